This design comes from an exercise in tuning for small area on the open sky130 flow, not from production work. At most, simulation tests tie the RTL to the original design; equivalence was not proved. The runs stand in the order in which they began. Some may have run side by side, so a run need not build on the results above it, and the first need not be the original design. Some runs may be left out. An edit can pass the tests and still lose a function that they never use. The RTL of runs 5 and 14 was laid out without a check of its function.

`design/flow/design.v`:
```
module project(
		CLOCK_50,						 
      KEY,
      SW,
		plot,
		x,
		y,
		colour,
		HEX0,
		HEX1,
		HEX2
	   );
	input			CLOCK_50;				 
	input   [9:0]   SW;
	input   [3:0]   KEY;
	output			plot;
	output	[7:0]	x;
	output	[6:0]	y;
	output	[2:0]	colour;
	output [6:0]HEX0, HEX1, HEX2;
	wire resetn;
	assign resetn = KEY[0];
	reg [2:0] colour;
	reg [7:0] x;
	reg [6:0] y;
	reg writeEn;
	assign plot = writeEn;
    wire [2:0] colourBg, colour1, colour2, colour3, colour4,colour5,colour6,colour7,colour8,colour9,colour10,colour11,colour12, colourp, coloure,colourm, colourClear,colourentrance,colourcrush;
	 wire [7:0]x0, x1,x2, x3, x4,x5,x6,x7,x8,x9,x10,x11,x12, xp, xm, xc,xe,xentrance,xcrush;
	 wire [6:0]y0, y1,y2, y3, y4,y5,y6,y7,y8,y9,y10,y11,y12, yp, ym, yc,ye,yentrance,ycrush;
	 wire finish_F0, finish_F1, finish_F2, finish_F3, finish_F4,finish_F5,finish_F6,finish_F7,finish_F8,finish_F9,finish_F10,finish_F11,finish_F12, finish_p, finish_e,finish_m, finish_c,finish_entrance,finish_crush;
	 wire writeEnBc, writeEn1, writeEn2, writeEn3, writeEn4,writeEn5,writeEn6,writeEn7,writeEn8,writeEn9,writeEn10,writeEn11,writeEn12, writeEnp, writeEnm, writeEnc,writeEne,writeEnentrance,writeEncrush;
	 wire ENbc, EN1,EN2, EN3, EN4,EN5,EN6,EN7,EN8,EN9,EN10,EN11,EN12, ENp, ENm, ENc,ENe,ENentrance,ENcrush;
	 wire resetCar;
	 wire [4:0] mux;
	 reg ENcount;
	 counter count0(
	 .CLOCK_50(CLOCK_50), 
	 .resetn(resetCar), 
	 .HEX0(HEX0), 
	 .HEX1(HEX1), 
	 .HEX2(HEX2),
	 .EN(ENcount));
	 always@(posedge CLOCK_50)
	 begin
		if(~resetCar)ENcount <= 0;
		else if(x_ori_h == 8'd26 && y_ori_h == 8'd21) ENcount <= 1;
		else if((endgame)||(crushed))ENcount <= 0;
	 end
	entrance entrance0(
		.resetn(resetCar),.clock(CLOCK_50), .EN(ENentrance),
		.plot(writeEnentrance),.finish(finish_entrance),
		.x(xentrance),
		.y(yentrance),
		.colour_out(colourentrance));
	 background b0(
		.resetn(resetCar),
		.clock(CLOCK_50),
		.EN(ENbc),
		.plot(writeEnBc),
		.finish(finish_F0),
		.x(x0),
		.y(y0),
		.colour_out(colourBg));
	menu m0(
	.resetn(resetCar), 
	.clock(CLOCK_50), 
	.EN(ENm),
	.plot(writeEnm), 
	.finish(finish_m), 
	.x(xm),
	.y(ym),
	.colour_out(colourm));
	crush crush0(
	.resetn(resetCar), 
	.clock(CLOCK_50), 
	.EN(ENcrush),
	.plot(writeEncrush), 
	.finish(finish_crush), 
	.x(xcrush),
	.y(ycrush),
	.colour_out(colourcrush));
	endgame e0(
	.resetn(resetCar), 
	.clock(CLOCK_50), 
	.EN(ENe),
	.plot(writeEne), 
	.finish(finish_e), 
	.x(xe),
	.y(ye),
	.colour_out(coloure));
	clearAll clear0 (
	.resetn(resetCar), 
	.clock(CLOCK_50), 
	.enable(ENc), 
	.finish_draw(finish_c), 
	.plot(writeEnc), 
	.output_x(xc), 
	.output_y(yc), 
	.colour_out(colourClear));
	 wire [7:0]x_ori_c1,x_ori_c2,x_ori_c3,x_ori_c4,x_ori_c5,x_ori_c6,x_ori_c7,x_ori_c8,x_ori_c9, x_ori_c10,x_ori_c11,x_ori_c12;
	 wire [6:0]y_ori_c9, y_ori_c10;
	 wire right, down,right1,down1;
      	car1 c1(
			.colour(3'b001),
			.resetn(resetCar),
			.clk(CLOCK_50),
			.EN(EN1),
			.plot(writeEn1),
			.finish_F1(finish_F1),
			.x(x1),
			.y(y1),
		   .colour_out(colour1),
			.x_ori(x_ori_c1));
	   	car2 c2(
			.colour(3'b010),
			.resetn(resetCar),
			.clk(CLOCK_50),
			.EN(EN2),
			.plot(writeEn2),
			.finish_F2(finish_F2),
			.x(x2),
			.y(y2),
		   .colour_out(colour2),
			.x_ori(x_ori_c2));
	   	car3 c3(
			.colour(3'b011),
			.resetn(resetCar),
			.clk(CLOCK_50),
			.EN(EN3),
			.plot(writeEn3),
			.finish_F3(finish_F3),
			.x(x3),
			.y(y3),
		   .colour_out(colour3),
			.x_ori(x_ori_c3));
			car4 c4(
			.colour(3'b100),
			.resetn(resetCar),
			.clk(CLOCK_50),
			.EN(EN4),
			.plot(writeEn4),
			.finish_F4(finish_F4),
			.x(x4),
			.y(y4),
		   .colour_out(colour4),
			.x_ori(x_ori_c4));
      	car5 c5(
			.colour(3'b101),
			.resetn(resetCar),
			.clk(CLOCK_50),
			.EN(EN5),
			.plot(writeEn5),
			.finish_F1(finish_F5),
			.x(x5),
			.y(y5),
		   .colour_out(colour5),
			.x_ori(x_ori_c5));
	   	car6 c6(
			.colour(3'b110),
			.resetn(resetCar),
			.clk(CLOCK_50),
			.EN(EN6),
			.plot(writeEn6),
			.finish_F2(finish_F6),
			.x(x6),
			.y(y6),
		   .colour_out(colour6),
			.x_ori(x_ori_c6));
	   	car7 c7(
			.colour(3'b111),
			.resetn(resetCar),
			.clk(CLOCK_50),
			.EN(EN7),
			.plot(writeEn7),
			.finish_F3(finish_F7),
			.x(x7),
			.y(y7),
		   .colour_out(colour7),
			.x_ori(x_ori_c7));
	   	car8 c8(
			.colour(3'b001),
			.resetn(resetCar),
			.clk(CLOCK_50),
			.EN(EN8),
			.plot(writeEn8),
			.finish_F3(finish_F8),
			.x(x8),
			.y(y8),
		   .colour_out(colour8),
			.x_ori(x_ori_c8));
		motocar9 c9(
		.colour(3'b110),
		.resetn(resetCar),
		.clk(CLOCK_50),
		.EN(EN9),
		.right(right), 
		.down(down),
		.plot(writeEn9),
		.finish_F1(finish_F9),
		.x(x9),
		.y(y9),
		.colour_out(colour9),
		.x_ori(x_ori_c9),
		.y_ori(y_ori_c9)
		);
		motocar10 c10(
		.colour(3'b110),
		.resetn(resetCar),
		.clk(CLOCK_50),
		.EN(EN10),
		.right(right1), 
		.down(down1),
		.plot(writeEn10),
		.finish_F1(finish_F10),
		.x(x10),
		.y(y10),
		.colour_out(colour10),
		.x_ori(x_ori_c10),
		.y_ori(y_ori_c10)
		);
      	car11 c11(
			.colour(3'b001),
			.resetn(resetCar),
			.clk(CLOCK_50),
			.EN(EN11),
			.plot(writeEn11),
			.finish_F1(finish_F11),
			.x(x11),
			.y(y11),
		   .colour_out(colour11),
			.x_ori(x_ori_c11));
	   	car12 c12(
			.colour(3'b011),
			.resetn(resetCar),
			.clk(CLOCK_50),
			.EN(EN12),
			.plot(writeEn12),
			.finish_F3(finish_F12),
			.x(x12),
			.y(y12),
		   .colour_out(colour12),
			.x_ori(x_ori_c12));
		wire [7:0] x_ori_h;
		wire [6:0] y_ori_h;
		human h1(
		.colour(SW[6:4]),
		.resetn(resetCar),
		.clk(CLOCK_50),
		.EN(ENp), 
		.left(SW[3]), 
		.right(SW[2]), 
		.up(SW[1]), 
		.down(SW[0]),
		.plot(writeEnp),
		.finish_P(finish_p),
		.x(xp),
		.y(yp),
		.x_ori(x_ori_h),
		.y_ori(y_ori_h),
		.colour_out(colourp));
		wire crushed, enCompare,level_up,endgame;
		comparator cmp0(
		.resetn(resetCar), 
		.clock(CLOCK_50), 
		.human_x(x_ori_h), 
		.car1_x(x_ori_c1),
		.car2_x(x_ori_c2),
		.car3_x(x_ori_c3),
		.car4_x(x_ori_c4),
		.car5_x(x_ori_c5),
		.car6_x(x_ori_c6),
		.car7_x(x_ori_c7),
		.car8_x(x_ori_c8),
		.car9_x(x_ori_c9),
		.car9_y(y_ori_c9),
		.right(right),
		.down(down),
		.car10_x(x_ori_c10),
		.car10_y(y_ori_c10),
		.car11_x(x_ori_c11),
		.car12_x(x_ori_c12),
		.right1(right1),
		.down1(down1),
		.human_y(y_ori_h), 
		.crushed(crushed),
		.enable(enCompare),
		.level_up(level_up),
		.endgame(endgame));
		BIGFSM F1(
		.finish_bc(finish_F0),
		.finish_F1(finish_F1), 
		.finish_F2(finish_F2),
		.finish_F3(finish_F3),
		.finish_F4(finish_F4),
		.finish_F5(finish_F5),
		.finish_F6(finish_F6),
		.finish_F7(finish_F7),
		.finish_F8(finish_F8),
		.finish_F9(finish_F9),
		.finish_F10(finish_F10),
		.finish_F11(finish_F11),
		.finish_F12(finish_F12),
		.finish_p(finish_p),
		.finish_m(finish_m),
		.finish_c(finish_c),
		.finish_e(finish_e),
		.finish_entrance(finish_entrance),
		.finish_crush(finish_crush),
		.clk(CLOCK_50),
		.resetn(resetn),
		.start(KEY[1]),
		.crushed(crushed),
		.level_up(level_up),
		.ENbc(ENbc),
		.EN1(EN1), 
		.EN2(EN2),
		.EN3(EN3),
		.EN4(EN4),
		.EN5(EN5),
		.EN6(EN6),
		.EN7(EN7),
		.EN8(EN8),
		.EN9(EN9),
		.EN10(EN10),
		.EN11(EN11),
		.EN12(EN12),
		.ENp(ENp),
		.ENm(ENm),
		.ENc(ENc),
		.ENe(ENe),
		.ENentrance(ENentrance),
		.ENcrush(ENcrush),
		.ENcompare(enCompare),
		.resetCar(resetCar),
		.mux(mux),
		.endgame(endgame));
			always @(*)
			begin
			   if (mux == 5'b00000)begin
					writeEn <= writeEnBc;
					x <= x0;
					y <= y0;
					colour <= colourBg;
					end
				else if (mux == 5'b00010)begin
					writeEn <= writeEn2;
					x <= x2;
					y <= y2;
					colour <= colour2;
					end
				else if (mux == 5'b00001)begin
					writeEn <= writeEn1;
					x <= x1;
					y <= y1;
					colour <= colour1;
					end
				else if (mux == 5'b00011)begin
					writeEn <= writeEn3;
					x <= x3;
					y <= y3;
					colour <= colour3;
					end
				else if (mux == 5'b00100)begin
					writeEn <= writeEn4;
					x <= x4;
					y <= y4;
					colour <= colour4;
					end
				else if (mux == 5'b00101)begin
					writeEn <= writeEnp;
					x <= xp;
					y <= yp;
					colour <= colourp;
					end
				else if (mux == 5'b00110)begin
					writeEn <= writeEnm;
					x <= xm;
					y <= ym;
					colour <= colourm;
					end
				else if (mux == 5'b00111)begin
					writeEn <= writeEnc;
					x <= xc;
					y <= yc;
					colour <= colourClear;
					end
				else if (mux == 5'b01000)begin
					writeEn <= writeEn5;
					x <= x5;
					y <= y5;
					colour <= colour5;
					end
				else if (mux == 5'b01001)begin
					writeEn <= writeEn6;
					x <= x6;
					y <= y6;
					colour <= colour6;
					end
				else if (mux == 5'b01010)begin
					writeEn <= writeEn7;
					x <= x7;
					y <= y7;
					colour <= colour7;
					end
				else if (mux == 5'b01011)begin
					writeEn <= writeEn8;
					x <= x8;
					y <= y8;
					colour <= colour8;
					end
				else if (mux == 5'b01100)begin
					writeEn <= writeEn9;
					x <= x9;
					y <= y9;
					colour <= colour9;
					end
				else if (mux == 5'b01101)begin
					writeEn <= writeEn10;
					x <= x10;
					y <= y10;
					colour <= colour10;
					end
				else if (mux == 5'b01110)begin
					writeEn <= writeEne;
					x <= xe;
					y <= ye;
					colour <= coloure;
					end
				else if (mux == 5'b01111)begin
					writeEn <= writeEnentrance;
					x <= xentrance;
					y <= yentrance;
					colour <= colourentrance;
					end
				else if (mux == 5'b10000)begin
					writeEn <= writeEn11;
					x <= x11;
					y <= y11;
					colour <= colour11;
					end
				else if (mux == 5'b10001)begin
					writeEn <= writeEn12;
					x <= x12;
					y <= y12;
					colour <= colour12;
					end
				else if (mux == 5'b10010)begin
					writeEn <= writeEncrush;
					x <= xcrush;
					y <= ycrush;
					colour <= colourcrush;
					end
				else begin
				   writeEn <= 0;
					x <= 0;
					y <= 0;
					colour <= 3'b000;
					end
			end
endmodule
module BIGFSM (
		input finish_bc, finish_F1, finish_F2, finish_F3, finish_F4,finish_F5,finish_F6,finish_F7,finish_F8,finish_F9,finish_F10,finish_F11,finish_F12, finish_p, finish_m,finish_c,finish_e,finish_entrance, finish_crush, 
		clk,resetn, start,crushed,level_up,endgame,
		output reg ENbc, EN1, EN2, EN3, EN4,EN5,EN6,EN7,EN8,EN9,EN10,EN11,EN12, ENp,ENm, ENc,ENe,ENentrance,ENcrush,ENcompare, resetCar,	
		output reg [4:0] mux);
		reg [4:0]current_state,next_state;
	localparam  Initiate   = 32'd0,
					Menu       = 32'd1,
					BackGround = 32'd2,
	            CAR1       = 32'd3,
			      CAR2       = 32'd4,
					CAR21       = 32'd19,
					CAR3       = 32'd5,
					CAR4       = 32'd6,
					CAR5       = 32'd10,
					CAR6       = 32'd11,
					CAR61       = 32'd20,
					CAR7       = 32'd12,
					CAR8       = 32'd13,
					CAR9       = 32'd14,
					CAR91       = 32'd15,
					CAR10       = 32'd16,
					CAR11       = 32'd21,
					CAR12       = 32'd22,
					END        = 32'd17,
					Human1     = 32'd7,
					Clear      = 32'd8,
					Crushed    = 32'd9,
					ENTRANCE   = 32'd18,
					Crush    = 32'd23;
	always @(*)
	begin: state_table
		case (current_state)
		   Initiate:       next_state = Menu;
			Menu:     		next_state = finish_m&~start ?  Clear : Menu;
			Clear:     		next_state = finish_c ?  ENTRANCE : Clear;
			ENTRANCE:      next_state = finish_entrance? BackGround : ENTRANCE;
			BackGround:     next_state = finish_bc ?  CAR1 : BackGround;
			CAR1:           next_state = finish_F1 ?  CAR2 : CAR1;
			CAR2:           next_state = finish_F2 ?  CAR21 : CAR2;
			CAR21:           next_state = finish_F2 ?  CAR3 : CAR21;
			CAR3:           next_state = finish_F3 ?  CAR4 : CAR3;
			CAR4:           next_state = finish_F4 ?  CAR5 : CAR4;
			CAR5:           next_state = finish_F5 ?  CAR6 : CAR5;
			CAR6:           next_state = finish_F6 ?  CAR61 : CAR6;
			CAR61:           next_state = finish_F6 ?  CAR7 : CAR61;
			CAR7:           next_state = finish_F7 ?  CAR8 : CAR7;
			CAR8:           next_state = finish_F8 ? CAR9 : CAR8;
			CAR9:          begin
								if (level_up)
									next_state = finish_F9 ? CAR91 : CAR9;
								else
									next_state = CAR91;
								end
			CAR91:         begin
								if (level_up)
									next_state = finish_F9 ? CAR10 : CAR91;
								else
									next_state = CAR10;
								end
			CAR10:         begin
								if (level_up)
									next_state = finish_F10 ? CAR11 : CAR10;
								else
									next_state = CAR11;
								end
			CAR11:          begin
								if (level_up)
									next_state = finish_F11 ? CAR12 : CAR11;
								else
									next_state = CAR12;
								end
			CAR12:          begin
								if (level_up)
									next_state = finish_F12 ? Human1 : CAR12;
								else
									next_state = Human1;
								end
			Human1:         next_state = finish_p?   Crush : Human1;
			Crush:            begin
									if (crushed)
										next_state = Crush;
									else
										next_state = END;
								end
			END:            begin
									if (endgame)
										next_state = END;
									else
										next_state = BackGround;
								end
			default: next_state = BackGround;
		endcase
	end
	always @(*)
	begin: signals
	  ENbc = 1'b0;
		EN1 = 1'b0;
		EN2 = 1'b0;
		EN3 = 1'b0;
		EN4 = 1'b0;
		EN5 = 1'b0;
		EN6 = 1'b0;
		EN7 = 1'b0;
		EN8 = 1'b0;
		EN9 = 1'b0;
		EN10 = 1'b0;
		EN11 = 1'b0;
		EN12 = 1'b0;
		ENp = 1'b0;
		ENm = 1'b0;
		ENc = 1'b0;
		ENe = 1'b0;
		ENentrance = 1'b0;
		mux = 5'b00000;
		ENcompare = 1'b0;
		ENcrush = 1'b0;
		resetCar = resetn;
		case (current_state)
		Initiate: begin
			resetCar = 1'b0;
			end
		ENTRANCE: begin
			ENentrance = 1'b1;
			mux = 5'b01111;
			end
		BackGround: begin
			ENbc = 1'b1;
			mux = 5'b00000;
			end
		CAR1: begin
			EN1 = 1'b1;
			mux = 5'b00001;
			end
		CAR2: begin
			EN2 = 1'b1;
			mux = 5'b00010;
			end
		CAR21: begin
			EN2 = 1'b1;
			mux = 5'b00010;
			end
		CAR3: begin
			EN3 = 1'b1;
			mux = 5'b00011;
			end
		CAR4: begin
			EN4 = 1'b1;
			mux = 5'b00100;
			end
		CAR5: begin
			EN5 = 1'b1;
			mux = 5'b01000;
			end
		CAR6: begin
			EN6 = 1'b1;
			mux = 5'b01001;
			end
		CAR61: begin
			EN6 = 1'b1;
			mux = 5'b01001;
			end
		CAR7: begin
			EN7 = 1'b1;
			mux = 5'b01010;
			end
		CAR8: begin
			EN8 = 1'b1;
			mux = 5'b01011;
			end
		CAR9:
		begin
		if(level_up)
			begin
			EN9 = 1'b1;
			mux = 5'b01100;
			end
		end
		CAR91: 
		begin
		if(level_up)
			begin
			EN9 = 1'b1;
			mux = 5'b01100;
			end
		end
		CAR10: 
		begin
		if(level_up)
			begin
			EN10 = 1'b1;
			mux = 5'b01101;
			end
		end
		CAR11: 
		begin
		if(level_up)
			begin
			EN11 = 1'b1;
			mux = 5'b10000;
			end
		end
		CAR12: 
		begin
		if(level_up)
			begin
			EN12 = 1'b1;
			mux = 5'b10001;
			end
		end
		Human1: 
		begin
			ENp = 1'b1;
			mux = 5'b00101;
		end
		Menu: begin
			ENm = 1'b1;
			mux = 5'b00110;
			end
		Clear: begin
			ENc = 1'b1;
			mux = 5'b00111;
			end
		END: begin
			if(endgame)begin
				ENe = 1'b1;
				mux = 5'b01110;
				end
			end
		Crush: begin
			if(crushed)begin
				ENcrush = 1'b1;
				mux = 5'b10010;
				end
			end
		endcase
	end
always@(posedge clk)
    begin: state_FFs
        if(!resetn)
            current_state <= Clear;
        else
            current_state <= next_state;
    end  
endmodule
module clearAll(resetn, clock, enable, finish_draw, plot, output_x, output_y, colour_out);
	input resetn, clock, enable; 
	output reg finish_draw, plot;
	output reg [7:0] output_x;
	output reg [6:0] output_y;
	output reg [2:0] colour_out;
	reg [7:0] input_x;
	reg [6:0] input_y; 
	always @(posedge clock)
	begin: load_register
		if (!resetn) begin
			colour_out <= 3'b000;
			input_x <= 0;
			input_y <= 0;
			end
		else 
			begin
			colour_out <= 3'b000;
			end
	end
	reg [7:0] q; 
	reg [6:0] p; 
	always @(posedge clock)
	begin: counter_draw
		if (!resetn) begin
			finish_draw <= 1'b0;
			q <= 0;
			p <= 0;
			plot <= 1'b0;
			end
		else if (enable)
			begin
				if(p == 120 && q == 160)begin
					finish_draw <= 1'b1;
					q <= 0;
					p <= 0;
				end
				else if (q == 160) begin
					q <= 0;
					p <= p + 1'b1;
					plot <= 1'b1;
					end
				else begin
					finish_draw <= 1'b0;
					q <= q + 1'b1;
					plot <= 1'b1;
					end
			end
	end
	always @(*)
	begin
		output_x = 0;   
		output_y = 0;
		if (!resetn) begin
			output_x = input_x;
			output_y = input_y;
		end
		else if(enable)
			begin
				output_x = input_x + q;
				output_y = input_y + p;
			end
	end
endmodule
module counter(CLOCK_50, resetn, HEX0, HEX1, HEX2, EN);
input CLOCK_50;
input resetn, EN;
output [6:0]HEX0, HEX1, HEX2;
wire [11:0]toHex;
theCounter t0 (.clock(CLOCK_50), .out(toHex), .resetn(resetn), .EN(EN));
seven_seg_decoder s0(.LED(HEX0[6:0]), .c(toHex[3:0]));
seven_seg_decoder s1(.LED(HEX1[6:0]), .c(toHex[7:4]));
seven_seg_decoder s2(.LED(HEX2[6:0]), .c(toHex[11:8]));
endmodule
module seven_seg_decoder (LED, c);
	input [3:0] c;
	output [6:0] LED;
	assign LED[0] = ~c[3] & ~c[2] & ~c[1] & c[0] | ~c[3] & c[2] & ~c[1] & ~c[0] | c[3] & ~c[2] & c[1] & c[0] | c[3] & c[2] & ~c[1] & c[0];
	assign LED[1] = ~c[3] & c[2] & ~c[1] & c[0] | c[3] & c[2] & ~c[0] | c[3] & c[1] & c[0] | c[2] & c[1] & ~c[0];
	assign LED[2] = c[3] & c[2] & ~c[0] | c[3] & c[2] & c[1] | ~c[3] & ~c[2] & c[1] & ~c[0];
	assign LED[3] = ~c[3] & c[2] & ~c[1] & ~c[0] | ~c[3] & ~c[2] & ~c[1] & c[0] | c[2] & c[1] & c[0] | c[3] & ~c[2] & c[1] & ~c[0];
	assign LED[4] = ~c[3] & c[2] & ~c[1] | ~c[3] & c[0] | ~c[2] & ~c[1] & c[0];
	assign LED[5] = ~c[3] & ~c[2] & c[0] | ~c[3] & c[1] & c[0] | ~c[3] & ~c[2] & c[1] | c[3] & c[2] & ~c[1] & c[0];
	assign LED[6] = ~c[3] & ~c[2] & ~c[1] | c[3] & c[2] & ~c[1] & ~c[0] | ~c[3] & c[2] & c[1] & c[0];
endmodule
module theCounter(clock, out, resetn, EN);
input clock, resetn, EN;
output [11:0]out;
wire [27:0]rateDriveOut;
wire enable;
RateDivider r0(.d(5*10**4-1), .clock(clock),.resetn(resetn),.enable(EN),.q(rateDriveOut), .parload(~enable));
assign enable = (rateDriveOut == 0) ? 1 : 0;
DisplayCounter d0(.clock(clock),.resetn(resetn), .enable(enable), .q(out[3:0]), .q2(out[7:4]), .q3(out[11:8]));
endmodule
module RateDivider(d,clock,resetn,enable, q, parload);
input clock, parload;
input resetn;
input enable;
input [27:0]d;
output reg [27:0]q;
	always @(posedge clock)  
	begin
		if (resetn == 1'b0 )  
			q <= d;  
		else if (parload == 1'b0)  
			q <= d;  
		else if ( enable == 1'b1 )  
			q <= q - 1'b1;  
	end
endmodule
module DisplayCounter(clock,resetn, enable, q, q2, q3);
input clock;
input resetn;
input enable;
output reg [3:0]q, q2, q3;
	always @(posedge clock)  
	begin
		if (resetn == 1'b0 )  
		begin
			q <= 0;  
			q2<= 0;
			q3 <= 0;
		end
		else if ( q == 4'b1010 )
		begin
			q <= 4'b0;  
			q2 <= q2 + 1'b1;  
		end
		else if ( q2 == 4'b1010 )
		begin
			q2 <= 4'b0;  
			q3 <= q3 + 1'b1;  
		end
		else if ( enable == 1'b1 )  
			q <= q + 1'b1;  
	end
endmodule
module car1(
		input [2:0] colour,
		input resetn,
		input clk,
		input EN,
		output plot,
		output finish_F1,
		output [7:0]x,
		output [6:0]y,
		output [2:0]colour_out,
		output [7:0]x_ori
		);
	wire draw;
	wire en_xy, en_delay, erase_colour, finish_draw, finish_erase, right;
	datapath1 D1(
			.colour(colour),
			.clk(clk),
			.resetn(resetn),
			.en_xy(en_xy), 
			.en_delay(en_delay),
			.erase_colour(erase_colour), 
			.draw(draw), 
			.right(right),
			.finish_draw(finish_draw),
			.finish_erase(finish_erase),
			.x(x),
			.y(y),
			.colour_out(colour_out),
			.x_ori(x_ori));
	FSM1 F1(
			.clk(clk), 
			.resetn(resetn),
			.finish_draw(finish_draw),
			.finish_erase(finish_erase),
			.EN(EN),
			.en_xy(en_xy), 
			.en_delay(en_delay), 
			.erase_colour(erase_colour), 
			.draw(draw), 
			.right(right),
			.finish_F1(finish_F1),
			.plot(plot),
			.x(x),
			.y(y));
endmodule
module datapath1(
			input [2:0]colour,
			input clk,
			input resetn,
			input en_xy, en_delay,erase_colour, draw, right,
			output finish_draw,
			output reg finish_erase,
			output reg [7:0]x,
			output reg [6:0]y,
			output reg [2:0]colour_out,
			output [7:0]x_ori);
			always @(*)
			begin
				if (resetn == 1'b0)
					colour_out <= 3'b000;
				else
				begin
					if (erase_colour == 1'b1)
						colour_out <= 3'b000;
					else
						colour_out <= colour;
				end
			end
			reg [19:0]q;
			always @(posedge clk)
			begin
				if (resetn == 1'b0)
					q <= 20'd0;
				else if (q == 20'd83)
					q <= 20'd0;
				else 
				begin
					if (en_delay == 1'b1)
						q <= q + 1'b1;
				end
			end
			wire en_frame;
			assign en_frame = (q == 20'd83)? 1:0;
			reg [3:0]frame;
			always @(posedge clk)
			begin
				if (resetn == 1'b0)
					frame <= 4'b0000;
				else if (frame == 4'd2)
					frame <= 4'b0000;
				else
				begin
					if (en_frame == 1'b1)
						frame <= frame + 1'b1;
				end
			end
			assign finish_draw = (frame == 4'd2)? 1:0;
			reg [7:0]x_original;
			reg [6:0]y_original;
			assign x_ori = x_original;
			always @(posedge clk)
			begin
				if (resetn == 1'b0)begin
					x_original <= 8'd27;
					y_original <= 7'd27;
					end
				else if (en_xy == 1'b1)
				begin
					if (x_original == 8'd127)
						x_original <= 8'd26;
					else
						x_original <= x_original + 1'b1;
				end
			end
			reg [4:0]q2;
			always @(posedge clk)
			begin
				if (resetn == 1'b0)begin
					q2 <= 5'b00000;
					finish_erase <= 1'b0;
					end
				else if (finish_draw)
					q2 <= 5'b00000;
				else if (draw)
				begin
					if (q2 == 5'b11111)begin
						q2 <= 5'b00000;
						finish_erase <= 1'b1;
						end
					else begin
						q2 <= q2 + 1'b1;
						finish_erase <= 1'b0;
						end
				end
			end
			always @(*)
			begin
				x = 0;   
				y = 0;
				if (!resetn) begin
					x = x_original;
					y = y_original;
				end
				else if(draw)
				begin
					x = x_original + q2[2:0];
					y = y_original + q2[4:3];
				end
			end
endmodule
module FSM1(
			input clk, resetn,finish_draw,finish_erase,EN,
			output reg en_xy, en_delay, erase_colour, draw, right,finish_F1,plot,
			input [7:0]x,
			input [6:0]y);
			reg [2:0] current_state, next_state;
			localparam  ERASE= 3'd0,
							NEW_XY = 3'd1,
							DRAW = 3'd2,
							WAIT = 3'd3;
			always @(*)
			begin: state_table
				case (current_state)
					WAIT: next_state = EN ? ERASE : WAIT;
					ERASE: next_state = finish_erase ? NEW_XY : ERASE;
					NEW_XY: next_state = DRAW;
					DRAW: next_state = finish_draw ?  WAIT: DRAW;
					default: next_state = WAIT;
				endcase
			end
			always @(*)
			begin: signals
				en_xy = 1'b0; 
				en_delay = 1'b0;
				erase_colour = 1'b0;
				draw = 1'b0;
				plot = 1'b0;
				finish_F1 = finish_draw;
				case (current_state)
					DRAW: begin
					en_delay = 1'b1;
					erase_colour = 1'b0;
					draw = 1'b1;
					plot = 1'b1;
						end
					ERASE: begin
					erase_colour = 1'b1;
					draw = 1'b1;
					plot = 1'b1;
					end
					NEW_XY :
					begin
					en_xy = 1'b1;
					end
					WAIT :
					begin
					end
				endcase
			end
			always@(posedge clk)
			begin: state_FFs
				if(!resetn)
					current_state <= WAIT;
				else
					current_state <= next_state;
			end  
endmodule
module car2(
		input [2:0] colour,
		input resetn,
		input clk,
		input EN,
		output plot,
		output finish_F2,
		output [7:0]x,
		output [6:0]y,
		output [2:0]colour_out,
		output [7:0]x_ori);
	wire draw;
	wire en_xy, en_delay, erase_colour, finish_draw, finish_erase, right;
	datapath D1(
			.colour(colour),
			.clk(clk),
			.resetn(resetn),
			.en_xy(en_xy), 
			.en_delay(en_delay),
			.erase_colour(erase_colour), 
			.draw(draw), 
			.right(right),
			.finish_draw(finish_draw),
			.finish_erase(finish_erase),
			.x(x),
			.y(y),
			.colour_out(colour_out),
			.x_ori(x_ori));
	FSM F1(
			.clk(clk), 
			.resetn(resetn),
			.finish_draw(finish_draw),
			.finish_erase(finish_erase),
			.EN(EN),
			.en_xy(en_xy), 
			.en_delay(en_delay), 
			.erase_colour(erase_colour), 
			.draw(draw), 
			.right(right),
			.finish_F1(finish_F2),
			.plot(plot),
			.x(x),
			.y(y));
endmodule
module datapath(
			input [2:0]colour,
			input clk,
			input resetn,
			input en_xy, en_delay,erase_colour, draw, right,
			output finish_draw,
			output reg finish_erase,
			output reg [7:0]x,
			output reg [6:0]y,
			output reg [2:0]colour_out,
			output [7:0]x_ori);
			always @(*)
			begin
				if (resetn == 1'b0)
					colour_out <= 3'b000;
				else
				begin
					if (erase_colour == 1'b1)
						colour_out <= 3'b000;
					else
						colour_out <= colour;
				end
			end
			reg [19:0]q;
			always @(posedge clk)
			begin
				if (resetn == 1'b0)
					q <= 20'd0;
				else if (q == 20'd83)
					q <= 20'd0;
				else 
				begin
					if (en_delay == 1'b1)
						q <= q + 1'b1;
				end
			end
			wire en_frame;
			assign en_frame = (q == 20'd83)? 1:0;
			reg [3:0]frame;
			always @(posedge clk)
			begin
				if (resetn == 1'b0)
					frame <= 4'b0000;
				else if (frame == 4'd5)
					frame <= 4'b0000;
				else
				begin
					if (en_frame == 1'b1)
						frame <= frame + 1'b1;
				end
			end
			assign finish_draw = (frame == 4'd5)? 1:0;
			reg [7:0]x_original;
			reg [6:0]y_original;
			assign x_ori = x_original;
			always @(posedge clk)
			begin
				if (resetn == 1'b0)begin
					x_original <= 8'd27;
					y_original <= 7'd60;
					end
				else if (en_xy == 1'b1)
				begin
					if (right == 1'b1)
						x_original <= x_original + 1'b1;
					else
						x_original <= x_original - 1'b1;
				end
			end
			reg [5:0]q2;
			always @(posedge clk)
			begin
				if (resetn == 1'b0)begin
					q2 <= 6'b000000;
					finish_erase <= 1'b0;
					end
				else if (finish_draw)
					q2 <= 6'b000000;
				else if (draw)
				begin
					if (q2 == 6'b111111)begin
						q2 <= 6'b000000;
						finish_erase <= 1'b1;
						end
					else begin
						q2 <= q2 + 1'b1;
						finish_erase <= 1'b0;
						end
				end
			end
			always @(*)
			begin
				x = 0;   
				y = 0;
				if (!resetn) begin
					x = x_original;
					y = y_original;
				end
				else if(draw)
				begin
					x = x_original + q2[3:0];
					y = y_original + q2[5:4];
				end
			end
endmodule
module FSM(
			input clk, resetn,finish_draw,finish_erase,EN,
			output reg en_xy, en_delay, erase_colour, draw, right,finish_F1,plot,
			input [7:0]x,
			input [6:0]y);
			reg [2:0] current_state, next_state;
			localparam  ERASE= 3'd0,
							NEW_XY = 3'd1,
							DRAW = 3'd2,
							WAIT = 3'd3;
			always @(*)
			begin: state_table
				case (current_state)
					WAIT: next_state = EN? ERASE: WAIT;
					ERASE: next_state = finish_erase ? NEW_XY : ERASE;
					NEW_XY: next_state = DRAW;
					DRAW: next_state = finish_draw ?  WAIT: DRAW;
					default: next_state = WAIT;
				endcase
			end
			always @(*)
			begin: signals
				en_xy = 1'b0; 
				en_delay = 1'b0;
				erase_colour = 1'b0;
				draw = 1'b0;
				plot = 1'b0;
				finish_F1 = finish_draw;
				case (current_state)
					DRAW: begin
					en_delay = 1'b1;
					erase_colour = 1'b0;
					draw = 1'b1;
					plot = 1'b1;
						end
					ERASE: begin
					erase_colour = 1'b1;
					draw = 1'b1;
					plot = 1'b1;
					end
					NEW_XY :
					begin
					en_xy = 1'b1;
					end
					WAIT :
					begin
					end
				endcase
			end
			always @(posedge clk)
			begin
				if(!resetn)
					right <= 1'b1;
				else
				begin
					if (x == 8'd26)
						right <= 1'b1;
					if (x == 8'd80)
						right <= 1'b0;
				end	
			end
			always@(posedge clk)
			begin: state_FFs
				if(!resetn)
					current_state <= ERASE;
				else
					current_state <= next_state;
			end  
endmodule
module car3(
		input [2:0] colour,
		input resetn,
		input clk,
		input EN,
		output plot,
		output finish_F3,
		output [7:0]x,
		output [6:0]y,
		output [2:0]colour_out,
		output [7:0]x_ori);
	wire draw;
	wire en_xy, en_delay, erase_colour, finish_draw, finish_erase, right;
	datapath2 D1(
			.colour(colour),
			.clk(clk),
			.resetn(resetn),
			.en_xy(en_xy), 
			.en_delay(en_delay),
			.erase_colour(erase_colour), 
			.draw(draw), 
			.right(right),
			.finish_draw(finish_draw),
			.finish_erase(finish_erase),
			.x(x),
			.y(y),
			.colour_out(colour_out),
			.x_ori(x_ori));
	FSM2 F1(
			.clk(clk), 
			.resetn(resetn),
			.finish_draw(finish_draw),
			.finish_erase(finish_erase),
			.EN(EN),
			.en_xy(en_xy), 
			.en_delay(en_delay), 
			.erase_colour(erase_colour), 
			.draw(draw), 
			.right(right),
			.finish_F1(finish_F3),
			.plot(plot),
			.x(x),
			.y(y));
endmodule
module datapath2(
			input [2:0]colour,
			input clk,
			input resetn,
			input en_xy, en_delay,erase_colour, draw, right,
			output finish_draw,
			output reg finish_erase,
			output reg [7:0]x,
			output reg [6:0]y,
			output reg [2:0]colour_out,
			output [7:0]x_ori);
			always @(*)
			begin
				if (resetn == 1'b0)
					colour_out <= 3'b000;
				else
				begin
					if (erase_colour == 1'b1)
						colour_out <= 3'b000;
					else
						colour_out <= colour;
				end
			end
			reg [19:0]q;
			always @(posedge clk)
			begin
				if (resetn == 1'b0)
					q <= 20'd0;
				else if (q == 20'd83)
					q <= 20'd0;
				else 
				begin
					if (en_delay == 1'b1)
						q <= q + 1'b1;
				end
			end
			wire en_frame;
			assign en_frame = (q == 20'd83)? 1:0;
			reg [3:0]frame;
			always @(posedge clk)
			begin
				if (resetn == 1'b0)
					frame <= 4'b0000;
				else if (frame == 4'd5)
					frame <= 4'b0000;
				else
				begin
					if (en_frame == 1'b1)
						frame <= frame + 1'b1;
				end
			end
			assign finish_draw = (frame == 4'd5)? 1:0;
			reg [7:0]x_original;
			reg [6:0]y_original;
			assign x_ori = x_original;
			always @(posedge clk)
			begin
				if (resetn == 1'b0)begin
					x_original <= 8'd47;
					y_original <= 7'd90;
					end
				else if (en_xy == 1'b1)
				begin
					if (x_original == 8'd127)
						x_original <= 8'd26;
					else
						x_original <= x_original + 1'b1;
				end
			end
			reg [4:0]q2;
			always @(posedge clk)
			begin
				if (resetn == 1'b0)begin
					q2 <= 5'b00000;
					finish_erase <= 1'b0;
					end
				else if (finish_draw)
					q2 <= 5'b00000;
				else if (draw)
				begin
					if (q2 == 5'b11111)begin
						q2 <= 5'b00000;
						finish_erase <= 1'b1;
						end
					else begin
						q2 <= q2 + 1'b1;
						finish_erase <= 1'b0;
						end
				end
			end
			always @(*)
			begin
				x = 0;   
				y = 0;
				if (!resetn) begin
					x = x_original;
					y = y_original;
				end
				else if(draw)
				begin
					x = x_original + q2[2:0];
					y = y_original + q2[4:3];
				end
			end
endmodule
module FSM2(
			input clk, resetn,finish_draw,finish_erase,EN,
			output reg en_xy, en_delay, erase_colour, draw, right,finish_F1,plot,
			input [7:0]x,
			input [6:0]y);
			reg [2:0] current_state, next_state;
			localparam  ERASE= 3'd0,
							NEW_XY = 3'd1,
							DRAW = 3'd2,
							WAIT = 3'd3;
			always @(*)
			begin: state_table
				case (current_state)
					WAIT: next_state = EN? ERASE: WAIT;
					ERASE: next_state = finish_erase ? NEW_XY : ERASE;
					NEW_XY: next_state = DRAW;
					DRAW: next_state = finish_draw ?  WAIT: DRAW;
					default: next_state = WAIT;
				endcase
			end
			always @(*)
			begin: signals
				en_xy = 1'b0; 
				en_delay = 1'b0;
				erase_colour = 1'b0;
				draw = 1'b0;
				plot = 1'b0;
				finish_F1 = finish_draw;
				case (current_state)
					DRAW: begin
					en_delay = 1'b1;
					erase_colour = 1'b0;
					draw = 1'b1;
					plot = 1'b1;
						end
					ERASE: begin
					erase_colour = 1'b1;
					draw = 1'b1;
					plot = 1'b1;
					end
					NEW_XY :
					begin
					en_xy = 1'b1;
					end
					WAIT :
					begin
					end
				endcase
			end
			always@(posedge clk)
			begin: state_FFs
				if(!resetn)
					current_state <= WAIT;
				else
					current_state <= next_state;
			end  
endmodule
module car4(
		input [2:0] colour,
		input resetn,
		input clk,
		input EN,
		output plot,
		output finish_F4,
		output [7:0]x,
		output [6:0]y,
		output [2:0]colour_out,
		output [7:0]x_ori);
	wire draw;
	wire en_xy, en_delay, erase_colour, finish_draw, finish_erase, right;
	datapath4 D1(
			.colour(colour),
			.clk(clk),
			.resetn(resetn),
			.en_xy(en_xy), 
			.en_delay(en_delay),
			.erase_colour(erase_colour), 
			.draw(draw), 
			.right(right),
			.finish_draw(finish_draw),
			.finish_erase(finish_erase),
			.x(x),
			.y(y),
			.colour_out(colour_out),
			.x_ori(x_ori));
	FSM4 F1(
			.clk(clk), 
			.resetn(resetn),
			.finish_draw(finish_draw),
			.finish_erase(finish_erase),
			.EN(EN),
			.en_xy(en_xy), 
			.en_delay(en_delay), 
			.erase_colour(erase_colour), 
			.draw(draw), 
			.right(right),
			.finish_F1(finish_F4),
			.plot(plot),
			.x(x),
			.y(y));
endmodule
module datapath4(
			input [2:0]colour,
			input clk,
			input resetn,
			input en_xy, en_delay,erase_colour, draw, right,
			output finish_draw,
			output reg finish_erase,
			output reg [7:0]x,
			output reg [6:0]y,
			output reg [2:0]colour_out,
			output [7:0]x_ori);
			always @(*)
			begin
				if (resetn == 1'b0)
					colour_out <= 3'b000;
				else
				begin
					if (erase_colour == 1'b1)
						colour_out <= 3'b000;
					else
						colour_out <= colour;
				end
			end
			reg [19:0]q;
			always @(posedge clk)
			begin
				if (resetn == 1'b0)
					q <= 20'd0;
				else if (q == 20'd83)
					q <= 20'd0;
				else 
				begin
					if (en_delay == 1'b1)
						q <= q + 1'b1;
				end
			end
			wire en_frame;
			assign en_frame = (q == 20'd83)? 1:0;
			reg [3:0]frame;
			always @(posedge clk)
			begin
				if (resetn == 1'b0)
					frame <= 4'b0000;
				else if (frame == 4'd1)
					frame <= 4'b0000;
				else
				begin
					if (en_frame == 1'b1)
						frame <= frame + 1'b1;
				end
			end
			assign finish_draw = (frame == 4'd1)? 1:0;
			reg [7:0]x_original;
			reg [6:0]y_original;
			assign x_ori = x_original;
			always @(posedge clk)
			begin
				if (resetn == 1'b0)begin
					x_original <= 8'd64;
					y_original <= 7'd27;
					end
				else if (en_xy == 1'b1)
				begin
					if (x_original == 8'd127)
						x_original <= 8'd26;
					else
						x_original <= x_original + 1'b1;
				end
			end
			reg [4:0]q2;
			always @(posedge clk)
			begin
				if (resetn == 1'b0)begin
					q2 <= 5'd0;
					finish_erase <= 1'b0;
					end
				else if (finish_draw)
					q2 <= 5'd0;
				else if (draw)
				begin
					if (q2 == 5'b11111)begin
						q2 <= 6'd0;
						finish_erase <= 1'b1;
						end
					else begin
						q2 <= q2 + 1'b1;
						finish_erase <= 1'b0;
						end
				end
			end
			always @(*)
			begin
				x = 0;   
				y = 0;
				if (!resetn) begin
					x = x_original;
					y = y_original;
				end
				else if(draw)
				begin
					x = x_original + q2[2:0];
					y = y_original + q2[4:3];
				end
			end
endmodule
module FSM4(
			input clk, resetn,finish_draw,finish_erase,EN,
			output reg en_xy, en_delay, erase_colour, draw, right,finish_F1,plot,
			input [7:0]x,
			input [6:0]y);
			reg [2:0] current_state, next_state;
			localparam  ERASE= 3'd0,
							NEW_XY = 3'd1,
							DRAW = 3'd2,
							WAIT = 3'd3;
			always @(*)
			begin: state_table
				case (current_state)
					WAIT: next_state = EN ? ERASE : WAIT;
					ERASE: next_state = finish_erase ? NEW_XY : ERASE;
					NEW_XY: next_state = DRAW;
					DRAW: next_state = finish_draw ?  WAIT: DRAW;
					default: next_state = WAIT;
				endcase
			end
			always @(*)
			begin: signals
				en_xy = 1'b0; 
				en_delay = 1'b0;
				erase_colour = 1'b0;
				draw = 1'b0;
				plot = 1'b0;
				finish_F1 = finish_draw;
				case (current_state)
					DRAW: begin
					en_delay = 1'b1;
					erase_colour = 1'b0;
					draw = 1'b1;
					plot = 1'b1;
						end
					ERASE: begin
					erase_colour = 1'b1;
					draw = 1'b1;
					plot = 1'b1;
					end
					NEW_XY :
					begin
					en_xy = 1'b1;
					end
					WAIT :
					begin
					end
				endcase
			end
			always@(posedge clk)
			begin: state_FFs
				if(!resetn)
					current_state <= WAIT;
				else
					current_state <= next_state;
			end  
endmodule
module car5(
		input [2:0] colour,
		input resetn,
		input clk,
		input EN,
		output plot,
		output finish_F1,
		output [7:0]x,
		output [6:0]y,
		output [2:0]colour_out,
		output [7:0]x_ori
		);
	wire draw;
	wire en_xy, en_delay, erase_colour, finish_draw, finish_erase, right;
	datapathcar5 D1(
			.colour(colour),
			.clk(clk),
			.resetn(resetn),
			.en_xy(en_xy), 
			.en_delay(en_delay),
			.erase_colour(erase_colour), 
			.draw(draw), 
			.right(right),
			.finish_draw(finish_draw),
			.finish_erase(finish_erase),
			.x(x),
			.y(y),
			.colour_out(colour_out),
			.x_ori(x_ori));
	FSMcar5 F1(
			.clk(clk), 
			.resetn(resetn),
			.finish_draw(finish_draw),
			.finish_erase(finish_erase),
			.EN(EN),
			.en_xy(en_xy), 
			.en_delay(en_delay), 
			.erase_colour(erase_colour), 
			.draw(draw), 
			.right(right),
			.finish_F1(finish_F1),
			.plot(plot),
			.x(x),
			.y(y));
endmodule
module datapathcar5(
			input [2:0]colour,
			input clk,
			input resetn,
			input en_xy, en_delay,erase_colour, draw, right,
			output finish_draw,
			output reg finish_erase,
			output reg [7:0]x,
			output reg [6:0]y,
			output reg [2:0]colour_out,
			output [7:0]x_ori);
			always @(*)
			begin
				if (resetn == 1'b0)
					colour_out <= 3'b000;
				else
				begin
					if (erase_colour == 1'b1)
						colour_out <= 3'b000;
					else
						colour_out <= colour;
				end
			end
			reg [19:0]q;
			always @(posedge clk)
			begin
				if (resetn == 1'b0)
					q <= 20'd0;
				else if (q == 20'd83)
					q <= 20'd0;
				else 
				begin
					if (en_delay == 1'b1)
						q <= q + 1'b1;
				end
			end
			wire en_frame;
			assign en_frame = (q == 20'd83)? 1:0;
			reg [3:0]frame;
			always @(posedge clk)
			begin
				if (resetn == 1'b0)
					frame <= 4'b0000;
				else if (frame == 4'd2)
					frame <= 4'b0000;
				else
				begin
					if (en_frame == 1'b1)
						frame <= frame + 1'b1;
				end
			end
			assign finish_draw = (frame == 4'd2)? 1:0;
			reg [7:0]x_original;
			reg [6:0]y_original;
			assign x_ori = x_original;
			always @(posedge clk)
			begin
				if (resetn == 1'b0)begin
					x_original <= 8'd102;
					y_original <= 7'd27;
					end
				else if (en_xy == 1'b1)
				begin
					if (x_original == 8'd127)
						x_original <= 8'd26;
					else
						x_original <= x_original + 1'b1;
				end
			end
			reg [4:0]q2;
			always @(posedge clk)
			begin
				if (resetn == 1'b0)begin
					q2 <= 5'b00000;
					finish_erase <= 1'b0;
					end
				else if (finish_draw)
					q2 <= 5'b00000;
				else if (draw)
				begin
					if (q2 == 5'b11111)begin
						q2 <= 5'b00000;
						finish_erase <= 1'b1;
						end
					else begin
						q2 <= q2 + 1'b1;
						finish_erase <= 1'b0;
						end
				end
			end
			always @(*)
			begin
				x = 0;   
				y = 0;
				if (!resetn) begin
					x = x_original;
					y = y_original;
				end
				else if(draw)
				begin
					x = x_original + q2[2:0];
					y = y_original + q2[4:3];
				end
			end
endmodule
module FSMcar5(
			input clk, resetn,finish_draw,finish_erase,EN,
			output reg en_xy, en_delay, erase_colour, draw, right,finish_F1,plot,
			input [7:0]x,
			input [6:0]y);
			reg [2:0] current_state, next_state;
			localparam  ERASE= 3'd0,
							NEW_XY = 3'd1,
							DRAW = 3'd2,
							WAIT = 3'd3;
			always @(*)
			begin: state_table
				case (current_state)
					WAIT: next_state = EN ? ERASE : WAIT;
					ERASE: next_state = finish_erase ? NEW_XY : ERASE;
					NEW_XY: next_state = DRAW;
					DRAW: next_state = finish_draw ?  WAIT: DRAW;
					default: next_state = WAIT;
				endcase
			end
			always @(*)
			begin: signals
				en_xy = 1'b0; 
				en_delay = 1'b0;
				erase_colour = 1'b0;
				draw = 1'b0;
				plot = 1'b0;
				finish_F1 = finish_draw;
				case (current_state)
					DRAW: begin
					en_delay = 1'b1;
					erase_colour = 1'b0;
					draw = 1'b1;
					plot = 1'b1;
						end
					ERASE: begin
					erase_colour = 1'b1;
					draw = 1'b1;
					plot = 1'b1;
					end
					NEW_XY :
					begin
					en_xy = 1'b1;
					end
					WAIT :
					begin
					end
				endcase
			end
			always@(posedge clk)
			begin: state_FFs
				if(!resetn)
					current_state <= WAIT;
				else
					current_state <= next_state;
			end  
endmodule
module car6(
		input [2:0] colour,
		input resetn,
		input clk,
		input EN,
		output plot,
		output finish_F2,
		output [7:0]x,
		output [6:0]y,
		output [2:0]colour_out,
		output [7:0]x_ori);
	wire draw;
	wire en_xy, en_delay, erase_colour, finish_draw, finish_erase, right;
	datapathcar6 D1(
			.colour(colour),
			.clk(clk),
			.resetn(resetn),
			.en_xy(en_xy), 
			.en_delay(en_delay),
			.erase_colour(erase_colour), 
			.draw(draw), 
			.right(right),
			.finish_draw(finish_draw),
			.finish_erase(finish_erase),
			.x(x),
			.y(y),
			.colour_out(colour_out),
			.x_ori(x_ori));
	FSMcar6 F1(
			.clk(clk), 
			.resetn(resetn),
			.finish_draw(finish_draw),
			.finish_erase(finish_erase),
			.EN(EN),
			.en_xy(en_xy), 
			.en_delay(en_delay), 
			.erase_colour(erase_colour), 
			.draw(draw), 
			.right(right),
			.finish_F1(finish_F2),
			.plot(plot),
			.x(x),
			.y(y));
endmodule
module datapathcar6(
			input [2:0]colour,
			input clk,
			input resetn,
			input en_xy, en_delay,erase_colour, draw, right,
			output finish_draw,
			output reg finish_erase,
			output reg [7:0]x,
			output reg [6:0]y,
			output reg [2:0]colour_out,
			output [7:0]x_ori);
			always @(*)
			begin
				if (resetn == 1'b0)
					colour_out <= 3'b000;
				else
				begin
					if (erase_colour == 1'b1)
						colour_out <= 3'b000;
					else
						colour_out <= colour;
				end
			end
			reg [19:0]q;
			always @(posedge clk)
			begin
				if (resetn == 1'b0)
					q <= 20'd0;
				else if (q == 20'd83)
					q <= 20'd0;
				else 
				begin
					if (en_delay == 1'b1)
						q <= q + 1'b1;
				end
			end
			wire en_frame;
			assign en_frame = (q == 20'd83)? 1:0;
			reg [3:0]frame;
			always @(posedge clk)
			begin
				if (resetn == 1'b0)
					frame <= 4'b0000;
				else if (frame == 4'd5)
					frame <= 4'b0000;
				else
				begin
					if (en_frame == 1'b1)
						frame <= frame + 1'b1;
				end
			end
			assign finish_draw = (frame == 4'd5)? 1:0;
			reg [7:0]x_original;
			reg [6:0]y_original;
			assign x_ori = x_original;
			always @(posedge clk)
			begin
				if (resetn == 1'b0)begin
					x_original <= 8'd105;
					y_original <= 7'd60;
					end
				else if (en_xy == 1'b1)
				begin
					if (right == 1'b1)
						x_original <= x_original + 1'b1;
					else
						x_original <= x_original - 1'b1;
				end
			end
			reg [5:0]q2;
			always @(posedge clk)
			begin
				if (resetn == 1'b0)begin
					q2 <= 6'b000000;
					finish_erase <= 1'b0;
					end
				else if (finish_draw)
					q2 <= 6'b000000;
				else if (draw)
				begin
					if (q2 == 6'b111111)begin
						q2 <= 6'b000000;
						finish_erase <= 1'b1;
						end
					else begin
						q2 <= q2 + 1'b1;
						finish_erase <= 1'b0;
						end
				end
			end
			always @(*)
			begin
				x = 0;   
				y = 0;
				if (!resetn) begin
					x = x_original;
					y = y_original;
				end
				else if(draw)
				begin
					x = x_original + q2[3:0];
					y = y_original + q2[5:4];
				end
			end
endmodule
module FSMcar6(
			input clk, resetn,finish_draw,finish_erase,EN,
			output reg en_xy, en_delay, erase_colour, draw, right,finish_F1,plot,
			input [7:0]x,
			input [6:0]y);
			reg [2:0] current_state, next_state;
			localparam  ERASE= 3'd0,
							NEW_XY = 3'd1,
							DRAW = 3'd2,
							WAIT = 3'd3;
			always @(*)
			begin: state_table
				case (current_state)
					WAIT: next_state = EN? ERASE: WAIT;
					ERASE: next_state = finish_erase ? NEW_XY : ERASE;
					NEW_XY: next_state = DRAW;
					DRAW: next_state = finish_draw ?  WAIT: DRAW;
					default: next_state = WAIT;
				endcase
			end
			always @(*)
			begin: signals
				en_xy = 1'b0; 
				en_delay = 1'b0;
				erase_colour = 1'b0;
				draw = 1'b0;
				plot = 1'b0;
				finish_F1 = finish_draw;
				case (current_state)
					DRAW: begin
					en_delay = 1'b1;
					erase_colour = 1'b0;
					draw = 1'b1;
					plot = 1'b1;
						end
					ERASE: begin
					erase_colour = 1'b1;
					draw = 1'b1;
					plot = 1'b1;
					end
					NEW_XY :
					begin
					en_xy = 1'b1;
					end
					WAIT :
					begin
					end
				endcase
			end
			always @(posedge clk)
			begin
				if(!resetn)
					right <= 1'b1;
				else
				begin
					if (x == 8'd80)
						right <= 1'b1;
					if (x == 8'd134)
						right <= 1'b0;
				end	
			end
			always@(posedge clk)
			begin: state_FFs
				if(!resetn)
					current_state <= ERASE;
				else
					current_state <= next_state;
			end  
endmodule
module car7(
		input [2:0] colour,
		input resetn,
		input clk,
		input EN,
		output plot,
		output finish_F3,
		output [7:0]x,
		output [6:0]y,
		output [2:0]colour_out,
		output [7:0]x_ori);
	wire draw;
	wire en_xy, en_delay, erase_colour, finish_draw, finish_erase, right;
	datapathcar7 D1(
			.colour(colour),
			.clk(clk),
			.resetn(resetn),
			.en_xy(en_xy), 
			.en_delay(en_delay),
			.erase_colour(erase_colour), 
			.draw(draw), 
			.right(right),
			.finish_draw(finish_draw),
			.finish_erase(finish_erase),
			.x(x),
			.y(y),
			.colour_out(colour_out),
			.x_ori(x_ori));
	FSMcar7 F1(
			.clk(clk), 
			.resetn(resetn),
			.finish_draw(finish_draw),
			.finish_erase(finish_erase),
			.EN(EN),
			.en_xy(en_xy), 
			.en_delay(en_delay), 
			.erase_colour(erase_colour), 
			.draw(draw), 
			.right(right),
			.finish_F1(finish_F3),
			.plot(plot),
			.x(x),
			.y(y));
endmodule
module datapathcar7(
			input [2:0]colour,
			input clk,
			input resetn,
			input en_xy, en_delay,erase_colour, draw, right,
			output finish_draw,
			output reg finish_erase,
			output reg [7:0]x,
			output reg [6:0]y,
			output reg [2:0]colour_out,
			output [7:0]x_ori);
			always @(*)
			begin
				if (resetn == 1'b0)
					colour_out <= 3'b000;
				else
				begin
					if (erase_colour == 1'b1)
						colour_out <= 3'b000;
					else
						colour_out <= colour;
				end
			end
			reg [19:0]q;
			always @(posedge clk)
			begin
				if (resetn == 1'b0)
					q <= 20'd0;
				else if (q == 20'd83)
					q <= 20'd0;
				else 
				begin
					if (en_delay == 1'b1)
						q <= q + 1'b1;
				end
			end
			wire en_frame;
			assign en_frame = (q == 20'd83)? 1:0;
			reg [3:0]frame;
			always @(posedge clk)
			begin
				if (resetn == 1'b0)
					frame <= 4'b0000;
				else if (frame == 4'd5)
					frame <= 4'b0000;
				else
				begin
					if (en_frame == 1'b1)
						frame <= frame + 1'b1;
				end
			end
			assign finish_draw = (frame == 4'd5)? 1:0;
			reg [7:0]x_original;
			reg [6:0]y_original;
			assign x_ori = x_original;
			always @(posedge clk)
			begin
				if (resetn == 1'b0)begin
					x_original <= 8'd87;
					y_original <= 7'd90;
					end
				else if (en_xy == 1'b1)
				begin
					if (x_original == 8'd127)
						x_original <= 8'd26;
					else
						x_original <= x_original + 1'b1;
				end
			end
			reg [4:0]q2;
			always @(posedge clk)
			begin
				if (resetn == 1'b0)begin
					q2 <= 5'b00000;
					finish_erase <= 1'b0;
					end
				else if (finish_draw)
					q2 <= 5'b00000;
				else if (draw)
				begin
					if (q2 == 5'b11111)begin
						q2 <= 5'b00000;
						finish_erase <= 1'b1;
						end
					else begin
						q2 <= q2 + 1'b1;
						finish_erase <= 1'b0;
						end
				end
			end
			always @(*)
			begin
				x = 0;   
				y = 0;
				if (!resetn) begin
					x = x_original;
					y = y_original;
				end
				else if(draw)
				begin
					x = x_original + q2[2:0];
					y = y_original + q2[4:3];
				end
			end
endmodule
module FSMcar7(
			input clk, resetn,finish_draw,finish_erase,EN,
			output reg en_xy, en_delay, erase_colour, draw, right,finish_F1,plot,
			input [7:0]x,
			input [6:0]y);
			reg [2:0] current_state, next_state;
			localparam  ERASE= 3'd0,
							NEW_XY = 3'd1,
							DRAW = 3'd2,
							WAIT = 3'd3;
			always @(*)
			begin: state_table
				case (current_state)
					WAIT: next_state = EN? ERASE: WAIT;
					ERASE: next_state = finish_erase ? NEW_XY : ERASE;
					NEW_XY: next_state = DRAW;
					DRAW: next_state = finish_draw ?  WAIT: DRAW;
					default: next_state = WAIT;
				endcase
			end
			always @(*)
			begin: signals
				en_xy = 1'b0; 
				en_delay = 1'b0;
				erase_colour = 1'b0;
				draw = 1'b0;
				plot = 1'b0;
				finish_F1 = finish_draw;
				case (current_state)
					DRAW: begin
					en_delay = 1'b1;
					erase_colour = 1'b0;
					draw = 1'b1;
					plot = 1'b1;
						end
					ERASE: begin
					erase_colour = 1'b1;
					draw = 1'b1;
					plot = 1'b1;
					end
					NEW_XY :
					begin
					en_xy = 1'b1;
					end
					WAIT :
					begin
					end
				endcase
			end
			always@(posedge clk)
			begin: state_FFs
				if(!resetn)
					current_state <= WAIT;
				else
					current_state <= next_state;
			end  
endmodule
module car8(
		input [2:0] colour,
		input resetn,
		input clk,
		input EN,
		output plot,
		output finish_F3,
		output [7:0]x,
		output [6:0]y,
		output [2:0]colour_out,
		output [7:0]x_ori);
	wire draw;
	wire en_xy, en_delay, erase_colour, finish_draw, finish_erase, right;
	datapathcar8 D1(
			.colour(colour),
			.clk(clk),
			.resetn(resetn),
			.en_xy(en_xy), 
			.en_delay(en_delay),
			.erase_colour(erase_colour), 
			.draw(draw), 
			.right(right),
			.finish_draw(finish_draw),
			.finish_erase(finish_erase),
			.x(x),
			.y(y),
			.colour_out(colour_out),
			.x_ori(x_ori));
	FSMcar8 F1(
			.clk(clk), 
			.resetn(resetn),
			.finish_draw(finish_draw),
			.finish_erase(finish_erase),
			.EN(EN),
			.en_xy(en_xy), 
			.en_delay(en_delay), 
			.erase_colour(erase_colour), 
			.draw(draw), 
			.right(right),
			.finish_F1(finish_F3),
			.plot(plot),
			.x(x),
			.y(y));
endmodule
module datapathcar8(
			input [2:0]colour,
			input clk,
			input resetn,
			input en_xy, en_delay,erase_colour, draw, right,
			output finish_draw,
			output reg finish_erase,
			output reg [7:0]x,
			output reg [6:0]y,
			output reg [2:0]colour_out,
			output [7:0]x_ori);
			always @(*)
			begin
				if (resetn == 1'b0)
					colour_out <= 3'b000;
				else
				begin
					if (erase_colour == 1'b1)
						colour_out <= 3'b000;
					else
						colour_out <= colour;
				end
			end
			reg [19:0]q;
			always @(posedge clk)
			begin
				if (resetn == 1'b0)
					q <= 20'd0;
				else if (q == 20'd833)
					q <= 20'd0;
				else 
				begin
					if (en_delay == 1'b1)
						q <= q + 1'b1;
				end
			end
			wire en_frame;
			assign en_frame = (q == 20'd833)? 1:0;
			reg [3:0]frame;
			always @(posedge clk)
			begin
				if (resetn == 1'b0)
					frame <= 4'b0000;
				else if (frame == 4'd5)
					frame <= 4'b0000;
				else
				begin
					if (en_frame == 1'b1)
						frame <= frame + 1'b1;
				end
			end
			assign finish_draw = (frame == 4'd5)? 1:0;
			reg [7:0]x_original;
			reg [6:0]y_original;
			assign x_ori = x_original;
			always @(posedge clk)
			begin
				if (resetn == 1'b0)begin
					x_original <= 8'd107;
					y_original <= 7'd90;
					end
				else if (en_xy == 1'b1)
				begin
					if (x_original == 8'd127)
						x_original <= 8'd26;
					else
						x_original <= x_original + 1'b1;
				end
			end
			reg [4:0]q2;
			always @(posedge clk)
			begin
				if (resetn == 1'b0)begin
					q2 <= 5'd0;
					finish_erase <= 1'b0;
					end
				else if (finish_draw)
					q2 <= 5'd0;
				else if (draw)
				begin
					if (q2 == 5'b11111)begin
						q2 <= 5'd0;
						finish_erase <= 1'b1;
						end
					else begin
						q2 <= q2 + 1'b1;
						finish_erase <= 1'b0;
						end
				end
			end
			always @(*)
			begin
				x = 0;   
				y = 0;
				if (!resetn) begin
					x = x_original;
					y = y_original;
				end
				else if(draw)
				begin
					x = x_original + q2[2:0];
					y = y_original + q2[4:3];
				end
			end
endmodule
module FSMcar8(
			input clk, resetn,finish_draw,finish_erase,EN,
			output reg en_xy, en_delay, erase_colour, draw, right,finish_F1,plot,
			input [7:0]x,
			input [6:0]y);
			reg [2:0] current_state, next_state;
			localparam  ERASE= 3'd0,
							NEW_XY = 3'd1,
							DRAW = 3'd2,
							WAIT = 3'd3;
			always @(*)
			begin: state_table
				case (current_state)
					WAIT: next_state = EN? ERASE: WAIT;
					ERASE: next_state = finish_erase ? NEW_XY : ERASE;
					NEW_XY: next_state = DRAW;
					DRAW: next_state = finish_draw ?  WAIT: DRAW;
					default: next_state = WAIT;
				endcase
			end
			always @(*)
			begin: signals
				en_xy = 1'b0; 
				en_delay = 1'b0;
				erase_colour = 1'b0;
				draw = 1'b0;
				plot = 1'b0;
				finish_F1 = finish_draw;
				case (current_state)
					DRAW: begin
					en_delay = 1'b1;
					erase_colour = 1'b0;
					draw = 1'b1;
					plot = 1'b1;
						end
					ERASE: begin
					erase_colour = 1'b1;
					draw = 1'b1;
					plot = 1'b1;
					end
					NEW_XY :
					begin
					en_xy = 1'b1;
					end
					WAIT :
					begin
					end
				endcase
			end
			always@(posedge clk)
			begin: state_FFs
				if(!resetn)
					current_state <= WAIT;
				else
					current_state <= next_state;
			end  
endmodule
module car11(
		input [2:0] colour,
		input resetn,
		input clk,
		input EN,
		output plot,
		output finish_F1,
		output [7:0]x,
		output [6:0]y,
		output [2:0]colour_out,
		output [7:0]x_ori
		);
	wire draw;
	wire en_xy, en_delay, erase_colour, finish_draw, finish_erase, right;
	datapath11 D1(
			.colour(colour),
			.clk(clk),
			.resetn(resetn),
			.en_xy(en_xy), 
			.en_delay(en_delay),
			.erase_colour(erase_colour), 
			.draw(draw), 
			.right(right),
			.finish_draw(finish_draw),
			.finish_erase(finish_erase),
			.x(x),
			.y(y),
			.colour_out(colour_out),
			.x_ori(x_ori));
	FSM11 F1(
			.clk(clk), 
			.resetn(resetn),
			.finish_draw(finish_draw),
			.finish_erase(finish_erase),
			.EN(EN),
			.en_xy(en_xy), 
			.en_delay(en_delay), 
			.erase_colour(erase_colour), 
			.draw(draw), 
			.right(right),
			.finish_F1(finish_F1),
			.plot(plot),
			.x(x),
			.y(y));
endmodule
module datapath11(
			input [2:0]colour,
			input clk,
			input resetn,
			input en_xy, en_delay,erase_colour, draw, right,
			output finish_draw,
			output reg finish_erase,
			output reg [7:0]x,
			output reg [6:0]y,
			output reg [2:0]colour_out,
			output [7:0]x_ori);
			always @(*)
			begin
				if (resetn == 1'b0)
					colour_out <= 3'b000;
				else
				begin
					if (erase_colour == 1'b1)
						colour_out <= 3'b000;
					else
						colour_out <= colour;
				end
			end
			reg [19:0]q;
			always @(posedge clk)
			begin
				if (resetn == 1'b0)
					q <= 20'd0;
				else if (q == 20'd8)
					q <= 20'd0;
				else 
				begin
					if (en_delay == 1'b1)
						q <= q + 1'b1;
				end
			end
			wire en_frame;
			assign en_frame = (q == 20'd8)? 1:0;
			reg [3:0]frame;
			always @(posedge clk)
			begin
				if (resetn == 1'b0)
					frame <= 4'b0000;
				else if (frame == 4'd2)
					frame <= 4'b0000;
				else
				begin
					if (en_frame == 1'b1)
						frame <= frame + 1'b1;
				end
			end
			assign finish_draw = (frame == 4'd2)? 1:0;
			reg [7:0]x_original;
			reg [6:0]y_original;
			assign x_ori = x_original;
			always @(posedge clk)
			begin
				if (resetn == 1'b0)begin
					x_original <= 8'd45;
					y_original <= 7'd45;
					end
				else if (en_xy == 1'b1)
				begin
					if (x_original == 8'd127)
						x_original <= 8'd26;
					else
						x_original <= x_original + 1'b1;
				end
			end
			reg [4:0]q2;
			always @(posedge clk)
			begin
				if (resetn == 1'b0)begin
					q2 <= 5'b00000;
					finish_erase <= 1'b0;
					end
				else if (finish_draw)
					q2 <= 5'b00000;
				else if (draw)
				begin
					if (q2 == 5'b11111)begin
						q2 <= 5'b00000;
						finish_erase <= 1'b1;
						end
					else begin
						q2 <= q2 + 1'b1;
						finish_erase <= 1'b0;
						end
				end
			end
			always @(*)
			begin
				x = 0;   
				y = 0;
				if (!resetn) begin
					x = x_original;
					y = y_original;
				end
				else if(draw)
				begin
					x = x_original + q2[2:0];
					y = y_original + q2[4:3];
				end
			end
endmodule
module FSM11(
			input clk, resetn,finish_draw,finish_erase,EN,
			output reg en_xy, en_delay, erase_colour, draw, right,finish_F1,plot,
			input [7:0]x,
			input [6:0]y);
			reg [2:0] current_state, next_state;
			localparam  ERASE= 3'd0,
							NEW_XY = 3'd1,
							DRAW = 3'd2,
							WAIT = 3'd3;
			always @(*)
			begin: state_table
				case (current_state)
					WAIT: next_state = EN ? ERASE : WAIT;
					ERASE: next_state = finish_erase ? NEW_XY : ERASE;
					NEW_XY: next_state = DRAW;
					DRAW: next_state = finish_draw ?  WAIT: DRAW;
					default: next_state = WAIT;
				endcase
			end
			always @(*)
			begin: signals
				en_xy = 1'b0; 
				en_delay = 1'b0;
				erase_colour = 1'b0;
				draw = 1'b0;
				plot = 1'b0;
				finish_F1 = finish_draw;
				case (current_state)
					DRAW: begin
					en_delay = 1'b1;
					erase_colour = 1'b0;
					draw = 1'b1;
					plot = 1'b1;
						end
					ERASE: begin
					erase_colour = 1'b1;
					draw = 1'b1;
					plot = 1'b1;
					end
					NEW_XY :
					begin
					en_xy = 1'b1;
					end
					WAIT :
					begin
					end
				endcase
			end
			always@(posedge clk)
			begin: state_FFs
				if(!resetn)
					current_state <= WAIT;
				else
					current_state <= next_state;
			end  
endmodule
module car12(
		input [2:0] colour,
		input resetn,
		input clk,
		input EN,
		output plot,
		output finish_F3,
		output [7:0]x,
		output [6:0]y,
		output [2:0]colour_out,
		output [7:0]x_ori);
	wire draw;
	wire en_xy, en_delay, erase_colour, finish_draw, finish_erase, right;
	datapath12 D1(
			.colour(colour),
			.clk(clk),
			.resetn(resetn),
			.en_xy(en_xy), 
			.en_delay(en_delay),
			.erase_colour(erase_colour), 
			.draw(draw), 
			.right(right),
			.finish_draw(finish_draw),
			.finish_erase(finish_erase),
			.x(x),
			.y(y),
			.colour_out(colour_out),
			.x_ori(x_ori));
	FSM12 F1(
			.clk(clk), 
			.resetn(resetn),
			.finish_draw(finish_draw),
			.finish_erase(finish_erase),
			.EN(EN),
			.en_xy(en_xy), 
			.en_delay(en_delay), 
			.erase_colour(erase_colour), 
			.draw(draw), 
			.right(right),
			.finish_F1(finish_F3),
			.plot(plot),
			.x(x),
			.y(y));
endmodule
module datapath12(
			input [2:0]colour,
			input clk,
			input resetn,
			input en_xy, en_delay,erase_colour, draw, right,
			output finish_draw,
			output reg finish_erase,
			output reg [7:0]x,
			output reg [6:0]y,
			output reg [2:0]colour_out,
			output [7:0]x_ori);
			always @(*)
			begin
				if (resetn == 1'b0)
					colour_out <= 3'b000;
				else
				begin
					if (erase_colour == 1'b1)
						colour_out <= 3'b000;
					else
						colour_out <= colour;
				end
			end
			reg [19:0]q;
			always @(posedge clk)
			begin
				if (resetn == 1'b0)
					q <= 20'd0;
				else if (q == 20'd8)
					q <= 20'd0;
				else 
				begin
					if (en_delay == 1'b1)
						q <= q + 1'b1;
				end
			end
			wire en_frame;
			assign en_frame = (q == 20'd8)? 1:0;
			reg [3:0]frame;
			always @(posedge clk)
			begin
				if (resetn == 1'b0)
					frame <= 4'b0000;
				else if (frame == 4'd5)
					frame <= 4'b0000;
				else
				begin
					if (en_frame == 1'b1)
						frame <= frame + 1'b1;
				end
			end
			assign finish_draw = (frame == 4'd5)? 1:0;
			reg [7:0]x_original;
			reg [6:0]y_original;
			assign x_ori = x_original;
			always @(posedge clk)
			begin
				if (resetn == 1'b0)begin
					x_original <= 8'd62;
					y_original <= 7'd75;
					end
				else if (en_xy == 1'b1)
				begin
					if (x_original == 8'd127)
						x_original <= 8'd26;
					else
						x_original <= x_original + 1'b1;
				end
			end
			reg [4:0]q2;
			always @(posedge clk)
			begin
				if (resetn == 1'b0)begin
					q2 <= 5'b00000;
					finish_erase <= 1'b0;
					end
				else if (finish_draw)
					q2 <= 5'b00000;
				else if (draw)
				begin
					if (q2 == 5'b11111)begin
						q2 <= 5'b00000;
						finish_erase <= 1'b1;
						end
					else begin
						q2 <= q2 + 1'b1;
						finish_erase <= 1'b0;
						end
				end
			end
			always @(*)
			begin
				x = 0;   
				y = 0;
				if (!resetn) begin
					x = x_original;
					y = y_original;
				end
				else if(draw)
				begin
					x = x_original + q2[2:0];
					y = y_original + q2[4:3];
				end
			end
endmodule
module FSM12(
			input clk, resetn,finish_draw,finish_erase,EN,
			output reg en_xy, en_delay, erase_colour, draw, right,finish_F1,plot,
			input [7:0]x,
			input [6:0]y);
			reg [2:0] current_state, next_state;
			localparam  ERASE= 3'd0,
							NEW_XY = 3'd1,
							DRAW = 3'd2,
							WAIT = 3'd3;
			always @(*)
			begin: state_table
				case (current_state)
					WAIT: next_state = EN? ERASE: WAIT;
					ERASE: next_state = finish_erase ? NEW_XY : ERASE;
					NEW_XY: next_state = DRAW;
					DRAW: next_state = finish_draw ?  WAIT: DRAW;
					default: next_state = WAIT;
				endcase
			end
			always @(*)
			begin: signals
				en_xy = 1'b0; 
				en_delay = 1'b0;
				erase_colour = 1'b0;
				draw = 1'b0;
				plot = 1'b0;
				finish_F1 = finish_draw;
				case (current_state)
					DRAW: begin
					en_delay = 1'b1;
					erase_colour = 1'b0;
					draw = 1'b1;
					plot = 1'b1;
						end
					ERASE: begin
					erase_colour = 1'b1;
					draw = 1'b1;
					plot = 1'b1;
					end
					NEW_XY :
					begin
					en_xy = 1'b1;
					end
					WAIT :
					begin
					end
				endcase
			end
			always@(posedge clk)
			begin: state_FFs
				if(!resetn)
					current_state <= WAIT;
				else
					current_state <= next_state;
			end  
endmodule
module motocar9(
		input [2:0] colour,
		input resetn,
		input clk,
		input EN,
		input right, down,
		output plot,
		output finish_F1,
		output [7:0]x,
		output [6:0]y,
		output [2:0]colour_out,
		output [7:0]x_ori,
		output [6:0]y_ori
		);
	wire draw;
	wire en_xy, en_delay, erase_colour, finish_draw, finish_erase;
	datapathcar9 D1(
			.colour(colour),
			.clk(clk),
			.resetn(resetn),
			.en_xy(en_xy), 
			.en_delay(en_delay),
			.erase_colour(erase_colour), 
			.draw(draw), 
			.right(right),
			.down(down),
			.finish_draw(finish_draw),
			.finish_erase(finish_erase),
			.x(x),
			.y(y),
			.colour_out(colour_out),
			.x_ori(x_ori),
			.y_ori(y_ori));
	FSMcar9 F1(
			.clk(clk), 
			.resetn(resetn),
			.finish_draw(finish_draw),
			.finish_erase(finish_erase),
			.EN(EN),
			.en_xy(en_xy), 
			.en_delay(en_delay), 
			.erase_colour(erase_colour), 
			.draw(draw),
			.finish_F1(finish_F1),
			.plot(plot),
			.x(x),
			.y(y));
endmodule
module datapathcar9(
			input [2:0]colour,
			input clk,
			input resetn,
			input en_xy, en_delay,erase_colour, draw, right,down,
			output finish_draw,
			output reg finish_erase,
			output reg [7:0]x,
			output reg [6:0]y,
			output reg [2:0]colour_out,
			output [7:0]x_ori,
			output [6:0]y_ori);
			always @(*)
			begin
				if (resetn == 1'b0)
					colour_out <= 3'b000;
				else
				begin
					if (erase_colour == 1'b1)
						colour_out <= 3'b000;
					else
						colour_out <= colour;
				end
			end
			reg [19:0]q;
			always @(posedge clk)
			begin
				if (resetn == 1'b0)
					q <= 20'd0;
				else if (q == 20'd83)
					q <= 20'd0;
				else 
				begin
					if (en_delay == 1'b1)
						q <= q + 1'b1;
				end
			end
			wire en_frame;
			assign en_frame = (q == 20'd83)? 1:0;
			reg [3:0]frame;
			always @(posedge clk)
			begin
				if (resetn == 1'b0)
					frame <= 4'b0000;
				else if (frame == 4'd2)
					frame <= 4'b0000;
				else
				begin
					if (en_frame == 1'b1)
						frame <= frame + 1'b1;
				end
			end
			assign finish_draw = (frame == 4'd2)? 1:0;
			reg [7:0]x_original;
			reg [6:0]y_original;
			assign x_ori = x_original;
			assign y_ori = y_original;
			always @(posedge clk)
			begin
				if (resetn == 1'b0)begin
					x_original <= 8'd30;
					y_original <= 7'd28;
					end
				else if (en_xy == 1'b1)
				begin
					if (right && down)begin
						x_original <= x_original + 1'b1;
						y_original <= y_original + 1'b1;
						end
					else if (!right && down)begin
						x_original <= x_original - 1'b1;
						y_original <= y_original + 1'b1;
						end
					else if (right && !down)begin
						x_original <= x_original + 1'b1;
						y_original <= y_original - 1'b1;
						end
					else begin
						x_original <= x_original - 1'b1;
						y_original <= y_original - 1'b1;
						end
				end
			end
			reg [1:0]q2;
			always @(posedge clk)
			begin
				if (resetn == 1'b0)begin
					q2 <= 2'd0;
					finish_erase <= 1'b0;
					end
				else if (finish_draw)
					q2 <= 2'd0;
				else if (draw)
				begin
					if (q2 == 2'b11)begin
						q2 <= 2'd0;
						finish_erase <= 1'b1;
						end
					else begin
						q2 <= q2 + 1'b1;
						finish_erase <= 1'b0;
						end
				end
				else
					q2 <= 2'd0;
			end
			always @(*)
			begin
				x = 0;   
				y = 0;
				if (!resetn) begin
					x = x_original;
					y = y_original;
				end
				else if(draw)
				begin
					x = x_original + q2[1:0];
					y = y_original;
				end
			end
endmodule
module FSMcar9(
			input clk, resetn,finish_draw,finish_erase,EN,
			output reg en_xy, en_delay, erase_colour, draw,finish_F1,plot,
			input [7:0]x,
			input [6:0]y);
			reg [2:0] current_state, next_state;
			localparam  ERASE= 3'd0,
							NEW_XY = 3'd1,
							DRAW = 3'd2,
							WAIT = 3'd3;
			always @(*)
			begin: state_table
				case (current_state)
					WAIT: next_state = EN ? ERASE : WAIT;
					ERASE: next_state = finish_erase ? NEW_XY : ERASE;
					NEW_XY: next_state = DRAW;
					DRAW: next_state = finish_draw ?  WAIT: DRAW;
					default: next_state = WAIT;
				endcase
			end
			always @(*)
			begin: signals
				en_xy = 1'b0; 
				en_delay = 1'b0;
				erase_colour = 1'b0;
				draw = 1'b0;
				plot = 1'b0;
				finish_F1 = finish_draw;
				case (current_state)
					DRAW: begin
					en_delay = 1'b1;
					erase_colour = 1'b0;
					draw = 1'b1;
					plot = 1'b1;
						end
					ERASE: begin
					erase_colour = 1'b1;
					draw = 1'b1;
					plot = 1'b1;
					end
					NEW_XY :
					begin
					en_xy = 1'b1;
					end
					WAIT :
					begin
					end
				endcase
			end
			always@(posedge clk)
			begin: state_FFs
				if(!resetn)
					current_state <= WAIT;
				else
					current_state <= next_state;
			end  
endmodule
module motocar10(
		input [2:0] colour,
		input resetn,
		input clk,
		input EN,
		input right, down,
		output plot,
		output finish_F1,
		output [7:0]x,
		output [6:0]y,
		output [2:0]colour_out,
		output [7:0]x_ori,
		output [6:0]y_ori
		);
	wire draw;
	wire en_xy, en_delay, erase_colour, finish_draw, finish_erase;
	datapathcar10 D1(
			.colour(colour),
			.clk(clk),
			.resetn(resetn),
			.en_xy(en_xy), 
			.en_delay(en_delay),
			.erase_colour(erase_colour), 
			.draw(draw), 
			.right(right),
			.down(down),
			.finish_draw(finish_draw),
			.finish_erase(finish_erase),
			.x(x),
			.y(y),
			.colour_out(colour_out),
			.x_ori(x_ori),
			.y_ori(y_ori));
	FSMcar10 F1(
			.clk(clk), 
			.resetn(resetn),
			.finish_draw(finish_draw),
			.finish_erase(finish_erase),
			.EN(EN),
			.en_xy(en_xy), 
			.en_delay(en_delay), 
			.erase_colour(erase_colour), 
			.draw(draw),
			.finish_F1(finish_F1),
			.plot(plot),
			.x(x),
			.y(y));
endmodule
module datapathcar10(
			input [2:0]colour,
			input clk,
			input resetn,
			input en_xy, en_delay,erase_colour, draw, right,down,
			output finish_draw,
			output reg finish_erase,
			output reg [7:0]x,
			output reg [6:0]y,
			output reg [2:0]colour_out,
			output [7:0]x_ori,
			output [6:0]y_ori);
			always @(*)
			begin
				if (resetn == 1'b0)
					colour_out <= 3'b000;
				else
				begin
					if (erase_colour == 1'b1)
						colour_out <= 3'b000;
					else
						colour_out <= colour;
				end
			end
			reg [19:0]q;
			always @(posedge clk)
			begin
				if (resetn == 1'b0)
					q <= 20'd0;
				else if (q == 20'd83)
					q <= 20'd0;
				else 
				begin
					if (en_delay == 1'b1)
						q <= q + 1'b1;
				end
			end
			wire en_frame;
			assign en_frame = (q == 20'd83)? 1:0;
			reg [3:0]frame;
			always @(posedge clk)
			begin
				if (resetn == 1'b0)
					frame <= 4'b0000;
				else if (frame == 4'd2)
					frame <= 4'b0000;
				else
				begin
					if (en_frame == 1'b1)
						frame <= frame + 1'b1;
				end
			end
			assign finish_draw = (frame == 4'd2)? 1:0;
			reg [7:0]x_original;
			reg [6:0]y_original;
			assign x_ori = x_original;
			assign y_ori = y_original;
			always @(posedge clk)
			begin
				if (resetn == 1'b0)begin
					x_original <= 8'd60;
					y_original <= 7'd91;
					end
				else if (en_xy == 1'b1)
				begin
					if (right && down)begin
						x_original <= x_original + 1'b1;
						y_original <= y_original + 1'b1;
						end
					else if (!right && down)begin
						x_original <= x_original - 1'b1;
						y_original <= y_original + 1'b1;
						end
					else if (right && !down)begin
						x_original <= x_original + 1'b1;
						y_original <= y_original - 1'b1;
						end
					else begin
						x_original <= x_original - 1'b1;
						y_original <= y_original - 1'b1;
						end
				end
			end
			reg [1:0]q2;
			always @(posedge clk)
			begin
				if (resetn == 1'b0)begin
					q2 <= 2'd0;
					finish_erase <= 1'b0;
					end
				else if (finish_draw)
					q2 <= 2'd0;
				else if (draw)
				begin
					if (q2 == 2'b11)begin
						q2 <= 2'd0;
						finish_erase <= 1'b1;
						end
					else begin
						q2 <= q2 + 1'b1;
						finish_erase <= 1'b0;
						end
				end
				else
					q2 <= 2'd0;
			end
			always @(*)
			begin
				x = 0;   
				y = 0;
				if (!resetn) begin
					x = x_original;
					y = y_original;
				end
				else if(draw)
				begin
					x = x_original + q2[1:0];
					y = y_original;
				end
			end
endmodule
module FSMcar10(
			input clk, resetn,finish_draw,finish_erase,EN,
			output reg en_xy, en_delay, erase_colour, draw,finish_F1,plot,
			input [7:0]x,
			input [6:0]y);
			reg [2:0] current_state, next_state;
			localparam  ERASE= 3'd0,
							NEW_XY = 3'd1,
							DRAW = 3'd2,
							WAIT = 3'd3;
			always @(*)
			begin: state_table
				case (current_state)
					WAIT: next_state = EN ? ERASE : WAIT;
					ERASE: next_state = finish_erase ? NEW_XY : ERASE;
					NEW_XY: next_state = DRAW;
					DRAW: next_state = finish_draw ?  WAIT: DRAW;
					default: next_state = WAIT;
				endcase
			end
			always @(*)
			begin: signals
				en_xy = 1'b0; 
				en_delay = 1'b0;
				erase_colour = 1'b0;
				draw = 1'b0;
				plot = 1'b0;
				finish_F1 = finish_draw;
				case (current_state)
					DRAW: begin
					en_delay = 1'b1;
					erase_colour = 1'b0;
					draw = 1'b1;
					plot = 1'b1;
						end
					ERASE: begin
					erase_colour = 1'b1;
					draw = 1'b1;
					plot = 1'b1;
					end
					NEW_XY :
					begin
					en_xy = 1'b1;
					end
					WAIT :
					begin
					end
				endcase
			end
			always@(posedge clk)
			begin: state_FFs
				if(!resetn)
					current_state <= WAIT;
				else
					current_state <= next_state;
			end  
endmodule
module human(
		input [2:0] colour,
		input resetn,
		input clk,
		input EN, left, right, up, down,
		output plot,
		output finish_P,
		output [7:0] x,
		output [6:0] y,
		output [7:0] x_ori,
		output [6:0] y_ori,
		output [2:0] colour_out);
	wire draw;
	wire en_xy, erase_colour, finish_draw, finish_erase;
	locationCounter l1(.resetn(resetn), 
						.clock(clk), 
						.en_move(en_xy), 
						.left(left), 
						.right(right), 
						.up(up), 
						.down(down), 
						.x_out(x_ori), 
						.y_out(y_ori));
	drawPeople d1(.clock(clk), 
					.resetn(resetn), 
					.enable(draw), 
					.erase(erase_colour), 
					.input_x(x_ori), 
					.input_y(y_ori), 
					.colour(colour),  
					.output_x(x), 
					.output_y(y), 
					.colour_out(colour_out), 
					.finish_draw(finish_draw),
					.finish_erase(finish_erase),
					.plot(plot));
	FSMPeople f1(.clk(clk), 
				.resetn(resetn),
				.finish_draw(finish_draw), 
				.finish_erase(finish_erase),
				.EN(EN), 
				.en_xy(en_xy), 
				.erase_colour(erase_colour), 
				.en_draw(draw), 
				.finish_Fp(finish_P));
endmodule
module locationCounter(resetn, clock, en_move, left, right, up, down, x_out, y_out);
	input resetn, clock, en_move, left, right, up, down;
	output reg [7:0] x_out;
	output reg [6:0] y_out;
	always@(posedge clock)
	begin 
		if(!resetn)
			x_out <= 8'd5;
		else if(en_move)
		begin
			if(x_out == 8'd133) 
			begin
				if(left)
					x_out <= x_out - 1'b1;
				else
					x_out <= x_out;
			end
			else if(x_out == 8'd26) 
			begin
				if(right)
					x_out <= x_out + 1'b1;
				else
					x_out <= x_out;
			end
			else
			begin
				if(left)
					x_out <= x_out - 1'b1;
				else if(right)
					x_out <= x_out + 1'b1;
				else
					x_out <= x_out;
			end
		end
		if(!resetn)
			y_out <= 7'd7;
		else if(en_move)
		begin
			if(y_out == 8'd9 || y_out == 8'd5 || x_out == 8'd9 || x_out == 8'd4) 
				begin
					x_out <= 8'd26;
					y_out <= 8'd21;
				end
			else if(y_out == 8'd102) 
			begin
				if(up)
					y_out <= y_out - 1'b1;
				else
					y_out <= y_out;
			end
			else if(y_out == 8'd21) 
			begin
				if(down)
					y_out <= y_out + 1'b1;
				else
					y_out <= y_out;
			end
			else
			begin
				if(up)
					y_out <= y_out - 1'b1;
				else if(down)
					y_out <= y_out + 1'b1;
				else
					y_out <= y_out;
			end
		end
	end
endmodule
module drawPeople(clock, resetn, enable, erase, input_x, input_y, colour,  output_x, output_y, colour_out, finish_draw, finish_erase, plot);
	input resetn, clock, enable, erase;
	input [7:0] input_x;
	input [6:0] input_y;
	input [2:0] colour;
	output reg finish_draw, finish_erase, plot;
	output reg [7:0] output_x;
	output reg [6:0] output_y;
	output reg [2:0] colour_out;
	always @(posedge clock)
	begin: load_register
		if (!resetn) begin
			colour_out <= 3'b000;
			end
		else 
			begin
				if (erase)
					colour_out <= 3'b000;
				else
					colour_out <= colour;
			end
	end
	reg [2:0] q2;
	always @(posedge clock)
	begin: counter
		if (!resetn) begin
			q2 <= 3'b000;
			finish_draw <= 1'b0;
			finish_erase <= 1'b0;
			plot <= 1'b0;
			end
		else if (enable)
			begin
				if (q2 == 3'b111) begin
					q2 <= 3'b000;
					finish_draw <= 1'b1;
					finish_erase <= 1'b1 & erase;
					plot <= 1'b0;
					end
				else begin
					q2<= q2 + 1'b1;
					finish_draw <= 1'b0;
					finish_erase <= 1'b0;
					plot <= 1'b1;
					end
			end
	end
	reg [1:0] q;
	always @(posedge clock)
	begin: counter_draw
		if (!resetn) begin
			q <= 2'b00;
			end
		else if (enable)
			begin
				if (q == 2'b11) begin
					q <= 2'b00;
					end
				else begin
					q <= q + 1'b1;
					end
			end
	end
	reg [7:0] hold_x;
	reg [6:0] hold_y;
	always @(posedge clock)
	begin: hold_register
		if (!resetn || enable) begin
			hold_x <= output_x;
			hold_y <= output_y;
		end
	end
	always @(*)
	begin
		output_x = hold_x;
		output_y = hold_y;
		if (!resetn) begin
			output_x = input_x;
			output_y = input_y;
		end
		else if(enable)
			begin
				output_x = input_x + q[0];
				output_y = input_y + q[1];
			end
	end
endmodule
module FSMPeople(
			input clk, resetn,finish_draw, finish_erase, EN,
			output reg en_xy, erase_colour, en_draw, finish_Fp);
			reg [2:0] current_state, next_state;
			localparam  ERASE= 3'd0,
							NEW_XY = 3'd1,
							DRAW = 3'd2,
							WAIT = 3'd3;
			always @(*)
			begin: state_table
				case (current_state)
					WAIT: next_state = EN ? ERASE : WAIT;
					ERASE: next_state = finish_erase ? NEW_XY : ERASE;
					NEW_XY: next_state = DRAW;
					DRAW: next_state = finish_draw ?  WAIT: DRAW;
					default: next_state = WAIT;
				endcase
			end
			always @(*)
			begin: signals
				en_xy = 1'b0;
				erase_colour = 1'b0;
				en_draw = 1'b0;
				finish_Fp = finish_draw & ~finish_erase;
				case (current_state)
					DRAW: begin
					en_draw = 1'b1;
						end
					ERASE: begin
					erase_colour = 1'b1;
					en_draw = 1'b1;
					end
					NEW_XY :
					begin
					en_xy = 1'b1;
					end
					WAIT :
					begin
					end
				endcase
			end
			always@(posedge clk)
			begin: state_FFs
				if(!resetn)
					current_state <= ERASE;
				else
					current_state <= next_state;
			end  
endmodule
module comparator(resetn, clock, 
						human_x, car1_x,car2_x,car3_x, car4_x, car5_x,car6_x,car7_x,car8_x,car9_x,car9_y,car10_x,car10_y,car11_x,car12_x,
						right,down,right1,down1,
						human_y, crushed, enable,level_up,endgame);
	input resetn, clock, enable;
	input [7:0]human_x, car1_x,car2_x,car3_x,car4_x,car5_x,car6_x,car7_x,car8_x,car9_x,car10_x,car11_x,car12_x;
	input [6:0]car9_y,car10_y;
	input [6:0]human_y;
	output reg crushed, endgame;
	output reg level_up;
	output reg right, down,right1,down1;
	always@(posedge clock)
	begin
		if (!resetn) begin
			right <= 1'b1;
			down <= 1'b1;
		end
		else begin
		if (car9_x <= 8'd26)
			right <= 1'b1;
		if (car9_x >= 8'd130)
			right <= 1'b0;
		if ((car9_y >= 7'd27)&& (car9_y <= 7'd31))begin	 
			if (car9_x == car1_x + 7'd8)begin
				right <= 1'b1;
				end
			if (car9_x + 2'd3 == car1_x)begin
				right <= 1'b0;
				end
			if (car9_x == car4_x + 7'd8)begin
				right <= 1'b1;
				end
			if (car9_x + 2'd3 == car4_x)begin
				right <= 1'b0;
				end
			if (car9_x == car5_x + 7'd8)begin
				right <= 1'b1;
				end
			if (car9_x + 2'd3 == car5_x)begin
				right <= 1'b0;
				end
		end
		if ((car9_y >= 7'd45)&&(car9_y <= 7'd49))begin
			if ((car9_x == car11_x + 7'd8))begin
				right <= 1'b1;
				end
			if (car9_x + 2'd3 == car11_x)begin
				right <= 1'b0;
				end
		end
		if((car9_y >= 7'd60) && (car9_y <= 7'd64))begin 
			if (car9_x == car2_x + 7'd16)begin
				right <= 1'b1;
				end
			if (car9_x + 2'd3 == car2_x)begin
				right <= 1'b0;
				end
			if (car9_x == car6_x + 7'd16)begin
				right <= 1'b1;
				end
			if (car9_x + 2'd3 == car6_x)begin
				right <= 1'b0;
				end
		end
		if ((car9_y >= 7'd75)&&(car9_y <= 7'd79))begin
			if ((car9_x == car12_x + 7'd8))begin
				right <= 1'b1;
				end
			if (car9_x + 2'd3 == car12_x)begin
				right <= 1'b0;
				end
			end
		if((car9_y >= 7'd90) && (car9_y <= 7'd94))begin 
			if (car9_x == car3_x + 7'd8)begin
				right <= 1'b1;
				end
			if (car9_x + 2'd3 == car3_x)begin
				right <= 1'b0;
				end
			if (car9_x == car7_x + 7'd8)begin
				right <= 1'b1;
				end
			if (car9_x + 2'd3 == car7_x)begin
				right <= 1'b0;
				end
			if (car9_x == car8_x + 7'd8)begin
				right <= 1'b1;
				end
			if (car9_x +2'd3 == car8_x)begin
				right <= 1'b0;
				end
		end
		if (car9_y == 7'd24)
			down <= 1'b1;
		if (car9_y == 7'd26)begin
			if (((car9_x >= car1_x) && (car9_x <= car1_x + 8))||((car9_x >= car4_x)&&(car9_x <= car4_x+8))||((car9_x >= car5_x)&&(car9_x <= car5_x+8)))
				down <= 1'b0;
		end
		if (car9_y == 7'd32)begin
			if (((car9_x >= car1_x) && (car9_x <= car1_x + 8))||((car9_x >= car4_x)&&(car9_x <= car4_x+8))||((car9_x >= car5_x)&&(car9_x <= car5_x+8)))
				down <= 1'b1;
		end
		if (car9_y == 7'd45)begin
			if ((car9_x >= car11_x)&&(car9_x <= car11_x + 8))
				down <= 1'b0;
		end
		if (car9_y == 7'd49)begin
			if ((car9_x >= car11_x)&&(car9_x <= car11_x + 8))
				down <= 1'b1;
		end
		if (car9_y == 7'd59)begin
			if (((car9_x >= car2_x)&&(car9_x <= car2_x+16))||((car9_x >= car6_x)&&(car9_x <= car6_x + 16)))
				down <= 1'b0;
		end
		if (car9_y == 7'd65)begin
			if (((car9_x >= car2_x)&&(car9_x <= car2_x+16))||((car9_x >= car6_x)&&(car9_x <= car6_x + 16)))
				down <= 1'b1;
		end
		if (car9_y == 7'd75)begin
			if ((car9_x >= car12_x)&&(car9_x <= car12_x + 8))
				down <= 1'b0;
		end
		if (car9_y == 7'd79)begin
			if ((car9_x >= car12_x)&&(car9_x <= car12_x + 8))
				down <= 1'b1;
		end
		if (car9_y == 7'd89)begin
			if (((car9_x >= car3_x) && (car9_x <= car3_x + 8))||((car9_x >= car7_x)&&(car9_x <= car7_x+8))||((car9_x >= car8_x)&&(car9_x <= car8_x+8)))
				down <= 1'b0;
		end
		if (car9_y == 7'd95)begin
			if (((car9_x >= car3_x) && (car9_x <= car3_x + 8))||((car9_x >= car7_x)&&(car9_x <= car7_x+8))||((car9_x >= car8_x)&&(car9_x <= car8_x+8)))
				down <= 1'b1;
		end
		if (car9_y == 7'd103)begin
			down <= 1'b0;
		end
		end
	end
	always@(posedge clock)
	begin
		if (!resetn) begin
			right1 <= 1'b1;
			down1 <= 1'b1;
		end
		else begin
		if (car10_x <= 8'd26)
			right1 <= 1'b1;
		if (car10_x >= 8'd130)
			right1 <= 1'b0;
		if ((car10_y >= 7'd27)&& (car10_y <= 7'd31))begin	 
			if (car10_x == car1_x + 7'd8)begin
				right1 <= 1'b1;
				end
			if (car10_x + 2'd3 == car1_x)begin
				right1 <= 1'b0;
				end
			if (car10_x == car4_x + 7'd8)begin
				right1 <= 1'b1;
				end
			if (car10_x + 2'd3 == car4_x)begin
				right1 <= 1'b0;
				end
			if (car10_x == car5_x + 7'd8)begin
				right1 <= 1'b1;
				end
			if (car10_x + 2'd3 == car5_x)begin
				right1 <= 1'b0;
				end
		end
		if ((car10_y >= 7'd45)&&(car10_y <= 7'd49))begin
			if ((car10_x == car11_x + 7'd8))begin
				right1 <= 1'b1;
				end
			if (car10_x + 2'd3 == car11_x)begin
				right1 <= 1'b0;
				end
		end
		if((car10_y >= 7'd60) && (car10_y <= 7'd64))begin 
			if (car10_x == car2_x + 7'd16)begin
				right1 <= 1'b1;
				end
			if (car10_x + 2'd3 == car2_x)begin
				right1 <= 1'b0;
				end
			if (car10_x == car6_x + 7'd16)begin
				right1 <= 1'b1;
				end
			if (car10_x + 2'd3 == car6_x)begin
				right1 <= 1'b0;
				end
		end
		if ((car10_y >= 7'd75)&&(car10_y <= 7'd79))begin
			if ((car10_x == car12_x + 7'd8))begin
				right1 <= 1'b1;
				end
			if (car10_x + 2'd3 == car12_x)begin
				right1 <= 1'b0;
				end
		end
		if((car10_y >= 7'd90) && (car10_y <= 7'd94))begin 
			if (car10_x == car3_x + 7'd8)begin
				right1 <= 1'b1;
				end
			if (car10_x + 2'd3 == car3_x)begin
				right1 <= 1'b0;
				end
			if (car10_x == car7_x + 7'd8)begin
				right1 <= 1'b1;
				end
			if (car10_x + 2'd3 == car7_x)begin
				right1 <= 1'b0;
				end
			if (car10_x == car8_x + 7'd8)begin
				right1 <= 1'b1;
				end
			if (car10_x +2'd3 == car8_x)begin
				right1 <= 1'b0;
				end
		end
		if (car10_y == 7'd24)
			down1 <= 1'b1;
		if (car10_y == 7'd26)begin
			if (((car10_x >= car1_x) && (car10_x <= car1_x + 8))||((car10_x >= car4_x)&&(car10_x <= car4_x+8))||((car10_x >= car5_x)&&(car10_x <= car5_x+8)))
				down1 <= 1'b0;
		end
		if (car10_y == 7'd32)begin
			if (((car10_x >= car1_x) && (car10_x <= car1_x + 8))||((car10_x >= car4_x)&&(car10_x <= car4_x+8))||((car10_x >= car5_x)&&(car10_x <= car5_x+8)))
				down1 <= 1'b1;
		end
		if (car10_y == 7'd45)begin
			if ((car10_x >= car11_x)&&(car10_x <= car11_x + 8))
				down1 <= 1'b0;
		end
		if (car10_y == 7'd49)begin
			if ((car10_x >= car11_x)&&(car10_x <= car11_x + 8))
				down1 <= 1'b1;
		end
		if (car10_y == 7'd59)begin
			if (((car10_x >= car2_x)&&(car10_x <= car2_x+16))||((car10_x >= car6_x)&&(car10_x <= car6_x + 16)))
				down1 <= 1'b0;
		end
		if (car10_y == 7'd65)begin
			if (((car10_x >= car2_x)&&(car10_x <= car2_x+16))||((car10_x >= car6_x)&&(car10_x <= car6_x + 16)))
				down1 <= 1'b1;
		end
		if (car10_y == 7'd75)begin
			if ((car10_x >= car12_x)&&(car10_x <= car12_x + 8))
				down1 <= 1'b0;
		end
		if (car10_y == 7'd79)begin
			if ((car10_x >= car12_x)&&(car10_x <= car12_x + 8))
				down1 <= 1'b1;
		end
		if (car10_y == 7'd89)begin
			if (((car10_x >= car3_x) && (car10_x <= car3_x + 8))||((car10_x >= car7_x)&&(car10_x <= car7_x+8))||((car10_x >= car8_x)&&(car10_x <= car8_x+8)))
				down1 <= 1'b0;
		end
		if (car10_y == 7'd95)begin
			if (((car10_x >= car3_x) && (car10_x <= car3_x + 8))||((car10_x >= car7_x)&&(car10_x <= car7_x+8))||((car10_x >= car8_x)&&(car10_x <= car8_x+8)))
				down1 <= 1'b1;
		end
		if (car10_y == 7'd103)begin
			down1 <= 1'b0;
		end
		end
	end
	always@(posedge clock)
	begin
		if(!resetn)
			level_up<= 1'b0;
		else if((human_x == 8'd133) && (human_y == 7'd102))
			level_up <= 1'b1;
	end
	always@(posedge clock)
	begin
	if(!resetn)begin 
		crushed <= 1'b0;
		endgame <= 1'b0;
		end
	else 
		begin
		if((human_y >= 7'd27) && (human_y <= 7'd31)) 
			begin
			if((human_x <= car1_x + 7'd8) && (human_x >= car1_x))
				crushed <= 1'b1;
			else if ((human_x <= car5_x + 7'd8) && (human_x >= car5_x))
				crushed <= 1'b1;
			else if ((human_x <= car4_x + 7'd8) && (human_x >= car4_x))
				crushed <= 1'b1;
			end
		if (level_up)begin
			if ((human_y >= 7'd45)&&(human_y <= 7'd49))begin
				if ((human_x <= car11_x + 7'd8)&&(human_x >= car11_x))
					crushed <= 1'b1;
			end
			else if ((human_y >= 7'd75)&&(human_y <= 7'd79))begin
				if ((human_x >= car12_x)&&(human_x <= car12_x + 8'd8))
					crushed <= 1'b1;
			end
			else if ((human_y == car9_y)||(human_y + 1'b1 == car9_y))
			begin
				if  ((human_x >= car9_x) && (human_x <= car9_x + 1'd4))
					crushed <= 1'b1;
				if ((human_x + 1'b1 >= car9_x) && (human_x + 1'b1 <= car9_x + 1'd4))
					crushed <= 1'b1;
			end
			else if ((human_y == car10_y)||(human_y + 1'b1 == car10_y))
			begin
				if  ((human_x >= car10_x) && (human_x <= car10_x + 1'd4))
					crushed <= 1'b1;
				if ((human_x + 1'b1 >= car10_x) && (human_x + 1'b1 <= car10_x + 1'd4))
					crushed <= 1'b1;
			end
			else if ((human_x == 8'd133)&&(human_y == 7'd21))
				endgame <= 1'b1;
		end
		if((human_y >= 7'd60) && (human_y <= 7'd64)) 
			begin
			if((human_x <= car2_x + 7'd16) && (human_x >= car2_x))
				crushed <= 1'b1;
			else if((human_x <= car6_x + 7'd16) && (human_x >= car6_x))
				crushed <= 1'b1;
			end
		if((human_y >= 7'd90) && (human_y <= 7'd94)) 
			begin
			if((human_x <= car3_x + 7'd8) && (human_x >= car3_x))
				crushed <= 1'b1;
			else if((human_x <= car7_x + 7'd8) && (human_x >= car7_x))
				crushed <= 1'b1;
			else if((human_x <= car8_x + 7'd8) && (human_x >= car8_x))
				crushed <= 1'b1;
			end
		end
	end
endmodule
module background(
		input resetn,clock, EN,
		output plot,finish,
		output reg [7:0]x,
		output reg [6:0]y,
		output [2:0]colour_out);
	wire h1,h2,v1,v2,b1;
	wire [7:0]x_h1, x_h2, x_v1, x_v2,x1;
	wire [6:0]y_h1, y_h2, y_v1, y_v2,y1;
	wire finish_draw_h1, finish_draw_h2, finish_draw_v1,finish_draw_v2,finish_draw1;
	datapath3 d0(
	.resetn(resetn), 
	.clock(clock),
	.h1(h1),.h2(h2),.v1(v1),.v2(v2),.b1(b1),
	.x_h1(x_h1),.x_h2(x_h2),.x_v1(x_v1),.x_v2(x_v2),.x1(x1),
	.y_h1(y_h1), .y_h2(y_h2), .y_v1(y_v1),.y_v2(y_v2),.y1(y1),
	.colour_out(colour_out),.finish_draw_h1(finish_draw_h1), .finish_draw_h2(finish_draw_h2), 
	.finish_draw_v1(finish_draw_v1),.finish_draw_v2(finish_draw_v2),.finish_draw1(finish_draw1));
	wire enh1,enh2,env1,env2,enb1;
	FSM3 f0(
	.clock(clock), .resetn(resetn), .EN(EN),
	.enh1(enh1), .enh2(enh2),.env1(env1),.env2(env2),.enb1(enb1),.h1(h1),.h2(h2),
	.v1(v1),.v2(v2),.b1(b1), .plot(plot), .finish(finish),
	.finish_draw_h1(finish_draw_h1),.finish_draw_h2(finish_draw_h2),
	.finish_draw_v1(finish_draw_v1),.finish_draw_v2(finish_draw_v2),.finish_draw1(finish_draw1));
	always @(*)
	begin
		x = 0;   
		y = 0;
		if (enh1 == 1'b1)begin
			x = x_h1;
			y = y_h1;
			end
		else if (enh2 == 1'b1)begin
			x = x_h2;
			y = y_h2;
			end
		else if (env1 == 1'b1)begin
			x = x_v1;
			y = y_v1;
				end
		else if (env2 == 1'b1)begin
			x = x_v2;
			y = y_v2;
			end
		else if (b1)begin
			x = x1;
			y = y1;
			end
	end
endmodule
module datapath3(
	input resetn, clock,
	input  h1,h2,v1,v2,b1,
	output reg [7:0]x_h1,x_h2,x_v1,x_v2,
	output reg [6:0]y_h1, y_h2, y_v1,y_v2,
	output [7:0]x1,
	output [6:0]y1,
	output reg [2:0] colour_out,
	output finish_draw_h1, finish_draw_h2, finish_draw_v1,finish_draw_v2,finish_draw1);
	always @(posedge clock)
	begin
		if (resetn == 1'b0)
			colour_out <= 3'b000;
		else if (b1)
			colour_out <= 3'b100;
		else
			colour_out <= 3'b100;
	end
	always @(posedge clock)
	begin
		if (!resetn)begin
			x_h1 <= 8'd25;
			y_h1 <= 7'd20;
			end
		else if (x_h1 == 8'd135)
			x_h1 <= 8'd25;
		else 
		begin
			if (h1 == 1'b1)
				x_h1 <= x_h1 + 1'b1;
		end
	end
	assign finish_draw_h1 = (x_h1 == 8'd135)? 1 : 0;
	always @(posedge clock)
	begin
		if (!resetn)begin
			x_h2 <= 8'd25;
			y_h2 <= 7'd104;
			end
		else if (x_h2 == 8'd135)
			x_h2 <= 8'd25;
		else 
		begin
			if (h2 == 1'b1)
				x_h2 <= x_h2 + 1'b1;
		end
	end
	assign finish_draw_h2 = (x_h2 == 8'd135)? 1 : 0;
	always @(posedge clock)
	begin
		if (!resetn)begin
			x_v1 <= 8'd25;
			y_v1 <= 7'd20;
			end
		else if (y_v1 == 7'd104)
			y_v1 <= 8'd20;
		else 
		begin
			if (v1 == 1'b1)
				y_v1 <= y_v1 + 1'b1;
		end
	end
	assign finish_draw_v1 = (y_v1 == 7'd104)? 1:0;
	always @(posedge clock)
	begin
		if (!resetn)begin
			x_v2 <= 8'd135;
			y_v2 <= 7'd20;
			end
		else if (y_v2 == 7'd104)
			y_v2 <= 7'd20;
		else 
		begin
			if (v2 == 1'b1)
				y_v2 <= y_v2 + 1'b1;
		end
	end
	assign finish_draw_v2 = (y_v2 == 7'd104)? 1:0;
	reg [1:0]q1;
	always@(posedge clock)
	begin
		if (!resetn)begin
			q1 <= 2'd0;
			end
		else if (q1 == 2'b11)
			q1 <= 2'd0;
		else if (b1)
			q1 <= q1 + 1'b1;
		else
			q1 <= 2'd0;
	end
	assign x1 = 8'd133 + q1[0];
	assign y1 = 7'd21 + q1[1];
	assign finish_draw1 = (q1 == 2'b11)? 1:0;
endmodule
module FSM3 (
	input clock, resetn,finish_draw_h1,finish_draw_h2,finish_draw_v1,finish_draw_v2,finish_draw1, EN,
	output reg enh1, enh2,env1,env2,enb1, h1,h2,v1,v2,b1, plot, finish);
reg [3:0] current_state, next_state;
	localparam 
				Begin   = 4'd0,
				DRAW_h1 = 4'd1,
				DRAW_h2 = 4'd2,
				DRAW_v1 = 4'd3,
				DRAW_v2 = 4'd4,
				DRAW_b1 = 4'd6,
				WAIT    = 4'd5;
	always @(*)
	begin: state_table
		case (current_state)
			Begin: next_state = EN? DRAW_h1 : Begin;
			DRAW_h1: next_state = finish_draw_h1? DRAW_h2 : DRAW_h1;
			DRAW_h2: next_state = finish_draw_h2? DRAW_v1 : DRAW_h2;
			DRAW_v1: next_state = finish_draw_v1? DRAW_v2 : DRAW_v1;
			DRAW_v2: next_state = finish_draw_v2? DRAW_b1 : DRAW_v2;
			DRAW_b1: next_state = finish_draw1? WAIT : DRAW_b1;
			WAIT: next_state = Begin;
			default: next_state = Begin;
		endcase
	end
	always @(*)
	begin: signals
		plot = 1'b0;
		enh1 = 1'b0;
		enh2 = 1'b0;
		env1 = 1'b0;
		env2 = 1'b0;
		enb1 = 1'b0;
		h1 = 1'b0;
		h2 = 1'b0;
		v1 = 1'b0;
		v2 = 1'b0;
		b1 = 1'b0;
		finish = 1'b0;
		case (current_state)
		Begin:begin
		end
		DRAW_h1:begin
			h1 = 1'b1;
			enh1 = 1'b1;
			plot = 1'b1;
		end
		DRAW_h2:begin
			h2 = 1'b1;
			enh2 = 1'b1;
			plot = 1'b1;
		end
		DRAW_v1:begin
			v1 = 1'b1;
			env1 = 1'b1;
			plot = 1'b1;
		end
		DRAW_v2:begin
			v2 = 1'b1;
			env2 = 1'b1;
			plot = 1'b1;
		end
		DRAW_b1:begin
			b1 = 1'b1;
			enb1 = 1'b1;
			plot = 1'b1;
		end
		WAIT:begin
			finish = 1'b1;
		end
		endcase
	end
always@(posedge clock)
    begin: state_FFs
        if(!resetn)
            current_state <= Begin;
        else
            current_state <= next_state;
    end  
endmodule
module menu(
	input resetn, clock, EN,
	output plot, finish, 
	output [7:0]x,
	output [6:0]y,
	output [2:0]colour_out);
	wire b1,b2,b3,b4,b5,b6,b7;
	wire reset_data;
	wire finish_draw_b1,finish_draw_b2,finish_draw_b3,finish_draw_b4,finish_draw_b5,finish_draw_b6,finish_draw_b7;
	datapathm dm(
		.b1(b1),.b2(b2),.b3(b3),.b4(b4),.b5(b5),.b6(b6),.b7(b7),
		.clock(clock), .reset_data(reset_data),
		.x(x),
		.y(y),
		.colour_out(colour_out),
		.finish_draw_b1(finish_draw_b1),.finish_draw_b2(finish_draw_b2),.finish_draw_b3(finish_draw_b3),
		.finish_draw_b4(finish_draw_b4),.finish_draw_b5(finish_draw_b5),.finish_draw_b6(finish_draw_b6),
		.finish_draw_b7(finish_draw_b7));
	FSMm Fm(
		.clock(clock), .resetn(resetn),.EN(EN),
		.finish_draw_b1(finish_draw_b1),.finish_draw_b2(finish_draw_b2),
		.finish_draw_b3(finish_draw_b3),.finish_draw_b4(finish_draw_b4),
		.finish_draw_b5(finish_draw_b5),
		.finish_draw_b6(finish_draw_b6),.finish_draw_b7(finish_draw_b7),
		.b1(b1),.b2(b2),.b3(b3),.b4(b4),.b5(b5),.b6(b6),.b7(b7), 
		.plot(plot),.finish_draw(finish),.reset_data(reset_data));
endmodule
module datapathm(
		input b1,b2,b3,b4,b5,b6,b7,
		input clock, reset_data,
		output reg [7:0]x,
		output reg [6:0]y,
		output reg [2:0] colour_out,
		output finish_draw_b1,finish_draw_b2,finish_draw_b3,finish_draw_b4,finish_draw_b5,finish_draw_b6,finish_draw_b7);
	always @(posedge clock)
	begin
		if (!reset_data)
			colour_out <= 3'b000;
		else
			colour_out <= 3'b011;
	end
	reg [7:0]x1,x2,x3,x4,x5,x6,x7;
	reg [6:0]y1,y2,y3,y4,y5,y6,y7;
	always @(posedge clock)
	begin
		if (!reset_data)begin
			x1 <= 8'd0;
			end
		else if (x1 == 8'd10)
			x1 <= 8'd0;
		else if (b1 == 1'b1)begin
			x1 <= x1 + 1'b1;
			end
		else
			x1 <= 8'd0;
	end
	wire eny1;
	assign eny1 = (x1 == 10)? 1:0;
	always @(posedge clock)
	begin
		if (!reset_data)begin
			y1 <= 7'd0;
			end
		else if (y1 == 7'd20)
			y1 <= 7'd0;
		else if (eny1 == 1'b1)begin
			y1 <= y1 + 1'b1;
			end
		else if (eny1 == 1'b0)begin 
			y1 <= y1;
			end
		else
			y1 <= 7'd0;	
	end
	assign finish_draw_b1 = (y1 == 7'd20)? 1:0;
	always @(posedge clock)
	begin
		if (!reset_data)begin
			x2 <= 8'd0;
			end
		else if (x2 == 8'd20)
			x2 <= 8'd0;
		else if (b2 == 1'b1)begin
			x2 <= x2 + 1'b1;
			end
		else
			x2 <= 8'd0;
	end
	wire eny2;
	assign eny2 = (x2 == 20)? 1:0;
	always @(posedge clock)
	begin
		if (!reset_data)begin
			y2 <= 7'd0;
			end
		else if (y2 == 7'd30)
			y2 <= 7'd0;
		else if (eny2 == 1'b1)begin
			y2 <= y2 + 1'b1;
			end
		else if (eny2 == 1'b0)begin 
			y2 <= y2;
			end
		else
			y2 <= 7'd0;	
	end
	assign finish_draw_b2 = (y2 == 7'd30)? 1:0;
	always @(posedge clock)
	begin
		if (!reset_data)begin
			x3 <= 8'd0;
			end
		else if (x3 == 8'd3)
			x3 <= 8'd0;
		else if (b3 == 1'b1)begin
			x3 <= x3 + 1'b1;
			end
		else
			x3 <= 8'd0;
	end
	wire eny3;
	assign eny3 = (x3 == 3)? 1:0;
	always @(posedge clock)
	begin
		if (!reset_data)begin
			y3 <= 7'd0;
			end
		else if (y3 == 7'd10)
			y3 <= 7'd0;
		else if (eny3 == 1'b1)begin
			y3 <= y3 + 1'b1;
			end
		else if (eny3 == 1'b0)begin 
			y3 <= y3;
			end
		else
			y3 <= 7'd0;	
	end
	assign finish_draw_b3 = (y3 == 7'd10)? 1:0;
	always @(posedge clock)
	begin
		if (!reset_data)begin
			x5 <= 8'd0;
			end
		else if (x5 == 8'd60)
			x5 <= 8'd0;
		else if (b5 == 1'b1)begin
			x5 <= x5 + 1'b1;
			end
		else
			x5 <= 8'd0;
	end
	wire eny5;
	assign eny5 = (x5 == 8'd60)? 1:0;
	always @(posedge clock)
	begin
		if (!reset_data)begin
			y5 <= 7'd0;
			end
		else if (y5 == 7'd35)
			y5 <= 7'd0;
		else if (eny5 == 1'b1)begin
			y5 <= y5 + 1'b1;
			end
		else if (eny5 == 1'b0)begin 
			y5 <= y5;
			end
		else
			y5 <= 7'd0;	
	end
	assign finish_draw_b5 = (y5 == 7'd35)? 1:0;
	always @(posedge clock)
	begin
		if (!reset_data)begin
			x7 <= 8'd0;
			end
		else if (x7 == 8'd7)
			x7 <= 8'd0;
		else if (b7 == 1'b1)begin
			x7 <= x7 + 1'b1;
			end
		else
			x7 <= 8'd0;
	end
	wire eny7;
	assign eny7 = (x7 == 7)? 1:0;
	always @(posedge clock)
	begin
		if (!reset_data)begin
			y7 <= 7'd0;
			end
		else if (y7 == 7'd3)
			y7 <= 7'd0;
		else if (eny7 == 1'b1)begin
			y7 <= y7 + 1'b1;
			end
		else if (eny7 == 1'b0)begin 
			y7 <= y7;
			end
		else
			y7 <= 7'd0;	
	end
	assign finish_draw_b7 = (y7 == 7'd3)? 1:0;
	reg [5:0]q;
	reg [5:0]q1;
	always @(posedge clock)
	begin
		if (!reset_data)
			q <= 6'b0000000;
		else if (q == 6'b100111)
			q <= 6'b000000;
		else if (b4 == 1'b1)
			q <= q + 1;
	end
	always @(posedge clock)
	begin
		if (!reset_data)
			q1 <= 6'b0000000;
		else if (q == 6'b100111)
			q1 <= 6'b000000;
		else if (b6 == 1'b1)
			q1 <= q1 + 1;
	end
	assign finish_draw_b4 = (q == 6'b100111)? 1:0;
	assign finish_draw_b6 = (q1 == 6'b100111)? 1:0;
	always @(*)
	begin
		x = 0;   
		y = 0;
		if (b1)begin
			x = 8'd80 + x1;
			y = 7'd50 + y1;
			end
		else if (b2)begin
			x = 8'd90 + x2;
			y = 7'd40 + y2;
			end
		else if (b3)begin
			x = 8'd110 + x3;
			y = 7'd55 + y3;
			end
		else if (b4)begin
			x = 8'd87 + q[2:0];
			y = 7'd70 + q[5:3];
			end
		else if (b5)begin
			x = 8'd113 + x5;
			y = 7'd35 + y5;
			end
		else if (b6)begin
			x = 8'd120 + q1[2:0];
			y = 7'd70 + q1[5:3];
			end
		else if (b7)begin
			x = 8'd83 + x7;
			y = 7'd47 + y7;
			end
	end
endmodule
module FSMm (
	input clock, resetn,EN,finish_draw_b1,finish_draw_b2,finish_draw_b3,finish_draw_b4,finish_draw_b5,finish_draw_b6,finish_draw_b7,
	output reg enb1, enb2,enb3,enb4,enb5,enb6, enb7, b1,b2,b3,b4,b5,b6,b7, plot, finish_draw,reset_data);
	reg [4:0] current_state, next_state;
	localparam DRAW_b1 = 5'd0,
				DRAW_b2 = 5'd1,
				DRAW_b3 = 5'd2,
				DRAW_b4 = 5'd3,
				DRAW_b5 = 5'd4,
				DRAW_b6 = 5'd5,
				DRAW_b7 = 5'd6,
				WAIT = 5'd7,
				RESET = 5'd8;
	always @(*)
	begin: state_table
		case (current_state)
			RESET: next_state = EN? DRAW_b1: RESET;
			DRAW_b1: next_state = finish_draw_b1? DRAW_b2 : DRAW_b1;
			DRAW_b2: next_state = finish_draw_b2? DRAW_b3 : DRAW_b2;
			DRAW_b3: next_state = finish_draw_b3? DRAW_b4 : DRAW_b3;
			DRAW_b4: next_state = finish_draw_b4? DRAW_b5 : DRAW_b4;
			DRAW_b5: next_state = finish_draw_b5? DRAW_b6 : DRAW_b5;
			DRAW_b6: next_state = finish_draw_b6? DRAW_b7 : DRAW_b6;
			DRAW_b7: next_state = finish_draw_b7? WAIT : DRAW_b7;
			WAIT: next_state = WAIT;
			default: next_state = RESET;
		endcase
	end
	always @(*)
	begin: signals
		plot = 1'b0;
		enb1 = 1'b0;
		enb2 = 1'b0;
		enb3 = 1'b0;
		enb4 = 1'b0;
		enb5 = 1'b0;
		enb6 = 1'b0;
		enb7 = 1'b0;
		b1 = 1'b0;
		b2 = 1'b0;
		b3 = 1'b0;
		b4 = 1'b0;
		b5 = 1'b0;
		b6 = 1'b0;
		b7 = 1'b0;
		reset_data = resetn;
		finish_draw = 1'b0;
		case (current_state)
		RESET:begin
			reset_data = 1'b0;
			end
		DRAW_b1:begin
			b1 = 1'b1;
			enb1 = 1'b1;
			plot = 1'b1;
		end
		DRAW_b2:begin
			b2 = 1'b1;
			enb2 = 1'b1;
			plot = 1'b1;
		end
		DRAW_b3:begin
			b3 = 1'b1;
			enb3 = 1'b1;
			plot = 1'b1;
		end
		DRAW_b4:begin
			b4 = 1'b1;
			enb4 = 1'b1;
			plot = 1'b1;
		end
		DRAW_b5:begin
			b5 = 1'b1;
			enb5 = 1'b1;
			plot = 1'b1;
		end
		DRAW_b6:begin
			b6 = 1'b1;
			enb6 = 1'b1;
			plot = 1'b1;
		end
		DRAW_b7:begin
			b7 = 1'b1;
			enb7 = 1'b1;
			plot = 1'b1;
		end
		WAIT:begin
			finish_draw = 1'b1;
		end
		endcase
	end
	always@(posedge clock)
    begin: state_FFs
        if(!resetn)
            current_state <= RESET;
        else
            current_state <= next_state;
    end  
endmodule
module crush(
	input resetn, clock, EN,
	output plot, finish, 
	output [7:0]x,
	output [6:0]y,
	output [2:0]colour_out);
	wire b1,b2,b3,b4,b5,b6,b7;
	wire reset_data;
	wire finish_draw_b1,finish_draw_b2,finish_draw_b3,finish_draw_b4,finish_draw_b5,finish_draw_b6,finish_draw_b7;
	datapathcrush dm(
		.b1(b1),.b2(b2),.b3(b3),.b4(b4),.b5(b5),.b6(b6),.b7(b7),
		.clock(clock), .reset_data(reset_data),
		.x(x),
		.y(y),
		.colour_out(colour_out),
		.finish_draw_b1(finish_draw_b1),.finish_draw_b2(finish_draw_b2),.finish_draw_b3(finish_draw_b3),
		.finish_draw_b4(finish_draw_b4),.finish_draw_b5(finish_draw_b5),.finish_draw_b6(finish_draw_b6),
		.finish_draw_b7(finish_draw_b7));
	FSMcrush Fm(
		.clock(clock), .resetn(resetn),.EN(EN),
		.finish_draw_b1(finish_draw_b1),.finish_draw_b2(finish_draw_b2),
		.finish_draw_b3(finish_draw_b3),.finish_draw_b4(finish_draw_b4),
		.finish_draw_b5(finish_draw_b5),
		.finish_draw_b6(finish_draw_b6),.finish_draw_b7(finish_draw_b7),
		.b1(b1),.b2(b2),.b3(b3),.b4(b4),.b5(b5),.b6(b6),.b7(b7), 
		.plot(plot),.finish_draw(finish),.reset_data(reset_data));
endmodule
module datapathcrush(
		input b1,b2,b3,b4,b5,b6,b7,
		input clock, reset_data,
		output reg [7:0]x,
		output reg [6:0]y,
		output reg [2:0] colour_out,
		output finish_draw_b1,finish_draw_b2,finish_draw_b3,finish_draw_b4,finish_draw_b5,finish_draw_b6,finish_draw_b7);
	always @(posedge clock)
	begin
		if (!reset_data)
			colour_out <= 3'b000;
		else
			colour_out <= 3'b011;
	end
	reg [7:0]x1,x2,x3,x4,x5,x6,x7;
	reg [6:0]y1,y2,y3,y4,y5,y6,y7;
	always @(posedge clock)
	begin
		if (!reset_data)begin
			x1 <= 8'd0;
			end
		else if (x1 == 8'd10)
			x1 <= 8'd0;
		else if (b1 == 1'b1)begin
			x1 <= x1 + 1'b1;
			end
		else
			x1 <= 8'd0;
	end
	wire eny1;
	assign eny1 = (x1 == 10)? 1:0;
	always @(posedge clock)
	begin
		if (!reset_data)begin
			y1 <= 7'd0;
			end
		else if (y1 == 7'd20)
			y1 <= 7'd0;
		else if (eny1 == 1'b1)begin
			y1 <= y1 + 1'b1;
			end
		else if (eny1 == 1'b0)begin 
			y1 <= y1;
			end
		else
			y1 <= 7'd0;	
	end
	assign finish_draw_b1 = (y1 == 7'd20)? 1:0;
	always @(posedge clock)
	begin
		if (!reset_data)begin
			x2 <= 8'd0;
			end
		else if (x2 == 8'd20)
			x2 <= 8'd0;
		else if (b2 == 1'b1)begin
			x2 <= x2 + 1'b1;
			end
		else
			x2 <= 8'd0;
	end
	wire eny2;
	assign eny2 = (x2 == 20)? 1:0;
	always @(posedge clock)
	begin
		if (!reset_data)begin
			y2 <= 7'd0;
			end
		else if (y2 == 7'd30)
			y2 <= 7'd0;
		else if (eny2 == 1'b1)begin
			y2 <= y2 + 1'b1;
			end
		else if (eny2 == 1'b0)begin 
			y2 <= y2;
			end
		else
			y2 <= 7'd0;	
	end
	assign finish_draw_b2 = (y2 == 7'd30)? 1:0;
	always @(posedge clock)
	begin
		if (!reset_data)begin
			x3 <= 8'd0;
			end
		else if (x3 == 8'd3)
			x3 <= 8'd0;
		else if (b3 == 1'b1)begin
			x3 <= x3 + 1'b1;
			end
		else
			x3 <= 8'd0;
	end
	wire eny3;
	assign eny3 = (x3 == 3)? 1:0;
	always @(posedge clock)
	begin
		if (!reset_data)begin
			y3 <= 7'd0;
			end
		else if (y3 == 7'd10)
			y3 <= 7'd0;
		else if (eny3 == 1'b1)begin
			y3 <= y3 + 1'b1;
			end
		else if (eny3 == 1'b0)begin 
			y3 <= y3;
			end
		else
			y3 <= 7'd0;	
	end
	assign finish_draw_b3 = (y3 == 7'd10)? 1:0;
	always @(posedge clock)
	begin
		if (!reset_data)begin
			x5 <= 8'd0;
			end
		else if (x5 == 8'd60)
			x5 <= 8'd0;
		else if (b5 == 1'b1)begin
			x5 <= x5 + 1'b1;
			end
		else
			x5 <= 8'd0;
	end
	wire eny5;
	assign eny5 = (x5 == 8'd60)? 1:0;
	always @(posedge clock)
	begin
		if (!reset_data)begin
			y5 <= 7'd0;
			end
		else if (y5 == 7'd35)
			y5 <= 7'd0;
		else if (eny5 == 1'b1)begin
			y5 <= y5 + 1'b1;
			end
		else if (eny5 == 1'b0)begin 
			y5 <= y5;
			end
		else
			y5 <= 7'd0;	
	end
	assign finish_draw_b5 = (y5 == 7'd35)? 1:0;
	always @(posedge clock)
	begin
		if (!reset_data)begin
			x7 <= 8'd0;
			end
		else if (x7 == 8'd7)
			x7 <= 8'd0;
		else if (b7 == 1'b1)begin
			x7 <= x7 + 1'b1;
			end
		else
			x7 <= 8'd0;
	end
	wire eny7;
	assign eny7 = (x7 == 7)? 1:0;
	always @(posedge clock)
	begin
		if (!reset_data)begin
			y7 <= 7'd0;
			end
		else if (y7 == 7'd3)
			y7 <= 7'd0;
		else if (eny7 == 1'b1)begin
			y7 <= y7 + 1'b1;
			end
		else if (eny7 == 1'b0)begin 
			y7 <= y7;
			end
		else
			y7 <= 7'd0;	
	end
	assign finish_draw_b7 = (y7 == 7'd3)? 1:0;
	reg [5:0]q;
	reg [5:0]q1;
	always @(posedge clock)
	begin
		if (!reset_data)
			q <= 6'b0000000;
		else if (q == 6'b100111)
			q <= 6'b000000;
		else if (b4 == 1'b1)
			q <= q + 1;
	end
	always @(posedge clock)
	begin
		if (!reset_data)
			q1 <= 6'b0000000;
		else if (q == 6'b100111)
			q1 <= 6'b000000;
		else if (b6 == 1'b1)
			q1 <= q1 + 1;
	end
	assign finish_draw_b4 = (q == 6'b100111)? 1:0;
	assign finish_draw_b6 = (q1 == 6'b100111)? 1:0;
	always @(*)
	begin
		x = 0;   
		y = 0;
		if (b1)begin
			x = 8'd80 + x1;
			y = 7'd50 + y1;
			end
		else if (b2)begin
			x = 8'd90 + x2;
			y = 7'd40 + y2;
			end
		else if (b3)begin
			x = 8'd110 + x3;
			y = 7'd55 + y3;
			end
		else if (b4)begin
			x = 8'd87 + q[2:0];
			y = 7'd70 + q[5:3];
			end
		else if (b5)begin
			x = 8'd113 + x5;
			y = 7'd35 + y5;
			end
		else if (b6)begin
			x = 8'd120 + q1[2:0];
			y = 7'd70 + q1[5:3];
			end
		else if (b7)begin
			x = 8'd83 + x7;
			y = 7'd47 + y7;
			end
	end
endmodule
module FSMcrush (
	input clock, resetn,EN,finish_draw_b1,finish_draw_b2,finish_draw_b3,finish_draw_b4,finish_draw_b5,finish_draw_b6,finish_draw_b7,
	output reg enb1, enb2,enb3,enb4,enb5,enb6, enb7, b1,b2,b3,b4,b5,b6,b7, plot, finish_draw,reset_data);
	reg [4:0] current_state, next_state;
	localparam DRAW_b1 = 5'd0,
				DRAW_b2 = 5'd1,
				DRAW_b3 = 5'd2,
				DRAW_b4 = 5'd3,
				DRAW_b5 = 5'd4,
				DRAW_b6 = 5'd5,
				DRAW_b7 = 5'd6,
				WAIT = 5'd7,
				RESET = 5'd8;
	always @(*)
	begin: state_table
		case (current_state)
			RESET: next_state = EN? DRAW_b1: RESET;
			DRAW_b1: next_state = finish_draw_b1? DRAW_b2 : DRAW_b1;
			DRAW_b2: next_state = finish_draw_b2? DRAW_b3 : DRAW_b2;
			DRAW_b3: next_state = finish_draw_b3? DRAW_b4 : DRAW_b3;
			DRAW_b4: next_state = finish_draw_b4? DRAW_b5 : DRAW_b4;
			DRAW_b5: next_state = finish_draw_b5? DRAW_b6 : DRAW_b5;
			DRAW_b6: next_state = finish_draw_b6? DRAW_b7 : DRAW_b6;
			DRAW_b7: next_state = finish_draw_b7? WAIT : DRAW_b7;
			WAIT: next_state = WAIT;
			default: next_state = RESET;
		endcase
	end
	always @(*)
	begin: signals
		plot = 1'b0;
		enb1 = 1'b0;
		enb2 = 1'b0;
		enb3 = 1'b0;
		enb4 = 1'b0;
		enb5 = 1'b0;
		enb6 = 1'b0;
		enb7 = 1'b0;
		b1 = 1'b0;
		b2 = 1'b0;
		b3 = 1'b0;
		b4 = 1'b0;
		b5 = 1'b0;
		b6 = 1'b0;
		b7 = 1'b0;
		reset_data = resetn;
		finish_draw = 1'b0;
		case (current_state)
		RESET:begin
			reset_data = 1'b0;
			end
		DRAW_b1:begin
			b1 = 1'b1;
			enb1 = 1'b1;
			plot = 1'b1;
		end
		DRAW_b2:begin
			b2 = 1'b1;
			enb2 = 1'b1;
			plot = 1'b1;
		end
		DRAW_b3:begin
			b3 = 1'b1;
			enb3 = 1'b1;
			plot = 1'b1;
		end
		DRAW_b4:begin
			b4 = 1'b1;
			enb4 = 1'b1;
			plot = 1'b1;
		end
		DRAW_b5:begin
			b5 = 1'b1;
			enb5 = 1'b1;
			plot = 1'b1;
		end
		DRAW_b6:begin
			b6 = 1'b1;
			enb6 = 1'b1;
			plot = 1'b1;
		end
		DRAW_b7:begin
			b7 = 1'b1;
			enb7 = 1'b1;
			plot = 1'b1;
		end
		WAIT:begin
			finish_draw = 1'b1;
		end
		endcase
	end
	always@(posedge clock)
    begin: state_FFs
        if(!resetn)
            current_state <= RESET;
        else
            current_state <= next_state;
    end  
endmodule
module endgame(
	input resetn, clock, EN,
	output plot, finish, 
	output [7:0]x,
	output [6:0]y,
	output [2:0]colour_out);
	wire b1,b2,b3,b4,b5,b6,b7,b8,b9,b10,b11;
	wire reset_data;
	wire finish_draw_b1,finish_draw_b2,finish_draw_b3,finish_draw_b4,finish_draw_b5,finish_draw_b6,finish_draw_b7,finish_draw_b8,finish_draw_b9,finish_draw_b10,finish_draw_b11;
	datapathe de(
		.b1(b1),.b2(b2),.b3(b3),.b4(b4),.b5(b5),.b6(b6),.b7(b7),.b8(b8),.b9(b9),.b10(b10),.b11(b11),
		.clock(clock), .reset_data(reset_data),
		.x(x),
		.y(y),
		.colour_out(colour_out),
		.finish_draw_b1(finish_draw_b1),.finish_draw_b2(finish_draw_b2),.finish_draw_b3(finish_draw_b3),
		.finish_draw_b4(finish_draw_b4),.finish_draw_b5(finish_draw_b5),.finish_draw_b6(finish_draw_b6),
		.finish_draw_b7(finish_draw_b7),.finish_draw_b8(finish_draw_b8),.finish_draw_b9(finish_draw_b9),
		.finish_draw_b10(finish_draw_b10),.finish_draw_b11(finish_draw_b11));
	FSMe Fe(
		.clock(clock), .resetn(resetn),.EN(EN),
		.finish_draw_b1(finish_draw_b1),.finish_draw_b2(finish_draw_b2),
		.finish_draw_b3(finish_draw_b3),.finish_draw_b4(finish_draw_b4),
		.finish_draw_b5(finish_draw_b5),
		.finish_draw_b6(finish_draw_b6),.finish_draw_b7(finish_draw_b7),
		.finish_draw_b8(finish_draw_b8),.finish_draw_b9(finish_draw_b9),
		.finish_draw_b10(finish_draw_b10),.finish_draw_b11(finish_draw_b11),
		.b1(b1),.b2(b2),.b3(b3),.b4(b4),.b5(b5),.b6(b6),.b7(b7),.b8(b8),.b9(b9),.b10(b10),.b11(b11), 
		.plot(plot),.finish_draw(finish),.reset_data(reset_data));
endmodule
module datapathe(
		input b1,b2,b3,b4,b5,b6,b7,b8,b9,b10,b11,
		input clock, reset_data,
		output reg [7:0]x,
		output reg [6:0]y,
		output reg [2:0] colour_out,
		output finish_draw_b1,finish_draw_b2,finish_draw_b3,finish_draw_b4,finish_draw_b5,finish_draw_b6,finish_draw_b7,finish_draw_b8,finish_draw_b9,finish_draw_b10,finish_draw_b11);
	always @(posedge clock)
	begin
		if (!reset_data)
			colour_out <= 3'b000;
		else
			colour_out <= 3'b011;
	end
	reg [7:0]x1,x2,x3,x4,x5,x6,x7,x8,x9,x10,x11;
	reg [6:0]y1,y2,y3,y4,y5,y6,y7,y8,y9,y10,y11;
	reg [7:0]q1,q2,q3,q4,q5,q7,q8,q9,q10,q11;
	reg [8:0]q6;
	always @(posedge clock)
	begin
		if (!reset_data)
			q1 <= 8'd0;
		else if (q1 == 8'b01100111)
			q1 <= 8'd0;
		else if (b1 == 1'b1)
			q1 <= q1 + 1;
	end
	assign finish_draw_b1 = (q1 == 8'b01100111)? 1:0;
	always @(posedge clock)
	begin
		if (!reset_data)
			q2 <= 8'd0;
		else if (q2 == 8'b01010011)
			q2 <= 8'd0;
		else if (b2 == 1'b1)
			q2 <= q2 + 1;
	end
	assign finish_draw_b2 = (q2 == 8'b01010011)? 1:0;
	always @(posedge clock)
	begin
		if (!reset_data)
			q3 <= 8'd0;
		else if (q3 == 8'b00111111)
			q3<= 8'd0;
		else if (b3 == 1'b1)
			q3 <= q3 + 1;
	end
	assign finish_draw_b3 = (q3 == 8'b00111111)? 1:0;
	always @(posedge clock)
	begin
		if (!reset_data)
			q4 <= 8'd0;
		else if (q4 == 8'd01010011)
			q4 <= 8'd0;
		else if (b4 == 1'b1)
			q4 <= q4 + 1;
	end
	assign finish_draw_b4 = (q4 == 8'd01010011)? 1:0;
	always @(posedge clock)
	begin
		if (!reset_data)
			q5 <= 8'd0;
		else if (q5 == 8'b01100111)
			q5 <= 8'd0;
		else if (b5 == 1'b1)
			q5 <= q5 + 1;
	end
	assign finish_draw_b5 = (q5 == 8'b01100111)? 1:0;
	always @(posedge clock)
	begin
		if (!reset_data)
			q6 <= 9'd0;
		else if (q6 == 9'b101000111)
			q6 <= 9'd0;
		else if (b6 == 1'b1)
			q6 <= q6 + 1;
	end
	assign finish_draw_b6 = (q6 == 9'b101000111)? 1:0;
	always @(posedge clock)
	begin
		if (!reset_data)
			q7 <= 8'd0;
		else if (q7 == 8'b10100011)
			q7 <= 8'd0;
		else if (b7 == 1'b1)
			q7 <= q7 + 1;
	end
	assign finish_draw_b7 = (q7 == 8'b10100011)? 1:0;
	always @(posedge clock)
	begin
		if (!reset_data)
			q8 <= 8'd0;
		else if (q8 == 8'b01010011)
			q8 <= 8'd0;
		else if (b8 == 1'b1)
			q8 <= q8 + 1;
	end
	assign finish_draw_b8 = (q8 == 8'b01010011)? 1:0;
	always @(posedge clock)
	begin
		if (!reset_data)
			q9 <= 8'd0;
		else if (q9 == 8'b01010011)
			q9 <= 8'd0;
		else if (b9 == 1'b1)
			q9 <= q9 + 1;
	end
	assign finish_draw_b9 = (q9 == 8'b01010011)? 1:0;
	always @(posedge clock)
	begin
		if (!reset_data)
			q10 <= 8'd0;
		else if (q10 == 8'b01010011)
			q10 <= 8'd0;
		else if (b10 == 1'b1)
			q10 <= q10 + 1;
	end
	assign finish_draw_b10 = (q10 == 8'b01010011)? 1:0;
	always @(posedge clock)
	begin
		if (!reset_data)
			q11 <= 8'd0;
		else if (q7 == 8'b10100011)
			q11 <= 8'd0;
		else if (b11 == 1'b1)
			q11 <= q11 + 1;
	end
	assign finish_draw_b11 = (q11 == 8'b10100011)? 1:0;
	always @(*)
	begin
		x = 0;   
		y = 0;
		if (b1)begin
			x = 8'd40 + q1[1:0];
			y = 7'd40 + q1[7:2];
			end
		else if (b2)begin
			x = 8'd44 + q2[1:0];
			y = 7'd60 + q2[7:2];
			end
		else if (b3)begin
			x = 8'd48 + q3[1:0];
			y = 7'd50 + q3[7:2];
			end
		else if (b4)begin
			x = 8'd52 + q4[1:0];
			y = 7'd60 + q4[7:2];
			end
		else if (b5)begin
			x = 8'd56 + q5[1:0];
			y = 7'd40 + q5[7:2];
			end
		else if (b6)begin
			x = 8'd70 + q6[2:0];
			y = 7'd40 + q6[8:3];
			end
		else if (b7)begin
			x = 8'd88 + q7[1:0];
			y = 7'd40 + q7[7:2];
			end
		else if (b8)begin
			x = 8'd92 + q8[1:0];
			y = 7'd40 + q8[7:2];
			end
		else if (b9)begin
			x = 8'd96 + q9[1:0];
			y = 7'd50 + q9[7:2];
			end
		else if (b10)begin
			x = 8'd100 + q10[1:0];
			y = 7'd60 + q10[7:2];
			end
		else if (b11)begin
			x = 8'd104 + q11[1:0];
			y = 7'd40 + q11[7:2];
			end
	end
endmodule
module FSMe (
	input clock, resetn,EN,finish_draw_b1,finish_draw_b2,finish_draw_b3,finish_draw_b4,finish_draw_b5,finish_draw_b6,finish_draw_b7,finish_draw_b8,finish_draw_b9,finish_draw_b10,finish_draw_b11,
	output reg enb1, enb2,enb3,enb4,enb5,enb6, enb7,enb8,enb9,enb10,enb11, b1,b2,b3,b4,b5,b6,b7,b8,b9,b10,b11, plot, finish_draw,reset_data);
	reg [4:0] current_state, next_state;
	localparam DRAW_b1 = 5'd0,
				DRAW_b2 = 5'd1,
				DRAW_b3 = 5'd2,
				DRAW_b4 = 5'd3,
				DRAW_b5 = 5'd4,
				DRAW_b6 = 5'd5,
				DRAW_b7 = 5'd6,
				DRAW_b8 = 5'd7,
				DRAW_b9 = 5'd8,
				DRAW_b10 = 5'd9,
				DRAW_b11 = 5'd10,
				WAIT = 5'd11,
				Begin = 5'd12;
	always @(*)
	begin: state_table
		case (current_state)
			Begin: next_state = EN? DRAW_b1 : Begin;
			DRAW_b1: next_state = finish_draw_b1? DRAW_b2 : DRAW_b1;
			DRAW_b2: next_state = finish_draw_b2? DRAW_b3 : DRAW_b2;
			DRAW_b3: next_state = finish_draw_b3? DRAW_b4 : DRAW_b3;
			DRAW_b4: next_state = finish_draw_b4? DRAW_b5 : DRAW_b4;
			DRAW_b5: next_state = finish_draw_b5? DRAW_b6 : DRAW_b5;
			DRAW_b6: next_state = finish_draw_b6? DRAW_b7 : DRAW_b6;
			DRAW_b7: next_state = finish_draw_b7? DRAW_b8 : DRAW_b7;
			DRAW_b8: next_state = finish_draw_b8? DRAW_b9 : DRAW_b8;
			DRAW_b9: next_state = finish_draw_b9? DRAW_b10 : DRAW_b9;
			DRAW_b10: next_state = finish_draw_b10? DRAW_b11 : DRAW_b10;
			DRAW_b11: next_state = finish_draw_b11? WAIT : DRAW_b11;
			WAIT: next_state = WAIT;
			default: next_state = Begin;
		endcase
	end
	always @(*)
	begin: signals
		plot = 1'b0;
		enb1 = 1'b0;
		enb2 = 1'b0;
		enb3 = 1'b0;
		enb4 = 1'b0;
		enb5 = 1'b0;
		enb6 = 1'b0;
		enb7 = 1'b0;
		enb8 = 1'b0;
		enb9 = 1'b0;
		enb10 = 1'b0;
		enb11 = 1'b0;
		b1 = 1'b0;
		b2 = 1'b0;
		b3 = 1'b0;
		b4 = 1'b0;
		b5 = 1'b0;
		b6 = 1'b0;
		b7 = 1'b0;
		b8 = 1'b0;
		b9 = 1'b0;
		b10 = 1'b0;
		b11 = 1'b0;
		reset_data = resetn;
		finish_draw = 1'b0;
		case (current_state)
		Begin:begin
			end
		DRAW_b1:begin
			b1 = 1'b1;
			enb1 = 1'b1;
			plot = 1'b1;
		end
		DRAW_b2:begin
			b2 = 1'b1;
			enb2 = 1'b1;
			plot = 1'b1;
		end
		DRAW_b3:begin
			b3 = 1'b1;
			enb3 = 1'b1;
			plot = 1'b1;
		end
		DRAW_b4:begin
			b4 = 1'b1;
			enb4 = 1'b1;
			plot = 1'b1;
		end
		DRAW_b5:begin
			b5 = 1'b1;
			enb5 = 1'b1;
			plot = 1'b1;
		end
		DRAW_b6:begin
			b6 = 1'b1;
			enb6 = 1'b1;
			plot = 1'b1;
		end
		DRAW_b7:begin
			b7 = 1'b1;
			enb7 = 1'b1;
			plot = 1'b1;
		end
		DRAW_b8:begin
			b8 = 1'b1;
			enb8 = 1'b1;
			plot = 1'b1;
		end
		DRAW_b9:begin
			b9 = 1'b1;
			enb9 = 1'b1;
			plot = 1'b1;
		end
		DRAW_b10:begin
			b10 = 1'b1;
			enb10 = 1'b1;
			plot = 1'b1;
		end
		DRAW_b11:begin
			b11 = 1'b1;
			enb11 = 1'b1;
			plot = 1'b1;
		end
		WAIT:begin
			finish_draw = 1'b1;
		end
		endcase
	end
	always@(posedge clock)
    begin: state_FFs
        if(!resetn)
            current_state <= Begin;
        else
            current_state <= next_state;
    end  
endmodule
module entrance(
		input resetn,clock, EN,
		output plot,finish,
		output reg [7:0]x,
		output reg [6:0]y,
		output [2:0]colour_out);
	wire b1,b2,b3,b4;
	wire [7:0]x1,x2,x3,x4;
	wire [6:0]y1,y2,y3,y4;
	wire finish_draw_b1,finish_draw_b2, finish_draw_b3,finish_draw_b4;
	datapathentrance d0(
	.resetn(resetn), 
	.clock(clock),
	.b1(b1),.b2(b2),.b3(b3),.b4(b4),
	.x1(x1),.x2(x2),.x3(x3),.x4(x4),
	.y1(y1),.y2(y2),.y3(y3),.y4(y4),
	.colour_out(colour_out),
	.finish_draw_b1(finish_draw_b1),.finish_draw_b2(finish_draw_b2),
	.finish_draw_b3(finish_draw_b3),.finish_draw_b4(finish_draw_b4));
	wire enb1,enb2, enb3,enb4;
	FSMentrance f0(
	.clock(clock), .resetn(resetn), .EN(EN),
	.enb1(enb1),.enb2(enb2),.enb3(enb3),.enb4(enb4),
	.b1(b1),.b2(b2),.b3(b3),.b4(b4), .plot(plot), .finish(finish),
	.finish_draw_b1(finish_draw_b1),.finish_draw_b2(finish_draw_b2),
	.finish_draw_b3(finish_draw_b3),.finish_draw_b4(finish_draw_b4));
	always @(*)
	begin
		x = 0;   
		y = 0;
		if (enb1 == 1'b1)begin
			x = x1;
			y = y1;
			end
		else if (enb2 == 1'b1)begin
			x = x2;
			y = y2;
			end
		else if (enb3 == 1'b1)begin
			x = x3;
			y = y3;
			end
		else if (enb4 == 1'b1)begin
			x = x4;
			y = y4;
			end
	end
endmodule
module datapathentrance(
	input resetn, clock,
	input  b1,b2,b3,b4,
	output [7:0]x1,x2,x3,x4,
	output [6:0]y1,y2,y3,y4,
	output reg [2:0] colour_out,
	output finish_draw_b1,finish_draw_b2,finish_draw_b3,finish_draw_b4);
	always @(posedge clock)
	begin
		if (resetn == 1'b0)
			colour_out <= 3'b000;
		else if (b1)
			colour_out <= 3'b100;
		else if (b2)begin
			if (q1 <= 6'b000110)
				colour_out <= 3'b100;
			else
				colour_out <= 3'b000;
		end
		else if (b3)begin
			if (q3 == 2'b11)
				colour_out <= 3'b010;
			else
				colour_out <= 3'b110;
			end
		else if (b4)
			colour_out <= 3'b010;
		else
			colour_out <= 3'b100;
	end
	reg [7:0]q;
	reg [5:0]q1;
	always @(posedge clock)
	begin
		if (!resetn)
			q <= 8'd0;
		else if (q == 8'b11111111)
			q <= 8'd0;
		else if (b1 == 1'b1)
			q <= q + 1;
		else
			q <= 6'd0;
	end
	always @(posedge clock)
	begin
		if (!resetn)
			q1 <= 6'd0;
		else if (q1 == 6'b111111)
			q1 <= 6'd0;
		else if (b2 == 1'b1)
			q1 <= q1 + 1;
		else
			q1 <= 6'd0;
	end
	assign x1 = q[3:0];
	assign y1 = q[7:4];
	assign x2 = 4 + q1[2:0];
	assign y2 = 4 + q1[5:3];
	assign finish_draw_b1 = (q == 8'b11111111)? 1:0;
	assign finish_draw_b2 = (q1 == 6'b111111)? 1:0;
	reg [1:0]q3,q4;
	always @(posedge clock)
	begin
		if (!resetn)
			q3 <= 2'd0;
		else if (q1 == 2'b11)
			q3 <= 2'd0;
		else if (b3 == 1'b1)
			q3 <= q3 + 1;
		else
			q3 <= 2'd0;
	end
	always @(posedge clock)
	begin
		if (!resetn)
			q4 <= 2'd0;
		else if (q4 == 2'b11)
			q4 <= 2'd0;
		else if (b4 == 1'b1)
			q4 <= q4 + 1;
		else
			q4 <= 2'd0;
	end
	assign x3 = 8'd133 + q3[0];
	assign y3 = 8'd102 + q3[1];
	assign x4 = 8'd133 + q4[0];
	assign y4 = 8'd21 + q4[1];
	assign finish_draw_b3 = (q3 == 2'b11)? 1:0;
	assign finish_draw_b4 = (q4 == 2'b11)? 1:0;
endmodule
module FSMentrance (
	input clock, resetn,finish_draw_b1,finish_draw_b2,finish_draw_b3,finish_draw_b4, EN,
	output reg enb1, enb2,enb3, enb4, b1, b2,b3, b4, plot, finish);
reg [3:0] current_state, next_state;
	localparam 
				Begin   = 4'd0,
				WAIT    = 4'd1,
				DRAW_B1 = 4'd2,
				DRAW_B2 = 4'd3,
				DRAW_B3 = 4'd4,
				DRAW_B4 = 4'd5;
	always @(*)
	begin: state_table
		case (current_state)
			Begin: next_state = EN? DRAW_B1 : Begin;
			DRAW_B1: next_state = finish_draw_b1? DRAW_B2 : DRAW_B1;
			DRAW_B2: next_state = finish_draw_b2? DRAW_B3 : DRAW_B2;
			DRAW_B3: next_state = finish_draw_b3? DRAW_B4 : DRAW_B3;
			DRAW_B4: next_state = finish_draw_b4? WAIT : DRAW_B4;
			WAIT: next_state = Begin;
			default: next_state = Begin;
		endcase
	end
	always @(*)
	begin: signals
		plot = 1'b0;
		enb1 = 1'b0;
		enb2 = 1'b0;
		enb3 = 1'b0;
		enb4 = 1'b0;
		b1 = 1'b0;
		b2 = 1'b0;
		b3 = 1'b0;
		b4 = 1'b0;
		finish = 1'b0;
		case (current_state)
		Begin:begin
		end
		DRAW_B1:begin
			b1 = 1'b1;
			enb1 = 1'b1;
			plot = 1'b1;
		end
		DRAW_B2:begin
			b2 = 1'b1;
			enb2 = 1'b1;
			plot = 1'b1;
		end
		DRAW_B3:begin
			b3 = 1'b1;
			enb3 = 1'b1;
			plot = 1'b1;
		end
		DRAW_B4:begin
			b4 = 1'b1;
			enb4 = 1'b1;
			plot = 1'b1;
		end
		WAIT:begin
			finish = 1'b1;
		end
		endcase
	end
always@(posedge clock)
    begin: state_FFs
        if(!resetn)
            current_state <= Begin;
        else
            current_state <= next_state;
    end  
endmodule
```
`design/flow/run.sh`:
```
#!/bin/bash
# synth_recipe.tcl (not shown) runs the flow's synth.tcl, then flattens the netlist and writes it again
# the make line also repeats each setting of config.mk as NAME=value (left out here)
make -C /OpenROAD-flow-scripts/flow DESIGN_CONFIG=/design/flow/config.mk WORK_HOME=/design/flow/orfs CLKGATE_MAP_FILE= SYNTH_SCRIPT=/design/flow/synth_recipe.tcl finish
```
`design/flow/config.mk`:
```
export PLATFORM = sky130hd
export DESIGN_NAME = project
export DESIGN_NICKNAME = project
export VERILOG_FILES = /design/flow/design.v
export SDC_FILE = /design/flow/constraint.sdc
export NUM_CORES = 4
export LEC_CHECK = 0
export CAP_MARGIN = 20
export CORE_MARGIN = 2
export CORE_UTILIZATION = 40
export SLEW_MARGIN = 20
```
`design/flow/constraint.sdc`:
```
create_clock -name core_clock -period 10.0 [get_ports {CLOCK_50}]
set_input_delay 2.0000 -clock core_clock [delete_from_list [all_inputs] [get_ports {CLOCK_50}]]
set_output_delay 2.0000 -clock core_clock [all_outputs]
set_load 0.01 [all_outputs]
```
==> results.sh, run 1 <==
export IMPL_synth_most_common_cell="nor2_1"
export IMPL_status="no timing/DRC/antenna violations"
export IMPL_routedWlPerCell_um=21.5
export IMPL_max_freq_mhz=115
export IMPL_syn_area_um2=68500
export IMPL_yosysSeqAreaShare_pct=28.1
export IMPL_cts_inserted_buffers=109
export IMPL_cts_root_buf="clkbuf_16"
export IMPL_grt_usage_pct=26.1
export IMPL_drt_iter0_drc=6033
export IMPL_antenna_found_initial=8
export IMPL_hold_viol_final=0
export IMPL_worst_path_max_fanout=88
export IMPL_clkLatencyLatePin_ns=0.77
export IMPL_yosys_area_share_adder_pct=13.5
export IMPL_grt_pass1_vias=59600
export IMPL_setup_viol=0
export IMPL_synth_nets=9451
export IMPL_place_congestion=1.03
export IMPL_gr_total_overflow=0
export IMPL_ant_nets=0
export IMPL_start_util_pct=40.4
export IMPL_cts_num_sinks=953
export IMPL_pin_count=55
export IMPL_finalCriticalPeriod_ns=8.66
export IMPL_dpl_cell_count=10700
export IMPL_syn2layout_area_growth_pct=9.31
export IMPL_vias=63500
export IMPL_synth_compound_area_share_pct=16.1
export IMPL_synth_flop_cell="dfxtp_1"
export IMPL_design_area_um2=74900
export IMPL_slew_headroom_pct=15.0
export IMPL_fin_nets=9317
export IMPL_yosysTopAreaCellShare_pct=27.4
export IMPL_rows=151
export IMPL_critPathLaunchType="primary input"
export IMPL_ys_seq_elements=953
export IMPL_cts_tree="done"
export IMPL_routed_via_density=5.84
export IMPL_dpl_cell_area_um2=71100
export IMPL_fp_dieArea_um2=175000
export IMPL_die_height_um=418
export IMPL_yosysWarnings=52
export IMPL_drcViolationCount=0
export IMPL_period_share_pct=86.6
export IMPL_die_w_um=418
export IMPL_postCtsHoldBufs=0
export IMPL_yosysTopAreaCell="dfxtp_1"
export IMPL_synth_edff_count=15
export IMPL_avgSynthCellArea_um2=7.87
export IMPL_io_buffers=49
export IMPL_async_flop_share_pct=0
export IMPL_required_ns=8.00
export IMPL_rsz0062_at_grt="no"
export IMPL_finalSetupTns_ns=0
export IMPL_ctsResizeCount=0
export IMPL_hp_class="flop to flop"
export IMPL_cts_max_path_buffers=3
export IMPL_clkTransAtPathRegs_ns=0.06
export IMPL_fin_cells=10900
export IMPL_cp_data_arrival_time_ns=6.66
export IMPL_synthXorXnorAreaFrac_pct=12.8
export IMPL_synth_top_family_by_area="simple AND/OR/NAND/NOR gates"
export IMPL_ys_types=95
export IMPL_synthTopCellsByArea="dfxtp_1 27%, ha_1 13%, xnor2_1 7.1%"
export IMPL_syn_inst=8704
export IMPL_layout_drive_gt1_share_pct=4.55
export IMPL_fin_skew_ns=0.0384
export IMPL_synth_mux_area_share_pct=1.23
export IMPL_critPathKind="primary input to output pin"
export IMPL_slew_violations=0
export IMPL_ctsHtreeMaxLevel=3
export IMPL_hpwl_um=175000
export IMPL_grt_pass1_wl_um=358000
export IMPL_grt_max_degree=136
export IMPL_cts_setup_buffers=0
export IMPL_endpoint_kind="output pin"
export IMPL_finalWirelength_um=234000
export IMPL_synth_simple_area_share_pct=23.8
export IMPL_max_cap_viol_count=0
export IMPL_tightestPinTransition_ns=1.27
export IMPL_synth_commonest_cells="1169 x nor2_1, 938 x dfxtp_1, 725 x nand2_1, 718 x ha_1, 554 x xnor2_1"
export IMPL_core_um2=170000
export IMPL_first_pass_iters=9
flip-flops by register name (all words and copies together) (netlist names), 20 cells and up:
signal / flops
c1.D1.q: 20
c10.D1.q: 20
c11.D1.q: 20
c12.D1.q: 20
c2.D1.q: 20
c3.D1.q: 20
c4.D1.q: 20
c5.D1.q: 20
c6.D1.q: 20
c7.D1.q: 20
c8.D1.q: 20
c9.D1.q: 20
count0.t0.r0.q: 28
layout by cell type (no fill, tap or decap), types with 52 or more instances in the layout:
master     Yosys  routed
a211oi_1      89      89
a21o_1        84      84
a21oi_1      553     553
a31oi_1       60      60
and3_1       137     137
buf_4          0     119
clkbuf_16      0     109
dfxtp_1      938     930
ha_1         718     717
inv_1        369     369
mux2i_1       73      73
nand2_1      725     725
nand2b_1     104     104
nand3_1      260     260
nand4_1      233     233
nor2_1      1169    1167
nor2b_1      104     104
nor3_1       196     196
nor4_1       107     106
o21ai_0      484     476
o22ai_1       52      52
or3_1         81      81
xnor2_1      554     553
xor2_1       426     426
cell type report:
type	instances	area [um^2]
multi-input cells	6955	46200
repair buffers	171	1430
flip-flops and latches	953	19200
fillers	16800	94800
clock buffers	151	3090
well taps	2218	2780
inverters	380	1430
diodes	2	5.00
clock inverters	52	696
critical path: stages:
cell and delay [ns]:
clkdlybuf4s50_1 0.74, o21ai_4 0.24, inv_8 0.57, buf_4 0.44, o211ai_1 0.16, o211ai_1 0.12
a21oi_1 0.12, a311oi_1 0.88, o21ai_0 0.42, a221o_1 0.47, clkdlybuf4s50_1 0.50
path summary, 6_finish.rpt:
kind / from / endpoint / slack (ns) / depth (start not counted)
worst max-delay path: KEY[0] / y[0] / 1.34 / 11
worst min-delay path: entrance0.d0.q3[0]$_SDFF_PP0_ / entrance0.d0.q3[0]$_SDFF_PP0_ / 0.45 / 1
worst max register to register: c5.D1.x_original[3]$_SDFFE_PN0N_ / cmp0.right$_SDFF_PN1_ / 5.18 / 14
worst min register to register: entrance0.d0.q3[0]$_SDFF_PP0_ / entrance0.d0.q3[0]$_SDFF_PP0_ / 0.45 / 1
layer usage:
layer,share of wire [%],global-route usage (%),up-vias
met5,0.029,0,-
met3,7.9,4.20,583
met1,43,34.7,30200
met4,5.8,13.3,10
li1,-,-,30400
met2,43,40.6,2308
kinds of logic (layout without fill, tap and decap cells):
logic type | after synthesis | count (layout)
flops | 953 | 953
compound gates | 1773 | 1773
other cells | 0 | 2
xor+xnor | 989 | 989
simple gates | 3378 | 3378
buf+inv | 796 | 754
fa+ha+maj | 732 | 732
mux | 83 | 83
metrics by stage:
step	setup slack [ns]	hold slack (ns)	util, %
2_1_floorplan	4.33	0.415	-
3_3_place_gp	1.46	0.432	41.9
3_5_place_dp	1.48	0.437	41.9
4_1_cts	1.44	0.450	44.1
5_1_grt	1.34	0.477	44.1
6_report	1.34	0.450	44.1
Power of run 1 is not shown: the default activity estimate is doubtful for this run.
==> inputs of run 2 (changes only) <==
==> design/flow/design.v (replaced) <==
module project(
	CLOCK_50,
	KEY,
	SW,
	plot,
	x,
	y,
	colour,
	HEX0,
	HEX1,
	HEX2
	);
	input          CLOCK_50;
	input  [9:0]   SW;
	input  [3:0]   KEY;
	output reg     plot;
	output [7:0]   x;
	output [6:0]   y;
	output reg [2:0] colour;
	output [6:0]   HEX0, HEX1, HEX2;
	wire clk = CLOCK_50;
	wire rn  = KEY[0];
	localparam S_CLR = 5'd0,  S_ENT = 5'd1,  S_BG  = 5'd2,
	           S_C1  = 5'd3,  S_C2  = 5'd4,  S_C21 = 5'd5,  S_C3  = 5'd6,
	           S_C4  = 5'd7,  S_C5  = 5'd8,  S_C6  = 5'd9,  S_C61 = 5'd10,
	           S_C7  = 5'd11, S_C8  = 5'd12, S_C9  = 5'd13, S_C91 = 5'd14,
	           S_C10 = 5'd15, S_C11 = 5'd16, S_C12 = 5'd17, S_HUM = 5'd18,
	           S_CRU = 5'd19, S_END = 5'd20;
	reg [4:0] st;
	reg [3:0] ph;
	reg [7:0] u;
	reg [6:0] v;
	reg [6:0] x1, x2, x3, x4, x5, x6, x7, x8, x11, x12;
	reg r2, r6;                   
	reg [7:0] x9, x10;            
	reg [6:0] y9, y10;
	reg [7:0] hx;                 
	reg [6:0] hy;
	reg [1:0] hq;                 
	reg [2:0] hcol;               
	reg fr1, frL, fe10;           
	reg level_up, crushed, endgame;
	reg right, down, right1, down1;
	wire iscar = (st >= S_C1) && (st <= S_C12);
	wire ismoto = (st == S_C9) || (st == S_C91) || (st == S_C10);
	wire iswide = (st == S_C2) || (st == S_C21) || (st == S_C6) || (st == S_C61);
	wire active = iscar && ((st < S_C9) || level_up);
	reg [7:0] cx;
	reg [6:0] cy;
	reg [2:0] ccol;
	reg [12:0] lterm;
	reg first;
	always @(*) begin
		cx = 8'd0; cy = 7'd0; ccol = 3'd0; lterm = 13'd0;
		first = 1'b0;
		case (st)
		S_C1:  begin cx = {1'b0,x1};  cy = 7'd27; ccol = 3'b001; lterm = 13'd168;  first = fr1; end
		S_C2,
		S_C21: begin cx = {1'b0,x2};  cy = 7'd60; ccol = 3'b010; lterm = 13'd420; end
		S_C3:  begin cx = {1'b0,x3};  cy = 7'd90; ccol = 3'b011; lterm = 13'd420;  first = fr1; end
		S_C4:  begin cx = {1'b0,x4};  cy = 7'd27; ccol = 3'b100; lterm = 13'd84;   first = fr1; end
		S_C5:  begin cx = {1'b0,x5};  cy = 7'd27; ccol = 3'b101; lterm = 13'd168;  first = fr1; end
		S_C6,
		S_C61: begin cx = {1'b0,x6};  cy = 7'd60; ccol = 3'b110; lterm = 13'd420; end
		S_C7:  begin cx = {1'b0,x7};  cy = 7'd90; ccol = 3'b111; lterm = 13'd420;  first = fr1; end
		S_C8:  begin cx = {1'b0,x8};  cy = 7'd90; ccol = 3'b001; lterm = 13'd4170; first = fr1; end
		S_C9:  begin cx = x9;  cy = y9;  ccol = 3'b110; lterm = 13'd167; first = frL; end
		S_C91: begin cx = x9;  cy = y9;  ccol = 3'b110; lterm = 13'd167; end
		S_C10: begin cx = x10; cy = y10; ccol = 3'b110; lterm = 13'd167; first = frL; end
		S_C11: begin cx = {1'b0,x11}; cy = 7'd45; ccol = 3'b001; lterm = 13'd18;  first = frL; end
		S_C12: begin cx = {1'b0,x12}; cy = 7'd75; ccol = 3'b011; lterm = 13'd45;  first = frL; end
		default: ;
		endcase
	end
	wire [12:0] R = {v[4:0], u};
	wire [12:0] lend = lterm + first;
	wire mfe = ((st == S_C91) && frL) || ((st == S_C10) && fe10);
	wire erase_done = ismoto ? (mfe ? (R == 13'd0) : (R == 13'd4)) :
	                  iswide ? (R == 13'd64) : (R == 13'd32);
	wire draw_done = (R == lend);
	reg [7:0] nhx;
	reg [6:0] nhy;
	always @(*) begin
		nhx = hx; nhy = hy;
		if (hx == 8'd133) begin
			if (SW[3]) nhx = hx - 1'b1;
		end else if (hx == 8'd26) begin
			if (SW[2]) nhx = hx + 1'b1;
		end else begin
			if (SW[3]) nhx = hx - 1'b1;
			else if (SW[2]) nhx = hx + 1'b1;
		end
		if (hy == 7'd9 || hy == 7'd5 || hx == 8'd9 || hx == 8'd4) begin
			nhx = 8'd26; nhy = 7'd21;
		end else if (hy == 7'd102) begin
			if (SW[1]) nhy = hy - 1'b1;
		end else if (hy == 7'd21) begin
			if (SW[0]) nhy = hy + 1'b1;
		end else begin
			if (SW[1]) nhy = hy - 1'b1;
			else if (SW[0]) nhy = hy + 1'b1;
		end
	end
	wire hmove = ((st == S_HUM) && (u == 8'd9)) ||
	             ((st == S_CLR) && (ph == 4'd1) && (v == 7'd0) && (u == 8'd9));
	wire newxy = active && (ph == 4'd2);
	always @(posedge clk) begin
		if (!rn) begin
			st <= S_CLR; ph <= 4'd0; u <= 8'd0; v <= 7'd0;
			fr1 <= 1'b1; frL <= 1'b1; fe10 <= 1'b0;
		end else begin
			case (st)
			S_CLR: begin
				if (ph == 4'd0) begin
					ph <= 4'd1; u <= u + 1'b1;
				end else if (ph == 4'd1) begin
					if (u == 8'd160) begin
						u <= 8'd0;
						if (v == 7'd120) begin v <= 7'd0; ph <= 4'd2; end
						else v <= v + 1'b1;
					end else u <= u + 1'b1;
				end else begin
					st <= S_ENT; ph <= 4'd0; u <= 8'd0; v <= 7'd0;
				end
			end
			S_ENT: begin
				if (ph == 4'd0) ph <= 4'd1;
				else if (ph == 4'd5) begin st <= S_BG; ph <= 4'd0; end
				else begin
					if ((ph == 4'd1 && u == 8'd15 && v == 7'd15) ||
					    (ph == 4'd2 && u == 8'd7 && v == 7'd7) ||
					    (ph >= 4'd3 && u == 8'd1 && v == 7'd1)) begin
						ph <= ph + 1'b1; u <= 8'd0; v <= 7'd0;
					end else if ((ph == 4'd1 && u == 8'd15) ||
					             (ph == 4'd2 && u == 8'd7) ||
					             (ph >= 4'd3 && u == 8'd1)) begin
						u <= 8'd0; v <= v + 1'b1;
					end else u <= u + 1'b1;
				end
			end
			S_BG: begin
				if (ph == 4'd0) ph <= 4'd1;
				else if (ph == 4'd6) begin st <= S_C1; ph <= 4'd0; end
				else if (ph == 4'd5) begin
					if (u == 8'd1 && v == 7'd1) begin ph <= 4'd6; u <= 8'd0; v <= 7'd0; end
					else if (u == 8'd1) begin u <= 8'd0; v <= v + 1'b1; end
					else u <= u + 1'b1;
				end else begin
					if (((ph == 4'd1 || ph == 4'd2) && u == 8'd110) ||
					    ((ph == 4'd3 || ph == 4'd4) && u == 8'd84)) begin
						ph <= ph + 1'b1; u <= 8'd0;
					end else u <= u + 1'b1;
				end
			end
			S_HUM: begin
				if (u == 8'd17) begin st <= S_CRU; u <= 8'd0; end
				else u <= u + 1'b1;
			end
			S_CRU: begin
				if (!crushed && ph == 4'd0) st <= S_END;
				else if (ph == 4'd0) ph <= 4'd1;
				else if (ph != 4'd8) begin
					if ((ph == 4'd1 && v == 7'd20) ||
					    (ph == 4'd2 && v == 7'd30) ||
					    (ph == 4'd3 && v == 7'd10) ||
					    (ph == 4'd4 && v == 7'd4 && u == 8'd7) ||
					    (ph == 4'd5 && v == 7'd35) ||
					    (ph == 4'd6 && v == 7'd4 && u == 8'd7) ||
					    (ph == 4'd7 && v == 7'd3)) begin
						ph <= ph + 1'b1; u <= 8'd0; v <= 7'd0;
					end else if ((ph == 4'd1 && u == 8'd10) ||
					             (ph == 4'd2 && u == 8'd20) ||
					             (ph == 4'd3 && u == 8'd3) ||
					             (ph == 4'd4 && u == 8'd7) ||
					             (ph == 4'd5 && u == 8'd60) ||
					             (ph == 4'd6 && u == 8'd7) ||
					             (ph == 4'd7 && u == 8'd7)) begin
						u <= 8'd0; v <= v + 1'b1;
					end else u <= u + 1'b1;
				end
			end
			S_END: begin
				if (!endgame && ph == 4'd0) st <= S_BG;
				else if (ph == 4'd0) ph <= 4'd1;
				else if (ph != 4'd12) begin
					if ((ph == 4'd1 && v == 7'd25 && u == 8'd3) ||
					    (ph == 4'd2 && v == 7'd20 && u == 8'd3) ||
					    (ph == 4'd3 && v == 7'd15 && u == 8'd3) ||
					    (ph == 4'd4 && v == 7'd22 && u == 8'd3) ||
					    (ph == 4'd5 && v == 7'd25 && u == 8'd3) ||
					    (ph == 4'd6 && v == 7'd40 && u == 8'd7) ||
					    (ph == 4'd7 && v == 7'd40 && u == 8'd3) ||
					    (ph == 4'd8 && v == 7'd20 && u == 8'd3) ||
					    (ph == 4'd9 && v == 7'd20 && u == 8'd3) ||
					    (ph == 4'd10 && v == 7'd20 && u == 8'd3) ||
					    (ph == 4'd11 && v == 7'd40 && u == 8'd3)) begin
						ph <= ph + 1'b1; u <= 8'd0; v <= 7'd0;
					end else if ((ph == 4'd6 && u == 8'd7) || (ph != 4'd6 && u == 8'd3)) begin
						u <= 8'd0; v <= v + 1'b1;
					end else u <= u + 1'b1;
				end
			end
			default: begin  
				if (!active) st <= st + 1'b1;
				else case (ph)
				4'd0: ph <= 4'd1;
				4'd1: begin
					if (erase_done) ph <= 4'd2;
					{v[4:0], u} <= R + 1'b1;
				end
				4'd2: begin
					ph <= 4'd3;
					u <= ismoto ? 8'd0 : 8'd1; v <= 7'd0;
				end
				default: begin
					if (draw_done) begin
						st <= st + 1'b1; ph <= 4'd0; u <= 8'd0; v <= 7'd0;
						if (st == S_C8) fr1 <= 1'b0;
						if (st == S_C12) frL <= 1'b0;
						if (st == S_C10) fe10 <= frL;
					end else {v[4:0], u} <= R + 1'b1;
				end
				endcase
			end
			endcase
		end
	end
	always @(posedge clk) begin
		if (!rn) begin
			x1 <= 7'd27; x2 <= 7'd28; x3 <= 7'd47; x4 <= 7'd64; x5 <= 7'd102;
			x6 <= 7'd106; x7 <= 7'd87; x8 <= 7'd107; x11 <= 7'd45; x12 <= 7'd62;
			r2 <= 1'b1; r6 <= 1'b1;
			x9 <= 8'd30; y9 <= 7'd28; x10 <= 8'd60; y10 <= 7'd91;
			hx <= 8'd5; hy <= 7'd7;
			hq <= 2'd1;
		end else begin
			if (newxy) begin
				case (st)
				S_C1:  x1 <= (x1 == 7'd127) ? 7'd26 : x1 + 1'b1;
				S_C3:  x3 <= (x3 == 7'd127) ? 7'd26 : x3 + 1'b1;
				S_C4:  x4 <= (x4 == 7'd127) ? 7'd26 : x4 + 1'b1;
				S_C5:  x5 <= (x5 == 7'd127) ? 7'd26 : x5 + 1'b1;
				S_C7:  x7 <= (x7 == 7'd127) ? 7'd26 : x7 + 1'b1;
				S_C8:  x8 <= (x8 == 7'd127) ? 7'd26 : x8 + 1'b1;
				S_C11: x11 <= (x11 == 7'd127) ? 7'd26 : x11 + 1'b1;
				S_C12: x12 <= (x12 == 7'd127) ? 7'd26 : x12 + 1'b1;
				S_C2, S_C21: begin
					x2 <= r2 ? x2 + 1'b1 : x2 - 1'b1;
					if (r2 && x2 == 7'd64) r2 <= 1'b0;
					else if (!r2 && x2 == 7'd27) r2 <= 1'b1;
				end
				S_C6, S_C61: begin
					x6 <= r6 ? x6 + 1'b1 : x6 - 1'b1;
					if (r6 && x6 == 7'd118) r6 <= 1'b0;
					else if (!r6 && x6 == 7'd81) r6 <= 1'b1;
				end
				S_C9, S_C91: begin
					x9 <= right ? x9 + 1'b1 : x9 - 1'b1;
					y9 <= down ? y9 + 1'b1 : y9 - 1'b1;
				end
				S_C10: begin
					x10 <= right1 ? x10 + 1'b1 : x10 - 1'b1;
					y10 <= down1 ? y10 + 1'b1 : y10 - 1'b1;
				end
				default: ;
				endcase
			end
			if (hmove) begin hx <= nhx; hy <= nhy; end
			if (st == S_HUM && u != 8'd0 && u != 8'd9) hq <= hq + 1'b1;
		end
	end
	always @(posedge clk) begin
		if (!rn) hcol <= 3'b000;
		else if (st == S_HUM && u >= 8'd1 && u <= 8'd8) hcol <= 3'b000;
		else hcol <= SW[6:4];
	end
	wire [7:0] human_x = hx;
	wire [6:0] human_y = hy;
	wire [7:0] car1_x = {1'b0,x1}, car2_x = {1'b0,x2}, car3_x = {1'b0,x3}, car4_x = {1'b0,x4};
	wire [7:0] car5_x = {1'b0,x5}, car6_x = {1'b0,x6}, car7_x = {1'b0,x7}, car8_x = {1'b0,x8};
	wire [7:0] car11_x = {1'b0,x11}, car12_x = {1'b0,x12};
	wire [7:0] car9_x = x9, car10_x = x10;
	wire [6:0] car9_y = y9, car10_y = y10;
	always@(posedge clk)
	begin
		if (!rn) begin
			right <= 1'b1;
			down <= 1'b1;
		end
		else begin
		if (car9_x <= 8'd26)
			right <= 1'b1;
		if (car9_x >= 8'd130)
			right <= 1'b0;
		if ((car9_y >= 7'd27)&& (car9_y <= 7'd31))begin
			if (car9_x == car1_x + 7'd8) right <= 1'b1;
			if (car9_x + 2'd3 == car1_x) right <= 1'b0;
			if (car9_x == car4_x + 7'd8) right <= 1'b1;
			if (car9_x + 2'd3 == car4_x) right <= 1'b0;
			if (car9_x == car5_x + 7'd8) right <= 1'b1;
			if (car9_x + 2'd3 == car5_x) right <= 1'b0;
		end
		if ((car9_y >= 7'd45)&&(car9_y <= 7'd49))begin
			if ((car9_x == car11_x + 7'd8)) right <= 1'b1;
			if (car9_x + 2'd3 == car11_x) right <= 1'b0;
		end
		if((car9_y >= 7'd60) && (car9_y <= 7'd64))begin
			if (car9_x == car2_x + 7'd16) right <= 1'b1;
			if (car9_x + 2'd3 == car2_x) right <= 1'b0;
			if (car9_x == car6_x + 7'd16) right <= 1'b1;
			if (car9_x + 2'd3 == car6_x) right <= 1'b0;
		end
		if ((car9_y >= 7'd75)&&(car9_y <= 7'd79))begin
			if ((car9_x == car12_x + 7'd8)) right <= 1'b1;
			if (car9_x + 2'd3 == car12_x) right <= 1'b0;
		end
		if((car9_y >= 7'd90) && (car9_y <= 7'd94))begin
			if (car9_x == car3_x + 7'd8) right <= 1'b1;
			if (car9_x + 2'd3 == car3_x) right <= 1'b0;
			if (car9_x == car7_x + 7'd8) right <= 1'b1;
			if (car9_x + 2'd3 == car7_x) right <= 1'b0;
			if (car9_x == car8_x + 7'd8) right <= 1'b1;
			if (car9_x +2'd3 == car8_x) right <= 1'b0;
		end
		if (car9_y == 7'd24)
			down <= 1'b1;
		if (car9_y == 7'd26)begin
			if (((car9_x >= car1_x) && (car9_x <= car1_x + 8))||((car9_x >= car4_x)&&(car9_x <= car4_x+8))||((car9_x >= car5_x)&&(car9_x <= car5_x+8)))
				down <= 1'b0;
		end
		if (car9_y == 7'd32)begin
			if (((car9_x >= car1_x) && (car9_x <= car1_x + 8))||((car9_x >= car4_x)&&(car9_x <= car4_x+8))||((car9_x >= car5_x)&&(car9_x <= car5_x+8)))
				down <= 1'b1;
		end
		if (car9_y == 7'd45)begin
			if ((car9_x >= car11_x)&&(car9_x <= car11_x + 8))
				down <= 1'b0;
		end
		if (car9_y == 7'd49)begin
			if ((car9_x >= car11_x)&&(car9_x <= car11_x + 8))
				down <= 1'b1;
		end
		if (car9_y == 7'd59)begin
			if (((car9_x >= car2_x)&&(car9_x <= car2_x+16))||((car9_x >= car6_x)&&(car9_x <= car6_x + 16)))
				down <= 1'b0;
		end
		if (car9_y == 7'd65)begin
			if (((car9_x >= car2_x)&&(car9_x <= car2_x+16))||((car9_x >= car6_x)&&(car9_x <= car6_x + 16)))
				down <= 1'b1;
		end
		if (car9_y == 7'd75)begin
			if ((car9_x >= car12_x)&&(car9_x <= car12_x + 8))
				down <= 1'b0;
		end
		if (car9_y == 7'd79)begin
			if ((car9_x >= car12_x)&&(car9_x <= car12_x + 8))
				down <= 1'b1;
		end
		if (car9_y == 7'd89)begin
			if (((car9_x >= car3_x) && (car9_x <= car3_x + 8))||((car9_x >= car7_x)&&(car9_x <= car7_x+8))||((car9_x >= car8_x)&&(car9_x <= car8_x+8)))
				down <= 1'b0;
		end
		if (car9_y == 7'd95)begin
			if (((car9_x >= car3_x) && (car9_x <= car3_x + 8))||((car9_x >= car7_x)&&(car9_x <= car7_x+8))||((car9_x >= car8_x)&&(car9_x <= car8_x+8)))
				down <= 1'b1;
		end
		if (car9_y == 7'd103)begin
			down <= 1'b0;
		end
		end
	end
	always@(posedge clk)
	begin
		if (!rn) begin
			right1 <= 1'b1;
			down1 <= 1'b1;
		end
		else begin
		if (car10_x <= 8'd26)
			right1 <= 1'b1;
		if (car10_x >= 8'd130)
			right1 <= 1'b0;
		if ((car10_y >= 7'd27)&& (car10_y <= 7'd31))begin
			if (car10_x == car1_x + 7'd8) right1 <= 1'b1;
			if (car10_x + 2'd3 == car1_x) right1 <= 1'b0;
			if (car10_x == car4_x + 7'd8) right1 <= 1'b1;
			if (car10_x + 2'd3 == car4_x) right1 <= 1'b0;
			if (car10_x == car5_x + 7'd8) right1 <= 1'b1;
			if (car10_x + 2'd3 == car5_x) right1 <= 1'b0;
		end
		if ((car10_y >= 7'd45)&&(car10_y <= 7'd49))begin
			if ((car10_x == car11_x + 7'd8)) right1 <= 1'b1;
			if (car10_x + 2'd3 == car11_x) right1 <= 1'b0;
		end
		if((car10_y >= 7'd60) && (car10_y <= 7'd64))begin
			if (car10_x == car2_x + 7'd16) right1 <= 1'b1;
			if (car10_x + 2'd3 == car2_x) right1 <= 1'b0;
			if (car10_x == car6_x + 7'd16) right1 <= 1'b1;
			if (car10_x + 2'd3 == car6_x) right1 <= 1'b0;
		end
		if ((car10_y >= 7'd75)&&(car10_y <= 7'd79))begin
			if ((car10_x == car12_x + 7'd8)) right1 <= 1'b1;
			if (car10_x + 2'd3 == car12_x) right1 <= 1'b0;
		end
		if((car10_y >= 7'd90) && (car10_y <= 7'd94))begin
			if (car10_x == car3_x + 7'd8) right1 <= 1'b1;
			if (car10_x + 2'd3 == car3_x) right1 <= 1'b0;
			if (car10_x == car7_x + 7'd8) right1 <= 1'b1;
			if (car10_x + 2'd3 == car7_x) right1 <= 1'b0;
			if (car10_x == car8_x + 7'd8) right1 <= 1'b1;
			if (car10_x +2'd3 == car8_x) right1 <= 1'b0;
		end
		if (car10_y == 7'd24)
			down1 <= 1'b1;
		if (car10_y == 7'd26)begin
			if (((car10_x >= car1_x) && (car10_x <= car1_x + 8))||((car10_x >= car4_x)&&(car10_x <= car4_x+8))||((car10_x >= car5_x)&&(car10_x <= car5_x+8)))
				down1 <= 1'b0;
		end
		if (car10_y == 7'd32)begin
			if (((car10_x >= car1_x) && (car10_x <= car1_x + 8))||((car10_x >= car4_x)&&(car10_x <= car4_x+8))||((car10_x >= car5_x)&&(car10_x <= car5_x+8)))
				down1 <= 1'b1;
		end
		if (car10_y == 7'd45)begin
			if ((car10_x >= car11_x)&&(car10_x <= car11_x + 8))
				down1 <= 1'b0;
		end
		if (car10_y == 7'd49)begin
			if ((car10_x >= car11_x)&&(car10_x <= car11_x + 8))
				down1 <= 1'b1;
		end
		if (car10_y == 7'd59)begin
			if (((car10_x >= car2_x)&&(car10_x <= car2_x+16))||((car10_x >= car6_x)&&(car10_x <= car6_x + 16)))
				down1 <= 1'b0;
		end
		if (car10_y == 7'd65)begin
			if (((car10_x >= car2_x)&&(car10_x <= car2_x+16))||((car10_x >= car6_x)&&(car10_x <= car6_x + 16)))
				down1 <= 1'b1;
		end
		if (car10_y == 7'd75)begin
			if ((car10_x >= car12_x)&&(car10_x <= car12_x + 8))
				down1 <= 1'b0;
		end
		if (car10_y == 7'd79)begin
			if ((car10_x >= car12_x)&&(car10_x <= car12_x + 8))
				down1 <= 1'b1;
		end
		if (car10_y == 7'd89)begin
			if (((car10_x >= car3_x) && (car10_x <= car3_x + 8))||((car10_x >= car7_x)&&(car10_x <= car7_x+8))||((car10_x >= car8_x)&&(car10_x <= car8_x+8)))
				down1 <= 1'b0;
		end
		if (car10_y == 7'd95)begin
			if (((car10_x >= car3_x) && (car10_x <= car3_x + 8))||((car10_x >= car7_x)&&(car10_x <= car7_x+8))||((car10_x >= car8_x)&&(car10_x <= car8_x+8)))
				down1 <= 1'b1;
		end
		if (car10_y == 7'd103)begin
			down1 <= 1'b0;
		end
		end
	end
	always@(posedge clk)
	begin
		if(!rn)
			level_up<= 1'b0;
		else if((human_x == 8'd133) && (human_y == 7'd102))
			level_up <= 1'b1;
	end
	always@(posedge clk)
	begin
	if(!rn)begin
		crushed <= 1'b0;
		endgame <= 1'b0;
		end
	else
		begin
		if((human_y >= 7'd27) && (human_y <= 7'd31))
			begin
			if((human_x <= car1_x + 7'd8) && (human_x >= car1_x))
				crushed <= 1'b1;
			else if ((human_x <= car5_x + 7'd8) && (human_x >= car5_x))
				crushed <= 1'b1;
			else if ((human_x <= car4_x + 7'd8) && (human_x >= car4_x))
				crushed <= 1'b1;
			end
		if (level_up)begin
			if ((human_y >= 7'd45)&&(human_y <= 7'd49))begin
				if ((human_x <= car11_x + 7'd8)&&(human_x >= car11_x))
					crushed <= 1'b1;
			end
			else if ((human_y >= 7'd75)&&(human_y <= 7'd79))begin
				if ((human_x >= car12_x)&&(human_x <= car12_x + 8'd8))
					crushed <= 1'b1;
			end
			else if ((human_y == car9_y)||(human_y + 1'b1 == car9_y))
			begin
				if  ((human_x >= car9_x) && (human_x <= car9_x + 1'd4))
					crushed <= 1'b1;
				if ((human_x + 1'b1 >= car9_x) && (human_x + 1'b1 <= car9_x + 1'd4))
					crushed <= 1'b1;
			end
			else if ((human_y == car10_y)||(human_y + 1'b1 == car10_y))
			begin
				if  ((human_x >= car10_x) && (human_x <= car10_x + 1'd4))
					crushed <= 1'b1;
				if ((human_x + 1'b1 >= car10_x) && (human_x + 1'b1 <= car10_x + 1'd4))
					crushed <= 1'b1;
			end
			else if ((human_x == 8'd133)&&(human_y == 7'd21))
				endgame <= 1'b1;
		end
		if((human_y >= 7'd60) && (human_y <= 7'd64))
			begin
			if((human_x <= car2_x + 7'd16) && (human_x >= car2_x))
				crushed <= 1'b1;
			else if((human_x <= car6_x + 7'd16) && (human_x >= car6_x))
				crushed <= 1'b1;
			end
		if((human_y >= 7'd90) && (human_y <= 7'd94))
			begin
			if((human_x <= car3_x + 7'd8) && (human_x >= car3_x))
				crushed <= 1'b1;
			else if((human_x <= car7_x + 7'd8) && (human_x >= car7_x))
				crushed <= 1'b1;
			else if((human_x <= car8_x + 7'd8) && (human_x >= car8_x))
				crushed <= 1'b1;
			end
		end
	end
	reg ENcount;
	always @(posedge clk) begin
		if (!rn) ENcount <= 1'b0;
		else if (hx == 8'd26 && hy == 7'd21) ENcount <= 1'b1;
		else if (endgame || crushed) ENcount <= 1'b0;
	end
	reg [15:0] rdiv;
	reg [3:0] d0, d1, d2;
	wire tick = (rdiv == 16'd0);
	always @(posedge clk) begin
		if (!rn) rdiv <= 16'd49999;
		else if (tick) rdiv <= 16'd49999;
		else if (ENcount) rdiv <= rdiv - 1'b1;
	end
	always @(posedge clk) begin
		if (!rn) begin d0 <= 4'd0; d1 <= 4'd0; d2 <= 4'd0; end
		else if (d0 == 4'd10) begin d0 <= 4'd0; d1 <= d1 + 1'b1; end
		else if (d1 == 4'd10) begin d1 <= 4'd0; d2 <= d2 + 1'b1; end
		else if (tick) d0 <= d0 + 1'b1;
	end
	seg7 s0(.c(d0), .LED(HEX0));
	seg7 s1(.c(d1), .LED(HEX1));
	seg7 s2(.c(d2), .LED(HEX2));
	reg [7:0] bx, ox;
	reg [6:0] by, oy;
	reg offen;
	wire [1:0] hqm = hq - 1'b1;
	always @(*) begin
		plot = 1'b0; bx = 8'd0; by = 7'd0; ox = 8'd0; oy = 7'd0; colour = 3'b000;
		offen = 1'b1;
		case (st)
		S_CLR: begin
			plot = (ph != 4'd0); ox = u; oy = v; offen = rn;
		end
		S_ENT: begin
			case (ph)
			4'd1: begin plot = 1'b1; ox = u; oy = v; colour = 3'b100; end
			4'd2: begin plot = 1'b1; bx = 8'd4; by = 7'd4; ox = u; oy = v;
			            colour = (v == 7'd0) ? 3'b100 : 3'b000; end
			4'd3: begin plot = 1'b1; bx = 8'd133; by = 7'd102; ox = u; oy = v;
			            colour = (u == 8'd0 && v == 7'd0) ? 3'b000 : 3'b110; end
			4'd4: begin plot = 1'b1; bx = 8'd133; by = 7'd21; ox = u; oy = v; colour = 3'b010; end
			default: ;
			endcase
		end
		S_BG: begin
			colour = 3'b100;
			case (ph)
			4'd1: begin plot = 1'b1; bx = 8'd25; by = 7'd20; ox = u; end
			4'd2: begin plot = 1'b1; bx = 8'd25; by = 7'd104; ox = u; end
			4'd3: begin plot = 1'b1; bx = 8'd25; by = 7'd20; oy = u[6:0]; end
			4'd4: begin plot = 1'b1; bx = 8'd135; by = 7'd20; oy = u[6:0]; end
			4'd5: begin plot = 1'b1; bx = 8'd133; by = 7'd21; ox = u; oy = v; end
			default: ;
			endcase
		end
		S_HUM: begin
			plot = (u != 8'd8) && (u != 8'd17);
			bx = hx; by = hy; colour = hcol; offen = rn;
			if (u == 8'd0 || u == 8'd9) begin ox = {7'd0, hqm[0]}; oy = {6'd0, hqm[1]}; end
			else begin ox = {7'd0, hq[0]}; oy = {6'd0, hq[1]}; end
		end
		S_CRU: begin
			colour = (ph == 4'd1 && u == 8'd0 && v == 7'd0) ? 3'b000 : 3'b011;
			ox = u; oy = v;
			plot = (ph != 4'd0) && (ph != 4'd8);
			case (ph)
			4'd1: begin bx = 8'd80;  by = 7'd50; end
			4'd2: begin bx = 8'd90;  by = 7'd40; end
			4'd3: begin bx = 8'd110; by = 7'd55; end
			4'd4: begin bx = 8'd87;  by = 7'd70; end
			4'd5: begin bx = 8'd113; by = 7'd35; end
			4'd6: begin bx = 8'd120; by = 7'd70; end
			4'd7: begin bx = 8'd83;  by = 7'd47; end
			default: ;
			endcase
		end
		S_END: begin
			colour = 3'b011;
			ox = u; oy = v;
			plot = (ph != 4'd0) && (ph != 4'd12);
			case (ph)
			4'd1:  begin bx = 8'd40;  by = 7'd40; end
			4'd2:  begin bx = 8'd44;  by = 7'd60; end
			4'd3:  begin bx = 8'd48;  by = 7'd50; end
			4'd4:  begin bx = 8'd52;  by = 7'd60; end
			4'd5:  begin bx = 8'd56;  by = 7'd40; end
			4'd6:  begin bx = 8'd70;  by = 7'd40; end
			4'd7:  begin bx = 8'd88;  by = 7'd40; end
			4'd8:  begin bx = 8'd92;  by = 7'd40; end
			4'd9:  begin bx = 8'd96;  by = 7'd50; end
			4'd10: begin bx = 8'd100; by = 7'd60; end
			4'd11: begin bx = 8'd104; by = 7'd40; end
			default: ;
			endcase
		end
		default: begin  
			if (active) begin
				plot = (ph == 4'd1) || (ph == 4'd3);
				bx = cx; by = cy; offen = rn;
				colour = (ph == 4'd3 && rn) ? ccol : 3'b000;
				if (ismoto) ox = {6'd0, u[1:0]};
				else if (iswide) begin ox = {4'd0, u[3:0]}; oy = {5'd0, u[5:4]}; end
				else begin ox = {5'd0, u[2:0]}; oy = {5'd0, u[4:3]}; end
			end
		end
		endcase
	end
	assign x = bx + (offen ? ox : 8'd0);
	assign y = by + (offen ? oy : 7'd0);
endmodule
module seg7 (LED, c);
	input [3:0] c;
	output [6:0] LED;
	assign LED[0] = ~c[3] & ~c[2] & ~c[1] & c[0] | ~c[3] & c[2] & ~c[1] & ~c[0] | c[3] & ~c[2] & c[1] & c[0] | c[3] & c[2] & ~c[1] & c[0];
	assign LED[1] = ~c[3] & c[2] & ~c[1] & c[0] | c[3] & c[2] & ~c[0] | c[3] & c[1] & c[0] | c[2] & c[1] & ~c[0];
	assign LED[2] = c[3] & c[2] & ~c[0] | c[3] & c[2] & c[1] | ~c[3] & ~c[2] & c[1] & ~c[0];
	assign LED[3] = ~c[3] & c[2] & ~c[1] & ~c[0] | ~c[3] & ~c[2] & ~c[1] & c[0] | c[2] & c[1] & c[0] | c[3] & ~c[2] & c[1] & ~c[0];
	assign LED[4] = ~c[3] & c[2] & ~c[1] | ~c[3] & c[0] | ~c[2] & ~c[1] & c[0];
	assign LED[5] = ~c[3] & ~c[2] & c[0] | ~c[3] & c[1] & c[0] | ~c[3] & ~c[2] & c[1] | c[3] & c[2] & ~c[1] & c[0];
	assign LED[6] = ~c[3] & ~c[2] & ~c[1] | c[3] & c[2] & ~c[1] & ~c[0] | ~c[3] & c[2] & c[1] & c[0];
endmodule
==> results.sh, run 2 <==
export IMPL_slew_violations=0
export IMPL_ctsResizeCount=0
export IMPL_critPathKind="flop to output pin"
export IMPL_layout_common_cells="485 x ha_1, 288 x a21oi_1, 286 x nor2_1"
export IMPL_syn_inst=3643
export IMPL_cp_data_arrival_time_ns=6.08
export IMPL_grt_pass1_vias=25300
export IMPL_multi_input_area_um2=22000
export IMPL_diodes=0
export IMPL_antenna_found_initial=3
export IMPL_start_util_pct=40.5
export IMPL_final_common_cell="ha_1"
export IMPL_max_cap_viol_count=0
export IMPL_regMostFlops="rdiv"
export IMPL_required_ns=8.00
export IMPL_yosysWarnings=5
export IMPL_endpoint_kind="output pin"
export IMPL_slew_headroom_pct=23.9
export IMPL_fp_dieArea_um2=70400
export IMPL_clkTransAtPathRegs_ns=0.09
export IMPL_cts_num_sinks=196
export IMPL_core_um2=67400
export IMPL_yosysTopAreaCell="ha_1"
export IMPL_cts_root_buf="clkbuf_16"
export IMPL_seqCellArea_um2=3940
export IMPL_clkLatencyLatePin_ns=0.51
export IMPL_status="no timing/DRC/antenna violations"
export IMPL_yosysTopAreaCellShare_pct=22.2
export IMPL_layout_drive_gt1_share_pct=4.17
export IMPL_yosysSeqAreaShare_pct=14.4
export IMPL_die_height_um=265
export IMPL_critPathLaunchType="flop"
export IMPL_path_cells="nand3b_1 > nor3_1 > a221oi_1 > nand2_1 > nand2_1 > nand2_1 > nand2_1 > o22ai_1 > ha_1 > fa_1 > a21oi_1 > nor2_1 > nor2_1 > o21bai_1 > a21oi_1 > xor2_1 > xnor2_1 > clkdlybuf4s50_1"
export IMPL_postCtsHoldBufs=0
export IMPL_ys_seq_elements=196
export IMPL_synth_most_common_cell="ha_1"
export IMPL_n_fill_cell=6877
export IMPL_rsz0062_at_grt="no"
export IMPL_setup_viol=0
export IMPL_hp_class="flop to flop"
export IMPL_slowest_stage="dfxtp_1"
export IMPL_period_share_pct=80.8
export IMPL_largest_reg_flops=16
export IMPL_async_flop_share_pct=0
export IMPL_gr_total_overflow=0
export IMPL_syn_area_um2=27300
export IMPL_cts_setup_buffers=0
export IMPL_finalCriticalPeriod_ns=8.08
export IMPL_synth_flop_cell="dfxtp_1"
export IMPL_first_pass_iters=6
export IMPL_hold_viol_final=0
export IMPL_cpPeakStageDelay_ns=1.05
export IMPL_rows=95
export IMPL_routed_via_density=6.24
export IMPL_synth_nets=4151
export IMPL_ctsHtreeMaxLevel=4
export IMPL_finalSetupTns_ns=0
export IMPL_grt_usage_pct=29.0
export IMPL_finalWirelength_um=104000
export IMPL_drt_iter0_drc=3326
export IMPL_tightestPinTransition_ns=1.14
export IMPL_drcViolationCount=0
export IMPL_io_buffers=48
export IMPL_routedWlPerCell_um=23.2
export IMPL_cp_common_cell="nand2_1"
export IMPL_cts_inserted_buffers=17
export IMPL_place_congestion=0.998
export IMPL_fin_nets=4094
export IMPL_hpwl_um=74800
export IMPL_cts_tree="done"
export IMPL_syn2layout_area_growth_pct=7.22
export IMPL_grt_pass1_wl_um=157000
export IMPL_max_freq_mhz=124
export IMPL_die_w_um=265
export IMPL_worst_path_max_fanout=36
export IMPL_synthTopCellsByArea="ha_1 22%, dfxtp_1 14%, xnor2_1 8.0%"
export IMPL_fin_skew_ns=0.0136
export IMPL_cts_max_path_buffers=2
export IMPL_pin_count=55
export IMPL_grt_max_degree=52
export IMPL_vias=27900
export IMPL_ant_nets=0
export IMPL_synth_commonest_cells="485 x ha_1, 288 x a21oi_1, 287 x nor2_1, 279 x nand2_1, 248 x xnor2_1"
export IMPL_ys_types=99
export IMPL_avgSynthCellArea_um2=7.50
export IMPL_synth_edff_count=0
run 2: cell count changes after synthesis, sizes merged, moves of 181 or more:
cell	delta
o21ai	-263
ha	-233
inv	-187
xor2	-359
nand4	-181
dfxtp	-742
nor2	-879
xnor2	-310
a21oi	-266
nand2	-443
run 2: worst paths after layout:
| path | startpoint | endpoint | slack (ns) | cells after the start |
|---|---|---|---|---|
| worst min register to register | fe10$_SDFFE_PN0P_ | fe10$_SDFFE_PN0P_ | 0.49 | 2 |
| worst max register to register | st[4]$_SDFFE_PN0P_ | flop | 3.57 | 19 |
| worst min-delay path | fe10$_SDFFE_PN0P_ | fe10$_SDFFE_PN0P_ | 0.49 | 2 |
| worst max-delay path | st[4]$_SDFFE_PN0P_ | y[6] | 1.92 | 18 |
run 2: cells by family (layout without fill, tap and decap cells):
| logic type | after synthesis | count (layout) | share of synthesized area (%) |
|---|---|---|---|
| buffers and inverters | 379 | 335 | 5.30 |
| XOR/XNOR | 320 | 320 | 10.3 |
| AO/OA/AOI/OAI | 989 | 989 | 23.2 |
| AND/OR/NAND/NOR | 1240 | 1240 | 23.1 |
| adder cells (fa/ha/maj) | 496 | 496 | 22.9 |
| flip-flops | 196 | 196 | 14.4 |
| multiplexers | 23 | 23 | 0.843 |
run 2: layout make-up:
cell class / instances / share of cell area [%]
timing repair buffer: 115 / 3.35
multi-input combinational: 3068 / 75.0
inverter: 188 / 2.42
tap: 873 / 3.73
clock buffer: 17 / 1.45
clock inverter: 15 / 0.649
sequential: 196 / 13.4
run 2: routing by layer:
metal	GRT usage [%]	vias up	wire length, um
met3	5.03	253	9850
met1	41.1	13100	46600
li1	-	13100	-
met5	0	-	39
met4	13.0	6	4590
met2	42.8	1367	42800
run 2: stage by stage:
| step | hold slack (ns) | setup slack [ns] | util, % | instance area (um^2) | std cells |
|---|---|---|---|---|---|
| after floorplan | 0.440 | 3.96 | - | 27300 | 3643 |
| after global placement | 0.460 | 2.67 | 42.5 | 28700 | 4439 |
| after detailed placement | 0.464 | 2.65 | 42.5 | 28700 | 4440 |
| after CTS | 0.484 | 2.06 | 43.5 | 29300 | 4472 |
| after global routing | 0.503 | 1.56 | 43.5 | 29300 | 4472 |
| final | 0.488 | 1.92 | 43.5 | 29300 | 4472 |
run 2: worst max-delay path: cells and delay by family, from the launching register on:
family	cells	cell delay, ns
simple gates	8	1.62
compound gates	5	1.40
flops	1	1.05
fa+ha+maj	2	0.62
buf+inv	1	0.55
xor+xnor	2	0.31
Power of run 2 is not shown: the default activity estimate is doubtful for this run.
==> inputs of run 3 (changes only) <==
==> design/flow/design.v (replaced) <==
module project(
	CLOCK_50,
	KEY,
	SW,
	plot,
	x,
	y,
	colour,
	HEX0,
	HEX1,
	HEX2
	);
	input          CLOCK_50;
	input  [9:0]   SW;
	input  [3:0]   KEY;
	output reg     plot;
	output [7:0]   x;
	output [6:0]   y;
	output reg [2:0] colour;
	output [6:0]   HEX0, HEX1, HEX2;
	wire clk = CLOCK_50;
	wire rn  = KEY[0];
	localparam S_CLR = 5'd0,  S_ENT = 5'd1,  S_BG  = 5'd2,
	           S_C1  = 5'd3,  S_C2  = 5'd4,  S_C21 = 5'd5,  S_C3  = 5'd6,
	           S_C4  = 5'd7,  S_C5  = 5'd8,  S_C6  = 5'd9,  S_C61 = 5'd10,
	           S_C7  = 5'd11, S_C8  = 5'd12, S_C9  = 5'd13, S_C91 = 5'd14,
	           S_C10 = 5'd15, S_C11 = 5'd16, S_C12 = 5'd17, S_HUM = 5'd18,
	           S_CRU = 5'd19, S_END = 5'd20;
	reg [4:0] st;
	reg [3:0] ph;
	reg [7:0] u;
	reg [6:0] v;
	reg [6:0] x1, x2, x3, x4, x5, x6, x7, x8, x11, x12;
	reg r2, r6;                   
	reg [7:0] x9, x10;            
	reg [6:0] y9, y10;
	reg [7:0] hx;                 
	reg [6:0] hy;
	reg [1:0] hq;                 
	reg [2:0] hcol;               
	reg fr1, frL, fe10;           
	reg level_up, crushed, endgame;
	reg right, down, right1, down1;
	reg [7:0] cxr;                
	wire iscar = (st >= S_C1) && (st <= S_C12);
	wire ismoto = (st == S_C9) || (st == S_C91) || (st == S_C10);
	wire iswide = (st == S_C2) || (st == S_C21) || (st == S_C6) || (st == S_C61);
	wire active = iscar && ((st < S_C9) || level_up);
	reg [6:0] cy;
	reg [2:0] ccol;
	reg [12:0] lterm;
	reg first;
	always @(*) begin
		cy = 7'd0; ccol = 3'd0; lterm = 13'd0;
		first = 1'b0;
		case (st)
		S_C1:  begin cy = 7'd27; ccol = 3'b001; lterm = 13'd168;  first = fr1; end
		S_C2,
		S_C21: begin cy = 7'd60; ccol = 3'b010; lterm = 13'd420; end
		S_C3:  begin cy = 7'd90; ccol = 3'b011; lterm = 13'd420;  first = fr1; end
		S_C4:  begin cy = 7'd27; ccol = 3'b100; lterm = 13'd84;   first = fr1; end
		S_C5:  begin cy = 7'd27; ccol = 3'b101; lterm = 13'd168;  first = fr1; end
		S_C6,
		S_C61: begin cy = 7'd60; ccol = 3'b110; lterm = 13'd420; end
		S_C7:  begin cy = 7'd90; ccol = 3'b111; lterm = 13'd420;  first = fr1; end
		S_C8:  begin cy = 7'd90; ccol = 3'b001; lterm = 13'd4170; first = fr1; end
		S_C9:  begin cy = y9;  ccol = 3'b110; lterm = 13'd167; first = frL; end
		S_C91: begin cy = y9;  ccol = 3'b110; lterm = 13'd167; end
		S_C10: begin cy = y10; ccol = 3'b110; lterm = 13'd167; first = frL; end
		S_C11: begin cy = 7'd45; ccol = 3'b001; lterm = 13'd18;  first = frL; end
		S_C12: begin cy = 7'd75; ccol = 3'b011; lterm = 13'd45;  first = frL; end
		default: ;
		endcase
	end
	reg cdir, cdy;
	always @(*) begin
		cdir = 1'b1; cdy = 1'b1;
		case (st)
		S_C2, S_C21: cdir = r2;
		S_C6, S_C61: cdir = r6;
		S_C9, S_C91: begin cdir = right; cdy = down; end
		S_C10: begin cdir = right1; cdy = down1; end
		default: ;
		endcase
	end
	wire wrapcar = !ismoto && !iswide;
	wire [7:0] nx = (wrapcar && cx == 8'd127) ? 8'd26 : (cdir ? cx + 1'b1 : cx - 1'b1);
	wire [6:0] ny = cdy ? cy + 1'b1 : cy - 1'b1;
	wire [7:0] cx = cxr;
	wire [12:0] R = {v[4:0], u};
	wire [12:0] lend = lterm + first;
	wire mfe = ((st == S_C91) && frL) || ((st == S_C10) && fe10);
	wire erase_done = ismoto ? (mfe ? (R == 13'd0) : (R == 13'd4)) :
	                  iswide ? (R == 13'd64) : (R == 13'd32);
	wire draw_done = (R == lend);
	wire mvl = SW[3] && (hx != 8'd26);
	wire mvr = SW[2] && (hx != 8'd133) && ((hx == 8'd26) || !SW[3]);
	wire mvu = SW[1] && (hy != 7'd21);
	wire mvd = SW[0] && (hy != 7'd102) && ((hy == 7'd21) || !SW[1]);
	wire jump = (hy == 7'd9) || (hy == 7'd5) || (hx == 8'd9) || (hx == 8'd4);
	wire [7:0] nhx = jump ? 8'd26 : hx + {{7{mvl}}, mvl | mvr};
	wire [6:0] nhy = jump ? 7'd21 : hy + {{6{mvu}}, mvu | mvd};
	wire hmove = ((st == S_HUM) && (u == 8'd9)) ||
	             ((st == S_CLR) && (ph == 4'd1) && (v == 7'd0) && (u == 8'd9));
	wire newxy = active && (ph == 4'd2);
	always @(posedge clk) begin
		if (!rn) begin
			st <= S_CLR; ph <= 4'd0; u <= 8'd0; v <= 7'd0;
			fr1 <= 1'b1; frL <= 1'b1; fe10 <= 1'b0;
		end else begin
			case (st)
			S_CLR: begin
				if (ph == 4'd0) begin
					ph <= 4'd1; u <= u + 1'b1;
				end else if (ph == 4'd1) begin
					if (u == 8'd160) begin
						u <= 8'd0;
						if (v == 7'd120) begin v <= 7'd0; ph <= 4'd2; end
						else v <= v + 1'b1;
					end else u <= u + 1'b1;
				end else begin
					st <= S_ENT; ph <= 4'd0; u <= 8'd0; v <= 7'd0;
				end
			end
			S_ENT: begin
				if (ph == 4'd0) ph <= 4'd1;
				else if (ph == 4'd5) begin st <= S_BG; ph <= 4'd0; end
				else begin
					if ((ph == 4'd1 && u == 8'd15 && v == 7'd15) ||
					    (ph == 4'd2 && u == 8'd7 && v == 7'd7) ||
					    (ph >= 4'd3 && u == 8'd1 && v == 7'd1)) begin
						ph <= ph + 1'b1; u <= 8'd0; v <= 7'd0;
					end else if ((ph == 4'd1 && u == 8'd15) ||
					             (ph == 4'd2 && u == 8'd7) ||
					             (ph >= 4'd3 && u == 8'd1)) begin
						u <= 8'd0; v <= v + 1'b1;
					end else u <= u + 1'b1;
				end
			end
			S_BG: begin
				if (ph == 4'd0) ph <= 4'd1;
				else if (ph == 4'd6) begin st <= S_C1; ph <= 4'd0; end
				else if (ph == 4'd5) begin
					if (u == 8'd1 && v == 7'd1) begin ph <= 4'd6; u <= 8'd0; v <= 7'd0; end
					else if (u == 8'd1) begin u <= 8'd0; v <= v + 1'b1; end
					else u <= u + 1'b1;
				end else begin
					if (((ph == 4'd1 || ph == 4'd2) && u == 8'd110) ||
					    ((ph == 4'd3 || ph == 4'd4) && u == 8'd84)) begin
						ph <= ph + 1'b1; u <= 8'd0;
					end else u <= u + 1'b1;
				end
			end
			S_HUM: begin
				if (u == 8'd17) begin st <= S_CRU; u <= 8'd0; end
				else u <= u + 1'b1;
			end
			S_CRU: begin
				if (!crushed && ph == 4'd0) st <= S_END;
				else if (ph == 4'd0) ph <= 4'd1;
				else if (ph != 4'd8) begin
					if ((ph == 4'd1 && v == 7'd20) ||
					    (ph == 4'd2 && v == 7'd30) ||
					    (ph == 4'd3 && v == 7'd10) ||
					    (ph == 4'd4 && v == 7'd4 && u == 8'd7) ||
					    (ph == 4'd5 && v == 7'd35) ||
					    (ph == 4'd6 && v == 7'd4 && u == 8'd7) ||
					    (ph == 4'd7 && v == 7'd3)) begin
						ph <= ph + 1'b1; u <= 8'd0; v <= 7'd0;
					end else if ((ph == 4'd1 && u == 8'd10) ||
					             (ph == 4'd2 && u == 8'd20) ||
					             (ph == 4'd3 && u == 8'd3) ||
					             (ph == 4'd4 && u == 8'd7) ||
					             (ph == 4'd5 && u == 8'd60) ||
					             (ph == 4'd6 && u == 8'd7) ||
					             (ph == 4'd7 && u == 8'd7)) begin
						u <= 8'd0; v <= v + 1'b1;
					end else u <= u + 1'b1;
				end
			end
			S_END: begin
				if (!endgame && ph == 4'd0) st <= S_BG;
				else if (ph == 4'd0) ph <= 4'd1;
				else if (ph != 4'd12) begin
					if ((ph == 4'd1 && v == 7'd25 && u == 8'd3) ||
					    (ph == 4'd2 && v == 7'd20 && u == 8'd3) ||
					    (ph == 4'd3 && v == 7'd15 && u == 8'd3) ||
					    (ph == 4'd4 && v == 7'd22 && u == 8'd3) ||
					    (ph == 4'd5 && v == 7'd25 && u == 8'd3) ||
					    (ph == 4'd6 && v == 7'd40 && u == 8'd7) ||
					    (ph == 4'd7 && v == 7'd40 && u == 8'd3) ||
					    (ph == 4'd8 && v == 7'd20 && u == 8'd3) ||
					    (ph == 4'd9 && v == 7'd20 && u == 8'd3) ||
					    (ph == 4'd10 && v == 7'd20 && u == 8'd3) ||
					    (ph == 4'd11 && v == 7'd40 && u == 8'd3)) begin
						ph <= ph + 1'b1; u <= 8'd0; v <= 7'd0;
					end else if ((ph == 4'd6 && u == 8'd7) || (ph != 4'd6 && u == 8'd3)) begin
						u <= 8'd0; v <= v + 1'b1;
					end else u <= u + 1'b1;
				end
			end
			default: begin  
				if (!active) st <= st + 1'b1;
				else case (ph)
				4'd0: ph <= 4'd1;
				4'd1: begin
					if (erase_done) ph <= 4'd2;
					{v[4:0], u} <= R + 1'b1;
				end
				4'd2: begin
					ph <= 4'd3;
					u <= ismoto ? 8'd0 : 8'd1; v <= 7'd0;
				end
				default: begin
					if (draw_done) begin
						st <= st + 1'b1; ph <= 4'd0; u <= 8'd0; v <= 7'd0;
						if (st == S_C8) fr1 <= 1'b0;
						if (st == S_C12) frL <= 1'b0;
						if (st == S_C10) fe10 <= frL;
					end else {v[4:0], u} <= R + 1'b1;
				end
				endcase
			end
			endcase
		end
	end
	always @(posedge clk) begin
		if (!rn) begin
			x1 <= 7'd27; x2 <= 7'd28; x3 <= 7'd47; x4 <= 7'd64; x5 <= 7'd102;
			x6 <= 7'd106; x7 <= 7'd87; x8 <= 7'd107; x11 <= 7'd45; x12 <= 7'd62;
			r2 <= 1'b1; r6 <= 1'b1;
			x9 <= 8'd30; y9 <= 7'd28; x10 <= 8'd60; y10 <= 7'd91;
			hx <= 8'd5; hy <= 7'd7;
			hq <= 2'd1;
		end else begin
			if (newxy) begin
				case (st)
				S_C1:  x1 <= nx[6:0];
				S_C2, S_C21: begin
					x2 <= nx[6:0];
					if (nx[6:0] == 7'd65) r2 <= 1'b0;
					else if (nx[6:0] == 7'd26) r2 <= 1'b1;
				end
				S_C3:  x3 <= nx[6:0];
				S_C4:  x4 <= nx[6:0];
				S_C5:  x5 <= nx[6:0];
				S_C6, S_C61: begin
					x6 <= nx[6:0];
					if (nx[6:0] == 7'd119) r6 <= 1'b0;
					else if (nx[6:0] == 7'd80) r6 <= 1'b1;
				end
				S_C7:  x7 <= nx[6:0];
				S_C8:  x8 <= nx[6:0];
				S_C9, S_C91: begin x9 <= nx; y9 <= ny; end
				S_C10: begin x10 <= nx; y10 <= ny; end
				S_C11: x11 <= nx[6:0];
				S_C12: x12 <= nx[6:0];
				default: ;
				endcase
			end
			if (hmove) begin hx <= nhx; hy <= nhy; end
			if (st == S_HUM && u != 8'd0 && u != 8'd9) hq <= hq + 1'b1;
		end
	end
	always @(posedge clk) begin
		if (iscar && ph == 4'd0) cxr <= pmux;
		else if (newxy) cxr <= nx;
	end
	always @(posedge clk) begin
		if (!rn) hcol <= 3'b000;
		else if (st == S_HUM && u >= 8'd1 && u <= 8'd8) hcol <= 3'b000;
		else hcol <= SW[6:4];
	end
	reg [4:0] sc;           
	reg pv, pr, pdv, pd;    
	reg [2:0] hf;           
	reg phit;
	reg [3:0] cidx;
	always @(*) begin
		case (st)
		S_C1: cidx = 4'd0;
		S_C4: cidx = 4'd1;
		S_C5: cidx = 4'd2;
		S_C11: cidx = 4'd3;
		S_C2, S_C21: cidx = 4'd4;
		S_C6, S_C61: cidx = 4'd5;
		S_C12: cidx = 4'd6;
		S_C3: cidx = 4'd7;
		S_C7: cidx = 4'd8;
		S_C8: cidx = 4'd9;
		S_C9, S_C91: cidx = 4'd10;
		default: cidx = 4'd11;
		endcase
	end
	wire crstep = (sc == 5'd10);
	wire hstep = (st == S_HUM) && (u <= 8'd9);
	wire hsub = crstep || hstep;
	wire sm = sc[4];
	wire [3:0] sk = sc[3:0];
	wire [3:0] msel = (iscar && (ph == 4'd0 || crstep)) ? cidx : hstep ? u[3:0] : sk;
	reg [7:0] pmux;
	always @(*) begin
		case (msel)
		4'd0: pmux = {1'b0, x1};
		4'd1: pmux = {1'b0, x4};
		4'd2: pmux = {1'b0, x5};
		4'd3: pmux = {1'b0, x11};
		4'd4: pmux = {1'b0, x2};
		4'd5: pmux = {1'b0, x6};
		4'd6: pmux = {1'b0, x12};
		4'd7: pmux = {1'b0, x3};
		4'd8: pmux = {1'b0, x7};
		4'd9: pmux = {1'b0, x8};
		4'd10: pmux = x9;
		default: pmux = x10;
		endcase
	end
	wire [7:0] sx = hsub ? hx : (sm ? x10 : x9);
	wire [6:0] sy = hsub ? hy : (sm ? y10 : y9);
	wire g1  = (msel <= 4'd2);
	wire g11 = (msel == 4'd3);
	wire g2  = (msel == 4'd4) || (msel == 4'd5);
	wire g12 = (msel == 4'd6);
	wire g3  = (msel >= 4'd7) && (msel <= 4'd9);
	wire srl = g1  ? (sy >= 7'd27 && sy <= 7'd31) :
	           g11 ? (sy >= 7'd45 && sy <= 7'd49) :
	           g2  ? (sy >= 7'd60 && sy <= 7'd64) :
	           g12 ? (sy >= 7'd75 && sy <= 7'd79) :
	           g3  ? (sy >= 7'd90 && sy <= 7'd94) : 1'b0;
	wire slw = g1  ? (sy >= 7'd26 && sy <= 7'd32) :
	           g11 ? (sy >= 7'd44 && sy <= 7'd50) :
	           g2  ? (sy >= 7'd59 && sy <= 7'd65) :
	           g12 ? (sy >= 7'd74 && sy <= 7'd80) :
	           g3  ? (sy >= 7'd89 && sy <= 7'd95) : 1'b0;
	wire sdtop = g1 ? (sy == 7'd26) : g11 ? (sy == 7'd45) : g2 ? (sy == 7'd59) :
	             g12 ? (sy == 7'd75) : g3 ? (sy == 7'd89) : 1'b0;
	wire sdbot = g1 ? (sy == 7'd32) : g11 ? (sy == 7'd49) : g2 ? (sy == 7'd65) :
	             g12 ? (sy == 7'd79) : g3 ? (sy == 7'd95) : 1'b0;
	wire gok = !(g11 || g12) || level_up;
	wire [8:0] sd = {1'b0, sx} - {1'b0, pmux};
	wire sneg = sd[8];
	wire [7:0] sdl = sd[7:0];
	wire in0 = !sneg && (g2 ? (sdl <= 8'd16) : (sdl <= 8'd8));
	wire inm = !sneg && (sdl != 8'd0) && (g2 ? (sdl <= 8'd17) : (sdl <= 8'd9));
	wire inp = (sd == 9'h1FF) || (!sneg && (g2 ? (sdl <= 8'd15) : (sdl <= 8'd7)));
	wire eqw = !sneg && (g2 ? (sdl == 8'd16) : (sdl == 8'd8));
	wire eqm3 = (sd == 9'h1FD);
	wire sf1 = srl && eqw;
	wire sf0 = srl && eqm3;
	wire sdt = sdtop && in0;
	wire sdb = sdbot && in0;
	wire first_step = (sk == 4'd0);
	wire pv0  = first_step ? ((sx <= 8'd26) || (sx >= 8'd130)) : pv;
	wire pr0  = first_step ? (sx <= 8'd26) : pr;
	wire pdv0 = first_step ? ((sy == 7'd24) || (sy == 7'd103)) : pdv;
	wire pd0  = first_step ? (sy == 7'd24) : pd;
	wire pv1  = pv0 || sf1 || sf0;
	wire pr1  = sf1 ? 1'b1 : sf0 ? 1'b0 : pr0;
	wire pdv1 = pdv0 || sdt || sdb;
	wire pd1  = sdt ? 1'b0 : sdb ? 1'b1 : pd0;
	wire scan_on = (sc != 5'd31) && !crstep;
	always @(posedge clk) begin
		if (!rn) begin
			sc <= 5'd31;
			right <= 1'b1; down <= 1'b1; right1 <= 1'b1; down1 <= 1'b1;
		end else if (newxy) begin
			sc <= 5'd10;
		end else if (crstep) begin
			sc <= 5'd0;
		end else if (scan_on) begin
			pv <= pv1; pr <= pr1; pdv <= pdv1; pd <= pd1;
			if (sk == 4'd9) begin
				sc <= sm ? 5'd31 : 5'd16;
				if (sm) begin
					if (pv1) right1 <= pr1;
					if (pdv1) down1 <= pd1;
				end else begin
					if (pv1) right <= pr1;
					if (pdv1) down <= pd1;
				end
			end else sc <= sc + 1'b1;
		end
	end
	wire hvalid = slw && gok;
	wire [2:0] hf1 = (u == 8'd0 ? 3'b000 : hf) | {3{hvalid}} & {inp, in0, inm};
	wire nlane = (nhy >= 7'd27 && nhy <= 7'd31) || (nhy >= 7'd45 && nhy <= 7'd49) ||
	             (nhy >= 7'd60 && nhy <= 7'd64) || (nhy >= 7'd75 && nhy <= 7'd79) ||
	             (nhy >= 7'd90 && nhy <= 7'd94);
	always @(posedge clk) begin
		if (hstep) hf <= hf1;
		if (hstep && u == 8'd9)
			phit <= !jump && nlane && (mvl ? hf1[0] : mvr ? hf1[2] : hf1[1]);
		else
			phit <= 1'b0;
	end
	wire crhit = crstep && iscar && srl && in0 && gok;
	wire L11 = (hy >= 7'd45) && (hy <= 7'd49);
	wire L12 = (hy >= 7'd75) && (hy <= 7'd79);
	wire [6:0] hy1 = hy + 1'b1;
	wire [7:0] hx1 = hx + 1'b1;
	wire m9y  = (hy == y9)  || (hy1 == y9);
	wire m10y = (hy == y10) || (hy1 == y10);
	wire hit9  = (hx == x9)  || (hx1 == x9);
	wire hit10 = (hx == x10) || (hx1 == x10);
	wire mhit = level_up && !L11 && !L12 && (m9y ? hit9 : (m10y && hit10));
	wire egame = level_up && !L11 && !L12 && !m9y && !m10y && (hx == 8'd133) && (hy == 7'd21);
	always@(posedge clk)
	begin
		if(!rn)
			level_up<= 1'b0;
		else if((hx == 8'd133) && (hy == 7'd102))
			level_up <= 1'b1;
	end
	always @(posedge clk) begin
		if (!rn) begin
			crushed <= 1'b0;
			endgame <= 1'b0;
		end else begin
			if (mhit || crhit || phit) crushed <= 1'b1;
			if (egame) endgame <= 1'b1;
		end
	end
	reg ENcount;
	always @(posedge clk) begin
		if (!rn) ENcount <= 1'b0;
		else if (hx == 8'd26 && hy == 7'd21) ENcount <= 1'b1;
		else if (endgame || crushed) ENcount <= 1'b0;
	end
	reg [15:0] rdiv;
	reg [3:0] d0, d1, d2;
	wire tick = (rdiv == 16'hd887);
	always @(posedge clk) begin
		if (!rn) rdiv <= 16'd1;
		else if (tick) rdiv <= 16'd1;
		else if (ENcount) rdiv <= {rdiv[14:0], rdiv[15] ^ rdiv[13] ^ rdiv[12] ^ rdiv[10]};
	end
	always @(posedge clk) begin
		if (!rn) begin d0 <= 4'd0; d1 <= 4'd0; d2 <= 4'd0; end
		else if (d0 == 4'd10) begin d0 <= 4'd0; d1 <= d1 + 1'b1; end
		else if (d1 == 4'd10) begin d1 <= 4'd0; d2 <= d2 + 1'b1; end
		else if (tick) d0 <= d0 + 1'b1;
	end
	seg7 s0(.c(d0), .LED(HEX0));
	seg7 s1(.c(d1), .LED(HEX1));
	seg7 s2(.c(d2), .LED(HEX2));
	reg [7:0] bx, ox;
	reg [6:0] by, oy;
	reg offen;
	wire [1:0] hqm = hq - 1'b1;
	always @(*) begin
		plot = 1'b0; bx = 8'd0; by = 7'd0; ox = 8'd0; oy = 7'd0; colour = 3'b000;
		offen = 1'b1;
		case (st)
		S_CLR: begin
			plot = (ph != 4'd0); ox = u; oy = v; offen = rn;
		end
		S_ENT: begin
			case (ph)
			4'd1: begin plot = 1'b1; ox = u; oy = v; colour = 3'b100; end
			4'd2: begin plot = 1'b1; bx = 8'd4; by = 7'd4; ox = u; oy = v;
			            colour = (v == 7'd0) ? 3'b100 : 3'b000; end
			4'd3: begin plot = 1'b1; bx = 8'd133; by = 7'd102; ox = u; oy = v;
			            colour = (u == 8'd0 && v == 7'd0) ? 3'b000 : 3'b110; end
			4'd4: begin plot = 1'b1; bx = 8'd133; by = 7'd21; ox = u; oy = v; colour = 3'b010; end
			default: ;
			endcase
		end
		S_BG: begin
			colour = 3'b100;
			case (ph)
			4'd1: begin plot = 1'b1; bx = 8'd25; by = 7'd20; ox = u; end
			4'd2: begin plot = 1'b1; bx = 8'd25; by = 7'd104; ox = u; end
			4'd3: begin plot = 1'b1; bx = 8'd25; by = 7'd20; oy = u[6:0]; end
			4'd4: begin plot = 1'b1; bx = 8'd135; by = 7'd20; oy = u[6:0]; end
			4'd5: begin plot = 1'b1; bx = 8'd133; by = 7'd21; ox = u; oy = v; end
			default: ;
			endcase
		end
		S_HUM: begin
			plot = (u != 8'd8) && (u != 8'd17);
			bx = hx; by = hy; colour = hcol; offen = rn;
			if (u == 8'd0 || u == 8'd9) begin ox = {7'd0, hqm[0]}; oy = {6'd0, hqm[1]}; end
			else begin ox = {7'd0, hq[0]}; oy = {6'd0, hq[1]}; end
		end
		S_CRU: begin
			colour = (ph == 4'd1 && u == 8'd0 && v == 7'd0) ? 3'b000 : 3'b011;
			ox = u; oy = v;
			plot = (ph != 4'd0) && (ph != 4'd8);
			case (ph)
			4'd1: begin bx = 8'd80;  by = 7'd50; end
			4'd2: begin bx = 8'd90;  by = 7'd40; end
			4'd3: begin bx = 8'd110; by = 7'd55; end
			4'd4: begin bx = 8'd87;  by = 7'd70; end
			4'd5: begin bx = 8'd113; by = 7'd35; end
			4'd6: begin bx = 8'd120; by = 7'd70; end
			4'd7: begin bx = 8'd83;  by = 7'd47; end
			default: ;
			endcase
		end
		S_END: begin
			colour = 3'b011;
			ox = u; oy = v;
			plot = (ph != 4'd0) && (ph != 4'd12);
			case (ph)
			4'd1:  begin bx = 8'd40;  by = 7'd40; end
			4'd2:  begin bx = 8'd44;  by = 7'd60; end
			4'd3:  begin bx = 8'd48;  by = 7'd50; end
			4'd4:  begin bx = 8'd52;  by = 7'd60; end
			4'd5:  begin bx = 8'd56;  by = 7'd40; end
			4'd6:  begin bx = 8'd70;  by = 7'd40; end
			4'd7:  begin bx = 8'd88;  by = 7'd40; end
			4'd8:  begin bx = 8'd92;  by = 7'd40; end
			4'd9:  begin bx = 8'd96;  by = 7'd50; end
			4'd10: begin bx = 8'd100; by = 7'd60; end
			4'd11: begin bx = 8'd104; by = 7'd40; end
			default: ;
			endcase
		end
		default: begin  
			if (active) begin
				plot = (ph == 4'd1) || (ph == 4'd3);
				bx = cx; by = cy; offen = rn;
				colour = (ph == 4'd3 && rn) ? ccol : 3'b000;
				if (ismoto) ox = {6'd0, u[1:0]};
				else if (iswide) begin ox = {4'd0, u[3:0]}; oy = {5'd0, u[5:4]}; end
				else begin ox = {5'd0, u[2:0]}; oy = {5'd0, u[4:3]}; end
			end
		end
		endcase
	end
	assign x = bx + (offen ? ox : 8'd0);
	assign y = by + (offen ? oy : 7'd0);
endmodule
module seg7 (LED, c);
	input [3:0] c;
	output [6:0] LED;
	assign LED[0] = ~c[3] & ~c[2] & ~c[1] & c[0] | ~c[3] & c[2] & ~c[1] & ~c[0] | c[3] & ~c[2] & c[1] & c[0] | c[3] & c[2] & ~c[1] & c[0];
	assign LED[1] = ~c[3] & c[2] & ~c[1] & c[0] | c[3] & c[2] & ~c[0] | c[3] & c[1] & c[0] | c[2] & c[1] & ~c[0];
	assign LED[2] = c[3] & c[2] & ~c[0] | c[3] & c[2] & c[1] | ~c[3] & ~c[2] & c[1] & ~c[0];
	assign LED[3] = ~c[3] & c[2] & ~c[1] & ~c[0] | ~c[3] & ~c[2] & ~c[1] & c[0] | c[2] & c[1] & c[0] | c[3] & ~c[2] & c[1] & ~c[0];
	assign LED[4] = ~c[3] & c[2] & ~c[1] | ~c[3] & c[0] | ~c[2] & ~c[1] & c[0];
	assign LED[5] = ~c[3] & ~c[2] & c[0] | ~c[3] & c[1] & c[0] | ~c[3] & ~c[2] & c[1] | c[3] & c[2] & ~c[1] & c[0];
	assign LED[6] = ~c[3] & ~c[2] & ~c[1] | c[3] & c[2] & ~c[1] & ~c[0] | ~c[3] & c[2] & c[1] & c[0];
endmodule
--- a/design/flow/config.mk
+++ b/design/flow/config.mk
@@ -7,2 +7,3 @@
 export LEC_CHECK = 0
+export ABC_AREA = 1
 export CAP_MARGIN = 20
==> results.sh, run 3 <==
export IMPL_status="no timing/DRC/antenna violations"
export IMPL_rsz0062_at_grt="no"
export IMPL_fin_skew_ns=0.0178
export IMPL_critPathLaunch="st[0]$_SDFFE_PN0N_"
export IMPL_clkLatencyLatePin_ns=0.57
export IMPL_finalWirelength_um=63100
export IMPL_hp_class="flop to flop"
export IMPL_highest_layer="met4"
export IMPL_cts_setup_buffers=0
export IMPL_grt_pass1_vias=17800
export IMPL_r2r_cells=30
export IMPL_largest_reg_flops=16
export IMPL_synth_commonest_cells="507 x nand2_1, 358 x inv_1, 234 x nor2_1, 220 x a21oi_1"
export IMPL_ys_types=72
export IMPL_postCtsHoldBufs=0
export IMPL_fin_nets=2819
export IMPL_finalSetupTns_ns=0
export IMPL_max_freq_mhz=114
export IMPL_routed_wl_met2_um=28000
export IMPL_drt_iter0_drc=1839
export IMPL_syn_area_um2=17700
export IMPL_synth_most_common_cell="nand2_1"
export IMPL_setup_viol=0
export IMPL_slew_violations=0
export IMPL_yosysWarnings=1
export IMPL_first_pass_iters=6
export IMPL_wl_met1_um=28600
export IMPL_ys_seq_elements=221
export IMPL_period_share_pct=88.1
export IMPL_ff2ff_setup_slack_ns=3.40
export IMPL_routedWlPerCell_um=19.0
export IMPL_grt_pass1_wl_um=99300
export IMPL_diodes=0
export IMPL_pin_count=55
export IMPL_timing_rr_start="sc[4]$_SDFFE_PN1P_"
export IMPL_async_flop_share_pct=0
export IMPL_ctsResizeCount=0
export IMPL_layout_common_cells="507 x nand2_1, 358 x inv_1, 234 x nor2_1"
export IMPL_io_buffers=48
export IMPL_place_congestion=0.986
export IMPL_die_w_um=215
export IMPL_synthTopCellsByArea="dfxtp_1 23%, nand2_1 11%, inv_1 7.6%"
export IMPL_tightestPinTransition_ns=1.03
export IMPL_grt_max_degree=62
export IMPL_endpoint_kind="output pin"
export IMPL_critPathKind="flop to output pin"
export IMPL_start_util_pct=40.4
export IMPL_cts_tree="done"
export IMPL_final_common_cell="nand2_1"
export IMPL_cts_root_buf="clkbuf_16"
export IMPL_avgSynthCellArea_um2=6.55
export IMPL_yosysTopAreaCellShare_pct=23.3
export IMPL_ctsHtreeMaxLevel=1
export IMPL_layout_drive_gt1_share_pct=7.26
export IMPL_max_cap_viol_count=0
export IMPL_rows=77
export IMPL_routed_via_density=5.67
export IMPL_crit_path_end="y[6]"
export IMPL_syn_inst=2706
export IMPL_hold_viol_final=0
export IMPL_cp_data_arrival_time_ns=6.81
export IMPL_critPathLaunchType="flop"
export IMPL_yosysTopAreaCell="dfxtp_1"
export IMPL_fp_dieArea_um2=46000
export IMPL_synth_flop_cell="dfxtp_1"
export IMPL_grt_usage_pct=26.7
export IMPL_cts_num_sinks=221
export IMPL_antenna_found_initial=0
export IMPL_finalCriticalPeriod_ns=8.81
export IMPL_worst_path_max_fanout=15
export IMPL_required_ns=8.00
export IMPL_vias=18800
export IMPL_yosysSeqAreaShare_pct=25.8
export IMPL_r2r_end="down1$_SDFFE_PN1P_"
export IMPL_gr_total_overflow=0
export IMPL_syn2layout_area_growth_pct=10.2
export IMPL_hpwl_um=47700
export IMPL_regMostFlops="rdiv"
export IMPL_slew_headroom_pct=31.0
export IMPL_clkTransAtPathRegs_ns=0.06
export IMPL_core_um2=43900
export IMPL_cts_inserted_buffers=28
export IMPL_wl_met3_um=4260
export IMPL_synth_nets=2820
export IMPL_die_height_um=215
export IMPL_cts_max_path_buffers=3
export IMPL_synth_edff_count=15
export IMPL_ant_nets=0
export IMPL_drcViolationCount=0
==> run 3: worst max-delay path: stages, from the launching register on <==
cell             delay [ns]
dfxtp_1                0.46
inv_1                  0.13
ha_1                   0.27
nand2_1                0.09
inv_1                  0.05
nand2_1                0.28
inv_1                  0.33
nor2_2                 0.28
nand2_2                0.15
nor2_4                 0.29
inv_2                  0.17
nor2_2                 0.59
inv_1                  0.45
a21oi_2                0.50
a221oi_1               0.21
ha_1                   0.28
fa_1                   0.41
a21oi_1                0.14
o21bai_1               0.10
nand2_1                0.07
nand2_1                0.05
a21oi_1                0.14
xnor2_1                0.15
xnor2_1                0.13
inv_1                  0.05
clkdlybuf4s50_1        0.47
==> run 3: cell type report <==
type	instances	area (um^2)
Sequential cell	221	4570
Clock inverter	9	103
Fill cell	4710	24400
Clock buffer	42	826
Multi-Input combinational cell	1990	11200
Tap cell	592	741
Timing Repair Buffer	59	561
Inverter	405	1520
==> run 3: kinds of logic (layout without fill, tap and decap cells) <==
kind of cell               Yosys count  count (layout)  share of synthesized area, %
AOI/OAI and AO/OA                  651             651                          21.7
xor gates and xnor gates            91              91                          4.50
adders and majority gates           99              99                          7.28
buffers and inverters              495             515                          10.9
DFF                                221             221                          25.8
muxes                                1               1                        0.0565
and+or+nand+nor                   1148            1148                          29.7
==> run 3: through the flow <==
step	setup WS (ns)	std cells	utilization (%)	hold slack, ns	cell area (um^2)
global route	0.878	3318	44.5	0.481	19500
CTS	1.43	3318	44.5	0.459	19500
global placement	2.10	3267	42.4	0.446	18600
detailed placement	2.03	3267	42.4	0.451	18600
floorplan	3.79	2706	-	0.430	17700
finish	1.19	3318	44.5	0.459	19500
==> run 3: per-layer routing <==
layer	global-route usage (%)	vias up
met3	3.16	128
met2	42.8	724
met1	37.1	8876
met4	9.54	0
met5	0	-
li1	-	9094
==> run 3: worst min-delay path by stage <==
stage | startpoint | end | slack [ns] | cells after the start
floorplan | x2[1]$_SDFFE_PN0P_ | x2[1]$_SDFFE_PN0P_ | 0.43 | 2
global placement | frL$_SDFFE_PN1P_ | frL$_SDFFE_PN1P_ | 0.45 | 2
detailed placement | fr1$_SDFFE_PN1P_ | fr1$_SDFFE_PN1P_ | 0.45 | 2
CTS | fr1$_SDFFE_PN1P_ | fr1$_SDFFE_PN1P_ | 0.46 | 2
global route | x2[1]$_SDFFE_PN0P_ | x2[1]$_SDFFE_PN0P_ | 0.48 | 2
finish | fr1$_SDFFE_PN1P_ | fr1$_SDFFE_PN1P_ | 0.46 | 2
Power of run 3 is not shown: the default activity estimate is doubtful for this run.
==> inputs of run 4 (changes only) <==
--- a/design/flow/design.v
+++ b/design/flow/design.v
@@ -32,3 +32,3 @@
 	reg [6:0] v;
-	reg [6:0] x1, x2, x3, x4, x5, x6, x7, x8, x11, x12;
+	reg [6:0] x1, x2, x6, x11;
 	reg r2, r6;                   
@@ -228,4 +228,3 @@
 		if (!rn) begin
-			x1 <= 7'd27; x2 <= 7'd28; x3 <= 7'd47; x4 <= 7'd64; x5 <= 7'd102;
-			x6 <= 7'd106; x7 <= 7'd87; x8 <= 7'd107; x11 <= 7'd45; x12 <= 7'd62;
+			x1 <= 7'd27; x2 <= 7'd28; x6 <= 7'd106; x11 <= 7'd45;
 			r2 <= 1'b1; r6 <= 1'b1;
@@ -243,5 +242,2 @@
 				end
-				S_C3:  x3 <= nx[6:0];
-				S_C4:  x4 <= nx[6:0];
-				S_C5:  x5 <= nx[6:0];
 				S_C6, S_C61: begin
@@ -251,4 +247,2 @@
 				end
-				S_C7:  x7 <= nx[6:0];
-				S_C8:  x8 <= nx[6:0];
 				S_C9, S_C91: begin x9 <= nx; y9 <= ny; end
@@ -256,3 +250,2 @@
 				S_C11: x11 <= nx[6:0];
-				S_C12: x12 <= nx[6:0];
 				default: ;
@@ -300,2 +293,27 @@
 	wire [3:0] msel = (iscar && (ph == 4'd0 || crstep)) ? cidx : hstep ? u[3:0] : sk;
+	wire c1m = (st > S_C1) || (st == S_C1 && ph == 4'd3);
+	wire ny3 = (st < S_C3) || (st == S_C3 && ph != 4'd3);
+	wire ny4 = (st < S_C4) || (st == S_C4 && ph != 4'd3);
+	wire ny5 = (st < S_C5) || (st == S_C5 && ph != 4'd3);
+	wire ny7 = (st < S_C7) || (st == S_C7 && ph != 4'd3);
+	wire ny8 = (st < S_C8) || (st == S_C8 && ph != 4'd3);
+	wire lag12 = level_up && ((st == S_C11 && ph == 4'd3) || (st == S_C12 && ph != 4'd3));
+	reg [7:0] koff;
+	reg rgb;
+	always @(*) begin
+		koff = 8'd0; rgb = 1'b0;
+		case (msel)
+		4'd1: koff = 8'd37 - (c1m && ny4);
+		4'd2: koff = 8'd75 - (c1m && ny5);
+		4'd3: rgb = 1'b1;
+		4'd6: begin rgb = 1'b1;
+		      koff = 8'd17 - lag12; end
+		4'd7: koff = 8'd20 - (c1m && ny3);
+		4'd8: koff = 8'd60 - (c1m && ny7);
+		4'd9: koff = 8'd80 - (c1m && ny8);
+		default: ;
+		endcase
+	end
+	wire [7:0] rp = {1'b0, rgb ? x11 : x1} + koff;
+	wire [7:0] rpos = rp[7] ? rp - 8'd102 : rp;
 	reg [7:0] pmux;
@@ -303,14 +321,7 @@
 		case (msel)
-		4'd0: pmux = {1'b0, x1};
-		4'd1: pmux = {1'b0, x4};
-		4'd2: pmux = {1'b0, x5};
-		4'd3: pmux = {1'b0, x11};
 		4'd4: pmux = {1'b0, x2};
 		4'd5: pmux = {1'b0, x6};
-		4'd6: pmux = {1'b0, x12};
-		4'd7: pmux = {1'b0, x3};
-		4'd8: pmux = {1'b0, x7};
-		4'd9: pmux = {1'b0, x8};
 		4'd10: pmux = x9;
-		default: pmux = x10;
+		4'd11: pmux = x10;
+		default: pmux = rpos;
 		endcase
@@ -324,16 +335,10 @@
 	wire g3  = (msel >= 4'd7) && (msel <= 4'd9);
-	wire srl = g1  ? (sy >= 7'd27 && sy <= 7'd31) :
-	           g11 ? (sy >= 7'd45 && sy <= 7'd49) :
-	           g2  ? (sy >= 7'd60 && sy <= 7'd64) :
-	           g12 ? (sy >= 7'd75 && sy <= 7'd79) :
-	           g3  ? (sy >= 7'd90 && sy <= 7'd94) : 1'b0;
-	wire slw = g1  ? (sy >= 7'd26 && sy <= 7'd32) :
-	           g11 ? (sy >= 7'd44 && sy <= 7'd50) :
-	           g2  ? (sy >= 7'd59 && sy <= 7'd65) :
-	           g12 ? (sy >= 7'd74 && sy <= 7'd80) :
-	           g3  ? (sy >= 7'd89 && sy <= 7'd95) : 1'b0;
-	wire sdtop = g1 ? (sy == 7'd26) : g11 ? (sy == 7'd45) : g2 ? (sy == 7'd59) :
-	             g12 ? (sy == 7'd75) : g3 ? (sy == 7'd89) : 1'b0;
-	wire sdbot = g1 ? (sy == 7'd32) : g11 ? (sy == 7'd49) : g2 ? (sy == 7'd65) :
-	             g12 ? (sy == 7'd79) : g3 ? (sy == 7'd95) : 1'b0;
+	wire gany = g1 || g11 || g2 || g12 || g3;
+	wire gsq = g11 || g12;      
+	wire [6:0] ybase = g1 ? 7'd27 : g11 ? 7'd45 : g2 ? 7'd60 : g12 ? 7'd75 : 7'd90;
+	wire [7:0] ydf = {1'b0, sy} - {1'b0, ybase};
+	wire srl = gany && !ydf[7] && (ydf[6:0] <= 7'd4);
+	wire slw = gany && ((ydf == 8'hFF) || (!ydf[7] && (ydf[6:0] <= 7'd5)));
+	wire sdtop = gany && (gsq ? (ydf == 8'd0) : (ydf == 8'hFF));
+	wire sdbot = gany && (gsq ? (ydf == 8'd4) : (ydf == 8'd5));
 	wire gok = !(g11 || g12) || level_up;
==> results.sh, run 4 <==
export IMPL_status="no timing/DRC/antenna violations"
export IMPL_synth_compound_area_share_pct=19.8
export IMPL_synth_top_family_by_area="simple AND/OR/NAND/NOR gates"
export IMPL_synth_flop_cell="dfxtp_1"
export IMPL_cts_root_buf="clkbuf_16"
export IMPL_setup_viol=0
export IMPL_max_cap_viol_count=0
export IMPL_core_um2=40600
export IMPL_layout_common_cells="537 x nand2_1, 330 x inv_1, 234 x nor2_1"
export IMPL_rsz0062_at_grt="no"
export IMPL_tightestPinTransition_ns=1.10
export IMPL_cp_data_arrival_time_ns=8.59
export IMPL_synthXorXnorAreaFrac_pct=5.56
export IMPL_drcViolationCount=0
export IMPL_synth_most_common_cell="nand2_1"
export IMPL_yosysTopAreaCell="dfxtp_1"
export IMPL_syn2layout_area_growth_pct=8.96
export IMPL_largest_reg_flops=16
export IMPL_final_common_cell="nand2_1"
export IMPL_synth_mux_area_share_pct=0.122
export IMPL_cts_inserted_buffers=17
export IMPL_gr_total_overflow=0
export IMPL_yosysTopAreaCellShare_pct=20.0
export IMPL_slew_violations=0
export IMPL_antenna_found_initial=0
export IMPL_cp_common_cell="nand2_1"
export IMPL_slew_headroom_pct=26.1
export IMPL_async_flop_share_pct=0
export IMPL_diodes=0
export IMPL_layout_drive_gt1_share_pct=5.96
export IMPL_fp_dieArea_um2=42600
export IMPL_grt_pass1_wl_um=90800
export IMPL_n_fill_cell=4300
export IMPL_grt_max_degree=74
export IMPL_yosys_area_share_adder_pct=9.19
export IMPL_drt_iter0_drc=1813
export IMPL_routedWlPerCell_um=18.8
export IMPL_grt_pass1_vias=16500
export IMPL_die_w_um=206
export IMPL_hold_viol_final=0
export IMPL_pin_count=55
export IMPL_grt_usage_pct=27.3
export IMPL_slowest_stage="nand3_1"
export IMPL_postCtsHoldBufs=0
export IMPL_ctsHtreeMaxLevel=4
export IMPL_place_congestion=0.999
export IMPL_cts_setup_buffers=0
export IMPL_cts_max_path_buffers=2
export IMPL_io_buffers=48
export IMPL_finalWirelength_um=58100
export IMPL_die_height_um=206
export IMPL_rows=74
export IMPL_fin_skew_ns=0.0155
export IMPL_critPathLaunchType="flop"
export IMPL_synth_simple_area_share_pct=32.3
export IMPL_syn_area_um2=16400
export IMPL_required_ns=10.32
export IMPL_fin_nets=2684
export IMPL_ant_nets=0
export IMPL_ys_types=71
export IMPL_hp_class="flop to flop"
export IMPL_max_freq_mhz=121
export IMPL_clkLatencyLatePin_ns=0.47
export IMPL_first_pass_iters=6
export IMPL_start_util_pct=40.3
export IMPL_synth_commonest_cells="537 x nand2_1, 331 x inv_1, 234 x nor2_1, 187 x a21oi_1, 182 x nand3_1"
export IMPL_period_share_pct=82.7
export IMPL_finalCriticalPeriod_ns=8.27
export IMPL_regMostFlops="rdiv"
export IMPL_ys_seq_elements=179
export IMPL_avgSynthCellArea_um2=6.43
export IMPL_clkTransAtPathRegs_ns=0.08
export IMPL_synth_edff_count=15
export IMPL_routed_via_density=5.70
export IMPL_hpwl_um=45300
export IMPL_vias=17700
export IMPL_endpoint_kind="flop"
export IMPL_worst_path_max_fanout=16
export IMPL_cts_tree="done"
export IMPL_yosysSeqAreaShare_pct=22.8
export IMPL_cts_num_sinks=179
export IMPL_finalSetupTns_ns=0
export IMPL_yosysWarnings=1
export IMPL_synth_nets=2680
export IMPL_ctsResizeCount=0
export IMPL_syn_inst=2550
export IMPL_synthTopCellsByArea="dfxtp_1 20%, nand2_1 12%, ha_1 8.1%"
export IMPL_critPathKind="flop to flop"
export IMPL_cpPeakStageDelay_ns=0.54
-- run 4: cells by family (layout without fill, tap and decap cells) --
group                      Yosys count  count (layout)
AOI/OAI and AO/OA                  548             548
buffers and inverters              437             454
DFF                                179             179
xor gates and xnor gates           104             104
muxes                                2               2
and+or+nand+nor                   1165            1165
adders and majority gates          115             115
-- run 4: area by class of cell --
cell class	instances	area, um^2	share of cell area, %
Multi-Input combinational cell	1934	11000	61.5
Sequential cell	179	3730	20.9
Inverter	363	1370	7.65
Tap cell	532	666	3.73
Timing Repair Buffer	59	561	3.14
Clock buffer	19	454	2.54
Clock inverter	13	97.6	0.547
-- run 4: metal layers --
layer,routed length (um),share of wire [%],GRT usage (%)
met1,25900,44,35.9
met2,26800,46,45.4
met3,3510,6.0,3.64
met4,2020,3.5,10.2
met5,0,0,0
-- run 4: path summary, 6_finish.rpt --
path | endpoint | slack, ns | cells past startpoint | startpoint
setup reg to reg | down$_SDFFE_PN1P_ | 1.73 | 46 | st[0]$_SDFFE_PN0P_
setup / recovery | down$_SDFFE_PN1P_ | 1.73 | 46 | st[0]$_SDFFE_PN0P_
hold reg to reg | right1$_SDFFE_PN1P_ | 0.47 | 2 | right1$_SDFFE_PN1P_
hold / removal | right1$_SDFFE_PN1P_ | 0.47 | 2 | right1$_SDFFE_PN1P_
-- run 4: critical path: cells and delay by family, from the launching register on --
| family | cells | cell delay, ns |
|---|---|---|
| DFF | 1 | 0.37 |
| AOI/OAI and AO/OA | 9 | 1.88 |
| buffers and inverters | 7 | 0.71 |
| adders and majority gates | 3 | 0.96 |
| and+or+nand+nor | 27 | 4.19 |
-- run 4: per-stage QoR --
step | cell area (um^2) | hold slack (ns) | util (%) | setup WS [ns] | cells
2_1_floorplan | 16400 | 0.429 | - | 3.64 | 2550
3_3_place_gp | 17300 | 0.443 | 42.6 | 2.05 | 3067
3_5_place_dp | 17300 | 0.447 | 42.6 | 1.91 | 3067
4_1_cts | 17900 | 0.467 | 43.9 | 1.85 | 3099
5_1_grt | 17900 | 0.494 | 43.9 | 0.910 | 3099
6_report | 17900 | 0.473 | 43.9 | 1.73 | 3099
Power of run 4 is not shown: the default activity estimate is doubtful for this run.
==> inputs of run 5 (changes only) <==
--- a/design/flow/design.v
+++ b/design/flow/design.v
@@ -104,2 +104,46 @@
 	             ((st == S_CLR) && (ph == 4'd1) && (v == 7'd0) && (u == 8'd9));
+	reg [7:0] pbx, pul, pud;
+	reg [6:0] pby, pvd;
+	reg [2:0] pcol;
+	reg pwait;
+	always @(*) begin
+		pbx = 8'd0; pby = 7'd0; pul = 8'd0; pud = 8'd0; pvd = 7'd0; pcol = 3'b000; pwait = 1'b0;
+		case ({st, ph})
+		{S_ENT, 4'd1}:  begin pul = 8'd15; pud = 8'd15; pvd = 7'd15; pcol = 3'b100; end
+		{S_ENT, 4'd2}:  begin pbx = 8'd4; pby = 7'd4; pul = 8'd7; pud = 8'd7; pvd = 7'd7;
+		                      pcol = (v == 7'd0) ? 3'b100 : 3'b000; end
+		{S_ENT, 4'd3}:  begin pbx = 8'd133; pby = 7'd102; pul = 8'd1; pud = 8'd1; pvd = 7'd1;
+		                      pcol = (u == 8'd0 && v == 7'd0) ? 3'b000 : 3'b110; end
+		{S_ENT, 4'd4}:  begin pbx = 8'd133; pby = 7'd21; pul = 8'd1; pud = 8'd1; pvd = 7'd1; pcol = 3'b010; end
+		{S_ENT, 4'd5}:  pwait = 1'b1;
+		{S_BG, 4'd1}:   begin pbx = 8'd25; pby = 7'd20; pul = 8'd110; pud = 8'd110; pvd = 7'd0; pcol = 3'b100; end
+		{S_BG, 4'd2}:   begin pbx = 8'd25; pby = 7'd104; pul = 8'd110; pud = 8'd110; pvd = 7'd0; pcol = 3'b100; end
+		{S_BG, 4'd3}:   begin pbx = 8'd25; pby = 7'd20; pul = 8'd0; pud = 8'd0; pvd = 7'd84; pcol = 3'b100; end
+		{S_BG, 4'd4}:   begin pbx = 8'd135; pby = 7'd20; pul = 8'd0; pud = 8'd0; pvd = 7'd84; pcol = 3'b100; end
+		{S_BG, 4'd5}:   begin pbx = 8'd133; pby = 7'd21; pul = 8'd1; pud = 8'd1; pvd = 7'd1; pcol = 3'b100; end
+		{S_BG, 4'd6}:   pwait = 1'b1;
+		{S_CRU, 4'd1}:  begin pbx = 8'd80;  pby = 7'd50; pul = 8'd10; pud = 8'd0; pvd = 7'd20;
+		                      pcol = (u == 8'd0 && v == 7'd0) ? 3'b000 : 3'b011; end
+		{S_CRU, 4'd2}:  begin pbx = 8'd90;  pby = 7'd40; pul = 8'd20; pud = 8'd0; pvd = 7'd30; pcol = 3'b011; end
+		{S_CRU, 4'd3}:  begin pbx = 8'd110; pby = 7'd55; pul = 8'd3;  pud = 8'd0; pvd = 7'd10; pcol = 3'b011; end
+		{S_CRU, 4'd4}:  begin pbx = 8'd87;  pby = 7'd70; pul = 8'd7;  pud = 8'd7; pvd = 7'd4;  pcol = 3'b011; end
+		{S_CRU, 4'd5}:  begin pbx = 8'd113; pby = 7'd35; pul = 8'd60; pud = 8'd0; pvd = 7'd35; pcol = 3'b011; end
+		{S_CRU, 4'd6}:  begin pbx = 8'd120; pby = 7'd70; pul = 8'd7;  pud = 8'd7; pvd = 7'd4;  pcol = 3'b011; end
+		{S_CRU, 4'd7}:  begin pbx = 8'd83;  pby = 7'd47; pul = 8'd7;  pud = 8'd0; pvd = 7'd3;  pcol = 3'b011; end
+		{S_CRU, 4'd8}:  pwait = 1'b1;
+		{S_END, 4'd1}:  begin pbx = 8'd40;  pby = 7'd40; pul = 8'd3; pud = 8'd3; pvd = 7'd25; pcol = 3'b011; end
+		{S_END, 4'd2}:  begin pbx = 8'd44;  pby = 7'd60; pul = 8'd3; pud = 8'd3; pvd = 7'd20; pcol = 3'b011; end
+		{S_END, 4'd3}:  begin pbx = 8'd48;  pby = 7'd50; pul = 8'd3; pud = 8'd3; pvd = 7'd15; pcol = 3'b011; end
+		{S_END, 4'd4}:  begin pbx = 8'd52;  pby = 7'd60; pul = 8'd3; pud = 8'd3; pvd = 7'd22; pcol = 3'b011; end
+		{S_END, 4'd5}:  begin pbx = 8'd56;  pby = 7'd40; pul = 8'd3; pud = 8'd3; pvd = 7'd25; pcol = 3'b011; end
+		{S_END, 4'd6}:  begin pbx = 8'd70;  pby = 7'd40; pul = 8'd7; pud = 8'd7; pvd = 7'd40; pcol = 3'b011; end
+		{S_END, 4'd7}:  begin pbx = 8'd88;  pby = 7'd40; pul = 8'd3; pud = 8'd3; pvd = 7'd40; pcol = 3'b011; end
+		{S_END, 4'd8}:  begin pbx = 8'd92;  pby = 7'd40; pul = 8'd3; pud = 8'd3; pvd = 7'd20; pcol = 3'b011; end
+		{S_END, 4'd9}:  begin pbx = 8'd96;  pby = 7'd50; pul = 8'd3; pud = 8'd3; pvd = 7'd20; pcol = 3'b011; end
+		{S_END, 4'd10}: begin pbx = 8'd100; pby = 7'd60; pul = 8'd3; pud = 8'd3; pvd = 7'd20; pcol = 3'b011; end
+		{S_END, 4'd11}: begin pbx = 8'd104; pby = 7'd40; pul = 8'd3; pud = 8'd3; pvd = 7'd40; pcol = 3'b011; end
+		{S_END, 4'd12}: pwait = 1'b1;
+		default: ;
+		endcase
+	end
 	wire newxy = active && (ph == 4'd2);
@@ -124,30 +168,15 @@
 			end
-			S_ENT: begin
-				if (ph == 4'd0) ph <= 4'd1;
-				else if (ph == 4'd5) begin st <= S_BG; ph <= 4'd0; end
-				else begin
-					if ((ph == 4'd1 && u == 8'd15 && v == 7'd15) ||
-					    (ph == 4'd2 && u == 8'd7 && v == 7'd7) ||
-					    (ph >= 4'd3 && u == 8'd1 && v == 7'd1)) begin
-						ph <= ph + 1'b1; u <= 8'd0; v <= 7'd0;
-					end else if ((ph == 4'd1 && u == 8'd15) ||
-					             (ph == 4'd2 && u == 8'd7) ||
-					             (ph >= 4'd3 && u == 8'd1)) begin
-						u <= 8'd0; v <= v + 1'b1;
-					end else u <= u + 1'b1;
-				end
-			end
-			S_BG: begin
-				if (ph == 4'd0) ph <= 4'd1;
-				else if (ph == 4'd6) begin st <= S_C1; ph <= 4'd0; end
-				else if (ph == 4'd5) begin
-					if (u == 8'd1 && v == 7'd1) begin ph <= 4'd6; u <= 8'd0; v <= 7'd0; end
-					else if (u == 8'd1) begin u <= 8'd0; v <= v + 1'b1; end
-					else u <= u + 1'b1;
-				end else begin
-					if (((ph == 4'd1 || ph == 4'd2) && u == 8'd110) ||
-					    ((ph == 4'd3 || ph == 4'd4) && u == 8'd84)) begin
-						ph <= ph + 1'b1; u <= 8'd0;
-					end else u <= u + 1'b1;
-				end
+			S_ENT, S_BG, S_CRU, S_END: begin
+				if (ph == 4'd0) begin
+					if (st == S_CRU && !crushed) st <= S_END;
+					else if (st == S_END && !endgame) st <= S_BG;
+					else ph <= 4'd1;
+				end else if (pwait) begin
+					if (st == S_ENT) begin st <= S_BG; ph <= 4'd0; end
+					else if (st == S_BG) begin st <= S_C1; ph <= 4'd0; end
+				end else if (u == pud && v == pvd) begin
+					ph <= ph + 1'b1; u <= 8'd0; v <= 7'd0;
+				end else if (u == pul) begin
+					u <= 8'd0; v <= v + 1'b1;
+				end else u <= u + 1'b1;
 			end
@@ -157,46 +186,2 @@
 			end
-			S_CRU: begin
-				if (!crushed && ph == 4'd0) st <= S_END;
-				else if (ph == 4'd0) ph <= 4'd1;
-				else if (ph != 4'd8) begin
-					if ((ph == 4'd1 && v == 7'd20) ||
-					    (ph == 4'd2 && v == 7'd30) ||
-					    (ph == 4'd3 && v == 7'd10) ||
-					    (ph == 4'd4 && v == 7'd4 && u == 8'd7) ||
-					    (ph == 4'd5 && v == 7'd35) ||
-					    (ph == 4'd6 && v == 7'd4 && u == 8'd7) ||
-					    (ph == 4'd7 && v == 7'd3)) begin
-						ph <= ph + 1'b1; u <= 8'd0; v <= 7'd0;
-					end else if ((ph == 4'd1 && u == 8'd10) ||
-					             (ph == 4'd2 && u == 8'd20) ||
-					             (ph == 4'd3 && u == 8'd3) ||
-					             (ph == 4'd4 && u == 8'd7) ||
-					             (ph == 4'd5 && u == 8'd60) ||
-					             (ph == 4'd6 && u == 8'd7) ||
-					             (ph == 4'd7 && u == 8'd7)) begin
-						u <= 8'd0; v <= v + 1'b1;
-					end else u <= u + 1'b1;
-				end
-			end
-			S_END: begin
-				if (!endgame && ph == 4'd0) st <= S_BG;
-				else if (ph == 4'd0) ph <= 4'd1;
-				else if (ph != 4'd12) begin
-					if ((ph == 4'd1 && v == 7'd25 && u == 8'd3) ||
-					    (ph == 4'd2 && v == 7'd20 && u == 8'd3) ||
-					    (ph == 4'd3 && v == 7'd15 && u == 8'd3) ||
-					    (ph == 4'd4 && v == 7'd22 && u == 8'd3) ||
-					    (ph == 4'd5 && v == 7'd25 && u == 8'd3) ||
-					    (ph == 4'd6 && v == 7'd40 && u == 8'd7) ||
-					    (ph == 4'd7 && v == 7'd40 && u == 8'd3) ||
-					    (ph == 4'd8 && v == 7'd20 && u == 8'd3) ||
-					    (ph == 4'd9 && v == 7'd20 && u == 8'd3) ||
-					    (ph == 4'd10 && v == 7'd20 && u == 8'd3) ||
-					    (ph == 4'd11 && v == 7'd40 && u == 8'd3)) begin
-						ph <= ph + 1'b1; u <= 8'd0; v <= 7'd0;
-					end else if ((ph == 4'd6 && u == 8'd7) || (ph != 4'd6 && u == 8'd3)) begin
-						u <= 8'd0; v <= v + 1'b1;
-					end else u <= u + 1'b1;
-				end
-			end
 			default: begin  
@@ -461,23 +446,5 @@
 		end
-		S_ENT: begin
-			case (ph)
-			4'd1: begin plot = 1'b1; ox = u; oy = v; colour = 3'b100; end
-			4'd2: begin plot = 1'b1; bx = 8'd4; by = 7'd4; ox = u; oy = v;
-			            colour = (v == 7'd0) ? 3'b100 : 3'b000; end
-			4'd3: begin plot = 1'b1; bx = 8'd133; by = 7'd102; ox = u; oy = v;
-			            colour = (u == 8'd0 && v == 7'd0) ? 3'b000 : 3'b110; end
-			4'd4: begin plot = 1'b1; bx = 8'd133; by = 7'd21; ox = u; oy = v; colour = 3'b010; end
-			default: ;
-			endcase
-		end
-		S_BG: begin
-			colour = 3'b100;
-			case (ph)
-			4'd1: begin plot = 1'b1; bx = 8'd25; by = 7'd20; ox = u; end
-			4'd2: begin plot = 1'b1; bx = 8'd25; by = 7'd104; ox = u; end
-			4'd3: begin plot = 1'b1; bx = 8'd25; by = 7'd20; oy = u[6:0]; end
-			4'd4: begin plot = 1'b1; bx = 8'd135; by = 7'd20; oy = u[6:0]; end
-			4'd5: begin plot = 1'b1; bx = 8'd133; by = 7'd21; ox = u; oy = v; end
-			default: ;
-			endcase
+		S_ENT, S_BG, S_CRU, S_END: begin
+			plot = (ph != 4'd0) && !pwait;
+			bx = pbx; by = pby; ox = u; oy = v; colour = pcol;
 		end
@@ -489,36 +456,2 @@
 		end
-		S_CRU: begin
-			colour = (ph == 4'd1 && u == 8'd0 && v == 7'd0) ? 3'b000 : 3'b011;
-			ox = u; oy = v;
-			plot = (ph != 4'd0) && (ph != 4'd8);
-			case (ph)
-			4'd1: begin bx = 8'd80;  by = 7'd50; end
-			4'd2: begin bx = 8'd90;  by = 7'd40; end
-			4'd3: begin bx = 8'd110; by = 7'd55; end
-			4'd4: begin bx = 8'd87;  by = 7'd70; end
-			4'd5: begin bx = 8'd113; by = 7'd35; end
-			4'd6: begin bx = 8'd120; by = 7'd70; end
-			4'd7: begin bx = 8'd83;  by = 7'd47; end
-			default: ;
-			endcase
-		end
-		S_END: begin
-			colour = 3'b011;
-			ox = u; oy = v;
-			plot = (ph != 4'd0) && (ph != 4'd12);
-			case (ph)
-			4'd1:  begin bx = 8'd40;  by = 7'd40; end
-			4'd2:  begin bx = 8'd44;  by = 7'd60; end
-			4'd3:  begin bx = 8'd48;  by = 7'd50; end
-			4'd4:  begin bx = 8'd52;  by = 7'd60; end
-			4'd5:  begin bx = 8'd56;  by = 7'd40; end
-			4'd6:  begin bx = 8'd70;  by = 7'd40; end
-			4'd7:  begin bx = 8'd88;  by = 7'd40; end
-			4'd8:  begin bx = 8'd92;  by = 7'd40; end
-			4'd9:  begin bx = 8'd96;  by = 7'd50; end
-			4'd10: begin bx = 8'd100; by = 7'd60; end
-			4'd11: begin bx = 8'd104; by = 7'd40; end
-			default: ;
-			endcase
-		end
 		default: begin  
--- a/design/flow/config.mk
+++ b/design/flow/config.mk
@@ -11,2 +11,5 @@
 export CORE_UTILIZATION = 40
+export CTS_BUF_LIST = sky130_fd_sc_hd__clkbuf_8
+export CTS_CLUSTER_DIAMETER = 150
+export CTS_CLUSTER_SIZE = 50
 export SLEW_MARGIN = 20
==> results.sh, run 5 <==
export IMPL_setup_viol=0
export IMPL_vias=17000
export IMPL_fin_ws_ns=1.37
export IMPL_yosysTopAreaCellShare_pct=19.5
export IMPL_final_common_cell="nand2_1"
export IMPL_cts_max_path_buffers=2
export IMPL_max_freq_mhz=116
export IMPL_fin_nets=2593
export IMPL_rows=72
export IMPL_ys_types=69
export IMPL_synth_most_common_cell="nand2_1"
export IMPL_max_cap_viol_count=0
export IMPL_diodes=0
export IMPL_synth_commonest_cells="548 x nand2_1, 322 x inv_1, 226 x nor2_1, 184 x a21oi_1, 154 x o21ai_0"
export IMPL_cts_num_sinks=168
export IMPL_hold_viol_final=0
export IMPL_grt_usage_pct=26.8
export IMPL_synth_edff_count=15
export IMPL_synthTopCellsByArea="dfxtp_1 20%, nand2_1 13%, ha_1 7.7%"
export IMPL_routedWlPerCell_um=18.4
export IMPL_yosysTopAreaCell="dfxtp_1"
export IMPL_start_util_pct=40.6
export IMPL_async_flop_share_pct=0
export IMPL_cp_data_arrival_time_ns=6.63
export IMPL_syn_inst=2462
export IMPL_finalSetupTns_ns=0
export IMPL_drcViolationCount=0
export IMPL_synth_flop_cell="dfxtp_1"
export IMPL_layout_common_cells="548 x nand2_1, 322 x inv_1, 226 x nor2_1"
export IMPL_ctsResizeCount=0
export IMPL_place_congestion=0.996
export IMPL_syn2layout_area_growth_pct=8.55
export IMPL_cts_inserted_buffers=17
export IMPL_critPathKind="flop to output pin"
export IMPL_yosysSeqAreaShare_pct=22.4
export IMPL_grt_max_degree=71
export IMPL_grt_pass1_wl_um=86100
export IMPL_layout_drive_gt1_share_pct=5.71
export IMPL_period_share_pct=86.3
export IMPL_slew_headroom_pct=35.2
export IMPL_cts_setup_buffers=0
export IMPL_pin_count=55
export IMPL_critPathLaunchType="flop"
export IMPL_core_um2=38600
export IMPL_clkTransAtPathRegs_ns=0.10
export IMPL_tightestPinTransition_ns=0.960
export IMPL_timing_hold_ws_ns=0.465
export IMPL_hp_class="flop to flop"
export IMPL_worst_path_max_fanout=17
export IMPL_endpoint_kind="output pin"
export IMPL_required_ns=8.00
export IMPL_routed_via_density=5.66
export IMPL_yosysWarnings=1
export IMPL_gr_total_overflow=0
export IMPL_hpwl_um=43200
export IMPL_first_pass_iters=8
export IMPL_rsz0062_at_grt="no"
export IMPL_cts_tree="done"
export IMPL_clkLatencyLatePin_ns=0.52
export IMPL_fin_skew_ns=0.0223
export IMPL_syn_area_um2=15700
export IMPL_cts_root_buf="clkbuf_8"
export IMPL_synth_nets=2583
export IMPL_status="no timing/DRC/antenna violations"
export IMPL_grt_pass1_vias=15700
export IMPL_antenna_found_initial=0
export IMPL_drt_iter0_drc=1503
export IMPL_ys_seq_elements=168
export IMPL_io_buffers=48
export IMPL_ctsHtreeMaxLevel=4
export IMPL_finalCriticalPeriod_ns=8.63
export IMPL_dp_slack_ns=1.69
export IMPL_die_height_um=202
export IMPL_slew_violations=0
export IMPL_die_w_um=202
export IMPL_ant_nets=0
export IMPL_postCtsHoldBufs=0
export IMPL_largest_reg_flops=16
export IMPL_avgSynthCellArea_um2=6.37
export IMPL_regMostFlops="rdiv"
export IMPL_fp_dieArea_um2=40800
export IMPL_finalWirelength_um=55300
export IMPL_n_fill_cell=4109
run 5: worst paths after layout:
kind	depth (start not counted)	startpoint	slack (ns)	end
max	21	st[0]$_SDFFE_PN0P_	1.37	x[7]
min	2	rdiv[7]$_SDFFE_PP0P_	0.47	rdiv[8]$_SDFFE_PP0P_
max reg2reg	46	st[4]$_SDFFE_PN0P_	1.59	down$_SDFFE_PN1P_
min reg2reg	2	rdiv[7]$_SDFFE_PP0P_	0.47	rdiv[8]$_SDFFE_PP0P_
run 5: cell families (layout without fill, tap and decap cells):
kind of cell / after synthesis / after routing / share of synthesized area, %
and+or+nand+nor: 1134 / 1134 / 32.1
AOI/OAI and AO/OA: 509 / 509 / 19.2
buffers and inverters: 419 / 442 / 10.3
DFF: 168 / 168 / 22.4
xor gates and xnor gates: 121 / 121 / 6.80
adders and majority gates: 106 / 106 / 8.89
muxes: 5 / 5 / 0.319
run 5: metal layers:
layer | wire, um | track usage [%] | up-vias
met4 | 1700 | 10.0 | 0
met3 | 4100 | 4.53 | 105
li1 | - | - | 8240
met5 | 0 | 0 | -
met1 | 24300 | 35.4 | 7985
met2 | 25100 | 43.6 | 655
run 5: layout make-up:
type	instances	area, um^2	share of cell area [%]
Tap cell	518	648	3.81
Clock buffer	18	248	1.46
Sequential cell	168	3510	20.6
Inverter	354	1330	7.80
Clock inverter	14	194	1.14
Multi-Input combinational cell	1875	10600	62.0
Timing Repair Buffer	56	536	3.15
run 5: worst max-delay path: stages, from the launching register on:
cell,delay (ns)
dfxtp_1,0.48
ha_1,0.37
nand2_1,0.12
nor2_1,0.65
nor2_1,0.13
nand2_2,0.26
nor2_4,0.15
inv_1,0.41
o21ai_1,0.20
nor2_2,0.54
inv_1,0.41
o221ai_1,0.57
ha_1,0.34
nand3_1,0.08
nand2_1,0.08
a21oi_1,0.14
o21bai_1,0.10
nand2_1,0.07
nand2_1,0.05
a21oi_1,0.15
xor2_1,0.21
clkdlybuf4s50_1,0.56
run 5: stage by stage:
stage | area (um^2) | instances | utilization, %
global placement | 16600 | 2971 | 42.9
CTS | 17000 | 3003 | 44.1
finish | 17000 | 3003 | 44.1
floorplan | 15700 | 2462 | -
global route | 17000 | 3003 | 44.1
detailed placement | 16600 | 2971 | 42.9
Power of run 5 is not shown: the default activity estimate is doubtful for this run.
==> inputs of run 6 (changes only) <==
--- a/design/flow/design.v
+++ b/design/flow/design.v
@@ -380,3 +380,5 @@
 		if (hstep) hf <= hf1;
-		if (hstep && u == 8'd9)
+		if (!rn)
+			phit <= 1'b0;
+		else if (hstep && u == 8'd9)
 			phit <= !jump && nlane && (mvl ? hf1[0] : mvr ? hf1[2] : hf1[1]);
--- a/design/flow/config.mk
+++ b/design/flow/config.mk
@@ -12,4 +12,4 @@
 export CTS_BUF_LIST = sky130_fd_sc_hd__clkbuf_8
-export CTS_CLUSTER_DIAMETER = 150
-export CTS_CLUSTER_SIZE = 50
+export CTS_CLUSTER_DIAMETER = 200
+export CTS_CLUSTER_SIZE = 40
 export SLEW_MARGIN = 20
==> results.sh, run 6 <==
export IMPL_status="no timing/DRC/antenna violations"
export IMPL_max_freq_mhz=121
export IMPL_regMostFlops="rdiv"
export IMPL_fin_nets=2626
export IMPL_synth_nets=2616
export IMPL_ys_seq_elements=168
export IMPL_gr_total_overflow=0
export IMPL_grt_max_degree=58
export IMPL_yosysWarnings=1
export IMPL_antenna_found_initial=0
export IMPL_hpwl_um=44200
export IMPL_cts_inserted_buffers=17
export IMPL_rows=72
export IMPL_critPathKind="flop to output pin"
export IMPL_hold_viol_final=0
export IMPL_synthTopCellsByArea="dfxtp_1 19%, nand2_1 13%, inv_1 7.6%"
export IMPL_cts_tree="done"
export IMPL_slew_headroom_pct=26.2
export IMPL_rsz0062_at_grt="no"
export IMPL_dp_slack_ns=2.03
export IMPL_layout_common_cells="530 x nand2_1, 323 x inv_1, 236 x nor2_1"
export IMPL_fin_skew_ns=0.0191
export IMPL_drcViolationCount=0
export IMPL_final_util_pct=44.0
export IMPL_wl_met3_um=3820
export IMPL_critPathLaunchType="flop"
export IMPL_yosysSeqAreaShare_pct=22.1
export IMPL_fin_ws_ns=1.76
export IMPL_cpPeakStageDelay_ns=0.72
export IMPL_path_cells="inv_2 > nand3_2 > inv_1 > nor2_1 > nand3_2 > nor2_2 > inv_1 > nor2_2 > inv_1 > a211oi_1 > ha_1 > nand3_1 > nand2_1 > a21oi_1 > o21bai_1 > nand2_1 > nand2_1 > a21oi_1 > xnor2_1 > clkdlybuf4s50_1"
export IMPL_final_common_cell="nand2_1"
export IMPL_grt_pass1_wl_um=86900
export IMPL_hp_start="fe10$_SDFFE_PN0P_"
export IMPL_cts_root_buf="clkbuf_8"
export IMPL_async_flop_share_pct=0
export IMPL_start_util_pct=40.8
export IMPL_syn_inst=2496
export IMPL_postCtsHoldBufs=0
export IMPL_cts_num_sinks=168
export IMPL_path_buf_inv=5
export IMPL_routedWlPerCell_um=18.5
export IMPL_ctsResizeCount=0
export IMPL_min_to="fe10$_SDFFE_PN0P_"
export IMPL_whs_path_depth=2
export IMPL_syn2layout_area_growth_pct=7.89
export IMPL_vias=17000
export IMPL_core_um2=38900
export IMPL_finalSetupTns_ns=0
export IMPL_clkLatencyLatePin_ns=0.52
export IMPL_r2r_cells=49
export IMPL_period_share_pct=82.4
export IMPL_ctsHtreeMaxLevel=4
export IMPL_hp_class="flop to flop"
export IMPL_place_congestion=0.990
export IMPL_ant_nets=0
export IMPL_avgSynthCellArea_um2=6.36
export IMPL_highest_layer="met5"
export IMPL_endpoint_kind="output pin"
export IMPL_finalCriticalPeriod_ns=8.24
export IMPL_grt_usage_pct=26.9
export IMPL_routed_via_density=5.59
export IMPL_fin_cells=3037
export IMPL_io_buffers=48
export IMPL_timing_rr_start="st[0]$_SDFFE_PN0P_"
export IMPL_wl_met1_um=25000
export IMPL_clkTransAtPathRegs_ns=0.09
export IMPL_setup_viol=0
export IMPL_cp_data_arrival_time_ns=6.24
export IMPL_routed_wl_met2_um=25300
export IMPL_cts_setup_buffers=0
export IMPL_slew_violations=0
export IMPL_required_ns=8.00
export IMPL_drt_iter0_drc=1582
export IMPL_grt_pass1_vias=15800
export IMPL_largest_reg_flops=16
export IMPL_max_cap_viol_count=0
export IMPL_diodes=0
export IMPL_die_height_um=203
export IMPL_cts_max_path_buffers=2
export IMPL_worst_path_max_fanout=13
export IMPL_dpl_cell_count=3005
export IMPL_pin_count=55
export IMPL_synth_edff_count=15
export IMPL_fp_dieArea_um2=41300
export IMPL_yosysTopAreaCellShare_pct=19.3
export IMPL_syn_area_um2=15900
export IMPL_synth_commonest_cells="530 x nand2_1, 323 x inv_1, 237 x nor2_1, 187 x nand3_1, 183 x a21oi_1"
export IMPL_synth_most_common_cell="nand2_1"
export IMPL_synth_flop_cell="dfxtp_1"
export IMPL_layout_drive_gt1_share_pct=6.55
export IMPL_first_pass_iters=5
export IMPL_tightestPinTransition_ns=1.10
export IMPL_ys_types=69
export IMPL_finalWirelength_um=56100
export IMPL_critical_path_top_delay_family="simple AND/OR/NAND/NOR gates"
export IMPL_ff2ff_setup_slack_ns=1.79
export IMPL_yosysTopAreaCell="dfxtp_1"
export IMPL_die_w_um=203
export IMPL_slowest_stage="dfxtp_1"
export IMPL_r2r_end="down$_SDFFE_PN1P_"
## run 6: cell types whose count changed after synthesis, sizes merged, moves of 6 or more
cell / delta
o21ai: +7
nand2: -7
nand3: +43
nor2: +23
nand3b: -6
o22ai: +6
nor3: -6
## run 6: through the flow
| stage | instance area, um^2 | hold WS, ns |
|---|---|---|
| floorplan | 15900 | 0.434 |
| global placement | 16700 | 0.448 |
| finish | 17100 | 0.466 |
| detailed placement | 16700 | 0.452 |
| global route | 17100 | 0.486 |
| CTS | 17100 | 0.471 |
## run 6: layout make-up
type / count / area, um^2
clock buffer: 17 / 234
clock inverter: 15 / 143
fill: 4179 / 21800
inverter: 359 / 1350
multi-input combinational: 1906 / 10700
sequential: 168 / 3510
tap: 518 / 648
timing repair buffer: 54 / 524
## run 6: cells by family (layout without fill, tap and decap cells)
group                    after synthesis  count (layout)  share of synthesized area (%)
adder cells (fa/ha/maj)              105             105                           8.70
AO/OA/AOI/OAI                        508             508                           18.8
multiplexers                           2               2                          0.126
buffers and inverters                422             445                           10.4
flip-flops                           168             168                           22.1
XOR/XNOR                             113             113                           6.23
AND/OR/NAND/NOR                     1178            1178                           33.6
## run 6: worst max-delay path by stage
stage                  startpoint  cells after the start                 to  slack (ns)
3_5_place_dp   st[0]$_SDFFE_PN0P_                     49  down$_SDFFE_PN1P_        2.03
3_3_place_gp   st[0]$_SDFFE_PN0P_                     48  down$_SDFFE_PN1P_        2.08
4_1_cts        st[0]$_SDFFE_PN0P_                     21               x[7]        1.88
6_report       st[2]$_SDFFE_PN0P_                     20               x[7]        1.76
5_1_grt        st[0]$_SDFFE_PN0P_                     48  down$_SDFFE_PN1P_        1.11
2_1_floorplan              KEY[0]                     13               x[6]        3.90
## run 6: routing by layer
layer	GRT usage [%]	vias up
met5	1.07	-
met4	11.2	2
met3	4.75	106
met2	43.1	610
met1	35.7	7904
li1	-	8345
## run 6: worst min-delay path, cell delays in order, from the launching register on
cell      delay (ns)
dfxtp_1         0.32
inv_1           0.05
a211oi_1        0.06
Power of run 6 is not shown: the default activity estimate is doubtful for this run.
==> inputs of run 7 (changes only) <==
--- a/design/flow/config.mk
+++ b/design/flow/config.mk
@@ -11,5 +11,5 @@
 export CORE_UTILIZATION = 40
-export CTS_BUF_LIST = sky130_fd_sc_hd__clkbuf_8
+export CTS_BUF_LIST = sky130_fd_sc_hd__clkbuf_16
 export CTS_CLUSTER_DIAMETER = 200
-export CTS_CLUSTER_SIZE = 40
+export CTS_CLUSTER_SIZE = 60
 export SLEW_MARGIN = 20
==> results.sh, run 7 <==
export IMPL_clkLatencyLatePin_ns=0.47
export IMPL_largest_reg_flops=16
export IMPL_cp_data_arrival_time_ns=8.52
export IMPL_ant_nets=0
export IMPL_endpoint_kind="flop"
export IMPL_grt_pass1_vias=15800
export IMPL_core_um2=38900
export IMPL_hp_class="flop to flop"
export IMPL_tightestPinTransition_ns=1.11
export IMPL_slew_headroom_pct=25.7
export IMPL_yosysWarnings=1
export IMPL_gr_total_overflow=0
export IMPL_cp_depth=49
export IMPL_die_w_um=203
export IMPL_layout_common_cells="530 x nand2_1, 323 x inv_1, 236 x nor2_1"
export IMPL_whs_path_depth=2
export IMPL_grt_pass1_wl_um=86900
export IMPL_routedWlPerCell_um=18.5
export IMPL_synthTopCellsByArea="dfxtp_1 19%, nand2_1 13%, inv_1 7.6%"
export IMPL_syn_inst=2496
export IMPL_required_ns=10.33
export IMPL_drt_iter0_drc=1687
export IMPL_die_height_um=203
export IMPL_worst_path_max_fanout=24
export IMPL_max_cap_viol_count=0
export IMPL_pin_count=55
export IMPL_regMostFlops="rdiv"
export IMPL_postCtsHoldBufs=0
export IMPL_synth_nets=2616
export IMPL_cp_common_cell="nand2_1"
export IMPL_first_pass_iters=6
export IMPL_synth_commonest_cells="530 x nand2_1, 323 x inv_1, 237 x nor2_1, 187 x nand3_1, 183 x a21oi_1"
export IMPL_r2r_cells=49
export IMPL_cts_inserted_buffers=17
export IMPL_syn2layout_area_growth_pct=9.09
export IMPL_critPathLaunchType="flop"
export IMPL_synth_most_common_cell="nand2_1"
export IMPL_ys_seq_elements=168
export IMPL_synth_flop_cell="dfxtp_1"
export IMPL_n_fill_cell=4153
export IMPL_final_common_cell="nand2_1"
export IMPL_drcViolationCount=0
export IMPL_hpwl_um=44200
export IMPL_vias=17000
export IMPL_io_buffers=48
export IMPL_slew_violations=0
export IMPL_synth_edff_count=15
export IMPL_finalSetupTns_ns=0
export IMPL_slowest_stage="a211oi_1"
export IMPL_fin_skew_ns=0.0123
export IMPL_rows=72
export IMPL_avgSynthCellArea_um2=6.36
export IMPL_status="no timing/DRC/antenna violations"
export IMPL_fin_nets=2626
export IMPL_setup_viol=0
export IMPL_syn_area_um2=15900
export IMPL_ctsHtreeMaxLevel=4
export IMPL_ys_types=69
export IMPL_ctsResizeCount=0
export IMPL_fin_cells=3037
export IMPL_cts_num_sinks=168
export IMPL_grt_usage_pct=27.0
export IMPL_critical_path_top_delay_family="simple AND/OR/NAND/NOR gates"
export IMPL_layout_drive_gt1_share_pct=6.55
export IMPL_cts_tree="done"
export IMPL_yosysTopAreaCellShare_pct=19.3
export IMPL_cpPeakStageDelay_ns=0.67
export IMPL_finalCriticalPeriod_ns=8.19
export IMPL_diodes=0
export IMPL_yosysSeqAreaShare_pct=22.1
export IMPL_finalWirelength_um=56100
export IMPL_period_share_pct=81.9
export IMPL_grt_max_degree=58
export IMPL_clkTransAtPathRegs_ns=0.07
export IMPL_critPathKind="flop to flop"
export IMPL_antenna_found_initial=0
export IMPL_dpl_cell_count=3005
export IMPL_cts_max_path_buffers=2
export IMPL_max_freq_mhz=122
export IMPL_cts_setup_buffers=0
export IMPL_fp_dieArea_um2=41300
export IMPL_start_util_pct=40.8
export IMPL_rsz0062_at_grt="no"
export IMPL_async_flop_share_pct=0
export IMPL_routed_via_density=5.61
export IMPL_hold_viol_final=0
export IMPL_cts_root_buf="clkbuf_16"
export IMPL_yosysTopAreaCell="dfxtp_1"
export IMPL_place_congestion=0.990
export IMPL_path_buf_inv=6
==> run 7: cell types whose count changed in the layout (fill, tap and decap cells not counted) <==
cell and change:
clkbuf_16 +17, clkbuf_8 -17
==> run 7: cell families after synthesis <==
group	count (synthesis)	share of synthesized area, %
simple gates	1178	33.6
compound gates	508	18.8
buf+inv	422	10.4
flops	168	22.1
xor+xnor	113	6.23
fa+ha+maj	105	8.70
mux	2	0.126
==> run 7: final cells by class <==
class / count / area [um^2] / area share, %
clock buffers: 17 / 425 / 2.46
inverters: 359 / 1350 / 7.79
well taps: 518 / 648 / 3.74
flip-flops and latches: 168 / 3510 / 20.3
multi-input cells: 1906 / 10700 / 61.9
clock inverters: 15 / 143 / 0.824
repair buffers: 54 / 524 / 3.03
==> run 7: worst register-to-register path: cells and delay by family, from the launching register on <==
family          cells  cell delay [ns]
compound gates      9             1.81
fa+ha+maj           3             0.90
flops               1             0.39
simple gates       31             4.05
buf+inv             6             0.91
==> run 7: stage by stage <==
| step | area, um^2 | hold slack (ns) | setup slack, ns | util, % |
|---|---|---|---|---|
| floorplan | 15900 | 0.434 | 3.90 | - |
| global placement | 16700 | 0.448 | 2.08 | 43.0 |
| detailed placement | 16700 | 0.452 | 2.03 | 43.0 |
| CTS | 17300 | 0.467 | 1.96 | 44.5 |
| global route | 17300 | 0.481 | 1.11 | 44.5 |
| finish | 17300 | 0.464 | 1.81 | 44.5 |
==> run 7: layer usage <==
| metal | global-route usage [%] | wire (um) | vias up |
|---|---|---|---|
| met3 | 4.73 | 4250 | 127 |
| met4 | 11.5 | 2040 | 2 |
| met1 | 35.5 | 24600 | 7879 |
| met2 | 43.2 | 25200 | 678 |
| met5 | 1.07 | 55 | - |
| li1 | - | - | 8356 |
==> run 7: worst paths after layout <==
check | startpoint | slack (ns) | to
setup / recovery | st[0]$_SDFFE_PN0P_ | 1.81 | down$_SDFFE_PN1P_
setup reg to reg | st[0]$_SDFFE_PN0P_ | 1.81 | down$_SDFFE_PN1P_
hold reg to reg | fe10$_SDFFE_PN0P_ | 0.46 | fe10$_SDFFE_PN0P_
hold / removal | fe10$_SDFFE_PN0P_ | 0.46 | fe10$_SDFFE_PN0P_
Power of run 7 is not shown: the default activity estimate is doubtful for this run.
==> inputs of run 8 (changes only) <==
--- a/design/flow/config.mk
+++ b/design/flow/config.mk
@@ -10,6 +10,5 @@
 export CORE_MARGIN = 2
-export CORE_UTILIZATION = 40
-export CTS_BUF_LIST = sky130_fd_sc_hd__clkbuf_16
-export CTS_CLUSTER_DIAMETER = 200
-export CTS_CLUSTER_SIZE = 60
+export CORE_UTILIZATION = 60
+export CTS_BUF_LIST = sky130_fd_sc_hd__clkbuf_8
+export PLACE_DENSITY = 0.75
 export SLEW_MARGIN = 20
==> results.sh, run 8 <==
export IMPL_synth_edff_count=15
export IMPL_synth_nets=2616
export IMPL_start_util_pct=61.1
export IMPL_fin_nets=2624
export IMPL_max_freq_mhz=120
export IMPL_cp_common_cell="nand2_1"
export IMPL_slew_violations=0
export IMPL_synthTopCellsByArea="dfxtp_1 19%, nand2_1 13%, inv_1 7.6%"
export IMPL_fin_skew_ns=0.0257
export IMPL_regMostFlops="rdiv"
export IMPL_grt_usage_pct=37.5
export IMPL_slew_headroom_pct=26.7
export IMPL_yosysTopAreaCell="dfxtp_1"
export IMPL_avgSynthCellArea_um2=6.36
export IMPL_yosysWarnings=1
export IMPL_hold_viol_final=0
export IMPL_ctsResizeCount=0
export IMPL_cts_inserted_buffers=17
export IMPL_dpl_cell_count=2820
export IMPL_r2r_end="down$_SDFFE_PN1P_"
export IMPL_cts_setup_buffers=0
export IMPL_r2r_cells=49
export IMPL_status="no timing/DRC/antenna violations"
export IMPL_clkLatencyLatePin_ns=0.49
export IMPL_syn_area_um2=15900
export IMPL_finalWirelength_um=53000
export IMPL_synth_most_common_cell="nand2_1"
export IMPL_first_pass_iters=6
export IMPL_min_to="rdiv[8]$_SDFFE_PP0P_"
export IMPL_cts_tree="done"
export IMPL_tightestPinTransition_ns=1.10
export IMPL_rows=59
export IMPL_grt_max_degree=79
export IMPL_postCtsHoldBufs=0
export IMPL_ctsHtreeMaxLevel=4
export IMPL_hp_class="flop to flop"
export IMPL_cp_data_arrival_time_ns=8.69
export IMPL_largest_reg_flops=16
export IMPL_place_congestion=1.02
export IMPL_timing_rr_start="st[0]$_SDFFE_PN0P_"
export IMPL_syn_inst=2496
export IMPL_diodes=0
export IMPL_synth_commonest_cells="530 x nand2_1, 323 x inv_1, 237 x nor2_1, 187 x nand3_1, 183 x a21oi_1"
export IMPL_routedWlPerCell_um=18.6
export IMPL_critPathLaunchType="flop"
export IMPL_rsz0062_at_grt="no"
export IMPL_cts_max_path_buffers=2
export IMPL_ys_seq_elements=168
export IMPL_ff2ff_setup_slack_ns=1.64
export IMPL_die_w_um=167
export IMPL_cts_root_buf="clkbuf_8"
export IMPL_critPathKind="flop to flop"
export IMPL_finalSetupTns_ns=0
export IMPL_syn2layout_area_growth_pct=6.67
export IMPL_drcViolationCount=0
export IMPL_antenna_found_initial=0
export IMPL_required_ns=10.33
export IMPL_yosysTopAreaCellShare_pct=19.3
export IMPL_hpwl_um=41300
export IMPL_grt_pass1_wl_um=84400
export IMPL_slowest_stage="a211oi_1"
export IMPL_worst_path_max_fanout=24
export IMPL_endpoint_kind="flop"
export IMPL_layout_common_cells="530 x nand2_1, 322 x inv_1, 236 x nor2_1"
export IMPL_synth_flop_cell="dfxtp_1"
export IMPL_gr_total_overflow=0
export IMPL_pin_count=55
export IMPL_hp_start="rdiv[7]$_SDFFE_PP0P_"
export IMPL_setup_viol=0
export IMPL_layout_drive_gt1_share_pct=6.52
export IMPL_period_share_pct=83.6
export IMPL_core_um2=26000
export IMPL_drt_iter0_drc=1945
export IMPL_cts_num_sinks=168
export IMPL_yosysSeqAreaShare_pct=22.1
export IMPL_io_buffers=48
export IMPL_fp_dieArea_um2=27800
export IMPL_whs_path_depth=2
export IMPL_final_common_cell="nand2_1"
export IMPL_fin_cells=2852
export IMPL_vias=17300
export IMPL_finalCriticalPeriod_ns=8.36
export IMPL_max_cap_viol_count=0
export IMPL_final_util_pct=65.2
export IMPL_async_flop_share_pct=0
export IMPL_die_height_um=167
export IMPL_routed_via_density=6.08
export IMPL_clkTransAtPathRegs_ns=0.11
export IMPL_cpPeakStageDelay_ns=0.64
export IMPL_grt_pass1_vias=16200
export IMPL_ys_types=69
export IMPL_ant_nets=0
-- run 8: cell count changes in the layout (fill, tap and decap cells not counted) --
cell	delta
buf_4	-1
buf_6	-1
bufinv_16	+2
clkbuf_16	-17
clkbuf_8	+18
clkinv_4	-1
clkinvlp_4	-2
inv_1	-1
inv_6	+1
-- run 8: cells by family after synthesis --
| family | share of synthesized area, % |
|---|---|
| compound gates | 18.8 |
| xor+xnor | 6.23 |
| fa+ha+maj | 8.70 |
| buf+inv | 10.4 |
| flops | 22.1 |
| mux | 0.126 |
| simple gates | 33.6 |
-- run 8: layer usage --
metal,share of wire (%),vias to the layer above,GRT usage (%)
met5,0,-,0
met4,4.5,0,16.6
met3,9.7,163,6.11
met2,44,880,59.6
met1,42,7953,50.3
li1,-,8342,-
-- run 8: cell type report --
cell class	count	area (um^2)
clock inverter	14	184
multi-input combinational	1906	10700
inverter	359	1350
fill	2482	9050
tap	335	419
sequential	168	3510
timing repair buffer	52	505
clock buffer	18	248
-- run 8: how the worst max path moves through the flow --
stage | from | endpoint | slack, ns
floorplan | KEY[0] | x[6] | 3.90
global placement | st[0]$_SDFFE_PN0P_ | down1$_SDFFE_PN1P_ | 2.18
detailed placement | st[0]$_SDFFE_PN0P_ | down$_SDFFE_PN1P_ | 2.01
CTS | st[0]$_SDFFE_PN0P_ | down$_SDFFE_PN1P_ | 1.92
global route | st[0]$_SDFFE_PN0P_ | down$_SDFFE_PN1P_ | 0.94
finish | st[0]$_SDFFE_PN0P_ | down$_SDFFE_PN1P_ | 1.64
-- run 8: per-stage QoR --
stage	hold slack, ns	setup WS (ns)	cell area [um^2]
after global placement	0.447	2.18	16500
final	0.448	1.64	16900
after CTS	0.450	1.92	16900
after global routing	0.473	0.940	16900
after detailed placement	0.457	2.01	16500
after floorplan	0.434	3.90	15900
-- run 8: critical path, delay by kind of cell, from the launching register on --
| kind | cells | cell delay (ns) |
|---|---|---|
| simple gates | 31 | 4.10 |
| buf+inv | 6 | 0.93 |
| compound gates | 9 | 1.84 |
| flops | 1 | 0.40 |
| fa+ha+maj | 3 | 0.87 |
Power of run 8 is not shown: the default activity estimate is doubtful for this run.
==> inputs of run 9 (changes only) <==
--- a/design/flow/config.mk
+++ b/design/flow/config.mk
@@ -8,7 +8,6 @@
 export ABC_AREA = 1
-export CAP_MARGIN = 20
+export CAP_MARGIN = 0
 export CORE_MARGIN = 2
-export CORE_UTILIZATION = 60
+export CORE_UTILIZATION = 40
 export CTS_BUF_LIST = sky130_fd_sc_hd__clkbuf_8
-export PLACE_DENSITY = 0.75
-export SLEW_MARGIN = 20
+export SLEW_MARGIN = 0
==> results.sh, run 9 <==
export IMPL_status="no timing/DRC/antenna violations"
export IMPL_cpPeakStageDelay_ns=0.70
export IMPL_cp_data_arrival_time_ns=6.14
export IMPL_regMostFlops="rdiv"
export IMPL_clkLatencyLatePin_ns=0.54
export IMPL_start_util_pct=40.8
export IMPL_cts_num_sinks=168
export IMPL_syn2layout_area_growth_pct=8.03
export IMPL_core_um2=38900
export IMPL_worst_path_max_fanout=13
export IMPL_rsz0062_at_grt="no"
export IMPL_cts_inserted_buffers=17
export IMPL_synth_simple_area_share_pct=33.6
export IMPL_die_height_um=203
export IMPL_synth_nets=2616
export IMPL_path_buf_inv=5
export IMPL_finalSetupTns_ns=0
export IMPL_endpoint_kind="output pin"
export IMPL_syn_inst=2496
export IMPL_cts_setup_buffers=0
export IMPL_final_common_cell="nand2_1"
export IMPL_grt_max_degree=58
export IMPL_synth_compound_area_share_pct=18.8
export IMPL_period_share_pct=81.4
export IMPL_fp_dieArea_um2=41300
export IMPL_critical_path_top_delay_family="simple AND/OR/NAND/NOR gates"
export IMPL_finalCriticalPeriod_ns=8.14
export IMPL_antenna_found_initial=0
export IMPL_yosysWarnings=1
export IMPL_postCtsHoldBufs=0
export IMPL_slowest_stage="dfxtp_1"
export IMPL_routed_via_density=5.61
export IMPL_routedWlPerCell_um=18.5
export IMPL_slew_violations=0
export IMPL_yosysTopAreaCell="dfxtp_1"
export IMPL_fin_nets=2625
export IMPL_synthXorXnorAreaFrac_pct=6.23
export IMPL_seqCellArea_um2=3510
export IMPL_ctsResizeCount=0
export IMPL_pin_count=55
export IMPL_async_flop_share_pct=0
export IMPL_grt_pass1_vias=15800
export IMPL_rows=72
export IMPL_yosys_area_share_adder_pct=8.70
export IMPL_hp_class="flop to flop"
export IMPL_gr_total_overflow=0
export IMPL_fin_skew_ns=0.0314
export IMPL_multi_input_area_um2=10700
export IMPL_avgSynthCellArea_um2=6.36
export IMPL_cts_root_buf="clkbuf_8"
export IMPL_diodes=0
export IMPL_finalWirelength_um=56200
export IMPL_slew_headroom_pct=18.2
export IMPL_largest_reg_flops=16
export IMPL_die_w_um=203
export IMPL_ys_seq_elements=168
export IMPL_synth_top_family_by_area="simple AND/OR/NAND/NOR gates"
export IMPL_drcViolationCount=0
export IMPL_synth_commonest_cells="530 x nand2_1, 323 x inv_1, 237 x nor2_1, 187 x nand3_1, 183 x a21oi_1"
export IMPL_hold_viol_final=0
export IMPL_ys_types=69
export IMPL_synth_most_common_cell="nand2_1"
export IMPL_critPathLaunchType="flop"
export IMPL_layout_common_cells="530 x nand2_1, 324 x inv_1, 237 x nor2_1"
export IMPL_drt_iter0_drc=1699
export IMPL_required_ns=8.00
export IMPL_cts_tree="done"
export IMPL_tightestPinTransition_ns=1.22
export IMPL_yosysTopAreaCellShare_pct=19.3
export IMPL_synth_flop_cell="dfxtp_1"
export IMPL_max_freq_mhz=123
export IMPL_vias=17000
export IMPL_grt_usage_pct=27.0
export IMPL_hpwl_um=44200
export IMPL_setup_viol=0
export IMPL_cts_max_path_buffers=2
export IMPL_clkTransAtPathRegs_ns=0.09
export IMPL_yosysSeqAreaShare_pct=22.1
export IMPL_io_buffers=48
export IMPL_synthTopCellsByArea="dfxtp_1 19%, nand2_1 13%, inv_1 7.6%"
export IMPL_max_cap_viol_count=0
export IMPL_ant_nets=0
export IMPL_synth_mux_area_share_pct=0.126
export IMPL_syn_area_um2=15900
export IMPL_synth_edff_count=15
export IMPL_grt_pass1_wl_um=87400
export IMPL_first_pass_iters=8
export IMPL_n_fill_cell=4153
export IMPL_path_cells="inv_2 > nand3_2 > inv_1 > nor2_1 > nand3_2 > nor2_2 > inv_1 > nor2_2 > inv_1 > a211oi_1 > ha_1 > nand3_1 > nand2_1 > a21oi_1 > o21bai_1 > nand2_1 > nand2_1 > a21oi_1 > xnor2_1 > clkdlybuf4s50_1"
export IMPL_ctsHtreeMaxLevel=4
export IMPL_place_congestion=0.990
export IMPL_critPathKind="flop to output pin"
export IMPL_layout_drive_gt1_share_pct=6.43
-- run 9: final timing paths --
| path | start | to | slack (ns) | cells after the start |
|---|---|---|---|---|
| setup / recovery | st[2]$_SDFFE_PN0P_ | x[7] | 1.86 | 20 |
| hold / removal | fe10$_SDFFE_PN0P_ | fe10$_SDFFE_PN0P_ | 0.47 | 2 |
| setup reg to reg | st[0]$_SDFFE_PN0P_ | down$_SDFFE_PN1P_ | 1.89 | 48 |
| hold reg to reg | fe10$_SDFFE_PN0P_ | fe10$_SDFFE_PN0P_ | 0.47 | 2 |
-- run 9: cell families after synthesis --
family          after synthesis
mux                           2
fa+ha+maj                   105
flops                       168
compound gates              508
simple gates               1178
xor+xnor                    113
buf+inv                     422
-- run 9: final cells by class --
cell class / instances / share of cell area (%)
inverters: 359 / 7.87
multi-input cells: 1906 / 62.5
clock buffers: 21 / 1.69
clock inverters: 11 / 0.722
well taps: 518 / 3.78
flip-flops and latches: 168 / 20.5
repair buffers: 53 / 2.99
-- run 9: through the flow --
step           area, um^2  setup slack (ns)  hold slack (ns)  instances  util [%]
2_1_floorplan       15900              3.90            0.434       2496         -
3_3_place_gp        16700              2.08            0.448       3004      43.0
3_5_place_dp        16700              2.04            0.457       3004      43.0
4_1_cts             17200              1.95            0.472       3036      44.1
5_1_grt             17200              1.06            0.495       3036      44.1
6_report            17200              1.86            0.470       3036      44.1
-- run 9: worst min-delay path, cell delays in order, from the launching register on --
cell and delay, ns:
dfxtp_1 0.32, inv_1 0.05, a211oi_1 0.06
-- run 9: per-layer routing --
layer  wire length [um]  GRT usage (%)  vias to the layer above  part of all wire [%]
met5                  0              0                        -                     0
met4               1950           10.9                        0                   3.5
met3               3780           3.55                      118                   6.7
met2              25300           43.7                      669                    45
met1              25200           36.3                     7888                    45
li1                   -              -                     8342                     -
Power of run 9 is not shown: the default activity estimate is doubtful for this run.
==> inputs of run 10 (changes only) <==
--- a/design/flow/config.mk
+++ b/design/flow/config.mk
@@ -8,3 +8,3 @@
 export ABC_AREA = 1
-export CAP_MARGIN = 0
+export CAP_MARGIN = 20
 export CORE_MARGIN = 2
@@ -12,2 +12,2 @@
 export CTS_BUF_LIST = sky130_fd_sc_hd__clkbuf_8
-export SLEW_MARGIN = 0
+export SLEW_MARGIN = 20
==> results.sh, run 10 <==
export IMPL_fin_nets=2626
export IMPL_cts_root_buf="clkbuf_8"
export IMPL_finalWirelength_um=56100
export IMPL_cts_tree="done"
export IMPL_cts_max_path_buffers=2
export IMPL_max_cap_viol_count=0
export IMPL_ctsResizeCount=0
export IMPL_cts_num_sinks=168
export IMPL_cp_data_arrival_time_ns=6.24
export IMPL_hpwl_um=44200
export IMPL_routedWlPerCell_um=18.5
export IMPL_grt_usage_pct=26.9
export IMPL_seqCellArea_um2=3510
export IMPL_slew_headroom_pct=26.2
export IMPL_vias=17000
export IMPL_ff2ff_setup_slack_ns=1.79
export IMPL_layout_common_cells="530 x nand2_1, 323 x inv_1, 236 x nor2_1"
export IMPL_largest_reg_flops=16
export IMPL_pin_count=55
export IMPL_die_height_um=203
export IMPL_synth_commonest_cells="530 x nand2_1, 323 x inv_1, 237 x nor2_1, 187 x nand3_1, 183 x a21oi_1"
export IMPL_slew_violations=0
export IMPL_grt_pass1_wl_um=86900
export IMPL_async_flop_share_pct=0
export IMPL_yosysTopAreaCell="dfxtp_1"
export IMPL_slowest_stage="dfxtp_1"
export IMPL_setup_viol=0
export IMPL_syn2layout_area_growth_pct=7.89
export IMPL_fp_dieArea_um2=41300
export IMPL_max_freq_mhz=121
export IMPL_final_common_cell="nand2_1"
export IMPL_gr_total_overflow=0
export IMPL_period_share_pct=82.4
export IMPL_ctsHtreeMaxLevel=4
export IMPL_worst_path_max_fanout=13
export IMPL_synth_edff_count=15
export IMPL_synth_simple_area_share_pct=33.6
export IMPL_synthXorXnorAreaFrac_pct=6.23
export IMPL_drt_iter0_drc=1582
export IMPL_clkLatencyLatePin_ns=0.52
export IMPL_antenna_found_initial=0
export IMPL_layout_drive_gt1_share_pct=6.55
export IMPL_clkTransAtPathRegs_ns=0.09
export IMPL_required_ns=8.00
export IMPL_finalSetupTns_ns=0
export IMPL_cts_inserted_buffers=17
export IMPL_synth_most_common_cell="nand2_1"
export IMPL_finalCriticalPeriod_ns=8.24
export IMPL_ant_nets=0
export IMPL_cts_setup_buffers=0
export IMPL_synth_compound_area_share_pct=18.8
export IMPL_rsz0062_at_grt="no"
export IMPL_postCtsHoldBufs=0
export IMPL_ys_types=69
export IMPL_hold_viol_final=0
export IMPL_dpl_cell_count=3005
export IMPL_io_buffers=48
export IMPL_synth_nets=2616
export IMPL_syn_inst=2496
export IMPL_start_util_pct=40.8
export IMPL_path_buf_inv=5
export IMPL_core_um2=38900
export IMPL_drcViolationCount=0
export IMPL_grt_pass1_vias=15800
export IMPL_tightestPinTransition_ns=1.10
export IMPL_first_pass_iters=5
export IMPL_grt_max_degree=58
export IMPL_multi_input_area_um2=10700
export IMPL_endpoint_kind="output pin"
export IMPL_regMostFlops="rdiv"
export IMPL_n_fill_cell=4179
export IMPL_synth_mux_area_share_pct=0.126
export IMPL_yosysSeqAreaShare_pct=22.1
export IMPL_path_cells="inv_2 > nand3_2 > inv_1 > nor2_1 > nand3_2 > nor2_2 > inv_1 > nor2_2 > inv_1 > a211oi_1 > ha_1 > nand3_1 > nand2_1 > a21oi_1 > o21bai_1 > nand2_1 > nand2_1 > a21oi_1 > xnor2_1 > clkdlybuf4s50_1"
export IMPL_synth_flop_cell="dfxtp_1"
export IMPL_yosysWarnings=1
export IMPL_critPathKind="flop to output pin"
export IMPL_fin_cells=3037
export IMPL_rows=72
export IMPL_cpPeakStageDelay_ns=0.72
export IMPL_ys_seq_elements=168
export IMPL_synth_top_family_by_area="simple AND/OR/NAND/NOR gates"
export IMPL_yosys_area_share_adder_pct=8.70
export IMPL_fin_skew_ns=0.0191
export IMPL_diodes=0
export IMPL_critical_path_top_delay_family="simple AND/OR/NAND/NOR gates"
export IMPL_die_w_um=203
export IMPL_routed_via_density=5.59
export IMPL_critPathLaunchType="flop"
export IMPL_status="no timing/DRC/antenna violations"
export IMPL_syn_area_um2=15900
export IMPL_avgSynthCellArea_um2=6.36
export IMPL_yosysTopAreaCellShare_pct=19.3
export IMPL_place_congestion=0.990
export IMPL_synthTopCellsByArea="dfxtp_1 19%, nand2_1 13%, inv_1 7.6%"
export IMPL_hp_class="flop to flop"
==> run 10: changes by cell type in the layout (fill, tap and decap cells not counted) <==
| cell | previous run | this run |
|---|---|---|
| nor2_2 | 20 | 21 |
| inv_1 | 324 | 323 |
| nor2_1 | 237 | 236 |
| inv_8 | 0 | 2 |
| inv_6 | 2 | 4 |
| clkinvlp_4 | 1 | 2 |
| buf_6 | 0 | 1 |
| bufinv_16 | 2 | 1 |
| clkbuf_8 | 21 | 17 |
| clkinv_2 | 1 | 2 |
==> run 10: kinds of logic after synthesis <==
family,count (synthesis)
adders and majority gates,105
and+or+nand+nor,1178
DFF,168
xor gates and xnor gates,113
muxes,2
AOI/OAI and AO/OA,508
buffers and inverters,422
==> run 10: path summary, 6_finish.rpt <==
kind                       from                 to  cells past startpoint
max          st[2]$_SDFFE_PN0P_               x[7]                     20
min           fe10$_SDFFE_PN0P_  fe10$_SDFFE_PN0P_                      2
max reg2reg  st[0]$_SDFFE_PN0P_  down$_SDFFE_PN1P_                     49
min reg2reg   fe10$_SDFFE_PN0P_  fe10$_SDFFE_PN0P_                      2
==> run 10: layout make-up <==
| class | instances | share of cell area [%] |
|---|---|---|
| flip-flops and latches | 168 | 20.5 |
| clock buffers | 17 | 1.37 |
| inverters | 359 | 7.88 |
| multi-input cells | 1906 | 62.6 |
| repair buffers | 54 | 3.06 |
| well taps | 518 | 3.78 |
| clock inverters | 15 | 0.833 |
==> run 10: metal layers <==
layer	wire (um)	vias up	global-route usage [%]
met4	1960	2	11.2
met3	3820	106	4.75
met5	50	-	1.07
met1	25000	7904	35.7
li1	-	8345	-
met2	25300	610	43.1
==> run 10: stage by stage <==
stage          worst slack [ns]  hold WS (ns)  area [um^2]  util (%)
2_1_floorplan              3.90         0.434        15900         -
3_3_place_gp               2.08         0.448        16700      43.0
3_5_place_dp               2.03         0.452        16700      43.0
4_1_cts                    1.88         0.471        17100      44.0
5_1_grt                    1.11         0.486        17100      44.0
6_report                   1.76         0.466        17100      44.0
==> run 10: tightest hold or removal path, delay by kind of cell, from the launching register on <==
kind	cells	cell delay [ns]
AOI/OAI and AO/OA	1	0.06
buffers and inverters	1	0.05
DFF	1	0.32
Power of run 10 is not shown: the default activity estimate is doubtful for this run.
==> inputs of run 11 (changes only) <==
--- a/design/flow/design.v
+++ b/design/flow/design.v
@@ -149,5 +149,34 @@
 	wire newxy = active && (ph == 4'd2);
+	wire ispic = (st == S_ENT) || (st == S_BG) || (st == S_CRU) || (st == S_END);
+	wire pdone = (u == pud) && (v == pvd);
+	wire clrend = (ph == 4'd1) && (u == 8'd160) && (v == 7'd120);
+	reg clr_uv;
+	reg [7:0] ulim;
+	always @(*) begin
+		ulim = 8'd255;
+		clr_uv = 1'b0;
+		if (st == S_CLR) begin
+			ulim = 8'd160;
+			clr_uv = clrend || (ph == 4'd2);
+		end else if (ispic) begin
+			ulim = pul;
+			clr_uv = (ph == 4'd0) || pwait || pdone;
+		end else if (st == S_HUM) begin
+			clr_uv = (u == 8'd17);
+		end else begin
+			clr_uv = !active || (ph == 4'd0) || newxy || ((ph == 4'd3) && draw_done);
+		end
+	end
+	always @(posedge clk) begin
+		if (!rn) begin
+			u <= 8'd0; v <= 7'd0;
+		end else if (clr_uv) begin
+			u <= {7'd0, newxy && !ismoto}; v <= 7'd0;
+		end else if (u == ulim) begin
+			u <= 8'd0; v <= v + 1'b1;
+		end else u <= u + 1'b1;
+	end
 	always @(posedge clk) begin
 		if (!rn) begin
-			st <= S_CLR; ph <= 4'd0; u <= 8'd0; v <= 7'd0;
+			st <= S_CLR; ph <= 4'd0;
 			fr1 <= 1'b1; frL <= 1'b1; fe10 <= 1'b0;
@@ -156,13 +185,5 @@
 			S_CLR: begin
-				if (ph == 4'd0) begin
-					ph <= 4'd1; u <= u + 1'b1;
-				end else if (ph == 4'd1) begin
-					if (u == 8'd160) begin
-						u <= 8'd0;
-						if (v == 7'd120) begin v <= 7'd0; ph <= 4'd2; end
-						else v <= v + 1'b1;
-					end else u <= u + 1'b1;
-				end else begin
-					st <= S_ENT; ph <= 4'd0; u <= 8'd0; v <= 7'd0;
-				end
+				if (ph == 4'd0) ph <= 4'd1;
+				else if (clrend) ph <= 4'd2;
+				else if (ph == 4'd2) begin st <= S_ENT; ph <= 4'd0; end
 			end
@@ -176,11 +197,6 @@
 					else if (st == S_BG) begin st <= S_C1; ph <= 4'd0; end
-				end else if (u == pud && v == pvd) begin
-					ph <= ph + 1'b1; u <= 8'd0; v <= 7'd0;
-				end else if (u == pul) begin
-					u <= 8'd0; v <= v + 1'b1;
-				end else u <= u + 1'b1;
+				end else if (pdone) ph <= ph + 1'b1;
 			end
 			S_HUM: begin
-				if (u == 8'd17) begin st <= S_CRU; u <= 8'd0; end
-				else u <= u + 1'b1;
+				if (u == 8'd17) st <= S_CRU;
 			end
@@ -190,13 +206,7 @@
 				4'd0: ph <= 4'd1;
-				4'd1: begin
-					if (erase_done) ph <= 4'd2;
-					{v[4:0], u} <= R + 1'b1;
-				end
-				4'd2: begin
-					ph <= 4'd3;
-					u <= ismoto ? 8'd0 : 8'd1; v <= 7'd0;
-				end
+				4'd1: if (erase_done) ph <= 4'd2;
+				4'd2: ph <= 4'd3;
 				default: begin
 					if (draw_done) begin
-						st <= st + 1'b1; ph <= 4'd0; u <= 8'd0; v <= 7'd0;
+						st <= st + 1'b1; ph <= 4'd0;
 						if (st == S_C8) fr1 <= 1'b0;
@@ -204,3 +214,3 @@
 						if (st == S_C10) fe10 <= frL;
-					end else {v[4:0], u} <= R + 1'b1;
+					end
 				end
==> results.sh, run 11 <==
export IMPL_regMostFlops="rdiv"
export IMPL_period_share_pct=83.2
export IMPL_drcViolationCount=0
export IMPL_die_height_um=202
export IMPL_drt_iter0_drc=1505
export IMPL_cpPeakStageDelay_ns=0.54
export IMPL_postCtsHoldBufs=0
export IMPL_core_um2=38600
export IMPL_yosysSeqAreaShare_pct=22.4
export IMPL_finalSetupTns_ns=0
export IMPL_rows=72
export IMPL_syn_area_um2=15700
export IMPL_critPathLaunchType="flop"
export IMPL_min_to="rdiv[3]$_SDFFE_PP0P_"
export IMPL_max_cap_viol_count=0
export IMPL_routed_via_density=5.56
export IMPL_ant_nets=0
export IMPL_grt_usage_pct=26.3
export IMPL_layout_common_cells="496 x nand2_1, 352 x inv_1, 238 x nor2_1"
export IMPL_synth_flop_cell="dfxtp_1"
export IMPL_path_buf_inv=7
export IMPL_vias=16700
export IMPL_setup_viol=0
export IMPL_synthTopCellsByArea="dfxtp_1 20%, nand2_1 12%, inv_1 8.4%"
export IMPL_cts_num_sinks=168
export IMPL_ff2ff_setup_slack_ns=1.68
export IMPL_hold_viol_final=0
export IMPL_cts_root_buf="clkbuf_8"
export IMPL_grt_pass1_vias=15900
export IMPL_layout_drive_gt1_share_pct=5.64
export IMPL_status="no timing/DRC/antenna violations"
export IMPL_pin_count=55
export IMPL_critical_path_top_delay_family="simple AND/OR/NAND/NOR gates"
export IMPL_synth_edff_count=15
export IMPL_grt_pass1_wl_um=85400
export IMPL_ctsHtreeMaxLevel=4
export IMPL_cp_data_arrival_time_ns=8.70
export IMPL_io_buffers=48
export IMPL_syn2layout_area_growth_pct=8.06
export IMPL_grt_max_degree=70
export IMPL_cts_setup_buffers=0
export IMPL_hp_start="rdiv[2]$_SDFFE_PP0P_"
export IMPL_synth_nets=2587
export IMPL_finalWirelength_um=53700
export IMPL_fin_skew_ns=0.0202
export IMPL_routedWlPerCell_um=17.9
export IMPL_cts_inserted_buffers=17
export IMPL_cts_max_path_buffers=2
export IMPL_r2r_end="down1$_SDFFE_PN1P_"
export IMPL_first_pass_iters=7
export IMPL_fin_nets=2592
export IMPL_antenna_found_initial=1
export IMPL_clkLatencyLatePin_ns=0.52
export IMPL_ys_seq_elements=168
export IMPL_die_w_um=202
export IMPL_synth_commonest_cells="496 x nand2_1, 351 x inv_1, 238 x nor2_1, 175 x a21oi_1, 158 x nand3_1"
export IMPL_required_ns=10.38
export IMPL_whs_path_depth=2
export IMPL_slew_violations=0
export IMPL_hp_class="flop to flop"
export IMPL_async_flop_share_pct=0
export IMPL_final_common_cell="nand2_1"
export IMPL_gr_total_overflow=0
export IMPL_clkTransAtPathRegs_ns=0.10
export IMPL_largest_reg_flops=16
export IMPL_synth_most_common_cell="nand2_1"
export IMPL_cp_common_cell="nand2_1"
export IMPL_worst_path_max_fanout=17
export IMPL_cts_tree="done"
export IMPL_diodes=0
export IMPL_finalCriticalPeriod_ns=8.32
export IMPL_timing_rr_start="st[0]$_SDFFE_PN0P_"
export IMPL_start_util_pct=40.5
export IMPL_ys_types=66
export IMPL_rsz0062_at_grt="no"
export IMPL_endpoint_kind="flop"
export IMPL_max_freq_mhz=120
export IMPL_slowest_stage="nor2_1"
export IMPL_yosysTopAreaCell="dfxtp_1"
export IMPL_yosysWarnings=1
export IMPL_avgSynthCellArea_um2=6.35
export IMPL_slew_headroom_pct=40.5
export IMPL_place_congestion=0.986
export IMPL_r2r_cells=48
export IMPL_fp_dieArea_um2=40700
export IMPL_hpwl_um=42300
export IMPL_yosysTopAreaCellShare_pct=19.6
export IMPL_ctsResizeCount=0
export IMPL_critPathKind="flop to flop"
export IMPL_syn_inst=2466
export IMPL_tightestPinTransition_ns=0.892
-- run 11: changes by cell type after synthesis, moves of 9 or more --
| cell | before | now |
|---|---|---|
| nand3_1 | 187 | 158 |
| nand4_1 | 42 | 59 |
| inv_1 | 323 | 351 |
| xor2_1 | 85 | 97 |
| nor3_1 | 65 | 74 |
| nand2_1 | 530 | 496 |
-- run 11: how the worst max path moves through the flow --
stage	from	endpoint	slack, ns	cells past startpoint
final	st[0]$_SDFFE_PN0P_	down1$_SDFFE_PN1P_	1.68	48
after global routing	st[0]$_SDFFE_PN0P_	down1$_SDFFE_PN1P_	0.80	48
after CTS	st[0]$_SDFFE_PN0P_	down1$_SDFFE_PN1P_	1.86	48
after detailed placement	st[0]$_SDFFE_PN0P_	down1$_SDFFE_PN1P_	1.88	43
after global placement	st[0]$_SDFFE_PN0P_	down$_SDFFE_PN1P_	2.03	43
after floorplan	KEY[0]	y[6]	3.60	15
-- run 11: per-stage QoR --
| stage | std cells | utilization [%] | setup slack (ns) | hold WS [ns] | cell area [um^2] |
|---|---|---|---|---|---|
| 3_3_place_gp | 2970 | 42.8 | 2.03 | 0.445 | 16500 |
| 6_report | 3002 | 43.8 | 1.68 | 0.472 | 16900 |
| 5_1_grt | 3002 | 43.8 | 0.801 | 0.482 | 16900 |
| 2_1_floorplan | 2466 | - | 3.60 | 0.431 | 15700 |
| 3_5_place_dp | 2970 | 42.8 | 1.88 | 0.454 | 16500 |
| 4_1_cts | 3002 | 43.8 | 1.86 | 0.470 | 16900 |
-- run 11: tightest hold or removal path: stages, from the launching register on --
cell and delay [ns]:
dfxtp_1 0.32, nand2_1 0.06, a21oi_1 0.05
-- run 11: metal layers --
metal | routed length (um) | global-route usage, %
met4 | 1740 | 8.77
met2 | 24500 | 43.8
met1 | 23900 | 34.8
met5 | 0 | 0
met3 | 3540 | 3.98
-- run 11: logic make-up after synthesis --
logic type               count (synthesis)  synth area share, %
AO/OA/AOI/OAI                          483                 17.8
XOR/XNOR                               129                 7.22
adder cells (fa/ha/maj)                106                 8.91
buffers and inverters                  452                 11.1
flip-flops                             168                 22.4
multiplexers                             1               0.0640
AND/OR/NAND/NOR                       1127                 32.5
-- run 11: area by class of cell --
class,instances,area (um^2)
Fill cell,4142,21700
Multi-Input combinational cell,1846,10400
Sequential cell,168,3510
Inverter,383,1440
Tap cell,518,648
Timing Repair Buffer,55,528
Clock buffer,19,262
Clock inverter,13,121
Power of run 11 is not shown: the default activity estimate is doubtful for this run.
==> inputs of run 12 (changes only) <==
==> design/flow/flow/run.sh (new file) <==
#!/bin/bash
# The standard layout (standard.sh, unchanged synthesis and steps), with two
# options passed through the environment:
#  - port buffers use the smallest buffer cell instead of clkdlybuf4s50_1;
#  - clock tree synthesis inserts no dummy loads.
set -e
export BUFFER_PORTS_ARGS="-buffer_cell sky130_fd_sc_hd__buf_1"
export CTS_ARGS="-sink_clustering_enable -repair_clock_nets -buf_list sky130_fd_sc_hd__clkbuf_8 -dont_use_dummy_load"
bash standard.sh > standard.log 2>&1
==> design/flow/standard.sh (new file) <==
#!/bin/bash
# synth_recipe.tcl (not shown) runs the flow's synth.tcl, then flattens the netlist and writes it again
# the make line also repeats each setting of config.mk as NAME=value (left out here)
make -C /OpenROAD-flow-scripts/flow DESIGN_CONFIG=/design/flow/config.mk WORK_HOME=/design/flow/orfs CLKGATE_MAP_FILE= SYNTH_SCRIPT=/design/flow/synth_recipe.tcl "${@:-finish}"
removed: design/flow/run.sh
==> results.sh, run 12 <==
export IMPL_cts_root_buf="clkbuf_8"
export IMPL_yosysSeqAreaShare_pct=22.4
export IMPL_regMostFlops="rdiv"
export IMPL_hp_class="flop to flop"
export IMPL_async_flop_share_pct=0
export IMPL_synth_edff_count=15
export IMPL_timing_hold_ws_ns=0.464
export IMPL_ctsResizeCount=0
export IMPL_cts_tree="done"
export IMPL_pin_count=55
export IMPL_synth_nets=2587
export IMPL_io_buffers=48
export IMPL_synth_commonest_cells="496 x nand2_1, 351 x inv_1, 238 x nor2_1, 175 x a21oi_1, 158 x nand3_1"
export IMPL_first_pass_iters=7
export IMPL_finalSetupTns_ns=0
export IMPL_hpwl_um=42200
export IMPL_max_cap_viol_count=0
export IMPL_postCtsHoldBufs=0
export IMPL_cts_num_sinks=168
export IMPL_die_height_um=202
export IMPL_ant_nets=0
export IMPL_n_fill_cell=4132
export IMPL_ctsHtreeMaxLevel=4
export IMPL_avgSynthCellArea_um2=6.35
export IMPL_antenna_found_initial=1
export IMPL_die_w_um=202
export IMPL_critPathLaunchType="flop"
export IMPL_drcViolationCount=0
export IMPL_yosysTopAreaCell="dfxtp_1"
export IMPL_synth_flop_cell="dfxtp_1"
export IMPL_grt_pass1_vias=15500
export IMPL_cp_data_arrival_time_ns=8.72
export IMPL_fin_nets=2591
export IMPL_cts_inserted_buffers=17
export IMPL_setup_viol=0
export IMPL_layout_common_cells="496 x nand2_1, 351 x inv_1, 238 x nor2_1"
export IMPL_diodes=0
export IMPL_largest_reg_flops=16
export IMPL_worst_path_max_fanout=17
export IMPL_yosysTopAreaCellShare_pct=19.6
export IMPL_drt_iter0_drc=1424
export IMPL_fp_dieArea_um2=40700
export IMPL_ys_types=66
export IMPL_syn2layout_area_growth_pct=5.18
export IMPL_tightestPinTransition_ns=1.06
export IMPL_fin_skew_ns=0.0402
export IMPL_clkLatencyLatePin_ns=0.51
export IMPL_rows=72
export IMPL_finalCriticalPeriod_ns=8.34
export IMPL_layout_drive_gt1_share_pct=5.06
export IMPL_start_util_pct=40.5
export IMPL_routedWlPerCell_um=17.9
export IMPL_grt_usage_pct=26.0
export IMPL_rsz0062_at_grt="no"
export IMPL_endpoint_kind="flop"
export IMPL_cp_common_cell="nand2_1"
export IMPL_cpPeakStageDelay_ns=0.52
export IMPL_clkTransAtPathRegs_ns=0.11
export IMPL_cts_setup_buffers=0
export IMPL_finalWirelength_um=53500
export IMPL_slew_headroom_pct=28.8
export IMPL_synthTopCellsByArea="dfxtp_1 20%, nand2_1 12%, inv_1 8.4%"
export IMPL_status="no timing/DRC/antenna violations"
export IMPL_max_freq_mhz=120
export IMPL_core_um2=38600
export IMPL_period_share_pct=83.4
export IMPL_slowest_stage="nor2_1"
export IMPL_ys_seq_elements=168
export IMPL_synth_most_common_cell="nand2_1"
export IMPL_grt_max_degree=70
export IMPL_yosysWarnings=1
export IMPL_hold_viol_final=0
export IMPL_place_congestion=0.965
export IMPL_vias=16600
export IMPL_syn_area_um2=15700
export IMPL_required_ns=10.37
export IMPL_final_common_cell="nand2_1"
export IMPL_grt_pass1_wl_um=84400
export IMPL_critPathKind="flop to flop"
export IMPL_slew_violations=0
export IMPL_gr_total_overflow=0
export IMPL_routed_via_density=5.54
export IMPL_syn_inst=2466
export IMPL_cts_max_path_buffers=2
## run 12: final timing paths
path / slack (ns) / cells after the start / startpoint / endpoint
min: 0.46 / 2 / fr1$_SDFFE_PN1P_ / fr1$_SDFFE_PN1P_
max: 1.66 / 48 / st[0]$_SDFFE_PN0P_ / down1$_SDFFE_PN1P_
max reg2reg: 1.66 / 48 / st[0]$_SDFFE_PN0P_ / down1$_SDFFE_PN1P_
min reg2reg: 0.46 / 2 / fr1$_SDFFE_PN1P_ / fr1$_SDFFE_PN1P_
## run 12: critical path, delay by kind of cell (launching register included)
family          cells  cell delay (ns)
flops               1             0.47
xor+xnor            1             0.26
fa+ha+maj           3             0.91
simple gates       27             4.26
compound gates     10             1.23
buf+inv             7             1.08
## run 12: metrics by stage
| stage | setup WS [ns] | util, % | std cells | cell area (um^2) |
|---|---|---|---|---|
| 2_1_floorplan | 3.60 | - | 2466 | 15700 |
| 3_3_place_gp | 2.01 | 42.0 | 2969 | 16200 |
| 3_5_place_dp | 1.79 | 42.0 | 2969 | 16200 |
| 4_1_cts | 1.79 | 42.6 | 2986 | 16500 |
| 5_1_grt | 0.764 | 42.6 | 2986 | 16500 |
| 6_report | 1.66 | 42.6 | 2986 | 16500 |
## run 12: per-layer routing
layer	up-vias	track usage (%)	routed length, um
met5	-	0	0
met4	0	9.69	1700
met3	92	3.98	3530
met2	602	42.4	24300
met1	7696	34.7	24000
li1	8161	-	-
## run 12: cell type report
type                       instances  area [um^2]  share of cell area (%)
multi-input combinational       1846        10400                    63.2
sequential                       168         3510                    21.3
inverter                         383         1440                    8.76
tap                              518          648                    3.94
clock buffer                      17          234                    1.42
timing repair buffer              54          226                    1.38
## run 12: logic make-up (layout without fill, tap and decap cells)
family | count (synthesis) | in the layout | share of synthesized area, %
xor+xnor | 129 | 129 | 7.22
flops | 168 | 168 | 22.4
buf+inv | 452 | 454 | 11.1
compound gates | 483 | 483 | 17.8
mux | 1 | 1 | 0.0640
fa+ha+maj | 106 | 106 | 8.91
simple gates | 1127 | 1127 | 32.5
Power of run 12 is not shown: the default activity estimate is doubtful for this run.
==> inputs of run 13 (changes only) <==
==> design/flow/flow/run.sh (replaced) <==
#!/bin/bash
# The standard layout (standard.sh, unchanged synthesis and steps), with
# three options passed through the environment:
#  - port buffers use the smallest buffer cell instead of clkdlybuf4s50_1;
#  - clock tree synthesis inserts no dummy loads;
#  - after floorplanning, combinational cells are set to drive strength 1
#    (flow/downsize.tcl); later repair steps size up where needed.
set -e
export BUFFER_PORTS_ARGS="-buffer_cell sky130_fd_sc_hd__buf_1"
export CTS_ARGS="-sink_clustering_enable -repair_clock_nets -buf_list sky130_fd_sc_hd__clkbuf_8 -dont_use_dummy_load"
export POST_FLOORPLAN_TCL="$(pwd)/flow/downsize.tcl"
bash standard.sh > standard.log 2>&1
==> design/flow/flow/downsize.tcl (new file) <==
# POST_FLOORPLAN hook: swap the combinational cells that synthesis mapped
# at a higher drive strength to drive strength 1.  Registers, clock and
# port buffers are not touched; the placement and timing repair steps
# size cells up again where slew, capacitance or timing need it.
set db [ord::get_db]
set block [ord::get_db_block]
set n 0
foreach inst [$block getInsts] {
  set name [[$inst getMaster] getName]
  if {[regexp {^(sky130_fd_sc_hd__(?:inv|nand2|nand3|nand4|nor2|nor3|nor4|and2|and3|and4|or2|or3|or4|a21oi|a31oi|o21ai|o21bai|a21o|o21a|a22oi|o22ai|a211oi|o211ai|xor2|xnor2|a2bb2oi|o2bb2ai|a221oi|o221ai|a32oi|o32ai|a41oi|o41ai|a311oi|o311ai|a2111oi|o2111ai|nand2b|nor2b|and2b|or2b)_)([0-9]+)$} $name -> base drv]} {
    if {$drv > 1} {
      set m [$db findMaster "${base}1"]
      if {$m != "NULL"} {
        $inst swapMaster $m
        incr n
      }
    }
  }
}
puts "downsize: swapped $n cells to drive strength 1"
==> results.sh, run 13 <==
export IMPL_critPathKind="flop to flop"
export IMPL_pin_count=55
export IMPL_fin_cells=2992
export IMPL_grt_use_met1_pct=33.6
export IMPL_syn_inst=2466
export IMPL_grt_pass1_vias=15500
export IMPL_cts_max_path_buffers=2
export IMPL_ctsResizeCount=0
export IMPL_diodes=0
export IMPL_die_height_um=202
export IMPL_slew_headroom_pct=42.4
export IMPL_grt_max_degree=71
export IMPL_whs_path_depth=2
export IMPL_dpl_cell_count=2975
export IMPL_synth_commonest_cells="496 x nand2_1, 351 x inv_1, 238 x nor2_1, 175 x a21oi_1, 158 x nand3_1"
export IMPL_drt_iter0_drc=1494
export IMPL_required_ns=10.42
export IMPL_hp_start="x1[3]$_SDFFE_PN1P_"
export IMPL_slew_violations=0
export IMPL_first_pass_iters=6
export IMPL_layout_drive_gt1_share_pct=1.33
export IMPL_gr_total_overflow=0
export IMPL_cp_common_cell="nand2_1"
export IMPL_hp_class="flop to flop"
export IMPL_max_cap_viol_count=0
export IMPL_cts_num_sinks=168
export IMPL_fin_skew_ns=0.0360
export IMPL_setup_viol=0
export IMPL_critical_path_top_delay_family="simple AND/OR/NAND/NOR gates"
export IMPL_place_congestion=0.969
export IMPL_path_buf_inv=7
export IMPL_largest_reg_flops=16
export IMPL_period_share_pct=86.6
export IMPL_yosysTopAreaCellShare_pct=19.6
export IMPL_synth_edff_count=15
export IMPL_grt_pass1_wl_um=84100
export IMPL_finalWirelength_um=53300
export IMPL_final_common_cell="nand2_1"
export IMPL_slowest_stage="nor2_1"
export IMPL_cts_root_buf="clkbuf_8"
export IMPL_synth_most_common_cell="nand2_1"
export IMPL_cts_setup_buffers=0
export IMPL_status="no timing/DRC/antenna violations"
export IMPL_hpwl_um=41900
export IMPL_min_to="x1[3]$_SDFFE_PN1P_"
export IMPL_start_util_pct=40.5
export IMPL_avgSynthCellArea_um2=6.35
export IMPL_r2r_cells=47
export IMPL_rsz0062_at_grt="no"
export IMPL_synth_flop_cell="dfxtp_1"
export IMPL_antenna_found_initial=1
export IMPL_timing_rr_start="ph[0]$_SDFFE_PN0P_"
export IMPL_hold_viol_final=0
export IMPL_syn2layout_area_growth_pct=3.54
export IMPL_fp_dieArea_um2=40700
export IMPL_layout_common_cells="514 x nand2_1, 378 x inv_1, 263 x nor2_1"
export IMPL_finalSetupTns_ns=0
export IMPL_synthTopCellsByArea="dfxtp_1 20%, nand2_1 12%, inv_1 8.4%"
export IMPL_cp_data_arrival_time_ns=9.07
export IMPL_ctsHtreeMaxLevel=4
export IMPL_ff2ff_setup_slack_ns=1.34
export IMPL_fin_nets=2597
export IMPL_grtUsageMet2_pct=42.6
export IMPL_cts_inserted_buffers=17
export IMPL_max_freq_mhz=116
export IMPL_core_um2=38600
export IMPL_yosysTopAreaCell="dfxtp_1"
export IMPL_yosysWarnings=1
export IMPL_met3_usage_pct=5.05
export IMPL_critPathLaunchType="flop"
export IMPL_top_usage_layer="met2"
export IMPL_finalCriticalPeriod_ns=8.66
export IMPL_synth_nets=2587
export IMPL_worst_path_max_fanout=13
export IMPL_ys_types=66
export IMPL_async_flop_share_pct=0
export IMPL_cts_tree="done"
export IMPL_endpoint_kind="flop"
export IMPL_vias=16600
export IMPL_yosysSeqAreaShare_pct=22.4
export IMPL_tightestPinTransition_ns=0.865
export IMPL_clkLatencyLatePin_ns=0.56
export IMPL_io_buffers=48
export IMPL_r2r_end="down$_SDFFE_PN1P_"
export IMPL_ys_seq_elements=168
export IMPL_die_w_um=202
export IMPL_rows=72
export IMPL_postCtsHoldBufs=0
export IMPL_clkTransAtPathRegs_ns=0.09
export IMPL_cpPeakStageDelay_ns=0.57
export IMPL_routed_via_density=5.55
export IMPL_routedWlPerCell_um=17.8
export IMPL_drcViolationCount=0
export IMPL_regMostFlops="rdiv"
export IMPL_syn_area_um2=15700
export IMPL_ant_nets=0
export IMPL_cp_depth=47
export IMPL_grt_usage_pct=26.2
## run 13: cell count changes in the layout (fill, tap and decap cells not counted), moves of 11 or more
cell	before	now
nand2_2	15	0
nor2_2	16	1
nand2_1	496	514
inv_2	27	1
nand3_1	158	169
nor2_1	238	263
inv_1	351	378
## run 13: worst register-to-register path, delay by kind of cell (launching register included)
kind / cells / cell delay (ns)
and+or+nand+nor: 28 / 5.27
AOI/OAI and AO/OA: 8 / 0.95
adders and majority gates: 3 / 0.88
buffers and inverters: 7 / 0.81
DFF: 1 / 0.35
xor gates and xnor gates: 1 / 0.26
## run 13: cell type report
type	count	area, um^2
well taps	518	648
fillers	4199	22400
clock buffers	17	234
inverters	383	1440
repair buffers	60	272
multi-input cells	1846	10100
flip-flops and latches	168	3510
## run 13: worst max-delay path by stage
stage                   endpoint                from  slack, ns
2_1_floorplan               y[6]              KEY[0]       3.60
4_1_cts        down$_SDFFE_PN1P_  ph[0]$_SDFFE_PN0P_       1.56
5_1_grt        down$_SDFFE_PN1P_  ph[0]$_SDFFE_PN0P_       0.72
6_report       down$_SDFFE_PN1P_  ph[0]$_SDFFE_PN0P_       1.34
3_3_place_gp   down$_SDFFE_PN1P_  ph[0]$_SDFFE_PN0P_       1.80
3_5_place_dp   down$_SDFFE_PN1P_  ph[0]$_SDFFE_PN0P_       1.64
## run 13: metal layers
layer  vias to the layer above  routed length, um
met5                         -                 13
met4                         2               2140
met3                       131               4350
met2                       697              23700
met1                      7596              23000
li1                       8172                  -
## run 13: cells by family (layout without fill, tap and decap cells)
family / Yosys count / count (layout) / share of synthesized area [%]
AND/OR/NAND/NOR: 1127 / 1127 / 32.5
AO/OA/AOI/OAI: 483 / 483 / 17.8
buffers and inverters: 452 / 460 / 11.1
flip-flops: 168 / 168 / 22.4
XOR/XNOR: 129 / 129 / 7.22
adder cells (fa/ha/maj): 106 / 106 / 8.91
multiplexers: 1 / 1 / 0.0640
## run 13: per-stage QoR
step	worst slack, ns	area [um^2]	utilization [%]	hold WS, ns
after floorplan	3.60	15700	-	0.431
after global placement	1.80	16000	41.3	0.442
after detailed placement	1.64	16000	41.3	0.454
after CTS	1.56	16200	41.9	0.473
after global routing	0.720	16200	41.9	0.487
final	1.34	16200	41.9	0.472
Power of run 13 is not shown: the default activity estimate is doubtful for this run.
==> inputs of run 14 (changes only) <==
--- a/design/flow/design.v
+++ b/design/flow/design.v
@@ -257,4 +257,3 @@
 	always @(posedge clk) begin
-		if (!rn) hcol <= 3'b000;
-		else if (st == S_HUM && u >= 8'd1 && u <= 8'd8) hcol <= 3'b000;
+		if (st == S_HUM && u >= 8'd1 && u <= 8'd8) hcol <= 3'b000;
 		else hcol <= SW[6:4];
@@ -262,3 +261,3 @@
 	reg [4:0] sc;           
-	reg pv, pr, pdv, pd;    
+	reg pv, pdv;            
 	reg [2:0] hf;           
@@ -351,11 +350,11 @@
 	wire sdb = sdbot && in0;
-	wire first_step = (sk == 4'd0);
-	wire pv0  = first_step ? ((sx <= 8'd26) || (sx >= 8'd130)) : pv;
-	wire pr0  = first_step ? (sx <= 8'd26) : pr;
-	wire pdv0 = first_step ? ((sy == 7'd24) || (sy == 7'd103)) : pdv;
-	wire pd0  = first_step ? (sy == 7'd24) : pd;
-	wire pv1  = pv0 || sf1 || sf0;
-	wire pr1  = sf1 ? 1'b1 : sf0 ? 1'b0 : pr0;
-	wire pdv1 = pdv0 || sdt || sdb;
-	wire pd1  = sdt ? 1'b0 : sdb ? 1'b1 : pd0;
+	wire rf_in = (sk == 4'd9) ? 1'b0 : pv;
+	wire df_in = (sk == 4'd9) ? 1'b0 : pdv;
+	wire fr = sf1 || sf0;
+	wire fd = sdt || sdb;
+	wire last_step = (sk == 4'd0);
+	wire wr_r = !rf_in && (fr || (last_step && ((sx <= 8'd26) || (sx >= 8'd130))));
+	wire val_r = fr ? sf1 : (sx <= 8'd26);
+	wire wr_d = !df_in && (fd || (last_step && ((sy == 7'd24) || (sy == 7'd103))));
+	wire val_d = fd ? sdb : (sy == 7'd24);
 	wire scan_on = (sc != 5'd31) && !crstep;
@@ -368,15 +367,13 @@
 		end else if (crstep) begin
-			sc <= 5'd0;
+			sc <= 5'd9;
 		end else if (scan_on) begin
-			pv <= pv1; pr <= pr1; pdv <= pdv1; pd <= pd1;
-			if (sk == 4'd9) begin
-				sc <= sm ? 5'd31 : 5'd16;
-				if (sm) begin
-					if (pv1) right1 <= pr1;
-					if (pdv1) down1 <= pd1;
-				end else begin
-					if (pv1) right <= pr1;
-					if (pdv1) down <= pd1;
-				end
-			end else sc <= sc + 1'b1;
+			pv <= rf_in || fr; pdv <= df_in || fd;
+			if (wr_r) begin
+				if (sm) right1 <= val_r; else right <= val_r;
+			end
+			if (wr_d) begin
+				if (sm) down1 <= val_d; else down <= val_d;
+			end
+			if (last_step) sc <= sm ? 5'd31 : 5'd25;
+			else sc <= sc - 1'b1;
 		end
@@ -407,3 +404,3 @@
 	wire mhit = level_up && !L11 && !L12 && (m9y ? hit9 : (m10y && hit10));
-	wire egame = level_up && !L11 && !L12 && !m9y && !m10y && (hx == 8'd133) && (hy == 7'd21);
+	wire egame = level_up && !m9y && !m10y && (hx == 8'd133) && (hy == 7'd21);
 	always@(posedge clk)
==> results.sh, run 14 <==
export IMPL_ctsResizeCount=0
export IMPL_tightestPinTransition_ns=1.16
export IMPL_max_freq_mhz=119
export IMPL_antenna_found_initial=1
export IMPL_ys_types=66
export IMPL_die_w_um=202
export IMPL_cts_inserted_buffers=17
export IMPL_layout_drive_gt1_share_pct=1.44
export IMPL_avgSynthCellArea_um2=6.30
export IMPL_critPathKind="flop to flop"
export IMPL_slew_violations=0
export IMPL_setup_viol=0
export IMPL_cts_setup_buffers=0
export IMPL_synth_most_common_cell="nand2_1"
export IMPL_required_ns=10.37
export IMPL_cts_num_sinks=166
export IMPL_postCtsHoldBufs=0
export IMPL_n_fill_cell=4167
export IMPL_die_height_um=202
export IMPL_synth_nets=2610
export IMPL_critPathLaunchType="flop"
export IMPL_syn_area_um2=15700
export IMPL_routed_via_density=5.58
export IMPL_slew_headroom_pct=21.8
export IMPL_io_buffers=48
export IMPL_fin_skew_ns=0.0387
export IMPL_grt_max_degree=70
export IMPL_fp_dieArea_um2=40800
export IMPL_finalCriticalPeriod_ns=8.40
export IMPL_hp_class="flop to flop"
export IMPL_ys_seq_elements=166
export IMPL_met3_usage_pct=4.45
export IMPL_start_util_pct=40.6
export IMPL_dpl_cell_area_um2=16000
export IMPL_syn2layout_area_growth_pct=3.67
export IMPL_drt_iter0_drc=1784
export IMPL_clkLatencyLatePin_ns=0.53
export IMPL_grt_usage_pct=26.6
export IMPL_final_util_pct=42.1
export IMPL_async_flop_share_pct=0
export IMPL_grt_use_met1_pct=36.2
export IMPL_design_area_um2=16300
export IMPL_drcViolationCount=0
export IMPL_cpPeakStageDelay_ns=0.50
export IMPL_syn_inst=2489
export IMPL_first_pass_iters=6
export IMPL_multi_input_area_um2=10200
export IMPL_fin_nets=2629
export IMPL_layout_common_cells="556 x nand2_1, 363 x inv_1, 269 x nor2_1"
export IMPL_seqCellArea_um2=3450
export IMPL_gr_total_overflow=0
export IMPL_cts_root_buf="clkbuf_8"
export IMPL_routedWlPerCell_um=18.0
export IMPL_whs_path_depth=2
export IMPL_largest_reg_flops=16
export IMPL_cts_tree="done"
export IMPL_cp_data_arrival_time_ns=8.77
export IMPL_rows=72
export IMPL_cp_common_cell="nand2_1"
export IMPL_endpoint_kind="flop"
export IMPL_hold_viol_final=0
export IMPL_grt_pass1_vias=15700
export IMPL_finalWirelength_um=54600
export IMPL_diodes=0
export IMPL_synthTopCellsByArea="dfxtp_1 20%, nand2_1 13%, inv_1 8.1%"
export IMPL_fin_cells=3024
export IMPL_rsz0062_at_grt="no"
export IMPL_slowest_stage="o21ai_1"
export IMPL_yosysWarnings=1
export IMPL_finalSetupTns_ns=0
export IMPL_cts_max_path_buffers=2
export IMPL_grt_pass1_wl_um=85800
export IMPL_regMostFlops="rdiv"
export IMPL_hpwl_um=43500
export IMPL_dpl_cell_count=3007
export IMPL_timing_rr_start="sc[4]$_SDFFE_PN1P_"
export IMPL_synth_commonest_cells="539 x nand2_1, 337 x inv_1, 244 x nor2_1, 176 x a21oi_1, 173 x nand3_1"
export IMPL_final_common_cell="nand2_1"
export IMPL_yosysTopAreaCellShare_pct=19.5
export IMPL_synth_flop_cell="dfxtp_1"
export IMPL_worst_path_max_fanout=26
export IMPL_yosysTopAreaCell="dfxtp_1"
export IMPL_max_cap_viol_count=0
export IMPL_period_share_pct=84.0
export IMPL_ff2ff_setup_slack_ns=1.60
export IMPL_synth_edff_count=13
export IMPL_hp_start="fr1$_SDFFE_PN1P_"
export IMPL_top_usage_layer="met2"
export IMPL_grtUsageMet2_pct=41.3
export IMPL_clkTransAtPathRegs_ns=0.09
export IMPL_r2r_end="down1$_SDFFE_PN1P_"
export IMPL_ctsHtreeMaxLevel=4
export IMPL_r2r_cells=42
export IMPL_vias=16900
export IMPL_ant_nets=0
export IMPL_place_congestion=0.997
export IMPL_pin_count=55
export IMPL_core_um2=38600
export IMPL_yosysSeqAreaShare_pct=22.0
export IMPL_min_to="fr1$_SDFFE_PN1P_"
export IMPL_status="no timing/DRC/antenna violations"
==> run 14: changes by cell type in the layout (fill, tap and decap cells not counted), moves of 7 or more <==
cell,delta
clkinv_1,+7
inv_1,-15
nand2_1,+42
nand3_1,+16
nand4_1,-12
o211ai_1,+12
o21ai_1,-8
==> run 14: metrics by stage <==
stage	setup WS [ns]	hold slack [ns]
global route	0.806	0.482
detailed placement	1.78	0.443
floorplan	3.72	0.430
finish	1.60	0.454
CTS	1.71	0.453
global placement	1.96	0.444
==> run 14: cell families after synthesis <==
family | after synthesis | synth area share [%]
simple gates | 1171 | 33.4
xor+xnor | 124 | 6.92
compound gates | 484 | 17.9
flops | 166 | 22.0
mux | 1 | 0.0638
fa+ha+maj | 106 | 8.88
buf+inv | 437 | 10.8
==> run 14: worst max path at each step <==
stage / start / slack (ns) / endpoint
floorplan: KEY[0] / 3.72 / y[6]
global placement: u[1]$_SDFF_PP0_ / 1.96 / down$_SDFFE_PN1P_
detailed placement: sc[4]$_SDFFE_PN1P_ / 1.78 / down1$_SDFFE_PN1P_
CTS: sc[4]$_SDFFE_PN1P_ / 1.71 / down1$_SDFFE_PN1P_
global route: sc[4]$_SDFFE_PN1P_ / 0.81 / down1$_SDFFE_PN1P_
finish: sc[4]$_SDFFE_PN1P_ / 1.60 / down1$_SDFFE_PN1P_
==> run 14: final cells by class <==
| type | count | area share [%] |
|---|---|---|
| clock buffer | 17 | 1.44 |
| timing repair buffer | 63 | 1.81 |
| multi-input combinational | 1886 | 62.9 |
| inverter | 374 | 8.64 |
| sequential | 166 | 21.2 |
| tap | 518 | 3.99 |
==> run 14: worst max-delay path: cells and delay by family (launching register included) <==
kind                     cells  cell delay, ns
adder cells (fa/ha/maj)      2            0.78
buffers and inverters        6            1.05
XOR/XNOR                     1            0.17
AO/OA/AOI/OAI               12            3.23
AND/OR/NAND/NOR             21            2.69
flip-flops                   1            0.32
==> run 14: per-layer routing <==
| metal | up-vias | part of all wire [%] |
|---|---|---|
| met5 | - | 0.024 |
| met4 | 2 | 4.2 |
| met3 | 114 | 7.6 |
| met2 | 646 | 43 |
| met1 | 7848 | 45 |
| li1 | 8264 | - |
Power of run 14 is not shown: the default activity estimate is doubtful for this run.
==> inputs of run 15 (changes only) <==
--- a/design/flow/design.v
+++ b/design/flow/design.v
@@ -257,3 +257,4 @@
 	always @(posedge clk) begin
-		if (st == S_HUM && u >= 8'd1 && u <= 8'd8) hcol <= 3'b000;
+		if (!rn) hcol <= 3'b000;
+		else if (st == S_HUM && u >= 8'd1 && u <= 8'd8) hcol <= 3'b000;
 		else hcol <= SW[6:4];
@@ -261,3 +262,3 @@
 	reg [4:0] sc;           
-	reg pv, pdv;            
+	reg pv, pr, pdv, pd;    
 	reg [2:0] hf;           
@@ -350,11 +351,11 @@
 	wire sdb = sdbot && in0;
-	wire rf_in = (sk == 4'd9) ? 1'b0 : pv;
-	wire df_in = (sk == 4'd9) ? 1'b0 : pdv;
-	wire fr = sf1 || sf0;
-	wire fd = sdt || sdb;
-	wire last_step = (sk == 4'd0);
-	wire wr_r = !rf_in && (fr || (last_step && ((sx <= 8'd26) || (sx >= 8'd130))));
-	wire val_r = fr ? sf1 : (sx <= 8'd26);
-	wire wr_d = !df_in && (fd || (last_step && ((sy == 7'd24) || (sy == 7'd103))));
-	wire val_d = fd ? sdb : (sy == 7'd24);
+	wire first_step = (sk == 4'd0);
+	wire pv0  = first_step ? ((sx <= 8'd26) || (sx >= 8'd130)) : pv;
+	wire pr0  = first_step ? (sx <= 8'd26) : pr;
+	wire pdv0 = first_step ? ((sy == 7'd24) || (sy == 7'd103)) : pdv;
+	wire pd0  = first_step ? (sy == 7'd24) : pd;
+	wire pv1  = pv0 || sf1 || sf0;
+	wire pr1  = sf1 ? 1'b1 : sf0 ? 1'b0 : pr0;
+	wire pdv1 = pdv0 || sdt || sdb;
+	wire pd1  = sdt ? 1'b0 : sdb ? 1'b1 : pd0;
 	wire scan_on = (sc != 5'd31) && !crstep;
@@ -367,13 +368,15 @@
 		end else if (crstep) begin
-			sc <= 5'd9;
+			sc <= 5'd0;
 		end else if (scan_on) begin
-			pv <= rf_in || fr; pdv <= df_in || fd;
-			if (wr_r) begin
-				if (sm) right1 <= val_r; else right <= val_r;
-			end
-			if (wr_d) begin
-				if (sm) down1 <= val_d; else down <= val_d;
-			end
-			if (last_step) sc <= sm ? 5'd31 : 5'd25;
-			else sc <= sc - 1'b1;
+			pv <= pv1; pr <= pr1; pdv <= pdv1; pd <= pd1;
+			if (sk == 4'd9) begin
+				sc <= sm ? 5'd31 : 5'd16;
+				if (sm) begin
+					if (pv1) right1 <= pr1;
+					if (pdv1) down1 <= pd1;
+				end else begin
+					if (pv1) right <= pr1;
+					if (pdv1) down <= pd1;
+				end
+			end else sc <= sc + 1'b1;
 		end
@@ -404,3 +407,3 @@
 	wire mhit = level_up && !L11 && !L12 && (m9y ? hit9 : (m10y && hit10));
-	wire egame = level_up && !m9y && !m10y && (hx == 8'd133) && (hy == 7'd21);
+	wire egame = level_up && !L11 && !L12 && !m9y && !m10y && (hx == 8'd133) && (hy == 7'd21);
 	always@(posedge clk)
==> design/flow/flow/run.sh (replaced) <==
#!/bin/bash
# The standard layout (standard.sh, unchanged synthesis and steps), with
# options passed through the environment:
#  - port buffers use the smallest buffer cell instead of clkdlybuf4s50_1;
#  - clock tree synthesis inserts no dummy loads;
#  - after floorplanning, flow/post_floorplan.tcl recovers area on the
#    combinational logic (restructure) and sets drive strength 1; later
#    repair steps size up where needed.
set -e
export BUFFER_PORTS_ARGS="-buffer_cell sky130_fd_sc_hd__buf_1"
export CTS_ARGS="-sink_clustering_enable -repair_clock_nets -buf_list sky130_fd_sc_hd__clkbuf_8 -dont_use_dummy_load"
export POST_FLOORPLAN_TCL="$(pwd)/flow/post_floorplan.tcl"
bash standard.sh > standard.log 2>&1
==> design/flow/flow/post_floorplan.tcl (new file) <==
# POST_FLOORPLAN hook.
# 1. Area recovery on the combinational logic with OpenROAD's restructure
#    (ABC).  Registers are not touched, so they keep the standard
#    synthesis's names and cell types.  ABC maps onto a copy of the
#    platform liberty without the cells the platform marks don't-use.
# 2. Combinational cells left at a higher drive strength are set to drive
#    strength 1; later repair steps size up where needed.
set rmp_dir [file join $::env(OBJECTS_DIR) rmp]
file mkdir $rmp_dir
set src_lib [file join $::env(PLATFORM_DIR) lib sky130_fd_sc_hd__tt_025C_1v80.lib]
set rmp_lib [file join $rmp_dir restructure.lib]
set fi [open $src_lib r]
set fo [open $rmp_lib w]
set skip 0
set depth 0
set dropped 0
while {[gets $fi line] >= 0} {
  if {!$skip && [regexp {^\s*cell\s*\(\s*"?sky130_fd_sc_hd__(lpflow_|probe|fill_)} $line]} {
    set skip 1
    set depth 0
    set opened 0
    incr dropped
  }
  if {$skip} {
    set o [regexp -all {\{} $line]
    set c [regexp -all {\}} $line]
    set depth [expr {$depth + $o - $c}]
    if {$o > 0} { set opened 1 }
    if {$opened && $depth <= 0} { set skip 0 }
    continue
  }
  puts $fo $line
}
close $fi
close $fo
puts "restructure: liberty copy without $dropped don't-use cells"
report_design_area
restructure -liberty_file $rmp_lib -target area \
  -tiehi_port sky130_fd_sc_hd__conb_1/HI -tielo_port sky130_fd_sc_hd__conb_1/LO \
  -work_dir $rmp_dir -abc_logfile [file join $rmp_dir abc.log]
report_design_area

set db [ord::get_db]
set block [ord::get_db_block]
set n 0
foreach inst [$block getInsts] {
  set name [[$inst getMaster] getName]
  if {[regexp {^(sky130_fd_sc_hd__(?:inv|clkinv|nand2|nand3|nand4|nor2|nor3|nor4|and2|and3|and4|or2|or3|or4|a21oi|a31oi|o21ai|o21bai|a21o|o21a|a22oi|o22ai|a211oi|o211ai|xor2|xnor2|a2bb2oi|o2bb2ai|a221oi|o221ai|a32oi|o32ai|a41oi|o41ai|a311oi|o311ai|a2111oi|o2111ai|nand2b|nor2b|and2b|or2b)_)([0-9]+)$} $name -> base drv]} {
    if {$drv > 1} {
      set m [$db findMaster "${base}1"]
      if {$m != "NULL"} {
        $inst swapMaster $m
        incr n
      }
    }
  }
}
puts "downsize: swapped $n cells to drive strength 1"
set bad 0
foreach inst [$block getInsts] {
  if {[regexp {lpflow_|probe|fill_} [[$inst getMaster] getName]]} { incr bad }
}
if {$bad > 0} { error "restructure left $bad don't-use cells" }
removed: design/flow/flow/downsize.tcl
==> results.sh, run 15 <==
export IMPL_start_util_pct=40.5
export IMPL_postCtsHoldBufs=0
export IMPL_grt_pass1_vias=13800
export IMPL_required_ns=10.47
export IMPL_hp_class="flop to flop"
export IMPL_place_congestion=1.00
export IMPL_regMostFlops="rdiv"
export IMPL_fin_nets=1897
export IMPL_clkLatencyLatePin_ns=0.51
export IMPL_routedWlPerCell_um=21.1
export IMPL_yosysSeqAreaShare_pct=22.4
export IMPL_yosysWarnings=1
export IMPL_cp_data_arrival_time_ns=9.48
export IMPL_clkTransAtPathRegs_ns=0.11
export IMPL_syn_area_um2=15700
export IMPL_gr_total_overflow=0
export IMPL_syn_inst=2466
export IMPL_synth_commonest_cells="496 x nand2_1, 351 x inv_1, 238 x nor2_1, 175 x a21oi_1, 158 x nand3_1"
export IMPL_largest_reg_flops=16
export IMPL_avgSynthCellArea_um2=6.35
export IMPL_synth_most_common_cell="nand2_1"
export IMPL_fp_dieArea_um2=40700
export IMPL_cts_root_buf="clkbuf_8"
export IMPL_finalWirelength_um=50500
export IMPL_wl_met3_um=4130
export IMPL_timing_rr_start="st[3]$_SDFFE_PN0P_"
export IMPL_synthTopCellsByArea="dfxtp_1 20%, nand2_1 12%, inv_1 8.4%"
export IMPL_wl_met1_um=21000
export IMPL_first_pass_iters=6
export IMPL_setup_viol=0
export IMPL_status="no timing/DRC/antenna violations"
export IMPL_ff2ff_setup_slack_ns=0.98
export IMPL_ys_seq_elements=168
export IMPL_hold_viol_final=0
export IMPL_worst_path_max_fanout=11
export IMPL_diodes=0
export IMPL_async_flop_share_pct=0
export IMPL_pin_count=55
export IMPL_critPathLaunch="st[3]$_SDFFE_PN0P_"
export IMPL_routed_via_density=6.28
export IMPL_final_common_cell="clkinv_1"
export IMPL_layout_drive_gt1_share_pct=3.94
export IMPL_grt_usage_pct=24.2
export IMPL_tightestPinTransition_ns=1.15
export IMPL_highest_layer="met4"
export IMPL_critPathLaunchType="flop"
export IMPL_cpPeakStageDelay_ns=0.51
export IMPL_grt_pass1_wl_um=78200
export IMPL_hp_start="frL$_SDFFE_PN1P_"
export IMPL_grt_max_degree=68
export IMPL_min_to="fe10$_SDFFE_PN0P_"
export IMPL_syn2layout_area_growth_pct=-11.4
export IMPL_routed_wl_met2_um=23200
export IMPL_ctsHtreeMaxLevel=4
export IMPL_antenna_found_initial=0
export IMPL_slew_violations=0
export IMPL_slew_headroom_pct=23.4
export IMPL_die_height_um=202
export IMPL_hpwl_um=38900
export IMPL_cp_common_cell="nor2_1"
export IMPL_layout_common_cells="267 x clkinv_1, 245 x nor2_1, 156 x o22ai_1"
export IMPL_die_w_um=202
export IMPL_synth_nets=2587
export IMPL_cts_max_path_buffers=2
export IMPL_yosysTopAreaCellShare_pct=19.6
export IMPL_slowest_stage="o21ai_0"
export IMPL_ys_types=66
export IMPL_rows=72
export IMPL_critPathKind="flop to flop"
export IMPL_synth_flop_cell="dfxtp_1"
export IMPL_cts_inserted_buffers=17
export IMPL_max_freq_mhz=111
export IMPL_synth_edff_count=15
export IMPL_finalSetupTns_ns=0
export IMPL_finalCriticalPeriod_ns=9.02
export IMPL_ctsResizeCount=0
export IMPL_io_buffers=48
export IMPL_drt_iter0_drc=1866
export IMPL_ant_nets=0
export IMPL_rsz0062_at_grt="no"
export IMPL_max_cap_viol_count=0
export IMPL_drcViolationCount=0
export IMPL_cts_setup_buffers=0
export IMPL_yosysTopAreaCell="dfxtp_1"
export IMPL_cts_tree="done"
export IMPL_r2r_end="phit$_SDFF_PN0_"
export IMPL_core_um2=38600
export IMPL_whs_path_depth=2
export IMPL_period_share_pct=90.2
export IMPL_cts_num_sinks=168
export IMPL_fin_skew_ns=0.0602
export IMPL_endpoint_kind="flop"
export IMPL_vias=15100
export IMPL_r2r_cells=48
[run 15: logic make-up after synthesis]
group	Yosys count	synth area share, %
XOR/XNOR	129	7.22
buffers and inverters	452	11.1
multiplexers	1	0.0640
AND/OR/NAND/NOR	1127	32.5
adder cells (fa/ha/maj)	106	8.91
AO/OA/AOI/OAI	483	17.8
flip-flops	168	22.4
[run 15: how the worst max path moves through the flow]
stage / end / slack [ns] / cells after the start
3_3_place_gp: phit$_SDFF_PN0_ / 0.95 / 48
2_1_floorplan: y[6] / 3.60 / 15
5_1_grt: down1$_SDFFE_PN1P_ / 0.04 / 47
3_5_place_dp: down1$_SDFFE_PN1P_ / 0.78 / 47
4_1_cts: down1$_SDFFE_PN1P_ / 0.75 / 47
6_report: phit$_SDFF_PN0_ / 0.98 / 48
[run 15: metrics by stage]
step | hold slack [ns] | instances | area (um^2) | utilization [%] | setup WS [ns]
after detailed placement | 0.460 | 2381 | 13600 | 35.1 | 0.777
after global placement | 0.448 | 2381 | 13600 | 35.1 | 0.948
final | 0.480 | 2398 | 13900 | 35.9 | 0.984
after CTS | 0.479 | 2398 | 13800 | 35.7 | 0.751
after floorplan | 0.431 | 2466 | 15700 | - | 3.60
after global routing | 0.507 | 2398 | 13900 | 35.9 | 0.0396
[run 15: critical path, delay by kind of cell (launching register included)]
family | cells | cell delay (ns)
compound gates | 19 | 3.90
xor+xnor | 1 | 0.14
buf+inv | 11 | 1.76
flops | 1 | 0.40
simple gates | 17 | 2.76
[run 15: metal layers]
metal | up-vias | GRT usage, %
met4 | 0 | 11.0
li1 | 7068 | -
met2 | 783 | 39.8
met1 | 7076 | 30.8
met5 | - | 0
met3 | 131 | 4.50
[run 15: cell type report]
type,instances,area [um^2]
clock buffers,17,234
fillers,4134,24800
inverters,275,1050
multi-input cells,1338,7990
flip-flops and latches,168,3520
well taps,518,648
repair buffers,82,437
Power of run 15 is not shown: the default activity estimate is doubtful for this run.

-- what the ideal ports hide --
Ports are ideal in the flow. The routed layouts listed here were re-timed in OpenROAD. Step 1 (the two cells are an assumption about what drives the block):
set clk [get_ports {CLOCK_50}]
set_driving_cell -lib_cell sky130_fd_sc_hd__clkbuf_16 $clk
set_driving_cell -lib_cell sky130_fd_sc_hd__buf_2 [delete_from_list [all_inputs] $clk]
Step 2, shift: input delay + t, output delay - t, t = (earliest + latest rising clock arrival at the registers) / 2. This alone moves slack from input paths to output paths. Three values: ideal ports, drivers, drivers and shift; two values: the first two.
run | shift t [ns] | slack for setup (ns) | worst setup path at the end
run 1 | 0.830 | 1.335 / 1.136 / 1.136 | input to output
run 2 | 0.579 | 1.921 / 1.852 / 2.431 | register to output
run 3 | 0.614 | 1.190 / 1.134 / 1.748 | register to output
run 4 | 0.510 | 1.729 / 1.729 / 1.729 | register to register
run 5 | 0.564 | 1.371 / 1.319 / 1.592 | register to register
run 6 | 0.565 | 1.757 / 1.704 / 1.793 | register to register
run 7 | 0.522 | 1.812 / 1.760 / 1.812 | register to register
run 8 | 0.524 | 1.642 / 1.642 / 1.642 | register to register
run 9 | 0.575 | 1.864 / 1.812 / 1.888 | register to register
run 10 | 0.565 | 1.757 / 1.704 / 1.793 | register to register
run 11 | 0.560 | 1.684 / 1.684 / 1.684 | register to register
run 12 | 0.544 | 1.657 / 1.657 / 1.657 | register to register
run 13 | 0.596 | 1.345 / 1.345 / 1.345 | register to register
run 14 | 0.559 | 1.603 / 1.603 / 1.603 | register to register
run 15 | 0.531 | 0.984 / 0.984 / 0.984 | register to register
After both steps setup and hold are still met in every run listed. For run 1, which loses most, drivers alone change the setup slack by -0.199 ns; drivers and shift together by -0.199 ns.
